What follows belongs to an exercise in optimizing a design on an open flow for small area and a short achievable clock period; a production flow would make more cautious choices. RTL that was checked went through simulation tests only; none was proved equivalent to the original. Runs are listed by start time; runs that overlapped did not see each other's results, and the first one shown may already differ from the original design. Not every run is shown, and edits may drop behaviour that the tests do not exercise. No functional check of the RTL was part of runs 30 and 31.

`design/flow/design.v`:
```
module question_6(
    input clk,
    input rst,
    input signed [15:0] x,
    output reg signed [15:0] y
);
    reg signed [15:0] x1, x2;       
    reg signed [15:0] y1, y2, y3;  
    always @(posedge clk or posedge rst) begin
        if (rst) begin
            x1 <= 16'sd0;
            x2 <= 16'sd0;
            y1 <= 16'sd0;
            y2 <= 16'sd0;
            y3 <= 16'sd0;
            y  <= 16'sd0;
        end else begin
            y <= x - x1 + x2 + y3 + (y1 >>> 1) + (y2 >>> 2);
            x2 <= x1;
            x1 <= x;
            y3 <= y2;
            y2 <= y1;
            y1 <= y;
        end
    end
endmodule
```
`design/flow/run.sh`:
```
#!/bin/bash
# synth_recipe.tcl (not shown) runs the flow's synth.tcl, then flattens the netlist and writes it again
# the make line also repeats each setting of config.mk as NAME=value (left out here)
make -C /OpenROAD-flow-scripts/flow DESIGN_CONFIG=/design/flow/config.mk WORK_HOME=/design/flow/orfs CLKGATE_MAP_FILE= SYNTH_SCRIPT=/design/flow/synth_recipe.tcl finish
```
`design/flow/config.mk`:
```
export PLATFORM = sky130hd
export DESIGN_NAME = question_6
export DESIGN_NICKNAME = question_6
export VERILOG_FILES = /design/flow/design.v
export SDC_FILE = /design/flow/constraint.sdc
export NUM_CORES = 4
export LEC_CHECK = 0
export CAP_MARGIN = 20
export CORE_MARGIN = 2
export CORE_UTILIZATION = 40
export SLEW_MARGIN = 20
```
`design/flow/constraint.sdc`:
```
create_clock -name core_clock -period 5.0 [get_ports {clk}]
set_input_delay 1.0000 -clock core_clock [delete_from_list [all_inputs] [get_ports {clk}]]
set_output_delay 1.0000 -clock core_clock [all_outputs]
set_load 0.01 [all_outputs]
```
==> results of run 1 <==
-- flip-flops by register name, indices dropped and copies added (netlist names) --
signal / count
y: 16
y1: 16
x1: 16
y3: 16
x2: 16
y2: 16
-- path summary, 6_finish.rpt --
| kind | startpoint | end | slack, ns |
|---|---|---|---|
| max | x[2] | y[12] | 0.57 |
| min | y2[0] | y3[0] | 0.34 |
| max reg2reg | y1[2] | y[12] | 1.24 |
| min reg2reg | y2[0] | y3[0] | 0.34 |
| max in group asynchronous | rst | x2[4] | 2.96 |
| min in group asynchronous | rst | x1[0] | 1.20 |
-- metal layers --
| layer | GRT usage | up-vias | wire, um |
|---|---|---|---|
| met3 | 0.0486 | 8 | 284 |
| met5 | 0 | - | 0 |
| li1 | - | 1146 | - |
| met1 | 0.180 | 1239 | 3230 |
| met4 | 0.0415 | 0 | 116 |
| met2 | 0.205 | 32 | 3460 |
-- layout by cell type, fill, tap and decap left out, types with 2 or more instances in the layout --
cell | synthesis | final
sky130_fd_sc_hd__xnor2_1 | 12 | 12
sky130_fd_sc_hd__fa_1 | 59 | 59
sky130_fd_sc_hd__dfrtp_1 | 96 | 96
sky130_fd_sc_hd__clkdlybuf4s50_1 | 0 | 33
sky130_fd_sc_hd__nand3_1 | 5 | 5
sky130_fd_sc_hd__inv_1 | 120 | 119
sky130_fd_sc_hd__ha_1 | 15 | 15
sky130_fd_sc_hd__xor2_1 | 3 | 3
sky130_fd_sc_hd__nor2_1 | 7 | 7
sky130_fd_sc_hd__nand2_1 | 6 | 6
sky130_fd_sc_hd__o21ai_0 | 2 | 2
sky130_fd_sc_hd__a21oi_1 | 12 | 12
sky130_fd_sc_hd__nor2b_1 | 3 | 3
sky130_fd_sc_hd__a21o_1 | 2 | 2
sky130_fd_sc_hd__clkbuf_8 | 0 | 4
sky130_fd_sc_hd__nor3_1 | 3 | 3
sky130_fd_sc_hd__nand2b_1 | 2 | 2
sky130_fd_sc_hd__clkbuf_16 | 0 | 9
-- cells by family after synthesis --
kind of cell	Yosys count
fa+ha+maj	74
flops	96
xor+xnor	15
simple gates	31
mux	1
compound gates	27
buf+inv	121
-- layout make-up --
type | count | area, um2
clock buffers | 14 | 284
clock inverters | 2 | 35.0
fillers | 1051 | 5890
inverters | 120 | 453
multi-input cells | 148 | 1840
flip-flops and latches | 96 | 2400
well taps | 143 | 179
repair buffers | 34 | 338
-- worst reg2reg max path: stages, from the launching register on --
cell and delay, ns:
sky130_fd_sc_hd__dfrtp_1 0.36, sky130_fd_sc_hd__inv_1 0.07, sky130_fd_sc_hd__fa_1 0.53, sky130_fd_sc_hd__inv_1 0.05
sky130_fd_sc_hd__fa_1 0.54, sky130_fd_sc_hd__inv_1 0.05, sky130_fd_sc_hd__fa_1 0.37, sky130_fd_sc_hd__inv_1 0.08
sky130_fd_sc_hd__ha_1 0.18, sky130_fd_sc_hd__inv_1 0.06, sky130_fd_sc_hd__fa_1 0.38, sky130_fd_sc_hd__nand2b_1 0.17
sky130_fd_sc_hd__a21oi_1 0.25, sky130_fd_sc_hd__o31ai_1 0.16, sky130_fd_sc_hd__a211o_1 0.28, sky130_fd_sc_hd__o311ai_0 0.10
-- per-stage QoR --
| step | util | cell area [um2] | worst slack (ns) | hold WS, ns |
|---|---|---|---|---|
| CTS | 0.484 | 5530 | 0.584 | 0.346 |
| global route | 0.484 | 5530 | 0.295 | 0.352 |
| detailed placement | 0.456 | 5210 | 0.217 | 0.335 |
| global placement | 0.456 | 5210 | 0.336 | 0.333 |
| floorplan | - | 4690 | 0.962 | 0.331 |
| finish | 0.484 | 5530 | 0.575 | 0.342 |
==> notes.md, run 1 <==
| Quantity | Value |
|:---|:---|
| Final routed wirelength across all metal layers | 7100 um |
| Crit-path slowest cell | sky130_fd_sc_hd__fa_1 |
| Clock transition time at the flip-flop clock pins of the worst setup and hold paths | 0.06 ns |
| Distinct cell type count after synthesis | 33 |
| Biggest fanout along the worst timing path | 3 |
| Number of nets in the layout | 501 |
| Run status | complete, no violations |
| Total number of clock tree sinks | 96 |
| Sequential element share of the synthesized area | 0.512 |
| Layout cell share with drive strength beyond 1 | 0.0435 |
| Share of flip-flops with an asynchronous set or reset after synthesis | 1.00 |
| Die Outline Area | 12,600 um2 |
| Mapped Nets | 457 |
| Mean instance size in the synthesized netlist | 12.9 um2 |
| Leading cell type by number of instances after synthesis | sky130_fd_sc_hd__inv_1 |
| Most used cell, CP | sky130_fd_sc_hd__fa_1 |
| Most instantiated flip-flop cell in the synthesis netlist | sky130_fd_sc_hd__dfrtp_1 |
| Final period utilization | 0.885 |
| Count of boundary I/O pins | 34 |
| Number of instances in the synthesized netlist | 365 |
| Source-to-sink clock delay at the later pin of the worst-skew pair | 0.34 ns |
| Largest net degree at the start of global routing | 77 |
| Initial Util | 0.411 |
| Max Cap Viol | 0 |
| Antenna violations before repair | 0 |
| Complex-gate fraction of the synthesized area | 0.0362 |
| RD Place Congestion | 0.755 |
| CP delay by family, top | adder cells |
| Highest Clock Rate | 0.226 GHz |
| Leading area contributor after synthesis | sky130_fd_sc_hd__dfrtp_1 |
| Measured slew at the worst slew-check pin | 0.929 ns |
| Filler-free cell count of the finished design | 557 |
| Synthesized cell area | 4690 um2 |
| Buffer cell driving the clock tree root | sky130_fd_sc_hd__clkbuf_16 |
| Vertical die dimension | 112 um |
| Overflow left after global routing | 0 |
| Antenna-violating nets left | 0 |
| Number of cells on the worst hold path | 0 |
| Via count of the first global-routing pass | 2,746 |
| Final critical-path required period | 4.43 ns |
| Area share of fa/ha/maj cells after synthesis | 0.292 |
| Yosys warning total | 1 |
| Worst EP arrival | 4.65 ns |
| Critical path's largest stage delay | 0.56 ns |
| Count of port buffers added during placement | 33 |
| Final setup fails | 0 |
| Post-CTS setup repair buffer count | 0 |
| TritonCTS clock tree | built |
| Mux cell area share after synthesis | 0.00213 |
| Setup repair after global routing missed its margin | no |
| Die outline width | 112 um |
| R2R depth | 15 |
| # placed instances | 541 |
| Detailed placement HPWL | 5420 um |
| Dominant combinational cell family by area after synthesis | adder cells |
| Quantity of hold-fixing buffers added after cts | 0 |
| Area share of xor/xnor cells in the synthesized design | 0.0280 |
| Average vias per placed instance | 4.35 |
| Per-cell routed wire length | 12.7 um |
| Post_cts resized | 0 |
| Number of synthesized flops with an enable pin | 0 |
| Standard-cell row count | 39 |
| Number of inserted diodes | 0 |
| Setup clock skew after layout | 0.00638 ns |
| Critical setup path kind | in2reg |
| Levels on crit path | 14 |
| Pre-Repair DR Iteration Count | 4 |
| Layout-stage area growth over the synthesis result | 17.8% |
| Critical Path Source Type | input pin |
| Worst max-slew margin expressed relative to the limit | 0.380 |
| Most area-consuming cells after synthesis | sky130_fd_sc_hd__dfrtp_1 (51%), sky130_fd_sc_hd__fa_1 (25%), sky130_fd_sc_hd__inv_1 (9.6%), sky130_fd_sc_hd__ha_1 (4.0%), sky130_fd_sc_hd__xnor2_1 (2.2%) |
| Buffer levels on the longest clock path | 2 |
| Flip-flop and latch count after synthesis | 96 |
| Number of buffers created by CTS | 9 |
| Area share of the largest cell type after synthesis | 0.512 |
| Post-route DRC | 0 |
| Number of vias in the routed layout | 2,425 |
| Setup TNS | 0 ns |
| Nature of the critical path endpoint | flip-flop |
| Top post-synthesis cells by count | sky130_fd_sc_hd__inv_1 (120), sky130_fd_sc_hd__dfrtp_1 (96), sky130_fd_sc_hd__fa_1 (59) |
| Cells traversed along the worst timing path | clkdlybuf4s50_1, inv_1, fa_1, fa_1, fa_1, inv_1, ha_1, inv_1, fa_1, nand2b_1, a21oi_1, o31ai_1, a211o_1, o311ai_0 |
| GRT Resource Usage Total | 0.134 |
| Final Max Slew Viols | 0 |
| Core Footprint | 11,400 um2 |
| Number of H-tree branching levels | 3 |
| Fraction of the mapped netlist area in simple logic gates | 0.0333 |
| Buffers & Inverters on Critical Path | 4 |
| Number of hold violations in the final report | 0 |
| Global-route wire length before repair | 13,000 um |
| First-iteration detailed-routing DRC count | 121 |
| Req. time, crit path | 5.22 ns |
| Hold WC Path Type | reg2reg |
Power of run 1 is not shown: default switching activity piles up to over one toggle a cycle in this logic, so the estimate is an artifact.
==> inputs of run 2 (changes only) <==
==> design/flow/design.v (replaced) <==
module pg3_pre (
    input  [15:0] a,
    input  [15:0] b,
    output [15:0] p,
    output [15:0] g,
    output [15:0] o
);
    assign p = a ^ b;
    assign g = a & b;
    assign o = a | b;
endmodule
module pg3_post #(parameter INV = 0) (
    input  [15:0] p,
    input  [15:0] g,
    input  [15:0] o,
    input  [15:0] ci,
    output [15:0] s,
    output [15:0] c
);
    wire [15:0] cc = INV ? ~ci : ci;
    assign s = p ^ cc;
    assign c = (cc & o) | (~cc & g);
endmodule
module add16 (
    input  [15:0] a,
    input  [15:0] b,
    output [15:0] s
);
    assign s = a + b;
endmodule
module question_6(
    input clk,
    input rst,
    input signed [15:0] x,
    output reg signed [15:0] y
);
    reg signed [15:0] s1, s2, s3;
    wire [15:0] y_sh1 = {y[15], y[15:1]};
    wire [15:0] y_sh2 = {y[15], y[15], y[15:2]};
    wire [15:0] p1, g1, o1, p2, g2, o2;
    wire [15:0] ss1, cc1, ss2, cc2;
    wire [15:0] y_n, s1_n, s2_n;
    pg3_pre pre1 (.a(s2), .b(y_sh1), .p(p1), .g(g1), .o(o1));
    pg3_pre pre2 (.a(s3), .b(y_sh2), .p(p2), .g(g2), .o(o2));
    pg3_post #(.INV(1)) post1 (.p(p1), .g(g1), .o(o1), .ci(x), .s(ss1), .c(cc1));
    pg3_post #(.INV(0)) post2 (.p(p2), .g(g2), .o(o2), .ci(x), .s(ss2), .c(cc2));
    add16 add_y  (.a(x),   .b(s1),                .s(y_n));
    add16 add_s1 (.a(ss1), .b({cc1[14:0], 1'b1}), .s(s1_n));
    add16 add_s2 (.a(ss2), .b({cc2[14:0], 1'b0}), .s(s2_n));
    always @(posedge clk or posedge rst) begin
        if (rst) begin
            s1 <= 16'sd0;
            s2 <= 16'sd0;
            s3 <= 16'sd0;
            y  <= 16'sd0;
        end else begin
            y  <= y_n;
            s1 <= s1_n;
            s2 <= s2_n;
            s3 <= y;
        end
    end
endmodule
==> design/flow/flow/run.sh (new file) <==
#!/bin/bash
# Own flow: the standard synthesis, then the combinational logic re-mapped by
# ABC with a delay target (flow/remap.tcl), then the standard layout steps.
# Each tool's output goes to a log file of its own in this folder.
set -euo pipefail
W=$(pwd)
R=$W/orfs/results/$FLOW_PLATFORM/question_6/base
D=$(cat flow/abc_delay_ps)

bash standard.sh synth > $W/log_1_standard_synth.txt 2>&1
cp $R/1_2_yosys.v $W/standard_synth.v

sed "s/{D}/$D/g" flow/abc_remap.script > $W/abc_remap.script
printf "set_driving_cell sky130_fd_sc_hd__buf_1\nset_load 5\n" > $W/abc_remap.constr
REMAP_IN=$W/standard_synth.v REMAP_OUT=$W/remap.v REMAP_SCRIPT=$W/abc_remap.script \
REMAP_CONSTR=$W/abc_remap.constr \
LIB_FILE=$FLOW_HOME/platforms/$FLOW_PLATFORM/lib/sky130_fd_sc_hd__tt_025C_1v80.lib \
  yosys -c flow/remap.tcl > $W/log_2_remap_yosys.txt 2>&1
# keep only the top module (the cell definitions were read from the library)
awk -v top="$FLOW_TOP" '$1=="module" && $2==top {f=1} f{print} /^endmodule/{f=0}' $W/remap.v.all > $W/remap.v
cp $W/remap.v $R/1_2_yosys.v
rm -f $R/1_synth.odb $R/1_synth.sdc

bash standard.sh finish > $W/log_3_standard_layout.txt 2>&1
==> design/flow/flow/abc_delay_ps (new file) <==
1300
==> design/flow/flow/abc_remap.script (new file) <==
strash
dch
map -D {D}
topo
stime -c
buffer -c
upsize -c -D {D}
dnsize -c -D {D}
stime -c
==> design/flow/flow/remap.tcl (new file) <==
# Re-map the combinational logic of the standard synthesis netlist with ABC,
# using a delay target, so that ABC recovers area off the critical paths
# instead of upsizing every gate. Flip-flops are kept as they are (same
# instances, names and cell types).
# env: REMAP_IN REMAP_OUT REMAP_SCRIPT LIB_FILE
yosys -import
set lib $::env(LIB_FILE)
read_liberty -lib $lib
read_verilog $::env(REMAP_IN)
read_liberty -overwrite -ignore_miss_func $lib
hierarchy -top $::env(FLOW_TOP)
set seq {}
foreach c [regexp -all -inline {sky130_fd_sc_hd__df[a-z0-9_]+} [read [open $::env(REMAP_IN)]]] {
  if {[lsearch $seq $c] < 0} { lappend seq $c }
}
setattr -mod -set keep_hierarchy 1 {*}$seq
flatten
select $::env(FLOW_TOP)
opt_clean
abc -liberty $lib -script $::env(REMAP_SCRIPT) -constr $::env(REMAP_CONSTR)
opt_clean -purge
hilomap -singleton -hicell sky130_fd_sc_hd__conb_1 HI -locell sky130_fd_sc_hd__conb_1 LO
insbuf -buf sky130_fd_sc_hd__buf_4 A X
opt_clean -purge
tee -o $::env(REMAP_OUT).stat stat -liberty $lib
write_verilog -noattr -nohex -nodec -selected $::env(REMAP_OUT).all
==> design/flow/standard.sh (new file) <==
#!/bin/bash
# synth_recipe.tcl (not shown) runs the flow's synth.tcl, then flattens the netlist and writes it again
# the make line also repeats each setting of config.mk as NAME=value (left out here)
make -C /OpenROAD-flow-scripts/flow DESIGN_CONFIG=/design/flow/config.mk WORK_HOME=/design/flow/orfs CLKGATE_MAP_FILE= SYNTH_SCRIPT=/design/flow/synth_recipe.tcl "${@:-finish}"
--- a/design/flow/config.mk
+++ b/design/flow/config.mk
@@ -8,4 +8,6 @@
 export CAP_MARGIN = 20
 export CORE_MARGIN = 2
 export CORE_UTILIZATION = 40
+export SETUP_SLACK_MARGIN = 0.5
 export SLEW_MARGIN = 20
+export TNS_END_PERCENT = 100
removed: design/flow/run.sh
==> run 2 against run 1 <==
The flow now stops in netlist read-in after synthesis (1_synth).
==> notes.md, run 2 <==
| Quantity | Value | Change |
|:---|:---|:---|
| Run status | stopped before the end |  |
| Yosys warning total | 1 | unchanged |
| Stop err | [ERROR STA-1390] question_6 is not a verilog module. |  |
| Stage where the run ended | netlist read-in after synthesis (1_synth) |  |
==> inputs of run 3 (changes only) <==
--- a/design/flow/flow/run.sh
+++ b/design/flow/flow/run.sh
@@ -17,7 +17,7 @@
 LIB_FILE=$FLOW_HOME/platforms/$FLOW_PLATFORM/lib/sky130_fd_sc_hd__tt_025C_1v80.lib \
   yosys -c flow/remap.tcl > $W/log_2_remap_yosys.txt 2>&1
 # keep only the top module (the cell definitions were read from the library)
-awk -v top="$FLOW_TOP" '$1=="module" && $2==top {f=1} f{print} /^endmodule/{f=0}' $W/remap.v.all > $W/remap.v
+awk -v top="$FLOW_TOP" '$1=="module" && index($2, top "(")==1 {f=1} f{print} /^endmodule/{f=0}' $W/remap.v.all > $W/remap.v
 cp $W/remap.v $R/1_2_yosys.v
 rm -f $R/1_synth.odb $R/1_synth.sdc
 
--- a/design/flow/flow/remap.tcl
+++ b/design/flow/flow/remap.tcl
@@ -17,7 +17,12 @@
 flatten
 select $::env(FLOW_TOP)
 opt_clean
-abc -liberty $lib -script $::env(REMAP_SCRIPT) -constr $::env(REMAP_CONSTR)
+# cells the platform marks don't-use (probe and low-power-flow cells)
+set dont_use {}
+foreach {m c} [regexp -all -inline {cell\s*\(\s*"?(sky130_fd_sc_hd__(?:lpflow_|probe)[A-Za-z0-9_]*)} [read [open $lib]]] {
+  lappend dont_use -dont_use $c
+}
+abc -liberty $lib {*}$dont_use -script $::env(REMAP_SCRIPT) -constr $::env(REMAP_CONSTR)
 opt_clean -purge
 hilomap -singleton -hicell sky130_fd_sc_hd__conb_1 HI -locell sky130_fd_sc_hd__conb_1 LO
 insbuf -buf sky130_fd_sc_hd__buf_4 A X
==> run 3 against run 2 <==
Now clean on timing, DRC and antenna.
==> notes.md, run 3 <==
| Quantity | Value | Change |
|:---|:---|:---|
| Run status | complete, no violations |  |
| Total number of clock tree sinks | 64 |  |
| First-iteration detailed-routing DRC count | 214 |  |
| Share of the core filled with cells | 0.467 |  |
| RD Place Congestion | 0.895 |  |
| Die Outline Area | 13,000 um2 |  |
| Critical setup path kind | in2reg |  |
| Number of hold violations in the final report | 0 |  |
| Via count of the first global-routing pass | 4,205 |  |
| Buffer levels on the longest clock path | 2 |  |
| Final critical-path required period | 3.05 ns |  |
| Clock transition time at the flip-flop clock pins of the worst setup and hold paths | 0.05 ns |  |
| Critical Path Source Type | input pin |  |
| Worst max-slew margin expressed relative to the limit | 0.573 |  |
| Count of boundary I/O pins | 34 |  |
| Source-to-sink clock delay at the later pin of the worst-skew pair | 0.34 ns |  |
| Critical register-to-register path endpoint | s2[15] |  |
| Detailed placement HPWL | 8860 um |  |
| Layout-stage area growth over the synthesis result | 15.4% |  |
| Crit Reg-Reg Startpoint | y[3] |  |
| Launch point of the worst path | x[4] |  |
| Cells traversed along the worst timing path | clkdlybuf4s50_1, a21oi_1, o21ai_0, nand2_1, xor2_1, nand3_1, nand4_2, nand4_2, nand3_1, nand2_1, nand4_1, o2111ai_1 |  |
| Average vias per placed instance | 5.03 |  |
| Final Max Slew Viols | 0 |  |
| Setup repair after global routing missed its margin | no |  |
| Endpoint of the most critical setup path | s2[15] |  |
| Hold_ws | 0.375 ns |  |
| Global-route wire length before repair | 19,000 um |  |
| Count of port buffers added during placement | 33 |  |
| Pre-Repair DR Iteration Count | 5 |  |
| Buffer cell driving the clock tree root | sky130_fd_sc_hd__clkbuf_16 |  |
| Measured slew at the worst slew-check pin | 0.640 ns |  |
| Vertical die dimension | 114 um |  |
| Critical path's largest stage delay | 0.54 ns |  |
| Antenna-violating nets left | 0 |  |
| Yosys warning total | 1 | unchanged |
| Setup clock skew after layout | 0.00635 ns |  |
| Number of instances in the synthesized netlist | 713 |  |
| Mapped Nets | 731 |  |
| Req. time, crit path | 5.17 ns |  |
| Quantity of hold-fixing buffers added after cts | 0 |  |
| Nature of the critical path endpoint | flip-flop |  |
| Final period utilization | 0.611 |  |
| R2R depth | 13 |  |
| Core Footprint | 11,900 um2 |  |
| Setup TNS | 0 ns |  |
| Number of buffers created by CTS | 9 |  |
| Die outline width | 114 um |  |
| Setup slack on the worst flop-to-flop path | 2.68 ns |  |
| Max Cap Viol | 0 |  |
| Final Instance Area | 5570 um2 |  |
| TritonCTS clock tree | built |  |
| Most used cells in the layout excluding fill and tap cells | sky130_fd_sc_hd__nand2_1 (169), sky130_fd_sc_hd__nor2_1 (114), sky130_fd_sc_hd__inv_1 (98) |  |
| Highest Clock Rate | 0.328 GHz |  |
| Initial Util | 0.405 |  |
| Number of nets in the layout | 761 |  |
| Leading cell type in the layout, fill and taps excluded | sky130_fd_sc_hd__nand2_1 |  |
| GRT Resource Usage Total | 0.189 |  |
| Synthesized cell area | 4820 um2 |  |
| Number of vias in the routed layout | 4,501 |  |
| Cell Area, Placed | 5230 um2 |  |
| Number of H-tree branching levels | 3 |  |
| Overflow left after global routing | 0 |  |
| Standard-cell row count | 40 |  |
| Number of inserted diodes | 0 |  |
| Largest net degree at the start of global routing | 36 |  |
| Per-cell routed wire length | 12.7 um |  |
| Post_cts resized | 0 |  |
| Layout cell share with drive strength beyond 1 | 0.0588 |  |
| Mean instance size in the synthesized netlist | 6.76 um2 |  |
| Biggest fanout along the worst timing path | 7 |  |
| Final routed wirelength across all metal layers | 11,300 um |  |
| Post-CTS setup repair buffer count | 0 |  |
| Antenna violations before repair | 0 |  |
| Crit-path slowest cell | sky130_fd_sc_hd__clkdlybuf4s50_1 |  |
| Post-route DRC | 0 |  |
| Worst EP arrival | 3.23 ns |  |
| Final setup fails | 0 |  |
| Hold WC Path Type | reg2reg |  |
==> run 3: stage by stage <==
| stage | cells | worst slack [ns] |
|---|---|---|
| after floorplan | 713 | 2.40 |
| after global placement | 879 | 1.64 |
| after detailed placement | 879 | 1.57 |
| after CTS | 895 | 1.92 |
| after global routing | 895 | 1.72 |
| final | 895 | 1.95 |
==> run 3: how the worst min path moves through the flow <==
stage | start | end | cells past startpoint
after floorplan | y[1] | s3[1] | 0
after detailed placement | y[0] | s3[0] | 0
after CTS | y[0] | s3[0] | 0
after global routing | y[0] | s3[0] | 0
final | y[0] | s3[0] | 0
after global placement | y[0] | s3[0] | 0
==> run 3: cell type report <==
cell class / instances / area (um2)
sequential: 64 / 1600
timing repair buffer: 34 / 338
clock buffer: 14 / 274
inverter: 101 / 379
clock inverter: 2 / 60.1
multi-input combinational: 533 / 2730
tap: 147 / 184
fill: 1198 / 6340
==> run 3: critical path, delay by kind of cell <==
family	cells	cell delay, ns
and+or+nand+nor	7	0.90
buffers and inverters	1	0.54
AOI/OAI and AO/OA	3	0.49
xor gates and xnor gates	1	0.29
==> run 3: per-layer routing <==
metal / global-route usage / routed length [um] / vias to the layer above
met5: 0 / 0 / -
met4: 0.0902 / 257 / 0
met3: 0.0271 / 444 / 15
met2: 0.318 / 5390 / 83
met1: 0.239 / 5250 / 2072
li1: - / - / 2331
Power of run 3 is not shown: the default activity estimate is doubtful for this run.
==> inputs of run 4 (changes only) <==
--- a/design/flow/config.mk
+++ b/design/flow/config.mk
@@ -8,6 +8,8 @@
 export CAP_MARGIN = 20
 export CORE_MARGIN = 2
 export CORE_UTILIZATION = 40
+export CTS_BUF_LIST = sky130_fd_sc_hd__clkbuf_8
+export CTS_CLUSTER_SIZE = 24
 export SETUP_SLACK_MARGIN = 0.5
 export SLEW_MARGIN = 20
 export TNS_END_PERCENT = 100
==> run 4 against run 3 <==
Synthesized area unchanged. Critical endpoint unchanged. Final cell count stayed put. Setup slack improved by 0.037 ns. Count of clock-buffer cells in the layout decreased by 2. Largest cell class unchanged.
==> notes.md, run 4 <==
| Quantity | Value | Change |
|:---|:---|:---|
| Count of port buffers added during placement | 33 | unchanged |
| Number of nets in the layout | 761 | unchanged |
| Count of boundary I/O pins | 34 | unchanged |
| Setup TNS | 0 ns | unchanged |
| Number of vias in the routed layout | 4,447 | -1.2% |
| Buffer cell driving the clock tree root | sky130_fd_sc_hd__clkbuf_8 |  |
| Layout cell share with drive strength beyond 1 | 0.0588 | unchanged |
| Worst max-slew margin expressed relative to the limit | 0.566 | -0.00653 |
| Setup clock skew after layout | 0.00898 ns | +0.00264 ns |
| Number of buffers created by CTS | 9 | unchanged |
| Number of instances in the synthesized netlist | 713 | unchanged |
| Worst EP arrival | 3.21 ns | -0.02 ns |
| Antenna-violating nets left | 0 | unchanged |
| Area of the multi-input gates | 2730 um2 | unchanged |
| Largest net degree at the start of global routing | 36 | unchanged |
| Final period utilization | 0.603 | -0.00738 |
| Sequential Area | 1600 um2 | unchanged |
| GRT Resource Usage Total | 0.187 | -0.00192 |
| Setup repair after global routing missed its margin | no |  |
| Mapped Nets | 731 | unchanged |
| Max Cap Viol | 0 | unchanged |
| Synthesized cell area | 4820 um2 | unchanged |
| Global-route wire length before repair | 18,900 um | -0.66% |
| Standard-cell row count | 40 | unchanged |
| Die outline width | 114 um | unchanged |
| Critical setup path kind | in2reg |  |
| Filler Cells Inserted | 1,213 | +1.3% |
| Per-cell routed wire length | 12.6 um | -0.56% |
| Layout-stage area growth over the synthesis result | 13.3% |  |
| Hold WC Path Type | reg2reg |  |
| Yosys warning total | 1 | unchanged |
| First-iteration detailed-routing DRC count | 195 | -8.9% |
| Biggest fanout along the worst timing path | 6 | -1 |
| Antenna violations before repair | 0 | unchanged |
| Final setup fails | 0 | unchanged |
| Average vias per placed instance | 4.97 | -1.2% |
| Setup slack on the worst flop-to-flop path | 2.68 ns | about the same |
| Number of H-tree branching levels | 3 | unchanged |
| Buffer levels on the longest clock path | 2 | unchanged |
| Final critical-path required period | 3.02 ns | -0.0369 ns |
| Number of hold violations in the final report | 0 | unchanged |
| Die Outline Area | 13,000 um2 | unchanged |
| Nature of the critical path endpoint | flip-flop |  |
| Critical Path Source Type | input pin |  |
| Core Footprint | 11,900 um2 | unchanged |
| Number of inserted diodes | 0 | unchanged |
| Leading cell type in the layout, fill and taps excluded | sky130_fd_sc_hd__nand2_1 |  |
| Vertical die dimension | 114 um | unchanged |
| Final Max Slew Viols | 0 | unchanged |
| Post-route DRC | 0 | unchanged |
| TritonCTS clock tree | built |  |
| Post-CTS setup repair buffer count | 0 | unchanged |
| Pre-Repair DR Iteration Count | 5 | unchanged |
| Clock transition time at the flip-flop clock pins of the worst setup and hold paths | 0.07 ns | +0.02 ns |
| RD Place Congestion | 0.895 | unchanged |
| Measured slew at the worst slew-check pin | 0.650 ns | +0.00977 ns |
| Post_cts resized | 0 | unchanged |
| Detailed placement HPWL | 8860 um | unchanged |
| Total number of clock tree sinks | 64 | unchanged |
| Via count of the first global-routing pass | 4,186 | -0.45% |
| Final routed wirelength across all metal layers | 11,300 um | -0.56% |
| Quantity of hold-fixing buffers added after cts | 0 | unchanged |
| Run status | complete, no violations |  |
| Source-to-sink clock delay at the later pin of the worst-skew pair | 0.37 ns | +0.03 ns |
| Mean instance size in the synthesized netlist | 6.76 um2 | unchanged |
| Overflow left after global routing | 0 | unchanged |
| Initial Util | 0.405 | unchanged |
| Most used cells in the layout excluding fill and tap cells | sky130_fd_sc_hd__nand2_1 (169), sky130_fd_sc_hd__nor2_1 (114), sky130_fd_sc_hd__inv_1 (100) |  |
| Highest Clock Rate | 0.332 GHz | +1.2% |
| Req. time, crit path | 5.20 ns | +0.03 ns |
## run 4: per-stage QoR
stage	cell area [um2]	util	instances	hold slack, ns	setup slack [ns]
3_3_place_gp	5230	0.439	879	0.364	1.64
3_5_place_dp	5230	0.439	879	0.366	1.57
6_report	5470	0.459	895	0.381	1.98
2_1_floorplan	4820	-	713	0.396	2.40
5_1_grt	5470	0.459	895	0.392	1.76
4_1_cts	5470	0.459	895	0.383	1.96
## run 4: critical path, stage by stage
cell,delay (ns)
sky130_fd_sc_hd__clkdlybuf4s50_1,0.51
sky130_fd_sc_hd__inv_1,0.14
sky130_fd_sc_hd__nand2_1,0.05
sky130_fd_sc_hd__o21ai_0,0.21
sky130_fd_sc_hd__nor2_1,0.10
sky130_fd_sc_hd__o21ai_1,0.31
sky130_fd_sc_hd__nand4_2,0.21
sky130_fd_sc_hd__nand4_2,0.16
sky130_fd_sc_hd__nand4_2,0.12
sky130_fd_sc_hd__nand3_1,0.09
sky130_fd_sc_hd__nand2_1,0.07
sky130_fd_sc_hd__nand4_1,0.07
sky130_fd_sc_hd__o2111ai_1,0.18
## run 4: worst paths after layout
| path | endpoint | cells past startpoint | from |
|---|---|---|---|
| max | s2[15] | 13 | x[2] |
| min | s3[0] | 0 | y[0] |
| max reg2reg | s2[15] | 12 | y[4] |
| min reg2reg | s3[0] | 0 | y[0] |
| max in group asynchronous | s3[7] | 3 | rst |
| min in group asynchronous | s1[1] | 2 | rst |
## run 4: cell type report
cell class	count	area share
sequential	64	0.293
clock buffer	12	0.0302
multi-input combinational	533	0.500
tap	147	0.0337
clock inverter	4	0.0124
timing repair buffer	34	0.0618
inverter	101	0.0694
## run 4: metal layers
layer  wire [um]  GRT usage
met3         362     0.0282
met4         298     0.0886
met5           0          0
met2        5300      0.314
met1        5320      0.236
Power of run 4 is not shown: the default activity estimate is doubtful for this run.
==> inputs of run 5 (changes only) <==
--- a/design/flow/config.mk
+++ b/design/flow/config.mk
@@ -10,6 +10,6 @@
 export CORE_UTILIZATION = 40
 export CTS_BUF_LIST = sky130_fd_sc_hd__clkbuf_8
 export CTS_CLUSTER_SIZE = 24
-export SETUP_SLACK_MARGIN = 0.5
+export SETUP_SLACK_MARGIN = 2.5
 export SLEW_MARGIN = 20
 export TNS_END_PERCENT = 100
==> run 5 against run 4 <==
Count of clock-buffer cells in the layout fell by 1. Largest cell class unchanged. Critical path depth fell by 12. Fmax rose by 22%. Non-clock buffer count rose by 28.
==> notes.md, run 5 <==
| Quantity | Value | Change |
|:---|:---|:---|
| Average vias per placed instance | 5.13 | +3.2% |
| Count of port buffers added during placement | 33 | unchanged |
| Number of H-tree branching levels | 3 | unchanged |
| Total number of clock tree sinks | 64 | unchanged |
| Buffers & Inverters on Critical Path | 1 | -1 |
| Mean instance size in the synthesized netlist | 6.76 um2 | unchanged |
| Source-to-sink clock delay at the later pin of the worst-skew pair | 0.37 ns | about the same |
| Number of buffers created by CTS | 9 | unchanged |
| Measured slew at the worst slew-check pin | 0.710 ns | +0.0596 ns |
| Setup TNS | 0 ns | unchanged |
| GRT Resource Usage Total | 0.200 | +0.0134 |
| Crit-path slowest cell | sky130_fd_sc_hd__clkdlybuf4s50_1 |  |
| TritonCTS clock tree | built |  |
| Pre-Repair DR Iteration Count | 5 | unchanged |
| Worst max-slew margin expressed relative to the limit | 0.526 | -0.0401 |
| Standard-cell row count | 40 | unchanged |
| Clock transition time at the flip-flop clock pins of the worst setup and hold paths | 0.07 ns | about the same |
| Largest net degree at the start of global routing | 34 | -5.6% |
| CP delay by family, top | buffers and inverters |  |
| Final Max Slew Viols | 0 | unchanged |
| Hold WC Path Type | reg2reg |  |
| Highest Clock Rate | 0.404 GHz | +22% |
| Critical path's largest stage delay | 0.60 ns | +0.09 ns |
| Initial Util | 0.405 | unchanged |
| Buffer levels on the longest clock path | 2 | unchanged |
| Setup clock skew after layout | 0.0106 ns | +0.00158 ns |
| Area of the multi-input gates | 3110 um2 | +14% |
| Overflow left after global routing | 0 | unchanged |
| Number of nets in the layout | 789 | +3.7% |
| Layout-stage area growth over the synthesis result | 25.4% |  |
| Layout cell share with drive strength beyond 1 | 0.211 | +0.153 |
| Per-cell routed wire length | 13.3 um | +5.9% |
| First-iteration detailed-routing DRC count | 236 | +21% |
| Count of boundary I/O pins | 34 | unchanged |
| Critical Path Source Type | flip-flop |  |
| Run status | complete, no violations |  |
| Yosys warning total | 1 | unchanged |
| Final critical-path required period | 2.47 ns | -0.542 ns |
| Setup repair after global routing missed its margin | yes |  |
| Detailed placement HPWL | 8830 um | -0.37% |
| Final routed wirelength across all metal layers | 12,300 um | +9.2% |
| Most used cells in the layout excluding fill and tap cells | sky130_fd_sc_hd__nand2_1 (155), sky130_fd_sc_hd__nor2_1 (99), sky130_fd_sc_hd__inv_1 (95) |  |
| Number of inserted diodes | 0 | unchanged |
| Leading cell type in the layout, fill and taps excluded | sky130_fd_sc_hd__nand2_1 |  |
| Antenna-violating nets left | 0 | unchanged |
| Via count of the first global-routing pass | 4,543 | +8.5% |
| Number of vias in the routed layout | 4,735 | +6.5% |
| Core Footprint | 11,900 um2 | unchanged |
| Buffer cell driving the clock tree root | sky130_fd_sc_hd__clkbuf_8 |  |
| Worst EP arrival | 1.47 ns | -1.74 ns |
| Number of instances in the synthesized netlist | 713 | unchanged |
| Critical setup path kind | reg2out |  |
| Final Instance Area | 6050 um2 | +11% |
| Cell Area, Placed | 5240 um2 | about the same |
| Cells traversed along the worst timing path | clkdlybuf4s50_1 |  |
| Max Cap Viol | 0 | unchanged |
| Synthesized cell area | 4820 um2 | unchanged |
| Final period utilization | 0.495 | -0.108 |
| Nature of the critical path endpoint | primary output |  |
| Post-route DRC | 0 | unchanged |
| Die Outline Area | 13,000 um2 | unchanged |
| RD Place Congestion | 0.913 | +2.0% |
| Filler Cells Inserted | 1,163 | -4.1% |
| Final setup fails | 0 | unchanged |
| Number of hold violations in the final report | 0 | unchanged |
| Req. time, crit path | 4.00 ns | -1.20 ns |
| Antenna violations before repair | 0 | unchanged |
| Global-route wire length before repair | 20,300 um | +7.8% |
| Mapped Nets | 731 | unchanged |
| Die outline width | 114 um | unchanged |
| Biggest fanout along the worst timing path | 8 | +2 |
| Sequential Area | 1610 um2 | +0.47% |
| Vertical die dimension | 114 um | unchanged |
## run 5: cell types whose count changed in the layout (fill, tap and decap cells not counted), sizes merged
cell and delta:
buf +30, bufinv +1, clkbuf +7, clkdlybuf4s50 -15
clkinv +1, clkinvlp +2, dlygate4sd2 +3, dlymetal6s2s +2
inv -3
## run 5: stage by stage
step / util / hold slack [ns] / std cells / setup slack [ns]
4_1_cts: 0.490 / 0.388 / 914 / 2.47
2_1_floorplan: - / 0.396 / 713 / 2.57
6_report: 0.508 / 0.387 / 923 / 2.53
5_1_grt: 0.508 / 0.404 / 923 / 2.45
3_5_place_dp: 0.440 / 0.365 / 879 / 1.58
3_3_place_gp: 0.440 / 0.370 / 879 / 1.66
## run 5: final timing paths
kind | depth (start not counted) | start | end | slack [ns]
setup / recovery | 1 | y[10] | y[10] | 2.53
min in group asynchronous | 2 | rst | s3[9] | 1.08
hold / removal | 0 | y[0] | s3[0] | 0.39
setup reg to reg | 13 | y[3] | s2[14] | 2.77
max in group asynchronous | 3 | rst | y[6] | 2.97
hold reg to reg | 0 | y[0] | s3[0] | 0.39
## run 5: layer usage
layer | up-vias | GRT usage | share of wire
met5 | - | 0 | 0
met4 | 0 | 0.100 | 0.029
met3 | 25 | 0.0372 | 0.041
met2 | 99 | 0.345 | 0.50
met1 | 2230 | 0.239 | 0.43
li1 | 2381 | - | -
## run 5: what timing repair did
action	in CTS	in global routing
gates cloned	0	0
buffers inserted	19	9
gates resized for setup	78	77
pin swaps	30	24
hold buffers	0	0
endpoints found under the setup margin	33	28
## run 5: cell type report
cell class	count	area share
multi-input cells	533	0.515
flip-flops and latches	64	0.266
repair buffers	62	0.0833
inverters	101	0.0637
well taps	147	0.0304
clock buffers	11	0.0250
clock inverters	5	0.0170
Power of run 5 is not shown: the default activity estimate is doubtful for this run.
==> inputs of run 6 (changes only) <==
--- a/design/flow/flow/run.sh
+++ b/design/flow/flow/run.sh
@@ -21,4 +21,5 @@
 cp $W/remap.v $R/1_2_yosys.v
 rm -f $R/1_synth.odb $R/1_synth.sdc
 
+export BUFFER_PORTS_ARGS="-buffer_cell sky130_fd_sc_hd__buf_2"
 bash standard.sh finish > $W/log_3_standard_layout.txt 2>&1
--- a/design/flow/config.mk
+++ b/design/flow/config.mk
@@ -10,6 +10,6 @@
 export CORE_UTILIZATION = 40
 export CTS_BUF_LIST = sky130_fd_sc_hd__clkbuf_8
 export CTS_CLUSTER_SIZE = 24
-export SETUP_SLACK_MARGIN = 2.5
+export SETUP_SLACK_MARGIN = 3.0
 export SLEW_MARGIN = 20
 export TNS_END_PERCENT = 100
==> run 6 against run 5 <==
Synthesized cell count unchanged. Fmax up 4.9%. Critical path type is now in2reg. Still clean on timing, DRC and antenna. Design area grew 14%. Sequential cell count unchanged.
==> notes.md, run 6 <==
| Quantity | Value | Change |
|:---|:---|:---|
| Run status | complete, no violations |  |
| Number of nets in the layout | 833 | +5.6% |
| Core Footprint | 11,900 um2 | unchanged |
| Setup TNS | 0 ns | unchanged |
| Die outline width | 114 um | unchanged |
| Biggest fanout along the worst timing path | 2 | -6 |
| Synthesized cell area | 4820 um2 | unchanged |
| Final critical-path required period | 2.36 ns | -0.115 ns |
| First-iteration detailed-routing DRC count | 177 | -25% |
| Antenna-violating nets left | 0 | unchanged |
| Nature of the critical path endpoint | flip-flop |  |
| Vertical die dimension | 114 um | unchanged |
| Clock transition time at the flip-flop clock pins of the worst setup and hold paths | 0.07 ns | about the same |
| Filler Cells Inserted | 1,050 | -9.7% |
| Highest Clock Rate | 0.424 GHz | +4.9% |
| Measured slew at the worst slew-check pin | 0.603 ns | -0.107 ns |
| Standard-cell row count | 40 | unchanged |
| Die Outline Area | 13,000 um2 | unchanged |
| Total number of clock tree sinks | 64 | unchanged |
| GRT Resource Usage Total | 0.214 | +0.0142 |
| Via count of the first global-routing pass | 4,713 | +3.7% |
| Per-cell routed wire length | 14.2 um | +6.2% |
| Hold WC Path Type | reg2reg |  |
| Critical Path Source Type | input pin |  |
| Overflow left after global routing | 0 | unchanged |
| Hold_ws | 0.392 ns | +0.00529 ns |
| Antenna violations before repair | 0 | unchanged |
| Mapped Nets | 731 | unchanged |
| Critical setup path kind | in2reg |  |
| TritonCTS clock tree | built |  |
| Number of hold violations in the final report | 0 | unchanged |
| Req. time, crit path | 5.26 ns | +1.26 ns |
| Initial Util | 0.405 | unchanged |
| RD Place Congestion | 0.867 | -5.1% |
| Final period utilization | 0.472 | -0.0229 |
| Worst max-slew margin expressed relative to the limit | 0.597 | +0.0712 |
| Number of H-tree branching levels | 3 | unchanged |
| Buffer levels on the longest clock path | 2 | unchanged |
| Leading cell type in the layout, fill and taps excluded | sky130_fd_sc_hd__nand2_1 |  |
| Quantity of hold-fixing buffers added after cts | 0 | unchanged |
| Number of inserted diodes | 0 | unchanged |
| Count of boundary I/O pins | 34 | unchanged |
| Number of buffers created by CTS | 9 | unchanged |
| Number of instances in the synthesized netlist | 713 | unchanged |
| Pre-Repair DR Iteration Count | 5 | unchanged |
| Dpl ws | 2.09 ns | +0.510 ns |
| Detailed placement HPWL | 9180 um | +4.0% |
| Global-route wire length before repair | 21,700 um | +6.7% |
| # placed instances | 879 | unchanged |
| Layout cell share with drive strength beyond 1 | 0.365 | +0.153 |
| Max Cap Viol | 0 | unchanged |
| Count of port buffers added during placement | 33 | unchanged |
| Yosys warning total | 1 | unchanged |
| Final Max Slew Viols | 0 | unchanged |
| Average vias per placed instance | 5.03 | -2.0% |
| Setup clock skew after layout | 0.00717 ns | -0.00340 ns |
| Buffer cell driving the clock tree root | sky130_fd_sc_hd__clkbuf_8 |  |
| Worst EP arrival | 2.62 ns | +1.15 ns |
| PnR worst setup slack | 2.64 ns | +0.115 ns |
| Setup repair after global routing missed its margin | yes |  |
| Layout-stage area growth over the synthesis result | 42.9% |  |
| Post-route DRC | 0 | unchanged |
| Source-to-sink clock delay at the later pin of the worst-skew pair | 0.37 ns | about the same |
| Number of vias in the routed layout | 4,860 | +2.6% |
| Largest net degree at the start of global routing | 39 | +15% |
| Final setup fails | 0 | unchanged |
| Final routed wirelength across all metal layers | 13,700 um | +11% |
| Mean instance size in the synthesized netlist | 6.76 um2 | unchanged |
| Filler-free cell count of the finished design | 967 | +4.8% |
| Most used cells in the layout excluding fill and tap cells | sky130_fd_sc_hd__nand2_1 (142), sky130_fd_sc_hd__inv_1 (94), sky130_fd_sc_hd__nor2_1 (87) |  |
## run 6: cell types whose count changed in the layout (fill, tap and decap cells not counted), moves of 12 or more
| cell | delta |
|---|---|
| sky130_fd_sc_hd__buf_2 | +13 |
| sky130_fd_sc_hd__buf_4 | +26 |
| sky130_fd_sc_hd__buf_6 | +29 |
| sky130_fd_sc_hd__clkdlybuf4s50_1 | -18 |
| sky130_fd_sc_hd__nand2_1 | -13 |
| sky130_fd_sc_hd__nor2_1 | -12 |
## run 6: final timing paths
check / to / cells past startpoint / slack (ns) / from
max in group asynchronous: y[5] / 3 / 3.37 / rst
worst max-delay path: s2[5] / 15 / 2.64 / x[1]
worst max register to register: s1[10] / 11 / 2.76 / y[5]
min in group asynchronous: s3[10] / 2 / 0.69 / rst
worst min register to register: s3[0] / 0 / 0.39 / y[0]
worst min-delay path: s3[0] / 0 / 0.39 / y[0]
## run 6: final cells by class
type,count,area [um2],share of cell area
Clock buffer,11,151,0.0220
Tap cell,147,184,0.0267
Sequential cell,64,1620,0.235
Timing Repair Buffer,106,950,0.138
Inverter,101,417,0.0605
Multi-Input combinational cell,533,3520,0.511
Clock inverter,5,47.5,0.00690
## run 6: per-layer routing
metal / GRT usage / vias to the layer above / wire [um]
met2: 0.384 / 79 / 7120
met4: 0.0862 / 0 / 335
met1: 0.246 / 2286 / 5770
met5: 0 / - / 0
met3: 0.0510 / 25 / 483
li1: - / 2470 / -
## run 6: timing repair
| item | 4_1_cts | 5_1_grt |
|---|---|---|
| buffers inserted | 49 | 23 |
| setup endpoints to repair | 45 | 46 |
| pin swaps | 63 | 62 |
| endpoints found under the hold margin | 0 | 0 |
| gates resized for setup | 142 | 86 |
## run 6: per-stage QoR
stage | instance area [um2] | util
after CTS | 6350 | 0.533
after global routing | 6890 | 0.578
after global placement | 5230 | 0.439
after detailed placement | 5230 | 0.439
after floorplan | 4990 | -
final | 6890 | 0.578
## run 6: critical path, stage by stage
cell,delay [ns]
sky130_fd_sc_hd__buf_12,0.12
sky130_fd_sc_hd__buf_6,0.12
sky130_fd_sc_hd__nor2_4,0.09
sky130_fd_sc_hd__nor2_4,0.06
sky130_fd_sc_hd__nor2_4,0.14
sky130_fd_sc_hd__o21ai_4,0.08
sky130_fd_sc_hd__buf_4,0.14
sky130_fd_sc_hd__buf_6,0.10
sky130_fd_sc_hd__buf_6,0.10
sky130_fd_sc_hd__buf_6,0.10
sky130_fd_sc_hd__buf_6,0.10
sky130_fd_sc_hd__and2_4,0.14
sky130_fd_sc_hd__nor2_4,0.09
sky130_fd_sc_hd__o21ai_2,0.07
sky130_fd_sc_hd__xor2_1,0.16
Power of run 6 is not shown: the default activity estimate is doubtful for this run.
==> inputs of run 7 (changes only) <==
==> design/flow/flow/abc_delay_ps (replaced) <==
1000
==> run 7 against run 6 <==
Critical endpoint is now s2[13]. Sequential share of layout area is 2.0 points lower. Non-clock buffer count is 12 higher. Critical path type unchanged. Sequential cell count stayed put. Largest cell class unchanged. Worst hold slack worse by 0.014 ns. Count of clock-buffer cells in the layout is 1 lower. Clock skew is 0.016 ns higher.
==> notes.md, run 7 <==
| Quantity | Value | Change |
|:---|:---|:---|
| Run status | complete, no violations |  |
| Most used cells in the layout excluding fill and tap cells | sky130_fd_sc_hd__nand2_1 (181), sky130_fd_sc_hd__inv_1 (91), sky130_fd_sc_hd__nor2_1 (82) |  |
| Leading cell type in the layout, fill and taps excluded | sky130_fd_sc_hd__nand2_1 |  |
| Number of cells on the worst hold path | 0 | unchanged |
| Overflow left after global routing | 0 | unchanged |
| Hold_ws | 0.379 ns | -0.0136 ns |
| Yosys warning total | 1 | unchanged |
| Critical setup path kind | in2reg |  |
| R2R depth | 11 | unchanged |
| Die Outline Area | 14,500 um2 | +12% |
| Cell Area, Placed | 5690 um2 | +8.7% |
| Worst EP arrival | 2.45 ns | -0.17 ns |
| Worst hold start | y[0] |  |
| Synthesized cell area | 5420 um2 | +12% |
| Pre-Repair DR Iteration Count | 4 | -1 |
| Final Instance Area | 7530 um2 | +9.3% |
| Count of boundary I/O pins | 34 | unchanged |
| Mapped Nets | 836 | +14% |
| Crit Reg-Reg Startpoint | y[2] |  |
| Clock transition time at the flip-flop clock pins of the worst setup and hold paths | 0.08 ns | about the same |
| TritonCTS clock tree | built |  |
| Antenna-violating nets left | 0 | unchanged |
| Number of inserted diodes | 0 | unchanged |
| Max Cap Viol | 0 | unchanged |
| Biggest fanout along the worst timing path | 5 | +3 |
| Die outline width | 120 um | +5.8% |
| Standard-cell row count | 42 | +5.0% |
| Layout-stage area growth over the synthesis result | 38.9% |  |
| RD Place Congestion | 0.876 | +1.1% |
| First-iteration detailed-routing DRC count | 277 | +56% |
| Number of H-tree branching levels | 3 | unchanged |
| Final critical-path required period | 2.19 ns | -0.168 ns |
| Post-route DRC | 0 | unchanged |
| Launch point of the worst path | x[2] |  |
| Hold WC Path Type | reg2reg |  |
| Via count of the first global-routing pass | 5,240 | +11% |
| Number of instances in the synthesized netlist | 818 | +15% |
| Largest net degree at the start of global routing | 43 | +10% |
| Final Max Slew Viols | 0 | unchanged |
| Worst max-slew margin expressed relative to the limit | 0.607 | +0.0103 |
| Initial Util | 0.409 | +0.00455 |
| Buffer levels on the longest clock path | 2 | unchanged |
| Detailed placement HPWL | 10,100 um | +10% |
| Number of hold violations in the final report | 0 | unchanged |
| Number of vias in the routed layout | 5,628 | +16% |
| Global-route wire length before repair | 24,800 um | +14% |
| Nature of the critical path endpoint | flip-flop |  |
| Critical Path Source Type | input pin |  |
| GRT Resource Usage Total | 0.215 | +0.000339 |
| Total number of clock tree sinks | 64 | unchanged |
| Count of port buffers added during placement | 33 | unchanged |
| Setup clock skew after layout | 0.0229 ns | +0.0157 ns |
| Buffer cell driving the clock tree root | sky130_fd_sc_hd__clkbuf_8 |  |
| Final routed wirelength across all metal layers | 15,900 um | +16% |
| Final setup fails | 0 | unchanged |
| Final period utilization | 0.438 | -0.0337 |
| Setup repair after global routing missed its margin | yes |  |
| Highest Clock Rate | 0.456 GHz | +7.7% |
| Antenna violations before repair | 0 | unchanged |
| Number of nets in the layout | 941 | +13% |
| Source-to-sink clock delay at the later pin of the worst-skew pair | 0.39 ns | +0.02 ns |
| Average vias per placed instance | 5.11 | +1.6% |
| Vertical die dimension | 120 um | +5.8% |
| Measured slew at the worst slew-check pin | 0.589 ns | -0.0141 ns |
| Layout cell share with drive strength beyond 1 | 0.362 | -0.00286 |
| Setup TNS | 0 ns | unchanged |
| Mean instance size in the synthesized netlist | 6.63 um2 | -2.0% |
| Number of buffers created by CTS | 9 | unchanged |
| Req. time, crit path | 5.26 ns | about the same |
| Per-cell routed wire length | 14.4 um | +1.9% |
| Core Footprint | 13,200 um2 | +11% |
## run 7: final cells by class
type                            instances  area, um2
Clock buffer                           10        138
Clock inverter                          4       16.3
Fill cell                            1228       5710
Inverter                              105        430
Multi-Input combinational cell        625       4050
Sequential cell                        64       1620
Tap cell                              176        220
Timing Repair Buffer                  118       1060
## run 7: worst paths after layout
path | end | slack, ns
worst max-delay path | s2[13] | 2.81
worst min-delay path | s3[0] | 0.38
worst max register to register | s1[15] | 2.87
worst min register to register | s3[0] | 0.38
max in group asynchronous | y[14] | 3.35
min in group asynchronous | s2[3] | 0.65
## run 7: through the flow
step,setup slack (ns),std cells,utilization
floorplan,2.68,818,-
global placement,2.27,1004,0.430
detailed placement,2.25,1004,0.430
CTS,2.78,1089,0.521
global route,2.71,1102,0.569
finish,2.81,1102,0.569
## run 7: per-layer routing
| layer | part of all wire | wire [um] | GRT usage | vias up |
|---|---|---|---|---|
| li1 | - | - | - | 2877 |
| met1 | 0.46 | 7290 | 0.284 | 2619 |
| met2 | 0.49 | 7720 | 0.348 | 105 |
| met3 | 0.037 | 595 | 0.0443 | 27 |
| met4 | 0.020 | 315 | 0.0749 | 0 |
| met5 | 0 | 0 | 0 | - |
## run 7: critical path: stages
cell                      delay [ns]
sky130_fd_sc_hd__buf_12         0.11
sky130_fd_sc_hd__a21oi_4        0.12
sky130_fd_sc_hd__o21ai_2        0.09
sky130_fd_sc_hd__a21o_1         0.23
sky130_fd_sc_hd__nand2_4        0.12
sky130_fd_sc_hd__nand4_4        0.10
sky130_fd_sc_hd__nand4_1        0.14
sky130_fd_sc_hd__nand4_1        0.20
sky130_fd_sc_hd__nand3_2        0.14
sky130_fd_sc_hd__nand2_2        0.06
sky130_fd_sc_hd__nand3_2        0.06
sky130_fd_sc_hd__nand2_2        0.07
## run 7: what timing repair did
action                                  4_1_cts  5_1_grt
setup buffers                                71       13
gates cloned                                  0        0
pin swaps                                    52       65
endpoints found under the setup margin       41       41
endpoints found under the hold margin         0        0
gates resized for setup                     133      141
hold buffers                                  0        0
Power of run 7 is not shown: the default activity estimate is doubtful for this run.
==> inputs of run 8 (changes only) <==
==> design/flow/flow/run.sh (replaced) <==
#!/bin/bash
# Own flow: the standard synthesis; then its combinational logic is cut out
# (flow/remap1.tcl), re-mapped by ABC with a delay target and with the late
# arrival of the x inputs declared (flow/abc.script.in), and put back
# (flow/remap3.tcl); then the standard layout steps, with plain buffers on
# the ports. Each tool's output goes to a log file of its own in this folder.
set -euo pipefail
W=$(pwd)
R=$W/orfs/results/$FLOW_PLATFORM/question_6/base
source flow/params
LIB=$FLOW_HOME/platforms/$FLOW_PLATFORM/lib/sky130_fd_sc_hd__tt_025C_1v80.lib
ABC=$(command -v yosys-abc || echo $FLOW_HOME/../tools/install/yosys/bin/yosys-abc)

bash standard.sh synth > $W/log_1_standard_synth.txt 2>&1
cp $R/1_2_yosys.v $W/standard_synth.v

export WORK=$W REMAP_IN=$W/standard_synth.v LIB_FILE=$LIB
yosys -c flow/remap1.tcl > $W/log_2_remap1_yosys.txt 2>&1

# declare the late arrival of the x inputs
awk -v A=$X_ARRIVAL '/^\.inputs/{print; for(i=2;i<=NF;i++) if($i ~ /^x\[/) arr=arr ".input_arrival " $i " " A " " A "\n"; next}
  /^\.outputs/{print; printf "%s", arr; next} {print}' $W/comb.blif > $W/comb_arr.blif
DU=$(grep -oE 'cell\s*\(\s*"?sky130_fd_sc_hd__(lpflow_|probe)[A-Za-z0-9_]*' $LIB | sed -E 's/.*(sky130_fd_sc_hd__)/-X \1/' | tr '\n' ' ')
printf "set_driving_cell sky130_fd_sc_hd__buf_1\nset_load 5\n" > $W/abc.constr
sed -e "s#@WORK@#$W#g" -e "s#@LIB@#$LIB#g" -e "s#@DONTUSE@#$DU#g" -e "s#@D@#$D#g" flow/abc.script.in > $W/abc.script
$ABC -f $W/abc.script > $W/log_3_abc.txt 2>&1
grep -vE '^\.(and_gate_delay|default_input_arrival|default_output_required|input_arrival|output_required)' \
  $W/comb_mapped_raw.blif > $W/comb_mapped.blif

yosys -c flow/remap3.tcl > $W/log_4_remap3_yosys.txt 2>&1
awk -v top="$FLOW_TOP" '$1=="module" && index($2, top "(")==1 {f=1} f{print} /^endmodule/{f=0}' $W/remap.v.all > $W/remap.v
cp $W/remap.v $R/1_2_yosys.v
rm -f $R/1_synth.odb $R/1_synth.sdc

export BUFFER_PORTS_ARGS="-buffer_cell sky130_fd_sc_hd__buf_2"
bash standard.sh finish > $W/log_5_standard_layout.txt 2>&1
==> design/flow/flow/abc.script.in (new file) <==
read_blif -n @WORK@/comb_arr.blif
read_lib -w @DONTUSE@ @LIB@
read_constr @WORK@/abc.constr
strash
dch
map -D @D@
topo
stime -c
buffer -c
upsize -c -D @D@
dnsize -c -D @D@
stime -c
write_blif @WORK@/comb_mapped_raw.blif
==> design/flow/flow/params (new file) <==
# ABC delay target (ps) and the arrival of the x inputs (ps) relative to the register outputs
D=1500
X_ARRIVAL=450
==> design/flow/flow/remap1.tcl (new file) <==
# stage 1: std netlist -> top (flops + comb instance) and module comb as blif
yosys -import
set lib $::env(LIB_FILE)
read_liberty -lib $lib
read_verilog $::env(REMAP_IN)
read_liberty -overwrite -ignore_miss_func $lib
hierarchy -top $::env(FLOW_TOP)
set seq {}
foreach c [regexp -all -inline {sky130_fd_sc_hd__df[a-z0-9_]+} [read [open $::env(REMAP_IN)]]] {
  if {[lsearch $seq $c] < 0} { lappend seq $c }
}
setattr -mod -set keep_hierarchy 1 {*}$seq
flatten
opt_clean -purge
# constant drivers (tie cells) become plain constants inside comb
setattr -set submod "\"comb\"" $::env(FLOW_TOP)/t:\$_*
submod $::env(FLOW_TOP)
opt_clean -purge
write_rtlil $::env(WORK)/stage1.il
write_blif -top question_6_comb -impltf $::env(WORK)/comb.blif
==> design/flow/flow/remap3.tcl (new file) <==
yosys -import
set lib $::env(LIB_FILE)
read_rtlil $::env(WORK)/stage1.il
delete question_6_comb
foreach m [regexp -all -inline {module \\(sky130_fd_sc_hd__\w+)} [read [open $::env(WORK)/stage1.il]]] {
  if {[string match "module*" $m]} continue
  delete $m
}
read_liberty -lib $lib
read_blif -wideports $::env(WORK)/comb_mapped.blif
hierarchy -top $::env(FLOW_TOP)
flatten
opt_clean -purge
hilomap -singleton -hicell sky130_fd_sc_hd__conb_1 HI -locell sky130_fd_sc_hd__conb_1 LO
insbuf -buf sky130_fd_sc_hd__buf_4 A X
opt_clean -purge
check -assert -mapped
tee -o $::env(WORK)/remap.stat stat -liberty $lib
write_verilog -noattr -nohex -nodec -selected $::env(WORK)/remap.v.all
--- a/design/flow/config.mk
+++ b/design/flow/config.mk
@@ -10,6 +10,6 @@
 export CORE_UTILIZATION = 40
 export CTS_BUF_LIST = sky130_fd_sc_hd__clkbuf_8
 export CTS_CLUSTER_SIZE = 24
-export SETUP_SLACK_MARGIN = 3.0
+export SETUP_SLACK_MARGIN = 2.5
 export SLEW_MARGIN = 20
 export TNS_END_PERCENT = 100
removed: design/flow/flow/abc_delay_ps
removed: design/flow/flow/abc_remap.script
removed: design/flow/flow/remap.tcl
==> run 8 against run 7 <==
Final cell count is 14% lower. Die area is 2.5% lower. Sequential share of layout area is 6.0 points higher. Register-to-register slack worse by 0.13 ns. Non-clock buffer count is 82 lower. Design area is 23% lower. Via count is 16% lower. Clock skew is 0.015 ns lower.
==> notes.md, run 8 <==
| Quantity | Value | Change |
|:---|:---|:---|
| Antenna-violating nets left | 0 | unchanged |
| Measured slew at the worst slew-check pin | 0.855 ns | +0.266 ns |
| Pre-Repair DR Iteration Count | 5 | +1 |
| Global-route wire length before repair | 22,000 um | -11% |
| Number of inserted diodes | 0 | unchanged |
| Total number of clock tree sinks | 64 | unchanged |
| Run status | complete, no violations |  |
| Setup repair after global routing missed its margin | yes |  |
| Clock transition time at the flip-flop clock pins of the worst setup and hold paths | 0.08 ns | about the same |
| Most crowded layer after global routing | met2 |  |
| Number of buffers created by CTS | 9 | unchanged |
| Largest net degree at the start of global routing | 65 | +51% |
| Req. time, crit path | 5.30 ns | +0.04 ns |
| Buffer levels on the longest clock path | 2 | unchanged |
| Die outline width | 119 um | -1.2% |
| Max Cap Viol | 0 | unchanged |
| Final critical-path required period | 2.42 ns | +0.233 ns |
| Number of hold violations in the final report | 0 | unchanged |
| Hold WC Path Type | reg2reg |  |
| Number of nets in the layout | 785 | -17% |
| Number of instances in the synthesized netlist | 748 | -8.6% |
| Setup clock skew after layout | 0.00785 ns | -0.0151 ns |
| Source-to-sink clock delay at the later pin of the worst-skew pair | 0.36 ns | -0.03 ns |
| Worst max-slew margin expressed relative to the limit | 0.430 | -0.177 |
| Most used cells in the layout excluding fill and tap cells | sky130_fd_sc_hd__nand2_1 (153), sky130_fd_sc_hd__nor2_1 (113), sky130_fd_sc_hd__inv_1 (81) |  |
| Layout cell share with drive strength beyond 1 | 0.139 | -0.223 |
| Average vias per placed instance | 4.99 | -2.3% |
| Global routing met3 resource utilization | 0.0321 | -0.0123 |
| Number of H-tree branching levels | 3 | unchanged |
| Hold_ws | 0.389 ns | +0.0105 ns |
| Filler-free cell count of the finished design | 944 | -14% |
| Final setup fails | 0 | unchanged |
| Levels on crit path | 10 | -2 |
| Buffers & Inverters on Critical Path | 2 | +1 |
| Critical setup path kind | in2reg |  |
| Standard-cell row count | 41 | -2.4% |
| Highest Clock Rate | 0.412 GHz | -9.6% |
| Antenna violations before repair | 0 | unchanged |
| R2R depth | 10 | -1 |
| Number of vias in the routed layout | 4,709 | -16% |
| # placed instances | 926 | -7.8% |
| Count of port buffers added during placement | 33 | unchanged |
| Worst EP arrival | 2.72 ns | +0.27 ns |
| Per-cell routed wire length | 13.5 um | -6.4% |
| Setup TNS | 0 ns | unchanged |
| RD Place Congestion | 0.924 | +5.5% |
| Overflow left after global routing | 0 | unchanged |
| First-iteration detailed-routing DRC count | 303 | +9.4% |
| Critical path's largest stage delay | 0.35 ns | +0.12 ns |
| Final routed wirelength across all metal layers | 12,800 um | -20% |
| GRT Resource Usage Total | 0.192 | -0.0227 |
| Count of boundary I/O pins | 34 | unchanged |
| Share of the core filled with cells | 0.457 | -0.112 |
| Most used cell, CP | sky130_fd_sc_hd__nand3_1 |  |
| Synthesized cell area | 5290 um2 | -2.5% |
| Detailed placement HPWL | 9780 um | -3.2% |
| Vertical die dimension | 119 um | -1.2% |
| Final Max Slew Viols | 0 | unchanged |
| Global routing usage on met1 | 0.254 | -0.0298 |
| Layout-stage area growth over the synthesis result | 10.4% |  |
| Setup slack on the worst flop-to-flop path | 2.74 ns | -0.13 ns |
| Crit-path slowest cell | sky130_fd_sc_hd__a41oi_1 |  |
| Nature of the critical path endpoint | flip-flop |  |
| Mean instance size in the synthesized netlist | 7.07 um2 | +6.6% |
| Biggest fanout along the worst timing path | 9 | +4 |
| Buffer cell driving the clock tree root | sky130_fd_sc_hd__clkbuf_8 |  |
| M2 GR Usage | 0.312 | -0.0364 |
| Initial Util | 0.414 | +0.00427 |
| Core Footprint | 12,800 um2 | -3.5% |
| CP delay by family, top | simple AND/OR/NAND/NOR gates |  |
| Final period utilization | 0.485 | +0.0466 |
| TritonCTS clock tree | built |  |
| Leading cell type in the layout, fill and taps excluded | sky130_fd_sc_hd__nand2_1 |  |
| Post-route DRC | 0 | unchanged |
| Number of cells on the worst hold path | 0 | unchanged |
| Die Outline Area | 14,100 um2 | -2.5% |
| Mapped Nets | 766 | -8.4% |
| Via count of the first global-routing pass | 4,758 | -9.2% |
| Yosys warning total | 1 | unchanged |
| Cells traversed along the worst timing path | buf_2, a21oi_1, inv_1, nor2_1, nor2_2, nor2_4, nand3_1, a41oi_1, o211ai_1, nand3_1 |  |
| Critical Path Source Type | input pin |  |
[run 8: metrics by stage]
step	setup WS (ns)	cell area, um2
floorplan	2.52	5300
global placement	2.23	5500
detailed placement	2.18	5500
CTS	2.56	5760
global route	2.48	5830
finish	2.58	5830
[run 8: routing by layer]
| layer | up-vias | wire (um) |
|---|---|---|
| met5 | - | 0 |
| met1 | 2183 | 6090 |
| met3 | 19 | 485 |
| li1 | 2433 | - |
| met2 | 74 | 5960 |
| met4 | 0 | 235 |
[run 8: final cells by class]
cell class,instances,area [um2]
Clock buffer,11,151
Clock inverter,5,103
Fill cell,1308,6940
Inverter,84,319
Multi-Input combinational cell,572,3260
Sequential cell,64,1600
Tap cell,172,215
Timing Repair Buffer,36,188
[run 8: final timing paths]
| path | start | endpoint |
|---|---|---|
| max in group asynchronous | rst | s1[0] |
| setup / recovery | x[4] | s2[15] |
| hold / removal | y[0] | s3[0] |
| hold reg to reg | y[0] | s3[0] |
| min in group asynchronous | rst | s3[15] |
| setup reg to reg | y[7] | s1[15] |
[run 8: worst register-to-register path, stage by stage, from the launching register on]
cell and delay (ns):
sky130_fd_sc_hd__dfrtp_1 0.55, sky130_fd_sc_hd__xor2_2 0.23, sky130_fd_sc_hd__xor2_1 0.22, sky130_fd_sc_hd__nand2_1 0.15, sky130_fd_sc_hd__a31oi_1 0.26, sky130_fd_sc_hd__a21boi_1 0.13, sky130_fd_sc_hd__o21ai_2 0.12, sky130_fd_sc_hd__nand4_2 0.15
sky130_fd_sc_hd__nand3_1 0.16, sky130_fd_sc_hd__o2bb2ai_1 0.13, sky130_fd_sc_hd__nand2_1 0.06
[run 8: what timing repair did]
item                                    in CTS  in global routing
endpoints found under the hold margin        0                  0
buffers inserted                             0                  2
hold buffers                                 0                  0
endpoints found under the setup margin       0                 16
gates resized for setup                      0                 21
Power of run 8 is left out: the tool's default activity adds up to more than one toggle a clock period on the data nets, which glitch-free logic cannot reach.
==> inputs of run 9 (changes only) <==
==> design/flow/flow/run.sh (replaced) <==
#!/bin/bash
# Own flow: the standard synthesis, then the combinational logic re-mapped by
# ABC with a delay target (flow/remap.tcl), then the standard layout steps.
# Each tool's output goes to a log file of its own in this folder.
set -euo pipefail
W=$(pwd)
R=$W/orfs/results/$FLOW_PLATFORM/question_6/base
D=$(cat flow/abc_delay_ps)

bash standard.sh synth > $W/log_1_standard_synth.txt 2>&1
cp $R/1_2_yosys.v $W/standard_synth.v

sed "s/{D}/$D/g" flow/abc_remap.script > $W/abc_remap.script
printf "set_driving_cell sky130_fd_sc_hd__buf_1\nset_load 5\n" > $W/abc_remap.constr
REMAP_IN=$W/standard_synth.v REMAP_OUT=$W/remap.v REMAP_SCRIPT=$W/abc_remap.script \
REMAP_CONSTR=$W/abc_remap.constr \
LIB_FILE=$FLOW_HOME/platforms/$FLOW_PLATFORM/lib/sky130_fd_sc_hd__tt_025C_1v80.lib \
  yosys -c flow/remap.tcl > $W/log_2_remap_yosys.txt 2>&1
# keep only the top module (the cell definitions were read from the library)
awk -v top="$FLOW_TOP" '$1=="module" && index($2, top "(")==1 {f=1} f{print} /^endmodule/{f=0}' $W/remap.v.all > $W/remap.v
cp $W/remap.v $R/1_2_yosys.v
rm -f $R/1_synth.odb $R/1_synth.sdc

export BUFFER_PORTS_ARGS="-buffer_cell sky130_fd_sc_hd__buf_2"
bash standard.sh finish > $W/log_3_standard_layout.txt 2>&1
==> design/flow/flow/abc_delay_ps (new file) <==
1300
==> design/flow/flow/abc_remap.script (new file) <==
strash
dch
map -D {D}
topo
stime -c
buffer -c
upsize -c -D {D}
dnsize -c -D {D}
stime -c
==> design/flow/flow/remap.tcl (new file) <==
# Re-map the combinational logic of the standard synthesis netlist with ABC,
# using a delay target, so that ABC recovers area off the critical paths
# instead of upsizing every gate. Flip-flops are kept as they are (same
# instances, names and cell types).
# env: REMAP_IN REMAP_OUT REMAP_SCRIPT LIB_FILE
yosys -import
set lib $::env(LIB_FILE)
read_liberty -lib $lib
read_verilog $::env(REMAP_IN)
read_liberty -overwrite -ignore_miss_func $lib
hierarchy -top $::env(FLOW_TOP)
set seq {}
foreach c [regexp -all -inline {sky130_fd_sc_hd__df[a-z0-9_]+} [read [open $::env(REMAP_IN)]]] {
  if {[lsearch $seq $c] < 0} { lappend seq $c }
}
setattr -mod -set keep_hierarchy 1 {*}$seq
flatten
select $::env(FLOW_TOP)
opt_clean
# cells the platform marks don't-use (probe and low-power-flow cells)
set dont_use {}
foreach {m c} [regexp -all -inline {cell\s*\(\s*"?(sky130_fd_sc_hd__(?:lpflow_|probe)[A-Za-z0-9_]*)} [read [open $lib]]] {
  lappend dont_use -dont_use $c
}
abc -liberty $lib {*}$dont_use -script $::env(REMAP_SCRIPT) -constr $::env(REMAP_CONSTR)
opt_clean -purge
hilomap -singleton -hicell sky130_fd_sc_hd__conb_1 HI -locell sky130_fd_sc_hd__conb_1 LO
insbuf -buf sky130_fd_sc_hd__buf_4 A X
opt_clean -purge
tee -o $::env(REMAP_OUT).stat stat -liberty $lib
write_verilog -noattr -nohex -nodec -selected $::env(REMAP_OUT).all
--- a/design/flow/config.mk
+++ b/design/flow/config.mk
@@ -10,6 +10,6 @@
 export CORE_UTILIZATION = 40
 export CTS_BUF_LIST = sky130_fd_sc_hd__clkbuf_8
 export CTS_CLUSTER_SIZE = 24
-export SETUP_SLACK_MARGIN = 2.5
+export SETUP_SLACK_MARGIN = 2.7
 export SLEW_MARGIN = 20
 export TNS_END_PERCENT = 100
removed: design/flow/flow/abc.script.in
removed: design/flow/flow/params
removed: design/flow/flow/remap1.tcl
removed: design/flow/flow/remap3.tcl
==> run 9 against run 8 <==
Final cell count shrank 3.1%. Non-clock buffer count increased by 21. Design area up 1.8%. Critical path type unchanged. Synthesized area shrank 8.7%. Register-to-register slack is essentially flat. Setup slack better by 0.022 ns. Global-route usage grew 0.42 points. Sequential share of layout area decreased by 0.45 points. First-iteration DRC count shrank 28%. Count of clock-buffer cells in the layout is 2 higher.
==> notes.md, run 9 <==
| Quantity | Value | Change |
|:---|:---|:---|
| Nature of the critical path endpoint | flip-flop |  |
| Buffer levels on the longest clock path | 2 | unchanged |
| Worst EP arrival | 2.70 ns | -0.02 ns |
| Buffers & Inverters on Critical Path | 3 | +1 |
| Cells traversed along the worst timing path | buf_8, inv_4, a21oi_4, buf_6, xor2_4, nand4_4, nand4_1, nand4_1, nand2_2, nand2_2, o2bb2ai_2, nand2_1 |  |
| Mapped Nets | 731 | -4.6% |
| Number of hold violations in the final report | 0 | unchanged |
| Mean instance size in the synthesized netlist | 6.76 um2 | -4.3% |
| Setup repair after global routing missed its margin | yes |  |
| Initial Util | 0.405 | -0.00882 |
| Critical Path Source Type | input pin |  |
| RD Place Congestion | 0.833 | -9.9% |
| Max Cap Viol | 0 | unchanged |
| CP delay by family, top | simple AND/OR/NAND/NOR gates |  |
| Layout cell share with drive strength beyond 1 | 0.229 | +0.0906 |
| Highest Clock Rate | 0.416 GHz | +0.90% |
| Final routed wirelength across all metal layers | 12,500 um | -2.4% |
| Pre-Repair DR Iteration Count | 4 | -1 |
| Clock transition time at the flip-flop clock pins of the worst setup and hold paths | 0.07 ns | about the same |
| Buffer cell driving the clock tree root | sky130_fd_sc_hd__clkbuf_8 |  |
| GRT Resource Usage Total | 0.196 | +0.00422 |
| Number of inserted diodes | 0 | unchanged |
| Worst max-slew margin expressed relative to the limit | 0.585 | +0.155 |
| Area of the multi-input gates | 3160 um2 | -2.9% |
| Layout-stage area growth over the synthesis result | 23.1% |  |
| Quantity of hold-fixing buffers added after cts | 0 | unchanged |
| Vertical die dimension | 114 um | -4.3% |
| Number of H-tree branching levels | 3 | unchanged |
| Filler Cells Inserted | 1,197 | -8.5% |
| Post-route DRC | 0 | unchanged |
| Die Outline Area | 13,000 um2 | -8.4% |
| Number of instances in the synthesized netlist | 713 | -4.7% |
| Synthesized cell area | 4820 um2 | -8.7% |
| Measured slew at the worst slew-check pin | 0.621 ns | -0.234 ns |
| Count of port buffers added during placement | 33 | unchanged |
| Number of nets in the layout | 784 | -0.13% |
| # placed instances | 879 | -5.1% |
| Detailed placement HPWL | 8890 um | -9.1% |
| Run status | complete, no violations |  |
| Per-cell routed wire length | 13.6 um | +0.66% |
| Setup TNS | 0 ns | unchanged |
| Via count of the first global-routing pass | 4,377 | -8.0% |
| Leading cell type in the layout, fill and taps excluded | sky130_fd_sc_hd__nand2_1 |  |
| Yosys warning total | 1 | unchanged |
| Final Max Slew Viols | 0 | unchanged |
| First-iteration detailed-routing DRC count | 218 | -28% |
| Antenna-violating nets left | 0 | unchanged |
| Setup clock skew after layout | 0.00971 ns | +0.00186 ns |
| Total number of clock tree sinks | 64 | unchanged |
| Critical setup path kind | in2reg |  |
| Overflow left after global routing | 0 | unchanged |
| Number of vias in the routed layout | 4,681 | -0.59% |
| Most used cells in the layout excluding fill and tap cells | sky130_fd_sc_hd__nand2_1 (150), sky130_fd_sc_hd__nor2_1 (103), sky130_fd_sc_hd__inv_1 (95) |  |
| Share of the core filled with cells | 0.498 | +0.0417 |
| Largest net degree at the start of global routing | 41 | -37% |
| Count of boundary I/O pins | 34 | unchanged |
| Number of buffers created by CTS | 9 | unchanged |
| Sequential Area | 1600 um2 | about the same |
| Crit-path slowest cell | sky130_fd_sc_hd__xor2_4 |  |
| Core Footprint | 11,900 um2 | -6.7% |
| Final setup fails | 0 | unchanged |
| Req. time, crit path | 5.30 ns | about the same |
| Global-route wire length before repair | 20,000 um | -9.1% |
| Standard-cell row count | 40 | -2.4% |
| Biggest fanout along the worst timing path | 6 | -3 |
| Final critical-path required period | 2.40 ns | -0.0217 ns |
| Source-to-sink clock delay at the later pin of the worst-skew pair | 0.36 ns | about the same |
| Die outline width | 114 um | -4.3% |
| Hold WC Path Type | reg2reg |  |
| Average vias per placed instance | 5.12 | +2.6% |
| TritonCTS clock tree | built |  |
| Final period utilization | 0.481 | -0.00434 |
| Hold_ws | 0.385 ns | -0.00380 ns |
| Critical path's largest stage delay | 0.24 ns | -0.11 ns |
| Antenna violations before repair | 0 | unchanged |
| Filler-free cell count of the finished design | 915 | -3.1% |
run 9: timing repair:
action,4_1_cts,5_1_grt
pin swaps,23,34
endpoints found under the setup margin,20,23
resized for setup,29,90
buffers inserted,9,14
run 9: metrics by stage:
stage / instance area [um2] / worst slack [ns]
after global placement: 5150 / 2.01
after CTS: 5530 / 2.69
after floorplan: 4900 / 2.67
after detailed placement: 5150 / 2.02
final: 5940 / 2.60
after global routing: 5940 / 2.50
run 9: path summary, 6_finish.rpt:
| kind | from | end | slack (ns) | cells after the start |
|---|---|---|---|---|
| worst min register to register | y[0] | s3[0] | 0.39 | 0 |
| worst min-delay path | y[0] | s3[0] | 0.39 | 0 |
| min in group asynchronous | rst | s2[8] | 0.70 | 2 |
| worst max-delay path | x[3] | s2[14] | 2.60 | 12 |
| worst max register to register | y[5] | s2[14] | 2.74 | 11 |
| max in group asynchronous | rst | y[6] | 3.32 | 3 |
run 9: per-layer routing:
layer  global-route usage  routed length, um  vias to the layer above
met2                0.356               6460                       64
met4               0.0707                182                        0
met3               0.0329                351                       14
met5                    0                  0                        -
met1                0.234               5460                     2227
li1                     -                  -                     2376
run 9: cell type report:
| type | instances | share of cell area |
|---|---|---|
| Multi-Input combinational cell | 533 | 0.533 |
| Sequential cell | 64 | 0.270 |
| Timing Repair Buffer | 57 | 0.0681 |
| Inverter | 101 | 0.0681 |
| Tap cell | 147 | 0.0310 |
| Clock buffer | 13 | 0.0301 |
Power of run 9 is not shown: the default activity estimate is doubtful for this run.
==> inputs of run 10 (changes only) <==
--- a/design/flow/config.mk
+++ b/design/flow/config.mk
@@ -7,9 +7,9 @@
 export LEC_CHECK = 0
 export CAP_MARGIN = 20
 export CORE_MARGIN = 2
-export CORE_UTILIZATION = 40
+export CORE_UTILIZATION = 60
 export CTS_BUF_LIST = sky130_fd_sc_hd__clkbuf_8
 export CTS_CLUSTER_SIZE = 24
-export SETUP_SLACK_MARGIN = 2.7
+export SETUP_SLACK_MARGIN = 2.5
 export SLEW_MARGIN = 20
 export TNS_END_PERCENT = 100
==> run 10 against run 9 <==
Critical endpoint is now y[7]. Synthesized area is the same. Via count shrank 2.1%. Design area shrank 7.7%. First-iteration DRC count shrank 25%. Fmax shrank 1.2%. Register-to-register slack is essentially flat. Critical path depth grew 1. Core utilization grew 21 points. Synthesized cell count is the same. Final cell count shrank 6.2%.
==> notes.md, run 10 <==
| Quantity | Value | Change |
|:---|:---|:---|
| Setup repair after global routing missed its margin | yes |  |
| Antenna violations before repair | 0 | unchanged |
| Run status | complete, no violations |  |
| Max Cap Viol | 0 | unchanged |
| Source-to-sink clock delay at the later pin of the worst-skew pair | 0.35 ns | about the same |
| Number of instances in the synthesized netlist | 713 | unchanged |
| Layout cell share with drive strength beyond 1 | 0.155 | -0.0744 |
| R2R depth | 15 | +4 |
| Final Max Slew Viols | 0 | unchanged |
| Sequential Area | 1600 um2 | about the same |
| Area of the multi-input gates | 2900 um2 | -8.3% |
| Setup TNS | 0 ns | unchanged |
| Vertical die dimension | 93.7 um | -18% |
| Mean instance size in the synthesized netlist | 6.76 um2 | unchanged |
| Synthesized cell area | 4820 um2 | unchanged |
| Number of inserted diodes | 0 | unchanged |
| PnR worst setup slack | 2.57 ns | -0.0292 ns |
| Post-route DRC | 0 | unchanged |
| Hold WC Path Type | reg2reg |  |
| Initial Util | 0.621 | +0.216 |
| Count of port buffers added during placement | 33 | unchanged |
| Final routed wirelength across all metal layers | 11,600 um | -6.5% |
| Yosys warning total | 1 | unchanged |
| Dpl ws | 1.99 ns | -0.0355 ns |
| Largest net degree at the start of global routing | 34 | -17% |
| Die Outline Area | 8770 um2 | -32% |
| Overflow left after global routing | 0 | unchanged |
| Total number of clock tree sinks | 64 | unchanged |
| Buffer levels on the longest clock path | 2 | unchanged |
| GRT Resource Usage Total | 0.275 | +0.0788 |
| Number of buffers created by CTS | 9 | unchanged |
| Number of H-tree branching levels | 3 | unchanged |
| Layout-stage area growth over the synthesis result | 13.6% |  |
| Measured slew at the worst slew-check pin | 0.722 ns | +0.101 ns |
| Filler Cells Inserted | 639 | -47% |
| RD Place Congestion | 0.847 | +1.7% |
| Clock transition time at the flip-flop clock pins of the worst setup and hold paths | 0.08 ns | about the same |
| Number of nets in the layout | 769 | -1.9% |
| Highest Clock Rate | 0.411 GHz | -1.2% |
| Antenna-violating nets left | 0 | unchanged |
| Per-cell routed wire length | 13.6 um | -0.28% |
| Critical setup path kind | in2reg |  |
| Mapped Nets | 731 | unchanged |
| Nature of the critical path endpoint | flip-flop |  |
| Final period utilization | 0.486 | +0.00585 |
| Die outline width | 93.7 um | -18% |
| # placed instances | 834 | -5.1% |
| Number of cells on the worst hold path | 0 | unchanged |
| First-iteration detailed-routing DRC count | 164 | -25% |
| Filler-free cell count of the finished design | 858 | -6.2% |
| Worst EP arrival | 2.67 ns | -0.03 ns |
| Detailed placement HPWL | 8820 um | -0.83% |
| Pre-Repair DR Iteration Count | 5 | +1 |
| Final setup fails | 0 | unchanged |
| Req. time, crit path | 5.24 ns | -0.06 ns |
| Setup clock skew after layout | 0.00951 ns | -0.000203 ns |
| Core Footprint | 7770 um2 | -35% |
| Count of boundary I/O pins | 34 | unchanged |
| Buffer cell driving the clock tree root | sky130_fd_sc_hd__clkbuf_8 |  |
| Critical Path Source Type | input pin |  |
| Number of hold violations in the final report | 0 | unchanged |
| Via count of the first global-routing pass | 4,272 | -2.4% |
| Standard-cell row count | 32 | -20% |
| Leading cell type in the layout, fill and taps excluded | sky130_fd_sc_hd__nand2_1 |  |
| Number of vias in the routed layout | 4,582 | -2.1% |
| TritonCTS clock tree | built |  |
| Worst max-slew margin expressed relative to the limit | 0.518 | -0.0677 |
| Global-route wire length before repair | 19,000 um | -5.0% |
| Average vias per placed instance | 5.34 | +4.4% |
| Most used cells in the layout excluding fill and tap cells | sky130_fd_sc_hd__nand2_1 (161), sky130_fd_sc_hd__nor2_1 (112), sky130_fd_sc_hd__inv_1 (97) |  |
| Biggest fanout along the worst timing path | 7 | +1 |
| Final critical-path required period | 2.43 ns | +0.0292 ns |
-- run 10: metrics by stage --
step                      utilization  area [um2]  hold WS, ns
after floorplan                     -        4830        0.396
after global placement          0.646        5010        0.351
after detailed placement        0.646        5010        0.382
after CTS                       0.679        5270        0.394
after global routing            0.705        5480        0.394
final                           0.705        5480        0.390
-- run 10: worst max-delay path, stage by stage --
cell	delay, ns
sky130_fd_sc_hd__buf_2	0.14
sky130_fd_sc_hd__inv_2	0.06
sky130_fd_sc_hd__nor2_4	0.13
sky130_fd_sc_hd__a21oi_4	0.08
sky130_fd_sc_hd__o21ai_2	0.16
sky130_fd_sc_hd__nand2_1	0.07
sky130_fd_sc_hd__nand2_1	0.11
sky130_fd_sc_hd__a21oi_2	0.09
sky130_fd_sc_hd__nand2_2	0.14
sky130_fd_sc_hd__nand2_1	0.12
sky130_fd_sc_hd__nor2_2	0.19
sky130_fd_sc_hd__nor2_2	0.08
sky130_fd_sc_hd__xor2_1	0.29
-- run 10: path summary, 6_finish.rpt --
| kind | start | end | slack (ns) |
|---|---|---|---|
| setup / recovery | x[0] | y[7] | 2.57 |
| hold / removal | y[0] | s3[0] | 0.39 |
| setup reg to reg | y[6] | s1[14] | 2.74 |
| hold reg to reg | y[0] | s3[0] | 0.39 |
| max in group asynchronous | rst | s1[14] | 3.36 |
| min in group asynchronous | rst | y[8] | 0.75 |
-- run 10: layout make-up --
cell class / count / share of cell area
multi-input combinational: 533 / 0.529
inverter: 101 / 0.0712
tap: 102 / 0.0233
clock buffer: 10 / 0.0251
timing repair buffer: 42 / 0.0436
sequential: 64 / 0.292
clock inverter: 6 / 0.0151
-- run 10: per-layer routing --
metal | vias to the layer above | share of wire | track usage
met4 | 0 | 0.021 | 0.105
li1 | 2350 | - | -
met5 | - | 0 | 0
met3 | 19 | 0.025 | 0.0337
met1 | 2142 | 0.46 | 0.352
met2 | 71 | 0.49 | 0.476
-- run 10: timing repair --
action,in CTS,in global routing
hold buffers,0,0
buffers inserted,1,7
endpoints found under the setup margin,11,23
pin swaps,4,23
gates resized for setup,10,40
Power of run 10 is not shown: the default activity estimate is doubtful for this run.
==> inputs of run 11 (changes only) <==
--- a/design/flow/config.mk
+++ b/design/flow/config.mk
@@ -7,7 +7,7 @@
 export LEC_CHECK = 0
 export CAP_MARGIN = 20
 export CORE_MARGIN = 2
-export CORE_UTILIZATION = 60
+export CORE_UTILIZATION = 40
 export CTS_BUF_LIST = sky130_fd_sc_hd__clkbuf_8
 export CTS_CLUSTER_SIZE = 24
 export SETUP_SLACK_MARGIN = 2.5
==> run 11 against run 10 <==
Critical endpoint is now s2[14]. Design area fell by 0.21%. Die area up 48%. Synthesized cell count is the same. First-iteration DRC count is 30% higher. Worst hold slack lost 0.016 ns. Still clean. Fmax fell by 0.13%. Count of clock-buffer cells in the layout grew 2. Sequential share of layout area rose by 0.060 points. Final cell count increased by 5.0%.
==> notes.md, run 11 <==
| Quantity | Value | Change |
|:---|:---|:---|
| Number of vias in the routed layout | 4,513 | -1.5% |
| Mean instance size in the synthesized netlist | 6.76 um2 | unchanged |
| Clock transition time at the flip-flop clock pins of the worst setup and hold paths | 0.08 ns | about the same |
| Global-route wire length before repair | 19,300 um | +1.5% |
| Worst EP arrival | 2.75 ns | +0.08 ns |
| Worst max-slew margin expressed relative to the limit | 0.410 | -0.108 |
| Buffer cell driving the clock tree root | sky130_fd_sc_hd__clkbuf_8 |  |
| Most used cell, CP | sky130_fd_sc_hd__nand2_1 |  |
| Area of the multi-input gates | 2880 um2 | -0.78% |
| Per-cell routed wire length | 12.9 um | -5.1% |
| Critical Path Source Type | input pin |  |
| Final routed wirelength across all metal layers | 11,600 um | -0.34% |
| Antenna-violating nets left | 0 | unchanged |
| Final critical-path required period | 2.44 ns | +0.00325 ns |
| TritonCTS clock tree | built |  |
| Filler Cells Inserted | 1,234 | +93% |
| Final Max Slew Viols | 0 | unchanged |
| Mapped Nets | 731 | unchanged |
| Initial Util | 0.405 | -0.216 |
| Yosys warning total | 1 | unchanged |
| Layout-stage area growth over the synthesis result | 13.4% |  |
| Number of nets in the layout | 767 | -0.26% |
| Req. time, crit path | 5.31 ns | +0.07 ns |
| Setup slack on the worst flop-to-flop path | 2.68 ns | -0.06 ns |
| Final setup fails | 0 | unchanged |
| Count of boundary I/O pins | 34 | unchanged |
| Leading cell type in the layout, fill and taps excluded | sky130_fd_sc_hd__nand2_1 |  |
| Antenna violations before repair | 0 | unchanged |
| Pre-Repair DR Iteration Count | 5 | unchanged |
| Number of buffers created by CTS | 9 | unchanged |
| Run status | complete, no violations |  |
| GRT Resource Usage Total | 0.189 | -0.0855 |
| Overflow left after global routing | 0 | unchanged |
| Hold WC Path Type | reg2reg |  |
| Measured slew at the worst slew-check pin | 0.883 ns | +0.161 ns |
| Critical setup path kind | in2reg |  |
| Standard-cell row count | 40 | +25% |
| Die outline width | 114 um | +22% |
| Largest net degree at the start of global routing | 40 | +18% |
| Average vias per placed instance | 5.01 | -6.2% |
| Critical path's largest stage delay | 0.25 ns | -0.04 ns |
| Die Outline Area | 13,000 um2 | +48% |
| Quantity of hold-fixing buffers added after cts | 0 | unchanged |
| Total number of clock tree sinks | 64 | unchanged |
| Most used cells in the layout excluding fill and tap cells | sky130_fd_sc_hd__nand2_1 (163), sky130_fd_sc_hd__nor2_1 (109), sky130_fd_sc_hd__inv_1 (97) |  |
| Detailed placement HPWL | 8910 um | +1.0% |
| Setup clock skew after layout | 0.00837 ns | -0.00114 ns |
| Sequential Area | 1600 um2 | unchanged |
| Cells traversed along the worst timing path | buf_2, a21oi_1, o21ai_0, nand2_1, xor2_2, nand4_2, nand4_1, nand4_1, nand2_1, nand2_1, o2bb2ai_1, nand2_1 |  |
| First-iteration detailed-routing DRC count | 214 | +30% |
| Number of H-tree branching levels | 3 | unchanged |
| Max Cap Viol | 0 | unchanged |
| Highest Clock Rate | 0.411 GHz | -0.13% |
| Via count of the first global-routing pass | 4,291 | +0.44% |
| Core Footprint | 11,900 um2 | +53% |
| Nature of the critical path endpoint | flip-flop |  |
| Setup repair after global routing missed its margin | yes |  |
| Vertical die dimension | 114 um | +22% |
| Number of hold violations in the final report | 0 | unchanged |
| Setup TNS | 0 ns | unchanged |
| Final period utilization | 0.487 | +0.000650 |
| Buffer levels on the longest clock path | 2 | unchanged |
| Synthesized cell area | 4820 um2 | unchanged |
| Layout cell share with drive strength beyond 1 | 0.153 | -0.00224 |
| Number of instances in the synthesized netlist | 713 | unchanged |
| Biggest fanout along the worst timing path | 7 | unchanged |
| Number of inserted diodes | 0 | unchanged |
| Source-to-sink clock delay at the later pin of the worst-skew pair | 0.37 ns | +0.02 ns |
| Crit-path slowest cell | sky130_fd_sc_hd__xor2_2 |  |
| RD Place Congestion | 0.839 | -0.90% |
| Post-route DRC | 0 | unchanged |
| Count of port buffers added during placement | 33 | unchanged |
run 11: metrics by stage:
step / hold WS (ns) / util / cells / area, um2 / worst slack [ns]
3_3_place_gp: 0.364 / 0.426 / 879 / 5070 / 2.10
5_1_grt: 0.391 / 0.459 / 901 / 5470 / 2.43
2_1_floorplan: 0.396 / - / 713 / 4830 / 2.57
4_1_cts: 0.381 / 0.442 / 895 / 5270 / 2.48
6_report: 0.374 / 0.459 / 901 / 5470 / 2.56
3_5_place_dp: 0.361 / 0.426 / 879 / 5070 / 2.02
run 11: timing repair:
| action | in CTS | in global routing |
|---|---|---|
| pin swaps | 0 | 20 |
| setup buffers | 0 | 6 |
| setup endpoints to repair | 6 | 21 |
| gates resized for setup | 3 | 46 |
run 11: metal layers:
| metal | share of wire | vias to the layer above | global-route usage | routed length, um |
|---|---|---|---|---|
| met1 | 0.46 | 2083 | 0.231 | 5340 |
| met3 | 0.031 | 18 | 0.0319 | 363 |
| met4 | 0.024 | 0 | 0.0902 | 276 |
| li1 | - | 2338 | - | - |
| met2 | 0.48 | 74 | 0.326 | 5630 |
| met5 | 0 | - | 0 | 0 |
run 11: final timing paths:
path / from / endpoint / cells after the start
worst max-delay path: x[4] / s2[14] / 12
worst min-delay path: y[0] / s3[0] / 0
worst max register to register: y[2] / s1[14] / 13
worst min register to register: y[0] / s3[0] / 0
max in group asynchronous: rst / s3[2] / 3
min in group asynchronous: rst / s3[9] / 2
run 11: cell type report:
| cell class | instances | area share |
|---|---|---|
| Inverter | 101 | 0.0714 |
| Clock buffer | 12 | 0.0302 |
| Multi-Input combinational cell | 533 | 0.526 |
| Clock inverter | 4 | 0.00343 |
| Timing Repair Buffer | 40 | 0.0421 |
| Sequential cell | 64 | 0.293 |
| Tap cell | 147 | 0.0336 |
run 11: worst max-delay path, delay by kind of cell:
kind                      cells  cell delay, ns
AOI/OAI and AO/OA             3            0.39
xor gates and xnor gates      1            0.25
buffers and inverters         1            0.14
and+or+nand+nor               7            0.95
Power of run 11 is not shown: the default activity estimate is doubtful for this run.
==> inputs of run 12 (changes only) <==
--- a/design/flow/flow/run.sh
+++ b/design/flow/flow/run.sh
@@ -22,4 +22,5 @@
 rm -f $R/1_synth.odb $R/1_synth.sdc
 
 export BUFFER_PORTS_ARGS="-buffer_cell sky130_fd_sc_hd__buf_2"
+export CTS_ARGS="-sink_clustering_enable -repair_clock_nets -buf_list sky130_fd_sc_hd__clkbuf_4 -root_buf sky130_fd_sc_hd__clkbuf_8 -sink_clustering_size 16 -dont_use_dummy_load"
 bash standard.sh finish > $W/log_3_standard_layout.txt 2>&1
==> run 12 against run 11 <==
Global-route usage down 0.15 points. Critical endpoint unchanged. Fmax up 0.57%. Die area unchanged. Wire length down 1.5%. Core utilization down 0.46 points. Via count down 0.86%. Worst hold slack worse by 0.0022 ns. Sequential cell count unchanged. Register-to-register slack better by 0.02 ns.
==> notes.md, run 12 <==
| Quantity | Value | Change |
|:---|:---|:---|
| Run status | complete, no violations |  |
| Count of port buffers added during placement | 33 | unchanged |
| Worst hold start | y[0] |  |
| Die outline width | 114 um | unchanged |
| Global routing usage on met1 | 0.229 | -0.00200 |
| Measured slew at the worst slew-check pin | 0.885 ns | +0.00219 ns |
| GRT Resource Usage Total | 0.188 | -0.00147 |
| Cells traversed along the worst timing path | buf_2, a21oi_1, o21ai_0, nand2_1, xor2_2, nand4_2, nand4_1, nand4_1, nand2_1, nand2_1, o2bb2ai_1, nand2_1 |  |
| Most used cells in the layout excluding fill and tap cells | sky130_fd_sc_hd__nand2_1 (164), sky130_fd_sc_hd__nor2_1 (109), sky130_fd_sc_hd__inv_1 (96) |  |
| Share of the core filled with cells | 0.454 | -0.00462 |
| Layout-stage area growth over the synthesis result | 12.2% |  |
| First-iteration detailed-routing DRC count | 235 | +9.8% |
| Number of cells on the worst hold path | 0 | unchanged |
| Quantity of hold-fixing buffers added after cts | 0 | unchanged |
| Hold_ws | 0.372 ns | -0.00217 ns |
| Critical Path Source Type | input pin |  |
| Number of H-tree branching levels | 3 | unchanged |
| Endpoint of the worst hold-timing path | s3[0] |  |
| Initial Util | 0.405 | unchanged |
| Number of nets in the layout | 768 | +0.13% |
| Yosys warning total | 1 | unchanged |
| Die Outline Area | 13,000 um2 | unchanged |
| Final Max Slew Viols | 0 | unchanged |
| Filler-free cell count of the finished design | 895 | -0.67% |
| Setup slack on the worst flop-to-flop path | 2.70 ns | +0.02 ns |
| Leading cell type in the layout, fill and taps excluded | sky130_fd_sc_hd__nand2_1 |  |
| Worst max-slew margin expressed relative to the limit | 0.409 | -0.00146 |
| Number of instances in the synthesized netlist | 713 | unchanged |
| M2 GR Usage | 0.324 | -0.00200 |
| Most crowded layer after global routing | met2 |  |
| Biggest fanout along the worst timing path | 7 | unchanged |
| Antenna violations before repair | 0 | unchanged |
| Mean instance size in the synthesized netlist | 6.76 um2 | unchanged |
| Final period utilization | 0.484 | -0.00275 |
| Overflow left after global routing | 0 | unchanged |
| Count of boundary I/O pins | 34 | unchanged |
| Core Footprint | 11,900 um2 | unchanged |
| R2R depth | 13 | unchanged |
| CP delay by family, top | simple AND/OR/NAND/NOR gates |  |
| Antenna-violating nets left | 0 | unchanged |
| Largest net degree at the start of global routing | 40 | unchanged |
| Buffers & Inverters on Critical Path | 1 | unchanged |
| Final critical-path required period | 2.42 ns | -0.0137 ns |
| Nature of the critical path endpoint | flip-flop |  |
| Number of inserted diodes | 0 | unchanged |
| Req. time, crit path | 5.30 ns | about the same |
| Synthesized cell area | 4820 um2 | unchanged |
| Worst EP arrival | 2.72 ns | -0.03 ns |
| Global-route wire length before repair | 19,100 um | -0.82% |
| Setup repair after global routing missed its margin | yes |  |
| Number of buffers created by CTS | 9 | unchanged |
| Source-to-sink clock delay at the later pin of the worst-skew pair | 0.36 ns | about the same |
| Hold WC Path Type | reg2reg |  |
| Clock transition time at the flip-flop clock pins of the worst setup and hold paths | 0.07 ns | about the same |
| Crit Reg-Reg Startpoint | y[2] |  |
| TritonCTS clock tree | built |  |
| Crit-path slowest cell | sky130_fd_sc_hd__xor2_2 |  |
| Via count of the first global-routing pass | 4,281 | -0.23% |
| Highest Clock Rate | 0.413 GHz | +0.57% |
| Post-route DRC | 0 | unchanged |
| Number of vias in the routed layout | 4,474 | -0.86% |
| Detailed placement HPWL | 8910 um | unchanged |
| # placed instances | 879 | unchanged |
| Critical register-to-register path endpoint | s1[14] |  |
| Setup TNS | 0 ns | unchanged |
| Buffer levels on the longest clock path | 2 | unchanged |
| Vertical die dimension | 114 um | unchanged |
| RD Place Congestion | 0.839 | unchanged |
| Max Cap Viol | 0 | unchanged |
| Standard-cell row count | 40 | unchanged |
| Most used cell, CP | sky130_fd_sc_hd__nand2_1 |  |
| Mapped Nets | 731 | unchanged |
| Critical setup path kind | in2reg |  |
| Global routing met3 resource utilization | 0.0319 | unchanged |
| Total number of clock tree sinks | 64 | unchanged |
| Layout cell share with drive strength beyond 1 | 0.146 | -0.00680 |
| Setup clock skew after layout | 0.0137 ns | +0.00531 ns |
| Pre-Repair DR Iteration Count | 5 | unchanged |
| Buffer cell driving the clock tree root | sky130_fd_sc_hd__clkbuf_8 |  |
| Average vias per placed instance | 5.00 | -0.20% |
| Number of hold violations in the final report | 0 | unchanged |
| Per-cell routed wire length | 12.8 um | -0.86% |
| Final setup fails | 0 | unchanged |
| Critical path's largest stage delay | 0.25 ns | about the same |
| Final routed wirelength across all metal layers | 11,400 um | -1.5% |
==> run 12: area by class of cell <==
cell class,instances,area (um2)
fillers,1232,6500
flip-flops and latches,64,1600
clock buffers,9,124
inverters,101,390
multi-input cells,533,2880
well taps,147,184
repair buffers,41,238
==> run 12: worst max path at each step <==
stage | start | endpoint | slack [ns] | depth (start not counted)
detailed placement | x[1] | s2[14] | 2.02 | 13
global route | x[1] | s1[14] | 2.43 | 13
floorplan | x[1] | s1[12] | 2.57 | 13
CTS | x[10] | s2[14] | 2.47 | 14
global placement | x[1] | y[14] | 2.10 | 15
finish | x[4] | s2[14] | 2.58 | 12
==> run 12: worst reg2reg max path, delay by kind of cell, from the launching register on <==
family | cells | cell delay [ns]
simple gates | 11 | 1.41
compound gates | 2 | 0.30
flops | 1 | 0.49
==> run 12: through the flow <==
step | worst slack (ns) | instance area [um2]
floorplan | 2.57 | 4830
global placement | 2.10 | 5070
detailed placement | 2.02 | 5070
CTS | 2.47 | 5210
global route | 2.43 | 5410
finish | 2.58 | 5410
==> run 12: repair_timing <==
action	4_1_cts	5_1_grt
pin swaps	0	20
setup endpoints to repair	6	21
resized for setup	3	45
buffers inserted	0	7
==> run 12: per-layer routing <==
| metal | routed length (um) | vias up |
|---|---|---|
| met5 | 0 | - |
| met4 | 276 | 0 |
| met3 | 339 | 17 |
| met2 | 5520 | 74 |
| met1 | 5300 | 2047 |
| li1 | - | 2336 |
Power of run 12 is not shown: the default activity estimate is doubtful for this run.
==> inputs of run 13 (changes only) <==
==> design/flow/flow/abc_delay_ps (replaced) <==
1400
==> design/flow/flow/abc_remap.script (replaced) <==
strash
dch
map -D {D}
strash
dch
map -D {D}
topo
stime -c
buffer -c
upsize -c -D {D}
dnsize -c -D {D}
==> run 13 against run 12 <==
Via count shrank 4.4%. Non-clock buffer count grew 7. Count of clock-buffer cells in the layout unchanged. Register-to-register slack better by 0.04 ns. Clock skew grew 0.0045 ns. Synthesized cell count is 3.8% lower. Highest routed layer unchanged.
==> notes.md, run 13 <==
| Quantity | Value | Change |
|:---|:---|:---|
| TritonCTS clock tree | built |  |
| Source-to-sink clock delay at the later pin of the worst-skew pair | 0.37 ns | about the same |
| Req. time, crit path | 5.26 ns | -0.04 ns |
| Core Footprint | 11,500 um2 | -3.7% |
| Crit-path slowest cell | sky130_fd_sc_hd__nor3_4 |  |
| Post-route DRC | 0 | unchanged |
| Final period utilization | 0.483 | -0.000858 |
| Critical Path Source Type | input pin |  |
| Via count of the first global-routing pass | 4,068 | -5.0% |
| Vertical die dimension | 113 um | -0.95% |
| Per-cell routed wire length | 12.7 um | -0.90% |
| Number of buffers created by CTS | 9 | unchanged |
| Worst hold start | y[0] |  |
| Initial Util | 0.412 | +0.00739 |
| Critical setup path kind | in2reg |  |
| R2R depth | 14 | +1 |
| Clock transition time at the flip-flop clock pins of the worst setup and hold paths | 0.08 ns | about the same |
| Overflow left after global routing | 0 | unchanged |
| Number of hold violations in the final report | 0 | unchanged |
| Detailed placement HPWL | 8320 um | -6.6% |
| Filler Cells Inserted | 1,153 | -6.4% |
| Worst max-slew margin expressed relative to the limit | 0.524 | +0.115 |
| Synthesized cell area | 4730 um2 | -2.0% |
| Worst EP arrival | 2.68 ns | -0.04 ns |
| Leading cell type in the layout, fill and taps excluded | sky130_fd_sc_hd__nand2_1 |  |
| Cell Area, Placed | 4960 um2 | -2.1% |
| Final Max Slew Viols | 0 | unchanged |
| Total number of clock tree sinks | 64 | unchanged |
| Cells traversed along the worst timing path | clkbuf_4, inv_2, o21ai_4, o21ai_2, o21ai_2, or2_4, nand2_4, nor3_4, nand3_2, a31oi_4, buf_4, nor2_1, nand2_1, nand2_1, nand2_1, nand2_1 |  |
| Number of H-tree branching levels | 3 | unchanged |
| RD Place Congestion | 0.860 | +2.5% |
| Buffer levels on the longest clock path | 2 | unchanged |
| Max Cap Viol | 0 | unchanged |
| Pre-Repair DR Iteration Count | 5 | unchanged |
| Die Outline Area | 12,700 um2 | -1.9% |
| Number of nets in the layout | 746 | -2.9% |
| Setup repair after global routing missed its margin | yes |  |
| Standard-cell row count | 39 | -2.5% |
| Number of vias in the routed layout | 4,277 | -4.4% |
| Antenna-violating nets left | 0 | unchanged |
| Final routed wirelength across all metal layers | 11,000 um | -3.8% |
| Mean instance size in the synthesized netlist | 6.89 um2 | +1.9% |
| Critical path's largest stage delay | 0.21 ns | -0.04 ns |
| Count of boundary I/O pins | 34 | unchanged |
| Yosys warning total | 1 | unchanged |
| Final Instance Area | 5370 um2 | -0.88% |
| First-iteration detailed-routing DRC count | 201 | -14% |
| Setup TNS | 0 ns | unchanged |
| Die outline width | 113 um | -0.95% |
| Hold WC Path Type | reg2reg |  |
| Endpoint of the worst hold-timing path | s3[0] |  |
| Biggest fanout along the worst timing path | 5 | -2 |
| Nature of the critical path endpoint | flip-flop |  |
| Most used cell, CP | sky130_fd_sc_hd__nand2_1 |  |
| GRT Resource Usage Total | 0.181 | -0.00712 |
| Layout cell share with drive strength beyond 1 | 0.189 | +0.0430 |
| Number of instances in the synthesized netlist | 686 | -3.8% |
| Number of inserted diodes | 0 | unchanged |
| Average vias per placed instance | 4.92 | -1.5% |
| Global-route wire length before repair | 18,400 um | -3.5% |
| Crit Reg-Reg Startpoint | y[7] |  |
| Hold_ws | 0.373 ns | +0.00125 ns |
| Mapped Nets | 704 | -3.7% |
| Antenna violations before repair | 0 | unchanged |
| Largest net degree at the start of global routing | 54 | +35% |
| Critical register-to-register path endpoint | s1[15] |  |
| Quantity of hold-fixing buffers added after cts | 0 | unchanged |
| Most used cells in the layout excluding fill and tap cells | sky130_fd_sc_hd__nand2_1 (145), sky130_fd_sc_hd__nor2_1 (118), sky130_fd_sc_hd__inv_1 (90) |  |
| Setup clock skew after layout | 0.0182 ns | +0.00449 ns |
| Setup slack on the worst flop-to-flop path | 2.74 ns | +0.04 ns |
| Highest Clock Rate | 0.414 GHz | +0.18% |
| Count of port buffers added during placement | 33 | unchanged |
| Run status | complete, no violations |  |
| Buffer cell driving the clock tree root | sky130_fd_sc_hd__clkbuf_8 |  |
| Number of cells on the worst hold path | 0 | unchanged |
| Layout-stage area growth over the synthesis result | 13.5% |  |
| Measured slew at the worst slew-check pin | 0.715 ns | -0.171 ns |
| Final critical-path required period | 2.42 ns | -0.00429 ns |
| Final setup fails | 0 | unchanged |
-- run 13: final cells by class --
cell class	count	area (um2)	share of cell area
timing repair buffer	48	283	0.0527
tap	143	179	0.0333
sequential	64	1600	0.299
inverter	102	389	0.0725
multi-input combinational	503	2790	0.520
clock buffer	9	124	0.0231
-- run 13: critical path, delay by kind of cell --
kind                   cells  cell delay, ns
buffers and inverters      3            0.37
AOI/OAI and AO/OA          4            0.47
and+or+nand+nor            9            0.83
-- run 13: metrics by stage --
stage          cells  utilization  worst slack (ns)
6_report         869        0.468              2.58
5_1_grt          869        0.468              2.46
4_1_cts          855        0.444              2.51
3_5_place_dp     846        0.433              2.12
3_3_place_gp     846        0.433              2.17
2_1_floorplan    686            -              2.51
-- run 13: metal layers --
layer  share of wire  track usage  wire length, um
met3           0.038       0.0477              417
met2            0.49        0.313             5400
met5               0            0                0
met1            0.46        0.225             5050
met4           0.012       0.0455              135
-- run 13: worst max-delay path by stage --
stage	slack, ns	end	cells after the start	startpoint
floorplan	2.51	s1[15]	13	x[6]
global placement	2.17	y[15]	14	x[0]
detailed placement	2.12	y[15]	14	x[0]
CTS	2.51	y[15]	14	x[0]
global route	2.46	s2[14]	13	x[2]
finish	2.58	s2[13]	16	x[10]
-- run 13: repair_timing --
action                     4_1_cts  5_1_grt
gates resized for setup          0       47
setup buffers                    0       14
setup endpoints to repair        0       19
Power of run 13 is not shown: the default activity estimate is doubtful for this run.
==> inputs of run 14 (changes only) <==
==> design/flow/flow/abc_delay_ps (replaced) <==
1600
==> run 14 against run 13 <==
Via count fell by 5.3%. Non-clock buffer count rose by 14. Register-to-register slack got worse by 0.11 ns. Count of clock-buffer cells in the layout unchanged. First-iteration DRC count decreased by 31%. Fmax fell by 3.1%. Critical path depth is 1 higher. Synthesized area is 3.5% lower. Design area is 3.4% higher. Sequential share of layout area fell by 0.92 points. Largest cell class unchanged.
==> notes.md, run 14 <==
| Quantity | Value | Change |
|:---|:---|:---|
| Run status | complete, no violations |  |
| Count of port buffers added during placement | 33 | unchanged |
| Setup repair after global routing missed its margin | yes |  |
| Synthesized cell area | 4560 um2 | -3.5% |
| Layout-stage area growth over the synthesis result | 21.6% |  |
| Per-cell routed wire length | 12.5 um | -1.4% |
| Worst max-slew margin expressed relative to the limit | 0.560 | +0.0360 |
| Buffer levels on the longest clock path | 2 | unchanged |
| Filler Cells Inserted | 1,038 | -10% |
| Average vias per placed instance | 4.80 | -2.6% |
| Final setup fails | 0 | unchanged |
| Worst hold start | y[0] |  |
| Pre-Repair DR Iteration Count | 4 | -1 |
| Source-to-sink clock delay at the later pin of the worst-skew pair | 0.36 ns | about the same |
| Number of inserted diodes | 0 | unchanged |
| Mapped Nets | 670 | -4.8% |
| Number of cells on the worst hold path | 0 | unchanged |
| Critical register-to-register path endpoint | s1[15] |  |
| Biggest fanout along the worst timing path | 6 | +1 |
| Setup slack on the worst flop-to-flop path | 2.63 ns | -0.11 ns |
| Detailed placement HPWL | 7500 um | -9.8% |
| Number of nets in the layout | 725 | -2.8% |
| Critical setup path kind | in2reg |  |
| Mean instance size in the synthesized netlist | 6.99 um2 | +1.5% |
| Overflow left after global routing | 0 | unchanged |
| Number of instances in the synthesized netlist | 652 | -5.0% |
| Count of boundary I/O pins | 34 | unchanged |
| Dpl ws | 1.91 ns | -0.207 ns |
| Final critical-path required period | 2.50 ns | +0.0783 ns |
| Antenna violations before repair | 0 | unchanged |
| Endpoint of the worst hold-timing path | s3[0] |  |
| First-iteration detailed-routing DRC count | 138 | -31% |
| Crit Reg-Reg Startpoint | y[6] |  |
| Die outline width | 111 um | -1.7% |
| Number of hold violations in the final report | 0 | unchanged |
| Setup TNS | 0 ns | unchanged |
| TritonCTS clock tree | built |  |
| Hold WC Path Type | reg2reg |  |
| Critical path's largest stage delay | 0.18 ns | -0.03 ns |
| Via count of the first global-routing pass | 3,850 | -5.4% |
| Buffers & Inverters on Critical Path | 2 | -1 |
| Max Cap Viol | 0 | unchanged |
| Core Footprint | 11,000 um2 | -4.2% |
| Final period utilization | 0.499 | +0.0157 |
| Measured slew at the worst slew-check pin | 0.659 ns | -0.0553 ns |
| Most used cells in the layout excluding fill and tap cells | sky130_fd_sc_hd__nor2_1 (119), sky130_fd_sc_hd__nand2_1 (113), sky130_fd_sc_hd__inv_1 (97) |  |
| Initial Util | 0.415 | +0.00291 |
| Final routed wirelength across all metal layers | 10,500 um | -4.2% |
| Largest net degree at the start of global routing | 37 | -31% |
| RD Place Congestion | 0.856 | -0.50% |
| R2R depth | 14 | unchanged |
| Cells traversed along the worst timing path | buf_12, nand2_8, a21oi_4, nand2_2, o21ai_2, nand2_2, nand2_2, nand2_2, nand2_4, a21oi_4, o21ai_4, nand2_2, a21oi_4, a21oi_4, a21oi_4, buf_6, xor2_1 |  |
| Number of H-tree branching levels | 3 | unchanged |
| Final Max Slew Viols | 0 | unchanged |
| Clock transition time at the flip-flop clock pins of the worst setup and hold paths | 0.07 ns | about the same |
| Post-route DRC | 0 | unchanged |
| Yosys warning total | 1 | unchanged |
| Antenna-violating nets left | 0 | unchanged |
| Nature of the critical path endpoint | flip-flop |  |
| PnR worst setup slack | 2.50 ns | -0.0783 ns |
| Quantity of hold-fixing buffers added after cts | 0 | unchanged |
| Crit-path slowest cell | sky130_fd_sc_hd__a21oi_4 |  |
| CP delay by family, top | compound AO/OA/AOI/OAI gates |  |
| Global-route wire length before repair | 17,200 um | -6.9% |
| Critical Path Source Type | input pin |  |
| Number of vias in the routed layout | 4,052 | -5.3% |
| Buffer cell driving the clock tree root | sky130_fd_sc_hd__clkbuf_8 |  |
| Layout cell share with drive strength beyond 1 | 0.235 | +0.0468 |
| Number of buffers created by CTS | 9 | unchanged |
| Vertical die dimension | 111 um | -1.7% |
| Standard-cell row count | 38 | -2.6% |
| Setup clock skew after layout | 0.0208 ns | +0.00268 ns |
| Worst EP arrival | 2.78 ns | +0.10 ns |
| Highest Clock Rate | 0.401 GHz | -3.1% |
| Die Outline Area | 12,300 um2 | -3.4% |
| Req. time, crit path | 5.29 ns | +0.03 ns |
| GRT Resource Usage Total | 0.173 | -0.00813 |
| Total number of clock tree sinks | 64 | unchanged |
| Leading cell type in the layout, fill and taps excluded | sky130_fd_sc_hd__nor2_1 |  |
-- run 14: final cells by class --
cell class	instances	area, um2	area share
inverters	103	414	0.0747
well taps	140	175	0.0316
multi-input cells	467	2790	0.503
clock buffers	9	124	0.0223
flip-flops and latches	64	1610	0.289
repair buffers	62	438	0.0789
-- run 14: through the flow --
step / utilization / hold slack, ns / area [um2] / std cells
floorplan: - / 0.373 / 4650 / 652
global placement: 0.442 / 0.360 / 4850 / 808
detailed placement: 0.442 / 0.367 / 4850 / 808
CTS: 0.472 / 0.396 / 5180 / 829
global route: 0.505 / 0.406 / 5550 / 845
finish: 0.505 / 0.396 / 5550 / 845
-- run 14: how the worst max path moves through the flow --
stage / from / slack [ns] / end / cells past startpoint
2_1_floorplan: x[0] / 2.29 / y[15] / 18
3_3_place_gp: x[2] / 1.91 / s1[12] / 13
3_5_place_dp: x[2] / 1.91 / s1[12] / 13
4_1_cts: x[0] / 2.45 / y[15] / 18
5_1_grt: x[1] / 2.41 / y[15] / 18
6_report: x[1] / 2.50 / y[11] / 17
-- run 14: layer usage --
metal	routed length (um)	share of wire	track usage	vias to the layer above
met5	0	0	0	-
met4	170	0.016	0.0733	0
met3	340	0.032	0.0306	12
met2	5270	0.50	0.299	46
met1	4750	0.45	0.211	1875
li1	-	-	-	2119
-- run 14: repair_timing --
action / 4_1_cts / 5_1_grt
buffers inserted: 12 / 16
endpoints found under the hold margin: 0 / 0
endpoints found under the setup margin: 16 / 17
pin swaps: 19 / 36
gates resized for setup: 31 / 66
Power of run 14 is not shown: the default activity estimate is doubtful for this run.
==> inputs of run 15 (changes only) <==
==> design/flow/flow/abc_delay_ps (replaced) <==
1400
--- a/design/flow/config.mk
+++ b/design/flow/config.mk
@@ -10,6 +10,6 @@
 export CORE_UTILIZATION = 40
 export CTS_BUF_LIST = sky130_fd_sc_hd__clkbuf_8
 export CTS_CLUSTER_SIZE = 24
-export SETUP_SLACK_MARGIN = 2.5
+export SETUP_SLACK_MARGIN = 2.6
 export SLEW_MARGIN = 20
 export TNS_END_PERCENT = 100
==> run 15 against run 14 <==
Sequential share of layout area is 1.4 points lower. Via count increased by 8.2%. First-iteration DRC count grew 8.7%. Sequential cell count unchanged. Largest cell class unchanged. Die area is 3.5% higher. Global-route usage rose by 1.0 points. Critical path depth decreased by 7. Still clean on timing, DRC and antenna. Synthesized cell count is 5.2% higher. Core utilization is 0.29 points higher. Count of clock-buffer cells in the layout did not move. Register-to-register slack better by 0.02 ns. Synthesized area is 3.7% higher.
==> notes.md, run 15 <==
| Quantity | Value | Change |
|:---|:---|:---|
| Run status | complete, no violations |  |
| Critical path's largest stage delay | 0.38 ns | +0.20 ns |
| RD Place Congestion | 0.853 | -0.36% |
| Buffer levels on the longest clock path | 2 | unchanged |
| Measured slew at the worst slew-check pin | 0.712 ns | +0.0531 ns |
| First-iteration detailed-routing DRC count | 150 | +8.7% |
| Post-route DRC | 0 | unchanged |
| Critical setup path kind | in2reg |  |
| Highest Clock Rate | 0.419 GHz | +4.6% |
| Layout cell share with drive strength beyond 1 | 0.259 | +0.0233 |
| Dpl ws | 2.10 ns | +0.184 ns |
| Total number of clock tree sinks | 64 | unchanged |
| Req. time, crit path | 5.28 ns | about the same |
| Final Max Slew Viols | 0 | unchanged |
| Count of port buffers added during placement | 33 | unchanged |
| Number of H-tree branching levels | 3 | unchanged |
| Leading cell type in the layout, fill and taps excluded | sky130_fd_sc_hd__nand2_1 |  |
| Crit Reg-Reg Startpoint | y[4] |  |
| Largest net degree at the start of global routing | 36 | -2.7% |
| # placed instances | 846 | +4.7% |
| Setup clock skew after layout | 0.0155 ns | -0.00537 ns |
| Yosys warning total | 1 | unchanged |
| Cells traversed along the worst timing path | clkbuf_4, inv_2, nor2_2, nor2_2, a22oi_2, or2_4, nand4_1, a41oi_4, buf_6, xor2_1 |  |
| Hold WC Path Type | reg2reg |  |
| Average vias per placed instance | 4.95 | +3.3% |
| Vertical die dimension | 113 um | +1.8% |
| Worst hold start | y[0] |  |
| Antenna-violating nets left | 0 | unchanged |
| Setup TNS | 0 ns | unchanged |
| Max Cap Viol | 0 | unchanged |
| GRT Resource Usage Total | 0.183 | +0.0101 |
| Mapped Nets | 704 | +5.1% |
| Final critical-path required period | 2.39 ns | -0.109 ns |
| Launch point of the worst path | x[7] |  |
| Global-route wire length before repair | 18,600 um | +8.3% |
| Pre-Repair DR Iteration Count | 4 | unchanged |
| Worst EP arrival | 2.66 ns | -0.12 ns |
| PnR worst setup slack | 2.61 ns | +0.109 ns |
| Number of inserted diodes | 0 | unchanged |
| Final routed wirelength across all metal layers | 11,800 um | +12% |
| Die Outline Area | 12,700 um2 | +3.5% |
| Per-cell routed wire length | 13.3 um | +6.5% |
| Core Footprint | 11,500 um2 | +4.4% |
| Via count of the first global-routing pass | 4,068 | +5.7% |
| Number of instances in the synthesized netlist | 686 | +5.2% |
| Setup repair after global routing missed its margin | yes |  |
| Number of vias in the routed layout | 4,383 | +8.2% |
| Share of the core filled with cells | 0.508 | +0.00289 |
| Die outline width | 113 um | +1.8% |
| Setup slack on the worst flop-to-flop path | 2.65 ns | +0.02 ns |
| Number of buffers created by CTS | 9 | unchanged |
| Number of cells on the worst hold path | 0 | unchanged |
| Worst max-slew margin expressed relative to the limit | 0.524 | -0.0354 |
| Critical register-to-register path endpoint | s2[12] |  |
| Initial Util | 0.412 | -0.00291 |
| Number of nets in the layout | 762 | +5.1% |
| Antenna violations before repair | 0 | unchanged |
| Source-to-sink clock delay at the later pin of the worst-skew pair | 0.36 ns | about the same |
| Layout-stage area growth over the synthesis result | 23.2% |  |
| Number of hold violations in the final report | 0 | unchanged |
| Nature of the critical path endpoint | flip-flop |  |
| Final setup fails | 0 | unchanged |
| Overflow left after global routing | 0 | unchanged |
| Synthesized cell area | 4730 um2 | +3.7% |
| Detailed placement HPWL | 8470 um | +13% |
| Crit-path slowest cell | sky130_fd_sc_hd__a41oi_4 |  |
| Filler-free cell count of the finished design | 885 | +4.7% |
| Buffer cell driving the clock tree root | sky130_fd_sc_hd__clkbuf_8 |  |
| Endpoint of the worst hold-timing path | s3[0] |  |
| Mean instance size in the synthesized netlist | 6.89 um2 | -1.5% |
| TritonCTS clock tree | built |  |
| Final period utilization | 0.477 | -0.0219 |
| Critical Path Source Type | input pin |  |
| Biggest fanout along the worst timing path | 6 | unchanged |
| Most used cell, CP | sky130_fd_sc_hd__nor2_2 |  |
| Count of boundary I/O pins | 34 | unchanged |
| Standard-cell row count | 39 | +2.6% |
| Most used cells in the layout excluding fill and tap cells | sky130_fd_sc_hd__nand2_1 (129), sky130_fd_sc_hd__nor2_1 (112), sky130_fd_sc_hd__inv_1 (86) |  |
| R2R depth | 11 | -3 |
| Clock transition time at the flip-flop clock pins of the worst setup and hold paths | 0.06 ns | about the same |
## run 15: repair_timing
item,in CTS,in global routing
pin swaps,5,52
resized for setup,7,134
setup endpoints to repair,4,21
hold buffers,0,0
buffers inserted,3,27
## run 15: worst max-delay path by stage
stage                     cells past startpoint  slack (ns)      to
after floorplan                              13        2.58  s1[15]
after global placement                       12        2.17  s2[14]
after detailed placement                     14        2.10  s2[14]
after CTS                                    14        2.58  s2[14]
after global routing                         13        2.49  s1[15]
final                                        10        2.61  s2[12]
## run 15: layout make-up
cell class | count | area, um2
inverter | 102 | 399
clock buffer | 9 | 124
tap | 143 | 179
fill | 1092 | 5640
timing repair buffer | 64 | 482
sequential | 64 | 1610
multi-input combinational | 503 | 3040
## run 15: per-stage QoR
stage	instance area, um2	hold WS [ns]
floorplan	4760	0.388
global placement	4980	0.358
detailed placement	4980	0.362
CTS	5160	0.378
global route	5830	0.397
finish	5830	0.378
## run 15: critical path, delay by kind of cell
family          cells  cell delay, ns
simple gates        4            0.61
compound gates      2            0.57
buf+inv             3            0.36
xor+xnor            1            0.13
## run 15: metal layers
| layer | track usage | routed length (um) | vias to the layer above |
|---|---|---|---|
| li1 | - | - | 2279 |
| met1 | 0.231 | 5220 | 2035 |
| met2 | 0.310 | 5920 | 57 |
| met3 | 0.0487 | 471 | 12 |
| met4 | 0.0488 | 146 | 0 |
| met5 | 0 | 0 | - |
Power of run 15 is not shown: the default activity estimate is doubtful for this run.
==> inputs of run 16 (changes only) <==
==> design/flow/flow/abc_delay_ps (replaced) <==
1200
--- a/design/flow/config.mk
+++ b/design/flow/config.mk
@@ -10,6 +10,6 @@
 export CORE_UTILIZATION = 40
 export CTS_BUF_LIST = sky130_fd_sc_hd__clkbuf_8
 export CTS_CLUSTER_SIZE = 24
-export SETUP_SLACK_MARGIN = 2.6
+export SETUP_SLACK_MARGIN = 2.7
 export SLEW_MARGIN = 20
 export TNS_END_PERCENT = 100
==> run 16 against run 15 <==
Count of clock-buffer cells in the layout unchanged. Sequential cell count unchanged. Fmax increased by 1.6%. Critical path type unchanged. Largest cell class unchanged. Synthesized cell count increased by 4.7%.
==> notes.md, run 16 <==
| Quantity | Value | Change |
|:---|:---|:---|
| Count of port buffers added during placement | 33 | unchanged |
| Number of inserted diodes | 0 | unchanged |
| Worst EP arrival | 2.58 ns | -0.08 ns |
| Average vias per placed instance | 5.22 | +5.4% |
| First-iteration detailed-routing DRC count | 218 | +45% |
| Initial Util | 0.415 | +0.00236 |
| Largest net degree at the start of global routing | 34 | -5.6% |
| Count of boundary I/O pins | 34 | unchanged |
| Launch point of the worst path | x[3] |  |
| R2R depth | 12 | +1 |
| Die Outline Area | 12,900 um2 | +1.4% |
| Setup TNS | 0 ns | unchanged |
| Hold WC Path Type | reg2reg |  |
| TritonCTS clock tree | built |  |
| Number of hold violations in the final report | 0 | unchanged |
| Crit-path slowest cell | sky130_fd_sc_hd__a31oi_4 |  |
| Endpoint of the worst hold-timing path | s3[0] |  |
| Number of nets in the layout | 800 | +5.0% |
| Setup repair after global routing missed its margin | yes |  |
| Core Footprint | 11,600 um2 | +0.85% |
| Filler Cells Inserted | 1,085 | -0.64% |
| Setup slack on the worst flop-to-flop path | 2.74 ns | +0.09 ns |
| Dpl ws | 2.14 ns | +0.0476 ns |
| Final critical-path required period | 2.35 ns | -0.0378 ns |
| Share of the core filled with cells | 0.528 | +0.0202 |
| Layout cell share with drive strength beyond 1 | 0.276 | +0.0169 |
| Vertical die dimension | 113 um | +0.68% |
| Per-cell routed wire length | 13.8 um | +3.6% |
| RD Place Congestion | 0.895 | +4.9% |
| Antenna-violating nets left | 0 | unchanged |
| Via count of the first global-routing pass | 4,435 | +9.0% |
| Die outline width | 113 um | +0.68% |
| Most used cells in the layout excluding fill and tap cells | sky130_fd_sc_hd__nand2_1 (158), sky130_fd_sc_hd__nor2_1 (91), sky130_fd_sc_hd__inv_1 (86) |  |
| Critical setup path kind | in2reg |  |
| Buffer cell driving the clock tree root | sky130_fd_sc_hd__clkbuf_8 |  |
| Worst hold start | y[0] |  |
| GRT Resource Usage Total | 0.195 | +0.0118 |
| Final period utilization | 0.470 | -0.00756 |
| Critical path's largest stage delay | 0.24 ns | -0.14 ns |
| Pre-Repair DR Iteration Count | 6 | +2 |
| Detailed placement HPWL | 8850 um | +4.5% |
| Layout-stage area growth over the synthesis result | 27.4% |  |
| Final setup fails | 0 | unchanged |
| Req. time, crit path | 5.24 ns | -0.04 ns |
| Standard-cell row count | 39 | unchanged |
| Critical Path Source Type | input pin |  |
| Final Instance Area | 6110 um2 | +4.9% |
| Global-route wire length before repair | 20,000 um | +7.4% |
| Cell Area, Placed | 5080 um2 | +2.0% |
| Max Cap Viol | 0 | unchanged |
| Run status | complete, no violations |  |
| Clock transition time at the flip-flop clock pins of the worst setup and hold paths | 0.08 ns | +0.02 ns |
| Final routed wirelength across all metal layers | 12,700 um | +8.1% |
| Setup clock skew after layout | 0.0207 ns | +0.00527 ns |
| Total number of clock tree sinks | 64 | unchanged |
| Mapped Nets | 736 | +4.5% |
| Yosys warning total | 1 | unchanged |
| Buffer levels on the longest clock path | 2 | unchanged |
| Final Max Slew Viols | 0 | unchanged |
| Measured slew at the worst slew-check pin | 0.782 ns | +0.0701 ns |
| Number of instances in the synthesized netlist | 718 | +4.7% |
| Highest Clock Rate | 0.426 GHz | +1.6% |
| Critical register-to-register path endpoint | s2[11] |  |
| Worst max-slew margin expressed relative to the limit | 0.477 | -0.0468 |
| Crit Reg-Reg Startpoint | y[7] |  |
| Post-route DRC | 0 | unchanged |
| Mean instance size in the synthesized netlist | 6.68 um2 | -3.1% |
| Leading cell type in the layout, fill and taps excluded | sky130_fd_sc_hd__nand2_1 |  |
| Number of vias in the routed layout | 4,817 | +9.9% |
| Number of buffers created by CTS | 9 | unchanged |
| Overflow left after global routing | 0 | unchanged |
| PnR worst setup slack | 2.65 ns | +0.0378 ns |
| Number of cells on the worst hold path | 0 | unchanged |
| Antenna violations before repair | 0 | unchanged |
| Cells traversed along the worst timing path | buf_4, inv_2, nand2_2, a31oi_4, xor2_2, nand4_1, buf_4, nand4_1, nand4_1, nand2_1, nand2_1, nand3_1, nand2_1 |  |
| Nature of the critical path endpoint | flip-flop |  |
| Biggest fanout along the worst timing path | 8 | +2 |
| Synthesized cell area | 4800 um2 | +1.4% |
| Number of H-tree branching levels | 3 | unchanged |
| Source-to-sink clock delay at the later pin of the worst-skew pair | 0.37 ns | about the same |
## run 16: layer usage
layer | GRT usage | vias up | wire [um]
li1 | - | 2441 | -
met4 | 0.0667 | 0 | 337
met2 | 0.322 | 88 | 6300
met3 | 0.0468 | 25 | 509
met1 | 0.250 | 2263 | 5560
met5 | 0 | - | 0
## run 16: timing repair
item,4_1_cts,5_1_grt
endpoints found under the setup margin,13,25
buffers inserted,13,24
pin swaps,21,68
hold buffers,0,0
gates resized for setup,26,153
## run 16: critical path: cells and delay by family
family	cells	cell delay [ns]
XOR/XNOR	1	0.16
AO/OA/AOI/OAI	1	0.24
AND/OR/NAND/NOR	8	0.79
buffers and inverters	3	0.39
## run 16: final cells by class
type                            instances  area [um2]  area share
Tap cell                              143         179      0.0293
Timing Repair Buffer                   71         523      0.0856
Sequential cell                        64        1610       0.263
Multi-Input combinational cell        538        3280       0.537
Clock buffer                            9         124      0.0203
Inverter                               98         399      0.0653
## run 16: worst max path at each step
stage             end  cells past startpoint
3_3_place_gp   s2[15]                     10
5_1_grt        s2[11]                     14
3_5_place_dp   s2[15]                     10
2_1_floorplan  s2[15]                     10
4_1_cts        s2[11]                     13
6_report       s2[11]                     13
## run 16: metrics by stage
stage          hold WS, ns  cells
2_1_floorplan        0.370    718
3_3_place_gp         0.358    877
3_5_place_dp         0.364    877
4_1_cts              0.390    899
5_1_grt              0.410    923
6_report             0.385    923
Power of run 16 is not shown: the default activity estimate is doubtful for this run.
==> inputs of run 17 (changes only) <==
==> design/flow/flow/abc_delay_ps (replaced) <==
1100
--- a/design/flow/config.mk
+++ b/design/flow/config.mk
@@ -10,6 +10,6 @@
 export CORE_UTILIZATION = 40
 export CTS_BUF_LIST = sky130_fd_sc_hd__clkbuf_8
 export CTS_CLUSTER_SIZE = 24
-export SETUP_SLACK_MARGIN = 2.7
+export SETUP_SLACK_MARGIN = 2.5
 export SLEW_MARGIN = 20
 export TNS_END_PERCENT = 100
==> run 17 against run 16 <==
Still clean. Setup slack gained 0.0051 ns. Sequential share of layout area up 2.1 points. Clock skew is 0.00079 ns lower. Worst hold slack better by 0.0011 ns. Via count grew 2.6%. Synthesized area rose by 9.4%. Design area is 7.7% lower. Critical path type unchanged. Highest routed layer unchanged.
==> notes.md, run 17 <==
| Quantity | Value | Change |
|:---|:---|:---|
| Worst EP arrival | 2.58 ns | about the same |
| Antenna-violating nets left | 0 | unchanged |
| Crit Reg-Reg Startpoint | y[10] |  |
| Quantity of hold-fixing buffers added after cts | 0 | unchanged |
| Global-route wire length before repair | 21,500 um | +7.7% |
| Critical path's largest stage delay | 0.22 ns | -0.02 ns |
| Nature of the critical path endpoint | flip-flop |  |
| Via count of the first global-routing pass | 4,640 | +4.6% |
| Initial Util | 0.413 | -0.00212 |
| Clock transition time at the flip-flop clock pins of the worst setup and hold paths | 0.07 ns | about the same |
| Buffer levels on the longest clock path | 2 | unchanged |
| Number of inserted diodes | 0 | unchanged |
| Req. time, crit path | 5.23 ns | about the same |
| Number of hold violations in the final report | 0 | unchanged |
| Pre-Repair DR Iteration Count | 5 | -1 |
| Mapped Nets | 790 | +7.3% |
| Standard-cell row count | 41 | +5.1% |
| Critical setup path kind | in2reg |  |
| Synthesized cell area | 5250 um2 | +9.4% |
| Total number of clock tree sinks | 64 | unchanged |
| Run status | complete, no violations |  |
| Final period utilization | 0.469 | -0.00101 |
| Worst max-slew margin expressed relative to the limit | 0.432 | -0.0453 |
| Post-route DRC | 0 | unchanged |
| Core Footprint | 12,700 um2 | +10% |
| Detailed placement HPWL | 9840 um | +11% |
| Leading cell type in the layout, fill and taps excluded | sky130_fd_sc_hd__nand2_1 |  |
| Most used cells in the layout excluding fill and tap cells | sky130_fd_sc_hd__nand2_1 (202), sky130_fd_sc_hd__inv_1 (96), sky130_fd_sc_hd__nor2_1 (90) |  |
| Number of H-tree branching levels | 3 | unchanged |
| Mean instance size in the synthesized netlist | 6.80 um2 | +1.8% |
| Count of port buffers added during placement | 33 | unchanged |
| GRT Resource Usage Total | 0.189 | -0.00511 |
| Measured slew at the worst slew-check pin | 0.852 ns | +0.0696 ns |
| RD Place Congestion | 0.873 | -2.4% |
| Number of nets in the layout | 817 | +2.1% |
| Final routed wirelength across all metal layers | 12,600 um | -0.68% |
| Largest net degree at the start of global routing | 65 | +91% |
| Overflow left after global routing | 0 | unchanged |
| Setup repair after global routing missed its margin | no |  |
| Number of vias in the routed layout | 4,942 | +2.6% |
| TritonCTS clock tree | built |  |
| Layout-stage area growth over the synthesis result | 7.44% |  |
| Vertical die dimension | 119 um | +4.5% |
| Final Max Slew Viols | 0 | unchanged |
| Highest Clock Rate | 0.427 GHz | +0.22% |
| Max Cap Viol | 0 | unchanged |
| Cells traversed along the worst timing path | buf_2, inv_2, o21ai_2, o21ai_1, nand3_1, nand2_1, nor2_1, a41oi_2, o211ai_1, nand2_1 |  |
| Final critical-path required period | 2.34 ns | -0.00505 ns |
| Die Outline Area | 14,100 um2 | +9.1% |
| Number of instances in the synthesized netlist | 772 | +7.5% |
| Endpoint of the most critical setup path | s2[14] |  |
| Per-cell routed wire length | 13.0 um | -5.4% |
| Setup TNS | 0 ns | unchanged |
| First-iteration detailed-routing DRC count | 347 | +59% |
| Biggest fanout along the worst timing path | 6 | -2 |
| Count of boundary I/O pins | 34 | unchanged |
| Hold WC Path Type | reg2reg |  |
| Launch point of the worst path | x[10] |  |
| Yosys warning total | 1 | unchanged |
| Source-to-sink clock delay at the later pin of the worst-skew pair | 0.37 ns | about the same |
| Setup slack on the worst flop-to-flop path | 2.82 ns | +0.08 ns |
| Buffer cell driving the clock tree root | sky130_fd_sc_hd__clkbuf_8 |  |
| R2R depth | 9 | -3 |
| Final setup fails | 0 | unchanged |
| Average vias per placed instance | 5.10 | -2.3% |
| Setup clock skew after layout | 0.0200 ns | -0.000790 ns |
| Antenna violations before repair | 0 | unchanged |
| Most used cell, CP | sky130_fd_sc_hd__nand2_1 |  |
| Number of buffers created by CTS | 9 | unchanged |
| Critical Path Source Type | input pin |  |
| Layout cell share with drive strength beyond 1 | 0.129 | -0.146 |
| Die outline width | 119 um | +4.5% |
| Crit-path slowest cell | sky130_fd_sc_hd__o21ai_2 |  |
| Critical register-to-register path endpoint | s2[14] |  |
## run 17: what timing repair did
item,CTS,global route
buffers inserted,0,0
setup endpoints to repair,0,1
resized for setup,0,2
## run 17: per-layer routing
metal  wire (um)  up-vias  share of wire  GRT usage
met4         218        0          0.017     0.0751
li1            -     2563              -          -
met5           0        -              0          0
met3         419       15          0.033     0.0265
met1        6080     2285           0.48      0.249
met2        5900       79           0.47      0.313
## run 17: worst min path at each step
stage / from / end / depth (start not counted)
after floorplan: y[15] / s3[15] / 0
after global placement: y[0] / s3[0] / 0
after detailed placement: y[0] / s3[0] / 0
after CTS: y[0] / s3[0] / 0
after global routing: y[0] / s3[0] / 0
final: y[0] / s3[0] / 0
## run 17: worst max-delay path: cells and delay by family
family | cells | cell delay [ns]
buf+inv | 2 | 0.24
simple gates | 4 | 0.59
compound gates | 4 | 0.76
## run 17: cell type report
type                       instances  area [um2]
fill                            1328        7080
timing repair buffer              34         173
inverter                         108         412
clock buffer                       9         124
multi-input combinational        582        3110
sequential                        64        1600
tap                              172         215
## run 17: metrics by stage
| step | hold WS (ns) | instances | cell area (um2) | setup WS, ns | utilization |
|---|---|---|---|---|---|
| after global placement | 0.357 | 960 | 5510 | 2.31 | 0.433 |
| after CTS | 0.388 | 969 | 5630 | 2.67 | 0.443 |
| final | 0.386 | 969 | 5640 | 2.66 | 0.443 |
| after detailed placement | 0.356 | 960 | 5510 | 2.29 | 0.433 |
| after floorplan | 0.370 | 772 | 5250 | 2.63 | - |
| after global routing | 0.414 | 969 | 5640 | 2.50 | 0.443 |
Power of run 17 is not shown: the default activity estimate is doubtful for this run.
==> inputs of run 18 (changes only) <==
==> design/flow/flow/abc_delay_ps (replaced) <==
1000
==> run 18 against run 17 <==
Still clean. Via count up 3.0%. Global-route usage up 0.45 points. First-iteration DRC count down 16%. Clock skew down 0.0075 ns. Die area up 3.2%. Count of clock-buffer cells in the layout unchanged. Critical path depth unchanged. Core utilization down 0.46 points. Synthesized area up 3.3%. Setup slack better by 0.048 ns. Final cell count up 3.2%. Largest cell class unchanged. Highest routed layer unchanged.
==> notes.md, run 18 <==
| Quantity | Value | Change |
|:---|:---|:---|
| Layout-stage area growth over the synthesis result | 7.13% |  |
| Number of nets in the layout | 844 | +3.3% |
| Filler Cells Inserted | 1,442 | +8.6% |
| Critical setup path kind | in2reg |  |
| Leading cell type in the layout, fill and taps excluded | sky130_fd_sc_hd__nand2_1 |  |
| Number of vias in the routed layout | 5,089 | +3.0% |
| Number of hold violations in the final report | 0 | unchanged |
| Vertical die dimension | 120 um | +1.6% |
| Cell Area, Placed | 5670 um2 | +3.0% |
| Final critical-path required period | 2.29 ns | -0.0483 ns |
| Final setup fails | 0 | unchanged |
| Standard-cell row count | 42 | +2.4% |
| Largest net degree at the start of global routing | 34 | -48% |
| RD Place Congestion | 0.865 | -0.96% |
| Via count of the first global-routing pass | 4,707 | +1.4% |
| Run status | complete, no violations |  |
| Post-CTS setup repair buffer count | 0 | unchanged |
| Worst EP arrival | 2.53 ns | -0.05 ns |
| Max Cap Viol | 0 | unchanged |
| Clock transition time at the flip-flop clock pins of the worst setup and hold paths | 0.07 ns | about the same |
| Mapped Nets | 820 | +3.8% |
| Layout cell share with drive strength beyond 1 | 0.133 | +0.00426 |
| Number of inserted diodes | 0 | unchanged |
| TritonCTS clock tree | built |  |
| Pre-Repair DR Iteration Count | 5 | unchanged |
| Overflow left after global routing | 0 | unchanged |
| Synthesized cell area | 5420 um2 | +3.3% |
| Per-cell routed wire length | 13.2 um | +1.3% |
| Global-route wire length before repair | 22,500 um | +4.6% |
| Most crowded layer after global routing | met2 |  |
| Final routed wirelength across all metal layers | 13,200 um | +4.5% |
| Most used cells in the layout excluding fill and tap cells | sky130_fd_sc_hd__nand2_1 (220), sky130_fd_sc_hd__nand3_1 (87), sky130_fd_sc_hd__nor2_1 (83) |  |
| Final period utilization | 0.459 | -0.00967 |
| Count of port buffers added during placement | 33 | unchanged |
| Worst max-slew margin expressed relative to the limit | 0.482 | +0.0502 |
| Number of H-tree branching levels | 3 | unchanged |
| Final Instance Area | 5810 um2 | +3.0% |
| Yosys warning total | 1 | unchanged |
| Core Footprint | 13,200 um2 | +4.1% |
| Final Max Slew Viols | 0 | unchanged |
| Nature of the critical path endpoint | flip-flop |  |
| Req. time, crit path | 5.24 ns | about the same |
| Measured slew at the worst slew-check pin | 0.775 ns | -0.0770 ns |
| Source-to-sink clock delay at the later pin of the worst-skew pair | 0.35 ns | -0.02 ns |
| Initial Util | 0.409 | -0.00308 |
| Global routing met3 resource utilization | 0.0236 | -0.00296 |
| Number of buffers created by CTS | 9 | unchanged |
| Total number of clock tree sinks | 64 | unchanged |
| Average vias per placed instance | 5.09 | -0.22% |
| Critical Path Source Type | input pin |  |
| Mean instance size in the synthesized netlist | 6.76 um2 | -0.55% |
| GRT Resource Usage Total | 0.194 | +0.00454 |
| Count of boundary I/O pins | 34 | unchanged |
| Detailed placement HPWL | 10,400 um | +5.7% |
| Antenna-violating nets left | 0 | unchanged |
| Antenna violations before repair | 0 | unchanged |
| Die Outline Area | 14,500 um2 | +3.2% |
| Die outline width | 120 um | +1.6% |
| M2 GR Usage | 0.317 | +0.00387 |
| Highest Clock Rate | 0.436 GHz | +2.1% |
| Setup repair after global routing missed its margin | no |  |
| Setup TNS | 0 ns | unchanged |
| Buffer cell driving the clock tree root | sky130_fd_sc_hd__clkbuf_8 |  |
| First-iteration detailed-routing DRC count | 291 | -16% |
| Post-route DRC | 0 | unchanged |
| Buffer levels on the longest clock path | 2 | unchanged |
| Biggest fanout along the worst timing path | 6 | unchanged |
| Setup clock skew after layout | 0.0125 ns | -0.00747 ns |
| Hold WC Path Type | reg2reg |  |
| Number of instances in the synthesized netlist | 802 | +3.9% |
| Global routing usage on met1 | 0.267 | +0.0176 |
==> run 18: what timing repair did <==
item / CTS / global route
gates resized for setup: 0 / 2
endpoints found under the setup margin: 0 / 3
hold buffers: 0 / 0
==> run 18: worst max-delay path, stage by stage <==
cell and delay (ns):
sky130_fd_sc_hd__buf_2 0.15, sky130_fd_sc_hd__inv_2 0.06, sky130_fd_sc_hd__a21oi_2 0.18, sky130_fd_sc_hd__nand3_1 0.17
sky130_fd_sc_hd__a21oi_4 0.24, sky130_fd_sc_hd__nand4_4 0.16, sky130_fd_sc_hd__nand3_2 0.15, sky130_fd_sc_hd__a31oi_1 0.13
sky130_fd_sc_hd__o211ai_1 0.18, sky130_fd_sc_hd__nand3_1 0.10
==> run 18: metal layers <==
layer | wire length, um | up-vias
met2 | 6010 | 62
met5 | 0 | -
li1 | - | 2700
met1 | 6580 | 2314
met3 | 396 | 13
met4 | 200 | 0
==> run 18: area by class of cell <==
type / count / area [um2] / share of cell area
Multi-Input combinational cell: 626 / 3350 / 0.576
Clock buffer: 9 / 124 / 0.0213
Tap cell: 176 / 220 / 0.0379
Inverter: 91 / 345 / 0.0594
Sequential cell: 64 / 1600 / 0.276
Timing Repair Buffer: 34 / 173 / 0.0297
==> run 18: final timing paths <==
kind / from / endpoint / slack (ns) / cells after the start
setup / recovery: x[0] / s2[15] / 2.71 / 10
hold / removal: y[0] / s3[0] / 0.39 / 0
setup reg to reg: y[4] / s2[15] / 2.88 / 9
hold reg to reg: y[0] / s3[0] / 0.39 / 0
max in group asynchronous: rst / s2[1] / 3.29 / 3
min in group asynchronous: rst / s3[8] / 0.77 / 2
==> run 18: stage by stage <==
stage                     instances  setup slack (ns)  hold WS, ns   util
after floorplan                 802              2.66        0.370      -
after global placement          991              2.30        0.375  0.428
after detailed placement        991              2.27        0.361  0.428
after CTS                      1000              2.67        0.391  0.438
after global routing           1000              2.53        0.400  0.439
final                          1000              2.71        0.387  0.439
Power of run 18 is not shown: the default activity estimate is doubtful for this run.
==> inputs of run 19 (changes only) <==
==> design/flow/flow/abc_delay_ps (replaced) <==
1200
--- a/design/flow/config.mk
+++ b/design/flow/config.mk
@@ -10,6 +10,6 @@
 export CORE_UTILIZATION = 40
 export CTS_BUF_LIST = sky130_fd_sc_hd__clkbuf_8
 export CTS_CLUSTER_SIZE = 24
-export SETUP_SLACK_MARGIN = 2.5
+export SETUP_SLACK_MARGIN = 2.3
 export SLEW_MARGIN = 20
 export TNS_END_PERCENT = 100
==> run 19 against run 18 <==
Still clean. Synthesized area fell by 12%. Global-route usage fell by 0.73 points. Wire length fell by 15%. Design area fell by 11%. Critical path type unchanged. Highest routed layer unchanged.
==> notes.md, run 19 <==
| Quantity | Value | Change |
|:---|:---|:---|
| Run status | complete, no violations |  |
| Final Max Slew Viols | 0 | unchanged |
| Post-route DRC | 0 | unchanged |
| Critical Path Source Type | input pin |  |
| Antenna-violating nets left | 0 | unchanged |
| Worst hold start | y[0] |  |
| Per-cell routed wire length | 12.7 um | -4.0% |
| First-iteration detailed-routing DRC count | 312 | +7.2% |
| Die Outline Area | 12,900 um2 | -11% |
| Number of instances in the synthesized netlist | 718 | -10% |
| Mean instance size in the synthesized netlist | 6.68 um2 | -1.2% |
| Buffer levels on the longest clock path | 2 | unchanged |
| Global-route wire length before repair | 19,000 um | -15% |
| Number of H-tree branching levels | 3 | unchanged |
| Number of cells on the worst hold path | 0 | unchanged |
| Post-CTS setup repair buffer count | 0 | unchanged |
| Antenna violations before repair | 0 | unchanged |
| Sequential Area | 1600 um2 | unchanged |
| Pre-Repair DR Iteration Count | 5 | unchanged |
| Yosys warning total | 1 | unchanged |
| Area of the multi-input gates | 2700 um2 | -19% |
| Number of hold violations in the final report | 0 | unchanged |
| Critical setup path kind | in2reg |  |
| Core Footprint | 11,600 um2 | -13% |
| Layout-stage area growth over the synthesis result | 7.25% |  |
| Hold WC Path Type | reg2reg |  |
| Buffer cell driving the clock tree root | sky130_fd_sc_hd__clkbuf_8 |  |
| Biggest fanout along the worst timing path | 6 | unchanged |
| Layout cell share with drive strength beyond 1 | 0.0929 | -0.0406 |
| Number of vias in the routed layout | 4,505 | -11% |
| Average vias per placed instance | 5.08 | about the same |
| CP delay by family, top | compound AO/OA/AOI/OAI gates |  |
| Setup repair after global routing missed its margin | no |  |
| TritonCTS clock tree | built |  |
| Final period utilization | 0.499 | +0.0396 |
| Critical register-to-register path endpoint | s2[15] |  |
| Nature of the critical path endpoint | flip-flop |  |
| Clock transition time at the flip-flop clock pins of the worst setup and hold paths | 0.07 ns | about the same |
| GRT Resource Usage Total | 0.187 | -0.00725 |
| Setup clock skew after layout | 0.0184 ns | +0.00596 ns |
| Source-to-sink clock delay at the later pin of the worst-skew pair | 0.37 ns | +0.02 ns |
| Die outline width | 113 um | -5.8% |
| Setup TNS | 0 ns | unchanged |
| Overflow left after global routing | 0 | unchanged |
| R2R depth | 9 | unchanged |
| Synthesized cell area | 4800 um2 | -12% |
| Most used cells in the layout excluding fill and tap cells | sky130_fd_sc_hd__nand2_1 (184), sky130_fd_sc_hd__nor2_1 (113), sky130_fd_sc_hd__inv_1 (94) |  |
| Standard-cell row count | 39 | -7.1% |
| Detailed placement HPWL | 8850 um | -15% |
| Worst max-slew margin expressed relative to the limit | 0.422 | -0.0605 |
| Initial Util | 0.415 | +0.00521 |
| Req. time, crit path | 5.24 ns | about the same |
| Setup slack on the worst flop-to-flop path | 2.73 ns | -0.15 ns |
| Cells traversed along the worst timing path | buf_2, inv_2, o21ai_1, a22oi_2, xor2_2, nand4_1, nand4_2, nand4_2, a31oi_1, o211ai_1 |  |
| Measured slew at the worst slew-check pin | 0.866 ns | +0.0911 ns |
| Largest net degree at the start of global routing | 40 | +18% |
| Final setup fails | 0 | unchanged |
| Highest Clock Rate | 0.401 GHz | -7.9% |
| Count of port buffers added during placement | 33 | unchanged |
| Critical path's largest stage delay | 0.24 ns | about the same |
| Max Cap Viol | 0 | unchanged |
| Crit-path slowest cell | sky130_fd_sc_hd__a22oi_2 |  |
| Number of nets in the layout | 763 | -9.6% |
| Endpoint of the worst hold-timing path | s3[0] |  |
| Filler Cells Inserted | 1,187 | -18% |
| Most used cell, CP | sky130_fd_sc_hd__nand4_2 |  |
| Final routed wirelength across all metal layers | 11,200 um | -15% |
| Count of boundary I/O pins | 34 | unchanged |
| Crit Reg-Reg Startpoint | y[7] |  |
| Number of inserted diodes | 0 | unchanged |
| Worst EP arrival | 2.74 ns | +0.21 ns |
| Total number of clock tree sinks | 64 | unchanged |
| Buffers & Inverters on Critical Path | 2 | unchanged |
| Vertical die dimension | 113 um | -5.8% |
| Via count of the first global-routing pass | 4,205 | -11% |
| Launch point of the worst path | x[5] |  |
| RD Place Congestion | 0.953 | +10% |
| Mapped Nets | 736 | -10% |
| Leading cell type in the layout, fill and taps excluded | sky130_fd_sc_hd__nand2_1 |  |
| Number of buffers created by CTS | 9 | unchanged |
| Final critical-path required period | 2.49 ns | +0.198 ns |
==> run 19: cell count changes in the layout (fill, tap and decap cells not counted), sizes merged, moves of 7 or more <==
cell    delta
a21boi     -7
a21oi     -11
inv        +8
nand2     -40
nand3     -70
nand4      -7
nor2      +27
o21ai     +12
==> run 19: layout make-up <==
cell class,instances,area share
multi-input combinational,538,0.525
inverter,98,0.0715
timing repair buffer,34,0.0336
clock buffer,9,0.0241
sequential,64,0.311
tap,143,0.0348
==> run 19: metal layers <==
layer | track usage | vias up | wire, um
met5 | 0 | - | 0
li1 | - | 2366 | -
met4 | 0.0650 | 0 | 182
met3 | 0.0505 | 15 | 465
met2 | 0.312 | 70 | 5340
met1 | 0.234 | 2054 | 5230
==> run 19: worst reg2reg max path, delay by kind of cell, from the launching register on <==
kind,cells,cell delay [ns]
AND/OR/NAND/NOR,4,0.76
flip-flops,1,0.48
AO/OA/AOI/OAI,4,0.69
XOR/XNOR,1,0.23
==> run 19: worst max-delay path by stage <==
stage	to	cells past startpoint
floorplan	s1[0]	1
global placement	s2[15]	10
detailed placement	s2[15]	10
CTS	s2[15]	10
global route	y[14]	14
finish	s2[15]	10
==> run 19: what timing repair did <==
action | CTS | global route
hold endpoints to repair | 0 | 0
setup endpoints to repair | 0 | 1
hold buffers | 0 | 0
gates resized for setup | 0 | 1
==> run 19: metrics by stage <==
| step | instance area (um2) | hold slack (ns) | utilization | std cells | setup WS (ns) |
|---|---|---|---|---|---|
| 3_5_place_dp | 5020 | 0.358 | 0.434 | 877 | 2.11 |
| 5_1_grt | 5140 | 0.403 | 0.445 | 886 | 2.31 |
| 3_3_place_gp | 5020 | 0.360 | 0.434 | 877 | 2.17 |
| 6_report | 5140 | 0.381 | 0.445 | 886 | 2.51 |
| 4_1_cts | 5140 | 0.384 | 0.445 | 886 | 2.49 |
| 2_1_floorplan | 4800 | 0.370 | - | 718 | 2.40 |
Power of run 19 is not shown: the default activity estimate is doubtful for this run.
==> inputs of run 20 (changes only) <==
==> design/flow/flow/abc_delay_ps (replaced) <==
1100
--- a/design/flow/config.mk
+++ b/design/flow/config.mk
@@ -10,6 +10,6 @@
 export CORE_UTILIZATION = 40
 export CTS_BUF_LIST = sky130_fd_sc_hd__clkbuf_8
 export CTS_CLUSTER_SIZE = 24
-export SETUP_SLACK_MARGIN = 2.3
+export SETUP_SLACK_MARGIN = 2.4
 export SLEW_MARGIN = 20
 export TNS_END_PERCENT = 100
==> run 20 against run 19 <==
Clock skew about the same. Critical path depth stayed put. Design area grew 9.4%. Synthesized area up 9.4%. Critical path type unchanged. First-iteration DRC count down 0.32%. Non-clock buffer count stayed put.
==> notes.md, run 20 <==
| Quantity | Value | Change |
|:---|:---|:---|
| Run status | complete, no violations |  |
| Layout cell share with drive strength beyond 1 | 0.128 | +0.0351 |
| Critical path's largest stage delay | 0.25 ns | about the same |
| Initial Util | 0.413 | -0.00212 |
| Clock transition time at the flip-flop clock pins of the worst setup and hold paths | 0.06 ns | about the same |
| Post-route DRC | 0 | unchanged |
| Max Cap Viol | 0 | unchanged |
| Final period utilization | 0.475 | -0.0237 |
| Detailed placement HPWL | 10,100 um | +14% |
| Number of cells on the worst hold path | 0 | unchanged |
| Post-CTS setup repair buffer count | 0 | unchanged |
| Count of port buffers added during placement | 33 | unchanged |
| Count of boundary I/O pins | 34 | unchanged |
| Req. time, crit path | 5.24 ns | about the same |
| Final Max Slew Viols | 0 | unchanged |
| Buffer levels on the longest clock path | 2 | unchanged |
| Setup repair after global routing missed its margin | no |  |
| Cells traversed along the worst timing path | buf_2, o21ai_1, o21ai_0, o211ai_2, nand2_1, a31oi_1, nand3_1, nand3_1, o2bb2ai_1, nand2_1 |  |
| Vertical die dimension | 119 um | +4.5% |
| Core Footprint | 12,700 um2 | +10% |
| Worst max-slew margin expressed relative to the limit | 0.447 | +0.0248 |
| Buffers & Inverters on Critical Path | 1 | -1 |
| Global-route wire length before repair | 21,600 um | +14% |
| RD Place Congestion | 0.903 | -5.3% |
| Biggest fanout along the worst timing path | 8 | +2 |
| Number of inserted diodes | 0 | unchanged |
| Critical Path Source Type | input pin |  |
| Global routing usage on met1 | 0.243 | +0.00888 |
| Die Outline Area | 14,100 um2 | +9.1% |
| Source-to-sink clock delay at the later pin of the worst-skew pair | 0.36 ns | about the same |
| Yosys warning total | 1 | unchanged |
| Synthesized cell area | 5250 um2 | +9.4% |
| Mean instance size in the synthesized netlist | 6.80 um2 | +1.8% |
| Leading cell type in the layout, fill and taps excluded | sky130_fd_sc_hd__nand2_1 |  |
| Final critical-path required period | 2.37 ns | -0.118 ns |
| Nature of the critical path endpoint | flip-flop |  |
| Number of H-tree branching levels | 3 | unchanged |
| Levels on crit path | 10 | unchanged |
| GRT Resource Usage Total | 0.192 | +0.00487 |
| TritonCTS clock tree | built |  |
| Most crowded layer after global routing | met2 |  |
| Total number of clock tree sinks | 64 | unchanged |
| Most used cells in the layout excluding fill and tap cells | sky130_fd_sc_hd__nand2_1 (202), sky130_fd_sc_hd__inv_1 (96), sky130_fd_sc_hd__nor2_1 (90) |  |
| Final setup fails | 0 | unchanged |
| Standard-cell row count | 41 | +5.1% |
| Number of nets in the layout | 817 | +7.1% |
| Global routing met3 resource utilization | 0.0507 | +0.000197 |
| Highest Clock Rate | 0.421 GHz | +5.0% |
| Average vias per placed instance | 5.11 | +0.55% |
| Number of buffers created by CTS | 9 | unchanged |
| Crit-path slowest cell | sky130_fd_sc_hd__o21ai_1 |  |
| Via count of the first global-routing pass | 4,743 | +13% |
| Number of hold violations in the final report | 0 | unchanged |
| Per-cell routed wire length | 13.2 um | +4.2% |
| Critical setup path kind | in2reg |  |
| Layout-stage area growth over the synthesis result | 7.25% | about the same |
| Antenna-violating nets left | 0 | unchanged |
| Mapped Nets | 790 | +7.3% |
| Worst EP arrival | 2.62 ns | -0.12 ns |
| R2R depth | 9 | unchanged |
| Post_cts resized | 0 | unchanged |
| Setup clock skew after layout | 0.0188 ns | +0.000327 ns |
| Largest net degree at the start of global routing | 46 | +15% |
| First-iteration detailed-routing DRC count | 311 | -0.32% |
| Antenna violations before repair | 0 | unchanged |
| M2 GR Usage | 0.318 | +0.00647 |
| Measured slew at the worst slew-check pin | 0.830 ns | -0.0359 ns |
| Overflow left after global routing | 0 | unchanged |
| CP delay by family, top | compound AO/OA/AOI/OAI gates |  |
| Setup TNS | 0 ns | unchanged |
| Pre-Repair DR Iteration Count | 5 | unchanged |
| Hold WC Path Type | reg2reg |  |
| Number of vias in the routed layout | 4,954 | +10% |
| Buffer cell driving the clock tree root | sky130_fd_sc_hd__clkbuf_8 |  |
| Number of instances in the synthesized netlist | 772 | +7.5% |
| Final routed wirelength across all metal layers | 12,800 um | +14% |
| Quantity of hold-fixing buffers added after cts | 0 | unchanged |
| Die outline width | 119 um | +4.5% |
run 20: cell types whose count changed in the layout (fill, tap and decap cells not counted), moves of 4 or more:
cell / before / now
sky130_fd_sc_hd__nand2_1: 184 / 202
sky130_fd_sc_hd__o21ai_2: 4 / 8
sky130_fd_sc_hd__nor2_1: 113 / 90
sky130_fd_sc_hd__nor3_1: 8 / 3
sky130_fd_sc_hd__and2_1: 6 / 1
sky130_fd_sc_hd__inv_2: 4 / 9
sky130_fd_sc_hd__o21ai_1: 24 / 15
sky130_fd_sc_hd__nand3_1: 29 / 70
sky130_fd_sc_hd__nand3_2: 1 / 7
sky130_fd_sc_hd__nand2_2: 0 / 6
sky130_fd_sc_hd__a21boi_0: 0 / 4
run 20: per-layer routing:
layer / wire length [um] / vias up
met5: 0 / -
met4: 170 / 0
met3: 454 / 15
met2: 6050 / 76
met1: 6100 / 2294
li1: - / 2569
run 20: area by class of cell:
| type | instances | area [um2] |
|---|---|---|
| fillers | 1308 | 7090 |
| repair buffers | 34 | 173 |
| multi-input cells | 582 | 3110 |
| well taps | 172 | 215 |
| clock buffers | 9 | 124 |
| flip-flops and latches | 64 | 1600 |
| inverters | 108 | 407 |
run 20: through the flow:
step	hold WS, ns	instances	cell area [um2]	setup WS, ns	util
2_1_floorplan	0.370	772	5250	2.40	-
3_3_place_gp	0.362	960	5500	2.29	0.433
3_5_place_dp	0.372	960	5500	2.24	0.433
4_1_cts	0.389	969	5630	2.61	0.442
5_1_grt	0.396	969	5630	2.42	0.442
6_report	0.381	969	5630	2.63	0.442
run 20: path summary, 6_finish.rpt:
check	to	slack, ns	startpoint
setup reg to reg	s1[15]	2.83	y[9]
setup / recovery	s1[15]	2.63	x[7]
max in group asynchronous	s2[3]	3.45	rst
hold / removal	s3[0]	0.38	y[0]
min in group asynchronous	s3[1]	0.76	rst
hold reg to reg	s3[0]	0.38	y[0]
run 20: worst reg2reg max path: cells and delay by family, from the launching register on:
kind / cells / cell delay [ns]
and+or+nand+nor: 5 / 0.78
AOI/OAI and AO/OA: 3 / 0.75
DFF: 1 / 0.44
buffers and inverters: 1 / 0.10
Power of run 20 is not shown: the default activity estimate is doubtful for this run.
==> inputs of run 21 (changes only) <==
--- a/design/flow/flow/run.sh
+++ b/design/flow/flow/run.sh
@@ -21,6 +21,6 @@
 cp $W/remap.v $R/1_2_yosys.v
 rm -f $R/1_synth.odb $R/1_synth.sdc
 
-export BUFFER_PORTS_ARGS="-buffer_cell sky130_fd_sc_hd__buf_2"
+export BUFFER_PORTS_ARGS="-buffer_cell sky130_fd_sc_hd__buf_1"
 export CTS_ARGS="-sink_clustering_enable -repair_clock_nets -buf_list sky130_fd_sc_hd__clkbuf_4 -root_buf sky130_fd_sc_hd__clkbuf_8 -sink_clustering_size 16 -dont_use_dummy_load"
 bash standard.sh finish > $W/log_3_standard_layout.txt 2>&1
==> design/flow/flow/abc_delay_ps (replaced) <==
1200
--- a/design/flow/config.mk
+++ b/design/flow/config.mk
@@ -10,6 +10,6 @@
 export CORE_UTILIZATION = 40
 export CTS_BUF_LIST = sky130_fd_sc_hd__clkbuf_8
 export CTS_CLUSTER_SIZE = 24
-export SETUP_SLACK_MARGIN = 2.4
+export SETUP_SLACK_MARGIN = 2.5
 export SLEW_MARGIN = 20
 export TNS_END_PERCENT = 100
==> run 21 against run 20 <==
Design area shrank 3.9%. Synthesized area shrank 8.6%. Worst hold slack better by 0.0085 ns. Final cell count is 7.6% lower. Non-clock buffer count grew 9. Core utilization increased by 2.5 points. Via count down 7.5%. Sequential cell count did not move. Clock skew fell by 0.0028 ns. Die area shrank 8.3%. Setup slack got worse by 0.058 ns.
==> notes.md, run 21 <==
| Quantity | Value | Change |
|:---|:---|:---|
| Run status | complete, no violations |  |
| Synthesized cell area | 4800 um2 | -8.6% |
| Setup clock skew after layout | 0.0159 ns | -0.00283 ns |
| Number of hold violations in the final report | 0 | unchanged |
| Hold WC Path Type | reg2reg |  |
| Setup repair after global routing missed its margin | yes |  |
| Critical setup path kind | in2reg |  |
| Number of inserted diodes | 0 | unchanged |
| Clock transition time at the flip-flop clock pins of the worst setup and hold paths | 0.07 ns | about the same |
| RD Place Congestion | 0.880 | -2.6% |
| Antenna violations before repair | 0 | unchanged |
| Worst max-slew margin expressed relative to the limit | 0.508 | +0.0611 |
| Nature of the critical path endpoint | flip-flop |  |
| Initial Util | 0.415 | +0.00212 |
| Buffer levels on the longest clock path | 2 | unchanged |
| Biggest fanout along the worst timing path | 8 | unchanged |
| Setup slack on the worst flop-to-flop path | 2.66 ns | -0.17 ns |
| Critical register-to-register path endpoint | s1[14] |  |
| Final routed wirelength across all metal layers | 11,800 um | -7.8% |
| Layout-stage area growth over the synthesis result | 12.8% |  |
| TritonCTS clock tree | built |  |
| Mapped Nets | 736 | -6.8% |
| Critical Path Source Type | input pin |  |
| Buffer cell driving the clock tree root | sky130_fd_sc_hd__clkbuf_8 |  |
| Core Footprint | 11,600 um2 | -9.1% |
| Worst hold start | y[0] |  |
| Source-to-sink clock delay at the later pin of the worst-skew pair | 0.35 ns | about the same |
| Pre-Repair DR Iteration Count | 5 | unchanged |
| Vertical die dimension | 113 um | -4.3% |
| Final critical-path required period | 2.43 ns | +0.0582 ns |
| Filler-free cell count of the finished design | 895 | -7.6% |
| Most used cells in the layout excluding fill and tap cells | sky130_fd_sc_hd__nand2_1 (182), sky130_fd_sc_hd__nor2_1 (108), sky130_fd_sc_hd__inv_1 (92) |  |
| Global-route wire length before repair | 19,000 um | -12% |
| Cell Area, Placed | 4980 um2 | -9.5% |
| Endpoint of the worst hold-timing path | s3[0] |  |
| Worst EP arrival | 2.65 ns | +0.03 ns |
| Overflow left after global routing | 0 | unchanged |
| Layout cell share with drive strength beyond 1 | 0.122 | -0.00564 |
| R2R depth | 11 | +2 |
| Detailed placement HPWL | 9000 um | -11% |
| Crit Reg-Reg Startpoint | y[2] |  |
| Final Max Slew Viols | 0 | unchanged |
| Average vias per placed instance | 5.12 | +0.14% |
| Count of port buffers added during placement | 33 | unchanged |
| Total number of clock tree sinks | 64 | unchanged |
| Die Outline Area | 12,900 um2 | -8.3% |
| Max Cap Viol | 0 | unchanged |
| Per-cell routed wire length | 13.2 um | -0.21% |
| Number of buffers created by CTS | 9 | unchanged |
| Number of nets in the layout | 772 | -5.5% |
| Standard-cell row count | 39 | -4.9% |
| Antenna-violating nets left | 0 | unchanged |
| Highest Clock Rate | 0.411 GHz | -2.4% |
| # placed instances | 877 | -8.6% |
| Measured slew at the worst slew-check pin | 0.737 ns | -0.0932 ns |
| Quantity of hold-fixing buffers added after cts | 0 | unchanged |
| GRT Resource Usage Total | 0.187 | -0.00511 |
| Largest net degree at the start of global routing | 35 | -24% |
| Setup TNS | 0 ns | unchanged |
| Req. time, crit path | 5.22 ns | -0.02 ns |
| Final setup fails | 0 | unchanged |
| Mean instance size in the synthesized netlist | 6.68 um2 | -1.8% |
| Die outline width | 113 um | -4.3% |
| Final period utilization | 0.486 | +0.0116 |
| Number of cells on the worst hold path | 0 | unchanged |
| First-iteration detailed-routing DRC count | 226 | -27% |
| Leading cell type in the layout, fill and taps excluded | sky130_fd_sc_hd__nand2_1 |  |
| Post-route DRC | 0 | unchanged |
| Number of instances in the synthesized netlist | 718 | -7.0% |
| Yosys warning total | 1 | unchanged |
| Count of boundary I/O pins | 34 | unchanged |
| Via count of the first global-routing pass | 4,199 | -11% |
| Number of vias in the routed layout | 4,582 | -7.5% |
| Number of H-tree branching levels | 3 | unchanged |
| Final Instance Area | 5410 um2 | -3.9% |
## run 21: changes by cell type in the layout (fill, tap and decap cells not counted), moves of 5 or more
cell	previous run	this run
sky130_fd_sc_hd__nor2_1	90	108
sky130_fd_sc_hd__nand3_1	70	25
sky130_fd_sc_hd__buf_1	0	22
sky130_fd_sc_hd__clkbuf_2	0	6
sky130_fd_sc_hd__nand2_1	202	182
sky130_fd_sc_hd__inv_2	9	4
sky130_fd_sc_hd__buf_4	1	10
sky130_fd_sc_hd__o21ai_2	8	13
sky130_fd_sc_hd__buf_2	33	2
## run 21: worst max-delay path, cell delays in order
cell	delay (ns)
sky130_fd_sc_hd__clkbuf_4	0.17
sky130_fd_sc_hd__nand3_2	0.10
sky130_fd_sc_hd__a31oi_4	0.25
sky130_fd_sc_hd__xor2_2	0.19
sky130_fd_sc_hd__nand4_1	0.22
sky130_fd_sc_hd__nand4_2	0.21
sky130_fd_sc_hd__nand4_4	0.16
sky130_fd_sc_hd__a31oi_4	0.23
sky130_fd_sc_hd__o211ai_1	0.12
## run 21: repair_timing
item                       4_1_cts  5_1_grt
pin swaps                        0       18
setup endpoints to repair       16       21
resized for setup                8       61
buffers inserted                 0        9
gates cloned                     0        0
## run 21: routing by layer
| metal | vias up | global-route usage | share of wire |
|---|---|---|---|
| li1 | 2386 | - | - |
| met1 | 2101 | 0.236 | 0.46 |
| met2 | 79 | 0.320 | 0.49 |
| met3 | 16 | 0.0388 | 0.037 |
| met4 | 0 | 0.0593 | 0.011 |
| met5 | - | 0 | 0 |
## run 21: worst max-delay path by stage
stage | from | end | slack [ns] | depth (start not counted)
2_1_floorplan | x[3] | s2[15] | 2.51 | 10
3_3_place_gp | x[5] | s2[13] | 2.05 | 10
3_5_place_dp | x[5] | s2[15] | 1.95 | 10
4_1_cts | x[5] | s2[15] | 2.48 | 10
5_1_grt | x[1] | s2[15] | 2.46 | 11
6_report | x[3] | s2[15] | 2.57 | 9
## run 21: per-stage QoR
| step | hold WS [ns] | utilization | worst slack, ns |
|---|---|---|---|
| after floorplan | 0.370 | - | 2.51 |
| after global placement | 0.364 | 0.431 | 2.05 |
| after detailed placement | 0.358 | 0.431 | 1.95 |
| after CTS | 0.390 | 0.443 | 2.48 |
| final | 0.389 | 0.468 | 2.57 |
| after global routing | 0.404 | 0.468 | 2.46 |
## run 21: final cells by class
cell class / count / area, um2
tap: 143 / 179
sequential: 64 / 1600
timing repair buffer: 43 / 228
clock buffer: 9 / 124
multi-input combinational: 538 / 2900
fill: 1171 / 6150
inverter: 98 / 374
Power of run 21 is not shown: the default activity estimate is doubtful for this run.
==> inputs of run 22 (changes only) <==
--- a/design/flow/flow/run.sh
+++ b/design/flow/flow/run.sh
@@ -21,6 +21,6 @@
 cp $W/remap.v $R/1_2_yosys.v
 rm -f $R/1_synth.odb $R/1_synth.sdc
 
-export BUFFER_PORTS_ARGS="-buffer_cell sky130_fd_sc_hd__buf_1"
+export BUFFER_PORTS_ARGS="-buffer_cell sky130_fd_sc_hd__buf_2"
 export CTS_ARGS="-sink_clustering_enable -repair_clock_nets -buf_list sky130_fd_sc_hd__clkbuf_4 -root_buf sky130_fd_sc_hd__clkbuf_8 -sink_clustering_size 16 -dont_use_dummy_load"
 bash standard.sh finish > $W/log_3_standard_layout.txt 2>&1
==> run 22 against run 21 <==
Design area decreased by 1.3%. Synthesized area unchanged. Setup slack improved by 0.060 ns. Global-route usage increased by 0.21 points. Via count decreased by 0.39%. Sequential share of layout area increased by 0.40 points. Synthesized cell count unchanged. Die area unchanged.
==> notes.md, run 22 <==
| Quantity | Value | Change |
|:---|:---|:---|
| Most used cells in the layout excluding fill and tap cells | sky130_fd_sc_hd__nand2_1 (184), sky130_fd_sc_hd__nor2_1 (113), sky130_fd_sc_hd__inv_1 (92) |  |
| RD Place Congestion | 0.954 | +8.5% |
| Die outline width | 113 um | unchanged |
| Setup clock skew after layout | 0.0144 ns | -0.00158 ns |
| Global routing met3 resource utilization | 0.0324 | -0.00638 |
| Antenna violations before repair | 0 | unchanged |
| Setup TNS | 0 ns | unchanged |
| M2 GR Usage | 0.315 | -0.00479 |
| Number of hold violations in the final report | 0 | unchanged |
| Antenna-violating nets left | 0 | unchanged |
| Final period utilization | 0.475 | -0.0119 |
| Dpl ws | 2.15 ns | +0.197 ns |
| Nature of the critical path endpoint | flip-flop |  |
| Final Max Slew Viols | 0 | unchanged |
| Hold WC Path Type | reg2reg |  |
| Number of inserted diodes | 0 | unchanged |
| Most crowded layer after global routing | met2 |  |
| Global routing usage on met1 | 0.239 | +0.00319 |
| Post-route DRC | 0 | unchanged |
| Synthesized cell area | 4800 um2 | unchanged |
| Number of nets in the layout | 770 | -0.26% |
| Critical setup path kind | in2reg |  |
| Req. time, crit path | 5.22 ns | about the same |
| Source-to-sink clock delay at the later pin of the worst-skew pair | 0.36 ns | about the same |
| Pre-Repair DR Iteration Count | 5 | unchanged |
| Final routed wirelength across all metal layers | 11,400 um | -3.6% |
| Count of boundary I/O pins | 34 | unchanged |
| Layout cell share with drive strength beyond 1 | 0.127 | +0.00433 |
| Critical Path Source Type | input pin |  |
| Yosys warning total | 1 | unchanged |
| Layout-stage area growth over the synthesis result | 11.3% |  |
| First-iteration detailed-routing DRC count | 236 | +4.4% |
| Overflow left after global routing | 0 | unchanged |
| Run status | complete, no violations |  |
| Die Outline Area | 12,900 um2 | unchanged |
| Number of H-tree branching levels | 3 | unchanged |
| Global-route wire length before repair | 19,200 um | +0.79% |
| Clock transition time at the flip-flop clock pins of the worst setup and hold paths | 0.06 ns | about the same |
| Worst EP arrival | 2.59 ns | -0.06 ns |
| Total number of clock tree sinks | 64 | unchanged |
| Per-cell routed wire length | 12.7 um | -3.4% |
| Initial Util | 0.415 | unchanged |
| Number of instances in the synthesized netlist | 718 | unchanged |
| Setup repair after global routing missed its margin | yes |  |
| Hold_ws | 0.376 ns | -0.0134 ns |
| Count of port buffers added during placement | 33 | unchanged |
| Mean instance size in the synthesized netlist | 6.68 um2 | unchanged |
| Number of buffers created by CTS | 9 | unchanged |
| Biggest fanout along the worst timing path | 7 | -1 |
| Largest net degree at the start of global routing | 41 | +17% |
| Worst max-slew margin expressed relative to the limit | 0.353 | -0.154 |
| Buffer levels on the longest clock path | 2 | unchanged |
| Final setup fails | 0 | unchanged |
| GRT Resource Usage Total | 0.189 | +0.00208 |
| Measured slew at the worst slew-check pin | 0.968 ns | +0.231 ns |
| Via count of the first global-routing pass | 4,305 | +2.5% |
| Highest Clock Rate | 0.421 GHz | +2.5% |
| Detailed placement HPWL | 8770 um | -2.6% |
| Quantity of hold-fixing buffers added after cts | 0 | unchanged |
| TritonCTS clock tree | built |  |
| Average vias per placed instance | 5.11 | -0.17% |
| Max Cap Viol | 0 | unchanged |
| Number of vias in the routed layout | 4,564 | -0.39% |
| Vertical die dimension | 113 um | unchanged |
| Final critical-path required period | 2.37 ns | -0.0595 ns |
| Mapped Nets | 736 | unchanged |
| Leading cell type in the layout, fill and taps excluded | sky130_fd_sc_hd__nand2_1 |  |
| Core Footprint | 11,600 um2 | unchanged |
| Standard-cell row count | 39 | unchanged |
| Filler Cells Inserted | 1,164 | -0.60% |
| Buffer cell driving the clock tree root | sky130_fd_sc_hd__clkbuf_8 |  |
| PnR worst setup slack | 2.63 ns | +0.0595 ns |
-- run 22: final timing paths --
path                       from      to  slack (ns)  cells after the start
setup / recovery           x[1]  s2[15]        2.63                     11
hold / removal             y[0]   s3[0]        0.38                      0
setup reg to reg           y[7]  s1[14]        2.70                     10
hold reg to reg            y[0]   s3[0]        0.38                      0
max in group asynchronous   rst  s1[15]        3.30                      3
min in group asynchronous   rst    y[5]        0.83                      2
-- run 22: metal layers --
| metal | vias up | routed length, um |
|---|---|---|
| met5 | - | 0 |
| met4 | 0 | 238 |
| met3 | 18 | 460 |
| met2 | 82 | 5360 |
| met1 | 2085 | 5290 |
| li1 | 2379 | - |
-- run 22: final cells by class --
type,count,area (um2),share of cell area
Tap cell,143,179,0.0335
Timing Repair Buffer,41,234,0.0438
Inverter,98,374,0.0701
Multi-Input combinational cell,538,2830,0.529
Clock buffer,9,124,0.0232
Sequential cell,64,1600,0.300
-- run 22: worst max-delay path, cell delays in order --
cell	delay, ns
sky130_fd_sc_hd__buf_6	0.11
sky130_fd_sc_hd__inv_2	0.06
sky130_fd_sc_hd__o21ai_2	0.05
sky130_fd_sc_hd__o21ai_2	0.16
sky130_fd_sc_hd__nand2_1	0.11
sky130_fd_sc_hd__a21oi_2	0.21
sky130_fd_sc_hd__nand4_1	0.22
sky130_fd_sc_hd__nand4_2	0.20
sky130_fd_sc_hd__nand4_4	0.14
sky130_fd_sc_hd__a31oi_4	0.22
sky130_fd_sc_hd__o211ai_1	0.11
-- run 22: timing repair --
item | in CTS | in global routing
gates resized for setup | 0 | 35
endpoints found under the setup margin | 0 | 16
buffers inserted | 0 | 7
-- run 22: metrics by stage --
step	cell area, um2	util	instances
6_report	5340	0.462	893
5_1_grt	5340	0.462	893
4_1_cts	5150	0.445	886
3_5_place_dp	5020	0.434	877
3_3_place_gp	5020	0.434	877
2_1_floorplan	4800	-	718
Power of run 22 is not shown: the default activity estimate is doubtful for this run.
==> inputs of run 23 (changes only) <==
--- a/design/flow/flow/run.sh
+++ b/design/flow/flow/run.sh
@@ -22,5 +22,5 @@
 rm -f $R/1_synth.odb $R/1_synth.sdc
 
 export BUFFER_PORTS_ARGS="-buffer_cell sky130_fd_sc_hd__buf_2"
-export CTS_ARGS="-sink_clustering_enable -repair_clock_nets -buf_list sky130_fd_sc_hd__clkbuf_4 -root_buf sky130_fd_sc_hd__clkbuf_8 -sink_clustering_size 16 -dont_use_dummy_load"
+export CTS_ARGS="-sink_clustering_enable -repair_clock_nets -buf_list sky130_fd_sc_hd__clkbuf_4 -root_buf sky130_fd_sc_hd__clkbuf_8 -sink_clustering_size 32 -sink_clustering_max_diameter 120 -dont_use_dummy_load"
 bash standard.sh finish > $W/log_3_standard_layout.txt 2>&1
==> run 23 against run 22 <==
Register-to-register slack barely moved. Clock skew did not move. Sequential share of layout area did not move. Still clean. Largest cell class unchanged. Die area did not move. First-iteration DRC count did not move. Design area did not move. Worst hold slack did not move. Non-clock buffer count did not move. Wire length did not move. Critical path depth did not move.
==> notes.md, run 23 <==
| Quantity | Value | Change |
|:---|:---|:---|
| Worst max-slew margin expressed relative to the limit | 0.353 | unchanged |
| Buffer cell driving the clock tree root | sky130_fd_sc_hd__clkbuf_8 |  |
| Filler-free cell count of the finished design | 893 | unchanged |
| Die Outline Area | 12,900 um2 | unchanged |
| Layout-stage area growth over the synthesis result | 11.3% | unchanged |
| Hold WC Path Type | reg2reg |  |
| Dpl ws | 2.15 ns | unchanged |
| Number of hold violations in the final report | 0 | unchanged |
| Antenna-violating nets left | 0 | unchanged |
| Number of nets in the layout | 770 | unchanged |
| Filler Cells Inserted | 1,164 | unchanged |
| Final period utilization | 0.475 | unchanged |
| Antenna violations before repair | 0 | unchanged |
| Largest net degree at the start of global routing | 41 | unchanged |
| Critical register-to-register path endpoint | s1[14] |  |
| GRT Resource Usage Total | 0.189 | unchanged |
| Final routed wirelength across all metal layers | 11,400 um | unchanged |
| Final setup fails | 0 | unchanged |
| TritonCTS clock tree | built |  |
| Overflow left after global routing | 0 | unchanged |
| Worst hold start | y[0] |  |
| Setup slack on the worst flop-to-flop path | 2.70 ns | about the same |
| Worst EP arrival | 2.59 ns | about the same |
| Vertical die dimension | 113 um | unchanged |
| Number of buffers created by CTS | 9 | unchanged |
| Die outline width | 113 um | unchanged |
| Buffer levels on the longest clock path | 2 | unchanged |
| Synthesized cell area | 4800 um2 | unchanged |
| Clock transition time at the flip-flop clock pins of the worst setup and hold paths | 0.06 ns | about the same |
| Critical Path Source Type | input pin |  |
| Critical setup path kind | in2reg |  |
| Most used cells in the layout excluding fill and tap cells | sky130_fd_sc_hd__nand2_1 (184), sky130_fd_sc_hd__nor2_1 (113), sky130_fd_sc_hd__inv_1 (92) |  |
| Setup TNS | 0 ns | unchanged |
| First-iteration detailed-routing DRC count | 236 | unchanged |
| Pre-Repair DR Iteration Count | 5 | unchanged |
| Global-route wire length before repair | 19,200 um | unchanged |
| Number of cells on the worst hold path | 0 | unchanged |
| RD Place Congestion | 0.954 | unchanged |
| Average vias per placed instance | 5.11 | unchanged |
| Setup clock skew after layout | 0.0144 ns | unchanged |
| Core Footprint | 11,600 um2 | unchanged |
| Mean instance size in the synthesized netlist | 6.68 um2 | unchanged |
| Mapped Nets | 736 | unchanged |
| Standard-cell row count | 39 | unchanged |
| Via count of the first global-routing pass | 4,305 | unchanged |
| Layout cell share with drive strength beyond 1 | 0.127 | unchanged |
| # placed instances | 877 | unchanged |
| Leading cell type in the layout, fill and taps excluded | sky130_fd_sc_hd__nand2_1 |  |
| Measured slew at the worst slew-check pin | 0.968 ns | unchanged |
| Setup repair after global routing missed its margin | yes |  |
| Number of instances in the synthesized netlist | 718 | unchanged |
| Biggest fanout along the worst timing path | 7 | unchanged |
| Number of H-tree branching levels | 3 | unchanged |
| PnR worst setup slack | 2.63 ns | unchanged |
| Max Cap Viol | 0 | unchanged |
| Initial Util | 0.415 | unchanged |
| Final Max Slew Viols | 0 | unchanged |
| Highest Clock Rate | 0.421 GHz | unchanged |
| Final critical-path required period | 2.37 ns | unchanged |
| Count of port buffers added during placement | 33 | unchanged |
| Count of boundary I/O pins | 34 | unchanged |
| Crit Reg-Reg Startpoint | y[7] |  |
| Run status | complete, no violations |  |
| Number of vias in the routed layout | 4,564 | unchanged |
| Post-route DRC | 0 | unchanged |
| Detailed placement HPWL | 8770 um | unchanged |
| Yosys warning total | 1 | unchanged |
| Per-cell routed wire length | 12.7 um | unchanged |
| Source-to-sink clock delay at the later pin of the worst-skew pair | 0.36 ns | about the same |
| Endpoint of the worst hold-timing path | s3[0] |  |
| Nature of the critical path endpoint | flip-flop |  |
| Number of inserted diodes | 0 | unchanged |
| R2R depth | 10 | unchanged |
| Req. time, crit path | 5.22 ns | about the same |
| Total number of clock tree sinks | 64 | unchanged |
-- run 23: how the worst max path moves through the flow --
stage	from	to	slack, ns	depth (start not counted)
finish	x[1]	s2[15]	2.63	11
global route	x[3]	s2[15]	2.46	9
CTS	x[1]	s2[15]	2.52	11
detailed placement	x[1]	s2[15]	2.15	11
global placement	x[5]	s2[15]	2.16	10
floorplan	x[3]	s2[15]	2.51	10
-- run 23: layout make-up --
type	instances	area, um2	area share
Multi-Input combinational cell	538	2830	0.529
Sequential cell	64	1600	0.300
Inverter	98	374	0.0701
Timing Repair Buffer	41	234	0.0438
Tap cell	143	179	0.0335
Clock buffer	9	124	0.0232
-- run 23: worst max-delay path, cell delays in order --
cell	delay, ns
sky130_fd_sc_hd__buf_6	0.11
sky130_fd_sc_hd__inv_2	0.06
sky130_fd_sc_hd__o21ai_2	0.05
sky130_fd_sc_hd__o21ai_2	0.16
sky130_fd_sc_hd__nand2_1	0.11
sky130_fd_sc_hd__a21oi_2	0.21
sky130_fd_sc_hd__nand4_1	0.22
sky130_fd_sc_hd__nand4_2	0.20
sky130_fd_sc_hd__nand4_4	0.14
sky130_fd_sc_hd__a31oi_4	0.22
sky130_fd_sc_hd__o211ai_1	0.11
-- run 23: stage by stage --
stage / hold slack [ns] / instance area, um2 / utilization
floorplan: 0.370 / 4800 / -
finish: 0.376 / 5340 / 0.462
global route: 0.399 / 5340 / 0.462
detailed placement: 0.364 / 5020 / 0.434
CTS: 0.381 / 5150 / 0.445
global placement: 0.358 / 5020 / 0.434
-- run 23: timing repair --
action | in CTS | in global routing
endpoints found under the setup margin | 0 | 16
hold buffers | 0 | 0
gates resized for setup | 0 | 35
buffers inserted | 0 | 7
hold endpoints to repair | 0 | 0
-- run 23: per-layer routing --
layer	vias up	track usage	part of all wire
met1	2085	0.239	0.47
li1	2379	-	-
met5	-	0	0
met2	82	0.315	0.47
met3	18	0.0324	0.041
met4	0	0.0862	0.021
Power of run 23 is not shown: the default activity estimate is doubtful for this run.
==> inputs of run 24 (changes only) <==
--- a/design/flow/flow/run.sh
+++ b/design/flow/flow/run.sh
@@ -22,5 +22,5 @@
 rm -f $R/1_synth.odb $R/1_synth.sdc
 
 export BUFFER_PORTS_ARGS="-buffer_cell sky130_fd_sc_hd__buf_2"
-export CTS_ARGS="-sink_clustering_enable -repair_clock_nets -buf_list sky130_fd_sc_hd__clkbuf_4 -root_buf sky130_fd_sc_hd__clkbuf_8 -sink_clustering_size 32 -sink_clustering_max_diameter 120 -dont_use_dummy_load"
+export CTS_ARGS="-sink_clustering_enable -repair_clock_nets -buf_list sky130_fd_sc_hd__clkbuf_4 -root_buf sky130_fd_sc_hd__clkbuf_8 -sink_clustering_size 16 -dont_use_dummy_load"
 bash standard.sh finish > $W/log_3_standard_layout.txt 2>&1
--- a/design/flow/config.mk
+++ b/design/flow/config.mk
@@ -10,6 +10,7 @@
 export CORE_UTILIZATION = 40
 export CTS_BUF_LIST = sky130_fd_sc_hd__clkbuf_8
 export CTS_CLUSTER_SIZE = 24
+export PLACE_DENSITY = 0.85
 export SETUP_SLACK_MARGIN = 2.5
 export SLEW_MARGIN = 20
 export TNS_END_PERCENT = 100
==> run 24 against run 23 <==
Count of clock-buffer cells in the layout stayed put. Sequential share of layout area is 0.17 points higher. Critical endpoint unchanged. Critical path depth is 1 lower. Fmax is 1.6% lower. Non-clock buffer count is 5 lower. Highest routed layer unchanged.
==> notes.md, run 24 <==
| Quantity | Value | Change |
|:---|:---|:---|
| Detailed placement HPWL | 8450 um | -3.6% |
| Yosys warning total | 1 | unchanged |
| Setup slack on the worst flop-to-flop path | 2.74 ns | +0.04 ns |
| RD Place Congestion | 0.882 | -7.6% |
| Cells traversed along the worst timing path | buf_2, inv_4, o21ai_2, a22oi_2, xor2_2, nand4_1, nand4_2, nand4_4, a31oi_4, o211ai_1 |  |
| Largest net degree at the start of global routing | 65 | +59% |
| Synthesized cell area | 4800 um2 | unchanged |
| Setup clock skew after layout | 0.0313 ns | +0.0170 ns |
| Critical setup path kind | in2reg |  |
| Buffer cell driving the clock tree root | sky130_fd_sc_hd__clkbuf_8 |  |
| Setup TNS | 0 ns | unchanged |
| Final critical-path required period | 2.41 ns | +0.0393 ns |
| Post-route DRC | 0 | unchanged |
| Highest Clock Rate | 0.415 GHz | -1.6% |
| TritonCTS clock tree | built |  |
| Count of port buffers added during placement | 33 | unchanged |
| Final period utilization | 0.482 | +0.00786 |
| Crit Reg-Reg Startpoint | y[2] |  |
| Antenna-violating nets left | 0 | unchanged |
| Initial Util | 0.415 | unchanged |
| Final setup fails | 0 | unchanged |
| First-iteration detailed-routing DRC count | 205 | -13% |
| Average vias per placed instance | 5.15 | +0.81% |
| Mapped Nets | 736 | unchanged |
| Final routed wirelength across all metal layers | 11,100 um | -2.5% |
| Req. time, crit path | 5.22 ns | about the same |
| Core Footprint | 11,600 um2 | unchanged |
| Hold WC Path Type | reg2reg |  |
| Die Outline Area | 12,900 um2 | unchanged |
| Number of instances in the synthesized netlist | 718 | unchanged |
| Number of hold violations in the final report | 0 | unchanged |
| Run status | complete, no violations |  |
| Standard-cell row count | 39 | unchanged |
| GRT Resource Usage Total | 0.183 | -0.00609 |
| Endpoint of the worst hold-timing path | s3[0] |  |
| Global-route wire length before repair | 18,700 um | -2.5% |
| Pre-Repair DR Iteration Count | 5 | unchanged |
| Worst EP arrival | 2.63 ns | +0.04 ns |
| Critical register-to-register path endpoint | s1[15] |  |
| Source-to-sink clock delay at the later pin of the worst-skew pair | 0.37 ns | about the same |
| Per-cell routed wire length | 12.5 um | -1.9% |
| Layout cell share with drive strength beyond 1 | 0.130 | +0.00353 |
| Critical path's largest stage delay | 0.25 ns | +0.03 ns |
| Clock transition time at the flip-flop clock pins of the worst setup and hold paths | 0.07 ns | about the same |
| Count of boundary I/O pins | 34 | unchanged |
| Biggest fanout along the worst timing path | 6 | -1 |
| Buffer levels on the longest clock path | 2 | unchanged |
| Number of cells on the worst hold path | 0 | unchanged |
| Number of vias in the routed layout | 4,575 | +0.24% |
| Setup repair after global routing missed its margin | yes |  |
| Critical Path Source Type | input pin |  |
| Crit-path slowest cell | sky130_fd_sc_hd__a31oi_4 |  |
| Max Cap Viol | 0 | unchanged |
| Number of inserted diodes | 0 | unchanged |
| Total number of clock tree sinks | 64 | unchanged |
| Vertical die dimension | 113 um | unchanged |
| Number of H-tree branching levels | 3 | unchanged |
| Leading cell type in the layout, fill and taps excluded | sky130_fd_sc_hd__nand2_1 |  |
| Antenna violations before repair | 0 | unchanged |
| Worst hold start | y[0] |  |
| Most used cells in the layout excluding fill and tap cells | sky130_fd_sc_hd__nand2_1 (182), sky130_fd_sc_hd__nor2_1 (105), sky130_fd_sc_hd__inv_1 (93) |  |
| Number of nets in the layout | 765 | -0.65% |
| Via count of the first global-routing pass | 4,321 | +0.37% |
| Overflow left after global routing | 0 | unchanged |
| Die outline width | 113 um | unchanged |
| Final Max Slew Viols | 0 | unchanged |
| Mean instance size in the synthesized netlist | 6.68 um2 | unchanged |
| Layout-stage area growth over the synthesis result | 10.7% |  |
| R2R depth | 11 | +1 |
| Number of buffers created by CTS | 9 | unchanged |
| Measured slew at the worst slew-check pin | 0.826 ns | -0.142 ns |
| Nature of the critical path endpoint | flip-flop |  |
| Worst max-slew margin expressed relative to the limit | 0.450 | +0.0961 |
[run 24: changes by cell type in the layout (fill, tap and decap cells not counted), sizes merged]
cell  before  now
buf       41   36
[run 24: critical path: cells and delay by family]
| kind | cells | cell delay (ns) |
|---|---|---|
| simple gates | 3 | 0.51 |
| compound gates | 4 | 0.66 |
| xor+xnor | 1 | 0.22 |
| buf+inv | 2 | 0.25 |
[run 24: what timing repair did]
item	4_1_cts	5_1_grt
buffers inserted	0	2
hold buffers	0	0
setup endpoints to repair	1	17
resized for setup	1	37
pin swaps	0	13
[run 24: per-stage QoR]
stage	utilization	cell area [um2]	instances	hold WS, ns	setup WS [ns]
final	0.459	5310	888	0.387	2.59
after global routing	0.459	5310	888	0.406	2.47
after CTS	0.446	5150	886	0.387	2.56
after detailed placement	0.434	5020	877	0.361	2.16
after global placement	0.434	5020	877	0.374	2.16
after floorplan	-	4800	718	0.370	2.51
[run 24: how the worst max path moves through the flow]
stage           from  endpoint  slack, ns  cells past startpoint
3_3_place_gp    x[7]     y[14]       2.16                      8
5_1_grt        x[10]    s1[14]       2.47                     12
3_5_place_dp    x[7]     y[11]       2.16                      8
2_1_floorplan   x[3]    s2[15]       2.51                     10
6_report        x[5]    s2[15]       2.59                     10
4_1_cts         x[0]     y[14]       2.56                     14
[run 24: cell type report]
type / count / area [um2]
clock buffers: 9 / 124
fillers: 1150 / 6260
inverters: 98 / 374
multi-input cells: 538 / 2840
flip-flops and latches: 64 / 1600
well taps: 143 / 179
repair buffers: 36 / 194
[run 24: metal layers]
metal  part of all wire  wire length [um]  track usage
met4             0.0095               105       0.0545
met5                  0                 0            0
met1               0.44              4850        0.220
met3              0.055               608       0.0521
met2               0.50              5510        0.318
Power of run 24 is not shown: the default activity estimate is doubtful for this run.
==> inputs of run 25 (changes only) <==
==> design/flow/flow/abc_remap.script (replaced) <==
strash
dch
map -D {D}
strash
dch
map -D {D}
topo
--- a/design/flow/config.mk
+++ b/design/flow/config.mk
@@ -10,7 +10,6 @@
 export CORE_UTILIZATION = 40
 export CTS_BUF_LIST = sky130_fd_sc_hd__clkbuf_8
 export CTS_CLUSTER_SIZE = 24
-export PLACE_DENSITY = 0.85
 export SETUP_SLACK_MARGIN = 2.5
 export SLEW_MARGIN = 20
 export TNS_END_PERCENT = 100
==> run 25 against run 24 <==
Highest routed layer unchanged. Largest cell class unchanged. Via count is 1.7% higher. Count of clock-buffer cells in the layout is the same. Wire length increased by 6.0%. Still clean.
==> notes.md, run 25 <==
| Quantity | Value | Change |
|:---|:---|:---|
| Run status | complete, no violations |  |
| Share of the core filled with cells | 0.481 | +0.0219 |
| Average vias per placed instance | 5.16 | +0.17% |
| Die outline width | 113 um | -0.81% |
| Number of nets in the layout | 779 | +1.8% |
| Most used cells in the layout excluding fill and tap cells | sky130_fd_sc_hd__nand2_1 (175), sky130_fd_sc_hd__nor2_1 (109), sky130_fd_sc_hd__clkinv_1 (89) |  |
| Post-route DRC | 0 | unchanged |
| Number of H-tree branching levels | 3 | unchanged |
| Per-cell routed wire length | 13.0 um | +4.3% |
| Critical Path Source Type | input pin |  |
| Quantity of hold-fixing buffers added after cts | 0 | unchanged |
| Final routed wirelength across all metal layers | 11,700 um | +6.0% |
| Measured slew at the worst slew-check pin | 0.944 ns | +0.119 ns |
| Critical setup path kind | in2reg |  |
| Hold WC Path Type | reg2reg |  |
| Mean instance size in the synthesized netlist | 6.60 um2 | -1.3% |
| Number of instances in the synthesized netlist | 715 | -0.42% |
| Number of inserted diodes | 0 | unchanged |
| Setup TNS | 0 ns | unchanged |
| Die Outline Area | 12,700 um2 | -1.6% |
| Mapped Nets | 733 | -0.41% |
| Layout cell share with drive strength beyond 1 | 0.188 | +0.0582 |
| Final critical-path required period | 2.47 ns | +0.0585 ns |
| Count of boundary I/O pins | 34 | unchanged |
| Synthesized cell area | 4720 um2 | -1.7% |
| Source-to-sink clock delay at the later pin of the worst-skew pair | 0.36 ns | about the same |
| Core Footprint | 11,500 um2 | -0.84% |
| First-iteration detailed-routing DRC count | 204 | -0.49% |
| Via count of the first global-routing pass | 4,332 | +0.25% |
| GRT Resource Usage Total | 0.190 | +0.00778 |
| Nature of the critical path endpoint | flip-flop |  |
| Yosys warning total | 1 | unchanged |
| Buffer levels on the longest clock path | 2 | unchanged |
| Vertical die dimension | 113 um | -0.81% |
| TritonCTS clock tree | built |  |
| Number of hold violations in the final report | 0 | unchanged |
| Buffer cell driving the clock tree root | sky130_fd_sc_hd__clkbuf_8 |  |
| Final Max Slew Viols | 0 | unchanged |
| Largest net degree at the start of global routing | 43 | -34% |
| Max Cap Viol | 0 | unchanged |
| RD Place Congestion | 0.861 | -2.4% |
| Most used cell, CP | sky130_fd_sc_hd__nand4_1 |  |
| Req. time, crit path | 5.24 ns | +0.02 ns |
| Setup clock skew after layout | 0.0171 ns | -0.0143 ns |
| Biggest fanout along the worst timing path | 6 | unchanged |
| Worst max-slew margin expressed relative to the limit | 0.369 | -0.0801 |
| Number of vias in the routed layout | 4,655 | +1.7% |
| Worst EP arrival | 2.71 ns | +0.08 ns |
| Highest Clock Rate | 0.405 GHz | -2.4% |
| Setup repair after global routing missed its margin | yes |  |
| PnR worst setup slack | 2.53 ns | -0.0585 ns |
| Global-route wire length before repair | 19,500 um | +4.1% |
| Dpl ws | 1.83 ns | -0.328 ns |
| Antenna-violating nets left | 0 | unchanged |
| Crit-path slowest cell | sky130_fd_sc_hd__a31oi_1 |  |
| Cells traversed along the worst timing path | buf_12, clkinv_8, o21ai_4, a22oi_2, xor2_2, nand4_1, nand4_1, nand4_1, a31oi_1, o211ai_1 |  |
| Pre-Repair DR Iteration Count | 4 | -1 |
| Total number of clock tree sinks | 64 | unchanged |
| Final setup fails | 0 | unchanged |
| Overflow left after global routing | 0 | unchanged |
| CP delay by family, top | simple AND/OR/NAND/NOR gates |  |
| Antenna violations before repair | 0 | unchanged |
| Layout-stage area growth over the synthesis result | 17.0% |  |
| Detailed placement HPWL | 8850 um | +4.7% |
| Final period utilization | 0.494 | +0.0117 |
| Number of buffers created by CTS | 9 | unchanged |
| Buffers & Inverters on Critical Path | 2 | unchanged |
| Leading cell type in the layout, fill and taps excluded | sky130_fd_sc_hd__nand2_1 |  |
| Standard-cell row count | 39 | unchanged |
| Count of port buffers added during placement | 33 | unchanged |
| Initial Util | 0.411 | -0.00345 |
| Clock transition time at the flip-flop clock pins of the worst setup and hold paths | 0.08 ns | about the same |
| Filler Cells Inserted | 1,155 | +0.43% |
| Critical path's largest stage delay | 0.26 ns | about the same |
==> run 25: path summary, 6_finish.rpt <==
| check | slack (ns) | cells past startpoint | startpoint | endpoint |
|---|---|---|---|---|
| min | 0.38 | 0 | y[0] | s3[0] |
| max in group asynchronous | 3.25 | 3 | rst | s2[8] |
| max reg2reg | 2.60 | 9 | y[5] | s2[15] |
| min reg2reg | 0.38 | 0 | y[0] | s3[0] |
| min in group asynchronous | 0.85 | 2 | rst | s3[15] |
| max | 2.53 | 10 | x[5] | s2[15] |
==> run 25: routing by layer <==
metal	global-route usage	part of all wire
met1	0.244	0.45
met2	0.325	0.50
met3	0.0346	0.039
met4	0.0626	0.014
met5	0	0
==> run 25: per-stage QoR <==
stage / area (um2) / instances / hold WS [ns]
2_1_floorplan: 4720 / 715 / 0.388
3_3_place_gp: 4960 / 877 / 0.358
3_5_place_dp: 4960 / 877 / 0.355
4_1_cts: 5220 / 894 / 0.382
5_1_grt: 5520 / 902 / 0.392
6_report: 5520 / 902 / 0.378
==> run 25: area by class of cell <==
| type | count | area [um2] | area share |
|---|---|---|---|
| multi-input cells | 538 | 2910 | 0.527 |
| repair buffers | 50 | 318 | 0.0576 |
| flip-flops and latches | 64 | 1600 | 0.291 |
| clock buffers | 9 | 124 | 0.0225 |
| well taps | 143 | 179 | 0.0324 |
| inverters | 98 | 382 | 0.0692 |
==> run 25: worst register-to-register path, cell delays in order (launching register included) <==
cell and delay (ns):
sky130_fd_sc_hd__dfrtp_1 0.46, sky130_fd_sc_hd__or2_2 0.38, sky130_fd_sc_hd__nor2_1 0.20, sky130_fd_sc_hd__a31oi_4 0.07
sky130_fd_sc_hd__xor2_2 0.16, sky130_fd_sc_hd__nand4_1 0.18, sky130_fd_sc_hd__nand4_1 0.21, sky130_fd_sc_hd__nand4_1 0.25
sky130_fd_sc_hd__a31oi_1 0.26, sky130_fd_sc_hd__o211ai_1 0.10
==> run 25: timing repair <==
item / CTS / global route
buffers inserted: 8 / 8
endpoints found under the setup margin: 18 / 22
pin swaps: 14 / 25
resized for setup: 26 / 79
Power of run 25 is not shown: the default activity estimate is doubtful for this run.
--- run 26: outline of the changes from run 25 ---
design/flow/design.v: 63 -> 1150 lines; modules unchanged: 0
  q6_inv: new, 3 lines
  q6_nand2: new, 3 lines
  q6_nor2: new, 3 lines
  q6_xor2: new, 3 lines
  q6_xnor2: new, 3 lines
  q6_nor2b: new, 3 lines
  q6_o21ai: new, 3 lines
  q6_a21oi: new, 3 lines
  question_6: edited, 33 -> 1126 lines, not shown
  removed: pg3_pre, pg3_post, add16
==> module q6_inv as of run 26 <==
module q6_inv (input a, output y);
    assign y = ~a;
endmodule
==> module q6_nand2 as of run 26 <==
module q6_nand2 (input a, input b, output y);
    assign y = ~(a & b);
endmodule
==> module q6_nor2 as of run 26 <==
module q6_nor2 (input a, input b, output y);
    assign y = ~(a | b);
endmodule
==> module q6_xor2 as of run 26 <==
module q6_xor2 (input a, input b, output y);
    assign y = a ^ b;
endmodule
==> module q6_xnor2 as of run 26 <==
module q6_xnor2 (input a, input b, output y);
    assign y = ~(a ^ b);
endmodule
==> module q6_nor2b as of run 26 <==
module q6_nor2b (input a, input bn, output y);
    assign y = ~(a | ~bn);
endmodule
==> module q6_o21ai as of run 26 <==
module q6_o21ai (input a1, input a2, input b1, output y);
    assign y = ~((a1 | a2) & b1);
endmodule
==> module q6_a21oi as of run 26 <==
module q6_a21oi (input a1, input a2, input b1, output y);
    assign y = ~((a1 & a2) | b1);
endmodule
removed: design/flow/flow/abc_delay_ps
removed: design/flow/flow/abc_remap.script
removed: design/flow/flow/remap.tcl
==> design/flow/flow/run.sh (replaced) <==
#!/bin/bash
set -euo pipefail
W=$(pwd)
R=$W/orfs/results/$FLOW_PLATFORM/question_6/base
LIB=$FLOW_HOME/platforms/$FLOW_PLATFORM/lib/sky130_fd_sc_hd__tt_025C_1v80.lib

bash standard.sh synth > $W/log_1_standard_synth.txt 2>&1
cp $R/1_2_yosys.v $W/standard_synth.v

WORK=$W LIB_FILE=$LIB yosys -c flow/synth_map.tcl > $W/log_2_own_synth_yosys.txt 2>&1

regs() { grep -oE 'sky130_fd_sc_hd__df[a-z0-9_]+ +[^ ]+' "$1" | sed -E 's/_[0-9]+ / /' | sort; }
regs $W/standard_synth.v > $W/regs_standard.txt
regs $W/own_synth.v > $W/regs_own.txt
if ! cmp -s $W/regs_standard.txt $W/regs_own.txt; then
  echo "registers differ from the standard synthesis" >&2
  diff $W/regs_standard.txt $W/regs_own.txt >&2 || true
  exit 1
fi

cp $W/own_synth.v $R/1_2_yosys.v
rm -f $R/1_synth.odb $R/1_synth.sdc

export BUFFER_PORTS_ARGS="-buffer_cell sky130_fd_sc_hd__buf_2"
export CTS_ARGS="-sink_clustering_enable -repair_clock_nets -buf_list sky130_fd_sc_hd__clkbuf_4 -root_buf sky130_fd_sc_hd__clkbuf_8 -sink_clustering_size 16 -dont_use_dummy_load"
bash standard.sh finish > $W/log_3_standard_layout.txt 2>&1
==> design/flow/flow/q6_cells.v (new file) <==
// One-to-one mapping of the design's q6_* gate modules onto library cells.
module q6_inv (input a, output y);
    sky130_fd_sc_hd__inv_1 _TECHMAP_REPLACE_ (.A(a), .Y(y));
endmodule
module q6_nand2 (input a, input b, output y);
    sky130_fd_sc_hd__nand2_1 _TECHMAP_REPLACE_ (.A(a), .B(b), .Y(y));
endmodule
module q6_nor2 (input a, input b, output y);
    sky130_fd_sc_hd__nor2_1 _TECHMAP_REPLACE_ (.A(a), .B(b), .Y(y));
endmodule
module q6_xor2 (input a, input b, output y);
    sky130_fd_sc_hd__xor2_1 _TECHMAP_REPLACE_ (.A(a), .B(b), .X(y));
endmodule
module q6_xnor2 (input a, input b, output y);
    sky130_fd_sc_hd__xnor2_1 _TECHMAP_REPLACE_ (.A(a), .B(b), .Y(y));
endmodule
module q6_nor2b (input a, input bn, output y);
    sky130_fd_sc_hd__nor2b_1 _TECHMAP_REPLACE_ (.A(a), .B_N(bn), .Y(y));
endmodule
module q6_o21ai (input a1, input a2, input b1, output y);
    sky130_fd_sc_hd__o21ai_1 _TECHMAP_REPLACE_ (.A1(a1), .A2(a2), .B1(b1), .Y(y));
endmodule
module q6_a21oi (input a1, input a2, input b1, output y);
    sky130_fd_sc_hd__a21oi_1 _TECHMAP_REPLACE_ (.A1(a1), .A2(a2), .B1(b1), .Y(y));
endmodule
// the reset inverter that the flip-flop mapping adds
module \$_NOT_ (input A, output Y);
    sky130_fd_sc_hd__inv_1 _TECHMAP_REPLACE_ (.A(A), .Y(Y));
endmodule
==> design/flow/flow/synth_map.tcl (new file) <==
# Own synthesis: the design's q6_* gate modules are mapped one to one onto
# library cells (flow/q6_cells.v); the registers are mapped and named as the
# standard synthesis does (<register>[<bit>]$_DFF_PP0_ on the same cell).
yosys -import
set lib $::env(LIB_FILE)
set top $::env(FLOW_TOP)
read_liberty -lib $lib
read_verilog -defer -sv $::env(FLOW_DESIGN)
hierarchy -check -top $top
yosys proc
opt_clean
techmap -map $::env(WORK)/flow/q6_cells.v
techmap
opt -fast
yosys rename -wire $top/t:\$_DFF*
dfflibmap -liberty $lib
opt -fast
techmap -map $::env(WORK)/flow/q6_cells.v
opt_clean -purge
hierarchy -top $top
check -assert -mapped
tee -o $::env(WORK)/own_synth.stat stat -liberty $lib
write_verilog -noattr -nohex -nodec $::env(WORK)/own_synth.v
--- a/design/flow/config.mk
+++ b/design/flow/config.mk
@@ -8,8 +8,6 @@
 export CAP_MARGIN = 20
 export CORE_MARGIN = 2
 export CORE_UTILIZATION = 40
-export CTS_BUF_LIST = sky130_fd_sc_hd__clkbuf_8
-export CTS_CLUSTER_SIZE = 24
 export SETUP_SLACK_MARGIN = 2.5
 export SLEW_MARGIN = 20
 export TNS_END_PERCENT = 100
==> run 26 against run 25 <==
Fmax up 4.8%. Count of clock-buffer cells in the layout stayed put. Sequential share of layout area grew 3.6 points. Critical path type unchanged. Still clean on timing, DRC and antenna. Largest cell class unchanged.
==> notes.md, run 26 <==
| Quantity | Value | Change |
|:---|:---|:---|
| Setup TNS | 0 ns | unchanged |
| Count of boundary I/O pins | 34 | unchanged |
| Number of instances in the synthesized netlist | 592 | -17% |
| Layout cell share with drive strength beyond 1 | 0.0787 | -0.110 |
| Buffer cell driving the clock tree root | sky130_fd_sc_hd__clkbuf_8 |  |
| Core Footprint | 10,700 um2 | -6.3% |
| GRT Resource Usage Total | 0.164 | -0.0266 |
| TritonCTS clock tree | built |  |
| Die Outline Area | 11,800 um2 | -6.8% |
| Global routing met3 resource utilization | 0.0424 | +0.00788 |
| Yosys warning total | 1 | unchanged |
| Global-route wire length before repair | 15,300 um | -22% |
| Measured slew at the worst slew-check pin | 0.838 ns | -0.107 ns |
| Number of cells on the worst hold path | 0 | unchanged |
| Worst hold start | y[0] |  |
| First-iteration detailed-routing DRC count | 104 | -49% |
| Final period utilization | 0.472 | -0.0225 |
| Final routed wirelength across all metal layers | 8830 um | -25% |
| Biggest fanout along the worst timing path | 8 | +2 |
| Critical setup path kind | in2reg |  |
| Sequential Area | 1600 um2 | -0.16% |
| Number of H-tree branching levels | 3 | unchanged |
| Highest Clock Rate | 0.424 GHz | +4.8% |
| Post-route DRC | 0 | unchanged |
| Final critical-path required period | 2.36 ns | -0.112 ns |
| Most used cells in the layout excluding fill and tap cells | sky130_fd_sc_hd__nor2_1 (99), sky130_fd_sc_hd__nand2_1 (87), sky130_fd_sc_hd__inv_1 (76) |  |
| Largest net degree at the start of global routing | 65 | +51% |
| Setup slack on the worst flop-to-flop path | 2.77 ns | +0.17 ns |
| Crit-path slowest cell | sky130_fd_sc_hd__a21oi_4 |  |
| Endpoint of the worst hold-timing path | s3[0] |  |
| Global routing usage on met1 | 0.199 | -0.0455 |
| Initial Util | 0.408 | -0.00311 |
| Nature of the critical path endpoint | flip-flop |  |
| Standard-cell row count | 38 | -2.6% |
| RD Place Congestion | 0.787 | -8.6% |
| Source-to-sink clock delay at the later pin of the worst-skew pair | 0.33 ns | -0.03 ns |
| Req. time, crit path | 5.21 ns | -0.03 ns |
| Buffer levels on the longest clock path | 2 | unchanged |
| R2R depth | 9 | unchanged |
| Final Max Slew Viols | 0 | unchanged |
| Vertical die dimension | 109 um | -3.4% |
| Most crowded layer after global routing | met2 |  |
| Run status | complete, no violations |  |
| Critical register-to-register path endpoint | s1[15] |  |
| Die outline width | 109 um | -3.4% |
| Per-cell routed wire length | 11.4 um | -12% |
| Number of hold violations in the final report | 0 | unchanged |
| Hold WC Path Type | reg2reg |  |
| Leading cell type in the layout, fill and taps excluded | sky130_fd_sc_hd__nor2_1 |  |
| Mean instance size in the synthesized netlist | 7.41 um2 | +12% |
| Number of vias in the routed layout | 3,610 | -22% |
| Number of nets in the layout | 655 | -16% |
| Crit Reg-Reg Startpoint | y[2] |  |
| Max Cap Viol | 0 | unchanged |
| Worst max-slew margin expressed relative to the limit | 0.442 | +0.0721 |
| Final setup fails | 0 | unchanged |
| Average vias per placed instance | 4.66 | -9.7% |
| Number of buffers created by CTS | 9 | unchanged |
| Setup repair after global routing missed its margin | no |  |
| Layout-stage area growth over the synthesis result | 11.7% |  |
| Filler Cells Inserted | 1,086 | -6.0% |
| Worst EP arrival | 2.56 ns | -0.15 ns |
| Antenna-violating nets left | 0 | unchanged |
| Total number of clock tree sinks | 64 | unchanged |
| Overflow left after global routing | 0 | unchanged |
| Clock transition time at the flip-flop clock pins of the worst setup and hold paths | 0.07 ns | about the same |
| Number of inserted diodes | 0 | unchanged |
| M2 GR Usage | 0.280 | -0.0442 |
| Via count of the first global-routing pass | 3,486 | -20% |
| Mapped Nets | 610 | -17% |
| Count of port buffers added during placement | 33 | unchanged |
| Critical path's largest stage delay | 0.30 ns | +0.04 ns |
| Antenna violations before repair | 0 | unchanged |
| Setup clock skew after layout | 0.0212 ns | +0.00409 ns |
| Area of the multi-input gates | 2530 um2 | -13% |
| Most used cell, CP | sky130_fd_sc_hd__xor2_1 |  |
| Synthesized cell area | 4390 um2 | -7.0% |
| Critical Path Source Type | input pin |  |
| Detailed placement HPWL | 6720 um | -24% |
| Cells traversed along the worst timing path | buf_2, xor2_1, nor2_1, inv_1, a21oi_1, o21ai_2, a21oi_4, o21ai_1, xor2_1 |  |
| Pre-Repair DR Iteration Count | 4 | unchanged |
[run 26: cell types whose count changed in the layout (fill, tap and decap cells not counted), sizes merged, moves of 12 or more]
cell,change
nor2,-15
nor2b,+43
nand2,-97
o211ai,-12
clkinv,-91
buf,-14
nand4,-12
inv,+69
nand3,-30
o21ai,+16
xnor2,+66
[run 26: final cells by class]
class                   count  share of cell area
flip-flops and latches     64               0.327
clock buffers               9              0.0253
multi-input cells         451               0.517
inverters                  77              0.0598
repair buffers             34              0.0352
well taps                 140              0.0358
[run 26: how the worst max path moves through the flow]
stage               endpoint  depth (start not counted)  start
global placement      s2[15]                          9   x[0]
detailed placement    s2[11]                          9   x[0]
finish                s1[15]                          9   x[1]
global route          s1[12]                          9   x[1]
CTS                   s2[11]                          9   x[0]
floorplan             s1[12]                          8   x[1]
[run 26: worst max-delay path, delay by kind of cell]
family | cells | cell delay, ns
xor gates and xnor gates | 2 | 0.31
and+or+nand+nor | 1 | 0.15
buffers and inverters | 2 | 0.19
AOI/OAI and AO/OA | 4 | 0.91
[run 26: through the flow]
stage	worst slack (ns)	util	hold slack (ns)	cell area [um2]	std cells
after global routing	2.51	0.456	0.411	4900	775
after global placement	1.99	0.441	0.359	4740	766
after floorplan	2.61	-	0.416	4390	592
final	2.64	0.456	0.385	4900	775
after CTS	2.51	0.454	0.398	4880	775
after detailed placement	1.93	0.441	0.372	4740	766
[run 26: metal layers]
layer | up-vias | share of wire
met5 | - | 0
met4 | 0 | 0.021
met3 | 14 | 0.032
met2 | 50 | 0.48
met1 | 1626 | 0.47
li1 | 1920 | -
[run 26: what timing repair did]
action | in CTS | in global routing
setup buffers | 0 | 0
pin swaps | 0 | 2
setup endpoints to repair | 21 | 17
gates resized for setup | 4 | 3
hold buffers | 0 | 0
Power of run 26 is left out: the tool's default activity adds up to more than one toggle a clock period on the data nets, which glitch-free logic cannot reach.
==> inputs of run 27 (changes only) <==
--- a/design/flow/config.mk
+++ b/design/flow/config.mk
@@ -8,6 +8,6 @@
 export CAP_MARGIN = 20
 export CORE_MARGIN = 2
 export CORE_UTILIZATION = 40
-export SETUP_SLACK_MARGIN = 2.5
+export SETUP_SLACK_MARGIN = 2.9
 export SLEW_MARGIN = 20
 export TNS_END_PERCENT = 100
==> run 27 against run 26 <==
Final cell count increased by 1.9%. Wire length increased by 4.8%. Still clean. Highest routed layer unchanged. Sequential cell count unchanged.
==> notes.md, run 27 <==
| Quantity | Value | Change |
|:---|:---|:---|
| Run status | complete, no violations |  |
| Leading cell type in the layout, fill and taps excluded | sky130_fd_sc_hd__nor2_1 |  |
| Number of nets in the layout | 670 | +2.3% |
| Via count of the first global-routing pass | 3,479 | -0.20% |
| Nature of the critical path endpoint | flip-flop |  |
| Average vias per placed instance | 4.78 | +2.5% |
| Max Cap Viol | 0 | unchanged |
| Biggest fanout along the worst timing path | 8 | unchanged |
| Standard-cell row count | 38 | unchanged |
| Die outline width | 109 um | unchanged |
| Post-route DRC | 0 | unchanged |
| Mean instance size in the synthesized netlist | 7.41 um2 | unchanged |
| Quantity of hold-fixing buffers added after cts | 0 | unchanged |
| Critical register-to-register path endpoint | s1[13] |  |
| Largest net degree at the start of global routing | 44 | -32% |
| Count of boundary I/O pins | 34 | unchanged |
| Buffer cell driving the clock tree root | sky130_fd_sc_hd__clkbuf_8 |  |
| Total number of clock tree sinks | 64 | unchanged |
| Worst EP arrival | 2.35 ns | -0.21 ns |
| Vertical die dimension | 109 um | unchanged |
| Highest Clock Rate | 0.472 GHz | +11% |
| Die Outline Area | 11,800 um2 | unchanged |
| Count of port buffers added during placement | 33 | unchanged |
| Worst max-slew margin expressed relative to the limit | 0.611 | +0.169 |
| Buffer levels on the longest clock path | 2 | unchanged |
| Source-to-sink clock delay at the later pin of the worst-skew pair | 0.34 ns | about the same |
| Pre-Repair DR Iteration Count | 4 | unchanged |
| Layout cell share with drive strength beyond 1 | 0.222 | +0.143 |
| Final Max Slew Viols | 0 | unchanged |
| Measured slew at the worst slew-check pin | 0.582 ns | -0.255 ns |
| Launch point of the worst path | x[7] |  |
| GRT Resource Usage Total | 0.163 | -0.000639 |
| Final setup fails | 0 | unchanged |
| Endpoint of the most critical setup path | s1[13] |  |
| Mapped Nets | 610 | unchanged |
| Setup slack on the worst flop-to-flop path | 2.99 ns | +0.22 ns |
| Detailed placement HPWL | 6710 um | -0.12% |
| Number of hold violations in the final report | 0 | unchanged |
| R2R depth | 10 | +1 |
| RD Place Congestion | 0.813 | +3.3% |
| Yosys warning total | 1 | unchanged |
| Clock transition time at the flip-flop clock pins of the worst setup and hold paths | 0.06 ns | about the same |
| Setup TNS | 0 ns | unchanged |
| Cell Area, Placed | 4880 um2 | +3.0% |
| Synthesized cell area | 4390 um2 | unchanged |
| Final period utilization | 0.424 | -0.0477 |
| Setup repair after global routing missed its margin | yes |  |
| Filler Cells Inserted | 1,023 | -5.8% |
| Req. time, crit path | 5.23 ns | +0.02 ns |
| Number of instances in the synthesized netlist | 592 | unchanged |
| Number of buffers created by CTS | 9 | unchanged |
| Final routed wirelength across all metal layers | 9250 um | +4.8% |
| First-iteration detailed-routing DRC count | 134 | +29% |
| Number of cells on the worst hold path | 0 | unchanged |
| Number of vias in the routed layout | 3,773 | +4.5% |
| Most used cells in the layout excluding fill and tap cells | sky130_fd_sc_hd__nor2_1 (85), sky130_fd_sc_hd__nand2_1 (84), sky130_fd_sc_hd__inv_1 (74) |  |
| TritonCTS clock tree | built |  |
| Critical Path Source Type | input pin |  |
| Hold_ws | 0.388 ns | +0.00274 ns |
| Overflow left after global routing | 0 | unchanged |
| Per-cell routed wire length | 11.7 um | +2.8% |
| Core Footprint | 10,700 um2 | unchanged |
| Crit Reg-Reg Startpoint | y[8] |  |
| Number of inserted diodes | 0 | unchanged |
| Final critical-path required period | 2.12 ns | -0.239 ns |
| Hold WC Path Type | reg2reg |  |
| Initial Util | 0.408 | unchanged |
| Setup clock skew after layout | 0.0110 ns | -0.0102 ns |
| Global-route wire length before repair | 14,900 um | -2.2% |
| Antenna-violating nets left | 0 | unchanged |
| Antenna violations before repair | 0 | unchanged |
| Final Instance Area | 5470 um2 | +12% |
| Critical setup path kind | in2reg |  |
| Layout-stage area growth over the synthesis result | 24.8% |  |
| Number of H-tree branching levels | 3 | unchanged |
## run 27: how the worst min path moves through the flow
stage	start	endpoint	slack, ns
after floorplan	y[0]	s3[0]	0.42
after global placement	y[0]	s3[0]	0.36
after detailed placement	y[0]	s3[0]	0.38
after CTS	y[0]	s3[0]	0.39
after global routing	y[0]	s3[0]	0.39
final	y[0]	s3[0]	0.39
## run 27: repair_timing
| action | 4_1_cts | 5_1_grt |
|---|---|---|
| buffers inserted | 4 | 10 |
| gates resized for setup | 18 | 61 |
| pin swaps | 10 | 15 |
| setup endpoints to repair | 25 | 32 |
## run 27: per-stage QoR
step | std cells | utilization | setup slack (ns)
after floorplan | 592 | - | 2.79
after global placement | 766 | 0.454 | 2.39
after detailed placement | 766 | 0.454 | 2.35
after CTS | 779 | 0.476 | 2.90
after global routing | 790 | 0.509 | 2.87
final | 790 | 0.509 | 2.88
## run 27: area by class of cell
class | count | area [um2] | area share
multi-input combinational | 451 | 2900 | 0.530
timing repair buffer | 49 | 357 | 0.0652
tap | 140 | 175 | 0.0320
inverter | 77 | 300 | 0.0549
clock buffer | 9 | 124 | 0.0226
sequential | 64 | 1620 | 0.295
## run 27: critical path, cell delays in order
cell                       delay (ns)
sky130_fd_sc_hd__clkbuf_4        0.16
sky130_fd_sc_hd__xor2_2          0.16
sky130_fd_sc_hd__nor2_1          0.18
sky130_fd_sc_hd__o21ai_1         0.12
sky130_fd_sc_hd__a21oi_1         0.15
sky130_fd_sc_hd__inv_1           0.08
sky130_fd_sc_hd__a21oi_4         0.14
sky130_fd_sc_hd__buf_12          0.14
sky130_fd_sc_hd__o21ai_1         0.07
sky130_fd_sc_hd__xor2_1          0.14
## run 27: routing by layer
| metal | track usage | vias up | share of wire |
|---|---|---|---|
| met5 | 0 | - | 0 |
| met3 | 0.0448 | 10 | 0.030 |
| met4 | 0.0577 | 0 | 0.012 |
| met2 | 0.288 | 46 | 0.50 |
| met1 | 0.189 | 1776 | 0.46 |
| li1 | - | 1941 | - |
Power of run 27 is left out for the same reason.
==> inputs of run 28 (changes only) <==
--- a/design/flow/config.mk
+++ b/design/flow/config.mk
@@ -8,6 +8,6 @@
 export CAP_MARGIN = 20
 export CORE_MARGIN = 2
 export CORE_UTILIZATION = 40
-export SETUP_SLACK_MARGIN = 2.9
+export SETUP_SLACK_MARGIN = 2.7
 export SLEW_MARGIN = 20
 export TNS_END_PERCENT = 100
==> run 28 against run 27 <==
Sequential cell count did not move. Via count down 4.1%. Critical path depth is 9 lower. Register-to-register slack got worse by 0.04 ns. First-iteration DRC count increased by 38%. Synthesized cell count is the same. Critical path type is now reg2out. Largest cell class unchanged. Highest routed layer unchanged.
==> notes.md, run 28 <==
| Quantity | Value | Change |
|:---|:---|:---|
| Setup TNS | 0 ns | unchanged |
| Overflow left after global routing | 0 | unchanged |
| Req. time, crit path | 4.00 ns | -1.23 ns |
| Leading cell type in the layout, fill and taps excluded | sky130_fd_sc_hd__nor2_1 |  |
| Antenna-violating nets left | 0 | unchanged |
| Clock transition time at the flip-flop clock pins of the worst setup and hold paths | 0.07 ns | about the same |
| Highest Clock Rate | 0.455 GHz | -3.6% |
| TritonCTS clock tree | built |  |
| First-iteration detailed-routing DRC count | 185 | +38% |
| Pre-Repair DR Iteration Count | 4 | unchanged |
| Final period utilization | 0.440 | +0.0158 |
| Worst EP arrival | 1.20 ns | -1.15 ns |
| RD Place Congestion | 0.783 | -3.7% |
| Most used cells in the layout excluding fill and tap cells | sky130_fd_sc_hd__nor2_1 (98), sky130_fd_sc_hd__nand2_1 (87), sky130_fd_sc_hd__inv_1 (76) |  |
| Setup slack on the worst flop-to-flop path | 2.95 ns | -0.04 ns |
| Total number of clock tree sinks | 64 | unchanged |
| Layout-stage area growth over the synthesis result | 13.5% |  |
| GRT Resource Usage Total | 0.168 | +0.00452 |
| PnR worst setup slack | 2.80 ns | -0.0788 ns |
| Number of buffers created by CTS | 9 | unchanged |
| Number of H-tree branching levels | 3 | unchanged |
| Final Instance Area | 4980 um2 | -9.1% |
| Synthesized cell area | 4390 um2 | unchanged |
| Dpl ws | 2.16 ns | -0.192 ns |
| Crit-path slowest cell | sky130_fd_sc_hd__dfrtp_1 |  |
| Count of port buffers added during placement | 33 | unchanged |
| Critical path's largest stage delay | 0.64 ns | +0.46 ns |
| Number of vias in the routed layout | 3,619 | -4.1% |
| Cells traversed along the worst timing path | buf_2 |  |
| Via count of the first global-routing pass | 3,375 | -3.0% |
| Core Footprint | 10,700 um2 | unchanged |
| Yosys warning total | 1 | unchanged |
| Run status | complete, no violations |  |
| # placed instances | 766 | unchanged |
| Final setup fails | 0 | unchanged |
| Buffer levels on the longest clock path | 2 | unchanged |
| Final Max Slew Viols | 0 | unchanged |
| Measured slew at the worst slew-check pin | 0.666 ns | +0.0834 ns |
| Die Outline Area | 11,800 um2 | unchanged |
| Final routed wirelength across all metal layers | 9030 um | -2.4% |
| Count of boundary I/O pins | 34 | unchanged |
| Biggest fanout along the worst timing path | 13 | +5 |
| Standard-cell row count | 38 | unchanged |
| Worst max-slew margin expressed relative to the limit | 0.556 | -0.0548 |
| Cell Area, Placed | 4750 um2 | -2.7% |
| Buffers & Inverters on Critical Path | 1 | -2 |
| Quantity of hold-fixing buffers added after cts | 0 | unchanged |
| Critical setup path kind | reg2out |  |
| Buffer cell driving the clock tree root | sky130_fd_sc_hd__clkbuf_8 |  |
| Average vias per placed instance | 4.65 | -2.6% |
| Hold WC Path Type | reg2reg |  |
| Initial Util | 0.408 | unchanged |
| Number of nets in the layout | 658 | -1.8% |
| Final critical-path required period | 2.20 ns | +0.0788 ns |
| Setup repair after global routing missed its margin | no |  |
| Number of inserted diodes | 0 | unchanged |
| CP delay by family, top | flip-flops |  |
| Per-cell routed wire length | 11.6 um | -0.93% |
| Mean instance size in the synthesized netlist | 7.41 um2 | unchanged |
| Layout cell share with drive strength beyond 1 | 0.0909 | -0.131 |
| Post-route DRC | 0 | unchanged |
| Filler-free cell count of the finished design | 778 | -1.5% |
| Critical Path Source Type | flip-flop |  |
| Antenna violations before repair | 0 | unchanged |
| Mapped Nets | 610 | unchanged |
| Max Cap Viol | 0 | unchanged |
| Largest net degree at the start of global routing | 51 | +16% |
| Number of hold violations in the final report | 0 | unchanged |
| Setup clock skew after layout | 0.0146 ns | +0.00364 ns |
| Vertical die dimension | 109 um | unchanged |
| Filler Cells Inserted | 1,099 | +7.4% |
| Detailed placement HPWL | 6740 um | +0.40% |
| Source-to-sink clock delay at the later pin of the worst-skew pair | 0.34 ns | about the same |
| Nature of the critical path endpoint | primary output |  |
| Die outline width | 109 um | unchanged |
| Global-route wire length before repair | 15,300 um | +2.2% |
| Number of instances in the synthesized netlist | 592 | unchanged |
## run 28: cell types whose count changed in the layout (fill, tap and decap cells not counted), sizes merged
cell	delta
clkbuf	-6
buf	-6
## run 28: worst paths after layout
check                          to  depth (start not counted)  startpoint
min reg2reg                 s3[0]                          0        y[0]
max reg2reg                 s2[9]                          8        y[3]
min in group asynchronous   s1[7]                          2         rst
max in group asynchronous  s2[12]                          3         rst
min                         s3[0]                          0        y[0]
max                         y[15]                          1       y[15]
## run 28: final cells by class
| class | count | area, um2 | area share |
|---|---|---|---|
| Multi-Input combinational cell | 451 | 2590 | 0.520 |
| Tap cell | 140 | 175 | 0.0352 |
| Sequential cell | 64 | 1600 | 0.322 |
| Inverter | 77 | 293 | 0.0588 |
| Clock buffer | 9 | 124 | 0.0249 |
| Timing Repair Buffer | 37 | 195 | 0.0392 |
## run 28: stage by stage
step | hold slack (ns) | util
after global routing | 0.394 | 0.463
after global placement | 0.356 | 0.442
final | 0.372 | 0.463
after detailed placement | 0.369 | 0.442
after floorplan | 0.416 | -
after CTS | 0.377 | 0.456
## run 28: layer usage
metal | up-vias | global-route usage | part of all wire
met5 | - | 0 | 0
met4 | 0 | 0.0549 | 0.014
met3 | 11 | 0.0377 | 0.027
met2 | 38 | 0.277 | 0.46
met1 | 1645 | 0.217 | 0.50
li1 | 1925 | - | -
## run 28: timing repair
| item | CTS | global route |
|---|---|---|
| setup endpoints to repair | 22 | 20 |
| cloned | 0 | 0 |
| gates resized for setup | 4 | 10 |
| hold endpoints to repair | 0 | 0 |
| setup buffers | 0 | 3 |
| pin swaps | 0 | 4 |
Power of run 28 is left out for the same reason.
==> inputs of run 29 (changes only) <==
--- a/design/flow/config.mk
+++ b/design/flow/config.mk
@@ -8,6 +8,6 @@
 export CAP_MARGIN = 20
 export CORE_MARGIN = 2
 export CORE_UTILIZATION = 40
-export SETUP_SLACK_MARGIN = 2.7
+export SETUP_SLACK_MARGIN = 2.8
 export SLEW_MARGIN = 20
 export TNS_END_PERCENT = 100
==> run 29 against run 28 <==
Synthesized area is the same. Die area is the same. Still clean on timing, DRC and antenna. Global-route usage grew 0.24 points. Largest cell class unchanged. Highest routed layer unchanged. First-iteration DRC count shrank 28%.
==> notes.md, run 29 <==
| Quantity | Value | Change |
|:---|:---|:---|
| Count of boundary I/O pins | 34 | unchanged |
| First-iteration detailed-routing DRC count | 133 | -28% |
| R2R depth | 10 | +2 |
| Hold WC Path Type | reg2reg |  |
| Most used cell, CP | sky130_fd_sc_hd__a21oi_4 |  |
| Buffer cell driving the clock tree root | sky130_fd_sc_hd__clkbuf_8 |  |
| Number of vias in the routed layout | 3,756 | +3.8% |
| Worst max-slew margin expressed relative to the limit | 0.597 | +0.0410 |
| Biggest fanout along the worst timing path | 8 | -5 |
| Final setup fails | 0 | unchanged |
| Run status | complete, no violations |  |
| Number of instances in the synthesized netlist | 592 | unchanged |
| Yosys warning total | 1 | unchanged |
| Number of nets in the layout | 673 | +2.3% |
| Critical path's largest stage delay | 0.17 ns | -0.47 ns |
| Layout-stage area growth over the synthesis result | 21.5% |  |
| Global-route wire length before repair | 15,600 um | +1.9% |
| Critical setup path kind | in2reg |  |
| Launch point of the worst path | x[1] |  |
| Buffers & Inverters on Critical Path | 3 | +2 |
| Leading cell type in the layout, fill and taps excluded | sky130_fd_sc_hd__nor2_1 |  |
| Cells traversed along the worst timing path | clkbuf_4, xor2_2, nor2_1, inv_1, a21oi_4, o21ai_4, a21oi_4, buf_12, o21ai_1, xor2_1 |  |
| Levels on crit path | 10 | +9 |
| Standard-cell row count | 38 | unchanged |
| Hold_ws | 0.379 ns | +0.00642 ns |
| Detailed placement HPWL | 6900 um | +2.3% |
| Critical register-to-register path endpoint | s1[14] |  |
| RD Place Congestion | 0.786 | +0.41% |
| Critical Path Source Type | input pin |  |
| Setup repair after global routing missed its margin | no |  |
| Setup TNS | 0 ns | unchanged |
| Antenna violations before repair | 0 | unchanged |
| Most used cells in the layout excluding fill and tap cells | sky130_fd_sc_hd__nor2_1 (91), sky130_fd_sc_hd__nand2_1 (86), sky130_fd_sc_hd__inv_1 (76) |  |
| Setup clock skew after layout | 0.0228 ns | +0.00818 ns |
| Layout cell share with drive strength beyond 1 | 0.179 | +0.0883 |
| Buffer levels on the longest clock path | 2 | unchanged |
| GRT Resource Usage Total | 0.170 | +0.00239 |
| Filler-free cell count of the finished design | 793 | +1.9% |
| Largest net degree at the start of global routing | 39 | -24% |
| Number of buffers created by CTS | 9 | unchanged |
| Final period utilization | 0.442 | +0.00258 |
| Count of port buffers added during placement | 33 | unchanged |
| Antenna-violating nets left | 0 | unchanged |
| Final routed wirelength across all metal layers | 9680 um | +7.2% |
| Max Cap Viol | 0 | unchanged |
| CP delay by family, top | compound AO/OA/AOI/OAI gates |  |
| Vertical die dimension | 109 um | unchanged |
| TritonCTS clock tree | built |  |
| Post-route DRC | 0 | unchanged |
| Clock transition time at the flip-flop clock pins of the worst setup and hold paths | 0.07 ns | about the same |
| Nature of the critical path endpoint | flip-flop |  |
| Measured slew at the worst slew-check pin | 0.603 ns | -0.0628 ns |
| Setup slack on the worst flop-to-flop path | 2.86 ns | -0.09 ns |
| Total number of clock tree sinks | 64 | unchanged |
| Source-to-sink clock delay at the later pin of the worst-skew pair | 0.34 ns | about the same |
| Synthesized cell area | 4390 um2 | unchanged |
| Die outline width | 109 um | unchanged |
| # placed instances | 766 | unchanged |
| Mapped Nets | 610 | unchanged |
| Crit Reg-Reg Startpoint | y[2] |  |
| Per-cell routed wire length | 12.2 um | +5.2% |
| Pre-Repair DR Iteration Count | 4 | unchanged |
| Number of H-tree branching levels | 3 | unchanged |
| Highest Clock Rate | 0.452 GHz | -0.58% |
| Core Footprint | 10,700 um2 | unchanged |
| PnR worst setup slack | 2.79 ns | -0.0129 ns |
| Crit-path slowest cell | sky130_fd_sc_hd__a21oi_4 |  |
| Mean instance size in the synthesized netlist | 7.41 um2 | unchanged |
| Via count of the first global-routing pass | 3,521 | +4.3% |
| Number of inserted diodes | 0 | unchanged |
| Worst EP arrival | 2.41 ns | +1.21 ns |
| Endpoint of the most critical setup path | s1[14] |  |
| Die Outline Area | 11,800 um2 | unchanged |
| Req. time, crit path | 5.20 ns | +1.20 ns |
| Number of hold violations in the final report | 0 | unchanged |
| Final Max Slew Viols | 0 | unchanged |
| Average vias per placed instance | 4.74 | +1.8% |
| Overflow left after global routing | 0 | unchanged |
| Initial Util | 0.408 | unchanged |
| Dpl ws | 2.26 ns | +0.104 ns |
| Final critical-path required period | 2.21 ns | +0.0129 ns |
## run 29: metal layers
layer	part of all wire	up-vias	global-route usage
met5	0	-	0
met4	0.011	0	0.0467
met3	0.024	12	0.0341
met2	0.52	45	0.311
met1	0.44	1755	0.202
li1	-	1944	-
## run 29: what timing repair did
item / CTS / global route
pin swaps: 7 / 16
setup buffers: 5 / 13
hold buffers: 0 / 0
gates cloned: 0 / 0
setup endpoints to repair: 23 / 22
resized for setup: 10 / 48
## run 29: final cells by class
cell class | instances | area, um2
repair buffers | 52 | 343
fillers | 1084 | 5420
well taps | 140 | 175
flip-flops and latches | 64 | 1600
inverters | 77 | 293
multi-input cells | 451 | 2790
clock buffers | 9 | 124
## run 29: how the worst min path moves through the flow
stage / slack (ns) / cells past startpoint / end / from
after global placement: 0.36 / 0 / s3[0] / y[0]
after detailed placement: 0.37 / 0 / s3[0] / y[0]
after floorplan: 0.42 / 0 / s3[0] / y[0]
after CTS: 0.38 / 0 / s3[0] / y[0]
final: 0.38 / 0 / s3[0] / y[0]
after global routing: 0.39 / 0 / s3[0] / y[0]
## run 29: stage by stage
step / utilization / cell area [um2]
2_1_floorplan: - / 4420
3_3_place_gp: 0.444 / 4770
3_5_place_dp: 0.444 / 4770
4_1_cts: 0.464 / 4990
5_1_grt: 0.496 / 5330
6_report: 0.496 / 5330
## run 29: worst reg2reg max path: cells and delay by family, from the launching register on
| kind | cells | cell delay, ns |
|---|---|---|
| flip-flops | 1 | 0.51 |
| AO/OA/AOI/OAI | 4 | 0.53 |
| XOR/XNOR | 3 | 0.57 |
| buffers and inverters | 2 | 0.24 |
| AND/OR/NAND/NOR | 1 | 0.16 |
Power of run 29 is left out for the same reason.
## Run 30: large edit since run 29, in outline
design/flow/design.v: 1150 -> 1128 lines; modules unchanged: 8
  question_6: edited, 1126 -> 1104 lines, shown in part
==> module question_6, changes in run 30, first 49 of 1406 lines <==
@@ -157,341 +157,341 @@
     wire n75;
     q6_nor2 g75 (.a(n45), .b(n44), .y(n75));
     wire n76;
-    q6_inv g76 (.a(n19), .y(n76));
+    q6_inv g76 (.a(n63), .y(n76));
     wire n77;
-    q6_inv g77 (.a(n34), .y(n77));
+    q6_o21ai g77 (.a1(n34), .a2(n76), .b1(n19), .y(n77));
     wire n78;
-    q6_a21oi g78 (.a1(n77), .a2(n63), .b1(n76), .y(n78));
+    q6_a21oi g78 (.a1(n65), .a2(n63), .b1(n64), .y(n78));
     wire n79;
-    q6_a21oi g79 (.a1(n65), .a2(n63), .b1(n64), .y(n79));
+    q6_inv g79 (.a(n23), .y(n79));
     wire n80;
-    q6_inv g80 (.a(n23), .y(n80));
+    q6_inv g80 (.a(n38), .y(n80));
     wire n81;
-    q6_inv g81 (.a(n38), .y(n81));
+    q6_a21oi g81 (.a1(n80), .a2(n66), .b1(n79), .y(n81));
     wire n82;
-    q6_a21oi g82 (.a1(n81), .a2(n66), .b1(n80), .y(n82));
+    q6_nand2 g82 (.a(n80), .b(n67), .y(n82));
     wire n83;
-    q6_nand2 g83 (.a(n81), .b(n67), .y(n83));
+    q6_a21oi g83 (.a1(n69), .a2(n66), .b1(n68), .y(n83));
     wire n84;
-    q6_a21oi g84 (.a1(n69), .a2(n66), .b1(n68), .y(n84));
+    q6_nand2 g84 (.a(n69), .b(n67), .y(n84));
     wire n85;
-    q6_nand2 g85 (.a(n69), .b(n67), .y(n85));
+    q6_inv g85 (.a(n27), .y(n85));
     wire n86;
-    q6_inv g86 (.a(n27), .y(n86));
+    q6_inv g86 (.a(n42), .y(n86));
     wire n87;
-    q6_inv g87 (.a(n42), .y(n87));
+    q6_a21oi g87 (.a1(n86), .a2(n70), .b1(n85), .y(n87));
     wire n88;
-    q6_a21oi g88 (.a1(n87), .a2(n70), .b1(n86), .y(n88));
+    q6_nand2 g88 (.a(n86), .b(n71), .y(n88));
     wire n89;
-    q6_nand2 g89 (.a(n87), .b(n71), .y(n89));
+    q6_a21oi g89 (.a1(n73), .a2(n70), .b1(n72), .y(n89));
     wire n90;
-    q6_a21oi g90 (.a1(n73), .a2(n70), .b1(n72), .y(n90));
+    q6_nand2 g90 (.a(n73), .b(n71), .y(n90));
     wire n91;
--- a/design/flow/config.mk
+++ b/design/flow/config.mk
@@ -8,6 +8,6 @@
 export CAP_MARGIN = 20
 export CORE_MARGIN = 2
 export CORE_UTILIZATION = 40
-export SETUP_SLACK_MARGIN = 2.8
+export SETUP_SLACK_MARGIN = 2.7
 export SLEW_MARGIN = 20
 export TNS_END_PERCENT = 100
==> run 30 against run 29 <==
Non-clock buffer count shrank 16. Global-route usage shrank 0.60 points. Register-to-register slack gained 0.03 ns. Wire length shrank 9.3%. Setup slack gained 0.035 ns. Clock skew grew 0.0021 ns. Largest cell class unchanged. Highest routed layer unchanged.
==> notes.md, run 30 <==
| Quantity | Value | Change |
|:---|:---|:---|
| Number of H-tree branching levels | 3 | unchanged |
| Leading cell type in the layout, fill and taps excluded | sky130_fd_sc_hd__nor2_1 |  |
| Pre-Repair DR Iteration Count | 5 | +1 |
| Average vias per placed instance | 4.74 | +0.16% |
| Detailed placement HPWL | 6600 um | -4.4% |
| Req. time, crit path | 5.22 ns | +0.02 ns |
| Critical Path Source Type | input pin |  |
| Overflow left after global routing | 0 | unchanged |
| Post-route DRC | 0 | unchanged |
| Final period utilization | 0.435 | -0.00706 |
| Setup repair after global routing missed its margin | yes |  |
| Core Footprint | 10,700 um2 | -0.44% |
| Vertical die dimension | 108 um | -0.45% |
| Count of port buffers added during placement | 33 | unchanged |
| Number of nets in the layout | 646 | -4.0% |
| Final setup fails | 0 | unchanged |
| Final Max Slew Viols | 0 | unchanged |
| Synthesized cell area | 4340 um2 | -0.94% |
| Per-cell routed wire length | 11.5 um | -6.1% |
| Final routed wirelength across all metal layers | 8780 um | -9.3% |
| Mean instance size in the synthesized netlist | 7.48 um2 | +0.93% |
| Number of buffers created by CTS | 9 | unchanged |
| Critical setup path kind | in2reg |  |
| Final critical-path required period | 2.18 ns | -0.0353 ns |
| Measured slew at the worst slew-check pin | 0.827 ns | +0.224 ns |
| Nature of the critical path endpoint | flip-flop |  |
| Highest Clock Rate | 0.460 GHz | +1.6% |
| Setup TNS | 0 ns | unchanged |
| Via count of the first global-routing pass | 3,463 | -1.6% |
| Mapped Nets | 599 | -1.8% |
| Total number of clock tree sinks | 64 | unchanged |
| Most used cells in the layout excluding fill and tap cells | sky130_fd_sc_hd__nor2_1 (99), sky130_fd_sc_hd__nand2_1 (86), sky130_fd_sc_hd__xnor2_1 (72) |  |
| Die outline width | 108 um | -0.45% |
| Setup clock skew after layout | 0.0249 ns | +0.00207 ns |
| Number of hold violations in the final report | 0 | unchanged |
| Hold_ws | 0.414 ns | +0.0347 ns |
| TritonCTS clock tree | built |  |
| RD Place Congestion | 0.790 | +0.51% |
| Count of boundary I/O pins | 34 | unchanged |
| First-iteration detailed-routing DRC count | 101 | -24% |
| Initial Util | 0.406 | -0.00205 |
| Source-to-sink clock delay at the later pin of the worst-skew pair | 0.35 ns | about the same |
| Max Cap Viol | 0 | unchanged |
| Buffer levels on the longest clock path | 2 | unchanged |
| Number of inserted diodes | 0 | unchanged |
| Antenna-violating nets left | 0 | unchanged |
| Die Outline Area | 11,700 um2 | -0.90% |
| Filler Cells Inserted | 1,082 | -0.18% |
| Layout-stage area growth over the synthesis result | 13.4% |  |
| Worst EP arrival | 2.40 ns | about the same |
| Biggest fanout along the worst timing path | 8 | unchanged |
| Clock transition time at the flip-flop clock pins of the worst setup and hold paths | 0.08 ns | about the same |
| Antenna violations before repair | 0 | unchanged |
| Global-route wire length before repair | 15,100 um | -2.8% |
| Yosys warning total | 1 | unchanged |
| Dpl ws | 2.10 ns | -0.156 ns |
| Worst max-slew margin expressed relative to the limit | 0.449 | -0.149 |
| Standard-cell row count | 38 | unchanged |
| Largest net degree at the start of global routing | 65 | +67% |
| Number of vias in the routed layout | 3,634 | -3.2% |
| Number of instances in the synthesized netlist | 581 | -1.9% |
| GRT Resource Usage Total | 0.164 | -0.00602 |
| Layout cell share with drive strength beyond 1 | 0.0958 | -0.0833 |
| PnR worst setup slack | 2.82 ns | +0.0353 ns |
| Run status | complete, no violations |  |
| Hold WC Path Type | reg2reg |  |
| Buffer cell driving the clock tree root | sky130_fd_sc_hd__clkbuf_8 |  |
run 30: cell count changes in the layout (fill, tap and decap cells not counted), moves of 6 or more:
cell | before | now
sky130_fd_sc_hd__xor2_2 | 8 | 0
sky130_fd_sc_hd__nor2_2 | 8 | 0
sky130_fd_sc_hd__xnor2_1 | 66 | 72
sky130_fd_sc_hd__o21ai_2 | 18 | 3
sky130_fd_sc_hd__inv_1 | 76 | 65
sky130_fd_sc_hd__o21ai_1 | 54 | 67
sky130_fd_sc_hd__buf_4 | 17 | 3
sky130_fd_sc_hd__a21oi_1 | 26 | 33
sky130_fd_sc_hd__xor2_1 | 31 | 38
sky130_fd_sc_hd__nor2_1 | 91 | 99
run 30: repair_timing:
item                                    CTS  global route
buffers inserted                          1             1
resized for setup                         6            11
pin swaps                                 1             2
endpoints found under the setup margin   22            22
hold buffers                              0             0
run 30: path summary, 6_finish.rpt:
kind / to / cells after the start / startpoint / slack (ns)
max in group asynchronous: y[15] / 3 / rst / 3.51
max: s1[10] / 8 / x[0] / 2.82
min: s3[0] / 0 / y[0] / 0.41
max reg2reg: s2[13] / 8 / y[3] / 2.89
min reg2reg: s3[0] / 0 / y[0] / 0.41
min in group asynchronous: s3[11] / 3 / rst / 0.93
run 30: worst max-delay path: stages:
cell and delay, ns:
sky130_fd_sc_hd__buf_2 0.15, sky130_fd_sc_hd__xor2_1 0.23, sky130_fd_sc_hd__inv_1 0.10, sky130_fd_sc_hd__o21ai_2 0.22
sky130_fd_sc_hd__a21oi_2 0.15, sky130_fd_sc_hd__o21ai_4 0.27, sky130_fd_sc_hd__a21oi_1 0.14, sky130_fd_sc_hd__xnor2_1 0.13
run 30: final cells by class:
class                           count  area [um2]  area share
Tap cell                          140         175      0.0356
Multi-Input combinational cell    451        2580       0.525
Inverter                           66         251      0.0511
Sequential cell                    64        1600       0.325
Clock buffer                        9         124      0.0252
Timing Repair Buffer               36         188      0.0381
run 30: stage by stage:
step	std cells	area [um2]	utilization
after floorplan	581	4360	-
after global placement	755	4700	0.440
after detailed placement	755	4700	0.440
after CTS	765	4860	0.455
after global routing	766	4920	0.460
final	766	4920	0.460
run 30: layer usage:
layer | share of wire | wire length (um) | track usage | up-vias
met3 | 0.043 | 376 | 0.0386 | 13
met2 | 0.47 | 4110 | 0.284 | 61
met5 | 0 | 0 | 0 | -
met4 | 0.014 | 126 | 0.0568 | 0
li1 | - | - | - | 1906
met1 | 0.47 | 4170 | 0.199 | 1654
Power of run 30 is left out for the same reason.
==> inputs of run 31 (changes only) <==
--- a/design/flow/config.mk
+++ b/design/flow/config.mk
@@ -7,7 +7,7 @@
 export LEC_CHECK = 0
 export CAP_MARGIN = 20
 export CORE_MARGIN = 2
-export CORE_UTILIZATION = 40
+export CORE_UTILIZATION = 55
 export SETUP_SLACK_MARGIN = 2.7
 export SLEW_MARGIN = 20
 export TNS_END_PERCENT = 100
==> run 31 against run 30 <==
Via count shrank 0.96%. Design area shrank 0.76%. Count of clock-buffer cells in the layout is the same. Worst hold slack lost 0.047 ns. First-iteration DRC count grew 46%. Clock skew shrank 0.0039 ns. Critical endpoint is now s1[11].
==> notes.md, run 31 <==
| Quantity | Value | Change |
|:---|:---|:---|
| Average vias per placed instance | 4.95 | +4.3% |
| Final setup fails | 0 | unchanged |
| Buffer levels on the longest clock path | 2 | unchanged |
| Pre-Repair DR Iteration Count | 5 | unchanged |
| Vertical die dimension | 92.9 um | -14% |
| Antenna violations before repair | 0 | unchanged |
| Core Footprint | 7690 um2 | -28% |
| Setup repair after global routing missed its margin | yes |  |
| Most used cells in the layout excluding fill and tap cells | sky130_fd_sc_hd__nor2_1 (99), sky130_fd_sc_hd__nand2_1 (86), sky130_fd_sc_hd__xnor2_1 (72) |  |
| Number of cells on the worst hold path | 0 | unchanged |
| Filler-free cell count of the finished design | 727 | -5.1% |
| Source-to-sink clock delay at the later pin of the worst-skew pair | 0.34 ns | about the same |
| Setup clock skew after layout | 0.0210 ns | -0.00390 ns |
| Worst hold start | y[0] |  |
| First-iteration detailed-routing DRC count | 147 | +46% |
| Number of instances in the synthesized netlist | 581 | unchanged |
| Critical Path Source Type | input pin |  |
| Buffer cell driving the clock tree root | sky130_fd_sc_hd__clkbuf_8 |  |
| Endpoint of the worst hold-timing path | s3[0] |  |
| Count of port buffers added during placement | 33 | unchanged |
| Count of boundary I/O pins | 34 | unchanged |
| Critical register-to-register path endpoint | s2[15] |  |
| Final Max Slew Viols | 0 | unchanged |
| Antenna-violating nets left | 0 | unchanged |
| Die Outline Area | 8630 um2 | -26% |
| Measured slew at the worst slew-check pin | 0.847 ns | +0.0196 ns |
| R2R depth | 8 | unchanged |
| Largest net degree at the start of global routing | 65 | unchanged |
| Total number of clock tree sinks | 64 | unchanged |
| Die outline width | 92.9 um | -14% |
| Overflow left after global routing | 0 | unchanged |
| Number of hold violations in the final report | 0 | unchanged |
| Final critical-path required period | 2.22 ns | +0.0465 ns |
| Number of inserted diodes | 0 | unchanged |
| Mapped Nets | 599 | unchanged |
| Via count of the first global-routing pass | 3,329 | -3.9% |
| Layout-stage area growth over the synthesis result | 12.5% |  |
| Number of buffers created by CTS | 9 | unchanged |
| Final period utilization | 0.445 | +0.00929 |
| Number of vias in the routed layout | 3,599 | -0.96% |
| Post-route DRC | 0 | unchanged |
| Number of H-tree branching levels | 3 | unchanged |
| Standard-cell row count | 32 | -16% |
| Per-cell routed wire length | 11.8 um | +2.7% |
| Worst max-slew margin expressed relative to the limit | 0.436 | -0.0130 |
| TritonCTS clock tree | built |  |
| Number of nets in the layout | 645 | -0.15% |
| # placed instances | 717 | -5.0% |
| Worst EP arrival | 2.43 ns | +0.03 ns |
| Yosys warning total | 1 | unchanged |
| Initial Util | 0.565 | +0.159 |
| Clock transition time at the flip-flop clock pins of the worst setup and hold paths | 0.07 ns | about the same |
| Highest Clock Rate | 0.450 GHz | -2.1% |
| Setup slack on the worst flop-to-flop path | 2.91 ns | +0.02 ns |
| Final routed wirelength across all metal layers | 8560 um | -2.5% |
| GRT Resource Usage Total | 0.211 | +0.0470 |
| Mean instance size in the synthesized netlist | 7.48 um2 | unchanged |
| Share of the core filled with cells | 0.636 | +0.175 |
| Synthesized cell area | 4340 um2 | unchanged |
| Leading cell type in the layout, fill and taps excluded | sky130_fd_sc_hd__nor2_1 |  |
| Layout cell share with drive strength beyond 1 | 0.0944 | -0.00145 |
| Max Cap Viol | 0 | unchanged |
| Setup TNS | 0 ns | unchanged |
| Nature of the critical path endpoint | flip-flop |  |
| Global-route wire length before repair | 14,300 um | -5.4% |
| Detailed placement HPWL | 6320 um | -4.2% |
| Critical setup path kind | in2reg |  |
| Hold_ws | 0.367 ns | -0.0466 ns |
| Run status | complete, no violations |  |
| Req. time, crit path | 5.21 ns | about the same |
| Biggest fanout along the worst timing path | 8 | unchanged |
| Crit Reg-Reg Startpoint | y[3] |  |
| Hold WC Path Type | reg2reg |  |
| RD Place Congestion | 0.795 | +0.53% |
[run 31: how the worst max path moves through the flow]
stage / start / to / slack, ns / depth (start not counted)
after floorplan: x[1] / s1[10] / 2.71 / 7
after global routing: x[0] / s1[10] / 2.67 / 8
after CTS: x[0] / s1[12] / 2.71 / 8
after detailed placement: x[0] / s2[15] / 2.16 / 9
final: x[0] / s1[11] / 2.78 / 8
after global placement: x[0] / s2[15] / 2.16 / 9
[run 31: layer usage]
| layer | vias up | track usage | share of wire |
|---|---|---|---|
| met2 | 48 | 0.364 | 0.48 |
| met3 | 8 | 0.0496 | 0.035 |
| met1 | 1649 | 0.266 | 0.47 |
| li1 | 1894 | - | - |
| met4 | 0 | 0.0564 | 0.0092 |
| met5 | - | 0 | 0 |
[run 31: cell type report]
type                       count  area [um2]
fill                         699        2800
tap                          102         128
timing repair buffer          35         180
sequential                    64        1600
inverter                      66         251
clock buffer                   9         124
multi-input combinational    451        2600
[run 31: critical path: stages]
cell and delay [ns]:
sky130_fd_sc_hd__buf_2 0.14, sky130_fd_sc_hd__xor2_1 0.25, sky130_fd_sc_hd__inv_1 0.13, sky130_fd_sc_hd__o21ai_4 0.23
sky130_fd_sc_hd__a21oi_4 0.12, sky130_fd_sc_hd__o21ai_4 0.29, sky130_fd_sc_hd__a21oi_1 0.14, sky130_fd_sc_hd__xnor2_1 0.13
[run 31: metrics by stage]
step / cell area (um2) / setup WS [ns]
finish: 4890 / 2.78
global route: 4890 / 2.67
CTS: 4810 / 2.71
detailed placement: 4660 / 2.16
global placement: 4660 / 2.16
floorplan: 4360 / 2.71
[run 31: repair_timing]
item	CTS	global route
pin swaps	0	5
resized for setup	6	13
hold buffers	0	0
gates cloned	0	0
setup endpoints to repair	21	19
buffers inserted	0	1
Power of run 31 is left out for the same reason.
--- run 32: outline of the changes from run 31 ---
design/flow/design.v: 1128 -> 1126 lines; modules unchanged: 8
  question_6: edited, 1104 -> 1102 lines, shown in part
==> module question_6, changes in run 32, first 49 of 921 lines <==
@@ -281,7 +281,7 @@
     wire n137;
     q6_xnor2 g137 (.a(s2[0]), .b(y[1]), .y(n137));
     wire n138;
-    q6_xor2 g138 (.a(n137), .b(x[0]), .y(n138));
+    q6_xnor2 g138 (.a(n137), .b(x[0]), .y(n138));
     wire n139;
     q6_nand2 g139 (.a(s2[0]), .b(y[1]), .y(n139));
     wire n140;
@@ -433,63 +433,63 @@
     wire n213;
     q6_xor2 g213 (.a(n212), .b(x[15]), .y(n213));
     wire n214;
-    q6_inv g214 (.a(n138), .y(n214));
+    q6_nand2 g214 (.a(n143), .b(n141), .y(n214));
     wire n215;
-    q6_nand2 g215 (.a(n143), .b(n141), .y(n215));
+    q6_nand2 g215 (.a(n148), .b(n146), .y(n215));
     wire n216;
-    q6_nand2 g216 (.a(n148), .b(n146), .y(n216));
+    q6_nand2 g216 (.a(n153), .b(n151), .y(n216));
     wire n217;
-    q6_nand2 g217 (.a(n153), .b(n151), .y(n217));
+    q6_nand2 g217 (.a(n158), .b(n156), .y(n217));
     wire n218;
-    q6_nand2 g218 (.a(n158), .b(n156), .y(n218));
+    q6_nand2 g218 (.a(n163), .b(n161), .y(n218));
     wire n219;
-    q6_nand2 g219 (.a(n163), .b(n161), .y(n219));
+    q6_nand2 g219 (.a(n168), .b(n166), .y(n219));
     wire n220;
-    q6_nand2 g220 (.a(n168), .b(n166), .y(n220));
+    q6_nand2 g220 (.a(n173), .b(n171), .y(n220));
     wire n221;
-    q6_nand2 g221 (.a(n173), .b(n171), .y(n221));
+    q6_nand2 g221 (.a(n178), .b(n176), .y(n221));
     wire n222;
-    q6_nand2 g222 (.a(n178), .b(n176), .y(n222));
+    q6_nand2 g222 (.a(n183), .b(n181), .y(n222));
     wire n223;
-    q6_nand2 g223 (.a(n183), .b(n181), .y(n223));
+    q6_nand2 g223 (.a(n188), .b(n186), .y(n223));
     wire n224;
-    q6_nand2 g224 (.a(n188), .b(n186), .y(n224));
+    q6_nand2 g224 (.a(n193), .b(n191), .y(n224));
     wire n225;
-    q6_nand2 g225 (.a(n193), .b(n191), .y(n225));
+    q6_nand2 g225 (.a(n198), .b(n196), .y(n225));
     wire n226;
--- a/design/flow/config.mk
+++ b/design/flow/config.mk
@@ -7,7 +7,7 @@
 export LEC_CHECK = 0
 export CAP_MARGIN = 20
 export CORE_MARGIN = 2
-export CORE_UTILIZATION = 55
-export SETUP_SLACK_MARGIN = 2.7
+export CORE_UTILIZATION = 40
+export SETUP_SLACK_MARGIN = 2.6
 export SLEW_MARGIN = 20
 export TNS_END_PERCENT = 100
==> run 32 against run 31 <==
Still clean. Sequential cell count is the same. Final cell count grew 5.2%. Non-clock buffer count grew 1.
==> notes.md, run 32 <==
| Quantity | Value | Change |
|:---|:---|:---|
| Run status | complete, no violations |  |
| Average vias per placed instance | 4.68 | -5.5% |
| Final routed wirelength across all metal layers | 8870 um | +3.6% |
| Layout-stage area growth over the synthesis result | 12.0% |  |
| Mean instance size in the synthesized netlist | 7.48 um2 | about the same |
| Setup clock skew after layout | 0.0159 ns | -0.00507 ns |
| Hold WC Path Type | reg2reg |  |
| Mapped Nets | 598 | -0.17% |
| Share of the core filled with cells | 0.454 | -0.181 |
| Largest net degree at the start of global routing | 65 | unchanged |
| Core Footprint | 10,700 um2 | +39% |
| Nature of the critical path endpoint | flip-flop |  |
| Overflow left after global routing | 0 | unchanged |
| Number of hold violations in the final report | 0 | unchanged |
| Setup repair after global routing missed its margin | yes |  |
| Worst EP arrival | 2.51 ns | +0.08 ns |
| Number of buffers created by CTS | 9 | unchanged |
| Max Cap Viol | 0 | unchanged |
| Quantity of hold-fixing buffers added after cts | 0 | unchanged |
| Final period utilization | 0.446 | +0.00185 |
| Critical setup path kind | in2reg |  |
| Final Max Slew Viols | 0 | unchanged |
| Critical register-to-register path endpoint | s1[15] |  |
| Pre-Repair DR Iteration Count | 4 | -1 |
| Initial Util | 0.406 | -0.159 |
| Global-route wire length before repair | 15,500 um | +8.3% |
| Buffer cell driving the clock tree root | sky130_fd_sc_hd__clkbuf_8 |  |
| Req. time, crit path | 5.28 ns | +0.07 ns |
| Buffers & Inverters on Critical Path | 1 | -1 |
| Detailed placement HPWL | 6720 um | +6.2% |
| Setup TNS | 0 ns | unchanged |
| Leading cell type in the layout, fill and taps excluded | sky130_fd_sc_hd__nor2_1 |  |
| Number of cells on the worst hold path | 0 | unchanged |
| Source-to-sink clock delay at the later pin of the worst-skew pair | 0.35 ns | about the same |
| Crit Reg-Reg Startpoint | y[2] |  |
| Setup slack on the worst flop-to-flop path | 2.89 ns | -0.02 ns |
| Vertical die dimension | 108 um | +16% |
| RD Place Congestion | 0.791 | -0.44% |
| Cells traversed along the worst timing path | buf_2, xnor2_1, o21ai_1, a21oi_2, o21ai_4, a21oi_1, xnor2_1 |  |
| CP delay by family, top | compound AO/OA/AOI/OAI gates |  |
| Count of boundary I/O pins | 34 | unchanged |
| Antenna violations before repair | 0 | unchanged |
| Most used cells in the layout excluding fill and tap cells | sky130_fd_sc_hd__nor2_1 (99), sky130_fd_sc_hd__nand2_1 (87), sky130_fd_sc_hd__xnor2_1 (75) |  |
| Via count of the first global-routing pass | 3,470 | +4.2% |
| Critical Path Source Type | input pin |  |
| Layout cell share with drive strength beyond 1 | 0.0832 | -0.0112 |
| Number of vias in the routed layout | 3,578 | -0.58% |
| Number of H-tree branching levels | 3 | unchanged |
| Number of instances in the synthesized netlist | 580 | -0.17% |
| Standard-cell row count | 38 | +19% |
| Per-cell routed wire length | 11.6 um | -1.5% |
| Highest Clock Rate | 0.448 GHz | -0.41% |
| Final Instance Area | 4860 um2 | -0.54% |
| Total number of clock tree sinks | 64 | unchanged |
| First-iteration detailed-routing DRC count | 122 | -17% |
| Final critical-path required period | 2.23 ns | +0.00923 ns |
| Worst hold start | y[0] |  |
| Yosys warning total | 1 | unchanged |
| R2R depth | 8 | unchanged |
| Measured slew at the worst slew-check pin | 0.815 ns | -0.0312 ns |
| TritonCTS clock tree | built |  |
| Synthesized cell area | 4340 um2 | about the same |
| Worst max-slew margin expressed relative to the limit | 0.456 | +0.0208 |
| Antenna-violating nets left | 0 | unchanged |
| Count of port buffers added during placement | 33 | unchanged |
| Number of inserted diodes | 0 | unchanged |
| Post-route DRC | 0 | unchanged |
| Endpoint of the worst hold-timing path | s3[0] |  |
| Die outline width | 108 um | +16% |
| Filler-free cell count of the finished design | 765 | +5.2% |
| Number of nets in the layout | 645 | unchanged |
| Final setup fails | 0 | unchanged |
| Die Outline Area | 11,700 um2 | +36% |
| Critical path's largest stage delay | 0.38 ns | +0.09 ns |
| Cell Area, Placed | 4690 um2 | +0.78% |
| Biggest fanout along the worst timing path | 8 | unchanged |
| Clock transition time at the flip-flop clock pins of the worst setup and hold paths | 0.07 ns | about the same |
| GRT Resource Usage Total | 0.169 | -0.0422 |
| Most used cell, CP | sky130_fd_sc_hd__xnor2_1 |  |
| Buffer levels on the longest clock path | 2 | unchanged |
| # placed instances | 754 | +5.2% |
| Crit-path slowest cell | sky130_fd_sc_hd__a21oi_2 |  |
[run 32: cell type report]
type	instances	area (um2)
Clock buffer	9	124
Sequential cell	64	1600
Timing Repair Buffer	36	188
Tap cell	140	175
Fill cell	1059	5840
Inverter	65	248
Multi-Input combinational cell	451	2520
[run 32: what timing repair did]
item | in CTS | in global routing
setup buffers | 2 | 0
gates resized for setup | 4 | 3
pin swaps | 1 | 0
endpoints found under the setup margin | 22 | 21
[run 32: worst max path at each step]
stage	startpoint	end	slack, ns	depth (start not counted)
after floorplan	x[1]	s1[15]	2.61	7
after global placement	x[0]	s2[15]	2.04	9
after detailed placement	x[0]	s2[14]	1.99	9
after CTS	x[2]	s2[15]	2.64	9
after global routing	x[2]	s2[15]	2.59	9
final	x[0]	s1[15]	2.77	7
[run 32: metal layers]
metal	wire, um	global-route usage	up-vias
met5	0	0	-
met4	119	0.0668	0
met3	244	0.0301	11
met2	4260	0.290	34
met1	4250	0.210	1644
li1	-	-	1889
[run 32: metrics by stage]
step / hold slack [ns] / setup WS, ns
detailed placement: 0.356 / 1.99
CTS: 0.372 / 2.64
finish: 0.371 / 2.77
global route: 0.406 / 2.59
global placement: 0.355 / 2.04
floorplan: 0.416 / 2.61
Power of run 32 is left out for the same reason.
==> inputs of run 33 (changes only) <==
--- a/design/flow/flow/run.sh
+++ b/design/flow/flow/run.sh
@@ -22,5 +22,5 @@
 rm -f $R/1_synth.odb $R/1_synth.sdc
 
 export BUFFER_PORTS_ARGS="-buffer_cell sky130_fd_sc_hd__buf_2"
-export CTS_ARGS="-sink_clustering_enable -repair_clock_nets -buf_list sky130_fd_sc_hd__clkbuf_4 -root_buf sky130_fd_sc_hd__clkbuf_8 -sink_clustering_size 16 -dont_use_dummy_load"
+export CTS_ARGS="-sink_clustering_enable -buf_list sky130_fd_sc_hd__clkbuf_4 -root_buf sky130_fd_sc_hd__clkbuf_8 -sink_clustering_size 16 -dont_use_dummy_load"
 bash standard.sh finish > $W/log_3_standard_layout.txt 2>&1
--- a/design/flow/config.mk
+++ b/design/flow/config.mk
@@ -8,6 +8,6 @@
 export CAP_MARGIN = 20
 export CORE_MARGIN = 2
 export CORE_UTILIZATION = 40
-export SETUP_SLACK_MARGIN = 2.6
+export SETUP_SLACK_MARGIN = 2.7
 export SLEW_MARGIN = 20
 export TNS_END_PERCENT = 100
==> run 33 against run 32 <==
Largest cell class unchanged. Critical endpoint unchanged. Register-to-register slack gained 0.06 ns. Core utilization is 0.47 points higher. Still clean on timing, DRC and antenna. Global-route usage shrank 0.55 points.
==> notes.md, run 33 <==
| Quantity | Value | Change |
|:---|:---|:---|
| Most crowded layer after global routing | met2 |  |
| Cells traversed along the worst timing path | buf_2, xor2_1, nor2_1, o21ai_2, a21oi_4, o21ai_4, a21oi_1, xnor2_1 |  |
| Number of hold violations in the final report | 0 | unchanged |
| Vertical die dimension | 108 um | unchanged |
| Antenna violations before repair | 0 | unchanged |
| Global-route wire length before repair | 15,000 um | -3.0% |
| Largest net degree at the start of global routing | 49 | -25% |
| Share of the core filled with cells | 0.459 | +0.00468 |
| Most used cells in the layout excluding fill and tap cells | sky130_fd_sc_hd__nor2_1 (99), sky130_fd_sc_hd__nand2_1 (87), sky130_fd_sc_hd__xnor2_1 (75) |  |
| Worst max-slew margin expressed relative to the limit | 0.585 | +0.128 |
| Buffers & Inverters on Critical Path | 1 | unchanged |
| Core Footprint | 10,700 um2 | unchanged |
| Req. time, crit path | 5.21 ns | -0.07 ns |
| Final critical-path required period | 2.18 ns | -0.0506 ns |
| Hold WC Path Type | reg2reg |  |
| Die outline width | 108 um | unchanged |
| Number of nets in the layout | 646 | +0.16% |
| Biggest fanout along the worst timing path | 8 | unchanged |
| Standard-cell row count | 38 | unchanged |
| Layout cell share with drive strength beyond 1 | 0.0911 | +0.00785 |
| Critical Path Source Type | input pin |  |
| Synthesized cell area | 4340 um2 | unchanged |
| RD Place Congestion | 0.801 | +1.3% |
| Hold_ws | 0.378 ns | +0.00670 ns |
| Initial Util | 0.406 | unchanged |
| Final period utilization | 0.436 | -0.0101 |
| Die Outline Area | 11,700 um2 | unchanged |
| Number of H-tree branching levels | 3 | unchanged |
| GRT Resource Usage Total | 0.163 | -0.00554 |
| Nature of the critical path endpoint | flip-flop |  |
| Number of inserted diodes | 0 | unchanged |
| Worst EP arrival | 2.39 ns | -0.12 ns |
| Mapped Nets | 598 | unchanged |
| CP delay by family, top | compound AO/OA/AOI/OAI gates |  |
| Clock transition time at the flip-flop clock pins of the worst setup and hold paths | 0.08 ns | about the same |
| Final setup fails | 0 | unchanged |
| Buffer cell driving the clock tree root | sky130_fd_sc_hd__clkbuf_8 |  |
| Total number of clock tree sinks | 64 | unchanged |
| Setup repair after global routing missed its margin | no |  |
| Number of instances in the synthesized netlist | 580 | unchanged |
| Filler Cells Inserted | 1,086 | +2.5% |
| Number of vias in the routed layout | 3,574 | -0.11% |
| M2 GR Usage | 0.277 | -0.0130 |
| Per-cell routed wire length | 11.5 um | -0.54% |
| Yosys warning total | 1 | unchanged |
| Buffer levels on the longest clock path | 2 | unchanged |
| Layout-stage area growth over the synthesis result | 13.1% |  |
| Critical path's largest stage delay | 0.30 ns | -0.08 ns |
| Crit-path slowest cell | sky130_fd_sc_hd__o21ai_4 |  |
| Final Max Slew Viols | 0 | unchanged |
| Final routed wirelength across all metal layers | 8840 um | -0.41% |
| Leading cell type in the layout, fill and taps excluded | sky130_fd_sc_hd__nor2_1 |  |
| Average vias per placed instance | 4.67 | -0.24% |
| Quantity of hold-fixing buffers added after cts | 0 | unchanged |
| Overflow left after global routing | 0 | unchanged |
| Source-to-sink clock delay at the later pin of the worst-skew pair | 0.35 ns | about the same |
| Mean instance size in the synthesized netlist | 7.48 um2 | unchanged |
| First-iteration detailed-routing DRC count | 135 | +11% |
| Via count of the first global-routing pass | 3,418 | -1.5% |
| Critical setup path kind | in2reg |  |
| Global routing usage on met1 | 0.206 | -0.00468 |
| Global routing met3 resource utilization | 0.0325 | +0.00241 |
| Detailed placement HPWL | 6720 um | about the same |
| TritonCTS clock tree | built |  |
| Setup clock skew after layout | 0.0247 ns | +0.00875 ns |
| Setup TNS | 0 ns | unchanged |
| Count of boundary I/O pins | 34 | unchanged |
| Antenna-violating nets left | 0 | unchanged |
| Pre-Repair DR Iteration Count | 4 | unchanged |
| Post-route DRC | 0 | unchanged |
| Run status | complete, no violations |  |
| Max Cap Viol | 0 | unchanged |
| Highest Clock Rate | 0.458 GHz | +2.3% |
| Number of buffers created by CTS | 9 | unchanged |
| Count of port buffers added during placement | 33 | unchanged |
| Measured slew at the worst slew-check pin | 0.623 ns | -0.192 ns |
[run 33: changes by cell type in the layout (fill, tap and decap cells not counted)]
cell                      previous run  this run
sky130_fd_sc_hd__o21ai_4             1         3
sky130_fd_sc_hd__buf_4               3         4
sky130_fd_sc_hd__a21oi_2             3         2
sky130_fd_sc_hd__dfrtp_1            64        63
sky130_fd_sc_hd__dfrtp_2             0         1
sky130_fd_sc_hd__a21oi_4             0         2
sky130_fd_sc_hd__o21ai_1            71        69
sky130_fd_sc_hd__a21oi_1            34        33
[run 33: final timing paths]
kind	start	to	slack, ns	cells after the start
hold / removal	y[0]	s3[0]	0.38	0
setup / recovery	x[1]	s1[15]	2.82	8
max in group asynchronous	rst	y[1]	3.41	3
setup reg to reg	y[2]	s1[15]	2.95	8
hold reg to reg	y[0]	s3[0]	0.38	0
min in group asynchronous	rst	y[5]	0.63	2
[run 33: what timing repair did]
item,4_1_cts,5_1_grt
setup endpoints to repair,23,21
resized for setup,6,7
endpoints found under the hold margin,0,0
pin swaps,1,3
buffers inserted,0,3
cloned,0,0
[run 33: metal layers]
layer | wire length [um] | share of wire | vias to the layer above
li1 | - | - | 1900
met1 | 4370 | 0.49 | 1626
met2 | 4140 | 0.47 | 42
met3 | 249 | 0.028 | 6
met4 | 76 | 0.0086 | 0
met5 | 0 | 0 | -
[run 33: final cells by class]
type	count	area [um2]	area share
clock buffer	9	124	0.0252
inverter	65	248	0.0504
multi-input combinational	451	2570	0.523
sequential	64	1600	0.326
tap	140	175	0.0357
timing repair buffer	37	195	0.0397
[run 33: metrics by stage]
step,cells,setup slack (ns),cell area [um2]
2_1_floorplan,580,2.71,4350
3_3_place_gp,754,2.18,4700
3_5_place_dp,754,2.14,4700
4_1_cts,763,2.71,4850
5_1_grt,766,2.71,4910
6_report,766,2.82,4910
Power of run 33 is left out for the same reason.
==> inputs of run 34 (changes only) <==
--- a/design/flow/flow/run.sh
+++ b/design/flow/flow/run.sh
@@ -22,5 +22,5 @@
 rm -f $R/1_synth.odb $R/1_synth.sdc
 
 export BUFFER_PORTS_ARGS="-buffer_cell sky130_fd_sc_hd__buf_2"
-export CTS_ARGS="-sink_clustering_enable -buf_list sky130_fd_sc_hd__clkbuf_4 -root_buf sky130_fd_sc_hd__clkbuf_8 -sink_clustering_size 16 -dont_use_dummy_load"
+export CTS_ARGS="-sink_clustering_enable -repair_clock_nets -buf_list sky130_fd_sc_hd__clkbuf_4 -root_buf sky130_fd_sc_hd__clkbuf_8 -sink_clustering_size 16 -dont_use_dummy_load"
 bash standard.sh finish > $W/log_3_standard_layout.txt 2>&1
--- a/design/flow/config.mk
+++ b/design/flow/config.mk
@@ -8,6 +8,6 @@
 export CAP_MARGIN = 20
 export CORE_MARGIN = 2
 export CORE_UTILIZATION = 40
-export SETUP_SLACK_MARGIN = 2.7
+export SETUP_SLACK_MARGIN = 2.8
 export SLEW_MARGIN = 20
 export TNS_END_PERCENT = 100
==> run 34 against run 33 <==
Still clean. Non-clock buffer count up 1. Setup slack better by 0.028 ns. Final cell count up 0.13%. Core utilization up 0.92 points.
==> notes.md, run 34 <==
| Quantity | Value | Change |
|:---|:---|:---|
| Setup clock skew after layout | 0.0144 ns | -0.0103 ns |
| Quantity of hold-fixing buffers added after cts | 0 | unchanged |
| Number of vias in the routed layout | 3,634 | +1.7% |
| Endpoint of the worst hold-timing path | s3[0] |  |
| # placed instances | 754 | unchanged |
| Total number of clock tree sinks | 64 | unchanged |
| Nature of the critical path endpoint | flip-flop |  |
| Max Cap Viol | 0 | unchanged |
| Biggest fanout along the worst timing path | 7 | -1 |
| Leading cell type in the layout, fill and taps excluded | sky130_fd_sc_hd__nor2_1 |  |
| Post-route DRC | 0 | unchanged |
| Most used cells in the layout excluding fill and tap cells | sky130_fd_sc_hd__nor2_1 (97), sky130_fd_sc_hd__nand2_1 (87), sky130_fd_sc_hd__xnor2_1 (72) |  |
| Final routed wirelength across all metal layers | 9150 um | +3.5% |
| TritonCTS clock tree | built |  |
| Dpl ws | 2.30 ns | +0.163 ns |
| Measured slew at the worst slew-check pin | 0.724 ns | +0.101 ns |
| First-iteration detailed-routing DRC count | 109 | -19% |
| Average vias per placed instance | 4.74 | +1.5% |
| Antenna-violating nets left | 0 | unchanged |
| Critical Path Source Type | input pin |  |
| Detailed placement HPWL | 6670 um | -0.77% |
| Cells traversed along the worst timing path | buf_2, inv_1, o21ai_1, nor2_2, nor2_1, a21oi_4, o21ai_4, buf_12, a21oi_1, xnor2_1 |  |
| Count of boundary I/O pins | 34 | unchanged |
| Final Max Slew Viols | 0 | unchanged |
| Global-route wire length before repair | 14,900 um | -0.51% |
| Number of H-tree branching levels | 3 | unchanged |
| Count of port buffers added during placement | 33 | unchanged |
| Number of cells on the worst hold path | 0 | unchanged |
| Overflow left after global routing | 0 | unchanged |
| Clock transition time at the flip-flop clock pins of the worst setup and hold paths | 0.06 ns | -0.02 ns |
| Number of instances in the synthesized netlist | 580 | unchanged |
| Via count of the first global-routing pass | 3,441 | +0.67% |
| Initial Util | 0.406 | unchanged |
| Crit-path slowest cell | sky130_fd_sc_hd__o21ai_1 |  |
| R2R depth | 8 | unchanged |
| Setup TNS | 0 ns | unchanged |
| Buffer levels on the longest clock path | 2 | unchanged |
| Hold WC Path Type | reg2reg |  |
| Worst hold start | y[0] |  |
| Synthesized cell area | 4340 um2 | unchanged |
| Layout-stage area growth over the synthesis result | 15.4% |  |
| Per-cell routed wire length | 11.9 um | +3.4% |
| GRT Resource Usage Total | 0.164 | +0.000637 |
| Buffer cell driving the clock tree root | sky130_fd_sc_hd__clkbuf_8 |  |
| Share of the core filled with cells | 0.468 | +0.00924 |
| Req. time, crit path | 5.23 ns | +0.02 ns |
| Final critical-path required period | 2.15 ns | -0.0284 ns |
| Critical register-to-register path endpoint | s1[10] |  |
| Worst EP arrival | 2.38 ns | about the same |
| Critical setup path kind | in2reg |  |
| Crit Reg-Reg Startpoint | y[2] |  |
| Setup repair after global routing missed its margin | no |  |
| Layout cell share with drive strength beyond 1 | 0.120 | +0.0286 |
| Filler Cells Inserted | 1,049 | -3.4% |
| Pre-Repair DR Iteration Count | 4 | unchanged |
| Core Footprint | 10,700 um2 | unchanged |
| Critical path's largest stage delay | 0.23 ns | -0.07 ns |
| Highest Clock Rate | 0.465 GHz | +1.3% |
| Die outline width | 108 um | unchanged |
| Run status | complete, no violations |  |
| Source-to-sink clock delay at the later pin of the worst-skew pair | 0.35 ns | about the same |
| Number of inserted diodes | 0 | unchanged |
| Vertical die dimension | 108 um | unchanged |
| RD Place Congestion | 0.751 | -6.2% |
| Antenna violations before repair | 0 | unchanged |
| Die Outline Area | 11,700 um2 | unchanged |
| Setup slack on the worst flop-to-flop path | 2.96 ns | about the same |
| Number of nets in the layout | 647 | +0.15% |
| Filler-free cell count of the finished design | 767 | +0.13% |
| Yosys warning total | 1 | unchanged |
| Worst max-slew margin expressed relative to the limit | 0.516 | -0.0683 |
| Standard-cell row count | 38 | unchanged |
| Final period utilization | 0.431 | -0.00568 |
| PnR worst setup slack | 2.85 ns | +0.0284 ns |
| Final setup fails | 0 | unchanged |
| Largest net degree at the start of global routing | 34 | -31% |
| Mapped Nets | 598 | unchanged |
| Number of hold violations in the final report | 0 | unchanged |
| Mean instance size in the synthesized netlist | 7.48 um2 | unchanged |
| Number of buffers created by CTS | 9 | unchanged |
==> run 34: routing by layer <==
metal,vias to the layer above,global-route usage,wire [um]
met5,-,0,0
li1,1893,-,-
met2,57,0.273,4420
met3,13,0.0512,323
met1,1671,0.203,4250
met4,0,0.0522,153
==> run 34: what timing repair did <==
action                     CTS  global route
resized for setup            6            20
pin swaps                    2             5
setup endpoints to repair   21            15
buffers inserted             1             3
==> run 34: critical path: cells and delay by family <==
family          cells  cell delay (ns)
xor+xnor            1             0.12
simple gates        2             0.29
compound gates      4             0.61
buf+inv             3             0.34
==> run 34: area by class of cell <==
cell class	instances	area [um2]	share of cell area
multi-input combinational	451	2640	0.527
timing repair buffer	38	218	0.0435
sequential	64	1600	0.320
inverter	65	248	0.0495
clock buffer	9	124	0.0247
tap	140	175	0.0350
==> run 34: worst max-delay path by stage <==
stage | from | endpoint | slack [ns] | depth (start not counted)
global route | x[1] | s1[9] | 2.76 | 8
global placement | x[0] | s2[15] | 2.33 | 9
finish | x[3] | s2[13] | 2.85 | 10
CTS | x[0] | s2[14] | 2.82 | 9
detailed placement | x[0] | s2[12] | 2.30 | 9
floorplan | x[0] | s2[15] | 2.80 | 8
==> run 34: metrics by stage <==
stage | hold WS (ns) | instance area, um2
CTS | 0.379 | 4880
finish | 0.372 | 5010
detailed placement | 0.364 | 4720
global placement | 0.353 | 4720
global route | 0.386 | 5010
floorplan | 0.416 | 4370
Power of run 34 is left out for the same reason.
==> inputs of run 35 (changes only) <==
--- a/design/flow/config.mk
+++ b/design/flow/config.mk
@@ -8,6 +8,6 @@
 export CAP_MARGIN = 20
 export CORE_MARGIN = 2
 export CORE_UTILIZATION = 40
-export SETUP_SLACK_MARGIN = 2.8
+export SETUP_SLACK_MARGIN = 2.7
 export SLEW_MARGIN = 20
 export TNS_END_PERCENT = 100
==> run 35 against run 34 <==
Count of clock-buffer cells in the layout stayed put. Non-clock buffer count fell by 1. Via count shrank 1.7%. Clock skew increased by 0.010 ns. Highest routed layer unchanged. Wire length fell by 3.4%. Setup slack worse by 0.028 ns. Global-route usage down 0.064 points. Final cell count shrank 0.13%. Critical endpoint is now s1[15]. Die area stayed put.
==> notes.md, run 35 <==
| Quantity | Value | Change |
|:---|:---|:---|
| Count of port buffers added during placement | 33 | unchanged |
| Number of cells on the worst hold path | 0 | unchanged |
| Die Outline Area | 11,700 um2 | unchanged |
| PnR worst setup slack | 2.82 ns | -0.0284 ns |
| Mean instance size in the synthesized netlist | 7.48 um2 | unchanged |
| Number of hold violations in the final report | 0 | unchanged |
| Post-route DRC | 0 | unchanged |
| Final critical-path required period | 2.18 ns | +0.0284 ns |
| Final Instance Area | 4910 um2 | -2.0% |
| Core Footprint | 10,700 um2 | unchanged |
| Number of H-tree branching levels | 3 | unchanged |
| Most used cells in the layout excluding fill and tap cells | sky130_fd_sc_hd__nor2_1 (99), sky130_fd_sc_hd__nand2_1 (87), sky130_fd_sc_hd__xnor2_1 (75) |  |
| Critical setup path kind | in2reg |  |
| R2R depth | 8 | unchanged |
| Req. time, crit path | 5.21 ns | -0.02 ns |
| Worst max-slew margin expressed relative to the limit | 0.585 | +0.0683 |
| Count of boundary I/O pins | 34 | unchanged |
| Setup clock skew after layout | 0.0247 ns | +0.0103 ns |
| Worst EP arrival | 2.39 ns | about the same |
| Number of nets in the layout | 646 | -0.15% |
| Worst hold start | y[0] |  |
| Critical path's largest stage delay | 0.30 ns | +0.07 ns |
| Pre-Repair DR Iteration Count | 4 | unchanged |
| Per-cell routed wire length | 11.5 um | -3.3% |
| Die outline width | 108 um | unchanged |
| Setup slack on the worst flop-to-flop path | 2.95 ns | about the same |
| Buffer cell driving the clock tree root | sky130_fd_sc_hd__clkbuf_8 |  |
| Source-to-sink clock delay at the later pin of the worst-skew pair | 0.35 ns | about the same |
| Standard-cell row count | 38 | unchanged |
| Cell Area, Placed | 4700 um2 | -0.40% |
| Crit-path slowest cell | sky130_fd_sc_hd__o21ai_4 |  |
| Largest net degree at the start of global routing | 49 | +44% |
| Filler-free cell count of the finished design | 766 | -0.13% |
| Via count of the first global-routing pass | 3,418 | -0.67% |
| # placed instances | 754 | unchanged |
| TritonCTS clock tree | built |  |
| Highest Clock Rate | 0.458 GHz | -1.3% |
| Mapped Nets | 598 | unchanged |
| Average vias per placed instance | 4.67 | -1.5% |
| Run status | complete, no violations |  |
| Final period utilization | 0.436 | +0.00568 |
| Detailed placement HPWL | 6720 um | +0.78% |
| Total number of clock tree sinks | 64 | unchanged |
| Cells traversed along the worst timing path | buf_2, xor2_1, nor2_1, o21ai_2, a21oi_4, o21ai_4, a21oi_1, xnor2_1 |  |
| Synthesized cell area | 4340 um2 | unchanged |
| Critical Path Source Type | input pin |  |
| First-iteration detailed-routing DRC count | 135 | +24% |
| Buffer levels on the longest clock path | 2 | unchanged |
| Number of inserted diodes | 0 | unchanged |
| Number of vias in the routed layout | 3,574 | -1.7% |
| GRT Resource Usage Total | 0.163 | -0.000637 |
| Number of instances in the synthesized netlist | 580 | unchanged |
| Measured slew at the worst slew-check pin | 0.623 ns | -0.101 ns |
| Antenna-violating nets left | 0 | unchanged |
| Final setup fails | 0 | unchanged |
| Hold WC Path Type | reg2reg |  |
| RD Place Congestion | 0.801 | +6.7% |
| Antenna violations before repair | 0 | unchanged |
| Overflow left after global routing | 0 | unchanged |
| Final routed wirelength across all metal layers | 8840 um | -3.4% |
| Nature of the critical path endpoint | flip-flop |  |
| Global-route wire length before repair | 15,000 um | +0.51% |
| Leading cell type in the layout, fill and taps excluded | sky130_fd_sc_hd__nor2_1 |  |
| Initial Util | 0.406 | unchanged |
| Layout cell share with drive strength beyond 1 | 0.0911 | -0.0286 |
| Clock transition time at the flip-flop clock pins of the worst setup and hold paths | 0.08 ns | +0.02 ns |
| Vertical die dimension | 108 um | unchanged |
| Critical register-to-register path endpoint | s1[15] |  |
| Setup TNS | 0 ns | unchanged |
| Biggest fanout along the worst timing path | 8 | +1 |
| Layout-stage area growth over the synthesis result | 13.1% |  |
| Setup repair after global routing missed its margin | no |  |
| Endpoint of the worst hold-timing path | s3[0] |  |
| Yosys warning total | 1 | unchanged |
| Max Cap Viol | 0 | unchanged |
| Number of buffers created by CTS | 9 | unchanged |
| Dpl ws | 2.14 ns | -0.163 ns |
| Crit Reg-Reg Startpoint | y[2] |  |
| Final Max Slew Viols | 0 | unchanged |
-- run 35: repair_timing --
action / CTS / global route
hold buffers: 0 / 0
resized for setup: 6 / 7
setup buffers: 0 / 3
endpoints found under the setup margin: 23 / 21
endpoints found under the hold margin: 0 / 0
pin swaps: 1 / 3
-- run 35: layout make-up --
type | instances | area, um2
well taps | 140 | 175
inverters | 65 | 248
multi-input cells | 451 | 2570
flip-flops and latches | 64 | 1600
fillers | 1086 | 5790
repair buffers | 37 | 195
clock buffers | 9 | 124
-- run 35: worst max-delay path: cells and delay by family --
kind | cells | cell delay [ns]
AO/OA/AOI/OAI | 4 | 0.80
XOR/XNOR | 2 | 0.34
buffers and inverters | 1 | 0.15
AND/OR/NAND/NOR | 1 | 0.10
-- run 35: through the flow --
| stage | hold WS, ns | utilization |
|---|---|---|
| after floorplan | 0.416 | - |
| after global routing | 0.388 | 0.459 |
| after CTS | 0.383 | 0.454 |
| after detailed placement | 0.362 | 0.439 |
| after global placement | 0.365 | 0.439 |
| final | 0.378 | 0.459 |
-- run 35: metal layers --
layer  part of all wire  global-route usage  up-vias
met4             0.0086              0.0614        0
met2               0.47               0.277       42
met3              0.028              0.0325        6
li1                   -                   -     1900
met5                  0                   0        -
met1               0.49               0.206     1626
-- run 35: worst max-delay path by stage --
stage	from	to	slack (ns)	cells past startpoint
floorplan	x[1]	s1[10]	2.71	7
global placement	x[0]	s2[15]	2.18	9
detailed placement	x[0]	s2[11]	2.14	9
CTS	x[1]	s1[14]	2.71	8
global route	x[1]	s1[15]	2.71	8
finish	x[1]	s1[15]	2.82	8
Power of run 35 is left out for the same reason.
==> inputs of run 36 (changes only) <==
--- a/design/flow/flow/run.sh
+++ b/design/flow/flow/run.sh
@@ -22,5 +22,5 @@
 rm -f $R/1_synth.odb $R/1_synth.sdc
 
 export BUFFER_PORTS_ARGS="-buffer_cell sky130_fd_sc_hd__buf_2"
-export CTS_ARGS="-sink_clustering_enable -repair_clock_nets -buf_list sky130_fd_sc_hd__clkbuf_4 -root_buf sky130_fd_sc_hd__clkbuf_8 -sink_clustering_size 16 -dont_use_dummy_load"
+export CTS_ARGS="-sink_clustering_enable -repair_clock_nets -buf_list sky130_fd_sc_hd__clkbuf_2 -root_buf sky130_fd_sc_hd__clkbuf_4 -sink_clustering_buffer sky130_fd_sc_hd__clkbuf_2 -sink_clustering_size 16 -dont_use_dummy_load"
 bash standard.sh finish > $W/log_3_standard_layout.txt 2>&1
==> run 36 against run 35 <==
Wire length rose by 0.18%. Count of clock-buffer cells in the layout did not move. Die area did not move. Register-to-register slack got worse by 0.05 ns. Sequential share of layout area rose by 0.69 points. Design area fell by 2.1%. Fmax rose by 0.36%. Via count rose by 0.11%. Clock skew rose by 0.011 ns.
==> notes.md, run 36 <==
| Quantity | Value | Change |
|:---|:---|:---|
| Run status | complete, no violations |  |
| Hold WC Path Type | reg2reg |  |
| Standard-cell row count | 38 | unchanged |
| Final routed wirelength across all metal layers | 8850 um | +0.18% |
| Critical path's largest stage delay | 0.35 ns | +0.05 ns |
| Initial Util | 0.406 | unchanged |
| Yosys warning total | 1 | unchanged |
| Total number of clock tree sinks | 64 | unchanged |
| Antenna violations before repair | 0 | unchanged |
| Final Max Slew Viols | 0 | unchanged |
| Max Cap Viol | 0 | unchanged |
| Largest net degree at the start of global routing | 49 | unchanged |
| Die outline width | 108 um | unchanged |
| Pre-Repair DR Iteration Count | 4 | unchanged |
| Antenna-violating nets left | 0 | unchanged |
| Biggest fanout along the worst timing path | 8 | unchanged |
| Leading cell type in the layout, fill and taps excluded | sky130_fd_sc_hd__nor2_1 |  |
| Source-to-sink clock delay at the later pin of the worst-skew pair | 0.42 ns | +0.07 ns |
| Post-route DRC | 0 | unchanged |
| CP delay by family, top | compound AO/OA/AOI/OAI gates |  |
| Highest Clock Rate | 0.460 GHz | +0.36% |
| Average vias per placed instance | 4.68 | +0.37% |
| Most used cells in the layout excluding fill and tap cells | sky130_fd_sc_hd__nor2_1 (99), sky130_fd_sc_hd__nand2_1 (87), sky130_fd_sc_hd__xnor2_1 (75) |  |
| Number of hold violations in the final report | 0 | unchanged |
| First-iteration detailed-routing DRC count | 116 | -14% |
| Global-route wire length before repair | 15,000 um | +0.14% |
| Final setup fails | 0 | unchanged |
| Clock transition time at the flip-flop clock pins of the worst setup and hold paths | 0.12 ns | +0.04 ns |
| Number of nets in the layout | 644 | -0.31% |
| Detailed placement HPWL | 6720 um | unchanged |
| Via count of the first global-routing pass | 3,431 | +0.38% |
| Buffer cell driving the clock tree root | sky130_fd_sc_hd__clkbuf_4 |  |
| Share of the core filled with cells | 0.450 | -0.00947 |
| GRT Resource Usage Total | 0.164 | +0.000255 |
| Setup TNS | 0 ns | unchanged |
| Worst max-slew margin expressed relative to the limit | 0.585 | about the same |
| Core Footprint | 10,700 um2 | unchanged |
| Worst EP arrival | 2.49 ns | +0.10 ns |
| Sequential Area | 1600 um2 | unchanged |
| Measured slew at the worst slew-check pin | 0.623 ns | -0.000409 ns |
| Layout-stage area growth over the synthesis result | 10.8% |  |
| RD Place Congestion | 0.801 | unchanged |
| Mean instance size in the synthesized netlist | 7.48 um2 | unchanged |
| Crit-path slowest cell | sky130_fd_sc_hd__a21oi_2 |  |
| Nature of the critical path endpoint | flip-flop |  |
| TritonCTS clock tree | built |  |
| Cells traversed along the worst timing path | buf_2, xor2_1, nor2_1, o21ai_2, a21oi_2, o21ai_4, a21oi_1, xnor2_1 |  |
| Vertical die dimension | 108 um | unchanged |
| Synthesized cell area | 4340 um2 | unchanged |
| Critical setup path kind | in2reg |  |
| Layout cell share with drive strength beyond 1 | 0.0849 | -0.00612 |
| Count of port buffers added during placement | 33 | unchanged |
| Req. time, crit path | 5.32 ns | +0.11 ns |
| Final critical-path required period | 2.17 ns | -0.00778 ns |
| Filler Cells Inserted | 1,097 | +1.0% |
| Area of the multi-input gates | 2540 um2 | -1.2% |
| Count of boundary I/O pins | 34 | unchanged |
| Number of inserted diodes | 0 | unchanged |
| Per-cell routed wire length | 11.6 um | +0.44% |
| Die Outline Area | 11,700 um2 | unchanged |
| Final period utilization | 0.435 | -0.00156 |
| Critical Path Source Type | input pin |  |
| Overflow left after global routing | 0 | unchanged |
| Mapped Nets | 598 | unchanged |
| Buffer levels on the longest clock path | 2 | unchanged |
| Number of vias in the routed layout | 3,578 | +0.11% |
| Setup clock skew after layout | 0.0361 ns | +0.0114 ns |
| Number of buffers created by CTS | 9 | unchanged |
| Buffers & Inverters on Critical Path | 1 | unchanged |
| Setup repair after global routing missed its margin | no |  |
| Number of H-tree branching levels | 3 | unchanged |
| Number of instances in the synthesized netlist | 580 | unchanged |
-- run 36: final timing paths --
path | cells after the start | slack (ns) | end | from
min reg2reg | 0 | 0.39 | s3[0] | y[0]
min | 0 | 0.39 | s3[0] | y[0]
max | 8 | 2.83 | s1[14] | x[1]
max in group asynchronous | 3 | 3.48 | y[1] | rst
min in group asynchronous | 2 | 0.55 | y[5] | rst
max reg2reg | 8 | 2.90 | s1[14] | y[2]
-- run 36: metal layers --
layer | vias to the layer above | global-route usage | wire length [um]
met2 | 38 | 0.279 | 4200
met3 | 4 | 0.0398 | 282
met1 | 1646 | 0.205 | 4310
li1 | 1890 | - | -
met5 | - | 0 | 0
met4 | 0 | 0.0504 | 61
-- run 36: metrics by stage --
stage | setup slack [ns] | cells | hold WS, ns | cell area [um2]
after floorplan | 2.71 | 580 | 0.416 | 4350
after global placement | 2.18 | 754 | 0.365 | 4700
after detailed placement | 2.14 | 754 | 0.362 | 4700
after CTS | 2.73 | 763 | 0.394 | 4790
after global routing | 2.70 | 764 | 0.400 | 4810
final | 2.83 | 764 | 0.387 | 4810
-- run 36: final cells by class --
cell class | count | area share
inverter | 65 | 0.0515
sequential | 64 | 0.333
timing repair buffer | 35 | 0.0375
multi-input combinational | 451 | 0.527
tap | 140 | 0.0364
clock buffer | 9 | 0.0140
-- run 36: what timing repair did --
action	4_1_cts	5_1_grt
gates cloned	0	0
setup buffers	0	1
pin swaps	1	2
setup endpoints to repair	20	14
hold buffers	0	0
gates resized for setup	6	2
-- run 36: worst register-to-register path, cell delays in order (launching register included) --
cell and delay [ns]:
sky130_fd_sc_hd__dfrtp_1 0.48, sky130_fd_sc_hd__xnor2_1 0.18, sky130_fd_sc_hd__xor2_1 0.18, sky130_fd_sc_hd__nor2_1 0.19, sky130_fd_sc_hd__o21ai_2 0.12, sky130_fd_sc_hd__a21oi_2 0.35
sky130_fd_sc_hd__o21ai_4 0.17, sky130_fd_sc_hd__a21oi_1 0.20, sky130_fd_sc_hd__xnor2_1 0.14
Power of run 36 is left out for the same reason.
==> inputs of run 37 (changes only) <==
--- a/design/flow/flow/run.sh
+++ b/design/flow/flow/run.sh
@@ -22,5 +22,5 @@
 rm -f $R/1_synth.odb $R/1_synth.sdc
 
 export BUFFER_PORTS_ARGS="-buffer_cell sky130_fd_sc_hd__buf_2"
-export CTS_ARGS="-sink_clustering_enable -repair_clock_nets -buf_list sky130_fd_sc_hd__clkbuf_2 -root_buf sky130_fd_sc_hd__clkbuf_4 -sink_clustering_buffer sky130_fd_sc_hd__clkbuf_2 -sink_clustering_size 16 -dont_use_dummy_load"
+export CTS_ARGS="-sink_clustering_enable -repair_clock_nets -buf_list sky130_fd_sc_hd__clkbuf_2 -root_buf sky130_fd_sc_hd__clkbuf_4 -sink_clustering_buffer sky130_fd_sc_hd__clkbuf_2 -sink_clustering_size 10 -dont_use_dummy_load"
 bash standard.sh finish > $W/log_3_standard_layout.txt 2>&1
==> run 37 against run 36 <==
Setup slack stayed put. Count of clock-buffer cells in the layout stayed put. Final cell count stayed put. Wire length stayed put. Synthesized cell count stayed put. Register-to-register slack hardly changed. Design area stayed put. Worst hold slack stayed put. Critical path type unchanged. Highest routed layer unchanged.
==> notes.md, run 37 <==
| Quantity | Value | Change |
|:---|:---|:---|
| Run status | complete, no violations |  |
| Number of buffers created by CTS | 9 | unchanged |
| CP delay by family, top | compound AO/OA/AOI/OAI gates |  |
| Cells traversed along the worst timing path | buf_2, xor2_1, nor2_1, o21ai_2, a21oi_2, o21ai_4, a21oi_1, xnor2_1 |  |
| Highest Clock Rate | 0.460 GHz | unchanged |
| Number of inserted diodes | 0 | unchanged |
| Pre-Repair DR Iteration Count | 4 | unchanged |
| Biggest fanout along the worst timing path | 8 | unchanged |
| First-iteration detailed-routing DRC count | 116 | unchanged |
| Sequential Area | 1600 um2 | unchanged |
| Per-cell routed wire length | 11.6 um | unchanged |
| Overflow left after global routing | 0 | unchanged |
| Number of vias in the routed layout | 3,578 | unchanged |
| Count of boundary I/O pins | 34 | unchanged |
| Source-to-sink clock delay at the later pin of the worst-skew pair | 0.42 ns | about the same |
| Die Outline Area | 11,700 um2 | unchanged |
| Final setup fails | 0 | unchanged |
| Die outline width | 108 um | unchanged |
| Number of cells on the worst hold path | 0 | unchanged |
| Layout cell share with drive strength beyond 1 | 0.0849 | unchanged |
| Worst EP arrival | 2.49 ns | about the same |
| Core Footprint | 10,700 um2 | unchanged |
| Max Cap Viol | 0 | unchanged |
| GRT Resource Usage Total | 0.164 | unchanged |
| Global-route wire length before repair | 15,000 um | unchanged |
| Buffers & Inverters on Critical Path | 1 | unchanged |
| Critical Path Source Type | input pin |  |
| Standard-cell row count | 38 | unchanged |
| Final period utilization | 0.435 | unchanged |
| Critical path's largest stage delay | 0.35 ns | about the same |
| Via count of the first global-routing pass | 3,431 | unchanged |
| TritonCTS clock tree | built |  |
| R2R depth | 8 | unchanged |
| Crit-path slowest cell | sky130_fd_sc_hd__a21oi_2 |  |
| Synthesized cell area | 4340 um2 | unchanged |
| Area of the multi-input gates | 2540 um2 | unchanged |
| Worst max-slew margin expressed relative to the limit | 0.585 | unchanged |
| Antenna-violating nets left | 0 | unchanged |
| Critical setup path kind | in2reg |  |
| Total number of clock tree sinks | 64 | unchanged |
| Antenna violations before repair | 0 | unchanged |
| Clock transition time at the flip-flop clock pins of the worst setup and hold paths | 0.12 ns | about the same |
| Initial Util | 0.406 | unchanged |
| Filler Cells Inserted | 1,097 | unchanged |
| Buffer levels on the longest clock path | 2 | unchanged |
| Final critical-path required period | 2.17 ns | unchanged |
| Mean instance size in the synthesized netlist | 7.48 um2 | unchanged |
| RD Place Congestion | 0.801 | unchanged |
| Quantity of hold-fixing buffers added after cts | 0 | unchanged |
| Final Max Slew Viols | 0 | unchanged |
| Number of hold violations in the final report | 0 | unchanged |
| Number of H-tree branching levels | 3 | unchanged |
| Final routed wirelength across all metal layers | 8850 um | unchanged |
| Mapped Nets | 598 | unchanged |
| Measured slew at the worst slew-check pin | 0.623 ns | unchanged |
| Yosys warning total | 1 | unchanged |
| Largest net degree at the start of global routing | 49 | unchanged |
| Number of nets in the layout | 644 | unchanged |
| Layout-stage area growth over the synthesis result | 10.8% | unchanged |
| Most used cells in the layout excluding fill and tap cells | sky130_fd_sc_hd__nor2_1 (99), sky130_fd_sc_hd__nand2_1 (87), sky130_fd_sc_hd__xnor2_1 (75) |  |
| Req. time, crit path | 5.32 ns | about the same |
| Average vias per placed instance | 4.68 | unchanged |
| Setup TNS | 0 ns | unchanged |
| Detailed placement HPWL | 6720 um | unchanged |
| Buffer cell driving the clock tree root | sky130_fd_sc_hd__clkbuf_4 |  |
| Leading cell type in the layout, fill and taps excluded | sky130_fd_sc_hd__nor2_1 |  |
| Post-route DRC | 0 | unchanged |
| Vertical die dimension | 108 um | unchanged |
| Count of port buffers added during placement | 33 | unchanged |
| Levels on crit path | 8 | unchanged |
| Nature of the critical path endpoint | flip-flop |  |
| Setup clock skew after layout | 0.0361 ns | unchanged |
| Hold WC Path Type | reg2reg |  |
| Setup repair after global routing missed its margin | no |  |
| Number of instances in the synthesized netlist | 580 | unchanged |
## run 37: worst paths after layout
kind	from	end	slack (ns)
max in group asynchronous	rst	y[1]	3.48
worst max-delay path	x[1]	s1[14]	2.83
worst min-delay path	y[0]	s3[0]	0.39
min in group asynchronous	rst	y[5]	0.55
worst max register to register	y[2]	s1[14]	2.90
worst min register to register	y[0]	s3[0]	0.39
## run 37: final cells by class
| cell class | count | share of cell area |
|---|---|---|
| multi-input combinational | 451 | 0.527 |
| tap | 140 | 0.0364 |
| sequential | 64 | 0.333 |
| clock buffer | 9 | 0.0140 |
| timing repair buffer | 35 | 0.0375 |
| inverter | 65 | 0.0515 |
## run 37: metrics by stage
| stage | std cells | instance area (um2) | setup WS, ns | hold WS (ns) | util |
|---|---|---|---|---|---|
| 6_report | 764 | 4810 | 2.83 | 0.387 | 0.450 |
| 5_1_grt | 764 | 4810 | 2.70 | 0.400 | 0.450 |
| 4_1_cts | 763 | 4790 | 2.73 | 0.394 | 0.448 |
| 3_5_place_dp | 754 | 4700 | 2.14 | 0.362 | 0.439 |
| 3_3_place_gp | 754 | 4700 | 2.18 | 0.365 | 0.439 |
| 2_1_floorplan | 580 | 4350 | 2.71 | 0.416 | - |
## run 37: timing repair
action / 4_1_cts / 5_1_grt
endpoints found under the hold margin: 0 / 0
pin swaps: 1 / 2
setup endpoints to repair: 20 / 14
buffers inserted: 0 / 1
gates resized for setup: 6 / 2
## run 37: per-layer routing
layer | track usage | vias to the layer above | wire (um)
li1 | - | 1890 | -
met1 | 0.205 | 1646 | 4310
met2 | 0.279 | 38 | 4200
met3 | 0.0398 | 4 | 282
met4 | 0.0504 | 0 | 61
met5 | 0 | - | 0
Power of run 37 is left out for the same reason.
==> inputs of run 38 (changes only) <==
--- a/design/flow/flow/run.sh
+++ b/design/flow/flow/run.sh
@@ -22,5 +22,5 @@
 rm -f $R/1_synth.odb $R/1_synth.sdc
 
 export BUFFER_PORTS_ARGS="-buffer_cell sky130_fd_sc_hd__buf_2"
-export CTS_ARGS="-sink_clustering_enable -repair_clock_nets -buf_list sky130_fd_sc_hd__clkbuf_2 -root_buf sky130_fd_sc_hd__clkbuf_4 -sink_clustering_buffer sky130_fd_sc_hd__clkbuf_2 -sink_clustering_size 10 -dont_use_dummy_load"
+export CTS_ARGS="-sink_clustering_enable -repair_clock_nets -buf_list sky130_fd_sc_hd__clkbuf_2 -root_buf sky130_fd_sc_hd__clkbuf_4 -sink_clustering_buffer sky130_fd_sc_hd__clkbuf_2 -sink_clustering_size 16 -sink_clustering_max_diameter 50 -dont_use_dummy_load"
 bash standard.sh finish > $W/log_3_standard_layout.txt 2>&1
==> run 38 against run 37 <==
Still clean on timing, DRC and antenna. Setup slack did not move. Final cell count unchanged. Die area is the same. Clock skew unchanged. Sequential cell count did not move. Synthesized cell count did not move. Wire length stayed put. Critical path depth unchanged. Via count stayed put. Critical path type unchanged.
==> notes.md, run 38 <==
| Quantity | Value | Change |
|:---|:---|:---|
| Run status | complete, no violations |  |
| Number of hold violations in the final report | 0 | unchanged |
| Layout cell share with drive strength beyond 1 | 0.0849 | unchanged |
| Setup slack on the worst flop-to-flop path | 2.90 ns | about the same |
| Number of inserted diodes | 0 | unchanged |
| Critical setup path kind | in2reg |  |
| Per-cell routed wire length | 11.6 um | unchanged |
| Req. time, crit path | 5.32 ns | about the same |
| Final Max Slew Viols | 0 | unchanged |
| TritonCTS clock tree | built |  |
| Sequential Area | 1600 um2 | unchanged |
| Hold WC Path Type | reg2reg |  |
| Worst max-slew margin expressed relative to the limit | 0.585 | unchanged |
| Critical register-to-register path endpoint | s1[14] |  |
| Initial Util | 0.406 | unchanged |
| Endpoint of the most critical setup path | s1[14] |  |
| Final Instance Area | 4810 um2 | unchanged |
| Average vias per placed instance | 4.68 | unchanged |
| M2 GR Usage | 0.279 | unchanged |
| Share of the core filled with cells | 0.450 | unchanged |
| Global-route wire length before repair | 15,000 um | unchanged |
| RD Place Congestion | 0.801 | unchanged |
| Launch point of the worst path | x[1] |  |
| Biggest fanout along the worst timing path | 8 | unchanged |
| Number of nets in the layout | 644 | unchanged |
| Hold_ws | 0.387 ns | unchanged |
| Pre-Repair DR Iteration Count | 4 | unchanged |
| Post-route DRC | 0 | unchanged |
| Leading cell type in the layout, fill and taps excluded | sky130_fd_sc_hd__nor2_1 |  |
| Number of instances in the synthesized netlist | 580 | unchanged |
| First-iteration detailed-routing DRC count | 116 | unchanged |
| Critical Path Source Type | input pin |  |
| Worst EP arrival | 2.49 ns | about the same |
| Detailed placement HPWL | 6720 um | unchanged |
| Number of vias in the routed layout | 3,578 | unchanged |
| Count of boundary I/O pins | 34 | unchanged |
| Synthesized cell area | 4340 um2 | unchanged |
| Crit Reg-Reg Startpoint | y[2] |  |
| Most used cells in the layout excluding fill and tap cells | sky130_fd_sc_hd__nor2_1 (99), sky130_fd_sc_hd__nand2_1 (87), sky130_fd_sc_hd__xnor2_1 (75) |  |
| Nature of the critical path endpoint | flip-flop |  |
| Final critical-path required period | 2.17 ns | unchanged |
| Standard-cell row count | 38 | unchanged |
| Core Footprint | 10,700 um2 | unchanged |
| Setup clock skew after layout | 0.0361 ns | unchanged |
| Count of port buffers added during placement | 33 | unchanged |
| Number of H-tree branching levels | 3 | unchanged |
| Layout-stage area growth over the synthesis result | 10.8% | unchanged |
| Filler Cells Inserted | 1,097 | unchanged |
| Total number of clock tree sinks | 64 | unchanged |
| Buffer levels on the longest clock path | 2 | unchanged |
| Cell Area, Placed | 4700 um2 | unchanged |
| GRT Resource Usage Total | 0.164 | unchanged |
| Highest Clock Rate | 0.460 GHz | unchanged |
| Overflow left after global routing | 0 | unchanged |
| Via count of the first global-routing pass | 3,431 | unchanged |
| Max Cap Viol | 0 | unchanged |
| Final period utilization | 0.435 | unchanged |
| Antenna violations before repair | 0 | unchanged |
| Source-to-sink clock delay at the later pin of the worst-skew pair | 0.42 ns | about the same |
| Buffer cell driving the clock tree root | sky130_fd_sc_hd__clkbuf_4 |  |
| Antenna-violating nets left | 0 | unchanged |
| Final routed wirelength across all metal layers | 8850 um | unchanged |
| Global routing usage on met1 | 0.205 | unchanged |
| Mean instance size in the synthesized netlist | 7.48 um2 | unchanged |
| Setup repair after global routing missed its margin | no |  |
| Mapped Nets | 598 | unchanged |
| Setup TNS | 0 ns | unchanged |
| Largest net degree at the start of global routing | 49 | unchanged |
| Final setup fails | 0 | unchanged |
| Clock transition time at the flip-flop clock pins of the worst setup and hold paths | 0.12 ns | about the same |
| Global routing met3 resource utilization | 0.0398 | unchanged |
| Area of the multi-input gates | 2540 um2 | unchanged |
| Quantity of hold-fixing buffers added after cts | 0 | unchanged |
| Die outline width | 108 um | unchanged |
| R2R depth | 8 | unchanged |
| Most crowded layer after global routing | met2 |  |
| Vertical die dimension | 108 um | unchanged |
| Number of buffers created by CTS | 9 | unchanged |
| Measured slew at the worst slew-check pin | 0.623 ns | unchanged |
| Die Outline Area | 11,700 um2 | unchanged |
| Yosys warning total | 1 | unchanged |
==> run 38: metrics by stage <==
step / setup slack [ns] / cells
2_1_floorplan: 2.71 / 580
3_3_place_gp: 2.18 / 754
3_5_place_dp: 2.14 / 754
4_1_cts: 2.73 / 763
5_1_grt: 2.70 / 764
6_report: 2.83 / 764
==> run 38: area by class of cell <==
| class | instances | share of cell area |
|---|---|---|
| clock buffers | 9 | 0.0140 |
| well taps | 140 | 0.0364 |
| repair buffers | 35 | 0.0375 |
| flip-flops and latches | 64 | 0.333 |
| inverters | 65 | 0.0515 |
| multi-input cells | 451 | 0.527 |
==> run 38: worst min-delay path by stage <==
stage          endpoint  slack, ns  cells after the start  from
2_1_floorplan     s3[0]       0.42                      0  y[0]
3_3_place_gp      s3[0]       0.37                      0  y[0]
3_5_place_dp      s3[0]       0.36                      0  y[0]
4_1_cts           s3[0]       0.39                      0  y[0]
5_1_grt           s3[0]       0.40                      0  y[0]
6_report          s3[0]       0.39                      0  y[0]
==> run 38: timing repair <==
item,in CTS,in global routing
buffers inserted,0,1
cloned,0,0
endpoints found under the hold margin,0,0
gates resized for setup,6,2
endpoints found under the setup margin,20,14
pin swaps,1,2
==> run 38: routing by layer <==
metal | routed length, um | part of all wire
met5 | 0 | 0
met4 | 61 | 0.0069
met1 | 4310 | 0.49
met2 | 4200 | 0.47
met3 | 282 | 0.032
==> run 38: worst max-delay path: stages <==
cell and delay [ns]:
sky130_fd_sc_hd__buf_2 0.14, sky130_fd_sc_hd__xor2_1 0.16, sky130_fd_sc_hd__nor2_1 0.19, sky130_fd_sc_hd__o21ai_2 0.12, sky130_fd_sc_hd__a21oi_2 0.35, sky130_fd_sc_hd__o21ai_4 0.17
sky130_fd_sc_hd__a21oi_1 0.20, sky130_fd_sc_hd__xnor2_1 0.14
Power of run 38 is left out for the same reason.
==> inputs of run 39 (changes only) <==
--- a/design/flow/flow/run.sh
+++ b/design/flow/flow/run.sh
@@ -22,5 +22,5 @@
 rm -f $R/1_synth.odb $R/1_synth.sdc
 
 export BUFFER_PORTS_ARGS="-buffer_cell sky130_fd_sc_hd__buf_2"
-export CTS_ARGS="-sink_clustering_enable -repair_clock_nets -buf_list sky130_fd_sc_hd__clkbuf_2 -root_buf sky130_fd_sc_hd__clkbuf_4 -sink_clustering_buffer sky130_fd_sc_hd__clkbuf_2 -sink_clustering_size 16 -sink_clustering_max_diameter 50 -dont_use_dummy_load"
+export CTS_ARGS="-sink_clustering_enable -repair_clock_nets -buf_list sky130_fd_sc_hd__clkbuf_2 -root_buf sky130_fd_sc_hd__clkbuf_4 -sink_clustering_buffer sky130_fd_sc_hd__clkbuf_2 -sink_clustering_size 16 -dont_use_dummy_load"
 bash standard.sh finish > $W/log_3_standard_layout.txt 2>&1
--- a/design/flow/config.mk
+++ b/design/flow/config.mk
@@ -8,6 +8,6 @@
 export CAP_MARGIN = 20
 export CORE_MARGIN = 2
 export CORE_UTILIZATION = 40
-export SETUP_SLACK_MARGIN = 2.7
+export SETUP_SLACK_MARGIN = 2.6
 export SLEW_MARGIN = 20
 export TNS_END_PERCENT = 100
==> run 39 against run 38 <==
Fmax down 4.2%. Sequential cell count unchanged. Die area unchanged. Highest routed layer unchanged. Largest cell class unchanged. Critical path type is now reg2out. Via count down 0.42%. Critical path depth down 7. Non-clock buffer count down 1. Design area down 0.44%.
==> notes.md, run 39 <==
| Quantity | Value | Change |
|:---|:---|:---|
| Max Cap Viol | 0 | unchanged |
| Buffers & Inverters on Critical Path | 1 | unchanged |
| Worst EP arrival | 1.27 ns | -1.22 ns |
| Mapped Nets | 598 | unchanged |
| Final critical-path required period | 2.27 ns | +0.0952 ns |
| Run status | complete, no violations |  |
| Filler Cells Inserted | 1,072 | -2.3% |
| Launch point of the worst path | y[15] |  |
| Most used cells in the layout excluding fill and tap cells | sky130_fd_sc_hd__nor2_1 (99), sky130_fd_sc_hd__nand2_1 (87), sky130_fd_sc_hd__xnor2_1 (75) |  |
| Core Footprint | 10,700 um2 | unchanged |
| Vertical die dimension | 108 um | unchanged |
| Setup slack on the worst flop-to-flop path | 2.79 ns | -0.11 ns |
| Mean instance size in the synthesized netlist | 7.48 um2 | unchanged |
| Post-CTS setup repair buffer count | 0 | unchanged |
| Leading cell type in the layout, fill and taps excluded | sky130_fd_sc_hd__nor2_1 |  |
| Detailed placement HPWL | 6720 um | about the same |
| Number of buffers created by CTS | 9 | unchanged |
| Share of the core filled with cells | 0.448 | -0.00199 |
| Number of vias in the routed layout | 3,563 | -0.42% |
| Crit-path slowest cell | sky130_fd_sc_hd__dfrtp_1 |  |
| Global-route wire length before repair | 15,500 um | +3.3% |
| Antenna violations before repair | 0 | unchanged |
| Per-cell routed wire length | 11.6 um | -0.21% |
| Setup clock skew after layout | 0.0255 ns | -0.0106 ns |
| Cells traversed along the worst timing path | buf_2 |  |
| TritonCTS clock tree | built |  |
| Die Outline Area | 11,700 um2 | unchanged |
| Final routed wirelength across all metal layers | 8840 um | -0.21% |
| Standard-cell row count | 38 | unchanged |
| Highest Clock Rate | 0.441 GHz | -4.2% |
| GRT Resource Usage Total | 0.169 | +0.00503 |
| Synthesized cell area | 4340 um2 | unchanged |
| Buffer cell driving the clock tree root | sky130_fd_sc_hd__clkbuf_4 |  |
| Yosys warning total | 1 | unchanged |
| Average vias per placed instance | 4.66 | -0.42% |
| Layout-stage area growth over the synthesis result | 10.3% |  |
| Worst hold start | y[0] |  |
| Largest net degree at the start of global routing | 65 | +33% |
| Critical Path Source Type | flip-flop |  |
| Final Max Slew Viols | 0 | unchanged |
| RD Place Congestion | 0.791 | -1.3% |
| Number of cells on the worst hold path | 0 | unchanged |
| Total number of clock tree sinks | 64 | unchanged |
| Biggest fanout along the worst timing path | 13 | +5 |
| Final setup fails | 0 | unchanged |
| Post-route DRC | 0 | unchanged |
| # placed instances | 754 | unchanged |
| Number of hold violations in the final report | 0 | unchanged |
| Die outline width | 108 um | unchanged |
| Count of port buffers added during placement | 33 | unchanged |
| Number of instances in the synthesized netlist | 580 | unchanged |
| First-iteration detailed-routing DRC count | 131 | +13% |
| Nature of the critical path endpoint | primary output |  |
| Count of boundary I/O pins | 34 | unchanged |
| Critical register-to-register path endpoint | s1[15] |  |
| Final period utilization | 0.454 | +0.0190 |
| Filler-free cell count of the finished design | 764 | unchanged |
| Worst max-slew margin expressed relative to the limit | 0.453 | -0.132 |
| Number of H-tree branching levels | 3 | unchanged |
| Critical path's largest stage delay | 0.64 ns | +0.29 ns |
| Number of nets in the layout | 643 | -0.16% |
| Via count of the first global-routing pass | 3,472 | +1.2% |
| Source-to-sink clock delay at the later pin of the worst-skew pair | 0.41 ns | about the same |
| Crit Reg-Reg Startpoint | y[2] |  |
| Antenna-violating nets left | 0 | unchanged |
| Initial Util | 0.406 | unchanged |
| Endpoint of the worst hold-timing path | s3[0] |  |
| Setup TNS | 0 ns | unchanged |
| CP delay by family, top | flip-flops |  |
| Req. time, crit path | 4.00 ns | -1.32 ns |
| Layout cell share with drive strength beyond 1 | 0.0787 | -0.00628 |
| Setup repair after global routing missed its margin | no |  |
| Critical setup path kind | reg2out |  |
| Measured slew at the worst slew-check pin | 0.821 ns | +0.198 ns |
| Hold WC Path Type | reg2reg |  |
| R2R depth | 8 | unchanged |
| Clock transition time at the flip-flop clock pins of the worst setup and hold paths | 0.10 ns | -0.02 ns |
| Overflow left after global routing | 0 | unchanged |
| Buffer levels on the longest clock path | 2 | unchanged |
| Pre-Repair DR Iteration Count | 4 | unchanged |
## run 39: routing by layer
metal	GRT usage	wire, um
met5	0	0
met4	0.0595	119
met3	0.0356	290
met2	0.288	4190
met1	0.211	4230
## run 39: cell type report
type / instances / area (um2) / share of cell area
timing repair buffer: 34 / 173 / 0.0361
inverter: 65 / 248 / 0.0517
sequential: 64 / 1600 / 0.334
multi-input combinational: 451 / 2520 / 0.527
clock buffer: 9 / 67.6 / 0.0141
antenna: 1 / 2.50 / 0.000523
tap: 140 / 175 / 0.0366
## run 39: worst max path at each step
stage / to / cells past startpoint / slack [ns]
3_5_place_dp: s2[14] / 9 / 1.99
5_1_grt: s1[14] / 8 / 2.60
3_3_place_gp: s2[15] / 9 / 2.04
2_1_floorplan: s1[15] / 7 / 2.61
6_report: y[15] / 1 / 2.73
4_1_cts: s1[15] / 7 / 2.61
## run 39: what timing repair did
action	4_1_cts	5_1_grt
hold buffers	0	0
endpoints found under the setup margin	20	13
gates resized for setup	3	3
endpoints found under the hold margin	0	0
## run 39: worst register-to-register path, cell delays in order, from the launching register on
cell	delay, ns
sky130_fd_sc_hd__dfrtp_1	0.49
sky130_fd_sc_hd__xnor2_1	0.21
sky130_fd_sc_hd__xor2_1	0.21
sky130_fd_sc_hd__nor2_1	0.09
sky130_fd_sc_hd__o21ai_1	0.28
sky130_fd_sc_hd__a21oi_2	0.18
sky130_fd_sc_hd__o21ai_2	0.36
sky130_fd_sc_hd__a21oi_1	0.16
sky130_fd_sc_hd__xnor2_1	0.14
## run 39: metrics by stage
step           hold slack (ns)  setup slack (ns)  cell area (um2)
2_1_floorplan            0.416              2.61             4340
3_3_place_gp             0.355              2.04             4690
3_5_place_dp             0.356              1.99             4690
4_1_cts                  0.381              2.61             4770
5_1_grt                  0.417              2.60             4790
6_report                 0.381              2.73             4790
Power of run 39 is left out for the same reason.
==> inputs of run 40 (changes only) <==
--- a/design/flow/config.mk
+++ b/design/flow/config.mk
@@ -8,6 +8,6 @@
 export CAP_MARGIN = 20
 export CORE_MARGIN = 2
 export CORE_UTILIZATION = 40
-export SETUP_SLACK_MARGIN = 2.6
+export SETUP_SLACK_MARGIN = 2.9
 export SLEW_MARGIN = 20
 export TNS_END_PERCENT = 100
==> run 40 against run 39 <==
Non-clock buffer count rose by 18. Die area is the same. Count of clock-buffer cells in the layout unchanged. Wire length rose by 2.8%. Synthesized cell count unchanged. Design area rose by 10%. Fmax is 11% higher.
==> notes.md, run 40 <==
| Quantity | Value | Change |
|:---|:---|:---|
| Yosys warning total | 1 | unchanged |
| First-iteration detailed-routing DRC count | 136 | +3.8% |
| Setup TNS | 0 ns | unchanged |
| Final critical-path required period | 2.05 ns | -0.220 ns |
| Leading cell type in the layout, fill and taps excluded | sky130_fd_sc_hd__nor2_1 |  |
| Global routing usage on met1 | 0.214 | +0.00270 |
| Antenna-violating nets left | 0 | unchanged |
| Largest net degree at the start of global routing | 41 | -37% |
| Critical setup path kind | in2reg |  |
| Number of nets in the layout | 661 | +2.8% |
| Quantity of hold-fixing buffers added after cts | 0 | unchanged |
| Dpl ws | 2.36 ns | +0.368 ns |
| Buffer cell driving the clock tree root | sky130_fd_sc_hd__clkbuf_4 |  |
| Core Footprint | 10,700 um2 | unchanged |
| R2R depth | 9 | +1 |
| Max Cap Viol | 0 | unchanged |
| RD Place Congestion | 0.779 | -1.5% |
| Global-route wire length before repair | 15,700 um | +0.89% |
| Global routing met3 resource utilization | 0.0332 | -0.00241 |
| Number of hold violations in the final report | 0 | unchanged |
| Number of H-tree branching levels | 3 | unchanged |
| Setup clock skew after layout | 0.0313 ns | +0.00580 ns |
| Most used cell, CP | sky130_fd_sc_hd__o21ai_4 |  |
| Post-route DRC | 0 | unchanged |
| Run status | complete, no violations |  |
| Cells traversed along the worst timing path | buf_2, inv_8, o21ai_4, nand2_2, o21ai_4, a21oi_4, o21ai_4, buf_12, a21oi_2, xnor2_1 |  |
| Mean instance size in the synthesized netlist | 7.48 um2 | unchanged |
| Number of instances in the synthesized netlist | 580 | unchanged |
| Measured slew at the worst slew-check pin | 0.603 ns | -0.218 ns |
| Count of boundary I/O pins | 34 | unchanged |
| Worst EP arrival | 2.35 ns | +1.08 ns |
| Most used cells in the layout excluding fill and tap cells | sky130_fd_sc_hd__nor2_1 (91), sky130_fd_sc_hd__nand2_1 (86), sky130_fd_sc_hd__xnor2_1 (66) |  |
| Number of inserted diodes | 0 | -1 |
| M2 GR Usage | 0.296 | +0.00854 |
| Final period utilization | 0.410 | -0.0440 |
| Final Max Slew Viols | 0 | unchanged |
| Crit-path slowest cell | sky130_fd_sc_hd__o21ai_4 |  |
| Total number of clock tree sinks | 64 | unchanged |
| Mapped Nets | 598 | unchanged |
| Overflow left after global routing | 0 | unchanged |
| Vertical die dimension | 108 um | unchanged |
| Number of buffers created by CTS | 9 | unchanged |
| Critical path's largest stage delay | 0.23 ns | -0.41 ns |
| Standard-cell row count | 38 | unchanged |
| Worst max-slew margin expressed relative to the limit | 0.597 | +0.144 |
| Die Outline Area | 11,700 um2 | unchanged |
| Count of port buffers added during placement | 33 | unchanged |
| TritonCTS clock tree | built |  |
| Pre-Repair DR Iteration Count | 4 | unchanged |
| Average vias per placed instance | 4.65 | -0.36% |
| Synthesized cell area | 4340 um2 | unchanged |
| Per-cell routed wire length | 11.6 um | +0.54% |
| Hold WC Path Type | reg2reg |  |
| Source-to-sink clock delay at the later pin of the worst-skew pair | 0.39 ns | -0.02 ns |
| Setup repair after global routing missed its margin | yes |  |
| Final setup fails | 0 | unchanged |
| Number of vias in the routed layout | 3,629 | +1.9% |
| PnR worst setup slack | 2.95 ns | +0.220 ns |
| Antenna violations before repair | 0 | unchanged |
| Biggest fanout along the worst timing path | 7 | -6 |
| Req. time, crit path | 5.30 ns | +1.30 ns |
| Layout cell share with drive strength beyond 1 | 0.211 | +0.132 |
| GRT Resource Usage Total | 0.169 | +0.000470 |
| Buffer levels on the longest clock path | 2 | unchanged |
| Layout-stage area growth over the synthesis result | 21.4% |  |
| Nature of the critical path endpoint | flip-flop |  |
| Die outline width | 108 um | unchanged |
| Initial Util | 0.406 | unchanged |
| Via count of the first global-routing pass | 3,555 | +2.4% |
| Highest Clock Rate | 0.488 GHz | +11% |
| Critical Path Source Type | input pin |  |
| Final routed wirelength across all metal layers | 9080 um | +2.8% |
| Clock transition time at the flip-flop clock pins of the worst setup and hold paths | 0.11 ns | about the same |
| Detailed placement HPWL | 6820 um | +1.5% |
| Most crowded layer after global routing | met2 |  |
| Number of cells on the worst hold path | 0 | unchanged |
## run 40: timing repair
action,4_1_cts,5_1_grt
pin swaps,2,4
setup buffers,2,16
endpoints found under the setup margin,34,24
resized for setup,16,23
## run 40: final timing paths
check | startpoint | to | slack (ns)
max | x[0] | s2[10] | 2.95
min | y[0] | s3[0] | 0.39
max reg2reg | y[3] | s2[10] | 3.04
min reg2reg | y[0] | s3[0] | 0.39
max in group asynchronous | rst | y[5] | 3.36
min in group asynchronous | rst | s3[9] | 0.65
## run 40: area by class of cell
cell class,count,area [um2]
multi-input cells,451,2800
repair buffers,52,348
well taps,140,175
clock buffers,9,67.6
inverters,65,255
flip-flops and latches,64,1620
fillers,1039,5430
## run 40: metal layers
| metal | share of wire | vias up |
|---|---|---|
| li1 | - | 1925 |
| met1 | 0.48 | 1650 |
| met2 | 0.48 | 48 |
| met3 | 0.027 | 6 |
| met4 | 0.0070 | 0 |
| met5 | 0 | - |
## run 40: stage by stage
step / cells / cell area [um2] / hold slack, ns / utilization
after global placement: 754 / 4910 / 0.361 / 0.459
final: 781 / 5270 / 0.388 / 0.493
after global routing: 781 / 5270 / 0.416 / 0.493
after floorplan: 580 / 4560 / 0.416 / -
after detailed placement: 754 / 4910 / 0.373 / 0.459
after CTS: 765 / 5050 / 0.392 / 0.473
## run 40: critical path, delay by kind of cell
family	cells	cell delay, ns
compound gates	5	0.68
xor+xnor	1	0.16
buf+inv	3	0.40
simple gates	1	0.10
Power of run 40 is left out for the same reason.
==> inputs of run 41 (changes only) <==
--- a/design/flow/config.mk
+++ b/design/flow/config.mk
@@ -8,6 +8,6 @@
 export CAP_MARGIN = 20
 export CORE_MARGIN = 2
 export CORE_UTILIZATION = 40
-export SETUP_SLACK_MARGIN = 2.9
+export SETUP_SLACK_MARGIN = 2.8
 export SLEW_MARGIN = 20
 export TNS_END_PERCENT = 100
==> run 41 against run 40 <==
Non-clock buffer count down 12. Final cell count down 1.5%. Critical path depth down 9. Wire length down 2.0%. Design area down 6.7%. Global-route usage down 0.67 points. Count of clock-buffer cells in the layout unchanged.
==> notes.md, run 41 <==
| Quantity | Value | Change |
|:---|:---|:---|
| Run status | complete, no violations |  |
| TritonCTS clock tree | built |  |
| Final routed wirelength across all metal layers | 8900 um | -2.0% |
| Die Outline Area | 11,700 um2 | unchanged |
| Number of instances in the synthesized netlist | 580 | unchanged |
| Endpoint of the worst hold-timing path | s3[0] |  |
| Setup repair after global routing missed its margin | no |  |
| Die outline width | 108 um | unchanged |
| Nature of the critical path endpoint | primary output |  |
| Initial Util | 0.406 | unchanged |
| Share of the core filled with cells | 0.459 | -0.0331 |
| First-iteration detailed-routing DRC count | 122 | -10% |
| Req. time, crit path | 4.00 ns | -1.30 ns |
| Dpl ws | 2.30 ns | -0.0535 ns |
| Pre-Repair DR Iteration Count | 4 | unchanged |
| Hold WC Path Type | reg2reg |  |
| Yosys warning total | 1 | unchanged |
| Per-cell routed wire length | 11.6 um | -0.46% |
| Final period utilization | 0.428 | +0.0178 |
| Worst EP arrival | 1.14 ns | -1.21 ns |
| Number of inserted diodes | 0 | unchanged |
| Number of nets in the layout | 649 | -1.8% |
| Critical path's largest stage delay | 0.53 ns | +0.30 ns |
| R2R depth | 8 | -1 |
| Biggest fanout along the worst timing path | 8 | +1 |
| Via count of the first global-routing pass | 3,443 | -3.2% |
| Setup clock skew after layout | 0.0291 ns | -0.00212 ns |
| Quantity of hold-fixing buffers added after cts | 0 | unchanged |
| Critical register-to-register path endpoint | s2[14] |  |
| Mapped Nets | 598 | unchanged |
| Count of boundary I/O pins | 34 | unchanged |
| Launch point of the worst path | y[3] |  |
| CP delay by family, top | flip-flops |  |
| Global-route wire length before repair | 14,900 um | -4.7% |
| Max Cap Viol | 0 | unchanged |
| Buffer cell driving the clock tree root | sky130_fd_sc_hd__clkbuf_4 |  |
| Number of vias in the routed layout | 3,607 | -0.61% |
| Detailed placement HPWL | 6670 um | -2.2% |
| Source-to-sink clock delay at the later pin of the worst-skew pair | 0.42 ns | +0.03 ns |
| Critical setup path kind | reg2out |  |
| Vertical die dimension | 108 um | unchanged |
| Cells traversed along the worst timing path | buf_2 |  |
| Core Footprint | 10,700 um2 | unchanged |
| PnR worst setup slack | 2.86 ns | -0.0892 ns |
| Setup slack on the worst flop-to-flop path | 2.94 ns | -0.10 ns |
| Total number of clock tree sinks | 64 | unchanged |
| Synthesized cell area | 4340 um2 | unchanged |
| RD Place Congestion | 0.751 | -3.6% |
| Standard-cell row count | 38 | unchanged |
| Antenna-violating nets left | 0 | unchanged |
| Most used cells in the layout excluding fill and tap cells | sky130_fd_sc_hd__nor2_1 (99), sky130_fd_sc_hd__nand2_1 (86), sky130_fd_sc_hd__xnor2_1 (73) |  |
| Worst max-slew margin expressed relative to the limit | 0.520 | -0.0770 |
| Final setup fails | 0 | unchanged |
| Final critical-path required period | 2.14 ns | +0.0892 ns |
| Clock transition time at the flip-flop clock pins of the worst setup and hold paths | 0.10 ns | about the same |
| Number of hold violations in the final report | 0 | unchanged |
| Layout cell share with drive strength beyond 1 | 0.113 | -0.0977 |
| Antenna violations before repair | 0 | unchanged |
| Number of buffers created by CTS | 9 | unchanged |
| Setup TNS | 0 ns | unchanged |
| Number of cells on the worst hold path | 0 | unchanged |
| Overflow left after global routing | 0 | unchanged |
| Buffer levels on the longest clock path | 2 | unchanged |
| Buffers & Inverters on Critical Path | 1 | -2 |
| GRT Resource Usage Total | 0.162 | -0.00665 |
| Mean instance size in the synthesized netlist | 7.48 um2 | unchanged |
| Number of H-tree branching levels | 3 | unchanged |
| Highest Clock Rate | 0.468 GHz | -4.2% |
| Measured slew at the worst slew-check pin | 0.718 ns | +0.115 ns |
| Worst hold start | y[0] |  |
| Critical Path Source Type | flip-flop |  |
| Average vias per placed instance | 4.69 | +0.94% |
| Layout-stage area growth over the synthesis result | 13.2% |  |
| Count of port buffers added during placement | 33 | unchanged |
| Post-route DRC | 0 | unchanged |
| Crit Reg-Reg Startpoint | y[3] |  |
| Largest net degree at the start of global routing | 34 | -17% |
| Final Max Slew Viols | 0 | unchanged |
| Crit-path slowest cell | sky130_fd_sc_hd__dfrtp_1 |  |
| Leading cell type in the layout, fill and taps excluded | sky130_fd_sc_hd__nor2_1 |  |
-- run 41: worst max path at each step --
stage,end,slack [ns],depth (start not counted)
after global routing,y[3],2.80,1
after global placement,s2[15],2.33,9
after detailed placement,s2[12],2.30,9
after floorplan,s2[15],2.80,8
final,y[3],2.86,1
after CTS,s1[10],2.81,7
-- run 41: metal layers --
metal  wire length [um]  vias up  GRT usage
met1               4240     1639      0.203
met5                  0        -          0
met4                143        0     0.0522
li1                   -     1898          -
met3                322       13     0.0422
met2               4200       57      0.274
-- run 41: layout make-up --
cell class	instances	area, um2
fill	1067	5780
multi-input combinational	451	2590
sequential	64	1610
inverter	65	248
timing repair buffer	40	218
tap	140	175
clock buffer	9	67.6
-- run 41: repair_timing --
action                     4_1_cts  5_1_grt
buffers inserted                 0        6
gates resized for setup          2       18
gates cloned                     0        0
setup endpoints to repair        7       29
pin swaps                        0        4
-- run 41: per-stage QoR --
stage | std cells | cell area [um2] | hold WS (ns)
after detailed placement | 754 | 4720 | 0.364
final | 769 | 4910 | 0.380
after global placement | 754 | 4720 | 0.353
after global routing | 769 | 4910 | 0.394
after CTS | 763 | 4790 | 0.388
after floorplan | 580 | 4370 | 0.416
Power of run 41 is left out for the same reason.
==> inputs of run 42 (changes only) <==
==> design/flow/design.v (replaced) <==
module q6_inv (input a, output y);
    assign y = ~a;
endmodule
module q6_nand2 (input a, input b, output y);
    assign y = ~(a & b);
endmodule
module q6_nor2 (input a, input b, output y);
    assign y = ~(a | b);
endmodule
module q6_xor2 (input a, input b, output y);
    assign y = a ^ b;
endmodule
module q6_xnor2 (input a, input b, output y);
    assign y = ~(a ^ b);
endmodule
module q6_nor2b (input a, input bn, output y);
    assign y = ~(a | ~bn);
endmodule
module q6_o21ai (input a1, input a2, input b1, output y);
    assign y = ~((a1 | a2) & b1);
endmodule
module q6_a21oi (input a1, input a2, input b1, output y);
    assign y = ~((a1 & a2) | b1);
endmodule
module q6_ha (input a, input b, output s, output c);
    assign s = a ^ b;
    assign c = a & b;
endmodule
module question_6(
    input clk,
    input rst,
    input signed [15:0] x,
    output reg signed [15:0] y
);
    reg signed [15:0] s1, s2, s3;
    wire [15:0] y_n, s1_n, s2_n;
    wire n1;
    q6_nand2 g1 (.a(x[0]), .b(s1[0]), .y(n1));
    wire n2;
    q6_nand2 g2 (.a(x[1]), .b(s1[1]), .y(n2));
    wire n3;
    q6_nand2 g3 (.a(x[2]), .b(s1[2]), .y(n3));
    wire n4;
    q6_nand2 g4 (.a(x[3]), .b(s1[3]), .y(n4));
    wire n5;
    q6_nand2 g5 (.a(x[4]), .b(s1[4]), .y(n5));
    wire n6;
    q6_nand2 g6 (.a(x[5]), .b(s1[5]), .y(n6));
    wire n7;
    q6_nand2 g7 (.a(x[6]), .b(s1[6]), .y(n7));
    wire n8;
    q6_nand2 g8 (.a(x[7]), .b(s1[7]), .y(n8));
    wire n9;
    q6_nand2 g9 (.a(x[8]), .b(s1[8]), .y(n9));
    wire n10;
    q6_nand2 g10 (.a(x[9]), .b(s1[9]), .y(n10));
    wire n11;
    q6_nand2 g11 (.a(x[10]), .b(s1[10]), .y(n11));
    wire n12;
    q6_nand2 g12 (.a(x[11]), .b(s1[11]), .y(n12));
    wire n13;
    q6_nand2 g13 (.a(x[12]), .b(s1[12]), .y(n13));
    wire n14;
    q6_nand2 g14 (.a(x[13]), .b(s1[13]), .y(n14));
    wire n15;
    q6_nand2 g15 (.a(x[14]), .b(s1[14]), .y(n15));
    wire n16;
    q6_nor2 g16 (.a(x[0]), .b(s1[0]), .y(n16));
    wire n17;
    q6_nor2 g17 (.a(x[1]), .b(s1[1]), .y(n17));
    wire n18;
    q6_nor2 g18 (.a(x[2]), .b(s1[2]), .y(n18));
    wire n19;
    q6_nor2 g19 (.a(x[3]), .b(s1[3]), .y(n19));
    wire n20;
    q6_nor2 g20 (.a(x[4]), .b(s1[4]), .y(n20));
    wire n21;
    q6_nor2 g21 (.a(x[5]), .b(s1[5]), .y(n21));
    wire n22;
    q6_nor2 g22 (.a(x[6]), .b(s1[6]), .y(n22));
    wire n23;
    q6_nor2 g23 (.a(x[7]), .b(s1[7]), .y(n23));
    wire n24;
    q6_nor2 g24 (.a(x[8]), .b(s1[8]), .y(n24));
    wire n25;
    q6_nor2 g25 (.a(x[9]), .b(s1[9]), .y(n25));
    wire n26;
    q6_nor2 g26 (.a(x[10]), .b(s1[10]), .y(n26));
    wire n27;
    q6_nor2 g27 (.a(x[11]), .b(s1[11]), .y(n27));
    wire n28;
    q6_nor2 g28 (.a(x[12]), .b(s1[12]), .y(n28));
    wire n29;
    q6_nor2 g29 (.a(x[13]), .b(s1[13]), .y(n29));
    wire n30;
    q6_nor2 g30 (.a(x[14]), .b(s1[14]), .y(n30));
    wire n31;
    q6_nor2b g31 (.a(n16), .bn(n1), .y(n31));
    wire n32;
    q6_nor2b g32 (.a(n17), .bn(n2), .y(n32));
    wire n33;
    q6_nor2b g33 (.a(n18), .bn(n3), .y(n33));
    wire n34;
    q6_nor2b g34 (.a(n19), .bn(n4), .y(n34));
    wire n35;
    q6_nor2b g35 (.a(n20), .bn(n5), .y(n35));
    wire n36;
    q6_nor2b g36 (.a(n21), .bn(n6), .y(n36));
    wire n37;
    q6_nor2b g37 (.a(n22), .bn(n7), .y(n37));
    wire n38;
    q6_nor2b g38 (.a(n23), .bn(n8), .y(n38));
    wire n39;
    q6_nor2b g39 (.a(n24), .bn(n9), .y(n39));
    wire n40;
    q6_nor2b g40 (.a(n25), .bn(n10), .y(n40));
    wire n41;
    q6_nor2b g41 (.a(n26), .bn(n11), .y(n41));
    wire n42;
    q6_nor2b g42 (.a(n27), .bn(n12), .y(n42));
    wire n43;
    q6_nor2b g43 (.a(n28), .bn(n13), .y(n43));
    wire n44;
    q6_nor2b g44 (.a(n29), .bn(n14), .y(n44));
    wire n45;
    q6_nor2b g45 (.a(n30), .bn(n15), .y(n45));
    wire n46;
    q6_xor2 g46 (.a(x[15]), .b(s1[15]), .y(n46));
    wire n47;
    q6_o21ai g47 (.a1(n17), .a2(n1), .b1(n2), .y(n47));
    wire n48;
    q6_o21ai g48 (.a1(n19), .a2(n3), .b1(n4), .y(n48));
    wire n49;
    q6_nor2 g49 (.a(n19), .b(n18), .y(n49));
    wire n50;
    q6_o21ai g50 (.a1(n21), .a2(n5), .b1(n6), .y(n50));
    wire n51;
    q6_nor2 g51 (.a(n21), .b(n20), .y(n51));
    wire n52;
    q6_o21ai g52 (.a1(n23), .a2(n7), .b1(n8), .y(n52));
    wire n53;
    q6_nor2 g53 (.a(n23), .b(n22), .y(n53));
    wire n54;
    q6_o21ai g54 (.a1(n25), .a2(n9), .b1(n10), .y(n54));
    wire n55;
    q6_nor2 g55 (.a(n25), .b(n24), .y(n55));
    wire n56;
    q6_o21ai g56 (.a1(n27), .a2(n11), .b1(n12), .y(n56));
    wire n57;
    q6_nor2 g57 (.a(n27), .b(n26), .y(n57));
    wire n58;
    q6_o21ai g58 (.a1(n29), .a2(n13), .b1(n14), .y(n58));
    wire n59;
    q6_nor2 g59 (.a(n29), .b(n28), .y(n59));
    wire n60;
    q6_inv g60 (.a(n47), .y(n60));
    wire n61;
    q6_o21ai g61 (.a1(n18), .a2(n60), .b1(n3), .y(n61));
    wire n62;
    q6_a21oi g62 (.a1(n49), .a2(n47), .b1(n48), .y(n62));
    wire n63;
    q6_inv g63 (.a(n7), .y(n63));
    wire n64;
    q6_inv g64 (.a(n22), .y(n64));
    wire n65;
    q6_a21oi g65 (.a1(n64), .a2(n50), .b1(n63), .y(n65));
    wire n66;
    q6_nand2 g66 (.a(n64), .b(n51), .y(n66));
    wire n67;
    q6_a21oi g67 (.a1(n53), .a2(n50), .b1(n52), .y(n67));
    wire n68;
    q6_nand2 g68 (.a(n53), .b(n51), .y(n68));
    wire n69;
    q6_inv g69 (.a(n11), .y(n69));
    wire n70;
    q6_inv g70 (.a(n26), .y(n70));
    wire n71;
    q6_a21oi g71 (.a1(n70), .a2(n54), .b1(n69), .y(n71));
    wire n72;
    q6_nand2 g72 (.a(n70), .b(n55), .y(n72));
    wire n73;
    q6_a21oi g73 (.a1(n57), .a2(n54), .b1(n56), .y(n73));
    wire n74;
    q6_nand2 g74 (.a(n57), .b(n55), .y(n74));
    wire n75;
    q6_inv g75 (.a(n15), .y(n75));
    wire n76;
    q6_inv g76 (.a(n30), .y(n76));
    wire n77;
    q6_a21oi g77 (.a1(n76), .a2(n58), .b1(n75), .y(n77));
    wire n78;
    q6_nand2 g78 (.a(n76), .b(n59), .y(n78));
    wire n79;
    q6_o21ai g79 (.a1(n20), .a2(n62), .b1(n5), .y(n79));
    wire n80;
    q6_inv g80 (.a(n50), .y(n80));
    wire n81;
    q6_inv g81 (.a(n51), .y(n81));
    wire n82;
    q6_o21ai g82 (.a1(n81), .a2(n62), .b1(n80), .y(n82));
    wire n83;
    q6_o21ai g83 (.a1(n66), .a2(n62), .b1(n65), .y(n83));
    wire n84;
    q6_o21ai g84 (.a1(n68), .a2(n62), .b1(n67), .y(n84));
    wire n85;
    q6_o21ai g85 (.a1(n28), .a2(n73), .b1(n13), .y(n85));
    wire n86;
    q6_nor2 g86 (.a(n28), .b(n74), .y(n86));
    wire n87;
    q6_inv g87 (.a(n58), .y(n87));
    wire n88;
    q6_inv g88 (.a(n59), .y(n88));
    wire n89;
    q6_o21ai g89 (.a1(n88), .a2(n73), .b1(n87), .y(n89));
    wire n90;
    q6_nor2 g90 (.a(n88), .b(n74), .y(n90));
    wire n91;
    q6_o21ai g91 (.a1(n78), .a2(n73), .b1(n77), .y(n91));
    wire n92;
    q6_nor2 g92 (.a(n78), .b(n74), .y(n92));
    wire n93;
    q6_inv g93 (.a(n9), .y(n93));
    wire n94;
    q6_inv g94 (.a(n24), .y(n94));
    wire n95;
    q6_a21oi g95 (.a1(n94), .a2(n84), .b1(n93), .y(n95));
    wire n96;
    q6_a21oi g96 (.a1(n55), .a2(n84), .b1(n54), .y(n96));
    wire n97;
    q6_inv g97 (.a(n71), .y(n97));
    wire n98;
    q6_inv g98 (.a(n72), .y(n98));
    wire n99;
    q6_a21oi g99 (.a1(n98), .a2(n84), .b1(n97), .y(n99));
    wire n100;
    q6_inv g100 (.a(n73), .y(n100));
    wire n101;
    q6_inv g101 (.a(n74), .y(n101));
    wire n102;
    q6_a21oi g102 (.a1(n101), .a2(n84), .b1(n100), .y(n102));
    wire n103;
    q6_a21oi g103 (.a1(n86), .a2(n84), .b1(n85), .y(n103));
    wire n104;
    q6_a21oi g104 (.a1(n90), .a2(n84), .b1(n89), .y(n104));
    wire n105;
    q6_a21oi g105 (.a1(n92), .a2(n84), .b1(n91), .y(n105));
    wire n106;
    q6_xnor2 g106 (.a(n32), .b(n1), .y(n106));
    wire n107;
    q6_xor2 g107 (.a(n33), .b(n47), .y(n107));
    wire n108;
    q6_xor2 g108 (.a(n34), .b(n61), .y(n108));
    wire n109;
    q6_xnor2 g109 (.a(n35), .b(n62), .y(n109));
    wire n110;
    q6_xor2 g110 (.a(n36), .b(n79), .y(n110));
    wire n111;
    q6_xor2 g111 (.a(n37), .b(n82), .y(n111));
    wire n112;
    q6_xor2 g112 (.a(n38), .b(n83), .y(n112));
    wire n113;
    q6_xor2 g113 (.a(n39), .b(n84), .y(n113));
    wire n114;
    q6_xnor2 g114 (.a(n40), .b(n95), .y(n114));
    wire n115;
    q6_xnor2 g115 (.a(n41), .b(n96), .y(n115));
    wire n116;
    q6_xnor2 g116 (.a(n42), .b(n99), .y(n116));
    wire n117;
    q6_xnor2 g117 (.a(n43), .b(n102), .y(n117));
    wire n118;
    q6_xnor2 g118 (.a(n44), .b(n103), .y(n118));
    wire n119;
    q6_xnor2 g119 (.a(n45), .b(n104), .y(n119));
    wire n120;
    q6_xnor2 g120 (.a(n46), .b(n105), .y(n120));
    wire n121;
    q6_xnor2 g121 (.a(s2[0]), .b(y[1]), .y(n121));
    wire n122;
    q6_xnor2 g122 (.a(n121), .b(x[0]), .y(n122));
    wire n123;
    q6_nand2 g123 (.a(s2[0]), .b(y[1]), .y(n123));
    wire n124;
    q6_o21ai g124 (.a1(x[0]), .a2(n121), .b1(n123), .y(n124));
    wire n125;
    q6_xnor2 g125 (.a(s2[1]), .b(y[2]), .y(n125));
    wire n126;
    q6_xor2 g126 (.a(n125), .b(x[1]), .y(n126));
    wire n127;
    q6_nand2 g127 (.a(s2[1]), .b(y[2]), .y(n127));
    wire n128;
    q6_o21ai g128 (.a1(x[1]), .a2(n125), .b1(n127), .y(n128));
    wire n129;
    q6_xnor2 g129 (.a(s2[2]), .b(y[3]), .y(n129));
    wire n130;
    q6_xor2 g130 (.a(n129), .b(x[2]), .y(n130));
    wire n131;
    q6_nand2 g131 (.a(s2[2]), .b(y[3]), .y(n131));
    wire n132;
    q6_o21ai g132 (.a1(x[2]), .a2(n129), .b1(n131), .y(n132));
    wire n133;
    q6_xnor2 g133 (.a(s2[3]), .b(y[4]), .y(n133));
    wire n134;
    q6_xor2 g134 (.a(n133), .b(x[3]), .y(n134));
    wire n135;
    q6_nand2 g135 (.a(s2[3]), .b(y[4]), .y(n135));
    wire n136;
    q6_o21ai g136 (.a1(x[3]), .a2(n133), .b1(n135), .y(n136));
    wire n137;
    q6_xnor2 g137 (.a(s2[4]), .b(y[5]), .y(n137));
    wire n138;
    q6_xor2 g138 (.a(n137), .b(x[4]), .y(n138));
    wire n139;
    q6_nand2 g139 (.a(s2[4]), .b(y[5]), .y(n139));
    wire n140;
    q6_o21ai g140 (.a1(x[4]), .a2(n137), .b1(n139), .y(n140));
    wire n141;
    q6_xnor2 g141 (.a(s2[5]), .b(y[6]), .y(n141));
    wire n142;
    q6_xor2 g142 (.a(n141), .b(x[5]), .y(n142));
    wire n143;
    q6_nand2 g143 (.a(s2[5]), .b(y[6]), .y(n143));
    wire n144;
    q6_o21ai g144 (.a1(x[5]), .a2(n141), .b1(n143), .y(n144));
    wire n145;
    q6_xnor2 g145 (.a(s2[6]), .b(y[7]), .y(n145));
    wire n146;
    q6_xor2 g146 (.a(n145), .b(x[6]), .y(n146));
    wire n147;
    q6_nand2 g147 (.a(s2[6]), .b(y[7]), .y(n147));
    wire n148;
    q6_o21ai g148 (.a1(x[6]), .a2(n145), .b1(n147), .y(n148));
    wire n149;
    q6_xnor2 g149 (.a(s2[7]), .b(y[8]), .y(n149));
    wire n150;
    q6_xor2 g150 (.a(n149), .b(x[7]), .y(n150));
    wire n151;
    q6_nand2 g151 (.a(s2[7]), .b(y[8]), .y(n151));
    wire n152;
    q6_o21ai g152 (.a1(x[7]), .a2(n149), .b1(n151), .y(n152));
    wire n153;
    q6_xnor2 g153 (.a(s2[8]), .b(y[9]), .y(n153));
    wire n154;
    q6_xor2 g154 (.a(n153), .b(x[8]), .y(n154));
    wire n155;
    q6_nand2 g155 (.a(s2[8]), .b(y[9]), .y(n155));
    wire n156;
    q6_o21ai g156 (.a1(x[8]), .a2(n153), .b1(n155), .y(n156));
    wire n157;
    q6_xnor2 g157 (.a(s2[9]), .b(y[10]), .y(n157));
    wire n158;
    q6_xor2 g158 (.a(n157), .b(x[9]), .y(n158));
    wire n159;
    q6_nand2 g159 (.a(s2[9]), .b(y[10]), .y(n159));
    wire n160;
    q6_o21ai g160 (.a1(x[9]), .a2(n157), .b1(n159), .y(n160));
    wire n161;
    q6_xnor2 g161 (.a(s2[10]), .b(y[11]), .y(n161));
    wire n162;
    q6_xor2 g162 (.a(n161), .b(x[10]), .y(n162));
    wire n163;
    q6_nand2 g163 (.a(s2[10]), .b(y[11]), .y(n163));
    wire n164;
    q6_o21ai g164 (.a1(x[10]), .a2(n161), .b1(n163), .y(n164));
    wire n165;
    q6_xnor2 g165 (.a(s2[11]), .b(y[12]), .y(n165));
    wire n166;
    q6_xor2 g166 (.a(n165), .b(x[11]), .y(n166));
    wire n167;
    q6_nand2 g167 (.a(s2[11]), .b(y[12]), .y(n167));
    wire n168;
    q6_o21ai g168 (.a1(x[11]), .a2(n165), .b1(n167), .y(n168));
    wire n169;
    q6_xnor2 g169 (.a(s2[12]), .b(y[13]), .y(n169));
    wire n170;
    q6_xor2 g170 (.a(n169), .b(x[12]), .y(n170));
    wire n171;
    q6_nand2 g171 (.a(s2[12]), .b(y[13]), .y(n171));
    wire n172;
    q6_o21ai g172 (.a1(x[12]), .a2(n169), .b1(n171), .y(n172));
    wire n173;
    q6_xnor2 g173 (.a(s2[13]), .b(y[14]), .y(n173));
    wire n174;
    q6_xor2 g174 (.a(n173), .b(x[13]), .y(n174));
    wire n175;
    q6_nand2 g175 (.a(s2[13]), .b(y[14]), .y(n175));
    wire n176;
    q6_o21ai g176 (.a1(x[13]), .a2(n173), .b1(n175), .y(n176));
    wire n177;
    q6_xnor2 g177 (.a(s2[14]), .b(y[15]), .y(n177));
    wire n178;
    q6_xor2 g178 (.a(n177), .b(x[14]), .y(n178));
    wire n179;
    q6_nand2 g179 (.a(s2[14]), .b(y[15]), .y(n179));
    wire n180;
    q6_o21ai g180 (.a1(x[14]), .a2(n177), .b1(n179), .y(n180));
    wire n181;
    q6_xnor2 g181 (.a(s2[15]), .b(y[15]), .y(n181));
    wire n182;
    q6_xor2 g182 (.a(n181), .b(x[15]), .y(n182));
    wire n183;
    q6_nand2 g183 (.a(n126), .b(n124), .y(n183));
    wire n184;
    q6_nand2 g184 (.a(n130), .b(n128), .y(n184));
    wire n185;
    q6_nand2 g185 (.a(n134), .b(n132), .y(n185));
    wire n186;
    q6_nand2 g186 (.a(n138), .b(n136), .y(n186));
    wire n187;
    q6_nand2 g187 (.a(n142), .b(n140), .y(n187));
    wire n188;
    q6_nand2 g188 (.a(n146), .b(n144), .y(n188));
    wire n189;
    q6_nand2 g189 (.a(n150), .b(n148), .y(n189));
    wire n190;
    q6_nand2 g190 (.a(n154), .b(n152), .y(n190));
    wire n191;
    q6_nand2 g191 (.a(n158), .b(n156), .y(n191));
    wire n192;
    q6_nand2 g192 (.a(n162), .b(n160), .y(n192));
    wire n193;
    q6_nand2 g193 (.a(n166), .b(n164), .y(n193));
    wire n194;
    q6_nand2 g194 (.a(n170), .b(n168), .y(n194));
    wire n195;
    q6_nand2 g195 (.a(n174), .b(n172), .y(n195));
    wire n196;
    q6_nand2 g196 (.a(n178), .b(n176), .y(n196));
    wire n197;
    q6_nor2 g197 (.a(n126), .b(n124), .y(n197));
    wire n198;
    q6_nor2 g198 (.a(n130), .b(n128), .y(n198));
    wire n199;
    q6_nor2 g199 (.a(n134), .b(n132), .y(n199));
    wire n200;
    q6_nor2 g200 (.a(n138), .b(n136), .y(n200));
    wire n201;
    q6_nor2 g201 (.a(n142), .b(n140), .y(n201));
    wire n202;
    q6_nor2 g202 (.a(n146), .b(n144), .y(n202));
    wire n203;
    q6_nor2 g203 (.a(n150), .b(n148), .y(n203));
    wire n204;
    q6_nor2 g204 (.a(n154), .b(n152), .y(n204));
    wire n205;
    q6_nor2 g205 (.a(n158), .b(n156), .y(n205));
    wire n206;
    q6_nor2 g206 (.a(n162), .b(n160), .y(n206));
    wire n207;
    q6_nor2 g207 (.a(n166), .b(n164), .y(n207));
    wire n208;
    q6_nor2 g208 (.a(n170), .b(n168), .y(n208));
    wire n209;
    q6_nor2 g209 (.a(n174), .b(n172), .y(n209));
    wire n210;
    q6_nor2 g210 (.a(n178), .b(n176), .y(n210));
    wire n211;
    q6_nor2b g211 (.a(n197), .bn(n183), .y(n211));
    wire n212;
    q6_nor2b g212 (.a(n198), .bn(n184), .y(n212));
    wire n213;
    q6_nor2b g213 (.a(n199), .bn(n185), .y(n213));
    wire n214;
    q6_nor2b g214 (.a(n200), .bn(n186), .y(n214));
    wire n215;
    q6_nor2b g215 (.a(n201), .bn(n187), .y(n215));
    wire n216;
    q6_nor2b g216 (.a(n202), .bn(n188), .y(n216));
    wire n217;
    q6_nor2b g217 (.a(n203), .bn(n189), .y(n217));
    wire n218;
    q6_nor2b g218 (.a(n204), .bn(n190), .y(n218));
    wire n219;
    q6_nor2b g219 (.a(n205), .bn(n191), .y(n219));
    wire n220;
    q6_nor2b g220 (.a(n206), .bn(n192), .y(n220));
    wire n221;
    q6_nor2b g221 (.a(n207), .bn(n193), .y(n221));
    wire n222;
    q6_nor2b g222 (.a(n208), .bn(n194), .y(n222));
    wire n223;
    q6_nor2b g223 (.a(n209), .bn(n195), .y(n223));
    wire n224;
    q6_nor2b g224 (.a(n210), .bn(n196), .y(n224));
    wire n225;
    q6_xor2 g225 (.a(n182), .b(n180), .y(n225));
    wire n226;
    q6_o21ai g226 (.a1(n197), .a2(n122), .b1(n183), .y(n226));
    wire n227;
    q6_o21ai g227 (.a1(n199), .a2(n184), .b1(n185), .y(n227));
    wire n228;
    q6_nor2 g228 (.a(n199), .b(n198), .y(n228));
    wire n229;
    q6_o21ai g229 (.a1(n201), .a2(n186), .b1(n187), .y(n229));
    wire n230;
    q6_nor2 g230 (.a(n201), .b(n200), .y(n230));
    wire n231;
    q6_o21ai g231 (.a1(n203), .a2(n188), .b1(n189), .y(n231));
    wire n232;
    q6_nor2 g232 (.a(n203), .b(n202), .y(n232));
    wire n233;
    q6_o21ai g233 (.a1(n205), .a2(n190), .b1(n191), .y(n233));
    wire n234;
    q6_nor2 g234 (.a(n205), .b(n204), .y(n234));
    wire n235;
    q6_o21ai g235 (.a1(n207), .a2(n192), .b1(n193), .y(n235));
    wire n236;
    q6_nor2 g236 (.a(n207), .b(n206), .y(n236));
    wire n237;
    q6_o21ai g237 (.a1(n209), .a2(n194), .b1(n195), .y(n237));
    wire n238;
    q6_nor2 g238 (.a(n209), .b(n208), .y(n238));
    wire n239;
    q6_inv g239 (.a(n226), .y(n239));
    wire n240;
    q6_o21ai g240 (.a1(n198), .a2(n239), .b1(n184), .y(n240));
    wire n241;
    q6_a21oi g241 (.a1(n228), .a2(n226), .b1(n227), .y(n241));
    wire n242;
    q6_inv g242 (.a(n188), .y(n242));
    wire n243;
    q6_inv g243 (.a(n202), .y(n243));
    wire n244;
    q6_a21oi g244 (.a1(n243), .a2(n229), .b1(n242), .y(n244));
    wire n245;
    q6_nand2 g245 (.a(n243), .b(n230), .y(n245));
    wire n246;
    q6_a21oi g246 (.a1(n232), .a2(n229), .b1(n231), .y(n246));
    wire n247;
    q6_nand2 g247 (.a(n232), .b(n230), .y(n247));
    wire n248;
    q6_inv g248 (.a(n192), .y(n248));
    wire n249;
    q6_inv g249 (.a(n206), .y(n249));
    wire n250;
    q6_a21oi g250 (.a1(n249), .a2(n233), .b1(n248), .y(n250));
    wire n251;
    q6_nand2 g251 (.a(n249), .b(n234), .y(n251));
    wire n252;
    q6_a21oi g252 (.a1(n236), .a2(n233), .b1(n235), .y(n252));
    wire n253;
    q6_nand2 g253 (.a(n236), .b(n234), .y(n253));
    wire n254;
    q6_inv g254 (.a(n196), .y(n254));
    wire n255;
    q6_inv g255 (.a(n210), .y(n255));
    wire n256;
    q6_a21oi g256 (.a1(n255), .a2(n237), .b1(n254), .y(n256));
    wire n257;
    q6_nand2 g257 (.a(n255), .b(n238), .y(n257));
    wire n258;
    q6_o21ai g258 (.a1(n200), .a2(n241), .b1(n186), .y(n258));
    wire n259;
    q6_inv g259 (.a(n229), .y(n259));
    wire n260;
    q6_inv g260 (.a(n230), .y(n260));
    wire n261;
    q6_o21ai g261 (.a1(n260), .a2(n241), .b1(n259), .y(n261));
    wire n262;
    q6_o21ai g262 (.a1(n245), .a2(n241), .b1(n244), .y(n262));
    wire n263;
    q6_o21ai g263 (.a1(n247), .a2(n241), .b1(n246), .y(n263));
    wire n264;
    q6_o21ai g264 (.a1(n208), .a2(n252), .b1(n194), .y(n264));
    wire n265;
    q6_nor2 g265 (.a(n208), .b(n253), .y(n265));
    wire n266;
    q6_inv g266 (.a(n237), .y(n266));
    wire n267;
    q6_inv g267 (.a(n238), .y(n267));
    wire n268;
    q6_o21ai g268 (.a1(n267), .a2(n252), .b1(n266), .y(n268));
    wire n269;
    q6_nor2 g269 (.a(n267), .b(n253), .y(n269));
    wire n270;
    q6_o21ai g270 (.a1(n257), .a2(n252), .b1(n256), .y(n270));
    wire n271;
    q6_nor2 g271 (.a(n257), .b(n253), .y(n271));
    wire n272;
    q6_inv g272 (.a(n190), .y(n272));
    wire n273;
    q6_inv g273 (.a(n204), .y(n273));
    wire n274;
    q6_a21oi g274 (.a1(n273), .a2(n263), .b1(n272), .y(n274));
    wire n275;
    q6_a21oi g275 (.a1(n234), .a2(n263), .b1(n233), .y(n275));
    wire n276;
    q6_inv g276 (.a(n250), .y(n276));
    wire n277;
    q6_inv g277 (.a(n251), .y(n277));
    wire n278;
    q6_a21oi g278 (.a1(n277), .a2(n263), .b1(n276), .y(n278));
    wire n279;
    q6_inv g279 (.a(n252), .y(n279));
    wire n280;
    q6_inv g280 (.a(n253), .y(n280));
    wire n281;
    q6_a21oi g281 (.a1(n280), .a2(n263), .b1(n279), .y(n281));
    wire n282;
    q6_a21oi g282 (.a1(n265), .a2(n263), .b1(n264), .y(n282));
    wire n283;
    q6_a21oi g283 (.a1(n269), .a2(n263), .b1(n268), .y(n283));
    wire n284;
    q6_a21oi g284 (.a1(n271), .a2(n263), .b1(n270), .y(n284));
    wire n285;
    q6_xnor2 g285 (.a(n211), .b(n122), .y(n285));
    wire n286;
    q6_xor2 g286 (.a(n212), .b(n226), .y(n286));
    wire n287;
    q6_xor2 g287 (.a(n213), .b(n240), .y(n287));
    wire n288;
    q6_xnor2 g288 (.a(n214), .b(n241), .y(n288));
    wire n289;
    q6_xor2 g289 (.a(n215), .b(n258), .y(n289));
    wire n290;
    q6_xor2 g290 (.a(n216), .b(n261), .y(n290));
    wire n291;
    q6_xor2 g291 (.a(n217), .b(n262), .y(n291));
    wire n292;
    q6_xor2 g292 (.a(n218), .b(n263), .y(n292));
    wire n293;
    q6_xnor2 g293 (.a(n219), .b(n274), .y(n293));
    wire n294;
    q6_xnor2 g294 (.a(n220), .b(n275), .y(n294));
    wire n295;
    q6_xnor2 g295 (.a(n221), .b(n278), .y(n295));
    wire n296;
    q6_xnor2 g296 (.a(n222), .b(n281), .y(n296));
    wire n297;
    q6_xnor2 g297 (.a(n223), .b(n282), .y(n297));
    wire n298;
    q6_xnor2 g298 (.a(n224), .b(n283), .y(n298));
    wire n299;
    q6_xnor2 g299 (.a(n225), .b(n284), .y(n299));
    wire n300s, n300c;
    q6_ha g300 (.a(s3[0]), .b(y[2]), .s(n300s), .c(n300c));
    wire n301;
    q6_xor2 g301 (.a(n300s), .b(x[0]), .y(n301));
    wire n302;
    q6_a21oi g302 (.a1(x[0]), .a2(n300s), .b1(n300c), .y(n302));
    wire n303s, n303c;
    q6_ha g303 (.a(s3[1]), .b(y[3]), .s(n303s), .c(n303c));
    wire n304;
    q6_xnor2 g304 (.a(n303s), .b(x[1]), .y(n304));
    wire n305;
    q6_a21oi g305 (.a1(x[1]), .a2(n303s), .b1(n303c), .y(n305));
    wire n306s, n306c;
    q6_ha g306 (.a(s3[2]), .b(y[4]), .s(n306s), .c(n306c));
    wire n307;
    q6_xnor2 g307 (.a(n306s), .b(x[2]), .y(n307));
    wire n308;
    q6_a21oi g308 (.a1(x[2]), .a2(n306s), .b1(n306c), .y(n308));
    wire n309s, n309c;
    q6_ha g309 (.a(s3[3]), .b(y[5]), .s(n309s), .c(n309c));
    wire n310;
    q6_xnor2 g310 (.a(n309s), .b(x[3]), .y(n310));
    wire n311;
    q6_a21oi g311 (.a1(x[3]), .a2(n309s), .b1(n309c), .y(n311));
    wire n312s, n312c;
    q6_ha g312 (.a(s3[4]), .b(y[6]), .s(n312s), .c(n312c));
    wire n313;
    q6_xnor2 g313 (.a(n312s), .b(x[4]), .y(n313));
    wire n314;
    q6_a21oi g314 (.a1(x[4]), .a2(n312s), .b1(n312c), .y(n314));
    wire n315s, n315c;
    q6_ha g315 (.a(s3[5]), .b(y[7]), .s(n315s), .c(n315c));
    wire n316;
    q6_xnor2 g316 (.a(n315s), .b(x[5]), .y(n316));
    wire n317;
    q6_a21oi g317 (.a1(x[5]), .a2(n315s), .b1(n315c), .y(n317));
    wire n318s, n318c;
    q6_ha g318 (.a(s3[6]), .b(y[8]), .s(n318s), .c(n318c));
    wire n319;
    q6_xnor2 g319 (.a(n318s), .b(x[6]), .y(n319));
    wire n320;
    q6_a21oi g320 (.a1(x[6]), .a2(n318s), .b1(n318c), .y(n320));
    wire n321s, n321c;
    q6_ha g321 (.a(s3[7]), .b(y[9]), .s(n321s), .c(n321c));
    wire n322;
    q6_xnor2 g322 (.a(n321s), .b(x[7]), .y(n322));
    wire n323;
    q6_a21oi g323 (.a1(x[7]), .a2(n321s), .b1(n321c), .y(n323));
    wire n324s, n324c;
    q6_ha g324 (.a(s3[8]), .b(y[10]), .s(n324s), .c(n324c));
    wire n325;
    q6_xnor2 g325 (.a(n324s), .b(x[8]), .y(n325));
    wire n326;
    q6_a21oi g326 (.a1(x[8]), .a2(n324s), .b1(n324c), .y(n326));
    wire n327s, n327c;
    q6_ha g327 (.a(s3[9]), .b(y[11]), .s(n327s), .c(n327c));
    wire n328;
    q6_xnor2 g328 (.a(n327s), .b(x[9]), .y(n328));
    wire n329;
    q6_a21oi g329 (.a1(x[9]), .a2(n327s), .b1(n327c), .y(n329));
    wire n330s, n330c;
    q6_ha g330 (.a(s3[10]), .b(y[12]), .s(n330s), .c(n330c));
    wire n331;
    q6_xnor2 g331 (.a(n330s), .b(x[10]), .y(n331));
    wire n332;
    q6_a21oi g332 (.a1(x[10]), .a2(n330s), .b1(n330c), .y(n332));
    wire n333s, n333c;
    q6_ha g333 (.a(s3[11]), .b(y[13]), .s(n333s), .c(n333c));
    wire n334;
    q6_xnor2 g334 (.a(n333s), .b(x[11]), .y(n334));
    wire n335;
    q6_a21oi g335 (.a1(x[11]), .a2(n333s), .b1(n333c), .y(n335));
    wire n336s, n336c;
    q6_ha g336 (.a(s3[12]), .b(y[14]), .s(n336s), .c(n336c));
    wire n337;
    q6_xnor2 g337 (.a(n336s), .b(x[12]), .y(n337));
    wire n338;
    q6_a21oi g338 (.a1(x[12]), .a2(n336s), .b1(n336c), .y(n338));
    wire n339s, n339c;
    q6_ha g339 (.a(s3[13]), .b(y[15]), .s(n339s), .c(n339c));
    wire n340;
    q6_xnor2 g340 (.a(n339s), .b(x[13]), .y(n340));
    wire n341;
    q6_a21oi g341 (.a1(x[13]), .a2(n339s), .b1(n339c), .y(n341));
    wire n342s, n342c;
    q6_ha g342 (.a(s3[14]), .b(y[15]), .s(n342s), .c(n342c));
    wire n343;
    q6_xnor2 g343 (.a(n342s), .b(x[14]), .y(n343));
    wire n344;
    q6_a21oi g344 (.a1(x[14]), .a2(n342s), .b1(n342c), .y(n344));
    wire n345;
    q6_xnor2 g345 (.a(s3[15]), .b(y[15]), .y(n345));
    wire n346;
    q6_xor2 g346 (.a(n345), .b(x[15]), .y(n346));
    wire n347;
    q6_nor2 g347 (.a(n304), .b(n302), .y(n347));
    wire n348;
    q6_nor2 g348 (.a(n307), .b(n305), .y(n348));
    wire n349;
    q6_nor2 g349 (.a(n310), .b(n308), .y(n349));
    wire n350;
    q6_nor2 g350 (.a(n313), .b(n311), .y(n350));
    wire n351;
    q6_nor2 g351 (.a(n316), .b(n314), .y(n351));
    wire n352;
    q6_nor2 g352 (.a(n319), .b(n317), .y(n352));
    wire n353;
    q6_nor2 g353 (.a(n322), .b(n320), .y(n353));
    wire n354;
    q6_nor2 g354 (.a(n325), .b(n323), .y(n354));
    wire n355;
    q6_nor2 g355 (.a(n328), .b(n326), .y(n355));
    wire n356;
    q6_nor2 g356 (.a(n331), .b(n329), .y(n356));
    wire n357;
    q6_nor2 g357 (.a(n334), .b(n332), .y(n357));
    wire n358;
    q6_nor2 g358 (.a(n337), .b(n335), .y(n358));
    wire n359;
    q6_nor2 g359 (.a(n340), .b(n338), .y(n359));
    wire n360;
    q6_nor2 g360 (.a(n343), .b(n341), .y(n360));
    wire n361;
    q6_nand2 g361 (.a(n304), .b(n302), .y(n361));
    wire n362;
    q6_nand2 g362 (.a(n307), .b(n305), .y(n362));
    wire n363;
    q6_nand2 g363 (.a(n310), .b(n308), .y(n363));
    wire n364;
    q6_nand2 g364 (.a(n313), .b(n311), .y(n364));
    wire n365;
    q6_nand2 g365 (.a(n316), .b(n314), .y(n365));
    wire n366;
    q6_nand2 g366 (.a(n319), .b(n317), .y(n366));
    wire n367;
    q6_nand2 g367 (.a(n322), .b(n320), .y(n367));
    wire n368;
    q6_nand2 g368 (.a(n325), .b(n323), .y(n368));
    wire n369;
    q6_nand2 g369 (.a(n328), .b(n326), .y(n369));
    wire n370;
    q6_nand2 g370 (.a(n331), .b(n329), .y(n370));
    wire n371;
    q6_nand2 g371 (.a(n334), .b(n332), .y(n371));
    wire n372;
    q6_nand2 g372 (.a(n337), .b(n335), .y(n372));
    wire n373;
    q6_nand2 g373 (.a(n340), .b(n338), .y(n373));
    wire n374;
    q6_nand2 g374 (.a(n343), .b(n341), .y(n374));
    wire n375;
    q6_nor2b g375 (.a(n347), .bn(n361), .y(n375));
    wire n376;
    q6_nor2b g376 (.a(n348), .bn(n362), .y(n376));
    wire n377;
    q6_nor2b g377 (.a(n349), .bn(n363), .y(n377));
    wire n378;
    q6_nor2b g378 (.a(n350), .bn(n364), .y(n378));
    wire n379;
    q6_nor2b g379 (.a(n351), .bn(n365), .y(n379));
    wire n380;
    q6_nor2b g380 (.a(n352), .bn(n366), .y(n380));
    wire n381;
    q6_nor2b g381 (.a(n353), .bn(n367), .y(n381));
    wire n382;
    q6_nor2b g382 (.a(n354), .bn(n368), .y(n382));
    wire n383;
    q6_nor2b g383 (.a(n355), .bn(n369), .y(n383));
    wire n384;
    q6_nor2b g384 (.a(n356), .bn(n370), .y(n384));
    wire n385;
    q6_nor2b g385 (.a(n357), .bn(n371), .y(n385));
    wire n386;
    q6_nor2b g386 (.a(n358), .bn(n372), .y(n386));
    wire n387;
    q6_nor2b g387 (.a(n359), .bn(n373), .y(n387));
    wire n388;
    q6_nor2b g388 (.a(n360), .bn(n374), .y(n388));
    wire n389;
    q6_xor2 g389 (.a(n346), .b(n344), .y(n389));
    wire n390;
    q6_a21oi g390 (.a1(n362), .a2(n347), .b1(n348), .y(n390));
    wire n391;
    q6_a21oi g391 (.a1(n364), .a2(n349), .b1(n350), .y(n391));
    wire n392;
    q6_nand2 g392 (.a(n364), .b(n363), .y(n392));
    wire n393;
    q6_a21oi g393 (.a1(n366), .a2(n351), .b1(n352), .y(n393));
    wire n394;
    q6_nand2 g394 (.a(n366), .b(n365), .y(n394));
    wire n395;
    q6_a21oi g395 (.a1(n368), .a2(n353), .b1(n354), .y(n395));
    wire n396;
    q6_nand2 g396 (.a(n368), .b(n367), .y(n396));
    wire n397;
    q6_a21oi g397 (.a1(n370), .a2(n355), .b1(n356), .y(n397));
    wire n398;
    q6_nand2 g398 (.a(n370), .b(n369), .y(n398));
    wire n399;
    q6_a21oi g399 (.a1(n372), .a2(n357), .b1(n358), .y(n399));
    wire n400;
    q6_nand2 g400 (.a(n372), .b(n371), .y(n400));
    wire n401;
    q6_a21oi g401 (.a1(n374), .a2(n359), .b1(n360), .y(n401));
    wire n402;
    q6_nand2 g402 (.a(n374), .b(n373), .y(n402));
    wire n403;
    q6_inv g403 (.a(n390), .y(n403));
    wire n404;
    q6_a21oi g404 (.a1(n363), .a2(n403), .b1(n349), .y(n404));
    wire n405;
    q6_o21ai g405 (.a1(n392), .a2(n390), .b1(n391), .y(n405));
    wire n406;
    q6_inv g406 (.a(n353), .y(n406));
    wire n407;
    q6_inv g407 (.a(n367), .y(n407));
    wire n408;
    q6_o21ai g408 (.a1(n407), .a2(n393), .b1(n406), .y(n408));
    wire n409;
    q6_nor2 g409 (.a(n407), .b(n394), .y(n409));
    wire n410;
    q6_o21ai g410 (.a1(n396), .a2(n393), .b1(n395), .y(n410));
    wire n411;
    q6_nor2 g411 (.a(n396), .b(n394), .y(n411));
    wire n412;
    q6_inv g412 (.a(n357), .y(n412));
    wire n413;
    q6_inv g413 (.a(n371), .y(n413));
    wire n414;
    q6_o21ai g414 (.a1(n413), .a2(n397), .b1(n412), .y(n414));
    wire n415;
    q6_nor2 g415 (.a(n413), .b(n398), .y(n415));
    wire n416;
    q6_o21ai g416 (.a1(n400), .a2(n397), .b1(n399), .y(n416));
    wire n417;
    q6_nor2 g417 (.a(n400), .b(n398), .y(n417));
    wire n418;
    q6_a21oi g418 (.a1(n365), .a2(n405), .b1(n351), .y(n418));
    wire n419;
    q6_inv g419 (.a(n393), .y(n419));
    wire n420;
    q6_inv g420 (.a(n394), .y(n420));
    wire n421;
    q6_a21oi g421 (.a1(n420), .a2(n405), .b1(n419), .y(n421));
    wire n422;
    q6_a21oi g422 (.a1(n409), .a2(n405), .b1(n408), .y(n422));
    wire n423;
    q6_a21oi g423 (.a1(n411), .a2(n405), .b1(n410), .y(n423));
    wire n424;
    q6_a21oi g424 (.a1(n373), .a2(n416), .b1(n359), .y(n424));
    wire n425;
    q6_nand2 g425 (.a(n373), .b(n417), .y(n425));
    wire n426;
    q6_inv g426 (.a(n401), .y(n426));
    wire n427;
    q6_inv g427 (.a(n402), .y(n427));
    wire n428;
    q6_a21oi g428 (.a1(n427), .a2(n416), .b1(n426), .y(n428));
    wire n429;
    q6_nand2 g429 (.a(n427), .b(n417), .y(n429));
    wire n430;
    q6_inv g430 (.a(n355), .y(n430));
    wire n431;
    q6_inv g431 (.a(n369), .y(n431));
    wire n432;
    q6_o21ai g432 (.a1(n431), .a2(n423), .b1(n430), .y(n432));
    wire n433;
    q6_o21ai g433 (.a1(n398), .a2(n423), .b1(n397), .y(n433));
    wire n434;
    q6_inv g434 (.a(n414), .y(n434));
    wire n435;
    q6_inv g435 (.a(n415), .y(n435));
    wire n436;
    q6_o21ai g436 (.a1(n435), .a2(n423), .b1(n434), .y(n436));
    wire n437;
    q6_inv g437 (.a(n416), .y(n437));
    wire n438;
    q6_inv g438 (.a(n417), .y(n438));
    wire n439;
    q6_o21ai g439 (.a1(n438), .a2(n423), .b1(n437), .y(n439));
    wire n440;
    q6_o21ai g440 (.a1(n425), .a2(n423), .b1(n424), .y(n440));
    wire n441;
    q6_o21ai g441 (.a1(n429), .a2(n423), .b1(n428), .y(n441));
    wire n442;
    q6_xor2 g442 (.a(n376), .b(n347), .y(n442));
    wire n443;
    q6_xnor2 g443 (.a(n377), .b(n390), .y(n443));
    wire n444;
    q6_xnor2 g444 (.a(n378), .b(n404), .y(n444));
    wire n445;
    q6_xor2 g445 (.a(n379), .b(n405), .y(n445));
    wire n446;
    q6_xnor2 g446 (.a(n380), .b(n418), .y(n446));
    wire n447;
    q6_xnor2 g447 (.a(n381), .b(n421), .y(n447));
    wire n448;
    q6_xnor2 g448 (.a(n382), .b(n422), .y(n448));
    wire n449;
    q6_xnor2 g449 (.a(n383), .b(n423), .y(n449));
    wire n450;
    q6_xor2 g450 (.a(n384), .b(n432), .y(n450));
    wire n451;
    q6_xor2 g451 (.a(n385), .b(n433), .y(n451));
    wire n452;
    q6_xor2 g452 (.a(n386), .b(n436), .y(n452));
    wire n453;
    q6_xor2 g453 (.a(n387), .b(n439), .y(n453));
    wire n454;
    q6_xor2 g454 (.a(n388), .b(n440), .y(n454));
    wire n455;
    q6_xor2 g455 (.a(n389), .b(n441), .y(n455));
    assign y_n[0] = n31;
    assign s1_n[0] = n122;
    assign s2_n[0] = n301;
    assign y_n[1] = n106;
    assign s1_n[1] = n285;
    assign s2_n[1] = n375;
    assign y_n[2] = n107;
    assign s1_n[2] = n286;
    assign s2_n[2] = n442;
    assign y_n[3] = n108;
    assign s1_n[3] = n287;
    assign s2_n[3] = n443;
    assign y_n[4] = n109;
    assign s1_n[4] = n288;
    assign s2_n[4] = n444;
    assign y_n[5] = n110;
    assign s1_n[5] = n289;
    assign s2_n[5] = n445;
    assign y_n[6] = n111;
    assign s1_n[6] = n290;
    assign s2_n[6] = n446;
    assign y_n[7] = n112;
    assign s1_n[7] = n291;
    assign s2_n[7] = n447;
    assign y_n[8] = n113;
    assign s1_n[8] = n292;
    assign s2_n[8] = n448;
    assign y_n[9] = n114;
    assign s1_n[9] = n293;
    assign s2_n[9] = n449;
    assign y_n[10] = n115;
    assign s1_n[10] = n294;
    assign s2_n[10] = n450;
    assign y_n[11] = n116;
    assign s1_n[11] = n295;
    assign s2_n[11] = n451;
    assign y_n[12] = n117;
    assign s1_n[12] = n296;
    assign s2_n[12] = n452;
    assign y_n[13] = n118;
    assign s1_n[13] = n297;
    assign s2_n[13] = n453;
    assign y_n[14] = n119;
    assign s1_n[14] = n298;
    assign s2_n[14] = n454;
    assign y_n[15] = n120;
    assign s1_n[15] = n299;
    assign s2_n[15] = n455;
    always @(posedge clk or posedge rst) begin
        if (rst) begin
            s1 <= 16'sd0;
            s2 <= 16'sd0;
            s3 <= 16'sd0;
            y  <= 16'sd0;
        end else begin
            y  <= y_n;
            s1 <= s1_n;
            s2 <= s2_n;
            s3 <= y;
        end
    end
endmodule
--- a/design/flow/flow/q6_cells.v
+++ b/design/flow/flow/q6_cells.v
@@ -27,3 +27,6 @@
 module \$_NOT_ (input A, output Y);
     sky130_fd_sc_hd__inv_1 _TECHMAP_REPLACE_ (.A(A), .Y(Y));
 endmodule
+module q6_ha (input a, input b, output s, output c);
+    sky130_fd_sc_hd__ha_1 _TECHMAP_REPLACE_ (.A(a), .B(b), .SUM(s), .COUT(c));
+endmodule
--- a/design/flow/config.mk
+++ b/design/flow/config.mk
@@ -8,6 +8,6 @@
 export CAP_MARGIN = 20
 export CORE_MARGIN = 2
 export CORE_UTILIZATION = 40
-export SETUP_SLACK_MARGIN = 2.8
+export SETUP_SLACK_MARGIN = 2.7
 export SLEW_MARGIN = 20
 export TNS_END_PERCENT = 100
==> run 42 against run 41 <==
Synthesized area down 3.9%. Global-route usage up 0.11 points. Clock skew up 0.013 ns. Critical path type is now reg2reg. Largest cell class unchanged.
==> notes.md, run 42 <==
| Quantity | Value | Change |
|:---|:---|:---|
| Cell Area, Placed | 4530 um2 | -4.0% |
| Standard-cell row count | 37 | -2.6% |
| Buffer levels on the longest clock path | 2 | unchanged |
| Initial Util | 0.408 | +0.00200 |
| Antenna-violating nets left | 0 | unchanged |
| Setup slack on the worst flop-to-flop path | 2.81 ns | -0.13 ns |
| Buffer cell driving the clock tree root | sky130_fd_sc_hd__clkbuf_4 |  |
| Critical register-to-register path endpoint | s2[11] |  |
| TritonCTS clock tree | built |  |
| Setup TNS | 0 ns | unchanged |
| Average vias per placed instance | 4.69 | about the same |
| Layout-stage area growth over the synthesis result | 12.2% |  |
| Setup repair after global routing missed its margin | yes |  |
| Core Footprint | 10,200 um2 | -4.4% |
| Number of H-tree branching levels | 3 | unchanged |
| Quantity of hold-fixing buffers added after cts | 0 | unchanged |
| Final Max Slew Viols | 0 | unchanged |
| Final Instance Area | 4680 um2 | -4.8% |
| Worst max-slew margin expressed relative to the limit | 0.435 | -0.0852 |
| Per-cell routed wire length | 11.9 um | +3.2% |
| Worst hold start | y[0] |  |
| Endpoint of the worst hold-timing path | s3[0] |  |
| Number of hold violations in the final report | 0 | unchanged |
| Total number of clock tree sinks | 64 | unchanged |
| Nature of the critical path endpoint | flip-flop |  |
| Crit Reg-Reg Startpoint | y[6] |  |
| Mean instance size in the synthesized netlist | 8.02 um2 | +7.2% |
| Biggest fanout along the worst timing path | 7 | -1 |
| Most used cells in the layout excluding fill and tap cells | sky130_fd_sc_hd__nand2_1 (76), sky130_fd_sc_hd__nor2_1 (65), sky130_fd_sc_hd__dfrtp_1 (63) |  |
| Number of nets in the layout | 600 | -7.6% |
| GRT Resource Usage Total | 0.163 | +0.00109 |
| Count of port buffers added during placement | 33 | unchanged |
| Final routed wirelength across all metal layers | 8370 um | -5.9% |
| Critical Path Source Type | flip-flop |  |
| Number of cells on the worst hold path | 0 | unchanged |
| Largest net degree at the start of global routing | 65 | +91% |
| Pre-Repair DR Iteration Count | 4 | unchanged |
| RD Place Congestion | 0.769 | +2.3% |
| Global-route wire length before repair | 14,800 um | -1.1% |
| Final setup fails | 0 | unchanged |
| Hold WC Path Type | reg2reg |  |
| First-iteration detailed-routing DRC count | 109 | -11% |
| Number of inserted diodes | 0 | unchanged |
| Antenna violations before repair | 0 | unchanged |
| Count of boundary I/O pins | 34 | unchanged |
| R2R depth | 8 | unchanged |
| Source-to-sink clock delay at the later pin of the worst-skew pair | 0.42 ns | about the same |
| Critical setup path kind | reg2reg |  |
| Overflow left after global routing | 0 | unchanged |
| Final critical-path required period | 2.19 ns | +0.0533 ns |
| Detailed placement HPWL | 6260 um | -6.1% |
| Max Cap Viol | 0 | unchanged |
| Final period utilization | 0.438 | +0.0107 |
| Clock transition time at the flip-flop clock pins of the worst setup and hold paths | 0.12 ns | +0.02 ns |
| Synthesized cell area | 4170 um2 | -3.9% |
| Worst EP arrival | 2.48 ns | +1.34 ns |
| Number of instances in the synthesized netlist | 520 | -10% |
| Die Outline Area | 11,300 um2 | -3.8% |
| Via count of the first global-routing pass | 3,298 | -4.2% |
| Yosys warning total | 1 | unchanged |
| Vertical die dimension | 106 um | -1.9% |
| Measured slew at the worst slew-check pin | 0.848 ns | +0.129 ns |
| Setup clock skew after layout | 0.0421 ns | +0.0130 ns |
| Highest Clock Rate | 0.456 GHz | -2.4% |
| Number of buffers created by CTS | 9 | unchanged |
| Run status | complete, no violations |  |
| Post-route DRC | 0 | unchanged |
| Leading cell type in the layout, fill and taps excluded | sky130_fd_sc_hd__nand2_1 |  |
| Mapped Nets | 553 | -7.5% |
| Layout cell share with drive strength beyond 1 | 0.104 | -0.00845 |
| Number of vias in the routed layout | 3,287 | -8.9% |
| Req. time, crit path | 5.29 ns | +1.29 ns |
| Die outline width | 106 um | -1.9% |
==> run 42: routing by layer <==
| layer | vias up | part of all wire | GRT usage | wire, um |
|---|---|---|---|---|
| met4 | 0 | 0.013 | 0.0498 | 107 |
| met2 | 37 | 0.49 | 0.276 | 4070 |
| li1 | 1751 | - | - | - |
| met3 | 9 | 0.028 | 0.0362 | 235 |
| met5 | - | 0 | 0 | 0 |
| met1 | 1490 | 0.47 | 0.209 | 3960 |
==> run 42: how the worst max path moves through the flow <==
stage | startpoint | end | slack (ns)
6_report | y[6] | s2[11] | 2.81
5_1_grt | y[3] | s2[11] | 2.70
4_1_cts | y[3] | s2[11] | 2.70
3_5_place_dp | x[1] | s2[12] | 2.12
3_3_place_gp | x[1] | s2[14] | 2.18
2_1_floorplan | x[1] | s1[10] | 2.70
==> run 42: per-stage QoR <==
step                      cells  utilization  hold slack (ns)  worst slack [ns]
final                       701        0.458            0.398              2.81
after CTS                   699        0.452            0.399              2.70
after global routing        701        0.458            0.409              2.70
after detailed placement    690        0.443            0.357              2.12
after floorplan             520            -            0.416              2.70
after global placement      690        0.443            0.360              2.18
==> run 42: final cells by class <==
cell class                      instances  area [um2]
Fill cell                            1030        5550
Inverter                               50         191
Timing Repair Buffer                   36         188
Clock buffer                            9        67.6
Tap cell                              136         170
Multi-Input combinational cell        406        2460
Sequential cell                        64        1600
==> run 42: worst max-delay path, cell delays in order, from the launching register on <==
cell	delay (ns)
sky130_fd_sc_hd__dfrtp_1	0.47
sky130_fd_sc_hd__ha_1	0.34
sky130_fd_sc_hd__xnor2_1	0.21
sky130_fd_sc_hd__nand2_1	0.13
sky130_fd_sc_hd__a21oi_2	0.23
sky130_fd_sc_hd__o21ai_4	0.13
sky130_fd_sc_hd__a21oi_4	0.29
sky130_fd_sc_hd__o21ai_1	0.12
sky130_fd_sc_hd__xor2_1	0.17
==> run 42: timing repair <==
item	4_1_cts	5_1_grt
resized for setup	5	9
pin swaps	0	3
gates cloned	0	0
setup endpoints to repair	21	17
buffers inserted	0	2
Power of run 42 is left out for the same reason.
==> inputs of run 43 (changes only) <==
--- a/design/flow/config.mk
+++ b/design/flow/config.mk
@@ -8,6 +8,6 @@
 export CAP_MARGIN = 20
 export CORE_MARGIN = 2
 export CORE_UTILIZATION = 40
-export SETUP_SLACK_MARGIN = 2.7
+export SETUP_SLACK_MARGIN = 2.8
 export SLEW_MARGIN = 20
 export TNS_END_PERCENT = 100
==> run 43 against run 42 <==
Sequential cell count unchanged. Clock skew decreased by 0.019 ns. Register-to-register slack improved by 0.10 ns. Critical path depth decreased by 7. Final cell count increased by 0.29%. Critical endpoint is now y[15]. Sequential share of layout area decreased by 0.34 points. Setup slack improved by 0.075 ns. Still clean. Worst hold slack improved by 0.0013 ns. Count of clock-buffer cells in the layout unchanged. Synthesized cell count unchanged.
==> notes.md, run 43 <==
| Quantity | Value | Change |
|:---|:---|:---|
| Number of instances in the synthesized netlist | 520 | unchanged |
| Number of buffers created by CTS | 9 | unchanged |
| Biggest fanout along the worst timing path | 8 | +1 |
| Mapped Nets | 553 | unchanged |
| Final critical-path required period | 2.12 ns | -0.0749 ns |
| Yosys warning total | 1 | unchanged |
| Leading cell type in the layout, fill and taps excluded | sky130_fd_sc_hd__nand2_1 |  |
| Global-route wire length before repair | 14,500 um | -2.0% |
| Nature of the critical path endpoint | primary output |  |
| Final routed wirelength across all metal layers | 8550 um | +2.1% |
| Layout-stage area growth over the synthesis result | 13.4% |  |
| Buffer levels on the longest clock path | 2 | unchanged |
| Setup repair after global routing missed its margin | yes |  |
| Final Max Slew Viols | 0 | unchanged |
| RD Place Congestion | 0.791 | +2.9% |
| Source-to-sink clock delay at the later pin of the worst-skew pair | 0.40 ns | -0.02 ns |
| Number of nets in the layout | 601 | +0.17% |
| Run status | complete, no violations |  |
| Req. time, crit path | 4.00 ns | -1.29 ns |
| Max Cap Viol | 0 | unchanged |
| Number of hold violations in the final report | 0 | unchanged |
| Vertical die dimension | 106 um | unchanged |
| Worst max-slew margin expressed relative to the limit | 0.608 | +0.173 |
| Antenna violations before repair | 1 | +1 |
| CP delay by family, top | flip-flops |  |
| Worst EP arrival | 1.12 ns | -1.36 ns |
| Buffer cell driving the clock tree root | sky130_fd_sc_hd__clkbuf_4 |  |
| TritonCTS clock tree | built |  |
| Average vias per placed instance | 4.81 | +2.5% |
| Antenna-violating nets left | 0 | unchanged |
| Overflow left after global routing | 0 | unchanged |
| Highest Clock Rate | 0.473 GHz | +3.5% |
| Crit-path slowest cell | sky130_fd_sc_hd__dfrtp_1 |  |
| Synthesized cell area | 4170 um2 | unchanged |
| First-iteration detailed-routing DRC count | 128 | +17% |
| Total number of clock tree sinks | 64 | unchanged |
| GRT Resource Usage Total | 0.164 | +0.000195 |
| Count of port buffers added during placement | 33 | unchanged |
| Layout cell share with drive strength beyond 1 | 0.117 | +0.0122 |
| Number of vias in the routed layout | 3,379 | +2.8% |
| Count of boundary I/O pins | 34 | unchanged |
| Measured slew at the worst slew-check pin | 0.588 ns | -0.260 ns |
| Via count of the first global-routing pass | 3,250 | -1.5% |
| Mean instance size in the synthesized netlist | 8.02 um2 | unchanged |
| Per-cell routed wire length | 12.2 um | +1.8% |
| Number of H-tree branching levels | 3 | unchanged |
| Setup TNS | 0 ns | unchanged |
| Largest net degree at the start of global routing | 46 | -29% |
| Die outline width | 106 um | unchanged |
| Detailed placement HPWL | 6480 um | +3.6% |
| Initial Util | 0.408 | unchanged |
| Critical path's largest stage delay | 0.52 ns | +0.05 ns |
| Hold WC Path Type | reg2reg |  |
| Final setup fails | 0 | unchanged |
| Final period utilization | 0.423 | -0.0150 |
| Critical setup path kind | reg2out |  |
| Core Footprint | 10,200 um2 | unchanged |
| Clock transition time at the flip-flop clock pins of the worst setup and hold paths | 0.11 ns | about the same |
| Pre-Repair DR Iteration Count | 4 | unchanged |
| Buffers & Inverters on Critical Path | 1 | +1 |
| Post-route DRC | 0 | unchanged |
| Most used cells in the layout excluding fill and tap cells | sky130_fd_sc_hd__nand2_1 (76), sky130_fd_sc_hd__nor2_1 (64), sky130_fd_sc_hd__dfrtp_1 (62) |  |
| Critical Path Source Type | flip-flop |  |
| Quantity of hold-fixing buffers added after cts | 0 | unchanged |
| Setup clock skew after layout | 0.0229 ns | -0.0192 ns |
| Cells traversed along the worst timing path | buf_2 |  |
| Die Outline Area | 11,300 um2 | unchanged |
| Standard-cell row count | 37 | unchanged |
-- run 43: changes by cell type in the layout (fill, tap and decap cells not counted), sizes merged --
| cell | before | now |
|---|---|---|
| diode | 0 | 1 |
| buf | 36 | 37 |
-- run 43: final cells by class --
cell class / count / area, um2
multi-input cells: 406 / 2500
well taps: 136 / 170
clock buffers: 9 / 67.6
diodes: 1 / 2.50
fillers: 993 / 5500
repair buffers: 37 / 195
flip-flops and latches: 64 / 1600
inverters: 50 / 191
-- run 43: repair_timing --
action | in CTS | in global routing
buffers inserted | 1 | 2
setup endpoints to repair | 15 | 24
resized for setup | 5 | 12
pin swaps | 3 | 4
-- run 43: final timing paths --
| path | from | end | slack [ns] | cells past startpoint |
|---|---|---|---|---|
| min in group asynchronous | rst | s3[3] | 0.61 | 2 |
| max in group asynchronous | rst | y[3] | 3.43 | 3 |
| worst min-delay path | y[0] | s3[0] | 0.40 | 0 |
| worst max register to register | y[3] | s2[11] | 2.91 | 8 |
| worst min register to register | y[0] | s3[0] | 0.40 | 0 |
| worst max-delay path | y[15] | y[15] | 2.88 | 1 |
-- run 43: worst register-to-register path, stage by stage, from the launching register on --
cell	delay, ns
sky130_fd_sc_hd__dfrtp_2	0.46
sky130_fd_sc_hd__ha_1	0.34
sky130_fd_sc_hd__xnor2_2	0.16
sky130_fd_sc_hd__nor2_2	0.22
sky130_fd_sc_hd__a21oi_4	0.11
sky130_fd_sc_hd__o21ai_4	0.27
sky130_fd_sc_hd__a21oi_4	0.14
sky130_fd_sc_hd__o21ai_1	0.16
sky130_fd_sc_hd__xor2_1	0.16
-- run 43: layer usage --
metal,GRT usage,part of all wire,vias to the layer above
met5,0,0,-
met4,0.0602,0.012,0
met3,0.0368,0.032,8
met2,0.265,0.46,44
met1,0.215,0.49,1567
li1,-,-,1760
-- run 43: stage by stage --
stage                     setup slack [ns]  hold slack, ns   util  std cells  instance area, um2
after floorplan                       2.82           0.416      -        520                4210
after global placement                2.37           0.360  0.445        690                4550
after detailed placement              2.33           0.368  0.445        690                4550
after CTS                             2.79           0.395  0.455        700                4650
after global routing                  2.77           0.403  0.463        703                4730
final                                 2.88           0.399  0.463        703                4730
Power of run 43 is left out for the same reason.
==> inputs of run 44 (changes only) <==
--- a/design/flow/config.mk
+++ b/design/flow/config.mk
@@ -8,6 +8,6 @@
 export CAP_MARGIN = 20
 export CORE_MARGIN = 2
 export CORE_UTILIZATION = 40
-export SETUP_SLACK_MARGIN = 2.8
+export SETUP_SLACK_MARGIN = 2.9
 export SLEW_MARGIN = 20
 export TNS_END_PERCENT = 100
==> run 44 against run 43 <==
Still clean. Worst hold slack worse by 0.0023 ns. Design area is 8.5% higher. Via count is 1.9% higher. Synthesized cell count stayed put. Wire length is 5.0% higher. Core utilization is 3.9 points higher.
==> notes.md, run 44 <==
| Quantity | Value | Change |
|:---|:---|:---|
| Nature of the critical path endpoint | primary output |  |
| Count of port buffers added during placement | 33 | unchanged |
| Cells traversed along the worst timing path | buf_2 |  |
| Number of buffers created by CTS | 9 | unchanged |
| Most used cells in the layout excluding fill and tap cells | sky130_fd_sc_hd__nand2_1 (75), sky130_fd_sc_hd__nor2_1 (56), sky130_fd_sc_hd__dfrtp_1 (50) |  |
| Number of cells on the worst hold path | 0 | unchanged |
| Critical Path Source Type | flip-flop |  |
| Final Max Slew Viols | 0 | unchanged |
| Measured slew at the worst slew-check pin | 0.688 ns | +0.0997 ns |
| Layout-stage area growth over the synthesis result | 23.0% |  |
| Critical setup path kind | reg2out |  |
| TritonCTS clock tree | built |  |
| Worst max-slew margin expressed relative to the limit | 0.540 | -0.0674 |
| Levels on crit path | 1 | unchanged |
| Core Footprint | 10,200 um2 | unchanged |
| Setup clock skew after layout | 0.0198 ns | -0.00308 ns |
| Average vias per placed instance | 4.86 | +1.1% |
| Antenna violations before repair | 0 | -1 |
| Max Cap Viol | 0 | unchanged |
| RD Place Congestion | 0.803 | +1.5% |
| Biggest fanout along the worst timing path | 5 | -3 |
| Largest net degree at the start of global routing | 37 | -20% |
| Setup repair after global routing missed its margin | yes |  |
| Number of hold violations in the final report | 0 | unchanged |
| Final critical-path required period | 2.06 ns | -0.0548 ns |
| First-iteration detailed-routing DRC count | 142 | +11% |
| Pre-Repair DR Iteration Count | 4 | unchanged |
| Number of vias in the routed layout | 3,444 | +1.9% |
| Run status | complete, no violations |  |
| Hold_ws | 0.397 ns | -0.00225 ns |
| Source-to-sink clock delay at the later pin of the worst-skew pair | 0.44 ns | +0.04 ns |
| Number of instances in the synthesized netlist | 520 | unchanged |
| Mean instance size in the synthesized netlist | 8.02 um2 | unchanged |
| PnR worst setup slack | 2.94 ns | +0.0548 ns |
| Die Outline Area | 11,300 um2 | unchanged |
| Total number of clock tree sinks | 64 | unchanged |
| Worst EP arrival | 1.06 ns | -0.06 ns |
| Vertical die dimension | 106 um | unchanged |
| Highest Clock Rate | 0.485 GHz | +2.7% |
| Req. time, crit path | 4.00 ns | about the same |
| Buffers & Inverters on Critical Path | 1 | unchanged |
| Number of inserted diodes | 0 | -1 |
| Layout cell share with drive strength beyond 1 | 0.237 | +0.121 |
| Setup TNS | 0 ns | unchanged |
| Crit-path slowest cell | sky130_fd_sc_hd__dfrtp_2 |  |
| CP delay by family, top | flip-flops |  |
| Buffer levels on the longest clock path | 2 | unchanged |
| Buffer cell driving the clock tree root | sky130_fd_sc_hd__clkbuf_4 |  |
| Number of H-tree branching levels | 3 | unchanged |
| Share of the core filled with cells | 0.502 | +0.0391 |
| Overflow left after global routing | 0 | unchanged |
| Critical path's largest stage delay | 0.48 ns | -0.04 ns |
| Final routed wirelength across all metal layers | 8980 um | +5.0% |
| Count of boundary I/O pins | 34 | unchanged |
| Global-route wire length before repair | 15,700 um | +8.3% |
| Detailed placement HPWL | 6640 um | +2.3% |
| Number of nets in the layout | 608 | +1.2% |
| Standard-cell row count | 37 | unchanged |
| Die outline width | 106 um | unchanged |
| Final setup fails | 0 | unchanged |
| Initial Util | 0.408 | unchanged |
| Leading cell type in the layout, fill and taps excluded | sky130_fd_sc_hd__nand2_1 |  |
| Hold WC Path Type | reg2reg |  |
| Dpl ws | 2.36 ns | +0.0346 ns |
| Post-route DRC | 0 | unchanged |
| Synthesized cell area | 4170 um2 | unchanged |
| Via count of the first global-routing pass | 3,439 | +5.8% |
| Per-cell routed wire length | 12.7 um | +4.1% |
| R2R depth | 8 | unchanged |
| Final period utilization | 0.412 | -0.0110 |
| GRT Resource Usage Total | 0.179 | +0.0150 |
| Clock transition time at the flip-flop clock pins of the worst setup and hold paths | 0.11 ns | about the same |
| Antenna-violating nets left | 0 | unchanged |
| Mapped Nets | 553 | unchanged |
| Yosys warning total | 1 | unchanged |
[run 44: layout make-up]
class,instances,area (um2)
Fill cell,976,5100
Multi-Input combinational cell,406,2800
Sequential cell,64,1620
Timing Repair Buffer,44,285
Inverter,50,191
Tap cell,136,170
Clock buffer,9,67.6
[run 44: final timing paths]
check / from / endpoint / slack, ns
min in group asynchronous: rst / y[1] / 0.66
setup reg to reg: y[2] / s2[15] / 2.98
max in group asynchronous: rst / y[8] / 3.40
setup / recovery: y[6] / y[6] / 2.94
hold reg to reg: y[0] / s3[0] / 0.40
hold / removal: y[0] / s3[0] / 0.40
[run 44: timing repair]
item | 4_1_cts | 5_1_grt
setup buffers | 4 | 6
hold buffers | 0 | 0
pin swaps | 5 | 5
setup endpoints to repair | 26 | 32
gates resized for setup | 13 | 46
[run 44: stage by stage]
stage	instances	cell area (um2)
3_3_place_gp	690	4680
5_1_grt	709	5130
3_5_place_dp	690	4680
6_report	709	5130
2_1_floorplan	520	4340
4_1_cts	703	4850
[run 44: routing by layer]
metal	routed length, um	track usage	up-vias
met1	4130	0.226	1603
met5	0	0	-
li1	-	-	1773
met2	4320	0.288	54
met3	344	0.0374	14
met4	182	0.0930	0
Power of run 44 is left out for the same reason.
==> inputs of run 45 (changes only) <==
--- a/design/flow/config.mk
+++ b/design/flow/config.mk
@@ -8,6 +8,6 @@
 export CAP_MARGIN = 20
 export CORE_MARGIN = 2
 export CORE_UTILIZATION = 40
-export SETUP_SLACK_MARGIN = 2.9
+export SETUP_SLACK_MARGIN = 2.75
 export SLEW_MARGIN = 20
 export TNS_END_PERCENT = 100
==> run 45 against run 44 <==
Die area unchanged. Non-clock buffer count is 9 lower. Synthesized area did not move.
==> notes.md, run 45 <==
| Quantity | Value | Change |
|:---|:---|:---|
| Final Max Slew Viols | 0 | unchanged |
| Setup clock skew after layout | 0.0315 ns | +0.0117 ns |
| First-iteration detailed-routing DRC count | 132 | -7.0% |
| Number of H-tree branching levels | 3 | unchanged |
| Vertical die dimension | 106 um | unchanged |
| Sequential Area | 1610 um2 | -0.54% |
| Buffers & Inverters on Critical Path | 1 | unchanged |
| Clock transition time at the flip-flop clock pins of the worst setup and hold paths | 0.09 ns | -0.02 ns |
| Antenna-violating nets left | 0 | unchanged |
| Cells traversed along the worst timing path | buf_2, xor2_1, nor2_1, o21ai_2, a21oi_4, o21ai_4, a21oi_1, xnor2_1 |  |
| Dpl ws | 2.21 ns | -0.149 ns |
| Source-to-sink clock delay at the later pin of the worst-skew pair | 0.41 ns | -0.03 ns |
| Critical setup path kind | in2reg |  |
| Final period utilization | 0.433 | +0.0210 |
| Worst hold start | y[0] |  |
| Leading cell type in the layout, fill and taps excluded | sky130_fd_sc_hd__nand2_1 |  |
| Number of instances in the synthesized netlist | 520 | unchanged |
| Final setup fails | 0 | unchanged |
| Standard-cell row count | 37 | unchanged |
| Number of vias in the routed layout | 3,317 | -3.7% |
| Most used cells in the layout excluding fill and tap cells | sky130_fd_sc_hd__nand2_1 (76), sky130_fd_sc_hd__nor2_1 (64), sky130_fd_sc_hd__dfrtp_1 (57) |  |
| Number of inserted diodes | 0 | unchanged |
| Average vias per placed instance | 4.74 | -2.4% |
| Synthesized cell area | 4170 um2 | unchanged |
| Pre-Repair DR Iteration Count | 4 | unchanged |
| Worst max-slew margin expressed relative to the limit | 0.443 | -0.0971 |
| Yosys warning total | 1 | unchanged |
| Post-route DRC | 0 | unchanged |
| Final routed wirelength across all metal layers | 8570 um | -4.6% |
| Hold WC Path Type | reg2reg |  |
| # placed instances | 690 | unchanged |
| Layout cell share with drive strength beyond 1 | 0.131 | -0.106 |
| Antenna violations before repair | 0 | unchanged |
| PnR worst setup slack | 2.83 ns | -0.105 ns |
| Highest Clock Rate | 0.462 GHz | -4.8% |
| Layout-stage area growth over the synthesis result | 13.7% |  |
| Biggest fanout along the worst timing path | 8 | +3 |
| Req. time, crit path | 5.27 ns | +1.27 ns |
| GRT Resource Usage Total | 0.162 | -0.0167 |
| Worst EP arrival | 2.44 ns | +1.38 ns |
| Global-route wire length before repair | 14,500 um | -7.7% |
| Initial Util | 0.408 | unchanged |
| Critical Path Source Type | input pin |  |
| Largest net degree at the start of global routing | 65 | +76% |
| Per-cell routed wire length | 12.2 um | -3.3% |
| Critical path's largest stage delay | 0.28 ns | -0.20 ns |
| Buffer levels on the longest clock path | 2 | unchanged |
| Max Cap Viol | 0 | unchanged |
| Die Outline Area | 11,300 um2 | unchanged |
| Detailed placement HPWL | 6350 um | -4.3% |
| Measured slew at the worst slew-check pin | 0.835 ns | +0.147 ns |
| Crit Reg-Reg Startpoint | y[5] |  |
| Count of boundary I/O pins | 34 | unchanged |
| RD Place Congestion | 0.800 | -0.42% |
| Quantity of hold-fixing buffers added after cts | 0 | unchanged |
| Core Footprint | 10,200 um2 | unchanged |
| Number of buffers created by CTS | 9 | unchanged |
| Mapped Nets | 553 | unchanged |
| Run status | complete, no violations |  |
| Final critical-path required period | 2.17 ns | +0.105 ns |
| TritonCTS clock tree | built |  |
| Via count of the first global-routing pass | 3,156 | -8.2% |
| Overflow left after global routing | 0 | unchanged |
| Number of hold violations in the final report | 0 | unchanged |
| Setup TNS | 0 ns | unchanged |
| Filler Cells Inserted | 995 | +1.9% |
| Crit-path slowest cell | sky130_fd_sc_hd__o21ai_4 |  |
| Area of the multi-input gates | 2520 um2 | -9.8% |
| Total number of clock tree sinks | 64 | unchanged |
| Nature of the critical path endpoint | flip-flop |  |
| Filler-free cell count of the finished design | 700 | -1.3% |
| Buffer cell driving the clock tree root | sky130_fd_sc_hd__clkbuf_4 |  |
| Number of nets in the layout | 599 | -1.5% |
| CP delay by family, top | compound AO/OA/AOI/OAI gates |  |
| Setup repair after global routing missed its margin | yes |  |
| Count of port buffers added during placement | 33 | unchanged |
| Launch point of the worst path | x[1] |  |
| Die outline width | 106 um | unchanged |
| Mean instance size in the synthesized netlist | 8.02 um2 | unchanged |
## run 45: stage by stage
stage	util	instance area, um2	hold slack (ns)
3_5_place_dp	0.443	4540	0.370
4_1_cts	0.453	4630	0.380
3_3_place_gp	0.443	4540	0.358
6_report	0.464	4740	0.375
2_1_floorplan	-	4190	0.416
5_1_grt	0.464	4740	0.397
## run 45: final cells by class
| cell class | instances | area share |
|---|---|---|
| multi-input combinational | 406 | 0.532 |
| sequential | 64 | 0.339 |
| inverter | 50 | 0.0403 |
| timing repair buffer | 35 | 0.0380 |
| tap | 136 | 0.0359 |
| clock buffer | 9 | 0.0142 |
## run 45: worst reg2reg max path, delay by kind of cell, from the launching register on
family	cells	cell delay, ns
XOR/XNOR	2	0.38
AND/OR/NAND/NOR	1	0.12
adder cells (fa/ha/maj)	1	0.31
flip-flops	1	0.46
AO/OA/AOI/OAI	4	0.76
## run 45: per-layer routing
layer,global-route usage,part of all wire,vias up
met1,0.205,0.46,1507
met4,0.0414,0.0092,0
met5,0,0,-
met2,0.277,0.49,51
met3,0.0405,0.037,8
li1,-,-,1751
## run 45: path summary, 6_finish.rpt
check                      endpoint  slack [ns]  depth (start not counted)
min reg2reg                   s3[0]        0.37                          0
max in group asynchronous      y[3]        3.53                          3
min in group asynchronous     s3[6]        0.85                          3
min                           s3[0]        0.37                          0
max                          s1[13]        2.83                          8
max reg2reg                  s2[10]        2.85                          8
## run 45: what timing repair did
| action | in CTS | in global routing |
|---|---|---|
| endpoints found under the setup margin | 20 | 19 |
| buffers inserted | 0 | 1 |
| pin swaps | 0 | 3 |
| gates resized for setup | 4 | 25 |
Power of run 45 is left out for the same reason.
==> inputs of run 46 (changes only) <==
--- a/design/flow/flow/run.sh
+++ b/design/flow/flow/run.sh
@@ -22,5 +22,5 @@
 rm -f $R/1_synth.odb $R/1_synth.sdc
 
 export BUFFER_PORTS_ARGS="-buffer_cell sky130_fd_sc_hd__buf_2"
-export CTS_ARGS="-sink_clustering_enable -repair_clock_nets -buf_list sky130_fd_sc_hd__clkbuf_2 -root_buf sky130_fd_sc_hd__clkbuf_4 -sink_clustering_buffer sky130_fd_sc_hd__clkbuf_2 -sink_clustering_size 16 -dont_use_dummy_load"
+export CTS_ARGS="-sink_clustering_enable -repair_clock_nets -buf_list sky130_fd_sc_hd__clkbuf_4 -root_buf sky130_fd_sc_hd__clkbuf_8 -sink_clustering_size 16 -dont_use_dummy_load"
 bash standard.sh finish > $W/log_3_standard_layout.txt 2>&1
--- a/design/flow/config.mk
+++ b/design/flow/config.mk
@@ -8,6 +8,6 @@
 export CAP_MARGIN = 20
 export CORE_MARGIN = 2
 export CORE_UTILIZATION = 40
-export SETUP_SLACK_MARGIN = 2.75
+export SETUP_SLACK_MARGIN = 2.8
 export SLEW_MARGIN = 20
 export TNS_END_PERCENT = 100
==> run 46 against run 45 <==
Still clean. Fmax is 0.78% lower. Synthesized cell count stayed put. Register-to-register slack better by 0.05 ns. Die area stayed put. Sequential cell count stayed put. Highest routed layer unchanged.
==> notes.md, run 46 <==
| Quantity | Value | Change |
|:---|:---|:---|
| Biggest fanout along the worst timing path | 8 | unchanged |
| Buffer cell driving the clock tree root | sky130_fd_sc_hd__clkbuf_8 |  |
| Per-cell routed wire length | 12.3 um | +0.81% |
| Standard-cell row count | 37 | unchanged |
| Req. time, crit path | 5.22 ns | -0.05 ns |
| GRT Resource Usage Total | 0.165 | +0.00254 |
| Number of vias in the routed layout | 3,400 | +2.5% |
| Number of instances in the synthesized netlist | 520 | unchanged |
| Number of hold violations in the final report | 0 | unchanged |
| Largest net degree at the start of global routing | 46 | -29% |
| Critical path's largest stage delay | 0.29 ns | about the same |
| Worst hold start | y[0] |  |
| Layout cell share with drive strength beyond 1 | 0.142 | +0.0111 |
| Source-to-sink clock delay at the later pin of the worst-skew pair | 0.34 ns | -0.07 ns |
| Number of inserted diodes | 0 | unchanged |
| Mean instance size in the synthesized netlist | 8.02 um2 | unchanged |
| Clock transition time at the flip-flop clock pins of the worst setup and hold paths | 0.07 ns | -0.02 ns |
| Final critical-path required period | 2.18 ns | +0.0170 ns |
| Count of boundary I/O pins | 34 | unchanged |
| Die Outline Area | 11,300 um2 | unchanged |
| Core Footprint | 10,200 um2 | unchanged |
| Leading cell type in the layout, fill and taps excluded | sky130_fd_sc_hd__nand2_1 |  |
| Final period utilization | 0.437 | +0.00341 |
| First-iteration detailed-routing DRC count | 99 | -25% |
| Max Cap Viol | 0 | unchanged |
| Synthesized cell area | 4170 um2 | unchanged |
| Via count of the first global-routing pass | 3,285 | +4.1% |
| R2R depth | 8 | unchanged |
| Critical setup path kind | in2reg |  |
| Antenna violations before repair | 0 | unchanged |
| Number of H-tree branching levels | 3 | unchanged |
| PnR worst setup slack | 2.82 ns | -0.0170 ns |
| Most used cells in the layout excluding fill and tap cells | sky130_fd_sc_hd__nand2_1 (76), sky130_fd_sc_hd__dfrtp_1 (62), sky130_fd_sc_hd__nor2_1 (59) |  |
| Number of nets in the layout | 604 | +0.83% |
| Final Max Slew Viols | 0 | unchanged |
| Worst max-slew margin expressed relative to the limit | 0.607 | +0.164 |
| Final routed wirelength across all metal layers | 8700 um | +1.5% |
| Number of buffers created by CTS | 9 | unchanged |
| Nature of the critical path endpoint | flip-flop |  |
| Measured slew at the worst slew-check pin | 0.589 ns | -0.246 ns |
| Cells traversed along the worst timing path | buf_2, xor2_1, nor2_1, o21ai_2, a21oi_4, o21ai_4, a21oi_1, xnor2_1 |  |
| Vertical die dimension | 106 um | unchanged |
| Die outline width | 106 um | unchanged |
| Setup clock skew after layout | 0.0125 ns | -0.0190 ns |
| Final setup fails | 0 | unchanged |
| Critical Path Source Type | input pin |  |
| Worst EP arrival | 2.40 ns | -0.04 ns |
| Yosys warning total | 1 | unchanged |
| Setup TNS | 0 ns | unchanged |
| RD Place Congestion | 0.791 | -1.1% |
| Global-route wire length before repair | 14,600 um | +1.1% |
| Hold WC Path Type | reg2reg |  |
| Mapped Nets | 553 | unchanged |
| Detailed placement HPWL | 6480 um | +2.1% |
| Highest Clock Rate | 0.458 GHz | -0.78% |
| Buffer levels on the longest clock path | 2 | unchanged |
| TritonCTS clock tree | built |  |
| Crit Reg-Reg Startpoint | y[7] |  |
| Layout-stage area growth over the synthesis result | 16.5% |  |
| Total number of clock tree sinks | 64 | unchanged |
| Count of port buffers added during placement | 33 | unchanged |
| Run status | complete, no violations |  |
| Critical register-to-register path endpoint | s2[11] |  |
| Endpoint of the worst hold-timing path | s3[0] |  |
| Crit-path slowest cell | sky130_fd_sc_hd__o21ai_4 |  |
| Post-route DRC | 0 | unchanged |
| Initial Util | 0.408 | unchanged |
| Quantity of hold-fixing buffers added after cts | 0 | unchanged |
| Setup repair after global routing missed its margin | yes |  |
| Setup slack on the worst flop-to-flop path | 2.90 ns | +0.05 ns |
| Overflow left after global routing | 0 | unchanged |
| Antenna-violating nets left | 0 | unchanged |
| Average vias per placed instance | 4.82 | +1.8% |
| Pre-Repair DR Iteration Count | 5 | +1 |
| Dpl ws | 2.33 ns | +0.114 ns |
| Number of cells on the worst hold path | 0 | unchanged |
[run 46: routing by layer]
metal  track usage  wire length [um]  vias to the layer above
met5             0                 0                        -
met4        0.0677               153                        0
met3        0.0276               236                       13
met2         0.269              4030                       45
met1         0.216              4280                     1580
li1              -                 -                     1762
[run 46: layout make-up]
cell class	instances	area [um2]
Timing Repair Buffer	40	218
Inverter	50	191
Sequential cell	64	1600
Fill cell	977	5370
Clock buffer	9	124
Multi-Input combinational cell	406	2550
Tap cell	136	170
[run 46: what timing repair did]
item	CTS	global route
hold endpoints to repair	0	0
gates cloned	0	0
pin swaps	3	7
resized for setup	8	21
setup endpoints to repair	20	23
buffers inserted	1	5
[run 46: worst max-delay path: cells and delay by family]
kind                   cells  cell delay [ns]
AO/OA/AOI/OAI              4             0.81
XOR/XNOR                   2             0.34
buffers and inverters      1             0.16
AND/OR/NAND/NOR            1             0.10
[run 46: worst max path at each step]
stage                     startpoint     end  cells past startpoint
after global placement          x[0]   y[15]                      7
after CTS                       y[3]  s2[11]                      8
final                           x[1]   s1[9]                      8
after global routing            x[1]  s1[12]                      8
after floorplan                 x[1]  s1[15]                      7
after detailed placement        x[1]  s2[14]                      8
[run 46: metrics by stage]
step | hold WS [ns] | instance area, um2 | cells | util
3_5_place_dp | 0.368 | 4550 | 690 | 0.445
4_1_cts | 0.386 | 4730 | 700 | 0.462
3_3_place_gp | 0.360 | 4550 | 690 | 0.445
2_1_floorplan | 0.416 | 4210 | 520 | -
6_report | 0.391 | 4860 | 705 | 0.475
5_1_grt | 0.393 | 4860 | 705 | 0.475
Power of run 46 is left out for the same reason.
==> inputs of run 47 (changes only) <==
--- a/design/flow/config.mk
+++ b/design/flow/config.mk
@@ -8,6 +8,6 @@
 export CAP_MARGIN = 20
 export CORE_MARGIN = 2
 export CORE_UTILIZATION = 40
-export SETUP_SLACK_MARGIN = 2.8
+export SETUP_SLACK_MARGIN = 2.7
 export SLEW_MARGIN = 20
 export TNS_END_PERCENT = 100
==> run 47 against run 46 <==
Wire length decreased by 2.8%. Synthesized cell count is the same. Still clean. Highest routed layer unchanged. Synthesized area did not move. Count of clock-buffer cells in the layout did not move.
==> notes.md, run 47 <==
| Quantity | Value | Change |
|:---|:---|:---|
| Req. time, crit path | 5.24 ns | +0.02 ns |
| Number of vias in the routed layout | 3,314 | -2.5% |
| Max Cap Viol | 0 | unchanged |
| Largest net degree at the start of global routing | 65 | +41% |
| Final Max Slew Viols | 0 | unchanged |
| Vertical die dimension | 106 um | unchanged |
| Final routed wirelength across all metal layers | 8460 um | -2.8% |
| Mapped Nets | 553 | unchanged |
| Run status | complete, no violations |  |
| Sequential Area | 1600 um2 | about the same |
| Overflow left after global routing | 0 | unchanged |
| Filler Cells Inserted | 1,020 | +4.4% |
| Via count of the first global-routing pass | 3,299 | +0.43% |
| Antenna-violating nets left | 0 | unchanged |
| Area of the multi-input gates | 2480 um2 | -2.9% |
| Final critical-path required period | 2.21 ns | +0.0305 ns |
| Count of boundary I/O pins | 34 | unchanged |
| Biggest fanout along the worst timing path | 8 | unchanged |
| Setup TNS | 0 ns | unchanged |
| Clock transition time at the flip-flop clock pins of the worst setup and hold paths | 0.08 ns | about the same |
| Buffer levels on the longest clock path | 2 | unchanged |
| RD Place Congestion | 0.769 | -2.8% |
| Global-route wire length before repair | 14,800 um | +1.0% |
| First-iteration detailed-routing DRC count | 111 | +12% |
| GRT Resource Usage Total | 0.163 | -0.00124 |
| Detailed placement HPWL | 6260 um | -3.5% |
| Number of inserted diodes | 0 | unchanged |
| Yosys warning total | 1 | unchanged |
| Average vias per placed instance | 4.72 | -2.1% |
| Post-route DRC | 0 | unchanged |
| Final setup fails | 0 | unchanged |
| Leading cell type in the layout, fill and taps excluded | sky130_fd_sc_hd__nand2_1 |  |
| Most used cells in the layout excluding fill and tap cells | sky130_fd_sc_hd__nand2_1 (76), sky130_fd_sc_hd__nor2_1 (65), sky130_fd_sc_hd__dfrtp_1 (63) |  |
| Number of hold violations in the final report | 0 | unchanged |
| Quantity of hold-fixing buffers added after cts | 0 | unchanged |
| Standard-cell row count | 37 | unchanged |
| Final period utilization | 0.443 | +0.00610 |
| Mean instance size in the synthesized netlist | 8.02 um2 | unchanged |
| Worst EP arrival | 2.45 ns | +0.05 ns |
| Number of instances in the synthesized netlist | 520 | unchanged |
| Number of nets in the layout | 601 | -0.50% |
| Initial Util | 0.408 | unchanged |
| TritonCTS clock tree | built |  |
| Measured slew at the worst slew-check pin | 0.840 ns | +0.251 ns |
| Worst max-slew margin expressed relative to the limit | 0.440 | -0.167 |
| Synthesized cell area | 4170 um2 | unchanged |
| Core Footprint | 10,200 um2 | unchanged |
| Setup clock skew after layout | 0.0278 ns | +0.0153 ns |
| Nature of the critical path endpoint | flip-flop |  |
| Source-to-sink clock delay at the later pin of the worst-skew pair | 0.34 ns | about the same |
| Antenna violations before repair | 0 | unchanged |
| Number of buffers created by CTS | 9 | unchanged |
| Total number of clock tree sinks | 64 | unchanged |
| Layout-stage area growth over the synthesis result | 14.1% |  |
| Critical Path Source Type | input pin |  |
| Critical setup path kind | in2reg |  |
| Count of port buffers added during placement | 33 | unchanged |
| Pre-Repair DR Iteration Count | 4 | -1 |
| Per-cell routed wire length | 12.0 um | -2.4% |
| Buffer cell driving the clock tree root | sky130_fd_sc_hd__clkbuf_8 |  |
| Layout cell share with drive strength beyond 1 | 0.110 | -0.0328 |
| Setup repair after global routing missed its margin | yes |  |
| Highest Clock Rate | 0.452 GHz | -1.4% |
| Die outline width | 106 um | unchanged |
| Hold WC Path Type | reg2reg |  |
| Number of H-tree branching levels | 3 | unchanged |
| Die Outline Area | 11,300 um2 | unchanged |
==> run 47: what timing repair did <==
item	4_1_cts	5_1_grt
pin swaps	0	5
endpoints found under the setup margin	23	20
buffers inserted	0	3
gates resized for setup	5	12
cloned	0	0
endpoints found under the hold margin	0	0
==> run 47: final timing paths <==
| path | from | endpoint | slack (ns) | depth (start not counted) |
|---|---|---|---|---|
| max | x[1] | s1[13] | 2.79 | 8 |
| min | y[0] | s3[0] | 0.39 | 0 |
| max reg2reg | y[6] | s2[11] | 2.81 | 8 |
| min reg2reg | y[0] | s3[0] | 0.39 | 0 |
| max in group asynchronous | rst | y[5] | 3.50 | 3 |
| min in group asynchronous | rst | y[5] | 0.93 | 3 |
==> run 47: layer usage <==
| layer | global-route usage | vias to the layer above | part of all wire |
|---|---|---|---|
| met2 | 0.277 | 44 | 0.49 |
| met4 | 0.0414 | 0 | 0.0092 |
| met1 | 0.209 | 1512 | 0.47 |
| li1 | - | 1751 | - |
| met5 | 0 | - | 0 |
| met3 | 0.0399 | 7 | 0.028 |
==> run 47: layout make-up <==
| cell class | instances | share of cell area |
|---|---|---|
| repair buffers | 37 | 0.0410 |
| clock buffers | 9 | 0.0260 |
| multi-input cells | 406 | 0.520 |
| flip-flops and latches | 64 | 0.337 |
| well taps | 136 | 0.0358 |
| inverters | 50 | 0.0402 |
==> run 47: through the flow <==
stage | instance area (um2) | setup WS [ns] | std cells | hold WS [ns] | utilization
2_1_floorplan | 4190 | 2.70 | 520 | 0.416 | -
3_3_place_gp | 4530 | 2.18 | 690 | 0.360 | 0.443
3_5_place_dp | 4530 | 2.12 | 690 | 0.357 | 0.443
4_1_cts | 4680 | 2.68 | 699 | 0.389 | 0.457
5_1_grt | 4760 | 2.69 | 702 | 0.398 | 0.465
6_report | 4760 | 2.79 | 702 | 0.388 | 0.465
==> run 47: worst max-delay path: stages <==
cell                      delay [ns]
sky130_fd_sc_hd__buf_2          0.15
sky130_fd_sc_hd__xor2_1         0.21
sky130_fd_sc_hd__nor2_1         0.10
sky130_fd_sc_hd__o21ai_2        0.25
sky130_fd_sc_hd__a21oi_4        0.14
sky130_fd_sc_hd__o21ai_4        0.29
sky130_fd_sc_hd__a21oi_1        0.13
sky130_fd_sc_hd__xnor2_1        0.18
Power of run 47 is left out for the same reason.

[separate check: timing with driven ports]
The flow's constraints put no driver on any port. The routed layouts listed below were extracted and timed again, unchanged, in two steps.
Step 1 sets driving cells, clkbuf_16 on the clock port and buf_2 on the other inputs (assumed; they add their load-dependent delay and slew).
Step 2 also shifts input and output timing later by t, the mid clock arrival at the registers, as if the neighbouring blocks saw the same clock.
Slacks: ideal ports / drivers / drivers and shift; pairs: ideal ports / drivers.
run | t, ns | slack for setup (ns) | latest minus earliest clock arrival (ns) | pins driven straight from the clock port
run 1 | 0.374 | 0.575 / 0.584 / 0.210 | 0.007 / 0.007 | 1
run 3 | 0.378 | 1.947 / 1.965 / 1.588 | 0.007 / 0.007 | 1
run 4 | 0.396 | 1.984 / 1.998 / 1.603 | 0.009 / 0.009 | 1
run 5 | 0.402 | 2.526 / 2.490 / 2.202 | 0.011 / 0.010 | 1
run 6 | 0.404 | 2.640 / 2.629 / 2.224 | 0.007 / 0.007 | 1
run 7 | 0.411 | 2.809 / 2.786 / 2.374 | 0.023 / 0.023 | 1
run 8 | 0.388 | 2.576 / 2.591 / 2.203 | 0.008 / 0.008 | 1
run 9 | 0.391 | 2.597 / 2.581 / 2.190 | 0.010 / 0.010 | 1
run 10 | 0.381 | 2.568 / 2.573 / 2.192 | 0.010 / 0.009 | 1
run 11 | 0.395 | 2.565 / 2.580 / 2.185 | 0.008 / 0.008 | 1
run 12 | 0.384 | 2.579 / 2.593 / 2.209 | 0.013 / 0.014 | 1
run 13 | 0.391 | 2.583 / 2.592 / 2.201 | 0.018 / 0.018 | 1
run 14 | 0.385 | 2.505 / 2.475 / 2.091 | 0.021 / 0.021 | 1
run 15 | 0.384 | 2.614 / 2.603 / 2.219 | 0.016 / 0.015 | 1
run 16 | 0.388 | 2.652 / 2.651 / 2.264 | 0.021 / 0.021 | 1
run 17 | 0.390 | 2.657 / 2.670 / 2.280 | 0.020 / 0.020 | 1
run 18 | 0.383 | 2.705 / 2.717 / 2.334 | 0.013 / 0.012 | 1
run 19 | 0.391 | 2.507 / 2.523 / 2.132 | 0.018 / 0.018 | 1
run 20 | 0.390 | 2.626 / 2.643 / 2.253 | 0.019 / 0.018 | 1
run 21 | 0.374 | 2.568 / 2.580 / 2.206 | 0.016 / 0.016 | 1
run 22 | 0.387 | 2.627 / 2.630 / 2.243 | 0.015 / 0.015 | 1
run 23 | 0.387 | 2.627 / 2.630 / 2.243 | 0.015 / 0.015 | 1
run 24 | 0.390 | 2.588 / 2.591 / 2.201 | 0.031 / 0.031 | 1
run 25 | 0.382 | 2.529 / 2.515 / 2.133 | 0.017 / 0.017 | 1
run 26 | 0.356 | 2.642 / 2.657 / 2.301 | 0.021 / 0.022 | 1
run 27 | 0.366 | 2.880 / 2.889 / 2.523 | 0.011 / 0.011 | 1
run 28 | 0.368 | 2.801 / 2.770 / 2.468 | 0.014 / 0.015 | 1
run 29 | 0.361 | 2.789 / 2.799 / 2.438 | 0.023 / 0.022 | 1
run 30 | 0.370 | 2.824 / 2.836 / 2.466 | 0.025 / 0.024 | 1
run 31 | 0.363 | 2.777 / 2.758 / 2.419 | 0.021 / 0.021 | 1
run 32 | 0.376 | 2.768 / 2.768 / 2.401 | 0.015 / 0.016 | 1
run 33 | 0.372 | 2.819 / 2.833 / 2.461 | 0.025 / 0.025 | 1
run 34 | 0.379 | 2.847 / 2.857 / 2.480 | 0.015 / 0.015 | 1
run 35 | 0.372 | 2.819 / 2.833 / 2.461 | 0.025 / 0.025 | 1
run 36 | 0.435 | 2.827 / 2.799 / 2.406 | 0.036 / 0.037 | 1
run 37 | 0.435 | 2.827 / 2.799 / 2.406 | 0.036 / 0.037 | 1
run 38 | 0.435 | 2.827 / 2.799 / 2.406 | 0.036 / 0.037 | 1
run 39 | 0.429 | 2.731 / 2.702 / 2.319 | 0.025 / 0.026 | 1
run 40 | 0.407 | 2.951 / 2.930 / 2.546 | 0.032 / 0.032 | 1
run 41 | 0.441 | 2.862 / 2.830 / 2.466 | 0.029 / 0.029 | 1
run 42 | 0.423 | 2.809 / 2.809 / 2.435 | 0.042 / 0.042 | 1
run 43 | 0.423 | 2.884 / 2.850 / 2.500 | 0.023 / 0.023 | 1
run 44 | 0.457 | 2.938 / 2.908 / 2.526 | 0.020 / 0.020 | 1
run 45 | 0.420 | 2.834 / 2.836 / 2.420 | 0.032 / 0.031 | 1
run 46 | 0.364 | 2.817 / 2.829 / 2.465 | 0.012 / 0.012 | 1
run 47 | 0.360 | 2.786 / 2.792 / 2.432 | 0.027 / 0.028 | 1
After both steps setup and hold are still met in every run listed. The setup slack of run 7, which loses most, moves by -0.023 ns with the drivers and by -0.435 ns with both steps.
